This design comes from an exercise in tuning for small area and a short achievable clock period on the open sky130 flow, not from production work. RTL that was checked went through simulation tests only; none was proved equivalent to the original. Order is by start time. A run may have started before the one above it ended, and the first run may already hold edits. Some runs may be left out. An edit can pass the tests and still lose a function that they never use. No functional check of the RTL was part of run 2. No activity file was given, so power comes from the tool's default toggle rates.

==> design/flow/design.v <==
`timescale 1ns / 1ps
module alu(
     input clk,
     input reset,
     input [5:0] opcode_in,
     input [7:0] src_data_in,
	 input [17:0] src_info_in,
	 input [16:0] des_info_in,
	 input nop_alu_in,
	 output reg branch_valid_out,	 
	 output reg branch_out,
	 output reg stall_alu_out,
	 output nop_alu_out,
	 output reg [7:0] des_data_out,
	 output reg [7:0] A,
	 output reg [7:0] B,
	 output reg [7:0] PSW,
	 output reg [15:0] PC,
	 output reg [15:0] SP,
	 output reg [15:0] DPTR
    );
	integer i;	
	always@(posedge clk)stall_alu_out<=1'b0;
	wire [2:0] unit_select;
	wire [3:0] operation_select;
	wire c_in,ac_in,f0_in,ov_in,p_in;
	wire [1:0] rs_in;
	assign c_in  = PSW[7];
	assign ac_in = PSW[6];
	assign f0_in = PSW[5];
	assign rs_in = PSW[4:3];
	assign ov_in = PSW[2];
	assign p_in  = PSW[0];
	assign unit_select      = opcode_in[5:3];
	assign operation_select = opcode_in[2:0];
	wire[16:0] mulitplier_out;
	assign mulitplier_out = {8'b0, A} * {8'b0, B};
	assign nop_alu_out = (des_info_in[16:15]==2'b11);
	reg [7:0] SFR_src_one;
	reg [7:0] des_data_out_C;
	reg [7:0] des_data_out_branch;
	reg c_branch;
	reg [7:0] A_C;
	reg [7:0] B_C;
	reg [7:0] PSW_C;
	reg [15:0] DPTR_C;
	reg [15:0] PC_C;
	reg [15:0] SP_C;
	reg [4:0] tmp; 	
	always@(*)begin
		case(src_info_in[12:8])
				5'b10000:SFR_src_one = A;
				5'b01000:SFR_src_one = B;
				5'b11000:SFR_src_one = PSW;
				5'b00010:SFR_src_one = DPTR[7:0]; 
				5'b00011:SFR_src_one = DPTR[15:8]; 
				5'b00100:SFR_src_one = PC[7:0]; 
				5'b00101:SFR_src_one = PC[15:8]; 
				5'b00110:SFR_src_one = SP[7:0]; 
				5'b00111:SFR_src_one = SP[15:8];
			   default:SFR_src_one = 8'b0;
	   endcase	   
	end
	always@(*)
			if(reset)begin
					branch_valid_out=1'b0;
					branch_out=1'b0;
					des_data_out_branch=8'b0;
					c_branch=PSW[7];
			end
			else begin
				des_data_out_branch=8'b0;
				c_branch=1'b0;
				if(~nop_alu_in)begin
					case(opcode_in)
							6'b101001:begin
								if(~(|A))begin branch_valid_out=1'b1;branch_out=1'b1;end
								else begin branch_valid_out=1'b1;branch_out=1'b0;end
								des_data_out_branch = 8'b0;
							end
							6'b101010:begin
								if(|A)begin branch_valid_out=1'b1;branch_out=1'b1;end
								else begin branch_valid_out=1'b1;branch_out=1'b0;end
								des_data_out_branch = 8'b0;
							end
							6'b101011:begin
								if(PSW[7])begin branch_valid_out=1'b1;branch_out=1'b1;end
								else begin branch_valid_out=1'b1;branch_out=1'b0;end
								des_data_out_branch = 8'b0;
							end
							6'b101100:begin
								if(~PSW[7])begin branch_valid_out=1'b1;branch_out=1'b1;end
								else begin branch_valid_out=1'b1;branch_out=1'b0;end
								des_data_out_branch = 8'b0;
							end
							6'b101101:begin
									if(src_info_in[17]&&src_info_in[16])begin
											if(|(SFR_src_one&(8'b1<<src_info_in[2:0])))begin
													branch_valid_out=1'b1;branch_out=1'b1;					
											end
											else begin
													branch_valid_out=1'b1;branch_out=1'b0;
											end
									end
									else begin
											if(|(src_data_in&(8'b1<<src_info_in[10:8])))begin
													branch_valid_out=1'b1;branch_out=1'b1;					
											end
											else begin
													branch_valid_out=1'b1;branch_out=1'b0;
											end
									end
									des_data_out_branch = 8'b0;
							end
							6'b101110:begin
									if(src_info_in[17]&&src_info_in[16])begin
											if(~|(SFR_src_one&(8'b1<<src_info_in[2:0])))begin
													branch_valid_out=1'b1;branch_out=1'b1;					
											end
											else begin
													branch_valid_out=1'b1;branch_out=1'b0;
											end
									end
									else begin
											if(~|(src_data_in&(8'b1<<src_info_in[10:8])))begin
													branch_valid_out=1'b1;branch_out=1'b1;					
											end
											else begin
													branch_valid_out=1'b1;branch_out=1'b0;
											end
									end
									des_data_out_branch = 8'b0;
							end
							6'b101111:begin
									if(src_info_in[17]&&src_info_in[16])begin
											if(|(SFR_src_one&(8'b1<<src_info_in[2:0])))begin
													branch_valid_out=1'b1;branch_out=1'b1;
													des_data_out_branch = SFR_src_one&~(8'b1<<src_info_in[2:0]);					
											end
											else begin
													branch_valid_out=1'b1;branch_out=1'b0;
													des_data_out_branch = 8'b0;
											end
									end
									else begin
											if(|(src_data_in&(8'b1<<src_info_in[10:8])))begin
													branch_valid_out=1'b1;branch_out=1'b1;					
													des_data_out_branch = src_data_in&~(8'b1<<src_info_in[10:8]);					
											end
											else begin
													branch_valid_out=1'b1;branch_out=1'b0;
													des_data_out_branch = 8'b0;
											end
									end
							end
							6'b100111:begin
									if(src_info_in[17:16]==2'b11)begin
											if(A!=SFR_src_one)begin
													branch_valid_out=1'b1;branch_out=1'b1;if(A<SFR_src_one)c_branch=1'b1;else c_branch=1'b0;
											end
											else begin branch_valid_out=1'b1;branch_out=1'b0;end
									end
									else begin
											if(A!=src_data_in)begin
													branch_valid_out=1'b1;branch_out=1'b1;if(A<src_data_in)c_branch=1'b1;else c_branch=1'b0;
											end
											else begin branch_valid_out=1'b1;branch_out=1'b0;end
									end
							end
							6'b110000:begin
									if(A!=src_info_in[7:0])begin
											branch_valid_out=1'b1;branch_out=1'b1;if(A<src_info_in[7:0])c_branch=1'b1;else c_branch=1'b0;
									end
									else begin branch_valid_out=1'b1;branch_out=1'b0;end
							end
							6'b110001:begin
									if(src_data_in!=des_info_in[7:0])begin
											branch_valid_out=1'b1;branch_out=1'b1;if(src_data_in<des_info_in[7:0])c_branch=1'b1;else c_branch=1'b0;
									end
									else begin branch_valid_out=1'b1;branch_out=1'b0;end
							end
							6'b110010:begin
									if(src_data_in!=des_info_in[7:0])begin
											branch_valid_out=1'b1;branch_out=1'b1;if(src_data_in<des_info_in[7:0])c_branch=1'b1;else c_branch=1'b0;
									end
									else begin branch_valid_out=1'b1;branch_out=1'b0;end
							end
							6'b101000:begin
									if(src_info_in[17:16]==2'b11)begin
											des_data_out_branch=SFR_src_one-8'b1;
											if(|des_data_out_branch)begin
													branch_valid_out=1'b1;branch_out=1'b1;
											end
											else begin branch_valid_out=1'b1;branch_out=1'b0;end
									end
									else begin
											des_data_out_branch=src_data_in-8'b1;
											if(|des_data_out_branch)begin
													branch_valid_out=1'b1;branch_out=1'b1;
											end
											else begin branch_valid_out=1'b1;branch_out=1'b0;end
									end
							end
							default:begin branch_valid_out=1'b0;branch_out=1'b0;des_data_out_branch=8'b0;end
					endcase
				end
				else begin branch_valid_out=1'b0;branch_out=1'b0;des_data_out_branch=8'b0;c_branch=PSW[7];end
			end
	always@(posedge clk)
			if (reset)begin
					des_data_out <= 8'b0;
					A <= 8'b0;
					B <= 8'b0;
					PSW <= 8'b0;
					DPTR <= 16'b0;
					PC <= 16'b0;
					SP <= 16'b0;
			end
			else begin
					if(opcode_in==6'b101111||opcode_in==6'b101000)des_data_out <= des_data_out_branch;else des_data_out<=des_data_out_C;	
					A <= A_C;
					B <= B_C;
					if(opcode_in==6'b100111||opcode_in==6'b110000||opcode_in==6'b110001||opcode_in==6'b110010)
					PSW <= {c_branch,PSW_C[6:0]};
					else PSW<= PSW_C;
					DPTR <= DPTR_C;
					PC <= PC_C;
					SP <= SP_C;
			end
	always@(*) begin
		tmp = 5'b0;
		i = 0;
		if (reset) begin
			des_data_out_C = 8'b0;
			A_C = 8'b0;
			B_C = 8'b0;
			PSW_C = 8'b0;
			PC_C = 16'b0;
			SP_C = 16'b0;
			DPTR_C = 16'b0;
		end
		else begin
				des_data_out_C = des_data_out;
				A_C = A;
				B_C = B;
				PSW_C = PSW;
				PC_C = PC;
				SP_C = SP;
				DPTR_C = DPTR;
			if(~nop_alu_in)begin
			case (unit_select)
				3'b000:
					case (operation_select)
						3'b000: begin
							if(src_info_in[17]&&src_info_in[16]) begin 
						    		{PSW_C[7],A_C} = {1'b0,A} + {1'b0,SFR_src_one};
									tmp = {1'b0,A[3:0]}+{1'b0,SFR_src_one[3:0]};
							end
							else if (src_info_in[17]&&src_info_in[15])begin
									{PSW_C[7],A_C} = {1'b0,A} + {1'b0,src_info_in[7:0]};
									tmp = {1'b0,A[3:0]}+{1'b0,src_info_in[3:0]};
							end
							else begin
									{PSW_C[7],A_C} = {1'b0,A} + {1'b0,src_data_in};
									tmp = {1'b0,A[3:0]}+{1'b0,src_data_in[3:0]};
							end
							PSW_C[2] = PSW_C[7] ^ A_C[7];
							PSW_C[6] = tmp[4];
						end
						3'b001: begin
							if (src_info_in[17]&&src_info_in[16]) begin 
						    		{PSW_C[7],A_C} = {1'b0,A} + {1'b0,SFR_src_one} + {8'b0,c_in};
									tmp = {1'b0,A[3:0]}+{1'b0,SFR_src_one[3:0]}+{4'b0,c_in};
							end
							else if (src_info_in[17]&&src_info_in[15])begin
									{PSW_C[7],A_C} = {1'b0,A} + {1'b0,src_info_in[7:0]} + {8'b0,c_in};
									tmp = {1'b0,A[3:0]}+{1'b0,src_info_in[3:0]}+{4'b0,c_in};
							end
							else begin
									{PSW_C[7],A_C} = {1'b0,A} + {1'b0,src_data_in}+{8'b0,c_in};
									tmp = {1'b0,A[3:0]}+{1'b0,src_data_in[3:0]}+{4'b0,c_in};
							end
							PSW_C[2] = PSW_C[7] ^ A_C[7];
							PSW_C[6] = tmp[4];
						end
						3'b010: begin
							if (src_info_in[17]&&src_info_in[16]) begin 
						    		{PSW_C[7],A_C} = {1'b0,A} - {1'b0,SFR_src_one} - {8'b0,c_in};
									tmp = {1'b0,A[3:0]}-{1'b0,SFR_src_one[3:0]}-{4'b0,c_in};
						    end
							else if (src_info_in[17]&&src_info_in[15])begin
									{PSW_C[7],A_C} = {1'b0,A} - {1'b0,src_info_in[7:0]}-{8'b0,c_in};
									tmp = {1'b0,A[3:0]}-{1'b0,src_info_in[3:0]}-{4'b0,c_in};
							end
							else begin
									{PSW_C[7],A_C} = {1'b0,A} - {1'b0,src_data_in}-{8'b0,c_in};
									tmp = {1'b0,A[3:0]}-{1'b0,src_data_in[3:0]}-{4'b0,c_in};
							end
							PSW_C[2] = PSW_C[7] ^ A_C[7];
							PSW_C[6] = tmp[4];
						end
						3'b011: begin
							if (src_info_in[17]&&src_info_in[16]) begin 
									if (src_info_in[12:11]==2'b10)
										A_C = A + 8'b1;
									else if (src_info_in[12:11]==2'b01)
									    B_C = B + 8'b1;
									else if (src_info_in[12:11]==2'b11)
										PSW_C = PSW + 8'b1;
									else if (src_info_in[10:8]==3'b010)
										DPTR_C ={DPTR[15:8], DPTR[7:0] + 8'b1};
									else if (src_info_in[10:8]==3'b011)
										DPTR_C = {DPTR[15:8] + 8'b1,DPTR[7:0]};
									else if (src_info_in[10:8]==3'b100)
										PC_C = {PC[15:8],PC[7:0] + 8'b1};
									else if (src_info_in[10:8]==3'b101)
										PC_C = {PC[15:8] + 8'b1,PC[7:0]};
									else if (src_info_in[10:8]==3'b110)
										SP_C = {SP[15:8],SP[7:0] + 8'b1};
									else if (src_info_in[10:8]==3'b111)
										SP_C = {SP[15:8] + 8'b1,SP[7:0]};
						    end
							else
                                    des_data_out_C = src_data_in + 8'b1;
							PSW_C = {1'b0,PSW[6:0]};
						end
						3'b100:begin
							if (src_info_in[17]&&src_info_in[16]) begin 
									if (src_info_in[12:11]==2'b10)
										A_C = A - 8'b1;
									else if (src_info_in[12:11]==2'b01)
									    B_C = B - 8'b1;
									else if (src_info_in[12:11]==2'b11)
										PSW_C = PSW - 8'b1;
									else if (src_info_in[10:8]==3'b010)
										DPTR_C ={DPTR[15:8], DPTR[7:0] - 8'b1};
									else if (src_info_in[10:8]==3'b011)
										DPTR_C = {DPTR[15:8] - 8'b1,DPTR[7:0]};
									else if (src_info_in[10:8]==3'b100)
										PC_C = {PC[15:8],PC[7:0] - 8'b1};
									else if (src_info_in[10:8]==3'b101)
										PC_C = {PC[15:8] - 8'b1,PC[7:0]};
									else if (src_info_in[10:8]==3'b110)
										SP_C = {SP[15:8],SP[7:0] - 8'b1};
									else if (src_info_in[10:8]==3'b111)
										SP_C = {SP[15:8] - 8'b1,SP[7:0]};
						    end
							else
                                    des_data_out_C = src_data_in - 8'b1;
							PSW_C = {1'b0,PSW[6:0]};
						end		
						3'b101: begin
							A_C      = mulitplier_out[7:0];
							B_C      = mulitplier_out[15:8];
							PSW_C    = {1'b0,PSW[6:3],|B,PSW[1:0]};
						end
						3'b110: begin
							if (|B)begin
								A_C       = A / B;		
								B_C       = A % B;
							end
							PSW_C = {1'b0,PSW[6:3],~(&B),PSW[1:0]};
						end
						3'b111: begin
							A_C[3:0] = (A[3] & (A[2] | A[1]) & ac_in) ?  (A[3:0] + 4'b0110) : A[3:0];
							A_C[7:4] = (A[7] & (A[6] | A[5]) & c_in ) ?  (A[7:4] + 4'b0110) : A[7:4];
							PSW_C = {A[7] | (A[6] & ( A[2] | A[3] | A[4])),PSW[6:0]};
						end
					endcase
				3'b010:
					case (operation_select)
						3'b000:begin 
							if (src_info_in[17]&&src_info_in[16]) begin 
						    		A_C = A & SFR_src_one;
							end
							else if (src_info_in[17]&&src_info_in[15])
									A_C = A & src_info_in[7:0];
							else
									A_C = A & src_data_in;
						end
						3'b100:begin
								if(src_info_in[17]&&src_info_in[15])begin 
										if(des_info_in[16]&&des_info_in[15])begin
												if (des_info_in[4:3]==2'b10|des_info_in[8])
													A_C = A & src_info_in[7:0];
												else if (des_info_in[4:3]==2'b01)
												    B_C = B & src_info_in[7:0];
												else if (des_info_in[4:3]==2'b11)
													PSW_C = PSW & src_info_in[7:0];
												else if (des_info_in[2:0]==3'b010)
													DPTR_C = {DPTR[15:8],DPTR[7:0] & src_info_in[7:0]};
												else if (des_info_in[2:0]==3'b011)
													DPTR_C = {DPTR[15:8] & src_info_in[7:0],DPTR[7:0]};
												else if (des_info_in[2:0]==3'b100)
													PC_C = {PC[15:8],PC[7:0] & src_info_in[7:0]};
												else if (des_info_in[2:0]==3'b101)
													PC_C = {PC[15:8] & src_info_in[7:0],PC[7:0]};
												else if (des_info_in[2:0]==3'b110)
													SP_C = {SP[15:8],SP[7:0] & src_info_in[7:0]};
												else if (des_info_in[2:0]==3'b111)
													SP_C = {SP[15:8] & src_info_in[7:0],SP[7:0]};
										end
										else
												des_data_out_C = src_data_in & src_info_in[7:0];
								end
								else begin
										if(des_info_in[16]&&des_info_in[15])begin
												if (des_info_in[4:3]==2'b10|des_info_in[8])
													A_C = A & A;
												else if (des_info_in[4:3]==2'b01)
												    B_C = B & A;
												else if (des_info_in[4:3]==2'b11)
													PSW_C = PSW & A;
												else if (des_info_in[2:0]==3'b010)
													DPTR_C = {DPTR[15:8],DPTR[7:0] & A};
												else if (des_info_in[2:0]==3'b011)
													DPTR_C = {DPTR[15:8] & A,DPTR[7:0]};
												else if (des_info_in[2:0]==3'b100)
													PC_C = {PC[15:8],PC[7:0] & A};
												else if (des_info_in[2:0]==3'b101)
													PC_C = {PC[15:8] & A,PC[7:0]};
												else if (des_info_in[2:0]==3'b110)
													SP_C = {SP[15:8],SP[7:0] & A};
												else if (des_info_in[2:0]==3'b111)
													SP_C = {SP[15:8] & A,SP[7:0]};
										end
										else
												des_data_out_C = src_data_in & A;
								end
						end
						3'b001:begin
							if (src_info_in[17]&&src_info_in[16]) begin 
						    		A_C = A | SFR_src_one;
							end
							else if (src_info_in[17]&&src_info_in[15])
									A_C = A | src_info_in[7:0];
							else
									A_C = A | src_data_in;
						end
						3'b101:begin
								if(src_info_in[17]&&src_info_in[15])begin 
										if(des_info_in[16]&&des_info_in[15])begin
												if (des_info_in[4:3]==2'b10|des_info_in[8])
													A_C = A | src_info_in[7:0];
												else if (des_info_in[4:3]==2'b01)
												    B_C = B | src_info_in[7:0];
												else if (des_info_in[4:3]==2'b11)
													PSW_C = PSW | src_info_in[7:0];
												else if (des_info_in[2:0]==3'b010)
													DPTR_C = {DPTR[15:8],DPTR[7:0] | src_info_in[7:0]};
												else if (des_info_in[2:0]==3'b011)
													DPTR_C = {DPTR[15:8] | src_info_in[7:0],DPTR[7:0]};
												else if (des_info_in[2:0]==3'b100)
													PC_C = {PC[15:8],PC[7:0] | src_info_in[7:0]};
												else if (des_info_in[2:0]==3'b101)
													PC_C = {PC[15:8] | src_info_in[7:0],PC[7:0]};
												else if (des_info_in[2:0]==3'b110)
													SP_C = {SP[15:8],SP[7:0] | src_info_in[7:0]};
												else if (des_info_in[2:0]==3'b111)
													SP_C = {SP[15:8] | src_info_in[7:0],SP[7:0]};
										end
										else
												des_data_out_C = src_data_in | src_info_in[7:0];
								end
								else begin
										if(des_info_in[16]&&des_info_in[15])begin
												if (des_info_in[4:3]==2'b10|des_info_in[8])
													A_C = A | A;
												else if (des_info_in[4:3]==2'b01)
												    B_C = B | A;
												else if (des_info_in[4:3]==2'b11)
													PSW_C = PSW | A;
												else if (des_info_in[2:0]==3'b010)
													DPTR_C = {DPTR[15:8],DPTR[7:0] | A};
												else if (des_info_in[2:0]==3'b011)
													DPTR_C = {DPTR[15:8] | A,DPTR[7:0]};
												else if (des_info_in[2:0]==3'b100)
													PC_C = {PC[15:8],PC[7:0] | A};
												else if (des_info_in[2:0]==3'b101)
													PC_C = {PC[15:8] | A,PC[7:0]};
												else if (des_info_in[2:0]==3'b110)
													SP_C = {SP[15:8],SP[7:0] | A};
												else if (des_info_in[2:0]==3'b111)
													SP_C = {SP[15:8] | A,SP[7:0]};
										end
										else
												des_data_out_C = src_data_in | A;
								end
						end
						3'b010:begin 
							if (src_info_in[17]&&src_info_in[16]) begin 
						    		A_C = A ^ SFR_src_one;
							end
							else if (src_info_in[17]&&src_info_in[15])
									A_C = A ^ src_info_in[7:0];
							else
									A_C = A ^ src_data_in;
						end
						3'b110:begin
								if(src_info_in[17]&&src_info_in[15])begin 
										if(des_info_in[16]&&des_info_in[15])begin
												if (des_info_in[4:3]==2'b10|des_info_in[8])
													A_C = A ^ src_info_in[7:0];
												else if (des_info_in[4:3]==2'b01)
												    B_C = B ^ src_info_in[7:0];
												else if (des_info_in[4:3]==2'b11)
													PSW_C = PSW ^ src_info_in[7:0];
												else if (des_info_in[2:0]==3'b010)
													DPTR_C = {DPTR[15:8],DPTR[7:0] ^ src_info_in[7:0]};
												else if (des_info_in[2:0]==3'b011)
													DPTR_C = {DPTR[15:8] ^ src_info_in[7:0],DPTR[7:0]};
												else if (des_info_in[2:0]==3'b100)
													PC_C = {PC[15:8],PC[7:0] ^ src_info_in[7:0]};
												else if (des_info_in[2:0]==3'b101)
													PC_C = {PC[15:8] ^ src_info_in[7:0],PC[7:0]};
												else if (des_info_in[2:0]==3'b110)
													SP_C = {SP[15:8],SP[7:0] ^ src_info_in[7:0]};
												else if (des_info_in[2:0]==3'b111)
													SP_C = {SP[15:8] ^ src_info_in[7:0],SP[7:0]};
										end
										else
												des_data_out_C = src_data_in ^ src_info_in[7:0];
								end
								else begin
										if(des_info_in[16]&&des_info_in[15])begin
												if (des_info_in[4:3]==2'b10|des_info_in[8])
													A_C = A ^ A;
												else if (des_info_in[4:3]==2'b01)
												    B_C = B ^ A;
												else if (des_info_in[4:3]==2'b11)
													PSW_C = PSW ^ A;
												else if (des_info_in[2:0]==3'b010)
													DPTR_C = {DPTR[15:8],DPTR[7:0] ^ A};
												else if (des_info_in[2:0]==3'b011)
													DPTR_C = {DPTR[15:8] ^ A,DPTR[7:0]};
												else if (des_info_in[2:0]==3'b100)
													PC_C = {PC[15:8],PC[7:0] ^ A};
												else if (des_info_in[2:0]==3'b101)
													PC_C = {PC[15:8] ^ A,PC[7:0]};
												else if (des_info_in[2:0]==3'b110)
													SP_C = {SP[15:8],SP[7:0] ^ A};
												else if (des_info_in[2:0]==3'b111)
													SP_C = {SP[15:8] ^ A,SP[7:0]};
										end
										else
												des_data_out_C = src_data_in ^ A;
								end
						end
						3'b011: begin A_C = 8'b0; end
						3'b111: begin A_C = ~A; end									
					endcase
			3'b001:
					case (operation_select)
							3'b001          : begin A_C = {A[0],A[7:1]};end
							3'b010          : begin A_C = {A[6:0],A[7]};end
							3'b101         : begin PSW_C = {A[0],PSW[6:0]};	A_C = {c_in,A[7:1]};	end
							3'b110         : begin PSW_C = {A[7],PSW[6:0]};	A_C = {A[6:0],c_in};	end
						3'b000    : begin
							if(src_info_in[17]&&src_info_in[16])begin
										if(des_info_in[16]&&des_info_in[15])begin
												if(des_info_in[4:3]==2'b10|des_info_in[8])begin
														A_C = SFR_src_one;
												end
												else if(des_info_in[4:3]==2'b01)begin
														B_C = SFR_src_one;
												end
												else if(des_info_in[4:3]==2'b11)begin
														PSW_C = SFR_src_one;
												end
												else if(des_info_in[2:0]==3'b010)begin
														DPTR_C[7:0] = SFR_src_one;
												end
												else if(des_info_in[2:0]==3'b011)begin
														DPTR_C[15:8] = SFR_src_one;
												end
												else if(des_info_in[2:0]==3'b100)begin
														PC_C[7:0] = SFR_src_one;
												end
												else if(des_info_in[2:0]==3'b101)begin
														PC_C[15:8] = SFR_src_one;
												end
												else if(des_info_in[2:0]==3'b110)begin
														SP_C[7:0] = SFR_src_one;
												end
												else if(des_info_in[2:0]==3'b111)begin
														SP_C[15:8] = SFR_src_one;
												end
										end
										else begin
												des_data_out_C = SFR_src_one;
										end
							end
							else if(src_info_in[17]&&src_info_in[15])begin
								if(des_info_in[16]&&des_info_in[15])begin
										if(des_info_in[4:3]==2'b10|des_info_in[8])begin
												A_C = src_info_in[7:0];
										end
										else if(des_info_in[4:3]==2'b01)begin
												B_C = src_info_in[7:0];
										end
										else if(des_info_in[4:3]==2'b11)begin
												PSW_C = src_info_in[7:0];
										end
										else if(des_info_in[2:0]==3'b010)begin
												DPTR_C[7:0] = src_info_in[7:0];
										end
										else if(des_info_in[2:0]==3'b011)begin
												DPTR_C[15:8] = src_info_in[7:0];
										end
										else if(des_info_in[2:0]==3'b100)begin
												PC_C[7:0] = src_info_in[7:0];
										end
										else if(des_info_in[2:0]==3'b101)begin
												PC_C[15:8] = src_info_in[7:0];
										end
										else if(des_info_in[2:0]==3'b110)begin
												SP_C[7:0] = src_info_in[7:0];
										end
										else if(des_info_in[2:0]==3'b111)begin
												SP_C[15:8] = src_info_in[7:0];
										end
								end
								else begin
										des_data_out_C = src_info_in[7:0];
								end
							end
							else begin
								if(des_info_in[16]&&des_info_in[15])begin
										if(des_info_in[4:3]==2'b10|des_info_in[8])begin
												A_C = src_data_in;
										end
										else if(des_info_in[4:3]==2'b01)begin
												B_C = src_data_in;
										end
										else if(des_info_in[4:3]==2'b11)begin
												PSW_C = src_data_in;
										end
										else if(des_info_in[2:0]==3'b010)begin
												DPTR_C[7:0] = src_data_in;
										end
										else if(des_info_in[2:0]==3'b011)begin
												DPTR_C[15:8] = src_data_in;
										end
										else if(des_info_in[2:0]==3'b100)begin
												PC_C[7:0] = src_data_in;
										end
										else if(des_info_in[2:0]==3'b101)begin
												PC_C[15:8] = src_data_in;
										end
										else if(des_info_in[2:0]==3'b110)begin
												SP_C[7:0] = src_data_in;
										end
										else if(des_info_in[2:0]==3'b111)begin
												SP_C[15:8] = src_data_in;
										end
								end
								else begin
										des_data_out_C = src_data_in;
								end	
							end
						end
						3'b011        : begin
							if (src_info_in[17]&&src_info_in[16]) begin 
									if (src_info_in[12:11]==2'b10)begin
											A_C = A;end
									else if (src_info_in[12:11]==2'b01)begin
											A_C = B;B_C = A;end
									else if (src_info_in[12:11]==2'b11)begin
											A_C = PSW;PSW_C = A;end
									else if (src_info_in[10:8]==3'b010)begin
											A_C = DPTR[7:0];DPTR_C[7:0] = A;end
									else if (src_info_in[10:8]==3'b011)begin
											A_C = DPTR[15:8];DPTR_C[15:8] = A;end
									else if (src_info_in[10:8]==3'b100)begin
											A_C = PC[7:0];PC_C[7:0] = A;end
									else if (src_info_in[10:8]==3'b101)begin
											A_C = PC[15:8];PC_C[15:8] = A;end
									else if (src_info_in[10:8]==3'b110)begin
											A_C = SP[7:0];SP_C[7:0] = A;end
									else if (src_info_in[10:8]==3'b111)begin
											A_C = SP[15:8];SP_C[15:8] = A;end
						    end
							else begin
									A_C = src_data_in;des_data_out_C = A;end
						end
						3'b111 : begin A_C = {A[3:0],A[7:4]};end
					endcase
				3'b011:
					case (operation_select)
							3'b000 : begin
									if(src_info_in[17]&&src_info_in[16])begin
											if (src_info_in[12:11]==2'b10)begin
													A_C=A&~(8'b1<<src_info_in[2:0]);end
											else if (src_info_in[12:11]==2'b01)begin
													B_C=B&~(8'b1<<src_info_in[2:0]);end
											else if (src_info_in[12:11]==2'b11)begin
													PSW_C=PSW&~(8'b1<<src_info_in[2:0]);end
											else if (src_info_in[10:8]==3'b010)begin
													DPTR_C=DPTR&~(16'b1<<src_info_in[2:0]);end
											else if (src_info_in[10:8]==3'b011)begin
													DPTR_C=DPTR&~((16'b1<<src_info_in[2:0])<<8);end
											else if (src_info_in[10:8]==3'b100)begin
													PC_C=PC&~(16'b1<<src_info_in[2:0]);end
											else if (src_info_in[10:8]==3'b101)begin
													PC_C=PC&~((16'b1<<src_info_in[2:0])<<8);end
											else if (src_info_in[10:8]==3'b110)begin
													SP_C=SP&~(16'b1<<src_info_in[2:0]);end
											else if (src_info_in[10:8]==3'b111)begin
													SP_C=SP&~((16'b1<<src_info_in[2:0])<<8);end
									end
									else begin
											des_data_out_C=src_data_in &~(8'b1<<src_info_in[10:8]);
									end
							end
							3'b001 : begin
									if(src_info_in[17]&&src_info_in[16])begin
											if (src_info_in[12:11]==2'b10)begin
													A_C=A|(8'b1<<src_info_in[2:0]);end
											else if (src_info_in[12:11]==2'b01)begin
													B_C=B|(8'b1<<src_info_in[2:0]);end
											else if (src_info_in[12:11]==2'b11)begin
													PSW_C=PSW|(8'b1<<src_info_in[2:0]);end
											else if (src_info_in[10:8]==3'b010)begin
													DPTR_C=DPTR|(16'b1<<src_info_in[2:0]);end
											else if (src_info_in[10:8]==3'b011)begin
													DPTR_C=DPTR|((16'b1<<src_info_in[2:0])<<8);end
											else if (src_info_in[10:8]==3'b100)begin
													PC_C=PC|(16'b1<<src_info_in[2:0]);end
											else if (src_info_in[10:8]==3'b101)begin
													PC_C=PC|((16'b1<<src_info_in[2:0])<<8);end
											else if (src_info_in[10:8]==3'b110)begin
													SP_C=SP|(16'b1<<src_info_in[2:0]);end
											else if (src_info_in[10:8]==3'b111)begin
													SP_C=SP|((16'b1<<src_info_in[2:0])<<8);end
									end
									else begin
											des_data_out_C=src_data_in |(8'b1<<src_info_in[10:8]);
									end
							end
							3'b010 : begin
									if(src_info_in[17]&&src_info_in[16])begin
											if (src_info_in[12:11]==2'b10)begin
													A_C=A^(8'b1<<src_info_in[2:0]);end
											else if (src_info_in[12:11]==2'b01)begin
													B_C=B^(8'b1<<src_info_in[2:0]);end
											else if (src_info_in[12:11]==2'b11)begin
													PSW_C=PSW^(8'b1<<src_info_in[2:0]);end
											else if (src_info_in[10:8]==3'b010)begin
													DPTR_C=DPTR^(16'b1<<src_info_in[2:0]);end
											else if (src_info_in[10:8]==3'b011)begin
													DPTR_C=DPTR^((16'b1<<src_info_in[2:0])<<8);end
											else if (src_info_in[10:8]==3'b100)begin
													PC_C=PC^(16'b1<<src_info_in[2:0]);end
											else if (src_info_in[10:8]==3'b101)begin
													PC_C=PC^((16'b1<<src_info_in[2:0])<<8);end
											else if (src_info_in[10:8]==3'b110)begin
													SP_C=SP^(16'b1<<src_info_in[2:0]);end
											else if (src_info_in[10:8]==3'b111)begin
													SP_C=SP^((16'b1<<src_info_in[2:0])<<8);end
									end
									else begin
											des_data_out_C=src_data_in ^(8'b1<<src_info_in[10:8]);
									end
							end
							3'b011 : begin
									if(src_info_in[17]&&src_info_in[16])begin
											PSW_C[7] = PSW[7] & SFR_src_one[src_info_in[2:0]];
									end
									else begin
											PSW_C[7] = PSW[7] & src_data_in[src_info_in[10:8]];
									end
							end
							3'b100 : begin
									if(src_info_in[17]&&src_info_in[16])begin
											PSW_C[7] = PSW[7] & ~SFR_src_one[src_info_in[2:0]];
									end
									else begin
											PSW_C[7] = PSW[7] & ~src_data_in[src_info_in[10:8]];
									end
							end
							3'b101       : begin
									if(src_info_in[17]&&src_info_in[16])begin
											PSW_C[7] = PSW[7] | SFR_src_one[src_info_in[2:0]];
									end
									else begin
											PSW_C[7] = PSW[7] | src_data_in[src_info_in[10:8]];
									end
							end
							3'b110   : begin
									if(src_info_in[17]&&src_info_in[16])begin
											PSW_C[7] = PSW[7] | ~SFR_src_one[src_info_in[2:0]];
									end
									else begin
											PSW_C[7] = PSW[7] | ~src_data_in[src_info_in[10:8]];
									end
							end
							3'b111 : begin
									if(des_info_in[16:15]==2'b11 && des_info_in[4:3]==2'b11 &&des_info_in[7:5]==3'b111)begin
											if(src_info_in[17:16]==2'b11)begin
													PSW_C[7] = SFR_src_one[src_info_in[2:0]];
											end
									        else begin
									        		PSW_C[7] = src_data_in[src_info_in[2:0]];
									        end
									end	
								    else begin
											if(des_info_in[16]&&des_info_in[15])begin
												if (des_info_in[4:3]==2'b10|des_info_in[8])begin
														A_C[des_info_in[7:5]]=PSW[7];end
												else if (des_info_in[4:3]==2'b01)begin
														B_C[des_info_in[7:5]]=PSW[7];end
												else if (des_info_in[4:3]==2'b11)begin
														PSW_C[des_info_in[7:5]]=PSW[7];end
												else if (des_info_in[2:0]==3'b010)begin
														DPTR_C[des_info_in[7:5]]=PSW[7];end
												else if (des_info_in[2:0]==3'b011)begin
														DPTR_C[{1'b1,des_info_in[2:0]}]=PSW[7];end
												else if (des_info_in[2:0]==3'b100)begin
														PC_C[des_info_in[7:5]]=PSW[7];end
												else if (des_info_in[2:0]==3'b101)begin
														PC_C[{1'b1,des_info_in[2:0]}]=PSW[7];end
												else if (des_info_in[2:0]==3'b110)begin
														SP_C[des_info_in[7:5]]=PSW[7];end
												else if (des_info_in[2:0]==3'b111)begin
														SP_C[{1'b1,des_info_in[2:0]}]=PSW[7];end
											end
											else begin
												for(i = 0;i < 8;i=i+1)
														if (i==src_info_in[2:0])
																des_data_out_C[i] = PSW[7];
														else
																des_data_out_C[i] = src_data_in[i];
											end
									end
							end
					endcase
			endcase
		end	
	end
	end
	endmodule
module decode(clk,rst,ins0,ins1,ins2,source0,dest0,alu,op_length,pc_branch,pc_reladdr,pc_absaddr,branch_valid,branch_test,flush,nop_dec,stall,stall_addr);
output stall;
input stall_addr;
input clk, rst;
input [7:0] ins0,ins1,ins2;
output reg [17:0] source0;
output reg [16:0] dest0;
output reg [5:0] alu;
output reg [1:0] op_length;
output reg [1:0] pc_branch;
output reg [7:0] pc_reladdr;
output reg [15:0] pc_absaddr;
output reg flush;
output nop_dec;
input branch_valid, branch_test;
assign nop_dec = (!(|ins0) || (ins0 == 8'b0000_0010)) ? 1'b1 : 1'b0;
assign stall = (((state == WAIT) && (next_state != IDLE)) || (next_state == WAIT));
localparam WAIT = 2'b0, IDLE = 2'b1, DEL = 2'b10;
reg [1:0] state, next_state;
always@(*) begin
  next_state = state;
  case (state)
    WAIT : if(branch_valid) next_state = IDLE;
    IDLE : if(!stall_addr && (
    	(ins0 == 8'b0001_0000) || 
    	(ins0 == 8'b0010_0000) || 
    	(ins0 == 8'b0011_0000) || 
    	(ins0[7:3] == 5'b10111) ||
    	(ins0[7:1] == 7'b1011011) || 
    	(ins0 == 8'b1011_0101) || 
		(ins0 == 8'b1011_0100) || 
		(ins0 == 8'b1101_0101) || 
		(ins0[7:3] == 5'b11011) || 
		(ins0 == 8'b0100_0000) || 
		(ins0 == 8'b0101_0000) || 
		(ins0 == 8'b0110_0000) || 
		(ins0 == 8'b0111_0000)))
          next_state = WAIT;
  endcase
end
always@(posedge clk)
  if(rst) state <= IDLE;
  else state <= next_state;
always@(*) begin
	flush = 1'b0;
	pc_branch = 2'b0;
  	pc_reladdr = 8'b0;
  	pc_absaddr = 8'b0;
	if (branch_valid && branch_test) begin
		flush = 1'b1;
	    if ((ins0 == 8'b0100_0000) || (ins0 == 8'b0101_0000) || (ins0 == 8'b0110_0000) || (ins0 == 8'b0111_0000) || (ins0[7:3] == 5'b11011)) begin
	    	pc_reladdr = ins1;
	    	pc_branch = 2'b10;
	    end
		else begin
			pc_reladdr = ins2;
			pc_branch = 2'b01;
		end
	end
	else if (ins0 == 8'b1000_0000) begin
		pc_branch = 2'b10; 
		pc_reladdr = ins1;
	end
	else if (ins0 == 8'b0111_0011) begin
		pc_branch = 2'b10; 
		pc_reladdr = ins1;
	end
	else if (ins0 == 8'b0000_0010) begin
		pc_branch = 2'b11; 
		pc_absaddr = {ins1,ins2};
	end
end
always@(*)
begin
        casex (ins0)
          8'bxxx1_0001  : op_length = 2'h2;
          8'bxxx0_0001   : op_length = 2'h2;
          8'b1011_1xxx : op_length = 2'h3;
          8'b1101_1xxx : op_length = 2'h2;
          8'b1010_1xxx : op_length = 2'h2;
          8'b0111_1xxx : op_length = 2'h2;
          8'b1000_1xxx : op_length = 2'h2;
          8'b1011_011x : op_length = 2'h3;
          8'b1000_011x : op_length = 2'h2;
          8'b1010_011x : op_length = 2'h2;
          8'b0111_011x : op_length = 2'h2;
          8'b0010_0101  : op_length = 2'h2;
          8'b0010_0100  : op_length = 2'h2;
          8'b0011_0101 : op_length = 2'h2;
          8'b0011_0100 : op_length = 2'h2;
          8'b0101_0101  : op_length = 2'h2;
          8'b0101_0100  : op_length = 2'h2;
          8'b0101_0010 : op_length = 2'h2;
          8'b0101_0011 : op_length = 2'h3;
          8'b1000_0010  : op_length = 2'h2;
          8'b1011_0000 : op_length = 2'h2;
          8'b1011_0101 : op_length = 2'h3;
          8'b1011_0100 : op_length = 2'h3;
          8'b1100_0010  : op_length = 2'h2;
          8'b1011_0010  : op_length = 2'h2;
          8'b0001_0101  : op_length = 2'h2;
          8'b1101_0101 : op_length = 2'h3;
          8'b0000_0101  : op_length = 2'h2;
          8'b0010_0000     : op_length = 2'h3;
          8'b0001_0000    : op_length = 2'h3;
          8'b0100_0000     : op_length = 2'h2;
          8'b0011_0000    : op_length = 2'h3;
          8'b0101_0000    : op_length = 2'h2;
          8'b0111_0000    : op_length = 2'h2;
          8'b0110_0000     : op_length = 2'h2;
          8'b0001_0010  : op_length = 2'h3;
          8'b0000_0010   : op_length = 2'h3;
          8'b1110_0101  : op_length = 2'h2;
          8'b0111_0100  : op_length = 2'h2;
          8'b1111_0101 : op_length = 2'h2;
          8'b1000_0101 : op_length = 2'h3;
          8'b0111_0101 : op_length = 2'h3;
          8'b1010_0010 : op_length = 2'h2;
          8'b1001_0010 : op_length = 2'h2;
          8'b1001_0000 : op_length = 2'h3;
          8'b0100_0101  : op_length = 2'h2;
          8'b0100_0100  : op_length = 2'h2;
          8'b0100_0010 : op_length = 2'h2;
          8'b0100_0011 : op_length = 2'h3;
          8'b0111_0010  : op_length = 2'h2;
          8'b1010_0000 : op_length = 2'h2;
          8'b1101_0000    : op_length = 2'h2;
          8'b1100_0000   : op_length = 2'h2;
          8'b1101_0010 : op_length = 2'h2;
          8'b1000_0000   : op_length = 2'h2;
          8'b1001_0101 : op_length = 2'h2;
          8'b1001_0100 : op_length = 2'h2;
          8'b1100_0101  : op_length = 2'h2;
          8'b0110_0101  : op_length = 2'h2;
          8'b0110_0100  : op_length = 2'h2;
          8'b0110_0010 : op_length = 2'h2;
          8'b0110_0011 : op_length = 2'h3;
          default : op_length = 2'h1;
        endcase
end
always@(*) begin
casex(ins0)
	8'b0010_0100	  : alu = 6'b0;
	8'b0010_0101	  : alu = 6'b0;
	8'b0010_011x	  : alu = 6'b0;
	8'b0010_1xxx	  : alu = 6'b0;
	8'b0011_0100	  : alu = 6'b1;
	8'b0011_0101	  : alu = 6'b1;
	8'b0011_011x	  : alu = 6'b1;
	8'b0011_1xxx	  : alu = 6'b1;
	8'b1001_0100	  : alu = 6'b10;
	8'b1001_0101	  : alu = 6'b10;
	8'b1001_011x	  : alu = 6'b10;
	8'b1001_1xxx	  : alu = 6'b10;
	8'b0000_0100	  : alu = 6'b11;
	8'b0000_0101	  : alu = 6'b11;
	8'b0000_1xxx	  : alu = 6'b11;
	8'b0000_011x	  : alu = 6'b11;
	8'b0001_0100	  : alu = 6'b100;
	8'b0001_0101	  : alu = 6'b100;
	8'b0001_1xxx	  : alu = 6'b100;
	8'b0001_011x	  : alu = 6'b100;
	8'b1010_0100 	  : alu = 6'b101;
	8'b1000_0100	  : alu = 6'b110;
	8'b1101_0100 	  : alu = 6'b111;
	8'b0101_0100	  : alu = 6'b10000;
	8'b0101_0101	  : alu = 6'b10000;
	8'b0101_011x	  : alu = 6'b10000;
	8'b0101_1xxx	  : alu = 6'b10000;
	8'b0101_0100	  : alu = 6'b10100;
	8'b0101_0010	  : alu = 6'b10100;
	8'b0100_0100	  : alu = 6'b10001;
	8'b0100_0101	  : alu = 6'b10001;
	8'b0100_011x	  : alu = 6'b10001;
	8'b0100_1xxx	  : alu = 6'b10001;
	8'b0100_0100	  : alu = 6'b10101;
	8'b0100_0010	  : alu = 6'b10101;
	8'b0110_0100	  : alu = 6'b10010;
	8'b0110_0101	  : alu = 6'b10010;
	8'b0110_011x	  : alu = 6'b10010;
	8'b0110_1xxx	  : alu = 6'b10010;
	8'b0110_0010	  : alu = 6'b10110;
	8'b1110_0100	  : alu = 6'b10011;
	8'b1111_0100 	  : alu = 6'b10111;
	8'b0000_0011 	  : alu = 6'b01001;
	8'b0010_0011 	  : alu = 6'b01010;
	8'b0001_0011 	  : alu = 6'b01101;
	8'b0011_0011 	  : alu = 6'b01110;
	8'b1110_1xxx	  : alu = 6'b01000;
	8'b1110_0101	  : alu = 6'b01000;
	8'b1110_011x	  : alu = 6'b01000;
	8'b0111_0100	  : alu = 6'b01000;
	8'b1111_1xxx	  : alu = 6'b01000;
	8'b1010_1xxx	  : alu = 6'b01000;
	8'b0111_1xxx	  : alu = 6'b01000;
	8'b1111_0101	  : alu = 6'b01000;
	8'b1000_1xxx	  : alu = 6'b01000;
	8'b1000_0101	  : alu = 6'b01000;
	8'b1000_011x	  : alu = 6'b01000;
	8'b0111_0101	  : alu = 6'b01000;
	8'b1111_011x	  : alu = 6'b01000;
	8'b1010_011x	  : alu = 6'b01000;
	8'b0111_011x	  : alu = 6'b01000;
	8'b1110_011x	  : alu = 6'b01000;
	8'b1111_011x	  : alu = 6'b01000;
	8'b1100_1xxx	  : alu = 6'b01011;
	8'b1100_0101	  : alu = 6'b01011;
	8'b1100_011x	  : alu = 6'b01011;
	8'b1100_0101	  : alu = 6'b01011;
  	8'b1100_0100     : alu = 6'b01111;
  	8'b1100_0010    : alu = 6'b11000;
  	8'b1100_0011    : alu = 6'b11000;
  	8'b1101_0011   : alu = 6'b11001; 
  	8'b1101_0010   : alu = 6'b11001; 
  	8'b1011_0010    : alu = 6'b11010; 
  	8'b1011_0011    : alu = 6'b11010; 
  	8'b1000_0010    : alu = 6'b11011;
  	8'b1011_0000   : alu = 6'b11100;
  	8'b0111_0010    : alu = 6'b11101;
  	8'b1010_0000   : alu = 6'b11110;
  	8'b1010_0010   : alu = 6'b11111;
  	8'b1001_0010   : alu = 6'b11111;
  	8'bxxx1_0001    : alu = 6'b100000;
  	8'b0001_0010    : alu = 6'b100001;
  	8'b0010_0010      : alu = 6'b100010;
  	8'bxxx0_0001     : alu = 6'b100011;
  	8'b0000_0010     : alu = 6'b100100;
  	8'b1000_0000     : alu = 6'b100101;
  	8'b0111_0011    : alu = 6'b100110;
  	8'b1011_0100   : alu = 6'b110000;
  	8'b1011_1xxx   : alu = 6'b110001;
  	8'b1011_011x   : alu = 6'b110010;
  	8'b1011_0101   : alu = 6'b100111;
  	8'b1101_1xxx   : alu = 6'b101000;
  	8'b1101_0101   : alu = 6'b101000;
  	8'b0110_0000       : alu = 6'b101001;
  	8'b0111_0000      : alu = 6'b101010;
  	8'b0100_0000       : alu = 6'b101011;
  	8'b0101_0000      : alu = 6'b101100;
  	8'b0010_0000       : alu = 6'b101101;
  	8'b0011_0000      : alu = 6'b101110;
  	8'b0001_0000      : alu = 6'b101111;
  	default   : alu = 6'b111111;
endcase
end
always@(*) begin
casex(ins0)
  	8'b1011_011x   	: dest0 = {9'b0,ins1};
  	8'b1011_0100   	: dest0 = {9'b0,ins1};
	8'b1101_0101		: dest0 = {3'b101,6'b0,ins1};
	8'b1101_1xxx		: dest0 = {3'b101,2'b10,9'b0,ins0[2:0]};
	8'b0000_0011			: dest0 = {2'b11,7'b1,8'b0};
	8'b0001_0011		: dest0 = {2'b11,7'b1,8'b0};
	8'b0010_0011			: dest0 = {2'b11,7'b1,8'b0};
	8'b0011_0011		: dest0 = {2'b11,7'b1,8'b0};
	8'b1100_0100		: dest0 = {2'b11,7'b1,8'b0};	
	8'b1101_0100			: dest0 = {2'b11,7'b1,8'b0};
	8'b1110_0100		: dest0 = {2'b11,7'b1,8'b0};	
	8'b1111_0100		: dest0 = {2'b11,7'b1,8'b0};	
	8'b0000_0100		: dest0 = {2'b11,7'b1,8'b0};	
	8'b0001_0100		: dest0 = {2'b11,7'b1,8'b0};	
	8'b0010_0100		: dest0 = {2'b11,7'b1,8'b0};	
	8'b0011_0100		: dest0 = {2'b11,7'b1,8'b0};	
	8'b0100_0100		: dest0 = {2'b11,7'b1,8'b0};	
	8'b0101_0100		: dest0 = {2'b11,7'b1,8'b0};	
	8'b0110_0100		: dest0 = {2'b11,7'b1,8'b0};	
	8'b0111_0100		: dest0 = {2'b11,7'b1,8'b0};	
	8'b1001_0100		: dest0 = {2'b11,7'b1,8'b0};	
	8'b0010_0101		: dest0 = {2'b11,7'b1,8'b0};	
	8'b0011_0101		: dest0 = {2'b11,7'b1,8'b0};	
	8'b0100_0101		: dest0 = {2'b11,7'b1,8'b0};	
	8'b0101_0101		: dest0 = {2'b11,7'b1,8'b0};	
	8'b0110_0101		: dest0 = {2'b11,7'b1,8'b0};	
	8'b1001_0101		: dest0 = {2'b11,7'b1,8'b0};	
	8'b1110_0101		: dest0 = {2'b11,7'b1,8'b0};	
	8'b0010_011x		: dest0 = {2'b11,7'b1,8'b0};	
	8'b0011_011x		: dest0 = {2'b11,7'b1,8'b0};	
	8'b0100_011x		: dest0 = {2'b11,7'b1,8'b0};	
	8'b0101_011x		: dest0 = {2'b11,7'b1,8'b0};	
	8'b0110_011x		: dest0 = {2'b11,7'b1,8'b0};	
	8'b1001_011x		: dest0 = {2'b11,7'b1,8'b0};	
	8'b1110_011x		: dest0 = {2'b11,7'b1,8'b0};	
	8'b0010_1xxx		: dest0 = {2'b11,7'b1,8'b0};	
	8'b0011_1xxx		: dest0 = {2'b11,7'b1,8'b0};	
	8'b0100_1xxx		: dest0 = {2'b11,7'b1,8'b0};	
	8'b0101_1xxx		: dest0 = {2'b11,7'b1,8'b0};	
	8'b0110_1xxx		: dest0 = {2'b11,7'b1,8'b0};	
	8'b1001_1xxx		: dest0 = {2'b11,7'b1,8'b0};	
	8'b1110_1xxx		: dest0 = {2'b11,7'b1,8'b0};	
	8'b0000_0101		: dest0 = {3'b101,6'b0,ins1};
	8'b0001_0101		: dest0 = {3'b101,6'b0,ins1};
	8'b0111_0101		: dest0 = {3'b101,6'b0,ins1};
	8'b1000_0101		: dest0 = {3'b101,6'b0,ins1};
	8'b1111_0101		: dest0 = {3'b101,6'b0,ins1};
	8'b1000_011x		: dest0 = {3'b101,6'b0,ins1};
	8'b1000_1xxx		: dest0 = {3'b101,6'b0,ins1};
	8'b0111_011x		: dest0 = {3'b101,2'b01,11'b0,ins0[0]};
	8'b1111_011x		: dest0 = {3'b101,2'b01,11'b0,ins0[0]};
	8'b1010_011x		: dest0 = {3'b101,2'b01,11'b0,ins0[0]};
	8'b1100_0101		: dest0 = {3'b101,6'b1,ins1};
	8'b1000_0100		: dest0 = {2'b11,7'b1,3'b0,2'b1,3'b0};
	8'b1010_0100		: dest0 = {2'b11,7'b1,3'b0,2'b1,3'b0};
	8'b1100_011x		: dest0 = {3'b101,2'b01,4'b1,7'b0,ins0[0]};
	8'b1101_011x		: dest0 = {3'b101,2'b01,4'b1,7'b0,ins0[0]};
	8'b0000_1xxx		: dest0 = {3'b101,2'b10,9'b0,ins0[2:0]};
	8'b0001_1xxx		: dest0 = {3'b101,2'b10,9'b0,ins0[2:0]};
	8'b0111_1xxx		: dest0 = {3'b101,2'b10,9'b0,ins0[2:0]};
	8'b1010_1xxx		: dest0 = {3'b101,2'b10,9'b0,ins0[2:0]};
	8'b1111_1xxx		: dest0 = {3'b101,2'b10,9'b0,ins0[2:0]};
	8'b1100_1xxx		: dest0 = {3'b101,2'b10,4'b1,5'b0,ins0[2:0]};
	8'b0111_0010		: dest0 = {3'b110,6'b0,3'd7,2'b11,3'b0};
	8'b1000_0010		: dest0 = {3'b110,6'b0,3'd7,2'b11,3'b0};
	8'b1010_0010		: dest0 = {3'b110,6'b0,3'd7,2'b11,3'b0};
	8'b1010_0000		: dest0 = {3'b110,6'b0,3'd7,2'b11,3'b0};
	8'b1011_0000		: dest0 = {3'b110,6'b0,3'd7,2'b11,3'b0};
	8'b1011_0011		: dest0 = {3'b110,6'b0,3'd7,2'b11,3'b0};
	8'b1100_0011		: dest0 = {3'b110,6'b0,3'd7,2'b11,3'b0};
	8'b1101_0011		: dest0 = {3'b110,6'b0,3'd7,2'b11,3'b0};
	8'b1011_0010		: dest0 = {3'b101,2'b11,4'b0,ins1};
	8'b1100_0010		: dest0 = {3'b101,2'b11,4'b0,ins1};
	8'b1101_0010		: dest0 = {3'b101,2'b11,4'b0,ins1};
	8'b1001_0010		: dest0 = {3'b101,2'b11,4'b0,ins1};
	8'b0000_011x		: dest0 = {3'b100,2'b01,11'b0,ins0[0]};		
	8'b0001_011x		: dest0 = {3'b100,2'b01,11'b0,ins0[0]};		
	8'b0100_0010		: dest0 = {3'b101,6'b0,ins1};
	8'b0101_0010		: dest0 = {3'b101,6'b0,ins1};
	8'b0110_0010		: dest0 = {3'b101,6'b0,ins1};
	default		: dest0 = 17'b0;
endcase
casex(ins0)
	8'b1011_0100		: source0 = {3'b101,7'b0,ins1};			
	8'b1011_0101		: source0 = {3'b100,7'b0,ins1};			
	8'b1011_011x		: source0 = {3'b100,2'b01,12'b0,ins0[0]};		
	8'b1011_1xxx		: source0 = {3'b100,2'b10,10'b0,ins0[2:0]};		
	8'b1101_0101		: source0 = {3'b100,7'b0,ins1};			
	8'b1101_1xxx		: source0 = {3'b100,2'b10,10'b0,ins0[2:0]};		
	8'b1100_0100   	: source0 = {3'b101,15'b0};
	8'b1101_0100     	: source0 = {3'b101,15'b0};
	8'b1110_0100  	: source0 = {3'b101,15'b0};
	8'b1111_0100  	: source0 = {3'b101,15'b0};
	8'b0000_0011     	: source0 = {3'b101,15'b0};
	8'b0001_0011    	: source0 = {3'b101,15'b0};
	8'b0010_0011     	: source0 = {3'b101,15'b0};
	8'b0011_0011    	: source0 = {3'b101,15'b0};
	8'b0000_0100  	: source0 = {3'b110,2'b0,2'b10,11'b0};
	8'b0001_0100  	: source0 = {3'b110,2'b0,2'b10,11'b0};
	8'b1000_0100    	: source0 = {3'b110,2'b0,2'b10,11'b0};
	8'b1010_0100    	: source0 = {3'b110,2'b0,2'b10,11'b0};
	8'b1111_0101 	: source0 = {3'b110,2'b0,2'b10,11'b0};
	8'b1111_011x 	: source0 = {3'b110,2'b0,2'b10,11'b0};
	8'b1111_1xxx 	: source0 = {3'b110,2'b0,2'b10,11'b0};
	8'b0010_0100		: source0 = {3'b101,7'b0,ins1};			
	8'b0011_0100		: source0 = {3'b101,7'b0,ins1};		
	8'b0100_0100		: source0 = {3'b101,7'b0,ins1};		
	8'b0101_0100		: source0 = {3'b101,7'b0,ins1};		
	8'b0110_0100		: source0 = {3'b101,7'b0,ins1};		
	8'b0111_0100		: source0 = {3'b101,7'b0,ins1};		
	8'b1001_0100		: source0 = {3'b101,7'b0,ins1};		
	8'b0111_0101		: source0 = {3'b101,7'b0,ins2};	
	8'b0111_011x		: source0 = {3'b101,7'b0,ins1};	
	8'b0111_1xxx		: source0 = {3'b101,7'b0,ins1};	
	8'b0000_0101		: source0 = {3'b100,7'b0,ins1};		
	8'b0001_0101		: source0 = {3'b100,7'b0,ins1};		
	8'b0010_0101		: source0 = {3'b100,7'b0,ins1};			
	8'b0011_0101		: source0 = {3'b100,7'b0,ins1};		
	8'b0100_0101		: source0 = {3'b100,7'b0,ins1};			
	8'b0101_0101		: source0 = {3'b100,7'b0,ins1};			
	8'b0110_0101		: source0 = {3'b100,7'b0,ins1};			
	8'b1001_0101		: source0 = {3'b100,7'b0,ins1};		
	8'b1110_0101		: source0 = {3'b100,7'b0,ins1};			
	8'b1100_0101		: source0 = {3'b100,7'b0,ins1};		
	8'b1000_0101		: source0 = {3'b100,7'b0,ins1};		
	8'b1010_011x		: source0 = {3'b100,7'b0,ins1};		
	8'b1010_1xxx		: source0 = {3'b100,7'b0,ins1};	
	8'b0100_0010		: source0 = {3'b100,7'b0,ins1};
	8'b0101_0010		: source0 = {3'b100,7'b0,ins1};
	8'b0110_0010		: source0 = {3'b100,7'b0,ins1};
	8'b0000_011x		: source0 = {3'b100,2'b01,12'b0,ins0[0]};		
	8'b0001_011x		: source0 = {3'b100,2'b01,12'b0,ins0[0]};		
	8'b0010_011x		: source0 = {3'b100,2'b01,12'b0,ins0[0]};			
	8'b0011_011x		: source0 = {3'b100,2'b01,12'b0,ins0[0]};			
	8'b0100_011x		: source0 = {3'b100,2'b01,12'b0,ins0[0]};			
	8'b0101_011x		: source0 = {3'b100,2'b01,12'b0,ins0[0]};			
	8'b0110_011x		: source0 = {3'b100,2'b01,12'b0,ins0[0]};			
	8'b1001_011x		: source0 = {3'b100,2'b01,12'b0,ins0[0]};			
	8'b1110_011x		: source0 = {3'b100,2'b01,12'b0,ins0[0]};			
	8'b1000_011x		: source0 = {3'b100,2'b01,12'b0,ins0[0]};		
	8'b1100_011x		: source0 = {3'b100,2'b01,12'b0,ins0[0]};		
	8'b1101_011x		: source0 = {3'b100,2'b01,12'b0,ins0[0]};		
	8'b0000_1xxx		: source0 = {3'b100,2'b10,10'b0,ins0[2:0]};		
	8'b0001_1xxx		: source0 = {3'b100,2'b10,10'b0,ins0[2:0]};		
	8'b0010_1xxx		: source0 = {3'b100,2'b10,10'b0,ins0[2:0]};			
	8'b0011_1xxx		: source0 = {3'b100,2'b10,10'b0,ins0[2:0]};			
	8'b0100_1xxx		: source0 = {3'b100,2'b10,10'b0,ins0[2:0]};			
	8'b0101_1xxx		: source0 = {3'b100,2'b10,10'b0,ins0[2:0]};			
	8'b0110_1xxx		: source0 = {3'b100,2'b10,10'b0,ins0[2:0]};			
	8'b1001_1xxx		: source0 = {3'b100,2'b10,10'b0,ins0[2:0]};			
	8'b1110_1xxx		: source0 = {3'b100,2'b10,10'b0,ins0[2:0]};			
	8'b1000_1xxx		: source0 = {3'b100,2'b10,10'b0,ins0[2:0]};		
	8'b1100_1xxx		: source0 = {3'b100,2'b10,10'b0,ins0[2:0]};		
	8'b0111_0010		: source0 = {3'b100,2'b11,2'b0,ins1[2:0],ins1};		
	8'b1000_0010		: source0 = {3'b100,2'b11,2'b0,ins1[2:0],ins1};		
	8'b1010_0010		: source0 = {3'b100,2'b11,2'b0,ins1[2:0],ins1};		
	8'b1010_0000		: source0 = {3'b100,2'b11,2'b0,ins1[2:0],ins1};		
	8'b1011_0000		: source0 = {3'b100,2'b11,2'b0,ins1[2:0],ins1};		
	8'b1011_0010		: source0 = {3'b100,2'b11,2'b0,ins1[2:0],ins1};		
	8'b1100_0010		: source0 = {3'b100,2'b11,2'b0,ins1[2:0],ins1};		
	8'b1101_0010		: source0 = {3'b100,2'b11,2'b0,ins1[2:0],ins1};		
	8'b0010_0000			: source0 = {3'b100,2'b11,2'b0,ins1[2:0],ins1};		
	8'b0011_0000		: source0 = {3'b100,2'b11,2'b0,ins1[2:0],ins1};		
	8'b0001_0000		: source0 = {3'b100,2'b11,2'b0,ins1[2:0],ins1};		
	8'b1011_0011	  	: source0 = {3'b110,2'b0,2'b11,3'b0,8'd7};			
	8'b1100_0011    	: source0 = {3'b110,2'b0,2'b11,3'b0,8'd7};						
	8'b1101_0011   	: source0 = {3'b110,2'b0,2'b11,3'b0,8'd7};			
	8'b1001_0010   	: source0 = {3'b110,2'b0,2'b11,3'b0,8'd7};					  
	default 	: source0 = 18'b0;
endcase
end
endmodule
`timescale 1ns / 1ps
module instruction_fetch(
    input clk,
    input rst,
    input [23:0] rom_data,
    output reg [7:0] data1,
    output reg [7:0] data2,
    output reg [7:0] data3
    );
	always@(posedge clk) begin
		if (rst) begin
			data1 <= 8'h0;
			data2 <= 8'h0;
			data3 <= 8'h0;
		end else begin
			data1 <= rom_data[7:0];
			data2 <= rom_data[15:8];
			data3 <= rom_data[23:16];
		end
	end
endmodule
module opAddress(clk,rst,source0,dest0,source1,dest1,dest2,dest3,dest4,R0,R1,R0_valid,R1_valid,R_invalid,addr8,addr16,rom_read,i_ram_read,e_ram_read,bank,stall,stall_alu,stall_dec_addr,nop_dec,nop2,nop3,nop4,hazard);
input clk,rst;
input [17:0] source0;
input [16:0] dest0,dest2,dest3,dest4;
output reg [17:0] source1;
output reg [16:0] dest1;
output [7:0] addr8;
output [15:0] addr16;
output reg rom_read;
output reg i_ram_read;
output reg e_ram_read;
input [1:0] bank;
input [7:0] R1,R0;
input R0_valid, R1_valid, R_invalid;
input stall_alu, nop_dec;
input nop2, nop3, nop4;
input stall_dec_addr;
reg [7:0] add_src, add_dst;
output stall;
output hazard;
assign hazard = stall_s || stall_d;
assign stall = (stall_s || stall_d) && !stall_dec_addr;
reg stall_s, stall_d;
always@(*) begin
  if (source0[17] && !source0[16] && !source0[15]) begin
    case (source0[14:13])
      2'b00   : add_src = source0[7:0];
      2'b01   : add_src = source0[0] ? R1 : R0;
      2'b10   : add_src = {3'b0,bank,source0[2:0]};
      2'b11   : add_src = source0[7] ? {source0[7:3],3'b0} : {2'b0,1'b1,source0[7:3]};
      default : add_src = 8'b0;
    endcase
    if( source0[14:13] != 2'b11 ) 
      case (add_src)
        8'h82 : source1 = {5'b11100,2'b0,3'd2,add_src};   
        8'h83 : source1 = {5'b11100,2'b0,3'd3,add_src};   
        8'h81 : source1 = {5'b11100,2'b0,3'd7,add_src};   
        8'hF0 : source1 = {5'b11100,2'd1,3'b0,add_src};  
        8'hE0 : source1 = {5'b11100,2'd2,3'b0,add_src};  
        8'hD0 : source1 = {5'b11100,2'd3,3'b0,add_src};  
        default : source1 = {10'b1000000000,add_src};
      endcase
    else
      case (add_src)
        8'h82 : source1 = {5'b11100,2'b0,3'd2,source0[7:0]};   
        8'h83 : source1 = {5'b11100,2'b0,3'd3,source0[7:0]};   
        8'h81 : source1 = {5'b11100,2'b0,3'd7,source0[7:0]};   
        8'hF0 : source1 = {5'b11100,2'd1,3'b0,source0[7:0]};  
        8'hE0 : source1 = {5'b11100,2'd2,3'b0,source0[7:0]};  
        8'hD0 : source1 = {5'b11100,2'd3,3'b0,source0[7:0]};  
        default : source1 = {7'b1000000,source0[2:0],add_src};
      endcase
  end
  else begin
    source1 = source0;
    add_src = 8'b0;
  end
end
always@(*) begin
	if (source0[17] && !source0[16] && !source0[15]) begin
		case (source0[14:13])
			2'b00 	: 
          if (!nop2 && ((dest2[16] && !dest2[15] && dest2[14] && (source0[7:0] == dest2[7:0])) || 
              (dest2[16] && !dest2[15] && dest2[14] && (source0[7:0] == dest2[7:0])) ||
              (dest2[16] && !dest2[15] && dest2[14] && (source0[7:0] == dest2[7:0])))) begin
            stall_s = 1'b1; 
          end
          else if (!nop3 && ((dest3[16] && !dest3[15] && dest3[14] && (source0[7:0] == dest3[7:0])) || 
              (dest3[16] && !dest3[15] && dest3[14] && (source0[7:0] == dest3[7:0])) ||
              (dest3[16] && !dest3[15] && dest3[14] && (source0[7:0] == dest3[7:0])))) begin
            stall_s = 1'b1; 
          end
          else if (!nop4 && ((dest4[16] && !dest4[15] && dest4[14] && (source0[7:0] == dest4[7:0])) || 
              (dest4[16] && !dest4[15] && dest4[14] && (source0[7:0] == dest4[7:0])) ||
              (dest4[16] && !dest4[15] && dest4[14] && (source0[7:0] == dest4[7:0])))) begin
            stall_s = 1'b1;
          end
          else begin
            stall_s = 1'b0;            
          end
			2'b11 	: 
          if (source0[17] && !source0[16]) begin
            if (!nop2 && ((dest2[16] && !dest2[15] && dest2[14] && (add_src == dest2[7:0])) || 
                (dest2[16] && !dest2[15] && dest2[14] && (add_src == dest2[7:0])) ||
                (dest2[16] && !dest2[15] && dest2[14] && (add_src == dest2[7:0])))) begin
              stall_s = 1'b1; 
            end
            else if (!nop3 && ((dest3[16] && !dest3[15] && dest3[14] && (add_src == dest3[7:0])) || 
                (dest3[16] && !dest3[15] && dest3[14] && (add_src == dest3[7:0])) ||
                (dest3[16] && !dest3[15] && dest3[14] && (add_src == dest3[7:0])))) begin
              stall_s = 1'b1; 
            end
            else if (!nop4 && ((dest4[16] && !dest4[15] && dest4[14] && (source0[7:0] == dest4[7:0])) || 
                (dest4[16] && !dest4[15] && dest4[14] && (add_src == dest4[7:0])) ||
                (dest4[16] && !dest4[15] && dest4[14] && (add_src == dest4[7:0])))) begin
              stall_s = 1'b1;
            end
            else stall_s = 1'b0;
          end
          else stall_s = 1'b0;            
			2'b01 	: 
               if (!nop2 && ((dest2[16] && dest2[15] && dest2[4] && dest2[3]) || (dest2[16] && !dest2[15] && ((dest2[10] && !source0[0]) || (dest2[11] && source0[0]))))) stall_s = 1'b1;
          else if (!nop3 && ((dest3[16] && dest3[15] && dest3[4] && dest3[3]) || (dest3[16] && !dest3[15] && ((dest3[10] && !source0[0]) || (dest3[11] && source0[0]))))) stall_s = 1'b1;
          else if (!nop4 && ((dest4[16] && dest4[15] && dest4[4] && dest4[3]) || (dest4[16] && !dest4[15] && ((dest4[10] && !source0[0]) || (dest4[11] && source0[0]))))) stall_s = 1'b1;
          else if ((!source0[0] && (!R0_valid || R_invalid)) || (source0[0] && (!R1_valid || R_invalid))) stall_s = 1'b1;
          else if (!nop2 && dest2[16] && !dest2[15] && (source1[7:0] == dest2[7:0])) stall_s = 1'b1;
          else if (!nop3 && dest3[16] && !dest3[15] && (source1[7:0] == dest3[7:0])) stall_s = 1'b1;
          else if (!nop4 && dest4[16] && !dest4[15] && (source1[7:0] == dest4[7:0])) stall_s = 1'b1;
          else stall_s = 1'b0;            
      2'b10 	: 
          if((!nop2 && (dest2[16] && dest2[15] && dest2[4] && dest2[3])) ||
             (!nop3 && (dest3[16] && dest3[15] && dest3[4] && dest3[3])) ||
             (!nop4 && (dest4[16] && dest4[15] && dest4[4] && dest4[3])))
            stall_s = 1'b1; 
          else if (!nop2 && dest2[16] && !dest2[15] && (dest2[7:0] == add_src)) stall_s = 1'b1;
          else if (!nop3 && dest3[16] && !dest3[15] && (dest3[7:0] == add_src)) stall_s = 1'b1;
          else if (!nop4 && dest4[16] && !dest4[15] && (dest4[7:0] == add_src)) stall_s = 1'b1;
          else begin
            stall_s = 1'b0;            
          end
		endcase
	end
  else begin
    stall_s = 1'b0;
  end
end
always@(*) begin
  if (dest0[16] && !dest0[15]) begin
    case (dest0[13:12])
      2'b00   : add_dst = dest0[7:0];
      2'b01   : add_dst = dest0[0] ? R1 : R0;
      2'b10   : add_dst = {3'b0,bank,dest0[2:0]};
      2'b11   : add_dst = dest0[7] ? {dest0[7:3],3'b0} : {2'b0,1'b1,dest0[7:3]};
      default : add_dst = 8'b0;
    endcase
    case (add_dst)
      8'h82 : dest1 = {3'b110,4'b0,dest0[9:8],dest0[2:0],2'd0,3'd2};
      8'h83 : dest1 = {3'b110,4'b0,dest0[9:8],dest0[2:0],2'd0,3'd3};
      8'h81 : dest1 = {3'b110,4'b0,dest0[9:8],dest0[2:0],2'd0,3'd7};
      8'hF0 : dest1 = {3'b110,4'b0,dest0[9:8],dest0[2:0],2'd1,3'd0};
      8'hE0 : dest1 = {3'b110,4'b0,dest0[9:8],dest0[2:0],2'd2,3'd0};
      8'hD0 : dest1 = {3'b110,4'b0,dest0[9:8],dest0[2:0],2'd3,3'd0};
      default : begin
        if      (add_dst == {3'b0,bank,3'b0})  dest1 = {5'b10100,2'b01,dest0[9:8],add_dst}; 
        else if (add_dst == {3'b0,bank,3'b1})  dest1 = {5'b10100,2'b10,dest0[9:8],add_dst}; 
        else                                   dest1 = {5'b10100,2'b00,dest0[9:8],add_dst}; 
      end
    endcase
  end
  else begin
    dest1 = dest0;
    add_dst = 8'b0;
  end
end
always@(*) begin
	if (dest0[16] && !dest0[15] && dest0[14]) begin
		case (dest0[13:12])
			2'b01 	: 
          if (!nop2 && ((dest2[16] && !dest2[15] && dest2[10] && !dest0[0]) ||
              (dest2[16] && !dest2[15] && dest2[11] && dest0[0]) ||
              (dest2[16] && dest2[15] && dest2[4] && dest2[3]))) begin
            stall_d = 1'b1; 
          end
          else if (!nop3 && ((dest3[16] && !dest3[15] && dest3[10] && !dest0[0]) ||
              (dest3[16] && !dest3[15] && dest3[11] && dest0[0]) ||
              (dest3[16] && dest3[15] && dest3[4] && dest3[3]))) begin
            stall_d = 1'b1; 
          end
          else if (!nop4 && ((dest4[16] && !dest4[15] && dest4[10] && !dest0[0]) ||
              (dest4[16] && !dest4[15] && dest4[11] && dest0[0]) ||
              (dest4[16] && dest4[15] && dest4[4] && dest4[3]))) begin
            stall_d = 1'b1; 
          end
          else if (!nop2 && dest2[16] && !dest2[15] && ((dest2[10] && !dest0[0]) || (dest2[11] && dest0[0]))) stall_d = 1'b1;
          else if (!nop3 && dest3[16] && !dest3[15] && ((dest3[10] && !dest0[0]) || (dest3[11] && dest0[0]))) stall_d = 1'b1;
          else if (!nop4 && dest4[16] && !dest4[15] && ((dest4[10] && !dest0[0]) || (dest4[11] && dest0[0]))) stall_d = 1'b1;
          else if ((!dest0[0] && (!R0_valid || R_invalid)) || (dest0[0] && (!R1_valid || R_invalid))) stall_d = 1'b1;
          else if (!nop2 && dest2[16] && !dest2[15] && (dest1[7:0] == dest2[7:0])) stall_d = 1'b1;
          else if (!nop3 && dest3[16] && !dest3[15] && (dest1[7:0] == dest3[7:0])) stall_d = 1'b1;
          else if (!nop4 && dest4[16] && !dest4[15] && (dest1[7:0] == dest4[7:0])) stall_d = 1'b1;
          else stall_d = 1'b0;            
			2'b10 	: 
          if ((!nop2 && dest2[16] && dest2[15] && dest2[4] && dest2[3]) ||
              (!nop3 && dest3[16] && dest3[15] && dest3[4] && dest3[3]) ||
              (!nop4 && dest4[16] && dest4[15] && dest4[4] && dest4[3]))
            stall_d = 1'b1;
          else if (!nop2 && dest2[16] && !dest2[15] && (dest2[7:0] == add_dst)) stall_d = 1'b1;
          else if (!nop3 && dest3[16] && !dest3[15] && (dest3[7:0] == add_dst)) stall_d = 1'b1;
          else if (!nop4 && dest4[16] && !dest4[15] && (dest4[7:0] == add_dst)) stall_d = 1'b1;
          else begin
            stall_d = 1'b0;            
          end
			default : 
          begin stall_d = 1'b0; end
		endcase
	end
	else begin
    stall_d = 1'b0;
  end
end
assign addr16 = source1[15:0];
assign addr8 = (source1[14] && source1[13]) ? (source1[7] ? {source1[7:3],3'b0} : {2'b0,1'b1,source1[7:3]}) : source1[7:0];
always@(*) begin
rom_read = 1'b0;
i_ram_read = 1'b0;
e_ram_read = 1'b0;
if (rst || stall_alu || nop_dec) begin
  rom_read = 1'b0;
  i_ram_read = 1'b0;
  e_ram_read = 1'b0;
end
else if (!source1[17])  
  	if (!source1[16]) e_ram_read = 1'b1;
  	else rom_read = 1'b1;
else 
	if (!source1[15] && !source1[16]) i_ram_read = 1'b1;
end
endmodule
module opReceive(clk,rst,iram_data,eram_data,operand,source2,nop);
input clk,rst;
input [7:0] iram_data;
input [7:0] eram_data;
output reg [7:0] operand;
input [17:0] source2;
input nop;
always@(posedge clk)
  if (rst)
    operand <= 8'b0;
	else if 		(source2[17] && !source2[16] && !source2[15])
		operand <= iram_data;
	else if (source2[17] && !source2[16] && source2[15])
		operand <= source2[7:0];
	else if (source2[17] && source2[16] && source2[15])
    operand <= 8'b0;
endmodule
module pc_module(
    input clk,
	input reset,
	input pc_inc_in,					 
    input [1:0] incval_in,				 
	input [1:0] pc_branch_in,			 
    input [7:0] reladdr_in,				 
    input [15:0] absaddr_in,			 
    output reg [15:0] insfetch_pc_out);	 
	reg [15:0] PC;
	always@(*) begin
		if (reset)
			insfetch_pc_out = 16'h0000;
		else if (pc_branch_in == 2'b10)
      insfetch_pc_out = PC + {{9{reladdr_in[7]}},reladdr_in[6:0]} + 16'd2;
      else if (pc_branch_in == 2'b01)
      insfetch_pc_out = PC + {{9{reladdr_in[7]}},reladdr_in[6:0]} + 16'd3;
		else if (pc_branch_in == 2'b11)
			insfetch_pc_out = absaddr_in;
		else if (pc_inc_in)
			insfetch_pc_out = PC + incval_in;
		else
			insfetch_pc_out = PC;
	end
	always@(posedge clk) 
		if(reset) 	PC <= 16'b0;
		else 		    PC <= insfetch_pc_out;
endmodule
module ram(clk,rst,read,r_addr,r_data,write,w_addr,w_data);
input clk, rst;
input read,write;
input [7:0] r_addr,w_addr,w_data;
output reg [7:0] r_data;
reg [7:0] ram [0:255];
always@(posedge clk)
  if (rst) r_data <= 8'b0;
  else if (read) r_data <= ram[r_addr];
always@(posedge clk) begin
	if (write) ram[w_addr] <= w_data;	
end
endmodule
module ramController(clk,rst,addr8,addr16,read,r_data,w_addr,write,w_data,next_bank,R0,R1,R0_valid,R1_valid,R_invalid);
input clk,rst;
input [7:0] addr8;
input [15:0] addr16;
input read,write;
input [7:0] w_addr;
input [7:0] w_data;
output [7:0] r_data;
input [1:0] next_bank;
output reg R0_valid, R1_valid;
output R_invalid;
output reg [7:0] R0;
output reg [7:0] R1;
reg [1:0] bank;
reg Read;
reg [7:0] R_addr;
wire [7:0] R_data;
localparam INIT = 2'b00, FETCH_R0 = 2'b01, FETCH_R1 = 2'b10, VALID = 2'b11;
reg [1:0] state, next_state, prev_state;
ram ram(clk,rst,Read,R_addr,R_data,write,w_addr,w_data);
assign r_data = R_data;
always@(posedge clk)
	if (rst) state <= INIT;
  else state <= next_state;
always@(posedge clk)
  if (rst) prev_state <= INIT;
  else prev_state <= state;
always@(*) begin
  next_state = state;
	case(state)
    INIT:
      next_state = FETCH_R0;
    FETCH_R0:
      if(R0_valid && R1_valid)  next_state = VALID;
      else if (R0_valid)        next_state = FETCH_R1;
      else if(!read)            next_state = FETCH_R1;
    FETCH_R1:
      if(R0_valid && R1_valid)  next_state = VALID;
      else if (R1_valid)        next_state = FETCH_R0;
      else if(!read)            next_state = VALID;
    VALID:
      if(!R0_valid)             next_state = FETCH_R0;
      else if (!R1_valid)       next_state = FETCH_R1;
  endcase
end
always@(*) begin
  if (rst) begin
    R_addr = 8'b0;
    Read = 1'b0;
  end
  else if (read) begin
    R_addr = addr8;
    Read = 1'b1;
  end
  else begin
    case(state)
      FETCH_R0: begin
        R_addr = {3'b0,next_bank,3'b0};
        Read = 1'b1;
      end
      FETCH_R1: begin
        R_addr = {3'b0,next_bank,3'b1};
        Read = 1'b1;
      end
      default: begin
        R_addr = addr8;
        Read = read;
      end
    endcase
  end
end
assign R_invalid = (bank != next_bank);
always@(posedge clk)
  if (rst) R0_valid <= 1'b0;
  else if (write && (w_addr == {3'b0,next_bank,3'b0})) R0_valid <= 1'b1;
  else if ((prev_state == FETCH_R0)&&(state != FETCH_R0)) R0_valid <= 1'b1;
  else if (R_invalid) R0_valid <= 1'b0;
always@(posedge clk)
  if (rst) R1_valid <= 1'b0;
  else if (write && (w_addr == {3'b0,next_bank,3'b1})) R1_valid <= 1'b1;
  else if ((prev_state == FETCH_R1)&&(state != FETCH_R1)) R1_valid <= 1'b1;
  else if (R_invalid) R1_valid <= 1'b0;
always@(posedge clk)
  if (rst) R0 <= 8'b0;
  else if ((prev_state == FETCH_R0) && (state != FETCH_R0)) R0 <= R_data;
  else if (write && (w_addr == {3'b0,next_bank,3'b0})) R0 <= w_data;
always@(posedge clk)
  if (rst) R1 <= 8'b0;
  else if ((prev_state == FETCH_R1) && (state != FETCH_R1)) R1 <= R_data;
  else if (write && (w_addr == {3'b0,next_bank,3'b1})) R1 <= w_data;
always@(posedge clk)
	if (rst) bank <= 2'b0;
	else if (bank != next_bank) bank <= next_bank;
endmodule
module writeBack(clk,rst,data,source4,dest4,mem_data,mem_write,mem_addr,nop);
input clk,rst;
input [7:0] data;
input [17:0] source4;
input [16:0] dest4;
output [7:0]  mem_data;
output reg [7:0]  mem_addr;
output reg mem_write;
input nop;
assign mem_data = (source4[17] && !source4[16] && source4[15]) ? source4[7:0] : data;
always@(*) begin
  if(rst || nop) mem_write = 1'b0;
  else if(dest4[16] && !dest4[15] && dest4[14]) mem_write = 1'b1;
  else mem_write = 1'b0;
end
always@(*) begin
  if(rst) mem_addr = 8'b0;
  else if(dest4[16] && !dest4[15] && dest4[14]) mem_addr = dest4[7:0];
  else mem_addr = 8'b0;
end
endmodule
module top(rst,clk,acc,rom_addr,rom_data,ram_we,ram_waddr,ram_wdata);
output [7:0] acc;
input rst,clk;
output [15:0] rom_addr;
input [23:0] rom_data;
output ram_we;
output [7:0] ram_waddr;
output [7:0] ram_wdata;
wire [7:0] ins0,ins1,ins2;
wire [7:0] ACC,B,PSW;
wire [15:0] SP;
wire [15:0] DPTR, PC;
wire [7:0] R1,R0;
wire [17:0] source0,source1;
reg [17:0] source2,source3,source4;
wire [16:0] dest0,dest1;
reg [16:0] dest2,dest3,dest4;
wire [7:0] iram_read_data;
wire [7:0] eram_read_data;
wire [7:0] ram_write_data;
wire [7:0] ram_write_addr;
wire [7:0] operand,data; 
assign acc = ACC;
assign eram_read_data = 8'b0;
assign rom_addr = pc;
assign ram_we = ram_write;
assign ram_waddr = ram_write_addr;
assign ram_wdata = ram_write_data;
wire [7:0] addr8;      
wire [15:0] addr16;  	
wire ram_read;
wire ram_write;
wire [5:0] ctrl1;
reg [5:0] ctrl2,ctrl3;
wire flush,rom_read,i_ram_read,e_ram_read;
wire stall_dec;
wire addr_hazard;
wire stall_addr,stall_addr1,stall_alu,stall_alu1;
wire [1:0] pc_incval, pc_branch;
wire [7:0] pc_reladdr;
wire [15:0] pc_absaddr;
wire [15:0] pc;
wire stall;
assign stall = stall_addr || stall_alu || stall_dec;
wire stall_dec_addr;
reg stall_dec_delay;
always@(posedge clk) stall_dec_delay <= stall_dec;
assign stall_dec_addr = stall_dec || stall_dec_delay;
reg nop2, nop3, nop4;
instruction_fetch ins_fetch(clk, rst, rom_data, ins0, ins1, ins2);
reg rst_seq;
always@(posedge clk) rst_seq <= rst;
reg [1:0] state, next_state;
localparam NONE = 2'b0, S1 = 2'b1, S2 = 2'b10;
always@(posedge clk)
  if (rst) state <= NONE;
  else state <= next_state;
  always@(*) begin
  next_state = state;
  case(state)
    NONE:
      if(stall) next_state = S1;
    S1:
      if(!stall_dec_delay) next_state = S2;
    S2:
      next_state = NONE;
  endcase
  end
pc_module program_counter(
	.clk(clk),
	.reset(rst),
	.pc_inc_in(!stall && !rst_seq),
	.incval_in(pc_incval),
	.pc_branch_in(pc_branch),
	.reladdr_in(pc_reladdr),
	.absaddr_in(pc_absaddr),
	.insfetch_pc_out(pc));
reg nop_add;
wire nop_dec;
wire nop_alu,branch_valid,branch_test;
reg stall_seq;
always@(posedge clk) stall_seq <= stall;
wire R0_valid, R1_valid, R_invalid;
decode 		  dec(clk,rst,ins0,ins1,ins2,source0,dest0,ctrl1,pc_incval,pc_branch,pc_reladdr,pc_absaddr,branch_valid,branch_test,flush,nop_dec,stall_dec,addr_hazard);
opAddress 	  opAdd(clk,rst,source0,dest0,source1,dest1,dest2,dest3,dest4,R0,R1,R0_valid,R1_valid,R_invalid,addr8,addr16,rom_read,i_ram_read,e_ram_read,PSW[4:3],stall_addr,stall_alu,stall_dec_addr,nop_add,nop2,nop3,nop4,addr_hazard);
opReceive	  opRec(clk,rst,iram_read_data,eram_read_data,operand,source2,nop2);
alu           alu(clk,rst,ctrl3,operand,source3,dest3,nop3,branch_valid,branch_test,stall_alu,nop_alu,data,ACC,B,PSW,PC,SP,DPTR);
writeBack     writeBack(clk,rst,data,source4,dest4,ram_write_data,ram_write,ram_write_addr,nop4);
ramController ramCtrl(clk,rst,addr8,addr16,i_ram_read,iram_read_data,ram_write_addr,ram_write,ram_write_data,PSW[4:3],R0,R1,R0_valid,R1_valid,R_invalid);
always@(*)
  if (rst || flush || nop_dec || stall_alu) nop_add = 1'b1;
  else nop_add = 1'b0;
always@(posedge clk) begin
	if (rst || flush || ((nop_dec || stall_addr || stall_dec_delay) && !stall_alu))  nop2 <= 1'b1;
	else  nop2 <= 1'b0;
	if (rst || flush)  nop3 <= 1'b1;
	else  nop3 <= nop2;
	if (rst || nop_alu || stall_alu)   nop4 <= 1'b1;
	else  nop4 <= nop3;
	if (rst)								begin source2 <= 18'b0; dest2 <= 17'b0; end
	else if (!stall_addr && !stall_alu) 	begin source2 <= source1; dest2 <= dest1; end
	if (rst) 								begin source3 <= 18'b0; dest3 <= 17'b0; end
	else if (!stall_alu) 					begin source3 <= source2; dest3 <= dest2; end	
	if (rst) 								begin source4 <= 18'b0; dest4 <= 17'b0; end
	else if (!stall_alu) 					begin source4 <= source3; dest4 <= dest3; end
	if (!stall_addr && !stall_alu) 			ctrl2 <= ctrl1; 
	if (!stall_alu) 						ctrl3 <= ctrl2; 
end
endmodule
==> design/flow/run.sh <==
#!/bin/bash
# synth_recipe.tcl (not shown) runs the flow's synth.tcl, then flattens the netlist and writes it again
# the make line also repeats each setting of config.mk as NAME=value (left out here)
make -C /OpenROAD-flow-scripts/flow DESIGN_CONFIG=/design/flow/config.mk WORK_HOME=/design/flow/orfs CLKGATE_MAP_FILE= SYNTH_SCRIPT=/design/flow/synth_recipe.tcl finish
==> design/flow/config.mk <==
export PLATFORM = sky130hd
export DESIGN_NAME = top
export DESIGN_NICKNAME = top
export VERILOG_FILES = /design/flow/design.v
export SDC_FILE = /design/flow/constraint.sdc
export NUM_CORES = 4
export LEC_CHECK = 0
export CAP_MARGIN = 20
export CORE_MARGIN = 2
export CORE_UTILIZATION = 45
export PLACE_DENSITY = 0.6
export SLEW_MARGIN = 20
==> design/flow/constraint.sdc <==
create_clock -name core_clock -period 20.0 [get_ports {clk}]
set_input_delay 4.0000 -clock core_clock [delete_from_list [all_inputs] [get_ports {clk}]]
set_output_delay 4.0000 -clock core_clock [all_outputs]
set_load 0.01 [all_outputs]
==> impl_metrics.toml, run 1 <==
[logic_synthesis]
ys.flop_type = "edfxtp_1"
synth.area.top_cells = "edfxtp_1 48%, ha_1 6.8%, nand2_1 6.7%"
avgSynthCellArea_um2 = 10.3
synth_top_area_share_pct = 48.0
ys_warn_count = 10
ys_seq_elements = 2311
yosys-top-cells-count = "2296 x nand2_1, 2054 x edfxtp_1, 852 x nor2_1"
yosysMostFrequentCell = "nand2_1"
synth-edff-count = 2054
async_reset_ff_share_pct = 0
ys_seq_area_share_pct = 52.0
synth_cells = 12500
syn_area_um2 = 128000
ys_types = 127
yosysTopAreaCell = "edfxtp_1"

[timing]
tightest_slew_ps = 1340
period_needed_ps = 16110
fmax_mhz = 62.1
drv_slew = 0
finalHoldViolCount = 0
maxSlewHeadroom_pct = 10.7
hold_ws_ps = 460
tns_ps = 0
rsz0062_at_grt = "no"
clock_skew_ps = 206
setup_viol = 0
fin_crit_sh_pct = 80.5

[worst_setup_path]
cpMaxStageDelayCell = "a311oi_1"
cpMostUsedCell = "o21ai_0"
crit_arrival_ps = 12110
crit_fanout = 45
worstSetupPathType = "reg2out"
worst_setup_path_end_kind = "output pin"
cp-start-kind = "register"
r2r-start = "alu.B[4]"
cp_top_family = "compound AO/OA/AOI/OAI gates"
startpoint = "source3[8]"
cpPeakStageDelay_ps = 660
worst-path-buf-inv = 8
worstPathRequired_ps = 16000

[route]
drtIter0Drc = 15100
wl_per_cell_um = 34.2
drc_errors = 0
drtAntennaViolNets = 0
drt_first_pass_iters = 9
vias = 109000
wl_um = 558000
vias_per_cell = 6.69

[pwr]
combPwrFrac_pct = 47.3
swShare_pct = 40.6
power_switching_mw = 7.85
leakagePower_nw = 51.4
p_int_mw = 11.5
peakVddDrop_mv = 1.08
p_seq_share_pct = 28.8
p_clk_share_pct = 23.9
p_per_area_nw_per_um2 = 137
total_power_mw = 19.3

[clock_tree]
clkTransAtPathRegs_ps = 60
clk_latency_ps = 1020
numCtsBuffers = 244
cts_max_path_buffers = 4
cts_tree = "done"
postCtsSetupBuffers = 0
htree_num_levels = 4
hold_buffers = 0
cts_resized = 0
cts_num_sinks = 2311
cts-root-buf = "clkbuf_16"

[hold_path]
hold_start = "dest2[8]"
worstHoldPathType = "reg2reg"

[die]
core_area_um2 = 284000
start_util_pct = 45.1
die_area_um2 = 290000
fp-row-count = 196
io_pins = 67
dieHeight_um = 538
die_x_um = 538

[outcome]
outcome = "complete, no violations"

[cells_and_area]
fillers = 25800
fin_nets = 13100
syn_to_final_growth_pct = 10.3
drive_gt1_share_pct = 7.98

[global_routing]
grt-ovfl-total = 0
grt_first_pass_wirelength_um = 779000
grt_pass1_vias = 102000
antenna_found_initial = 26
grt_max_degree = 194
grt_usage_pct = 37.4

[placed_design]
hpwl_um = 365000
place.gp.congestion = 1.02
numPortBuffers = 66

[run]
drv_cap = 0
## worst reg2reg max path: cells and delay by family, from the launching register on
kind / cells / cell delay [ps]
buffers and inverters: 2 / 780
and+or+nand+nor: 13 / 3130
DFF: 1 / 450
AOI/OAI and AO/OA: 41 / 8410
adders and majority gates: 7 / 2050
muxes: 1 / 460
## final cells by class
class	count	area, um^2	share of cell area, %
diodes	24	60.1	0.0424
clock inverters	168	1690	1.19
flip-flops and latches	2311	66800	47.2
clock buffers	286	6310	4.46
multi-input cells	8994	57100	40.3
repair buffers	454	3770	2.66
inverters	293	1160	0.820
well taps	3762	4710	3.32
## final timing paths
| kind | to | slack, ps | cells after the start |
|---|---|---|---|
| hold / removal | dest3[8] | 460 | 1 |
| hold reg to reg | dest3[8] | 460 | 1 |
| setup reg to reg | alu.B[2] | 4630 | 64 |
| setup / recovery | rom_addr[14] | 3890 | 42 |
## stage by stage
stage	instances	instance area (um^2)	worst slack, ps	utilization (%)
2_1_floorplan	12500	128000	6880	-
3_3_place_gp	15800	134000	4650	47.0
3_5_place_dp	15800	134000	4740	47.0
4_1_cts	16300	142000	3950	49.8
5_1_grt	16300	142000	2970	49.8
6_report	16300	142000	3890	49.8
## cell families (layout without fill, tap and decap cells)
kind of cell | Yosys count | count (layout) | synth area share [%]
XOR/XNOR | 270 | 270 | 1.85
flip-flops | 2311 | 2311 | 52.0
multiplexers | 427 | 427 | 3.44
AO/OA/AOI/OAI | 2848 | 2848 | 15.0
adder cells (fa/ha/maj) | 753 | 753 | 7.62
buffers and inverters | 1193 | 1201 | 3.80
AND/OR/NAND/NOR | 4696 | 4696 | 16.2
other | 0 | 24 | 0
## flip-flops by register name, summed over array words and instances (netlist names), 11 cells and up
name	cells
ramCtrl.ram.ram	2048
dest3	14
source3	16
dest4	13
dest2	14
alu.PC	16
alu.SP	16
source4	11
program_counter.PC	16
alu.DPTR	16
source2	16
## placed cells by master (no fill, tap or decap), types with 173 or more instances in the layout
master	instances
nor2_1	834
nand3_1	648
buf_4	373
xnor2_1	208
edfxtp_1	2054
o21ai_0	430
ha_1	703
clkbuf_16	244
a311oi_1	204
nand2_1	2282
nor3_1	181
inv_1	266
a21oi_1	753
dfxtp_1	243
o22ai_1	221
and3_1	173
mux2i_1	375
## power by group through the flow
stage,clock network [mW],logic [mW],registers (mW)
after floorplan,0,9.59,5.66
after global placement,0,9.10,5.66
after detailed placement,0,9.01,5.67
after CTS,4.65,8.97,5.56
after global routing,4.83,9.50,5.57
final,4.63,9.15,5.57
## layer usage
layer	vias to the layer above	track usage, %	wire [um]
met3	1861	8.95	61500
met1	53600	48.1	211000
li1	46000	-	-
met4	22	24.7	43200
met2	7424	56.2	242000
met5	-	0	146
==> run 2: changes to the inputs <==
==> design/flow/design.v (replaced) <==
`timescale 1ns / 1ps
module alu(
     input clk,
     input reset,
     input [5:0] opcode_in,
     input [7:0] src_data_in,
	 input [17:0] src_info_in,
	 input [16:0] des_info_in,
	 input nop_alu_in,
	 output reg branch_valid_out,
	 output reg branch_out,
	 output nop_alu_out,
	 output reg [7:0] des_data_out,
	 output reg [7:0] A,
	 output reg [7:0] B,
	 output reg [7:0] PSW,
	 output [15:0] SP,
	 output [15:0] DPTR
    );
	wire [17:0] src = src_info_in;
	wire [16:0] des = des_info_in;
	wire [7:0] opnd = src_data_in;
	reg [7:0] SPH, DPL, DPH;
	assign SP = {SPH, 8'b0};
	assign DPTR = {DPH, DPL};
	wire c_in  = PSW[7];
	wire ac_in = PSW[6];
	assign nop_alu_out = (des[16:15] == 2'b11);
	wire s_sfr = src[17] & src[16];
	wire s_imm = src[17] & src[15];
	reg [7:0] sfrv;
	always @(*) begin
		case (src[12:8])
			5'b10000: sfrv = A;
			5'b01000: sfrv = B;
			5'b11000: sfrv = PSW;
			5'b00010: sfrv = DPL;
			5'b00011: sfrv = DPH;
			5'b00111: sfrv = SPH;
			default:  sfrv = 8'b0;
		endcase
	end
	wire [7:0] sv = s_sfr ? sfrv : s_imm ? src[7:0] : opnd;
	wire ts_a  = (src[12:11] == 2'b10);
	wire ts_b  = (src[12:11] == 2'b01);
	wire ts_p  = (src[12:11] == 2'b11);
	wire ts_lo = (src[12:11] == 2'b00);
	wire ts_dl = ts_lo & (src[10:8] == 3'b010);
	wire ts_dh = ts_lo & (src[10:8] == 3'b011);
	wire ts_sh = ts_lo & (src[10:8] == 3'b111);
	wire ts_pc = ts_lo & ((src[10:8] == 3'b100) | (src[10:8] == 3'b101) | (src[10:8] == 3'b110));
	wire [7:0] tsv = ts_a ? A : ts_b ? B : ts_p ? PSW : ts_dl ? DPL : ts_dh ? DPH : ts_sh ? SPH : ts_pc ? 8'b0 : A;
	wire d_sfr = des[16] & des[15];
	wire td_a  = (des[4:3] == 2'b10) | des[8];
	wire td_b  = ~td_a & (des[4:3] == 2'b01);
	wire td_p  = ~td_a & (des[4:3] == 2'b11);
	wire td_lo = ~td_a & (des[4:3] == 2'b00);
	wire td_dl = td_lo & (des[2:0] == 3'b010);
	wire td_dh = td_lo & (des[2:0] == 3'b011);
	wire td_sh = td_lo & (des[2:0] == 3'b111);
	wire [7:0] tdv = td_a ? A : td_b ? B : td_p ? PSW : td_dl ? DPL : td_dh ? DPH : td_sh ? SPH : 8'b0;
	wire d_is_c = (des[16:15] == 2'b11) && (des[4:3] == 2'b11) && (des[7:5] == 3'b111);
	wire v = ~nop_alu_in;
	wire [2:0] u = opcode_in[5:3];
	wire [2:0] o = opcode_in[2:0];
	wire u_ar = v & (u == 3'b000);
	wire u_tr = v & (u == 3'b001);
	wire u_lg = v & (u == 3'b010);
	wire u_bo = v & (u == 3'b011);
	wire op_addsub = u_ar & (o == 3'd0 || o == 3'd1 || o == 3'd2);
	wire op_incdec = u_ar & (o == 3'd3 || o == 3'd4);
	wire op_mul    = u_ar & (o == 3'd5);
	wire op_div    = u_ar & (o == 3'd6);
	wire op_da     = u_ar & (o == 3'd7);
	wire op_mov    = u_tr & (o == 3'd0);
	wire op_rr     = u_tr & (o == 3'd1);
	wire op_rl     = u_tr & (o == 3'd2);
	wire op_xch    = u_tr & (o == 3'd3);
	wire op_rrc    = u_tr & (o == 3'd5);
	wire op_rlc    = u_tr & (o == 3'd6);
	wire op_swapn  = u_tr & (o == 3'd7);
	wire op_lga    = u_lg & (o == 3'd0 || o == 3'd1 || o == 3'd2);
	wire op_lgd    = u_lg & (o == 3'd4 || o == 3'd5 || o == 3'd6);
	wire op_clra   = u_lg & (o == 3'd3);
	wire op_cpla   = u_lg & (o == 3'd7);
	wire op_bmod   = u_bo & (o == 3'd0 || o == 3'd1 || o == 3'd2);
	wire op_cbit   = u_bo & (o == 3'd3 || o == 3'd4 || o == 3'd5 || o == 3'd6);
	wire op_movb   = u_bo & (o == 3'd7);
	wire sub = (o == 3'd2);
	wire cin = (o == 3'd0) ? sub : (sub ? ~c_in : c_in);
	wire [7:0] sv_x = sub ? ~sv : sv;
	wire [4:0] lo_sum = {1'b0, A[3:0]} + {1'b0, sv_x[3:0]} + {4'b0, cin};
	wire [4:0] hi_sum = {1'b0, A[7:4]} + {1'b0, sv_x[7:4]} + {4'b0, lo_sum[4]};
	wire [7:0] as_res = {hi_sum[3:0], lo_sum[3:0]};
	wire as_c  = hi_sum[4] ^ sub;
	wire as_ac = lo_sum[4] ^ sub;
	wire [7:0] id_in  = s_sfr ? tsv : opnd;
	wire [7:0] id_res = (o == 3'd3) ? id_in + 8'd1 : id_in - 8'd1;
	wire [15:0] mul_res = A * B;
	wire [7:0] div_q, div_r;
	wire [9:0] div_b1 = {2'b0, B};
	wire [9:0] div_b2 = {1'b0, B, 1'b0};
	wire [9:0] div_b3 = div_b1 + div_b2;
	wire [1:0] div_p3 = A[7:6];
	wire [10:0] div_e3_1 = {9'b0, div_p3} - {1'b0, div_b1};
	wire [10:0] div_e3_2 = {9'b0, div_p3} - {1'b0, div_b2};
	wire [10:0] div_e3_3 = {9'b0, div_p3} - {1'b0, div_b3};
	wire [1:0] div_q3 = ~div_e3_3[10] ? 2'd3 : ~div_e3_2[10] ? 2'd2 : ~div_e3_1[10] ? 2'd1 : 2'd0;
	wire [1:0] div_r3 = ~div_e3_3[10] ? div_e3_3[1:0] : ~div_e3_2[10] ? div_e3_2[1:0] : ~div_e3_1[10] ? div_e3_1[1:0] : div_p3;
	wire [3:0] div_p2 = {div_r3, A[5:4]};
	wire [10:0] div_e2_1 = {7'b0, div_p2} - {1'b0, div_b1};
	wire [10:0] div_e2_2 = {7'b0, div_p2} - {1'b0, div_b2};
	wire [10:0] div_e2_3 = {7'b0, div_p2} - {1'b0, div_b3};
	wire [1:0] div_q2 = ~div_e2_3[10] ? 2'd3 : ~div_e2_2[10] ? 2'd2 : ~div_e2_1[10] ? 2'd1 : 2'd0;
	wire [3:0] div_r2 = ~div_e2_3[10] ? div_e2_3[3:0] : ~div_e2_2[10] ? div_e2_2[3:0] : ~div_e2_1[10] ? div_e2_1[3:0] : div_p2;
	wire [5:0] div_p1 = {div_r2, A[3:2]};
	wire [10:0] div_e1_1 = {5'b0, div_p1} - {1'b0, div_b1};
	wire [10:0] div_e1_2 = {5'b0, div_p1} - {1'b0, div_b2};
	wire [10:0] div_e1_3 = {5'b0, div_p1} - {1'b0, div_b3};
	wire [1:0] div_q1 = ~div_e1_3[10] ? 2'd3 : ~div_e1_2[10] ? 2'd2 : ~div_e1_1[10] ? 2'd1 : 2'd0;
	wire [5:0] div_r1 = ~div_e1_3[10] ? div_e1_3[5:0] : ~div_e1_2[10] ? div_e1_2[5:0] : ~div_e1_1[10] ? div_e1_1[5:0] : div_p1;
	wire [7:0] div_p0 = {div_r1, A[1:0]};
	wire [10:0] div_e0_1 = {3'b0, div_p0} - {1'b0, div_b1};
	wire [10:0] div_e0_2 = {3'b0, div_p0} - {1'b0, div_b2};
	wire [10:0] div_e0_3 = {3'b0, div_p0} - {1'b0, div_b3};
	wire [1:0] div_q0 = ~div_e0_3[10] ? 2'd3 : ~div_e0_2[10] ? 2'd2 : ~div_e0_1[10] ? 2'd1 : 2'd0;
	assign div_r = ~div_e0_3[10] ? div_e0_3[7:0] : ~div_e0_2[10] ? div_e0_2[7:0] : ~div_e0_1[10] ? div_e0_1[7:0] : div_p0;
	assign div_q = {div_q3, div_q2, div_q1, div_q0};
	wire b_nz = |B;
	wire [7:0] da_res;
	assign da_res[3:0] = (A[3] & (A[2] | A[1]) & ac_in) ? (A[3:0] + 4'b0110) : A[3:0];
	assign da_res[7:4] = (A[7] & (A[6] | A[5]) & c_in) ? (A[7:4] + 4'b0110) : A[7:4];
	wire da_c = A[7] | (A[6] & (A[2] | A[3] | A[4]));
	function [7:0] lop;
		input [1:0] f;
		input [7:0] x, y;
		lop = (f == 2'b00) ? (x & y) : (f == 2'b01) ? (x | y) : (x ^ y);
	endfunction
	wire [7:0] lx = (src[17] & src[15]) ? src[7:0] : A;
	function [7:0] bmod;
		input [1:0] f;
		input [7:0] x;
		input [2:0] i;
		reg [7:0] m;
		begin
			m = 8'b1 << i;
			bmod = (f == 2'b00) ? (x & ~m) : (f == 2'b01) ? (x | m) : (x ^ m);
		end
	endfunction
	wire bitv = s_sfr ? sfrv[src[2:0]] : opnd[src[10:8]];
	wire [2:0] td_bit = td_dh ? 3'd3 : td_sh ? 3'd7 : des[7:5];
	wire we_s = s_sfr & (op_incdec | op_xch | op_bmod);
	wire [7:0] ws = op_incdec ? id_res : op_xch ? A : bmod(o[1:0], tsv, src[2:0]);
	wire we_d = d_sfr & (op_mov | op_lgd | (op_movb & ~d_is_c));
	reg [7:0] wd;
	always @(*) begin
		wd = tdv;
		if (op_mov) wd = sv;
		else if (op_lgd) wd = lop(o[1:0], tdv, lx);
		else wd[td_bit] = c_in;
	end
	reg [7:0] A_C, B_C, PSW_C, DPL_C, DPH_C, SPH_C, dd_C;
	always @(*) begin
		A_C = A;
		if (op_addsub)                 A_C = as_res;
		if (op_mul)                    A_C = mul_res[7:0];
		if (op_div & b_nz)             A_C = div_q;
		if (op_da)                     A_C = da_res;
		if (op_rr)                     A_C = {A[0], A[7:1]};
		if (op_rl)                     A_C = {A[6:0], A[7]};
		if (op_rrc)                    A_C = {c_in, A[7:1]};
		if (op_rlc)                    A_C = {A[6:0], c_in};
		if (op_swapn)                  A_C = {A[3:0], A[7:4]};
		if (op_xch)                    A_C = s_sfr ? tsv : opnd;
		if (op_lga)                    A_C = lop(o[1:0], A, sv);
		if (op_clra)                   A_C = 8'b0;
		if (op_cpla)                   A_C = ~A;
		if (we_s & ts_a & ~op_xch)     A_C = ws;
		if (we_d & td_a)               A_C = wd;
		B_C = B;
		if (op_mul)                    B_C = mul_res[15:8];
		if (op_div & b_nz)             B_C = div_r;
		if (we_s & ts_b)               B_C = ws;
		if (we_d & td_b)               B_C = wd;
		PSW_C = PSW;
		if (op_addsub)                 PSW_C = {as_c, as_ac, PSW[5:3], as_c ^ as_res[7], PSW[1:0]};
		if (op_mul)                    PSW_C = {1'b0, PSW[6:3], b_nz, PSW[1:0]};
		if (op_div)                    PSW_C = {1'b0, PSW[6:3], ~(&B), PSW[1:0]};
		if (op_da)                     PSW_C = {da_c, PSW[6:0]};
		if (op_rrc)                    PSW_C = {A[0], PSW[6:0]};
		if (op_rlc)                    PSW_C = {A[7], PSW[6:0]};
		if (we_s & ts_p & ~op_incdec)  PSW_C = ws;
		if (op_incdec)                 PSW_C = {1'b0, PSW[6:0]};
		if (we_d & td_p)               PSW_C = wd;
		if (op_cbit)                   PSW_C = {(o == 3'd3) ? (c_in & bitv) : (o == 3'd4) ? (c_in & ~bitv) :
		                                        (o == 3'd5) ? (c_in | bitv) : (c_in | ~bitv), PSW[6:0]};
		if (op_movb & d_is_c)          PSW_C = {(src[17:16] == 2'b11) ? sfrv[src[2:0]] : opnd[src[2:0]], PSW[6:0]};
		DPL_C = DPL;
		if (we_s & ts_dl)              DPL_C = ws;
		if (we_d & td_dl)              DPL_C = wd;
		DPH_C = DPH;
		if (we_s & ts_dh)              DPH_C = ws;
		if (we_d & td_dh)              DPH_C = wd;
		SPH_C = SPH;
		if (we_s & ts_sh)              SPH_C = ws;
		if (we_d & td_sh)              SPH_C = wd;
		dd_C = des_data_out;
		if (op_incdec & ~s_sfr)        dd_C = id_res;
		if (op_mov & ~d_sfr)           dd_C = sv;
		if (op_xch & ~s_sfr)           dd_C = A;
		if (op_lgd & ~d_sfr)           dd_C = lop(o[1:0], opnd, lx);
		if (op_bmod & ~s_sfr)          dd_C = bmod(o[1:0], opnd, src[10:8]);
		if (op_movb & ~d_is_c & ~d_sfr) begin dd_C = opnd; dd_C[src[2:0]] = c_in; end
	end
	reg [7:0] dd_branch;
	reg c_branch;
	wire [7:0] bval = (src[17:16] == 2'b11) ? sfrv : opnd;
	wire [7:0] dj = bval - 8'b1;
	wire [7:0] jbc_clr = s_sfr ? (sfrv & ~(8'b1 << src[2:0])) : (opnd & ~(8'b1 << src[10:8]));
	wire [7:0] cj_x = (opcode_in == 6'b110001 || opcode_in == 6'b110010) ? opnd : A;
	wire [7:0] cj_y = (opcode_in == 6'b110001 || opcode_in == 6'b110010) ? des[7:0] :
	                  (opcode_in == 6'b110000) ? src[7:0] : bval;
	wire cj_ne = (cj_x != cj_y);
	wire cj_lt = (cj_x < cj_y);
	always @(*) begin
		branch_valid_out = 1'b0;
		branch_out = 1'b0;
		dd_branch = 8'b0;
		c_branch = PSW[7];
		if (v) begin
			c_branch = 1'b0;
			case (opcode_in)
				6'b101001:  begin branch_valid_out = 1'b1; branch_out = ~(|A); end
				6'b101010: begin branch_valid_out = 1'b1; branch_out = |A; end
				6'b101011:  begin branch_valid_out = 1'b1; branch_out = c_in; end
				6'b101100: begin branch_valid_out = 1'b1; branch_out = ~c_in; end
				6'b101101:  begin branch_valid_out = 1'b1; branch_out = bitv; end
				6'b101110: begin branch_valid_out = 1'b1; branch_out = ~bitv; end
				6'b101111: begin branch_valid_out = 1'b1; branch_out = bitv; dd_branch = bitv ? jbc_clr : 8'b0; end
				6'b100111, 6'b110000, 6'b110001, 6'b110010:
				          begin branch_valid_out = 1'b1; branch_out = cj_ne; c_branch = cj_ne & cj_lt; end
				6'b101000: begin branch_valid_out = 1'b1; branch_out = |dj; dd_branch = dj; end
				default: ;
			endcase
		end
	end
	wire is_cjne = (opcode_in == 6'b100111) || (opcode_in == 6'b110000) ||
	               (opcode_in == 6'b110001) || (opcode_in == 6'b110010);
	always@(posedge clk)
		if (reset) begin
			des_data_out <= 8'b0;
			A <= 8'b0;
			B <= 8'b0;
			PSW <= 8'b0;
			DPL <= 8'b0;
			DPH <= 8'b0;
			SPH <= 8'b0;
		end
		else begin
			des_data_out <= (opcode_in == 6'b101111 || opcode_in == 6'b101000) ? dd_branch : dd_C;
			A <= A_C;
			B <= B_C;
			PSW <= is_cjne ? {c_branch, PSW_C[6:0]} : PSW_C;
			DPL <= DPL_C;
			DPH <= DPH_C;
			SPH <= SPH_C;
		end
endmodule
module decode(ins0,ins1,ins2,source0,dest0,alu,op_length);
input [7:0] ins0,ins1,ins2;
output reg [17:0] source0;
output reg [16:0] dest0;
output reg [5:0] alu;
output reg [1:0] op_length;
always@(*)
begin
        casex (ins0)
          8'bxxx1_0001  : op_length = 2'h2;
          8'bxxx0_0001   : op_length = 2'h2;
          8'b1011_1xxx : op_length = 2'h3;
          8'b1101_1xxx : op_length = 2'h2;
          8'b1010_1xxx : op_length = 2'h2;
          8'b0111_1xxx : op_length = 2'h2;
          8'b1000_1xxx : op_length = 2'h2;
          8'b1011_011x : op_length = 2'h3;
          8'b1000_011x : op_length = 2'h2;
          8'b1010_011x : op_length = 2'h2;
          8'b0111_011x : op_length = 2'h2;
          8'b0010_0101  : op_length = 2'h2;
          8'b0010_0100  : op_length = 2'h2;
          8'b0011_0101 : op_length = 2'h2;
          8'b0011_0100 : op_length = 2'h2;
          8'b0101_0101  : op_length = 2'h2;
          8'b0101_0100  : op_length = 2'h2;
          8'b0101_0010 : op_length = 2'h2;
          8'b0101_0011 : op_length = 2'h3;
          8'b1000_0010  : op_length = 2'h2;
          8'b1011_0000 : op_length = 2'h2;
          8'b1011_0101 : op_length = 2'h3;
          8'b1011_0100 : op_length = 2'h3;
          8'b1100_0010  : op_length = 2'h2;
          8'b1011_0010  : op_length = 2'h2;
          8'b0001_0101  : op_length = 2'h2;
          8'b1101_0101 : op_length = 2'h3;
          8'b0000_0101  : op_length = 2'h2;
          8'b0010_0000     : op_length = 2'h3;
          8'b0001_0000    : op_length = 2'h3;
          8'b0100_0000     : op_length = 2'h2;
          8'b0011_0000    : op_length = 2'h3;
          8'b0101_0000    : op_length = 2'h2;
          8'b0111_0000    : op_length = 2'h2;
          8'b0110_0000     : op_length = 2'h2;
          8'b0001_0010  : op_length = 2'h3;
          8'b0000_0010   : op_length = 2'h3;
          8'b1110_0101  : op_length = 2'h2;
          8'b0111_0100  : op_length = 2'h2;
          8'b1111_0101 : op_length = 2'h2;
          8'b1000_0101 : op_length = 2'h3;
          8'b0111_0101 : op_length = 2'h3;
          8'b1010_0010 : op_length = 2'h2;
          8'b1001_0010 : op_length = 2'h2;
          8'b1001_0000 : op_length = 2'h3;
          8'b0100_0101  : op_length = 2'h2;
          8'b0100_0100  : op_length = 2'h2;
          8'b0100_0010 : op_length = 2'h2;
          8'b0100_0011 : op_length = 2'h3;
          8'b0111_0010  : op_length = 2'h2;
          8'b1010_0000 : op_length = 2'h2;
          8'b1101_0000    : op_length = 2'h2;
          8'b1100_0000   : op_length = 2'h2;
          8'b1101_0010 : op_length = 2'h2;
          8'b1000_0000   : op_length = 2'h2;
          8'b1001_0101 : op_length = 2'h2;
          8'b1001_0100 : op_length = 2'h2;
          8'b1100_0101  : op_length = 2'h2;
          8'b0110_0101  : op_length = 2'h2;
          8'b0110_0100  : op_length = 2'h2;
          8'b0110_0010 : op_length = 2'h2;
          8'b0110_0011 : op_length = 2'h3;
          default : op_length = 2'h1;
        endcase
end
always@(*) begin
casex(ins0)
	8'b0010_0100	  : alu = 6'b0;
	8'b0010_0101	  : alu = 6'b0;
	8'b0010_011x	  : alu = 6'b0;
	8'b0010_1xxx	  : alu = 6'b0;
	8'b0011_0100	  : alu = 6'b1;
	8'b0011_0101	  : alu = 6'b1;
	8'b0011_011x	  : alu = 6'b1;
	8'b0011_1xxx	  : alu = 6'b1;
	8'b1001_0100	  : alu = 6'b10;
	8'b1001_0101	  : alu = 6'b10;
	8'b1001_011x	  : alu = 6'b10;
	8'b1001_1xxx	  : alu = 6'b10;
	8'b0000_0100	  : alu = 6'b11;
	8'b0000_0101	  : alu = 6'b11;
	8'b0000_1xxx	  : alu = 6'b11;
	8'b0000_011x	  : alu = 6'b11;
	8'b0001_0100	  : alu = 6'b100;
	8'b0001_0101	  : alu = 6'b100;
	8'b0001_1xxx	  : alu = 6'b100;
	8'b0001_011x	  : alu = 6'b100;
	8'b1010_0100 	  : alu = 6'b101;
	8'b1000_0100	  : alu = 6'b110;
	8'b1101_0100 	  : alu = 6'b111;
	8'b0101_0100	  : alu = 6'b10000;
	8'b0101_0101	  : alu = 6'b10000;
	8'b0101_011x	  : alu = 6'b10000;
	8'b0101_1xxx	  : alu = 6'b10000;
	8'b0101_0100	  : alu = 6'b10100;
	8'b0101_0010	  : alu = 6'b10100;
	8'b0100_0100	  : alu = 6'b10001;
	8'b0100_0101	  : alu = 6'b10001;
	8'b0100_011x	  : alu = 6'b10001;
	8'b0100_1xxx	  : alu = 6'b10001;
	8'b0100_0100	  : alu = 6'b10101;
	8'b0100_0010	  : alu = 6'b10101;
	8'b0110_0100	  : alu = 6'b10010;
	8'b0110_0101	  : alu = 6'b10010;
	8'b0110_011x	  : alu = 6'b10010;
	8'b0110_1xxx	  : alu = 6'b10010;
	8'b0110_0010	  : alu = 6'b10110;
	8'b1110_0100	  : alu = 6'b10011;
	8'b1111_0100 	  : alu = 6'b10111;
	8'b0000_0011 	  : alu = 6'b01001;
	8'b0010_0011 	  : alu = 6'b01010;
	8'b0001_0011 	  : alu = 6'b01101;
	8'b0011_0011 	  : alu = 6'b01110;
	8'b1110_1xxx	  : alu = 6'b01000;
	8'b1110_0101	  : alu = 6'b01000;
	8'b1110_011x	  : alu = 6'b01000;
	8'b0111_0100	  : alu = 6'b01000;
	8'b1111_1xxx	  : alu = 6'b01000;
	8'b1010_1xxx	  : alu = 6'b01000;
	8'b0111_1xxx	  : alu = 6'b01000;
	8'b1111_0101	  : alu = 6'b01000;
	8'b1000_1xxx	  : alu = 6'b01000;
	8'b1000_0101	  : alu = 6'b01000;
	8'b1000_011x	  : alu = 6'b01000;
	8'b0111_0101	  : alu = 6'b01000;
	8'b1111_011x	  : alu = 6'b01000;
	8'b1010_011x	  : alu = 6'b01000;
	8'b0111_011x	  : alu = 6'b01000;
	8'b1110_011x	  : alu = 6'b01000;
	8'b1111_011x	  : alu = 6'b01000;
	8'b1100_1xxx	  : alu = 6'b01011;
	8'b1100_0101	  : alu = 6'b01011;
	8'b1100_011x	  : alu = 6'b01011;
	8'b1100_0101	  : alu = 6'b01011;
  	8'b1100_0100     : alu = 6'b01111;
  	8'b1100_0010    : alu = 6'b11000;
  	8'b1100_0011    : alu = 6'b11000;
  	8'b1101_0011   : alu = 6'b11001; 
  	8'b1101_0010   : alu = 6'b11001; 
  	8'b1011_0010    : alu = 6'b11010; 
  	8'b1011_0011    : alu = 6'b11010; 
  	8'b1000_0010    : alu = 6'b11011;
  	8'b1011_0000   : alu = 6'b11100;
  	8'b0111_0010    : alu = 6'b11101;
  	8'b1010_0000   : alu = 6'b11110;
  	8'b1010_0010   : alu = 6'b11111;
  	8'b1001_0010   : alu = 6'b11111;
  	8'bxxx1_0001    : alu = 6'b100000;
  	8'b0001_0010    : alu = 6'b100001;
  	8'b0010_0010      : alu = 6'b100010;
  	8'bxxx0_0001     : alu = 6'b100011;
  	8'b0000_0010     : alu = 6'b100100;
  	8'b1000_0000     : alu = 6'b100101;
  	8'b0111_0011    : alu = 6'b100110;
  	8'b1011_0100   : alu = 6'b110000;
  	8'b1011_1xxx   : alu = 6'b110001;
  	8'b1011_011x   : alu = 6'b110010;
  	8'b1011_0101   : alu = 6'b100111;
  	8'b1101_1xxx   : alu = 6'b101000;
  	8'b1101_0101   : alu = 6'b101000;
  	8'b0110_0000       : alu = 6'b101001;
  	8'b0111_0000      : alu = 6'b101010;
  	8'b0100_0000       : alu = 6'b101011;
  	8'b0101_0000      : alu = 6'b101100;
  	8'b0010_0000       : alu = 6'b101101;
  	8'b0011_0000      : alu = 6'b101110;
  	8'b0001_0000      : alu = 6'b101111;
  	default   : alu = 6'b111111;
endcase
end
always@(*) begin
casex(ins0)
  	8'b1011_011x   	: dest0 = {9'b0,ins1};
  	8'b1011_0100   	: dest0 = {9'b0,ins1};
	8'b1101_0101		: dest0 = {3'b101,6'b0,ins1};
	8'b1101_1xxx		: dest0 = {3'b101,2'b10,9'b0,ins0[2:0]};
	8'b0000_0011			: dest0 = {2'b11,7'b1,8'b0};
	8'b0001_0011		: dest0 = {2'b11,7'b1,8'b0};
	8'b0010_0011			: dest0 = {2'b11,7'b1,8'b0};
	8'b0011_0011		: dest0 = {2'b11,7'b1,8'b0};
	8'b1100_0100		: dest0 = {2'b11,7'b1,8'b0};	
	8'b1101_0100			: dest0 = {2'b11,7'b1,8'b0};
	8'b1110_0100		: dest0 = {2'b11,7'b1,8'b0};	
	8'b1111_0100		: dest0 = {2'b11,7'b1,8'b0};	
	8'b0000_0100		: dest0 = {2'b11,7'b1,8'b0};	
	8'b0001_0100		: dest0 = {2'b11,7'b1,8'b0};	
	8'b0010_0100		: dest0 = {2'b11,7'b1,8'b0};	
	8'b0011_0100		: dest0 = {2'b11,7'b1,8'b0};	
	8'b0100_0100		: dest0 = {2'b11,7'b1,8'b0};	
	8'b0101_0100		: dest0 = {2'b11,7'b1,8'b0};	
	8'b0110_0100		: dest0 = {2'b11,7'b1,8'b0};	
	8'b0111_0100		: dest0 = {2'b11,7'b1,8'b0};	
	8'b1001_0100		: dest0 = {2'b11,7'b1,8'b0};	
	8'b0010_0101		: dest0 = {2'b11,7'b1,8'b0};	
	8'b0011_0101		: dest0 = {2'b11,7'b1,8'b0};	
	8'b0100_0101		: dest0 = {2'b11,7'b1,8'b0};	
	8'b0101_0101		: dest0 = {2'b11,7'b1,8'b0};	
	8'b0110_0101		: dest0 = {2'b11,7'b1,8'b0};	
	8'b1001_0101		: dest0 = {2'b11,7'b1,8'b0};	
	8'b1110_0101		: dest0 = {2'b11,7'b1,8'b0};	
	8'b0010_011x		: dest0 = {2'b11,7'b1,8'b0};	
	8'b0011_011x		: dest0 = {2'b11,7'b1,8'b0};	
	8'b0100_011x		: dest0 = {2'b11,7'b1,8'b0};	
	8'b0101_011x		: dest0 = {2'b11,7'b1,8'b0};	
	8'b0110_011x		: dest0 = {2'b11,7'b1,8'b0};	
	8'b1001_011x		: dest0 = {2'b11,7'b1,8'b0};	
	8'b1110_011x		: dest0 = {2'b11,7'b1,8'b0};	
	8'b0010_1xxx		: dest0 = {2'b11,7'b1,8'b0};	
	8'b0011_1xxx		: dest0 = {2'b11,7'b1,8'b0};	
	8'b0100_1xxx		: dest0 = {2'b11,7'b1,8'b0};	
	8'b0101_1xxx		: dest0 = {2'b11,7'b1,8'b0};	
	8'b0110_1xxx		: dest0 = {2'b11,7'b1,8'b0};	
	8'b1001_1xxx		: dest0 = {2'b11,7'b1,8'b0};	
	8'b1110_1xxx		: dest0 = {2'b11,7'b1,8'b0};	
	8'b0000_0101		: dest0 = {3'b101,6'b0,ins1};
	8'b0001_0101		: dest0 = {3'b101,6'b0,ins1};
	8'b0111_0101		: dest0 = {3'b101,6'b0,ins1};
	8'b1000_0101		: dest0 = {3'b101,6'b0,ins1};
	8'b1111_0101		: dest0 = {3'b101,6'b0,ins1};
	8'b1000_011x		: dest0 = {3'b101,6'b0,ins1};
	8'b1000_1xxx		: dest0 = {3'b101,6'b0,ins1};
	8'b0111_011x		: dest0 = {3'b101,2'b01,11'b0,ins0[0]};
	8'b1111_011x		: dest0 = {3'b101,2'b01,11'b0,ins0[0]};
	8'b1010_011x		: dest0 = {3'b101,2'b01,11'b0,ins0[0]};
	8'b1100_0101		: dest0 = {3'b101,6'b1,ins1};
	8'b1000_0100		: dest0 = {2'b11,7'b1,3'b0,2'b1,3'b0};
	8'b1010_0100		: dest0 = {2'b11,7'b1,3'b0,2'b1,3'b0};
	8'b1100_011x		: dest0 = {3'b101,2'b01,4'b1,7'b0,ins0[0]};
	8'b1101_011x		: dest0 = {3'b101,2'b01,4'b1,7'b0,ins0[0]};
	8'b0000_1xxx		: dest0 = {3'b101,2'b10,9'b0,ins0[2:0]};
	8'b0001_1xxx		: dest0 = {3'b101,2'b10,9'b0,ins0[2:0]};
	8'b0111_1xxx		: dest0 = {3'b101,2'b10,9'b0,ins0[2:0]};
	8'b1010_1xxx		: dest0 = {3'b101,2'b10,9'b0,ins0[2:0]};
	8'b1111_1xxx		: dest0 = {3'b101,2'b10,9'b0,ins0[2:0]};
	8'b1100_1xxx		: dest0 = {3'b101,2'b10,4'b1,5'b0,ins0[2:0]};
	8'b0111_0010		: dest0 = {3'b110,6'b0,3'd7,2'b11,3'b0};
	8'b1000_0010		: dest0 = {3'b110,6'b0,3'd7,2'b11,3'b0};
	8'b1010_0010		: dest0 = {3'b110,6'b0,3'd7,2'b11,3'b0};
	8'b1010_0000		: dest0 = {3'b110,6'b0,3'd7,2'b11,3'b0};
	8'b1011_0000		: dest0 = {3'b110,6'b0,3'd7,2'b11,3'b0};
	8'b1011_0011		: dest0 = {3'b110,6'b0,3'd7,2'b11,3'b0};
	8'b1100_0011		: dest0 = {3'b110,6'b0,3'd7,2'b11,3'b0};
	8'b1101_0011		: dest0 = {3'b110,6'b0,3'd7,2'b11,3'b0};
	8'b1011_0010		: dest0 = {3'b101,2'b11,4'b0,ins1};
	8'b1100_0010		: dest0 = {3'b101,2'b11,4'b0,ins1};
	8'b1101_0010		: dest0 = {3'b101,2'b11,4'b0,ins1};
	8'b1001_0010		: dest0 = {3'b101,2'b11,4'b0,ins1};
	8'b0000_011x		: dest0 = {3'b100,2'b01,11'b0,ins0[0]};		
	8'b0001_011x		: dest0 = {3'b100,2'b01,11'b0,ins0[0]};		
	8'b0100_0010		: dest0 = {3'b101,6'b0,ins1};
	8'b0101_0010		: dest0 = {3'b101,6'b0,ins1};
	8'b0110_0010		: dest0 = {3'b101,6'b0,ins1};
	default		: dest0 = 17'b0;
endcase
casex(ins0)
	8'b1011_0100		: source0 = {3'b101,7'b0,ins1};			
	8'b1011_0101		: source0 = {3'b100,7'b0,ins1};			
	8'b1011_011x		: source0 = {3'b100,2'b01,12'b0,ins0[0]};		
	8'b1011_1xxx		: source0 = {3'b100,2'b10,10'b0,ins0[2:0]};		
	8'b1101_0101		: source0 = {3'b100,7'b0,ins1};			
	8'b1101_1xxx		: source0 = {3'b100,2'b10,10'b0,ins0[2:0]};		
	8'b1100_0100   	: source0 = {3'b101,15'b0};
	8'b1101_0100     	: source0 = {3'b101,15'b0};
	8'b1110_0100  	: source0 = {3'b101,15'b0};
	8'b1111_0100  	: source0 = {3'b101,15'b0};
	8'b0000_0011     	: source0 = {3'b101,15'b0};
	8'b0001_0011    	: source0 = {3'b101,15'b0};
	8'b0010_0011     	: source0 = {3'b101,15'b0};
	8'b0011_0011    	: source0 = {3'b101,15'b0};
	8'b0000_0100  	: source0 = {3'b110,2'b0,2'b10,11'b0};
	8'b0001_0100  	: source0 = {3'b110,2'b0,2'b10,11'b0};
	8'b1000_0100    	: source0 = {3'b110,2'b0,2'b10,11'b0};
	8'b1010_0100    	: source0 = {3'b110,2'b0,2'b10,11'b0};
	8'b1111_0101 	: source0 = {3'b110,2'b0,2'b10,11'b0};
	8'b1111_011x 	: source0 = {3'b110,2'b0,2'b10,11'b0};
	8'b1111_1xxx 	: source0 = {3'b110,2'b0,2'b10,11'b0};
	8'b0010_0100		: source0 = {3'b101,7'b0,ins1};			
	8'b0011_0100		: source0 = {3'b101,7'b0,ins1};		
	8'b0100_0100		: source0 = {3'b101,7'b0,ins1};		
	8'b0101_0100		: source0 = {3'b101,7'b0,ins1};		
	8'b0110_0100		: source0 = {3'b101,7'b0,ins1};		
	8'b0111_0100		: source0 = {3'b101,7'b0,ins1};		
	8'b1001_0100		: source0 = {3'b101,7'b0,ins1};		
	8'b0111_0101		: source0 = {3'b101,7'b0,ins2};	
	8'b0111_011x		: source0 = {3'b101,7'b0,ins1};	
	8'b0111_1xxx		: source0 = {3'b101,7'b0,ins1};	
	8'b0000_0101		: source0 = {3'b100,7'b0,ins1};		
	8'b0001_0101		: source0 = {3'b100,7'b0,ins1};		
	8'b0010_0101		: source0 = {3'b100,7'b0,ins1};			
	8'b0011_0101		: source0 = {3'b100,7'b0,ins1};		
	8'b0100_0101		: source0 = {3'b100,7'b0,ins1};			
	8'b0101_0101		: source0 = {3'b100,7'b0,ins1};			
	8'b0110_0101		: source0 = {3'b100,7'b0,ins1};			
	8'b1001_0101		: source0 = {3'b100,7'b0,ins1};		
	8'b1110_0101		: source0 = {3'b100,7'b0,ins1};			
	8'b1100_0101		: source0 = {3'b100,7'b0,ins1};		
	8'b1000_0101		: source0 = {3'b100,7'b0,ins1};		
	8'b1010_011x		: source0 = {3'b100,7'b0,ins1};		
	8'b1010_1xxx		: source0 = {3'b100,7'b0,ins1};	
	8'b0100_0010		: source0 = {3'b100,7'b0,ins1};
	8'b0101_0010		: source0 = {3'b100,7'b0,ins1};
	8'b0110_0010		: source0 = {3'b100,7'b0,ins1};
	8'b0000_011x		: source0 = {3'b100,2'b01,12'b0,ins0[0]};		
	8'b0001_011x		: source0 = {3'b100,2'b01,12'b0,ins0[0]};		
	8'b0010_011x		: source0 = {3'b100,2'b01,12'b0,ins0[0]};			
	8'b0011_011x		: source0 = {3'b100,2'b01,12'b0,ins0[0]};			
	8'b0100_011x		: source0 = {3'b100,2'b01,12'b0,ins0[0]};			
	8'b0101_011x		: source0 = {3'b100,2'b01,12'b0,ins0[0]};			
	8'b0110_011x		: source0 = {3'b100,2'b01,12'b0,ins0[0]};			
	8'b1001_011x		: source0 = {3'b100,2'b01,12'b0,ins0[0]};			
	8'b1110_011x		: source0 = {3'b100,2'b01,12'b0,ins0[0]};			
	8'b1000_011x		: source0 = {3'b100,2'b01,12'b0,ins0[0]};		
	8'b1100_011x		: source0 = {3'b100,2'b01,12'b0,ins0[0]};		
	8'b1101_011x		: source0 = {3'b100,2'b01,12'b0,ins0[0]};		
	8'b0000_1xxx		: source0 = {3'b100,2'b10,10'b0,ins0[2:0]};		
	8'b0001_1xxx		: source0 = {3'b100,2'b10,10'b0,ins0[2:0]};		
	8'b0010_1xxx		: source0 = {3'b100,2'b10,10'b0,ins0[2:0]};			
	8'b0011_1xxx		: source0 = {3'b100,2'b10,10'b0,ins0[2:0]};			
	8'b0100_1xxx		: source0 = {3'b100,2'b10,10'b0,ins0[2:0]};			
	8'b0101_1xxx		: source0 = {3'b100,2'b10,10'b0,ins0[2:0]};			
	8'b0110_1xxx		: source0 = {3'b100,2'b10,10'b0,ins0[2:0]};			
	8'b1001_1xxx		: source0 = {3'b100,2'b10,10'b0,ins0[2:0]};			
	8'b1110_1xxx		: source0 = {3'b100,2'b10,10'b0,ins0[2:0]};			
	8'b1000_1xxx		: source0 = {3'b100,2'b10,10'b0,ins0[2:0]};		
	8'b1100_1xxx		: source0 = {3'b100,2'b10,10'b0,ins0[2:0]};		
	8'b0111_0010		: source0 = {3'b100,2'b11,2'b0,ins1[2:0],ins1};		
	8'b1000_0010		: source0 = {3'b100,2'b11,2'b0,ins1[2:0],ins1};		
	8'b1010_0010		: source0 = {3'b100,2'b11,2'b0,ins1[2:0],ins1};		
	8'b1010_0000		: source0 = {3'b100,2'b11,2'b0,ins1[2:0],ins1};		
	8'b1011_0000		: source0 = {3'b100,2'b11,2'b0,ins1[2:0],ins1};		
	8'b1011_0010		: source0 = {3'b100,2'b11,2'b0,ins1[2:0],ins1};		
	8'b1100_0010		: source0 = {3'b100,2'b11,2'b0,ins1[2:0],ins1};		
	8'b1101_0010		: source0 = {3'b100,2'b11,2'b0,ins1[2:0],ins1};		
	8'b0010_0000			: source0 = {3'b100,2'b11,2'b0,ins1[2:0],ins1};		
	8'b0011_0000		: source0 = {3'b100,2'b11,2'b0,ins1[2:0],ins1};		
	8'b0001_0000		: source0 = {3'b100,2'b11,2'b0,ins1[2:0],ins1};		
	8'b1011_0011	  	: source0 = {3'b110,2'b0,2'b11,3'b0,8'd7};			
	8'b1100_0011    	: source0 = {3'b110,2'b0,2'b11,3'b0,8'd7};						
	8'b1101_0011   	: source0 = {3'b110,2'b0,2'b11,3'b0,8'd7};			
	8'b1001_0010   	: source0 = {3'b110,2'b0,2'b11,3'b0,8'd7};					  
	default 	: source0 = 18'b0;
endcase
end
endmodule
module opAddress(clk,rst,source0,dest0,source1,dest1,dest2,dest3,dest4,R0,R1,R0_valid,R1_valid,R_invalid,addr8,addr16,rom_read,i_ram_read,e_ram_read,bank,nop_dec,nop2,nop3,nop4,hazard);
input clk,rst;
input [17:0] source0;
input [16:0] dest0,dest2,dest3,dest4;
output reg [17:0] source1;
output reg [16:0] dest1;
output [7:0] addr8;
output [15:0] addr16;
output reg rom_read;
output reg i_ram_read;
output reg e_ram_read;
input [1:0] bank;
input [7:0] R1,R0;
input R0_valid, R1_valid, R_invalid;
input nop_dec;
input nop2, nop3, nop4;
reg [7:0] add_src, add_dst;
output hazard;
assign hazard = stall_s || stall_d;
reg stall_s, stall_d;
always@(*) begin
  if (source0[17] && !source0[16] && !source0[15]) begin
    case (source0[14:13])
      2'b00   : add_src = source0[7:0];
      2'b01   : add_src = source0[0] ? R1 : R0;
      2'b10   : add_src = {3'b0,bank,source0[2:0]};
      2'b11   : add_src = source0[7] ? {source0[7:3],3'b0} : {2'b0,1'b1,source0[7:3]};
      default : add_src = 8'b0;
    endcase
    if( source0[14:13] != 2'b11 ) 
      case (add_src)
        8'h82 : source1 = {5'b11100,2'b0,3'd2,add_src};   
        8'h83 : source1 = {5'b11100,2'b0,3'd3,add_src};   
        8'h81 : source1 = {5'b11100,2'b0,3'd7,add_src};   
        8'hF0 : source1 = {5'b11100,2'd1,3'b0,add_src};  
        8'hE0 : source1 = {5'b11100,2'd2,3'b0,add_src};  
        8'hD0 : source1 = {5'b11100,2'd3,3'b0,add_src};  
        default : source1 = {10'b1000000000,add_src};
      endcase
    else
      case (add_src)
        8'h82 : source1 = {5'b11100,2'b0,3'd2,source0[7:0]};   
        8'h83 : source1 = {5'b11100,2'b0,3'd3,source0[7:0]};   
        8'h81 : source1 = {5'b11100,2'b0,3'd7,source0[7:0]};   
        8'hF0 : source1 = {5'b11100,2'd1,3'b0,source0[7:0]};  
        8'hE0 : source1 = {5'b11100,2'd2,3'b0,source0[7:0]};  
        8'hD0 : source1 = {5'b11100,2'd3,3'b0,source0[7:0]};  
        default : source1 = {7'b1000000,source0[2:0],add_src};
      endcase
  end
  else begin
    source1 = source0;
    add_src = 8'b0;
  end
end
always@(*) begin
	if (source0[17] && !source0[16] && !source0[15]) begin
		case (source0[14:13])
			2'b00 	: 
          if (!nop2 && ((dest2[16] && !dest2[15] && dest2[14] && (source0[7:0] == dest2[7:0])) || 
              (dest2[16] && !dest2[15] && dest2[14] && (source0[7:0] == dest2[7:0])) ||
              (dest2[16] && !dest2[15] && dest2[14] && (source0[7:0] == dest2[7:0])))) begin
            stall_s = 1'b1; 
          end
          else if (!nop3 && ((dest3[16] && !dest3[15] && dest3[14] && (source0[7:0] == dest3[7:0])) || 
              (dest3[16] && !dest3[15] && dest3[14] && (source0[7:0] == dest3[7:0])) ||
              (dest3[16] && !dest3[15] && dest3[14] && (source0[7:0] == dest3[7:0])))) begin
            stall_s = 1'b1; 
          end
          else if (!nop4 && ((dest4[16] && !dest4[15] && dest4[14] && (source0[7:0] == dest4[7:0])) || 
              (dest4[16] && !dest4[15] && dest4[14] && (source0[7:0] == dest4[7:0])) ||
              (dest4[16] && !dest4[15] && dest4[14] && (source0[7:0] == dest4[7:0])))) begin
            stall_s = 1'b1;
          end
          else begin
            stall_s = 1'b0;            
          end
			2'b11 	: 
          if (source0[17] && !source0[16]) begin
            if (!nop2 && ((dest2[16] && !dest2[15] && dest2[14] && (add_src == dest2[7:0])) || 
                (dest2[16] && !dest2[15] && dest2[14] && (add_src == dest2[7:0])) ||
                (dest2[16] && !dest2[15] && dest2[14] && (add_src == dest2[7:0])))) begin
              stall_s = 1'b1; 
            end
            else if (!nop3 && ((dest3[16] && !dest3[15] && dest3[14] && (add_src == dest3[7:0])) || 
                (dest3[16] && !dest3[15] && dest3[14] && (add_src == dest3[7:0])) ||
                (dest3[16] && !dest3[15] && dest3[14] && (add_src == dest3[7:0])))) begin
              stall_s = 1'b1; 
            end
            else if (!nop4 && ((dest4[16] && !dest4[15] && dest4[14] && (source0[7:0] == dest4[7:0])) || 
                (dest4[16] && !dest4[15] && dest4[14] && (add_src == dest4[7:0])) ||
                (dest4[16] && !dest4[15] && dest4[14] && (add_src == dest4[7:0])))) begin
              stall_s = 1'b1;
            end
            else stall_s = 1'b0;
          end
          else stall_s = 1'b0;            
			2'b01 	: 
               if (!nop2 && ((dest2[16] && dest2[15] && dest2[4] && dest2[3]) || (dest2[16] && !dest2[15] && ((dest2[10] && !source0[0]) || (dest2[11] && source0[0]))))) stall_s = 1'b1;
          else if (!nop3 && ((dest3[16] && dest3[15] && dest3[4] && dest3[3]) || (dest3[16] && !dest3[15] && ((dest3[10] && !source0[0]) || (dest3[11] && source0[0]))))) stall_s = 1'b1;
          else if (!nop4 && ((dest4[16] && dest4[15] && dest4[4] && dest4[3]) || (dest4[16] && !dest4[15] && ((dest4[10] && !source0[0]) || (dest4[11] && source0[0]))))) stall_s = 1'b1;
          else if ((!source0[0] && (!R0_valid || R_invalid)) || (source0[0] && (!R1_valid || R_invalid))) stall_s = 1'b1;
          else if (!nop2 && dest2[16] && !dest2[15] && (source1[7:0] == dest2[7:0])) stall_s = 1'b1;
          else if (!nop3 && dest3[16] && !dest3[15] && (source1[7:0] == dest3[7:0])) stall_s = 1'b1;
          else if (!nop4 && dest4[16] && !dest4[15] && (source1[7:0] == dest4[7:0])) stall_s = 1'b1;
          else stall_s = 1'b0;            
      2'b10 	: 
          if((!nop2 && (dest2[16] && dest2[15] && dest2[4] && dest2[3])) ||
             (!nop3 && (dest3[16] && dest3[15] && dest3[4] && dest3[3])) ||
             (!nop4 && (dest4[16] && dest4[15] && dest4[4] && dest4[3])))
            stall_s = 1'b1; 
          else if (!nop2 && dest2[16] && !dest2[15] && (dest2[7:0] == add_src)) stall_s = 1'b1;
          else if (!nop3 && dest3[16] && !dest3[15] && (dest3[7:0] == add_src)) stall_s = 1'b1;
          else if (!nop4 && dest4[16] && !dest4[15] && (dest4[7:0] == add_src)) stall_s = 1'b1;
          else begin
            stall_s = 1'b0;            
          end
		endcase
	end
  else begin
    stall_s = 1'b0;
  end
end
always@(*) begin
  if (dest0[16] && !dest0[15]) begin
    case (dest0[13:12])
      2'b00   : add_dst = dest0[7:0];
      2'b01   : add_dst = dest0[0] ? R1 : R0;
      2'b10   : add_dst = {3'b0,bank,dest0[2:0]};
      2'b11   : add_dst = dest0[7] ? {dest0[7:3],3'b0} : {2'b0,1'b1,dest0[7:3]};
      default : add_dst = 8'b0;
    endcase
    case (add_dst)
      8'h82 : dest1 = {3'b110,4'b0,dest0[9:8],dest0[2:0],2'd0,3'd2};
      8'h83 : dest1 = {3'b110,4'b0,dest0[9:8],dest0[2:0],2'd0,3'd3};
      8'h81 : dest1 = {3'b110,4'b0,dest0[9:8],dest0[2:0],2'd0,3'd7};
      8'hF0 : dest1 = {3'b110,4'b0,dest0[9:8],dest0[2:0],2'd1,3'd0};
      8'hE0 : dest1 = {3'b110,4'b0,dest0[9:8],dest0[2:0],2'd2,3'd0};
      8'hD0 : dest1 = {3'b110,4'b0,dest0[9:8],dest0[2:0],2'd3,3'd0};
      default : begin
        if      (add_dst == {3'b0,bank,3'b0})  dest1 = {5'b10100,2'b01,dest0[9:8],add_dst}; 
        else if (add_dst == {3'b0,bank,3'b1})  dest1 = {5'b10100,2'b10,dest0[9:8],add_dst}; 
        else                                   dest1 = {5'b10100,2'b00,dest0[9:8],add_dst}; 
      end
    endcase
  end
  else begin
    dest1 = dest0;
    add_dst = 8'b0;
  end
end
always@(*) begin
	if (dest0[16] && !dest0[15] && dest0[14]) begin
		case (dest0[13:12])
			2'b01 	: 
          if (!nop2 && ((dest2[16] && !dest2[15] && dest2[10] && !dest0[0]) ||
              (dest2[16] && !dest2[15] && dest2[11] && dest0[0]) ||
              (dest2[16] && dest2[15] && dest2[4] && dest2[3]))) begin
            stall_d = 1'b1; 
          end
          else if (!nop3 && ((dest3[16] && !dest3[15] && dest3[10] && !dest0[0]) ||
              (dest3[16] && !dest3[15] && dest3[11] && dest0[0]) ||
              (dest3[16] && dest3[15] && dest3[4] && dest3[3]))) begin
            stall_d = 1'b1; 
          end
          else if (!nop4 && ((dest4[16] && !dest4[15] && dest4[10] && !dest0[0]) ||
              (dest4[16] && !dest4[15] && dest4[11] && dest0[0]) ||
              (dest4[16] && dest4[15] && dest4[4] && dest4[3]))) begin
            stall_d = 1'b1; 
          end
          else if (!nop2 && dest2[16] && !dest2[15] && ((dest2[10] && !dest0[0]) || (dest2[11] && dest0[0]))) stall_d = 1'b1;
          else if (!nop3 && dest3[16] && !dest3[15] && ((dest3[10] && !dest0[0]) || (dest3[11] && dest0[0]))) stall_d = 1'b1;
          else if (!nop4 && dest4[16] && !dest4[15] && ((dest4[10] && !dest0[0]) || (dest4[11] && dest0[0]))) stall_d = 1'b1;
          else if ((!dest0[0] && (!R0_valid || R_invalid)) || (dest0[0] && (!R1_valid || R_invalid))) stall_d = 1'b1;
          else if (!nop2 && dest2[16] && !dest2[15] && (dest1[7:0] == dest2[7:0])) stall_d = 1'b1;
          else if (!nop3 && dest3[16] && !dest3[15] && (dest1[7:0] == dest3[7:0])) stall_d = 1'b1;
          else if (!nop4 && dest4[16] && !dest4[15] && (dest1[7:0] == dest4[7:0])) stall_d = 1'b1;
          else stall_d = 1'b0;            
			2'b10 	: 
          if ((!nop2 && dest2[16] && dest2[15] && dest2[4] && dest2[3]) ||
              (!nop3 && dest3[16] && dest3[15] && dest3[4] && dest3[3]) ||
              (!nop4 && dest4[16] && dest4[15] && dest4[4] && dest4[3]))
            stall_d = 1'b1;
          else if (!nop2 && dest2[16] && !dest2[15] && (dest2[7:0] == add_dst)) stall_d = 1'b1;
          else if (!nop3 && dest3[16] && !dest3[15] && (dest3[7:0] == add_dst)) stall_d = 1'b1;
          else if (!nop4 && dest4[16] && !dest4[15] && (dest4[7:0] == add_dst)) stall_d = 1'b1;
          else begin
            stall_d = 1'b0;            
          end
			default : 
          begin stall_d = 1'b0; end
		endcase
	end
	else begin
    stall_d = 1'b0;
  end
end
assign addr16 = source1[15:0];
assign addr8 = (source1[14] && source1[13]) ? (source1[7] ? {source1[7:3],3'b0} : {2'b0,1'b1,source1[7:3]}) : source1[7:0];
always@(*) begin
rom_read = 1'b0;
i_ram_read = 1'b0;
e_ram_read = 1'b0;
if (rst || nop_dec) begin
  rom_read = 1'b0;
  i_ram_read = 1'b0;
  e_ram_read = 1'b0;
end
else if (!source1[17])  
  	if (!source1[16]) e_ram_read = 1'b1;
  	else rom_read = 1'b1;
else 
	if (!source1[15] && !source1[16]) i_ram_read = 1'b1;
end
endmodule
module opReceive(clk,rst,iram_data,operand,source2);
input clk,rst;
input [7:0] iram_data;
output reg [7:0] operand;
input [17:0] source2;
always@(posedge clk)
  if (rst)
    operand <= 8'b0;
  else if (source2[17] && !source2[16] && !source2[15])
    operand <= iram_data;
  else if (source2[17] && !source2[16] && source2[15])
    operand <= source2[7:0];
  else if (source2[17] && source2[16] && source2[15])
    operand <= 8'b0;
endmodule
module ram(clk,rst,read,r_addr,fetch,fbank,fsel,r_data,write,w_addr,w_data);
input clk, rst;
input read, fetch, write;
input [7:0] r_addr, w_addr, w_data;
input [1:0] fbank;
input fsel;
output reg [7:0] r_data;
function is_sfr;
  input [7:0] a;
  is_sfr = (a == 8'h81) || (a == 8'h82) || (a == 8'h83) || (a == 8'hD0) || (a == 8'hE0) || (a == 8'hF0);
endfunction
reg [7:0] mem [0:255];
wire [15:0] rh = 16'b1 << r_addr[7:4];
wire [15:0] rl = 16'b1 << r_addr[3:0];
wire [15:0] wh = 16'b1 << w_addr[7:4];
wire [15:0] wl = {16{write}} & (16'b1 << w_addr[3:0]);
reg [7:0] rd;
integer i;
always @(*) begin
  rd = 8'b0;
  for (i = 0; i < 256; i = i + 1)
    if (!is_sfr(i)) rd = rd | (mem[i] & {8{rh[i >> 4] & rl[i & 15]}});
end
wire [7:0] fd = mem[{3'b0, fbank, 2'b0, fsel}];
always@(posedge clk)
  if (rst) r_data <= 8'b0;
  else if (read) r_data <= rd;
  else if (fetch) r_data <= fd;
genvar g;
generate for (g = 0; g < 256; g = g + 1) begin : w
  if (!((g == 8'h81) || (g == 8'h82) || (g == 8'h83) || (g == 8'hD0) || (g == 8'hE0) || (g == 8'hF0))) begin : b
    always @(posedge clk) if (wh[g >> 4] & wl[g & 15]) mem[g] <= w_data;
  end
end endgenerate
endmodule
module ramController(clk,rst,addr8,read,r_data,w_addr,write,w_data,next_bank,R0,R1,R0_valid,R1_valid,R_invalid);
input clk,rst;
input [7:0] addr8;
input read,write;
input [7:0] w_addr;
input [7:0] w_data;
output [7:0] r_data;
input [1:0] next_bank;
output reg R0_valid, R1_valid;
output R_invalid;
output reg [7:0] R0;
output reg [7:0] R1;
reg [1:0] bank;
localparam INIT = 2'b00, FETCH_R0 = 2'b01, FETCH_R1 = 2'b10, VALID = 2'b11;
reg [1:0] state, next_state, prev_state;
wire fetch = (state == FETCH_R0) || (state == FETCH_R1);
ram ram(clk,rst,read,addr8,fetch,next_bank,state[1],r_data,write,w_addr,w_data);
always@(posedge clk)
	if (rst) state <= INIT;
  else state <= next_state;
always@(posedge clk)
  if (rst) prev_state <= INIT;
  else prev_state <= state;
always@(*) begin
  next_state = state;
	case(state)
    INIT:
      next_state = FETCH_R0;
    FETCH_R0:
      if(R0_valid && R1_valid)  next_state = VALID;
      else if (R0_valid)        next_state = FETCH_R1;
      else if(!read)            next_state = FETCH_R1;
    FETCH_R1:
      if(R0_valid && R1_valid)  next_state = VALID;
      else if (R1_valid)        next_state = FETCH_R0;
      else if(!read)            next_state = VALID;
    VALID:
      if(!R0_valid)             next_state = FETCH_R0;
      else if (!R1_valid)       next_state = FETCH_R1;
  endcase
end
assign R_invalid = (bank != next_bank);
wire w_r0 = write && (w_addr == {3'b0,next_bank,3'b0});
wire w_r1 = write && (w_addr == {3'b0,next_bank,3'b1});
wire got_r0 = (prev_state == FETCH_R0) && (state != FETCH_R0);
wire got_r1 = (prev_state == FETCH_R1) && (state != FETCH_R1);
always@(posedge clk)
  if (rst) R0_valid <= 1'b0;
  else if (w_r0) R0_valid <= 1'b1;
  else if (got_r0) R0_valid <= 1'b1;
  else if (R_invalid) R0_valid <= 1'b0;
always@(posedge clk)
  if (rst) R1_valid <= 1'b0;
  else if (w_r1) R1_valid <= 1'b1;
  else if (got_r1) R1_valid <= 1'b1;
  else if (R_invalid) R1_valid <= 1'b0;
always@(posedge clk)
  if (rst) R0 <= 8'b0;
  else if (got_r0) R0 <= r_data;
  else if (w_r0) R0 <= w_data;
always@(posedge clk)
  if (rst) R1 <= 8'b0;
  else if (got_r1) R1 <= r_data;
  else if (w_r1) R1 <= w_data;
always@(posedge clk)
	if (rst) bank <= 2'b0;
	else if (bank != next_bank) bank <= next_bank;
endmodule
module top(rst,clk,acc,rom_addr,rom_data,ram_we,ram_waddr,ram_wdata);
output [7:0] acc;
input rst,clk;
output [15:0] rom_addr;
input [23:0] rom_data;
output ram_we;
output [7:0] ram_waddr;
output [7:0] ram_wdata;
wire [7:0] ACC,B,PSW;
wire [15:0] SP;
wire [15:0] DPTR, PC_alu;
wire [7:0] R1,R0;
wire R0_valid, R1_valid, R_invalid;
wire [17:0] source0,source1;
reg [17:0] source2,source3,source4;
wire [16:0] dest0,dest1;
reg [16:0] dest2,dest3,dest4;
wire [5:0] ctrl1;
reg [5:0] ctrl2,ctrl3;
reg nop2, nop3, nop4;
wire [7:0] iram_read_data;
wire [7:0] operand, data;
wire [7:0] addr8;
wire [15:0] addr16;
wire rom_read, i_ram_read, e_ram_read;
wire [1:0] op_len;
wire [7:0] f0 = rst ? 8'h00 : rom_data[7:0];
wire [7:0] f1 = rst ? 8'h00 : rom_data[15:8];
wire [7:0] f2 = rst ? 8'h00 : rom_data[23:16];
wire [17:0] f_source0;
wire [16:0] f_dest0;
wire [5:0] f_ctrl1;
wire [1:0] f_op_len;
decode dec(f0,f1,f2,f_source0,f_dest0,f_ctrl1,f_op_len);
reg [7:0] ins1, ins2;
reg [17:0] source0_r;
reg [16:0] dest0_r;
reg [5:0] ctrl1_r;
reg [1:0] op_len_r;
reg nop_dec, is_short, is_condbr, is_rjmp, is_ljmp;
always@(posedge clk) begin
  ins1 <= f1; ins2 <= f2;
  source0_r <= f_source0; dest0_r <= f_dest0; ctrl1_r <= f_ctrl1; op_len_r <= f_op_len;
  nop_dec   <= (f0 == 8'h00) || (f0 == 8'b0000_0010);
  is_short  <= (f0 == 8'b0100_0000) || (f0 == 8'b0101_0000) || (f0 == 8'b0110_0000) || (f0 == 8'b0111_0000) || (f0[7:3] == 5'b11011);
  is_condbr <= (f0 == 8'b0001_0000) || (f0 == 8'b0010_0000) || (f0 == 8'b0011_0000) || (f0[7:3] == 5'b10111) ||
               (f0[7:1] == 7'b1011011) || (f0 == 8'b1011_0101) || (f0 == 8'b1011_0100) || (f0 == 8'b1101_0101) ||
               (f0[7:3] == 5'b11011) || (f0 == 8'b0100_0000) || (f0 == 8'b0101_0000) || (f0 == 8'b0110_0000) || (f0 == 8'b0111_0000);
  is_rjmp   <= (f0 == 8'b1000_0000) || (f0 == 8'b0111_0011);
  is_ljmp   <= (f0 == 8'b0000_0010);
end
assign source0 = source0_r;
assign dest0 = dest0_r;
assign ctrl1 = ctrl1_r;
assign op_len = op_len_r;
reg rst_seq;
always@(posedge clk) rst_seq <= rst;
wire bv_nr, bt_nr;
wire bv = bv_nr & ~rst;
wire bt = bt_nr & ~rst;
wire flush = bv & bt;
reg dwait;
wire hazard;
wire stall_dec    = dwait ? ~bv    : (~hazard & is_condbr);
wire stall_dec_nr = dwait ? ~bv_nr : (~hazard & is_condbr);
always@(posedge clk)
  if (rst) dwait <= 1'b0;
  else if (dwait) dwait <= ~bv;
  else dwait <= ~hazard & is_condbr;
reg stall_dec_delay;
always@(posedge clk) stall_dec_delay <= stall_dec;
wire stall_addr    = hazard & ~(stall_dec    | stall_dec_delay);
wire stall_addr_nr = hazard & ~(stall_dec_nr | stall_dec_delay);
wire stall    = stall_addr    | stall_dec;
wire stall_nr = stall_addr_nr | stall_dec_nr;
reg [15:0] PC;
wire [15:0] pc_t1 = PC + {{8{ins1[7]}}, ins1} + 16'd2;
wire [15:0] pc_t2 = PC + {{8{ins2[7]}}, ins2} + 16'd3;
wire [15:0] pc_t4 = PC + {14'b0, op_len};
wire pc_inc_nr = ~stall_nr & ~rst_seq;
wire taken_nr = bv_nr & bt_nr;
wire [15:0] pc_jmp = is_rjmp ? pc_t1 : is_ljmp ? {ins1, ins2} : pc_t4;
wire [15:0] pc_tkn = is_short ? pc_t1 : pc_t2;
wire pc_go = is_rjmp | is_ljmp | pc_inc_nr;
wire [15:0] pc_nr = taken_nr ? pc_tkn : pc_go ? pc_jmp : PC;
assign rom_addr = rst ? 16'h0000 : pc_nr;
always@(posedge clk) PC <= rom_addr;
wire nop_add = rst || flush || nop_dec;
opAddress opAdd(clk,rst,source0,dest0,source1,dest1,dest2,dest3,dest4,R0,R1,R0_valid,R1_valid,R_invalid,addr8,addr16,rom_read,i_ram_read,e_ram_read,PSW[4:3],nop_add,nop2,nop3,nop4,hazard);
wire nop_alu;
always@(posedge clk) begin
  if (rst || flush || nop_dec || stall_addr || stall_dec_delay) nop2 <= 1'b1;
  else nop2 <= 1'b0;
  if (rst || flush) nop3 <= 1'b1;
  else nop3 <= nop2;
  if (rst || nop_alu) nop4 <= 1'b1;
  else nop4 <= nop3;
  if (rst)              begin source2 <= 18'b0; dest2 <= 17'b0; end
  else if (!stall_addr) begin source2 <= source1; dest2 <= dest1; end
  if (rst) begin source3 <= 18'b0; dest3 <= 17'b0; end
  else     begin source3 <= source2; dest3 <= dest2; end
  if (rst) begin source4 <= 18'b0; dest4 <= 17'b0; end
  else     begin source4 <= source3; dest4 <= dest3; end
  if (!stall_addr) ctrl2 <= ctrl1;
  ctrl3 <= ctrl2;
end
opReceive opRec(clk,rst,iram_read_data,operand,source2);
alu alu(clk,rst,ctrl3,operand,source3,dest3,nop3,bv_nr,bt_nr,nop_alu,data,ACC,B,PSW,SP,DPTR);
assign acc = ACC;
wire wb_dst_ram = dest4[16] && !dest4[15] && dest4[14];
wire ram_write = !rst && !nop4 && wb_dst_ram;
wire [7:0] ram_write_addr = (!rst && wb_dst_ram) ? dest4[7:0] : 8'b0;
wire [7:0] ram_write_data = (source4[17] && !source4[16] && source4[15]) ? source4[7:0] : data;
assign ram_we = ram_write;
assign ram_waddr = ram_write_addr;
assign ram_wdata = ram_write_data;
ramController ramCtrl(clk,rst,addr8,i_ram_read,iram_read_data,ram_write_addr,ram_write,ram_write_data,PSW[4:3],R0,R1,R0_valid,R1_valid,R_invalid);
endmodule
==> impl_metrics.toml, run 2 <==
[die]
core_area_um2 = 237000
die_x_um = 492
start_util_pct = 45.1
dieHeight_um = 492
die_area_um2 = 242000
io_pins = 67
fp-row-count = 179

[logic_synthesis]
ys.flop_type = "edfxtp_1"
synth_top_area_share_pct = 56.2
ys_types = 126
synthXorXnorAreaFrac_pct = 1.56
yosysMostFrequentCell = "edfxtp_1"
synth_compound_area_share_pct = 17.2
synth_mux_area_share_pct = 1.63
ys_seq_elements = 2274
synthAdderAreaFrac_pct = 4.48
avgSynthCellArea_um2 = 12.2
syn_area_um2 = 107000
synth.area.top_cells = "edfxtp_1 56%, dfxtp_1 5.0%, ha_1 3.4%"
yosys-top-cells-count = "2006 x edfxtp_1, 777 x nor2_1, 598 x nand2_1"
ys_warn_count = 56
yosys.area_share.simple_pct = 11.0
ys_seq_area_share_pct = 61.2
synth-edff-count = 2006
async_reset_ff_share_pct = 0
synth_cells = 8756
synth_top_family_by_area = "compound AO/OA/AOI/OAI gates"
yosysTopAreaCell = "edfxtp_1"

[clock_tree]
cts_num_sinks = 2274
cts-root-buf = "clkbuf_16"
clkTransAtPathRegs_ps = 60
hold_buffers = 0
cts_resized = 0
numCtsBuffers = 235
htree_num_levels = 4
cts_max_path_buffers = 3
clk_latency_ps = 1020
cts_tree = "done"
postCtsSetupBuffers = 0

[cells_and_area]
largest-register = "ramCtrl.ram.mem"
drive_gt1_share_pct = 14.4
largest_reg_flops = 2000
layout_commonest_cell = "edfxtp_1"
fillers = 20600
syn_to_final_growth_pct = 15.2
reg_top3 = "ramCtrl.ram.mem x2000, source0_r x17"
final_cell_mix = "2006 x edfxtp_1, 601 x nor2_1, 590 x nand2_1"
fin_nets = 9437

[route]
drc_errors = 0
drtAntennaViolNets = 0
vias_per_cell = 7.75
vias = 97200
drt_first_pass_iters = 14
wl_um = 650000
drtIter0Drc = 21400
wl_per_cell_um = 51.9

[timing]
worst_slack_ps = 8510
clock_skew_ps = 135
tightest_slew_ps = 1530
finalHoldViolCount = 0
rsz0062_at_grt = "no"
setup_viol = 0
fmax_mhz = 87.0
maxSlewHeadroom_pct = -2.09
fin_crit_sh_pct = 57.4
drv_slew = 4
period_needed_ps = 11490
tns_ps = 0

[worst_setup_path]
rrSetupSlack_ps = 8510
crit_arrival_ps = 12290
crit_fanout = 12
cp-start-kind = "register"
r2r-start = "alu.B[3]"
timing.rr.end = "alu.B[0]"
worst_setup_path_end_kind = "register"
cpMostUsedCell = "a21oi_1"
reg2reg_depth = 42
cpMaxStageDelayCell = "o21ai_1"
worstSetupPathType = "reg2reg"
worstPathRequired_ps = 20800
cpPeakStageDelay_ps = 700

[hold_path]
worstHoldPathType = "reg2reg"
hold_depth = 0
hold_start = "ctrl2[3]"
min_to = "ctrl3[3]"

[global_routing]
grt-ovfl-total = 0
grt_max_degree = 177
grt_usage_pct = 52.4
grt_pass1_vias = 85000
grt_first_pass_wirelength_um = 838000
antenna_found_initial = 92

[pwr]
p_seq_share_pct = 46.8
p_int_mw = 8.14
p_clk_share_pct = 38.6
swShare_pct = 29.4
p_per_area_nw_per_um2 = 93.4
power_switching_mw = 3.39
leakagePower_nw = 41.0
combPwrFrac_pct = 14.6
peakVddDrop_mv = 0.0869

[outcome]
so_faults = "max-capacitance violations, max-slew violations"
outcome = "complete, but fails checks"

[placed_design]
pre_cts_ws_ps = 8600
numPortBuffers = 66
hpwl_um = 442000
place.gp.congestion = 1.13

[run]
drv_cap = 3
run 2: final cells by class:
cell class | instances | area [um^2] | area share (%)
well taps | 3167 | 3960 | 3.21
multi-input cells | 5695 | 39900 | 32.4
inverters | 224 | 901 | 0.730
diodes | 99 | 248 | 0.201
clock buffers | 289 | 6140 | 4.98
repair buffers | 631 | 5180 | 4.20
flip-flops and latches | 2274 | 65600 | 53.1
clock inverters | 152 | 1470 | 1.19
run 2: how the worst max path moves through the flow:
| stage | slack, ps | depth (start not counted) | end | from |
|---|---|---|---|---|
| final | 8510 | 42 | alu.B[0] | alu.B[3] |
| after global routing | 7390 | 41 | alu.B[0] | alu.B[3] |
| after CTS | 8520 | 13 | rom_addr[6] | source0_r[7] |
| after detailed placement | 8600 | 41 | alu.A[0] | alu.B[3] |
| after global placement | 8440 | 41 | alu.A[0] | alu.B[3] |
| after floorplan | 10120 | 8 | rom_addr[7] | rst |
run 2: critical path, delay by kind of cell (launching register included):
family | cells | cell delay [ps]
DFF | 1 | 620
adders and majority gates | 4 | 1530
buffers and inverters | 4 | 510
muxes | 4 | 2170
and+or+nand+nor | 7 | 1630
AOI/OAI and AO/OA | 23 | 4940
run 2: power groups by stage:
stage | clock network (mW) | registers (mW) | logic, mW
finish | 4.45 | 5.39 | 1.68
global route | 4.57 | 5.39 | 1.70
CTS | 4.39 | 5.39 | 1.57
detailed placement | 0 | 5.49 | 1.56
global placement | 0 | 5.49 | 1.55
floorplan | 0 | 5.49 | 0.847
run 2: cells by family after synthesis:
logic type / after synthesis
compound gates: 2527
xor+xnor: 191
fa+ha+maj: 350
buf+inv: 787
flops: 2274
mux: 154
simple gates: 2473
run 2: routing by layer:
| metal | global-route usage (%) | vias up | wire length, um |
|---|---|---|---|
| met5 | 2.22 | - | 1160 |
| met4 | 43.3 | 58 | 70800 |
| li1 | - | 35200 | - |
| met1 | 60.7 | 48100 | 214000 |
| met2 | 70.2 | 10800 | 256000 |
| met3 | 28.6 | 3043 | 109000 |
run 2: per-stage QoR:
step                      cell area, um^2  util, %  std cells  hold WS (ps)  power (mW)
after detailed placement           115000     48.5      12000           334        7.05
after global routing               123000     51.9      12500           343        11.7
final                              123000     52.0      12500           339        11.5
after CTS                          123000     51.7      12400           345        11.3
after global placement             115000     48.4      12000           331        7.05
after floorplan                    107000        -       8756           323        6.34
==> run 3: changes to the inputs <==
==> design/flow/design.v (replaced) <==
module ram(clk,rst,read,r_addr,fetch,fbank,fsel,r_data,write,w_addr,w_data);
input clk, rst;
input read, fetch, write;
input [7:0] r_addr, w_addr, w_data;
input [1:0] fbank;
input fsel;
output reg [7:0] r_data;
function is_sfr;
  input integer a;
  is_sfr = (a == 8'h81) || (a == 8'h82) || (a == 8'h83) || (a == 8'hD0) || (a == 8'hE0) || (a == 8'hF0);
endfunction
reg [7:0] mem [0:255];
wire [15:0] rh = 16'b1 << r_addr[7:4];
wire [15:0] rl = 16'b1 << r_addr[3:0];
wire [15:0] wh = 16'b1 << w_addr[7:4];
wire [15:0] wl = {16{write}} & (16'b1 << w_addr[3:0]);
localparam NG = 86;
wire [8*NG-1:0] grp_n;
genvar g;
generate for (g = 0; g < NG; g = g + 1) begin : rg
  wire [7:0] d0 = is_sfr(3*g)   ? 8'b0 : mem[3*g];
  wire [7:0] d1 = (3*g+1 > 255 || is_sfr(3*g+1)) ? 8'b0 : mem[(3*g+1) & 255];
  wire [7:0] d2 = (3*g+2 > 255 || is_sfr(3*g+2)) ? 8'b0 : mem[(3*g+2) & 255];
  wire s0 = rh[(3*g) >> 4] & rl[(3*g) & 15];
  wire s1 = (3*g+1 > 255) ? 1'b0 : rh[((3*g+1) >> 4) & 15] & rl[(3*g+1) & 15];
  wire s2 = (3*g+2 > 255) ? 1'b0 : rh[((3*g+2) >> 4) & 15] & rl[(3*g+2) & 15];
  ram_aoi3 a(d0, d1, d2, s0, s1, s2, grp_n[8*g +: 8]);
end endgenerate
reg [7:0] rd;
integer i;
always @(*) begin
  rd = 8'b0;
  for (i = 0; i < NG; i = i + 1)
    rd = rd | ~grp_n[8*i +: 8];
end
wire [7:0] fd = mem[{3'b0, fbank, 2'b0, fsel}];
always@(posedge clk)
  if (rst) r_data <= 8'b0;
  else if (read) r_data <= rd;
  else if (fetch) r_data <= fd;
generate for (g = 0; g < 256; g = g + 1) begin : w
  if (!is_sfr(g)) begin : b
    always @(posedge clk) if (wh[g >> 4] & wl[g & 15]) mem[g] <= w_data;
  end
end endgenerate
endmodule
module ram_aoi3(d0, d1, d2, s0, s1, s2, y_n);
input [7:0] d0, d1, d2;
input s0, s1, s2;
output [7:0] y_n;
assign y_n = ~((d0 & {8{s0}}) | (d1 & {8{s1}}) | (d2 & {8{s2}}));
endmodule
module top(rst,clk,acc,rom_addr,rom_data,ram_we,ram_waddr,ram_wdata);
output [7:0] acc;
input rst,clk;
output [15:0] rom_addr;
input [23:0] rom_data;
output ram_we;
output [7:0] ram_waddr;
output [7:0] ram_wdata;
reg [7:0] Rs, Rd;
reg [17:0] f_source0;
reg [16:0] f_dest0;
reg [5:0] f_ctrl1;
reg [1:0] f_op_len;
reg [17:0] source1;
reg [16:0] dest1;
wire [7:0] addr8;
wire [15:0] addr16;
reg  rom_read;
reg  i_ram_read;
reg  e_ram_read;
wire  hazard;
reg [7:0] add_src, add_dst;
reg stall_s, stall_d;
reg [7:0] operand;
reg  bv_nr;
reg  bt_nr;
wire  nop_alu;
reg [7:0] data;
reg [7:0] ACC;
reg [7:0] B;
reg [7:0] PSW;
wire [15:0] SP;
wire [15:0] DPTR;
reg [7:0] SPH, DPL, DPH;
reg [7:0] sfrv;
wire [7:0] div_q, div_r;
wire [7:0] da_res;
reg [7:0] m;
reg [7:0] wd;
reg [7:0] A_C, B_C, PSW_C, DPL_C, DPH_C, SPH_C, dd_C;
reg [7:0] dd_branch;
reg c_branch;
wire [7:0] iram_read_data;
reg  R0_valid;
reg  R1_valid;
wire  R_invalid;
reg [7:0] R0;
reg [7:0] R1;
reg [1:0] bank;
reg [1:0] state, next_state, prev_state;
wire [17:0] source0;
reg [17:0] source2,source3,source4;
wire [16:0] dest0;
reg [16:0] dest2,dest3,dest4;
wire [5:0] ctrl1;
reg [5:0] ctrl2,ctrl3;
reg nop2, nop3, nop4;
wire [1:0] op_len;
wire [7:0] f0 = rst ? 8'h00 : rom_data[7:0];
wire [7:0] f1 = rst ? 8'h00 : rom_data[15:8];
wire [7:0] f2 = rst ? 8'h00 : rom_data[23:16];
reg [7:0] ins1, ins2;
reg [17:0] source0_r;
reg [16:0] dest0_r;
reg [5:0] ctrl1_r;
reg [1:0] op_len_r;
reg nop_dec, is_short, is_condbr, is_rjmp, is_ljmp;
always@(posedge clk) begin
  ins1 <= f1; ins2 <= f2;
  source0_r <= f_source0; dest0_r <= f_dest0; ctrl1_r <= f_ctrl1; op_len_r <= f_op_len;
  nop_dec   <= (f0 == 8'h00) || (f0 == 8'b0000_0010);
  is_short  <= (f0 == 8'b0100_0000) || (f0 == 8'b0101_0000) || (f0 == 8'b0110_0000) || (f0 == 8'b0111_0000) || (f0[7:3] == 5'b11011);
  is_condbr <= (f0 == 8'b0001_0000) || (f0 == 8'b0010_0000) || (f0 == 8'b0011_0000) || (f0[7:3] == 5'b10111) ||
               (f0[7:1] == 7'b1011011) || (f0 == 8'b1011_0101) || (f0 == 8'b1011_0100) || (f0 == 8'b1101_0101) ||
               (f0[7:3] == 5'b11011) || (f0 == 8'b0100_0000) || (f0 == 8'b0101_0000) || (f0 == 8'b0110_0000) || (f0 == 8'b0111_0000);
  is_rjmp   <= (f0 == 8'b1000_0000) || (f0 == 8'b0111_0011);
  is_ljmp   <= (f0 == 8'b0000_0010);
end
assign source0 = source0_r;
assign dest0 = dest0_r;
assign ctrl1 = ctrl1_r;
assign op_len = op_len_r;
reg rst_seq;
always@(posedge clk) rst_seq <= rst;
wire bv = bv_nr & ~rst;
wire bt = bt_nr & ~rst;
wire flush = bv & bt;
reg dwait;
wire stall_dec    = dwait ? ~bv    : (~hazard & is_condbr);
wire stall_dec_nr = dwait ? ~bv_nr : (~hazard & is_condbr);
always@(posedge clk)
  if (rst) dwait <= 1'b0;
  else if (dwait) dwait <= ~bv;
  else dwait <= ~hazard & is_condbr;
reg stall_dec_delay;
always@(posedge clk) stall_dec_delay <= stall_dec;
wire stall_addr    = hazard & ~(stall_dec    | stall_dec_delay);
wire stall_addr_nr = hazard & ~(stall_dec_nr | stall_dec_delay);
wire stall    = stall_addr    | stall_dec;
wire stall_nr = stall_addr_nr | stall_dec_nr;
reg [15:0] PC;
wire [15:0] pc_t1 = PC + {{8{ins1[7]}}, ins1} + 16'd2;
wire [15:0] pc_t2 = PC + {{8{ins2[7]}}, ins2} + 16'd3;
wire [15:0] pc_t4 = PC + {14'b0, op_len};
wire pc_inc_nr = ~stall_nr & ~rst_seq;
wire taken_nr = bv_nr & bt_nr;
wire [15:0] pc_jmp = is_rjmp ? pc_t1 : is_ljmp ? {ins1, ins2} : pc_t4;
wire [15:0] pc_tkn = is_short ? pc_t1 : pc_t2;
wire pc_go = is_rjmp | is_ljmp | pc_inc_nr;
wire [15:0] pc_nr = taken_nr ? pc_tkn : pc_go ? pc_jmp : PC;
assign rom_addr = rst ? 16'h0000 : pc_nr;
always@(posedge clk) PC <= rom_addr;
wire nop_add = rst || flush || nop_dec;
always@(posedge clk) begin
  if (rst || flush || nop_dec || stall_addr || stall_dec_delay) nop2 <= 1'b1;
  else nop2 <= 1'b0;
  if (rst || flush) nop3 <= 1'b1;
  else nop3 <= nop2;
  if (rst || nop_alu) nop4 <= 1'b1;
  else nop4 <= nop3;
  if (rst)              begin source2 <= 18'b0; dest2 <= 17'b0; end
  else if (!stall_addr) begin source2 <= source1; dest2 <= dest1; end
  if (rst) begin source3 <= 18'b0; dest3 <= 17'b0; end
  else     begin source3 <= source2; dest3 <= dest2; end
  if (rst) begin source4 <= 18'b0; dest4 <= 17'b0; end
  else     begin source4 <= source3; dest4 <= dest3; end
  if (!stall_addr) ctrl2 <= ctrl1;
  ctrl3 <= ctrl2;
end
assign acc = ACC;
wire wb_dst_ram = dest4[16] && !dest4[15] && dest4[14];
wire ram_write = !rst && !nop4 && wb_dst_ram;
wire [7:0] ram_write_addr = (!rst && wb_dst_ram) ? dest4[7:0] : 8'b0;
wire [7:0] ram_write_data = (source4[17] && !source4[16] && source4[15]) ? source4[7:0] : data;
assign ram_we = ram_write;
assign ram_waddr = ram_write_addr;
assign ram_wdata = ram_write_data;
always@(*)
begin
        casex (f0)
          8'bxxx1_0001  : f_op_len = 2'h2;
          8'bxxx0_0001   : f_op_len = 2'h2;
          8'b1011_1xxx : f_op_len = 2'h3;
          8'b1101_1xxx : f_op_len = 2'h2;
          8'b1010_1xxx : f_op_len = 2'h2;
          8'b0111_1xxx : f_op_len = 2'h2;
          8'b1000_1xxx : f_op_len = 2'h2;
          8'b1011_011x : f_op_len = 2'h3;
          8'b1000_011x : f_op_len = 2'h2;
          8'b1010_011x : f_op_len = 2'h2;
          8'b0111_011x : f_op_len = 2'h2;
          8'b0010_0101  : f_op_len = 2'h2;
          8'b0010_0100  : f_op_len = 2'h2;
          8'b0011_0101 : f_op_len = 2'h2;
          8'b0011_0100 : f_op_len = 2'h2;
          8'b0101_0101  : f_op_len = 2'h2;
          8'b0101_0100  : f_op_len = 2'h2;
          8'b0101_0010 : f_op_len = 2'h2;
          8'b0101_0011 : f_op_len = 2'h3;
          8'b1000_0010  : f_op_len = 2'h2;
          8'b1011_0000 : f_op_len = 2'h2;
          8'b1011_0101 : f_op_len = 2'h3;
          8'b1011_0100 : f_op_len = 2'h3;
          8'b1100_0010  : f_op_len = 2'h2;
          8'b1011_0010  : f_op_len = 2'h2;
          8'b0001_0101  : f_op_len = 2'h2;
          8'b1101_0101 : f_op_len = 2'h3;
          8'b0000_0101  : f_op_len = 2'h2;
          8'b0010_0000     : f_op_len = 2'h3;
          8'b0001_0000    : f_op_len = 2'h3;
          8'b0100_0000     : f_op_len = 2'h2;
          8'b0011_0000    : f_op_len = 2'h3;
          8'b0101_0000    : f_op_len = 2'h2;
          8'b0111_0000    : f_op_len = 2'h2;
          8'b0110_0000     : f_op_len = 2'h2;
          8'b0001_0010  : f_op_len = 2'h3;
          8'b0000_0010   : f_op_len = 2'h3;
          8'b1110_0101  : f_op_len = 2'h2;
          8'b0111_0100  : f_op_len = 2'h2;
          8'b1111_0101 : f_op_len = 2'h2;
          8'b1000_0101 : f_op_len = 2'h3;
          8'b0111_0101 : f_op_len = 2'h3;
          8'b1010_0010 : f_op_len = 2'h2;
          8'b1001_0010 : f_op_len = 2'h2;
          8'b1001_0000 : f_op_len = 2'h3;
          8'b0100_0101  : f_op_len = 2'h2;
          8'b0100_0100  : f_op_len = 2'h2;
          8'b0100_0010 : f_op_len = 2'h2;
          8'b0100_0011 : f_op_len = 2'h3;
          8'b0111_0010  : f_op_len = 2'h2;
          8'b1010_0000 : f_op_len = 2'h2;
          8'b1101_0000    : f_op_len = 2'h2;
          8'b1100_0000   : f_op_len = 2'h2;
          8'b1101_0010 : f_op_len = 2'h2;
          8'b1000_0000   : f_op_len = 2'h2;
          8'b1001_0101 : f_op_len = 2'h2;
          8'b1001_0100 : f_op_len = 2'h2;
          8'b1100_0101  : f_op_len = 2'h2;
          8'b0110_0101  : f_op_len = 2'h2;
          8'b0110_0100  : f_op_len = 2'h2;
          8'b0110_0010 : f_op_len = 2'h2;
          8'b0110_0011 : f_op_len = 2'h3;
          default : f_op_len = 2'h1;
        endcase
end
always@(*) begin
casex(f0)
	8'b0010_0100	  : f_ctrl1 = 6'b0;
	8'b0010_0101	  : f_ctrl1 = 6'b0;
	8'b0010_011x	  : f_ctrl1 = 6'b0;
	8'b0010_1xxx	  : f_ctrl1 = 6'b0;
	8'b0011_0100	  : f_ctrl1 = 6'b1;
	8'b0011_0101	  : f_ctrl1 = 6'b1;
	8'b0011_011x	  : f_ctrl1 = 6'b1;
	8'b0011_1xxx	  : f_ctrl1 = 6'b1;
	8'b1001_0100	  : f_ctrl1 = 6'b10;
	8'b1001_0101	  : f_ctrl1 = 6'b10;
	8'b1001_011x	  : f_ctrl1 = 6'b10;
	8'b1001_1xxx	  : f_ctrl1 = 6'b10;
	8'b0000_0100	  : f_ctrl1 = 6'b11;
	8'b0000_0101	  : f_ctrl1 = 6'b11;
	8'b0000_1xxx	  : f_ctrl1 = 6'b11;
	8'b0000_011x	  : f_ctrl1 = 6'b11;
	8'b0001_0100	  : f_ctrl1 = 6'b100;
	8'b0001_0101	  : f_ctrl1 = 6'b100;
	8'b0001_1xxx	  : f_ctrl1 = 6'b100;
	8'b0001_011x	  : f_ctrl1 = 6'b100;
	8'b1010_0100 	  : f_ctrl1 = 6'b101;
	8'b1000_0100	  : f_ctrl1 = 6'b110;
	8'b1101_0100 	  : f_ctrl1 = 6'b111;
	8'b0101_0100	  : f_ctrl1 = 6'b10000;
	8'b0101_0101	  : f_ctrl1 = 6'b10000;
	8'b0101_011x	  : f_ctrl1 = 6'b10000;
	8'b0101_1xxx	  : f_ctrl1 = 6'b10000;
	8'b0101_0100	  : f_ctrl1 = 6'b10100;
	8'b0101_0010	  : f_ctrl1 = 6'b10100;
	8'b0100_0100	  : f_ctrl1 = 6'b10001;
	8'b0100_0101	  : f_ctrl1 = 6'b10001;
	8'b0100_011x	  : f_ctrl1 = 6'b10001;
	8'b0100_1xxx	  : f_ctrl1 = 6'b10001;
	8'b0100_0100	  : f_ctrl1 = 6'b10101;
	8'b0100_0010	  : f_ctrl1 = 6'b10101;
	8'b0110_0100	  : f_ctrl1 = 6'b10010;
	8'b0110_0101	  : f_ctrl1 = 6'b10010;
	8'b0110_011x	  : f_ctrl1 = 6'b10010;
	8'b0110_1xxx	  : f_ctrl1 = 6'b10010;
	8'b0110_0010	  : f_ctrl1 = 6'b10110;
	8'b1110_0100	  : f_ctrl1 = 6'b10011;
	8'b1111_0100 	  : f_ctrl1 = 6'b10111;
	8'b0000_0011 	  : f_ctrl1 = 6'b01001;
	8'b0010_0011 	  : f_ctrl1 = 6'b01010;
	8'b0001_0011 	  : f_ctrl1 = 6'b01101;
	8'b0011_0011 	  : f_ctrl1 = 6'b01110;
	8'b1110_1xxx	  : f_ctrl1 = 6'b01000;
	8'b1110_0101	  : f_ctrl1 = 6'b01000;
	8'b1110_011x	  : f_ctrl1 = 6'b01000;
	8'b0111_0100	  : f_ctrl1 = 6'b01000;
	8'b1111_1xxx	  : f_ctrl1 = 6'b01000;
	8'b1010_1xxx	  : f_ctrl1 = 6'b01000;
	8'b0111_1xxx	  : f_ctrl1 = 6'b01000;
	8'b1111_0101	  : f_ctrl1 = 6'b01000;
	8'b1000_1xxx	  : f_ctrl1 = 6'b01000;
	8'b1000_0101	  : f_ctrl1 = 6'b01000;
	8'b1000_011x	  : f_ctrl1 = 6'b01000;
	8'b0111_0101	  : f_ctrl1 = 6'b01000;
	8'b1111_011x	  : f_ctrl1 = 6'b01000;
	8'b1010_011x	  : f_ctrl1 = 6'b01000;
	8'b0111_011x	  : f_ctrl1 = 6'b01000;
	8'b1110_011x	  : f_ctrl1 = 6'b01000;
	8'b1111_011x	  : f_ctrl1 = 6'b01000;
	8'b1100_1xxx	  : f_ctrl1 = 6'b01011;
	8'b1100_0101	  : f_ctrl1 = 6'b01011;
	8'b1100_011x	  : f_ctrl1 = 6'b01011;
	8'b1100_0101	  : f_ctrl1 = 6'b01011;
  	8'b1100_0100     : f_ctrl1 = 6'b01111;
  	8'b1100_0010    : f_ctrl1 = 6'b11000;
  	8'b1100_0011    : f_ctrl1 = 6'b11000;
  	8'b1101_0011   : f_ctrl1 = 6'b11001; 
  	8'b1101_0010   : f_ctrl1 = 6'b11001; 
  	8'b1011_0010    : f_ctrl1 = 6'b11010; 
  	8'b1011_0011    : f_ctrl1 = 6'b11010; 
  	8'b1000_0010    : f_ctrl1 = 6'b11011;
  	8'b1011_0000   : f_ctrl1 = 6'b11100;
  	8'b0111_0010    : f_ctrl1 = 6'b11101;
  	8'b1010_0000   : f_ctrl1 = 6'b11110;
  	8'b1010_0010   : f_ctrl1 = 6'b11111;
  	8'b1001_0010   : f_ctrl1 = 6'b11111;
  	8'bxxx1_0001    : f_ctrl1 = 6'b100000;
  	8'b0001_0010    : f_ctrl1 = 6'b100001;
  	8'b0010_0010      : f_ctrl1 = 6'b100010;
  	8'bxxx0_0001     : f_ctrl1 = 6'b100011;
  	8'b0000_0010     : f_ctrl1 = 6'b100100;
  	8'b1000_0000     : f_ctrl1 = 6'b100101;
  	8'b0111_0011    : f_ctrl1 = 6'b100110;
  	8'b1011_0100   : f_ctrl1 = 6'b110000;
  	8'b1011_1xxx   : f_ctrl1 = 6'b110001;
  	8'b1011_011x   : f_ctrl1 = 6'b110010;
  	8'b1011_0101   : f_ctrl1 = 6'b100111;
  	8'b1101_1xxx   : f_ctrl1 = 6'b101000;
  	8'b1101_0101   : f_ctrl1 = 6'b101000;
  	8'b0110_0000       : f_ctrl1 = 6'b101001;
  	8'b0111_0000      : f_ctrl1 = 6'b101010;
  	8'b0100_0000       : f_ctrl1 = 6'b101011;
  	8'b0101_0000      : f_ctrl1 = 6'b101100;
  	8'b0010_0000       : f_ctrl1 = 6'b101101;
  	8'b0011_0000      : f_ctrl1 = 6'b101110;
  	8'b0001_0000      : f_ctrl1 = 6'b101111;
  	default   : f_ctrl1 = 6'b111111;
endcase
end
always@(*) begin
casex(f0)
  	8'b1011_011x   	: f_dest0 = {9'b0,f1};
  	8'b1011_0100   	: f_dest0 = {9'b0,f1};
	8'b1101_0101		: f_dest0 = {3'b101,6'b0,f1};
	8'b1101_1xxx		: f_dest0 = {3'b101,2'b10,9'b0,f0[2:0]};
	8'b0000_0011			: f_dest0 = {2'b11,7'b1,8'b0};
	8'b0001_0011		: f_dest0 = {2'b11,7'b1,8'b0};
	8'b0010_0011			: f_dest0 = {2'b11,7'b1,8'b0};
	8'b0011_0011		: f_dest0 = {2'b11,7'b1,8'b0};
	8'b1100_0100		: f_dest0 = {2'b11,7'b1,8'b0};	
	8'b1101_0100			: f_dest0 = {2'b11,7'b1,8'b0};
	8'b1110_0100		: f_dest0 = {2'b11,7'b1,8'b0};	
	8'b1111_0100		: f_dest0 = {2'b11,7'b1,8'b0};	
	8'b0000_0100		: f_dest0 = {2'b11,7'b1,8'b0};	
	8'b0001_0100		: f_dest0 = {2'b11,7'b1,8'b0};	
	8'b0010_0100		: f_dest0 = {2'b11,7'b1,8'b0};	
	8'b0011_0100		: f_dest0 = {2'b11,7'b1,8'b0};	
	8'b0100_0100		: f_dest0 = {2'b11,7'b1,8'b0};	
	8'b0101_0100		: f_dest0 = {2'b11,7'b1,8'b0};	
	8'b0110_0100		: f_dest0 = {2'b11,7'b1,8'b0};	
	8'b0111_0100		: f_dest0 = {2'b11,7'b1,8'b0};	
	8'b1001_0100		: f_dest0 = {2'b11,7'b1,8'b0};	
	8'b0010_0101		: f_dest0 = {2'b11,7'b1,8'b0};	
	8'b0011_0101		: f_dest0 = {2'b11,7'b1,8'b0};	
	8'b0100_0101		: f_dest0 = {2'b11,7'b1,8'b0};	
	8'b0101_0101		: f_dest0 = {2'b11,7'b1,8'b0};	
	8'b0110_0101		: f_dest0 = {2'b11,7'b1,8'b0};	
	8'b1001_0101		: f_dest0 = {2'b11,7'b1,8'b0};	
	8'b1110_0101		: f_dest0 = {2'b11,7'b1,8'b0};	
	8'b0010_011x		: f_dest0 = {2'b11,7'b1,8'b0};	
	8'b0011_011x		: f_dest0 = {2'b11,7'b1,8'b0};	
	8'b0100_011x		: f_dest0 = {2'b11,7'b1,8'b0};	
	8'b0101_011x		: f_dest0 = {2'b11,7'b1,8'b0};	
	8'b0110_011x		: f_dest0 = {2'b11,7'b1,8'b0};	
	8'b1001_011x		: f_dest0 = {2'b11,7'b1,8'b0};	
	8'b1110_011x		: f_dest0 = {2'b11,7'b1,8'b0};	
	8'b0010_1xxx		: f_dest0 = {2'b11,7'b1,8'b0};	
	8'b0011_1xxx		: f_dest0 = {2'b11,7'b1,8'b0};	
	8'b0100_1xxx		: f_dest0 = {2'b11,7'b1,8'b0};	
	8'b0101_1xxx		: f_dest0 = {2'b11,7'b1,8'b0};	
	8'b0110_1xxx		: f_dest0 = {2'b11,7'b1,8'b0};	
	8'b1001_1xxx		: f_dest0 = {2'b11,7'b1,8'b0};	
	8'b1110_1xxx		: f_dest0 = {2'b11,7'b1,8'b0};	
	8'b0000_0101		: f_dest0 = {3'b101,6'b0,f1};
	8'b0001_0101		: f_dest0 = {3'b101,6'b0,f1};
	8'b0111_0101		: f_dest0 = {3'b101,6'b0,f1};
	8'b1000_0101		: f_dest0 = {3'b101,6'b0,f1};
	8'b1111_0101		: f_dest0 = {3'b101,6'b0,f1};
	8'b1000_011x		: f_dest0 = {3'b101,6'b0,f1};
	8'b1000_1xxx		: f_dest0 = {3'b101,6'b0,f1};
	8'b0111_011x		: f_dest0 = {3'b101,2'b01,11'b0,f0[0]};
	8'b1111_011x		: f_dest0 = {3'b101,2'b01,11'b0,f0[0]};
	8'b1010_011x		: f_dest0 = {3'b101,2'b01,11'b0,f0[0]};
	8'b1100_0101		: f_dest0 = {3'b101,6'b1,f1};
	8'b1000_0100		: f_dest0 = {2'b11,7'b1,3'b0,2'b1,3'b0};
	8'b1010_0100		: f_dest0 = {2'b11,7'b1,3'b0,2'b1,3'b0};
	8'b1100_011x		: f_dest0 = {3'b101,2'b01,4'b1,7'b0,f0[0]};
	8'b1101_011x		: f_dest0 = {3'b101,2'b01,4'b1,7'b0,f0[0]};
	8'b0000_1xxx		: f_dest0 = {3'b101,2'b10,9'b0,f0[2:0]};
	8'b0001_1xxx		: f_dest0 = {3'b101,2'b10,9'b0,f0[2:0]};
	8'b0111_1xxx		: f_dest0 = {3'b101,2'b10,9'b0,f0[2:0]};
	8'b1010_1xxx		: f_dest0 = {3'b101,2'b10,9'b0,f0[2:0]};
	8'b1111_1xxx		: f_dest0 = {3'b101,2'b10,9'b0,f0[2:0]};
	8'b1100_1xxx		: f_dest0 = {3'b101,2'b10,4'b1,5'b0,f0[2:0]};
	8'b0111_0010		: f_dest0 = {3'b110,6'b0,3'd7,2'b11,3'b0};
	8'b1000_0010		: f_dest0 = {3'b110,6'b0,3'd7,2'b11,3'b0};
	8'b1010_0010		: f_dest0 = {3'b110,6'b0,3'd7,2'b11,3'b0};
	8'b1010_0000		: f_dest0 = {3'b110,6'b0,3'd7,2'b11,3'b0};
	8'b1011_0000		: f_dest0 = {3'b110,6'b0,3'd7,2'b11,3'b0};
	8'b1011_0011		: f_dest0 = {3'b110,6'b0,3'd7,2'b11,3'b0};
	8'b1100_0011		: f_dest0 = {3'b110,6'b0,3'd7,2'b11,3'b0};
	8'b1101_0011		: f_dest0 = {3'b110,6'b0,3'd7,2'b11,3'b0};
	8'b1011_0010		: f_dest0 = {3'b101,2'b11,4'b0,f1};
	8'b1100_0010		: f_dest0 = {3'b101,2'b11,4'b0,f1};
	8'b1101_0010		: f_dest0 = {3'b101,2'b11,4'b0,f1};
	8'b1001_0010		: f_dest0 = {3'b101,2'b11,4'b0,f1};
	8'b0000_011x		: f_dest0 = {3'b100,2'b01,11'b0,f0[0]};		
	8'b0001_011x		: f_dest0 = {3'b100,2'b01,11'b0,f0[0]};		
	8'b0100_0010		: f_dest0 = {3'b101,6'b0,f1};
	8'b0101_0010		: f_dest0 = {3'b101,6'b0,f1};
	8'b0110_0010		: f_dest0 = {3'b101,6'b0,f1};
	default		: f_dest0 = 17'b0;
endcase
casex(f0)
	8'b1011_0100		: f_source0 = {3'b101,7'b0,f1};			
	8'b1011_0101		: f_source0 = {3'b100,7'b0,f1};			
	8'b1011_011x		: f_source0 = {3'b100,2'b01,12'b0,f0[0]};		
	8'b1011_1xxx		: f_source0 = {3'b100,2'b10,10'b0,f0[2:0]};		
	8'b1101_0101		: f_source0 = {3'b100,7'b0,f1};			
	8'b1101_1xxx		: f_source0 = {3'b100,2'b10,10'b0,f0[2:0]};		
	8'b1100_0100   	: f_source0 = {3'b101,15'b0};
	8'b1101_0100     	: f_source0 = {3'b101,15'b0};
	8'b1110_0100  	: f_source0 = {3'b101,15'b0};
	8'b1111_0100  	: f_source0 = {3'b101,15'b0};
	8'b0000_0011     	: f_source0 = {3'b101,15'b0};
	8'b0001_0011    	: f_source0 = {3'b101,15'b0};
	8'b0010_0011     	: f_source0 = {3'b101,15'b0};
	8'b0011_0011    	: f_source0 = {3'b101,15'b0};
	8'b0000_0100  	: f_source0 = {3'b110,2'b0,2'b10,11'b0};
	8'b0001_0100  	: f_source0 = {3'b110,2'b0,2'b10,11'b0};
	8'b1000_0100    	: f_source0 = {3'b110,2'b0,2'b10,11'b0};
	8'b1010_0100    	: f_source0 = {3'b110,2'b0,2'b10,11'b0};
	8'b1111_0101 	: f_source0 = {3'b110,2'b0,2'b10,11'b0};
	8'b1111_011x 	: f_source0 = {3'b110,2'b0,2'b10,11'b0};
	8'b1111_1xxx 	: f_source0 = {3'b110,2'b0,2'b10,11'b0};
	8'b0010_0100		: f_source0 = {3'b101,7'b0,f1};			
	8'b0011_0100		: f_source0 = {3'b101,7'b0,f1};		
	8'b0100_0100		: f_source0 = {3'b101,7'b0,f1};		
	8'b0101_0100		: f_source0 = {3'b101,7'b0,f1};		
	8'b0110_0100		: f_source0 = {3'b101,7'b0,f1};		
	8'b0111_0100		: f_source0 = {3'b101,7'b0,f1};		
	8'b1001_0100		: f_source0 = {3'b101,7'b0,f1};		
	8'b0111_0101		: f_source0 = {3'b101,7'b0,f2};	
	8'b0111_011x		: f_source0 = {3'b101,7'b0,f1};	
	8'b0111_1xxx		: f_source0 = {3'b101,7'b0,f1};	
	8'b0000_0101		: f_source0 = {3'b100,7'b0,f1};		
	8'b0001_0101		: f_source0 = {3'b100,7'b0,f1};		
	8'b0010_0101		: f_source0 = {3'b100,7'b0,f1};			
	8'b0011_0101		: f_source0 = {3'b100,7'b0,f1};		
	8'b0100_0101		: f_source0 = {3'b100,7'b0,f1};			
	8'b0101_0101		: f_source0 = {3'b100,7'b0,f1};			
	8'b0110_0101		: f_source0 = {3'b100,7'b0,f1};			
	8'b1001_0101		: f_source0 = {3'b100,7'b0,f1};		
	8'b1110_0101		: f_source0 = {3'b100,7'b0,f1};			
	8'b1100_0101		: f_source0 = {3'b100,7'b0,f1};		
	8'b1000_0101		: f_source0 = {3'b100,7'b0,f1};		
	8'b1010_011x		: f_source0 = {3'b100,7'b0,f1};		
	8'b1010_1xxx		: f_source0 = {3'b100,7'b0,f1};	
	8'b0100_0010		: f_source0 = {3'b100,7'b0,f1};
	8'b0101_0010		: f_source0 = {3'b100,7'b0,f1};
	8'b0110_0010		: f_source0 = {3'b100,7'b0,f1};
	8'b0000_011x		: f_source0 = {3'b100,2'b01,12'b0,f0[0]};		
	8'b0001_011x		: f_source0 = {3'b100,2'b01,12'b0,f0[0]};		
	8'b0010_011x		: f_source0 = {3'b100,2'b01,12'b0,f0[0]};			
	8'b0011_011x		: f_source0 = {3'b100,2'b01,12'b0,f0[0]};			
	8'b0100_011x		: f_source0 = {3'b100,2'b01,12'b0,f0[0]};			
	8'b0101_011x		: f_source0 = {3'b100,2'b01,12'b0,f0[0]};			
	8'b0110_011x		: f_source0 = {3'b100,2'b01,12'b0,f0[0]};			
	8'b1001_011x		: f_source0 = {3'b100,2'b01,12'b0,f0[0]};			
	8'b1110_011x		: f_source0 = {3'b100,2'b01,12'b0,f0[0]};			
	8'b1000_011x		: f_source0 = {3'b100,2'b01,12'b0,f0[0]};		
	8'b1100_011x		: f_source0 = {3'b100,2'b01,12'b0,f0[0]};		
	8'b1101_011x		: f_source0 = {3'b100,2'b01,12'b0,f0[0]};		
	8'b0000_1xxx		: f_source0 = {3'b100,2'b10,10'b0,f0[2:0]};		
	8'b0001_1xxx		: f_source0 = {3'b100,2'b10,10'b0,f0[2:0]};		
	8'b0010_1xxx		: f_source0 = {3'b100,2'b10,10'b0,f0[2:0]};			
	8'b0011_1xxx		: f_source0 = {3'b100,2'b10,10'b0,f0[2:0]};			
	8'b0100_1xxx		: f_source0 = {3'b100,2'b10,10'b0,f0[2:0]};			
	8'b0101_1xxx		: f_source0 = {3'b100,2'b10,10'b0,f0[2:0]};			
	8'b0110_1xxx		: f_source0 = {3'b100,2'b10,10'b0,f0[2:0]};			
	8'b1001_1xxx		: f_source0 = {3'b100,2'b10,10'b0,f0[2:0]};			
	8'b1110_1xxx		: f_source0 = {3'b100,2'b10,10'b0,f0[2:0]};			
	8'b1000_1xxx		: f_source0 = {3'b100,2'b10,10'b0,f0[2:0]};		
	8'b1100_1xxx		: f_source0 = {3'b100,2'b10,10'b0,f0[2:0]};		
	8'b0111_0010		: f_source0 = {3'b100,2'b11,2'b0,f1[2:0],f1};		
	8'b1000_0010		: f_source0 = {3'b100,2'b11,2'b0,f1[2:0],f1};		
	8'b1010_0010		: f_source0 = {3'b100,2'b11,2'b0,f1[2:0],f1};		
	8'b1010_0000		: f_source0 = {3'b100,2'b11,2'b0,f1[2:0],f1};		
	8'b1011_0000		: f_source0 = {3'b100,2'b11,2'b0,f1[2:0],f1};		
	8'b1011_0010		: f_source0 = {3'b100,2'b11,2'b0,f1[2:0],f1};		
	8'b1100_0010		: f_source0 = {3'b100,2'b11,2'b0,f1[2:0],f1};		
	8'b1101_0010		: f_source0 = {3'b100,2'b11,2'b0,f1[2:0],f1};		
	8'b0010_0000			: f_source0 = {3'b100,2'b11,2'b0,f1[2:0],f1};		
	8'b0011_0000		: f_source0 = {3'b100,2'b11,2'b0,f1[2:0],f1};		
	8'b0001_0000		: f_source0 = {3'b100,2'b11,2'b0,f1[2:0],f1};		
	8'b1011_0011	  	: f_source0 = {3'b110,2'b0,2'b11,3'b0,8'd7};			
	8'b1100_0011    	: f_source0 = {3'b110,2'b0,2'b11,3'b0,8'd7};						
	8'b1101_0011   	: f_source0 = {3'b110,2'b0,2'b11,3'b0,8'd7};			
	8'b1001_0010   	: f_source0 = {3'b110,2'b0,2'b11,3'b0,8'd7};					  
	default 	: f_source0 = 18'b0;
endcase
end
assign hazard = stall_s || stall_d;
always@(*) begin
  if (source0[17] && !source0[16] && !source0[15]) begin
    case (source0[14:13])
      2'b00   : add_src = source0[7:0];
      2'b01   : add_src = Rs;
      2'b10   : add_src = {3'b0,PSW[4:3],source0[2:0]};
      2'b11   : add_src = source0[7] ? {source0[7:3],3'b0} : {2'b0,1'b1,source0[7:3]};
      default : add_src = 8'b0;
    endcase
    if( source0[14:13] != 2'b11 ) 
      case (add_src)
        8'h82 : source1 = {5'b11100,2'b0,3'd2,add_src};   
        8'h83 : source1 = {5'b11100,2'b0,3'd3,add_src};   
        8'h81 : source1 = {5'b11100,2'b0,3'd7,add_src};   
        8'hF0 : source1 = {5'b11100,2'd1,3'b0,add_src};  
        8'hE0 : source1 = {5'b11100,2'd2,3'b0,add_src};  
        8'hD0 : source1 = {5'b11100,2'd3,3'b0,add_src};  
        default : source1 = {10'b1000000000,add_src};
      endcase
    else
      case (add_src)
        8'h82 : source1 = {5'b11100,2'b0,3'd2,source0[7:0]};   
        8'h83 : source1 = {5'b11100,2'b0,3'd3,source0[7:0]};   
        8'h81 : source1 = {5'b11100,2'b0,3'd7,source0[7:0]};   
        8'hF0 : source1 = {5'b11100,2'd1,3'b0,source0[7:0]};  
        8'hE0 : source1 = {5'b11100,2'd2,3'b0,source0[7:0]};  
        8'hD0 : source1 = {5'b11100,2'd3,3'b0,source0[7:0]};  
        default : source1 = {7'b1000000,source0[2:0],add_src};
      endcase
  end
  else begin
    source1 = source0;
    add_src = 8'b0;
  end
end
always@(*) begin
	if (source0[17] && !source0[16] && !source0[15]) begin
		case (source0[14:13])
			2'b00 	: 
          if (!nop2 && ((dest2[16] && !dest2[15] && dest2[14] && (source0[7:0] == dest2[7:0])) || 
              (dest2[16] && !dest2[15] && dest2[14] && (source0[7:0] == dest2[7:0])) ||
              (dest2[16] && !dest2[15] && dest2[14] && (source0[7:0] == dest2[7:0])))) begin
            stall_s = 1'b1; 
          end
          else if (!nop3 && ((dest3[16] && !dest3[15] && dest3[14] && (source0[7:0] == dest3[7:0])) || 
              (dest3[16] && !dest3[15] && dest3[14] && (source0[7:0] == dest3[7:0])) ||
              (dest3[16] && !dest3[15] && dest3[14] && (source0[7:0] == dest3[7:0])))) begin
            stall_s = 1'b1; 
          end
          else if (!nop4 && ((dest4[16] && !dest4[15] && dest4[14] && (source0[7:0] == dest4[7:0])) || 
              (dest4[16] && !dest4[15] && dest4[14] && (source0[7:0] == dest4[7:0])) ||
              (dest4[16] && !dest4[15] && dest4[14] && (source0[7:0] == dest4[7:0])))) begin
            stall_s = 1'b1;
          end
          else begin
            stall_s = 1'b0;            
          end
			2'b11 	: 
          if (source0[17] && !source0[16]) begin
            if (!nop2 && ((dest2[16] && !dest2[15] && dest2[14] && (add_src == dest2[7:0])) || 
                (dest2[16] && !dest2[15] && dest2[14] && (add_src == dest2[7:0])) ||
                (dest2[16] && !dest2[15] && dest2[14] && (add_src == dest2[7:0])))) begin
              stall_s = 1'b1; 
            end
            else if (!nop3 && ((dest3[16] && !dest3[15] && dest3[14] && (add_src == dest3[7:0])) || 
                (dest3[16] && !dest3[15] && dest3[14] && (add_src == dest3[7:0])) ||
                (dest3[16] && !dest3[15] && dest3[14] && (add_src == dest3[7:0])))) begin
              stall_s = 1'b1; 
            end
            else if (!nop4 && ((dest4[16] && !dest4[15] && dest4[14] && (source0[7:0] == dest4[7:0])) || 
                (dest4[16] && !dest4[15] && dest4[14] && (add_src == dest4[7:0])) ||
                (dest4[16] && !dest4[15] && dest4[14] && (add_src == dest4[7:0])))) begin
              stall_s = 1'b1;
            end
            else stall_s = 1'b0;
          end
          else stall_s = 1'b0;            
			2'b01 	: 
               if (!nop2 && ((dest2[16] && dest2[15] && dest2[4] && dest2[3]) || (dest2[16] && !dest2[15] && ((dest2[10] && !source0[0]) || (dest2[11] && source0[0]))))) stall_s = 1'b1;
          else if (!nop3 && ((dest3[16] && dest3[15] && dest3[4] && dest3[3]) || (dest3[16] && !dest3[15] && ((dest3[10] && !source0[0]) || (dest3[11] && source0[0]))))) stall_s = 1'b1;
          else if (!nop4 && ((dest4[16] && dest4[15] && dest4[4] && dest4[3]) || (dest4[16] && !dest4[15] && ((dest4[10] && !source0[0]) || (dest4[11] && source0[0]))))) stall_s = 1'b1;
          else if ((!source0[0] && (!R0_valid || R_invalid)) || (source0[0] && (!R1_valid || R_invalid))) stall_s = 1'b1;
          else if (!nop2 && dest2[16] && !dest2[15] && (source1[7:0] == dest2[7:0])) stall_s = 1'b1;
          else if (!nop3 && dest3[16] && !dest3[15] && (source1[7:0] == dest3[7:0])) stall_s = 1'b1;
          else if (!nop4 && dest4[16] && !dest4[15] && (source1[7:0] == dest4[7:0])) stall_s = 1'b1;
          else stall_s = 1'b0;            
      2'b10 	: 
          if((!nop2 && (dest2[16] && dest2[15] && dest2[4] && dest2[3])) ||
             (!nop3 && (dest3[16] && dest3[15] && dest3[4] && dest3[3])) ||
             (!nop4 && (dest4[16] && dest4[15] && dest4[4] && dest4[3])))
            stall_s = 1'b1; 
          else if (!nop2 && dest2[16] && !dest2[15] && (dest2[7:0] == add_src)) stall_s = 1'b1;
          else if (!nop3 && dest3[16] && !dest3[15] && (dest3[7:0] == add_src)) stall_s = 1'b1;
          else if (!nop4 && dest4[16] && !dest4[15] && (dest4[7:0] == add_src)) stall_s = 1'b1;
          else begin
            stall_s = 1'b0;            
          end
		endcase
	end
  else begin
    stall_s = 1'b0;
  end
end
always@(*) begin
  if (dest0[16] && !dest0[15]) begin
    case (dest0[13:12])
      2'b00   : add_dst = dest0[7:0];
      2'b01   : add_dst = Rd;
      2'b10   : add_dst = {3'b0,PSW[4:3],dest0[2:0]};
      2'b11   : add_dst = dest0[7] ? {dest0[7:3],3'b0} : {2'b0,1'b1,dest0[7:3]};
      default : add_dst = 8'b0;
    endcase
    case (add_dst)
      8'h82 : dest1 = {3'b110,4'b0,dest0[9:8],dest0[2:0],2'd0,3'd2};
      8'h83 : dest1 = {3'b110,4'b0,dest0[9:8],dest0[2:0],2'd0,3'd3};
      8'h81 : dest1 = {3'b110,4'b0,dest0[9:8],dest0[2:0],2'd0,3'd7};
      8'hF0 : dest1 = {3'b110,4'b0,dest0[9:8],dest0[2:0],2'd1,3'd0};
      8'hE0 : dest1 = {3'b110,4'b0,dest0[9:8],dest0[2:0],2'd2,3'd0};
      8'hD0 : dest1 = {3'b110,4'b0,dest0[9:8],dest0[2:0],2'd3,3'd0};
      default : begin
        if      (add_dst == {3'b0,PSW[4:3],3'b0})  dest1 = {5'b10100,2'b01,dest0[9:8],add_dst}; 
        else if (add_dst == {3'b0,PSW[4:3],3'b1})  dest1 = {5'b10100,2'b10,dest0[9:8],add_dst}; 
        else                                   dest1 = {5'b10100,2'b00,dest0[9:8],add_dst}; 
      end
    endcase
  end
  else begin
    dest1 = dest0;
    add_dst = 8'b0;
  end
end
always@(*) begin
	if (dest0[16] && !dest0[15] && dest0[14]) begin
		case (dest0[13:12])
			2'b01 	: 
          if (!nop2 && ((dest2[16] && !dest2[15] && dest2[10] && !dest0[0]) ||
              (dest2[16] && !dest2[15] && dest2[11] && dest0[0]) ||
              (dest2[16] && dest2[15] && dest2[4] && dest2[3]))) begin
            stall_d = 1'b1; 
          end
          else if (!nop3 && ((dest3[16] && !dest3[15] && dest3[10] && !dest0[0]) ||
              (dest3[16] && !dest3[15] && dest3[11] && dest0[0]) ||
              (dest3[16] && dest3[15] && dest3[4] && dest3[3]))) begin
            stall_d = 1'b1; 
          end
          else if (!nop4 && ((dest4[16] && !dest4[15] && dest4[10] && !dest0[0]) ||
              (dest4[16] && !dest4[15] && dest4[11] && dest0[0]) ||
              (dest4[16] && dest4[15] && dest4[4] && dest4[3]))) begin
            stall_d = 1'b1; 
          end
          else if (!nop2 && dest2[16] && !dest2[15] && ((dest2[10] && !dest0[0]) || (dest2[11] && dest0[0]))) stall_d = 1'b1;
          else if (!nop3 && dest3[16] && !dest3[15] && ((dest3[10] && !dest0[0]) || (dest3[11] && dest0[0]))) stall_d = 1'b1;
          else if (!nop4 && dest4[16] && !dest4[15] && ((dest4[10] && !dest0[0]) || (dest4[11] && dest0[0]))) stall_d = 1'b1;
          else if ((!dest0[0] && (!R0_valid || R_invalid)) || (dest0[0] && (!R1_valid || R_invalid))) stall_d = 1'b1;
          else if (!nop2 && dest2[16] && !dest2[15] && (dest1[7:0] == dest2[7:0])) stall_d = 1'b1;
          else if (!nop3 && dest3[16] && !dest3[15] && (dest1[7:0] == dest3[7:0])) stall_d = 1'b1;
          else if (!nop4 && dest4[16] && !dest4[15] && (dest1[7:0] == dest4[7:0])) stall_d = 1'b1;
          else stall_d = 1'b0;            
			2'b10 	: 
          if ((!nop2 && dest2[16] && dest2[15] && dest2[4] && dest2[3]) ||
              (!nop3 && dest3[16] && dest3[15] && dest3[4] && dest3[3]) ||
              (!nop4 && dest4[16] && dest4[15] && dest4[4] && dest4[3]))
            stall_d = 1'b1;
          else if (!nop2 && dest2[16] && !dest2[15] && (dest2[7:0] == add_dst)) stall_d = 1'b1;
          else if (!nop3 && dest3[16] && !dest3[15] && (dest3[7:0] == add_dst)) stall_d = 1'b1;
          else if (!nop4 && dest4[16] && !dest4[15] && (dest4[7:0] == add_dst)) stall_d = 1'b1;
          else begin
            stall_d = 1'b0;            
          end
			default : 
          begin stall_d = 1'b0; end
		endcase
	end
	else begin
    stall_d = 1'b0;
  end
end
assign addr16 = source1[15:0];
assign addr8 = (source1[14] && source1[13]) ? (source1[7] ? {source1[7:3],3'b0} : {2'b0,1'b1,source1[7:3]}) : source1[7:0];
always@(*) begin
rom_read = 1'b0;
i_ram_read = 1'b0;
e_ram_read = 1'b0;
if (rst || nop_add) begin
  rom_read = 1'b0;
  i_ram_read = 1'b0;
  e_ram_read = 1'b0;
end
else if (!source1[17])  
  	if (!source1[16]) e_ram_read = 1'b1;
  	else rom_read = 1'b1;
else 
	if (!source1[15] && !source1[16]) i_ram_read = 1'b1;
end
always@(posedge clk)
  if (rst)
    operand <= 8'b0;
  else if (source2[17] && !source2[16] && !source2[15])
    operand <= iram_read_data;
  else if (source2[17] && !source2[16] && source2[15])
    operand <= source2[7:0];
  else if (source2[17] && source2[16] && source2[15])
    operand <= 8'b0;
	wire [17:0] src = source3;
	wire [16:0] des = dest3;
	wire [7:0] opnd = operand;
	assign SP = {SPH, 8'b0};
	assign DPTR = {DPH, DPL};
	wire c_in  = PSW[7];
	wire ac_in = PSW[6];
	assign nop_alu = (des[16:15] == 2'b11);
	wire s_sfr = src[17] & src[16];
	wire s_imm = src[17] & src[15];
	always @(*) begin
		case (src[12:8])
			5'b10000: sfrv = ACC;
			5'b01000: sfrv = B;
			5'b11000: sfrv = PSW;
			5'b00010: sfrv = DPL;
			5'b00011: sfrv = DPH;
			5'b00111: sfrv = SPH;
			default:  sfrv = 8'b0;
		endcase
	end
	wire [7:0] sv = s_sfr ? sfrv : s_imm ? src[7:0] : opnd;
	wire ts_a  = (src[12:11] == 2'b10);
	wire ts_b  = (src[12:11] == 2'b01);
	wire ts_p  = (src[12:11] == 2'b11);
	wire ts_lo = (src[12:11] == 2'b00);
	wire ts_dl = ts_lo & (src[10:8] == 3'b010);
	wire ts_dh = ts_lo & (src[10:8] == 3'b011);
	wire ts_sh = ts_lo & (src[10:8] == 3'b111);
	wire ts_pc = ts_lo & ((src[10:8] == 3'b100) | (src[10:8] == 3'b101) | (src[10:8] == 3'b110));
	wire [7:0] tsv = ts_a ? ACC : ts_b ? B : ts_p ? PSW : ts_dl ? DPL : ts_dh ? DPH : ts_sh ? SPH : ts_pc ? 8'b0 : ACC;
	wire d_sfr = des[16] & des[15];
	wire td_a  = (des[4:3] == 2'b10) | des[8];
	wire td_b  = ~td_a & (des[4:3] == 2'b01);
	wire td_p  = ~td_a & (des[4:3] == 2'b11);
	wire td_lo = ~td_a & (des[4:3] == 2'b00);
	wire td_dl = td_lo & (des[2:0] == 3'b010);
	wire td_dh = td_lo & (des[2:0] == 3'b011);
	wire td_sh = td_lo & (des[2:0] == 3'b111);
	wire [7:0] tdv = td_a ? ACC : td_b ? B : td_p ? PSW : td_dl ? DPL : td_dh ? DPH : td_sh ? SPH : 8'b0;
	wire d_is_c = (des[16:15] == 2'b11) && (des[4:3] == 2'b11) && (des[7:5] == 3'b111);
	wire v = ~nop3;
	wire [2:0] u = ctrl3[5:3];
	wire [2:0] o = ctrl3[2:0];
	wire u_ar = v & (u == 3'b000);
	wire u_tr = v & (u == 3'b001);
	wire u_lg = v & (u == 3'b010);
	wire u_bo = v & (u == 3'b011);
	wire op_addsub = u_ar & (o == 3'd0 || o == 3'd1 || o == 3'd2);
	wire op_incdec = u_ar & (o == 3'd3 || o == 3'd4);
	wire op_mul    = u_ar & (o == 3'd5);
	wire op_div    = u_ar & (o == 3'd6);
	wire op_da     = u_ar & (o == 3'd7);
	wire op_mov    = u_tr & (o == 3'd0);
	wire op_rr     = u_tr & (o == 3'd1);
	wire op_rl     = u_tr & (o == 3'd2);
	wire op_xch    = u_tr & (o == 3'd3);
	wire op_rrc    = u_tr & (o == 3'd5);
	wire op_rlc    = u_tr & (o == 3'd6);
	wire op_swapn  = u_tr & (o == 3'd7);
	wire op_lga    = u_lg & (o == 3'd0 || o == 3'd1 || o == 3'd2);
	wire op_lgd    = u_lg & (o == 3'd4 || o == 3'd5 || o == 3'd6);
	wire op_clra   = u_lg & (o == 3'd3);
	wire op_cpla   = u_lg & (o == 3'd7);
	wire op_bmod   = u_bo & (o == 3'd0 || o == 3'd1 || o == 3'd2);
	wire op_cbit   = u_bo & (o == 3'd3 || o == 3'd4 || o == 3'd5 || o == 3'd6);
	wire op_movb   = u_bo & (o == 3'd7);
	wire sub = (o == 3'd2);
	wire cin = (o == 3'd0) ? sub : (sub ? ~c_in : c_in);
	wire [7:0] sv_x = sub ? ~sv : sv;
	wire [4:0] lo_sum = {1'b0, ACC[3:0]} + {1'b0, sv_x[3:0]} + {4'b0, cin};
	wire [4:0] hi_sum = {1'b0, ACC[7:4]} + {1'b0, sv_x[7:4]} + {4'b0, lo_sum[4]};
	wire [7:0] as_res = {hi_sum[3:0], lo_sum[3:0]};
	wire as_c  = hi_sum[4] ^ sub;
	wire as_ac = lo_sum[4] ^ sub;
	wire [7:0] id_in  = s_sfr ? tsv : opnd;
	wire [7:0] id_res = (o == 3'd3) ? id_in + 8'd1 : id_in - 8'd1;
	wire [15:0] mul_res = ACC * B;
	wire [9:0] div_b1 = {2'b0, B};
	wire [9:0] div_b2 = {1'b0, B, 1'b0};
	wire [9:0] div_b3 = div_b1 + div_b2;
	wire [1:0] div_p3 = ACC[7:6];
	wire [10:0] div_e3_1 = {9'b0, div_p3} - {1'b0, div_b1};
	wire [10:0] div_e3_2 = {9'b0, div_p3} - {1'b0, div_b2};
	wire [10:0] div_e3_3 = {9'b0, div_p3} - {1'b0, div_b3};
	wire [1:0] div_q3 = ~div_e3_3[10] ? 2'd3 : ~div_e3_2[10] ? 2'd2 : ~div_e3_1[10] ? 2'd1 : 2'd0;
	wire [1:0] div_r3 = ~div_e3_3[10] ? div_e3_3[1:0] : ~div_e3_2[10] ? div_e3_2[1:0] : ~div_e3_1[10] ? div_e3_1[1:0] : div_p3;
	wire [3:0] div_p2 = {div_r3, ACC[5:4]};
	wire [10:0] div_e2_1 = {7'b0, div_p2} - {1'b0, div_b1};
	wire [10:0] div_e2_2 = {7'b0, div_p2} - {1'b0, div_b2};
	wire [10:0] div_e2_3 = {7'b0, div_p2} - {1'b0, div_b3};
	wire [1:0] div_q2 = ~div_e2_3[10] ? 2'd3 : ~div_e2_2[10] ? 2'd2 : ~div_e2_1[10] ? 2'd1 : 2'd0;
	wire [3:0] div_r2 = ~div_e2_3[10] ? div_e2_3[3:0] : ~div_e2_2[10] ? div_e2_2[3:0] : ~div_e2_1[10] ? div_e2_1[3:0] : div_p2;
	wire [5:0] div_p1 = {div_r2, ACC[3:2]};
	wire [10:0] div_e1_1 = {5'b0, div_p1} - {1'b0, div_b1};
	wire [10:0] div_e1_2 = {5'b0, div_p1} - {1'b0, div_b2};
	wire [10:0] div_e1_3 = {5'b0, div_p1} - {1'b0, div_b3};
	wire [1:0] div_q1 = ~div_e1_3[10] ? 2'd3 : ~div_e1_2[10] ? 2'd2 : ~div_e1_1[10] ? 2'd1 : 2'd0;
	wire [5:0] div_r1 = ~div_e1_3[10] ? div_e1_3[5:0] : ~div_e1_2[10] ? div_e1_2[5:0] : ~div_e1_1[10] ? div_e1_1[5:0] : div_p1;
	wire [7:0] div_p0 = {div_r1, ACC[1:0]};
	wire [10:0] div_e0_1 = {3'b0, div_p0} - {1'b0, div_b1};
	wire [10:0] div_e0_2 = {3'b0, div_p0} - {1'b0, div_b2};
	wire [10:0] div_e0_3 = {3'b0, div_p0} - {1'b0, div_b3};
	wire [1:0] div_q0 = ~div_e0_3[10] ? 2'd3 : ~div_e0_2[10] ? 2'd2 : ~div_e0_1[10] ? 2'd1 : 2'd0;
	assign div_r = ~div_e0_3[10] ? div_e0_3[7:0] : ~div_e0_2[10] ? div_e0_2[7:0] : ~div_e0_1[10] ? div_e0_1[7:0] : div_p0;
	assign div_q = {div_q3, div_q2, div_q1, div_q0};
	wire b_nz = |B;
	assign da_res[3:0] = (ACC[3] & (ACC[2] | ACC[1]) & ac_in) ? (ACC[3:0] + 4'b0110) : ACC[3:0];
	assign da_res[7:4] = (ACC[7] & (ACC[6] | ACC[5]) & c_in) ? (ACC[7:4] + 4'b0110) : ACC[7:4];
	wire da_c = ACC[7] | (ACC[6] & (ACC[2] | ACC[3] | ACC[4]));
	function [7:0] lop;
		input [1:0] f;
		input [7:0] x, y;
		lop = (f == 2'b00) ? (x & y) : (f == 2'b01) ? (x | y) : (x ^ y);
	endfunction
	wire [7:0] lx = (src[17] & src[15]) ? src[7:0] : ACC;
	function [7:0] bmod;
		input [1:0] f;
		input [7:0] x;
		input [2:0] i;
		bmod = (f == 2'b00) ? (x & ~(8'b1 << i)) : (f == 2'b01) ? (x | (8'b1 << i)) : (x ^ (8'b1 << i));
	endfunction
	wire bitv = s_sfr ? sfrv[src[2:0]] : opnd[src[10:8]];
	wire [2:0] td_bit = td_dh ? 3'd3 : td_sh ? 3'd7 : des[7:5];
	wire we_s = s_sfr & (op_incdec | op_xch | op_bmod);
	wire [7:0] ws = op_incdec ? id_res : op_xch ? ACC : bmod(o[1:0], tsv, src[2:0]);
	wire we_d = d_sfr & (op_mov | op_lgd | (op_movb & ~d_is_c));
	always @(*) begin
		wd = tdv;
		if (op_mov) wd = sv;
		else if (op_lgd) wd = lop(o[1:0], tdv, lx);
		else wd[td_bit] = c_in;
	end
	always @(*) begin
		A_C = ACC;
		if (op_addsub)                 A_C = as_res;
		if (op_mul)                    A_C = mul_res[7:0];
		if (op_div & b_nz)             A_C = div_q;
		if (op_da)                     A_C = da_res;
		if (op_rr)                     A_C = {ACC[0], ACC[7:1]};
		if (op_rl)                     A_C = {ACC[6:0], ACC[7]};
		if (op_rrc)                    A_C = {c_in, ACC[7:1]};
		if (op_rlc)                    A_C = {ACC[6:0], c_in};
		if (op_swapn)                  A_C = {ACC[3:0], ACC[7:4]};
		if (op_xch)                    A_C = s_sfr ? tsv : opnd;
		if (op_lga)                    A_C = lop(o[1:0], ACC, sv);
		if (op_clra)                   A_C = 8'b0;
		if (op_cpla)                   A_C = ~ACC;
		if (we_s & ts_a & ~op_xch)     A_C = ws;
		if (we_d & td_a)               A_C = wd;
		B_C = B;
		if (op_mul)                    B_C = mul_res[15:8];
		if (op_div & b_nz)             B_C = div_r;
		if (we_s & ts_b)               B_C = ws;
		if (we_d & td_b)               B_C = wd;
		PSW_C = PSW;
		if (op_addsub)                 PSW_C = {as_c, as_ac, PSW[5:3], as_c ^ as_res[7], PSW[1:0]};
		if (op_mul)                    PSW_C = {1'b0, PSW[6:3], b_nz, PSW[1:0]};
		if (op_div)                    PSW_C = {1'b0, PSW[6:3], ~(&B), PSW[1:0]};
		if (op_da)                     PSW_C = {da_c, PSW[6:0]};
		if (op_rrc)                    PSW_C = {ACC[0], PSW[6:0]};
		if (op_rlc)                    PSW_C = {ACC[7], PSW[6:0]};
		if (we_s & ts_p & ~op_incdec)  PSW_C = ws;
		if (op_incdec)                 PSW_C = {1'b0, PSW[6:0]};
		if (we_d & td_p)               PSW_C = wd;
		if (op_cbit)                   PSW_C = {(o == 3'd3) ? (c_in & bitv) : (o == 3'd4) ? (c_in & ~bitv) :
		                                        (o == 3'd5) ? (c_in | bitv) : (c_in | ~bitv), PSW[6:0]};
		if (op_movb & d_is_c)          PSW_C = {(src[17:16] == 2'b11) ? sfrv[src[2:0]] : opnd[src[2:0]], PSW[6:0]};
		DPL_C = DPL;
		if (we_s & ts_dl)              DPL_C = ws;
		if (we_d & td_dl)              DPL_C = wd;
		DPH_C = DPH;
		if (we_s & ts_dh)              DPH_C = ws;
		if (we_d & td_dh)              DPH_C = wd;
		SPH_C = SPH;
		if (we_s & ts_sh)              SPH_C = ws;
		if (we_d & td_sh)              SPH_C = wd;
		dd_C = data;
		if (op_incdec & ~s_sfr)        dd_C = id_res;
		if (op_mov & ~d_sfr)           dd_C = sv;
		if (op_xch & ~s_sfr)           dd_C = ACC;
		if (op_lgd & ~d_sfr)           dd_C = lop(o[1:0], opnd, lx);
		if (op_bmod & ~s_sfr)          dd_C = bmod(o[1:0], opnd, src[10:8]);
		if (op_movb & ~d_is_c & ~d_sfr) begin dd_C = opnd; dd_C[src[2:0]] = c_in; end
	end
	wire [7:0] bval = (src[17:16] == 2'b11) ? sfrv : opnd;
	wire [7:0] dj = bval - 8'b1;
	wire [7:0] jbc_clr = s_sfr ? (sfrv & ~(8'b1 << src[2:0])) : (opnd & ~(8'b1 << src[10:8]));
	wire [7:0] cj_x = (ctrl3 == 6'b110001 || ctrl3 == 6'b110010) ? opnd : ACC;
	wire [7:0] cj_y = (ctrl3 == 6'b110001 || ctrl3 == 6'b110010) ? des[7:0] :
	                  (ctrl3 == 6'b110000) ? src[7:0] : bval;
	wire cj_ne = (cj_x != cj_y);
	wire cj_lt = (cj_x < cj_y);
	always @(*) begin
		bv_nr = 1'b0;
		bt_nr = 1'b0;
		dd_branch = 8'b0;
		c_branch = PSW[7];
		if (v) begin
			c_branch = 1'b0;
			case (ctrl3)
				6'b101001:  begin bv_nr = 1'b1; bt_nr = ~(|ACC); end
				6'b101010: begin bv_nr = 1'b1; bt_nr = |ACC; end
				6'b101011:  begin bv_nr = 1'b1; bt_nr = c_in; end
				6'b101100: begin bv_nr = 1'b1; bt_nr = ~c_in; end
				6'b101101:  begin bv_nr = 1'b1; bt_nr = bitv; end
				6'b101110: begin bv_nr = 1'b1; bt_nr = ~bitv; end
				6'b101111: begin bv_nr = 1'b1; bt_nr = bitv; dd_branch = bitv ? jbc_clr : 8'b0; end
				6'b100111, 6'b110000, 6'b110001, 6'b110010:
				          begin bv_nr = 1'b1; bt_nr = cj_ne; c_branch = cj_ne & cj_lt; end
				6'b101000: begin bv_nr = 1'b1; bt_nr = |dj; dd_branch = dj; end
				default: ;
			endcase
		end
	end
	wire is_cjne = (ctrl3 == 6'b100111) || (ctrl3 == 6'b110000) ||
	               (ctrl3 == 6'b110001) || (ctrl3 == 6'b110010);
	always@(posedge clk)
		if (rst) begin
			data <= 8'b0;
			ACC <= 8'b0;
			B <= 8'b0;
			PSW <= 8'b0;
			DPL <= 8'b0;
			DPH <= 8'b0;
			SPH <= 8'b0;
		end
		else begin
			data <= (ctrl3 == 6'b101111 || ctrl3 == 6'b101000) ? dd_branch : dd_C;
			ACC <= A_C;
			B <= B_C;
			PSW <= is_cjne ? {c_branch, PSW_C[6:0]} : PSW_C;
			DPL <= DPL_C;
			DPH <= DPH_C;
			SPH <= SPH_C;
		end
localparam INIT = 2'b00, FETCH_R0 = 2'b01, FETCH_R1 = 2'b10, VALID = 2'b11;
wire fetch = (state == FETCH_R0) || (state == FETCH_R1);
ram ram(clk,rst,i_ram_read,addr8,fetch,PSW[4:3],state[1],iram_read_data,ram_write,ram_write_addr,ram_write_data);
always@(posedge clk)
	if (rst) state <= INIT;
  else state <= next_state;
always@(posedge clk)
  if (rst) prev_state <= INIT;
  else prev_state <= state;
always@(*) begin
  next_state = state;
	case(state)
    INIT:
      next_state = FETCH_R0;
    FETCH_R0:
      if(R0_valid && R1_valid)  next_state = VALID;
      else if (R0_valid)        next_state = FETCH_R1;
      else if(!i_ram_read)            next_state = FETCH_R1;
    FETCH_R1:
      if(R0_valid && R1_valid)  next_state = VALID;
      else if (R1_valid)        next_state = FETCH_R0;
      else if(!i_ram_read)            next_state = VALID;
    VALID:
      if(!R0_valid)             next_state = FETCH_R0;
      else if (!R1_valid)       next_state = FETCH_R1;
  endcase
end
assign R_invalid = (bank != PSW[4:3]);
wire w_r0 = ram_write && (ram_write_addr == {3'b0,PSW[4:3],3'b0});
wire w_r1 = ram_write && (ram_write_addr == {3'b0,PSW[4:3],3'b1});
wire got_r0 = (prev_state == FETCH_R0) && (state != FETCH_R0);
wire got_r1 = (prev_state == FETCH_R1) && (state != FETCH_R1);
always@(posedge clk)
  if (rst) R0_valid <= 1'b0;
  else if (w_r0) R0_valid <= 1'b1;
  else if (got_r0) R0_valid <= 1'b1;
  else if (R_invalid) R0_valid <= 1'b0;
always@(posedge clk)
  if (rst) R1_valid <= 1'b0;
  else if (w_r1) R1_valid <= 1'b1;
  else if (got_r1) R1_valid <= 1'b1;
  else if (R_invalid) R1_valid <= 1'b0;
wire [7:0] R0_next = rst ? 8'b0 : got_r0 ? iram_read_data : w_r0 ? ram_write_data : R0;
wire [7:0] R1_next = rst ? 8'b0 : got_r1 ? iram_read_data : w_r1 ? ram_write_data : R1;
always@(posedge clk) begin
  R0 <= R0_next;
  R1 <= R1_next;
end
always@(posedge clk) begin
  Rs <= f_source0[0] ? R1_next : R0_next;
  Rd <= f_dest0[0] ? R1_next : R0_next;
end
always@(posedge clk)
	if (rst) bank <= 2'b0;
	else if (bank != PSW[4:3]) bank <= PSW[4:3];
endmodule
==> design/flow/flow/run.sh (new file) <==
#!/bin/bash
# The standard layout, with timing repair aiming past the clock period so that
# the resizer works on the paths that set the achieved period.
set -euo pipefail
export SETUP_SLACK_MARGIN=11
export TNS_END_PERCENT=100
bash standard.sh > flow_standard.log 2>&1
==> design/flow/standard.sh (new file) <==
#!/bin/bash
# synth_recipe.tcl (not shown) runs the flow's synth.tcl, then flattens the netlist and writes it again
# the make line also repeats each setting of config.mk as NAME=value (left out here)
make -C /OpenROAD-flow-scripts/flow DESIGN_CONFIG=/design/flow/config.mk WORK_HOME=/design/flow/orfs CLKGATE_MAP_FILE= SYNTH_SCRIPT=/design/flow/synth_recipe.tcl "${@:-finish}"
--- a/design/flow/config.mk
+++ b/design/flow/config.mk
@@ -7,3 +7,3 @@
 export LEC_CHECK = 0
-export CAP_MARGIN = 20
+export CAP_MARGIN = 45
 export CORE_MARGIN = 2
@@ -11,2 +11,3 @@
 export PLACE_DENSITY = 0.6
-export SLEW_MARGIN = 20
+export SLEW_MARGIN = 45
+export SYNTH_HIERARCHICAL = 1
removed: design/flow/run.sh
==> impl_metrics.toml, run 3 <==
[logic_synthesis]
ys_seq_elements = 2290
yosysMostFrequentCell = "edfxtp_1"
avgSynthCellArea_um2 = 13.1
ys_types = 107
synth.area.top_cells = "edfxtp_1 59%, a222oi_1 6.8%, dfxtp_1 5.5%"
synth_top_area_share_pct = 58.5
yosysTopAreaCell = "edfxtp_1"
ys_warn_count = 57
ys.flop_type = "edfxtp_1"
yosys-top-cells-count = "2006 x edfxtp_1, 949 x nor2_1, 703 x a222oi_1"
synth-edff-count = 2006
syn_area_um2 = 103000
synth_cells = 7887
async_reset_ff_share_pct = 0
ys_seq_area_share_pct = 64.0

[clock_tree]
htree_num_levels = 4
clk_latency_ps = 910
cts_num_sinks = 2290
numCtsBuffers = 224
cts_tree = "done"
hold_buffers = 0
clkTransAtPathRegs_ps = 60
cts_max_path_buffers = 3
cts-root-buf = "clkbuf_16"

[die]
die_x_um = 482
start_util_pct = 45.3
die_area_um2 = 233000
dieHeight_um = 482
fp-row-count = 175
io_pins = 67
core_area_um2 = 227000

[route]
drc_errors = 0
vias_per_cell = 6.65
drt_first_pass_iters = 11
wl_um = 361000
drtAntennaViolNets = 0
wl_per_cell_um = 32.0
vias = 75000
drtIter0Drc = 13600

[cells_and_area]
layout.cells.non_filler = 11300
syn_to_final_growth_pct = 14.2
reg_top3 = "ram.mem x2000, source0_r x17"
layout_commonest_cell = "edfxtp_1"
largest_reg_flops = 2000
largest-register = "ram.mem"
post-route-util_pct = 51.7
fin_area_um2 = 118000
final_cell_mix = "2006 x edfxtp_1, 851 x nor2_1, 703 x a222oi_1"
fin_nets = 8459
drive_gt1_share_pct = 13.8

[timing]
period_needed_ps = 9580
fin_crit_sh_pct = 47.9
setup_viol = 0
tns_ps = 0
tightest_slew_ps = 871
fmax_mhz = 104
finalHoldViolCount = 0
maxSlewHeadroom_pct = 41.9
clock_skew_ps = 94.4
rsz0062_at_grt = "yes"
drv_slew = 0
worst_slack_ps = 10420

[global_routing]
met2_usage_pct = 47.4
grt_util_met3_pct = 5.37
grt_usage_pct = 30.2
met1_usage_pct = 41.4
grt_first_pass_wirelength_um = 511000
grt_max_degree = 171
grt_pass1_vias = 70800
grt-ovfl-total = 0
grt-busiest-layer = "met2"
antenna_found_initial = 16

[placed_design]
placed_area_um2 = 108000
hpwl_um = 236000
pre_cts_ws_ps = 9520
numPortBuffers = 66
placed_cells = 10700
place.gp.congestion = 0.985

[hold_path]
worstHoldPathType = "reg2reg"

[worst_setup_path]
worstPathRequired_ps = 16000
cp-start-kind = "register"
cpMaxStageDelayCell = "or4_4"
crit_fanout = 11
crit_arrival_ps = 5580
cpPeakStageDelay_ps = 580
worstSetupPathType = "reg2out"
crit_chain = "buf_4 -> ha_4 -> nor2b_2 -> a22oi_2 -> or4_4 -> o22a_1 -> o32ai_4 -> mux2_4 -> a2111oi_4 -> nand4_1 -> a41oi_4 -> o31ai_4 -> a311o_2 -> buf_6 -> buf_16 -> mux2i_4 -> o22ai_4 -> buf_2"
worst_setup_path_end_kind = "output pin"

[outcome]
outcome = "complete, no violations"

[pwr]
p_per_area_nw_per_um2 = 92.1
leakagePower_nw = 39.4
peakVddDrop_mv = 0.0867

[run]
drv_cap = 0
==> run 3: cell types whose count changed after synthesis, sizes merged, moves of 106 or more <==
cell / previous run / this run
a32oi: 196 / 6
nor2: 781 / 952
a222oi: 62 / 703
a22oi: 372 / 62
a21oi: 442 / 328
nand3: 271 / 92
a22o: 119 / 13
nand2: 598 / 437
==> run 3: critical path: cells and delay by family, from the launching register on <==
kind	cells	cell delay, ps
mux	2	540
buf+inv	4	580
compound gates	8	1950
flops	1	360
simple gates	3	1090
fa+ha+maj	1	210
==> run 3: area by class of cell <==
class	count	area (um^2)
inverters	240	915
clock buffers	264	5840
repair buffers	416	3490
multi-input cells	4913	35900
diodes	2	5.00
clock inverters	152	1630
flip-flops and latches	2290	66000
well taps	3009	3760
fillers	19200	110000
==> run 3: logic make-up after synthesis <==
kind of cell	count (synthesis)	synth area share [%]
AO/OA/AOI/OAI	1896	14.5
XOR/XNOR	207	1.76
adder cells (fa/ha/maj)	348	4.64
buffers and inverters	751	3.05
flip-flops	2290	64.0
multiplexers	177	2.02
other	1	0.00364
AND/OR/NAND/NOR	2217	10.0
==> run 3: stage by stage <==
stage               hold slack, ps  power, mW
global placement               329       6.51
detailed placement             329       6.53
global route                   342       11.1
finish                         337       10.8
floorplan                      323       6.09
CTS                            336       10.8
==> run 3: timing repair <==
action | CTS | global route
setup endpoints to repair | 35 | 29
setup buffers | 90 | 47
pin swaps | 42 | 52
endpoints found under the hold margin | 0 | 0
gates resized for setup | 218 | 112
gates cloned | 5 | 0
==> run 3: per-module statistics from Yosys, one instance, submodules excluded <==
module / copies in the design / flip-flops and latches
top: 1 / 282
ram: 1 / 2008
ram_aoi3: 86 / 0
==> run 3: final timing paths <==
kind                            slack [ps]            to  cells past startpoint   startpoint
worst max-delay path                 10420  rom_addr[10]                     18  dest0_r[12]
worst min register to register         340      ctrl3[5]                      0     ctrl2[5]
worst max register to register       11070        ACC[4]                     58         B[1]
worst min-delay path                   340      ctrl3[5]                      0     ctrl2[5]
==> run 3: power by group <==
part	internal (mW)	switching, mW
Sequential	5.34	0.0712
Combinational	0.336	0.784
Clock	2.42	1.87
Total	8.09	2.73
==> run 3: metal layers <==
layer	wire length, um	vias to the layer above
met5	61	-
met4	17400	8
met3	39000	844
met2	166000	4859
met1	139000	37500
li1	-	31800
==> run 4: changes to the inputs <==
==> design/flow/run.sh (new file) <==
#!/bin/bash
# synth_recipe.tcl (not shown) runs the flow's synth.tcl, then flattens the netlist and writes it again
# the make line also repeats each setting of config.mk as NAME=value (left out here)
make -C /OpenROAD-flow-scripts/flow DESIGN_CONFIG=/design/flow/config.mk WORK_HOME=/design/flow/orfs CLKGATE_MAP_FILE= SYNTH_SCRIPT=/design/flow/synth_recipe.tcl finish
removed: design/flow/flow/run.sh
removed: design/flow/standard.sh
==> impl_metrics.toml, run 4 <==
[route]
vias = 74300
drtAntennaViolNets = 0
drc_errors = 0
wl_um = 362000
wl_per_cell_um = 32.5
drtIter0Drc = 13100
drt_first_pass_iters = 13
vias_per_cell = 6.67

[timing]
rsz0062_at_grt = "no"
tightest_slew_ps = 978
period_needed_ps = 11180
hold_ws_ps = 340
clock_skew_ps = 98.6
maxSlewHeadroom_pct = 34.2
tns_ps = 0
finalHoldViolCount = 0
setup_viol = 0
fmax_mhz = 89.4
drv_slew = 0
fin_crit_sh_pct = 55.9

[logic_synthesis]
yosysMostFrequentCell = "edfxtp_1"
ys_seq_elements = 2290
yosys.area_share.simple_pct = 10.0
ys_types = 107
synth_compound_area_share_pct = 14.5
synth_top_area_share_pct = 58.5
ys_warn_count = 57
synth_mux_area_share_pct = 2.02
synth.area.top_cells = "edfxtp_1 59%, a222oi_1 6.8%, dfxtp_1 5.5%"
synthXorXnorAreaFrac_pct = 1.76
yosys-top-cells-count = "2006 x edfxtp_1, 949 x nor2_1, 703 x a222oi_1"
synth-edff-count = 2006
avgSynthCellArea_um2 = 13.1
syn_area_um2 = 103000
synth_cells = 7887
ys.flop_type = "edfxtp_1"
synth_top_family_by_area = "compound AO/OA/AOI/OAI gates"
synthAdderAreaFrac_pct = 4.64
yosysTopAreaCell = "edfxtp_1"
async_reset_ff_share_pct = 0
ys_seq_area_share_pct = 64.0

[global_routing]
antenna_found_initial = 12
grt_pass1_vias = 70500
grt_usage_pct = 30.3
grt_max_degree = 137
grt-ovfl-total = 0
grt_first_pass_wirelength_um = 513000

[clock_tree]
hold_buffers = 0
clk_latency_ps = 940
postCtsSetupBuffers = 0
cts_tree = "done"
clkTransAtPathRegs_ps = 60
cts_resized = 0
numCtsBuffers = 226
cts-root-buf = "clkbuf_16"
cts_max_path_buffers = 3
cts_num_sinks = 2290
htree_num_levels = 4

[cells_and_area]
layout.cells.non_filler = 11100
layout_commonest_cell = "edfxtp_1"
largest_reg_flops = 2000
multi_input_area_um2 = 35000
fillers = 19400
reg_top3 = "ram.mem x2000, source0_r x17"
largest-register = "ram.mem"
fin_nets = 8313
syn_to_final_growth_pct = 11.8
drive_gt1_share_pct = 10.4
final_cell_mix = "2006 x edfxtp_1, 842 x nor2_1, 703 x a222oi_1"
seq_area_um2 = 65900

[outcome]
outcome = "complete, no violations"

[pwr]
peakVddDrop_mv = 0.0781
leakagePower_nw = 38.3
p_per_area_nw_per_um2 = 92.4

[placed_design]
placed_cells = 10700
place.gp.congestion = 0.974
numPortBuffers = 66
hpwl_um = 240000

[worst_setup_path]
worst_setup_path_end_kind = "output pin"
r2r-start = "B[3]"
cp-start-kind = "register"
crit_fanout = 23
startpoint = "source3[11]"
rrSetupSlack_ps = 9440
worstSetupPathType = "reg2out"
worstPathRequired_ps = 16000
crit_arrival_ps = 7180

[die]
io_pins = 67
dieHeight_um = 482
die_area_um2 = 233000
start_util_pct = 45.3
die_x_um = 482
fp-row-count = 175
core_area_um2 = 227000

[hold_path]
hold_start = "ctrl2[4]"
worstHoldPathType = "reg2reg"

[run]
drv_cap = 0
==> run 4: path summary, 6_finish.rpt <==
kind                                      to  cells after the start
worst max-delay path            rom_addr[13]                     17
worst min-delay path                ctrl3[4]                      0
worst max register to register        ACC[0]                     42
worst min register to register      ctrl3[4]                      0
==> run 4: stage by stage <==
stage	worst slack [ps]	util, %	area [um^2]	power [mW]
floorplan	10230	-	103000	6.09
global placement	9760	47.0	107000	6.50
detailed placement	9660	47.2	107000	6.52
CTS	8980	50.4	115000	10.6
global route	8640	50.6	115000	10.9
finish	8820	50.6	115000	10.6
==> run 4: cell type report <==
| cell class | instances | share of cell area (%) |
|---|---|---|
| Inverter | 240 | 0.783 |
| Timing Repair Buffer | 270 | 1.94 |
| Clock buffer | 283 | 5.24 |
| Multi-Input combinational cell | 4911 | 30.4 |
| Clock inverter | 134 | 1.06 |
| Antenna cell | 7 | 0.0152 |
| Tap cell | 3009 | 3.27 |
| Sequential cell | 2290 | 57.3 |
==> run 4: report_power, final <==
group	total, mW	switching (mW)	internal (mW)
Combinational	1.05	0.757	0.290
Sequential	5.41	0.0694	5.34
Clock	4.18	1.89	2.29
==> run 4: cell families (layout without fill, tap and decap cells) <==
logic type / after synthesis / count (layout)
AOI/OAI and AO/OA: 1896 / 1896
and+or+nand+nor: 2217 / 2217
other: 1 / 73
adders and majority gates: 348 / 348
DFF: 2290 / 2290
buffers and inverters: 751 / 927
xor gates and xnor gates: 207 / 207
muxes: 177 / 177
==> run 4: layer usage <==
metal	track usage (%)	part of all wire (%)	vias up
li1	-	-	31500
met1	42.0	39	37400
met2	47.3	46	4656
met3	5.40	10	783
met4	12.7	4.6	8
met5	0	0.015	-
==> run 4: per-module statistics from Yosys (local to each module, per instance) <==
module    copies in the design  flip-flops and latches  cells inside  area, um^2
ram_aoi3                    86                       0            10        90.1
ram                          1                    2008          2997       65000
top                          1                     282          4030       30200
==> run 4: critical path, stage by stage (launching register included) <==
cell	delay, ps
dfxtp_1	560
nor4bb_1	710
nor2b_1	570
a22o_1	280
a221oi_1	100
a21oi_1	480
nor2_1	70
o21ai_0	170
o221ai_1	140
ha_1	330
nand4_1	120
o21ai_0	530
o21a_1	210
o211ai_1	90
o21bai_1	450
nand2b_2	460
o32ai_1	450
clkdlybuf4s50_1	600
==> run 5: changes to the inputs <==
--- a/design/flow/design.v
+++ b/design/flow/design.v
@@ -60,2 +60,4 @@
 output [7:0] ram_wdata;
+reg [10:0] brf;
+reg [20:0] opf;
 reg [7:0] Rs, Rd;
@@ -74,3 +76,2 @@
 reg [7:0] add_src, add_dst;
-reg stall_s, stall_d;
 reg [7:0] operand;
@@ -162,3 +163,3 @@
 wire [15:0] pc_nr = taken_nr ? pc_tkn : pc_go ? pc_jmp : PC;
-assign rom_addr = rst ? 16'h0000 : pc_nr;
+rst_gate #(16) rom_addr_gate(rst, pc_nr, rom_addr);
 always@(posedge clk) PC <= rom_addr;
@@ -186,4 +187,4 @@
 wire [7:0] ram_write_data = (source4[17] && !source4[16] && source4[15]) ? source4[7:0] : data;
-assign ram_we = ram_write;
-assign ram_waddr = ram_write_addr;
+rst_gate #(1) ram_we_gate(rst, !nop4 && wb_dst_ram, ram_we);
+rst_gate #(8) ram_waddr_gate(rst, wb_dst_ram ? dest4[7:0] : 8'b0, ram_waddr);
 assign ram_wdata = ram_write_data;
@@ -535,3 +536,2 @@
 end
-assign hazard = stall_s || stall_d;
 always@(*) begin
@@ -572,70 +572,2 @@
 always@(*) begin
-	if (source0[17] && !source0[16] && !source0[15]) begin
-		case (source0[14:13])
-			2'b00 	: 
-          if (!nop2 && ((dest2[16] && !dest2[15] && dest2[14] && (source0[7:0] == dest2[7:0])) || 
-              (dest2[16] && !dest2[15] && dest2[14] && (source0[7:0] == dest2[7:0])) ||
-              (dest2[16] && !dest2[15] && dest2[14] && (source0[7:0] == dest2[7:0])))) begin
-            stall_s = 1'b1; 
-          end
-          else if (!nop3 && ((dest3[16] && !dest3[15] && dest3[14] && (source0[7:0] == dest3[7:0])) || 
-              (dest3[16] && !dest3[15] && dest3[14] && (source0[7:0] == dest3[7:0])) ||
-              (dest3[16] && !dest3[15] && dest3[14] && (source0[7:0] == dest3[7:0])))) begin
-            stall_s = 1'b1; 
-          end
-          else if (!nop4 && ((dest4[16] && !dest4[15] && dest4[14] && (source0[7:0] == dest4[7:0])) || 
-              (dest4[16] && !dest4[15] && dest4[14] && (source0[7:0] == dest4[7:0])) ||
-              (dest4[16] && !dest4[15] && dest4[14] && (source0[7:0] == dest4[7:0])))) begin
-            stall_s = 1'b1;
-          end
-          else begin
-            stall_s = 1'b0;            
-          end
-			2'b11 	: 
-          if (source0[17] && !source0[16]) begin
-            if (!nop2 && ((dest2[16] && !dest2[15] && dest2[14] && (add_src == dest2[7:0])) || 
-                (dest2[16] && !dest2[15] && dest2[14] && (add_src == dest2[7:0])) ||
-                (dest2[16] && !dest2[15] && dest2[14] && (add_src == dest2[7:0])))) begin
-              stall_s = 1'b1; 
-            end
-            else if (!nop3 && ((dest3[16] && !dest3[15] && dest3[14] && (add_src == dest3[7:0])) || 
-                (dest3[16] && !dest3[15] && dest3[14] && (add_src == dest3[7:0])) ||
-                (dest3[16] && !dest3[15] && dest3[14] && (add_src == dest3[7:0])))) begin
-              stall_s = 1'b1; 
-            end
-            else if (!nop4 && ((dest4[16] && !dest4[15] && dest4[14] && (source0[7:0] == dest4[7:0])) || 
-                (dest4[16] && !dest4[15] && dest4[14] && (add_src == dest4[7:0])) ||
-                (dest4[16] && !dest4[15] && dest4[14] && (add_src == dest4[7:0])))) begin
-              stall_s = 1'b1;
-            end
-            else stall_s = 1'b0;
-          end
-          else stall_s = 1'b0;            
-			2'b01 	: 
-               if (!nop2 && ((dest2[16] && dest2[15] && dest2[4] && dest2[3]) || (dest2[16] && !dest2[15] && ((dest2[10] && !source0[0]) || (dest2[11] && source0[0]))))) stall_s = 1'b1;
-          else if (!nop3 && ((dest3[16] && dest3[15] && dest3[4] && dest3[3]) || (dest3[16] && !dest3[15] && ((dest3[10] && !source0[0]) || (dest3[11] && source0[0]))))) stall_s = 1'b1;
-          else if (!nop4 && ((dest4[16] && dest4[15] && dest4[4] && dest4[3]) || (dest4[16] && !dest4[15] && ((dest4[10] && !source0[0]) || (dest4[11] && source0[0]))))) stall_s = 1'b1;
-          else if ((!source0[0] && (!R0_valid || R_invalid)) || (source0[0] && (!R1_valid || R_invalid))) stall_s = 1'b1;
-          else if (!nop2 && dest2[16] && !dest2[15] && (source1[7:0] == dest2[7:0])) stall_s = 1'b1;
-          else if (!nop3 && dest3[16] && !dest3[15] && (source1[7:0] == dest3[7:0])) stall_s = 1'b1;
-          else if (!nop4 && dest4[16] && !dest4[15] && (source1[7:0] == dest4[7:0])) stall_s = 1'b1;
-          else stall_s = 1'b0;            
-      2'b10 	: 
-          if((!nop2 && (dest2[16] && dest2[15] && dest2[4] && dest2[3])) ||
-             (!nop3 && (dest3[16] && dest3[15] && dest3[4] && dest3[3])) ||
-             (!nop4 && (dest4[16] && dest4[15] && dest4[4] && dest4[3])))
-            stall_s = 1'b1; 
-          else if (!nop2 && dest2[16] && !dest2[15] && (dest2[7:0] == add_src)) stall_s = 1'b1;
-          else if (!nop3 && dest3[16] && !dest3[15] && (dest3[7:0] == add_src)) stall_s = 1'b1;
-          else if (!nop4 && dest4[16] && !dest4[15] && (dest4[7:0] == add_src)) stall_s = 1'b1;
-          else begin
-            stall_s = 1'b0;            
-          end
-		endcase
-	end
-  else begin
-    stall_s = 1'b0;
-  end
-end
-always@(*) begin
   if (dest0[16] && !dest0[15]) begin
@@ -667,48 +599,2 @@
 end
-always@(*) begin
-	if (dest0[16] && !dest0[15] && dest0[14]) begin
-		case (dest0[13:12])
-			2'b01 	: 
-          if (!nop2 && ((dest2[16] && !dest2[15] && dest2[10] && !dest0[0]) ||
-              (dest2[16] && !dest2[15] && dest2[11] && dest0[0]) ||
-              (dest2[16] && dest2[15] && dest2[4] && dest2[3]))) begin
-            stall_d = 1'b1; 
-          end
-          else if (!nop3 && ((dest3[16] && !dest3[15] && dest3[10] && !dest0[0]) ||
-              (dest3[16] && !dest3[15] && dest3[11] && dest0[0]) ||
-              (dest3[16] && dest3[15] && dest3[4] && dest3[3]))) begin
-            stall_d = 1'b1; 
-          end
-          else if (!nop4 && ((dest4[16] && !dest4[15] && dest4[10] && !dest0[0]) ||
-              (dest4[16] && !dest4[15] && dest4[11] && dest0[0]) ||
-              (dest4[16] && dest4[15] && dest4[4] && dest4[3]))) begin
-            stall_d = 1'b1; 
-          end
-          else if (!nop2 && dest2[16] && !dest2[15] && ((dest2[10] && !dest0[0]) || (dest2[11] && dest0[0]))) stall_d = 1'b1;
-          else if (!nop3 && dest3[16] && !dest3[15] && ((dest3[10] && !dest0[0]) || (dest3[11] && dest0[0]))) stall_d = 1'b1;
-          else if (!nop4 && dest4[16] && !dest4[15] && ((dest4[10] && !dest0[0]) || (dest4[11] && dest0[0]))) stall_d = 1'b1;
-          else if ((!dest0[0] && (!R0_valid || R_invalid)) || (dest0[0] && (!R1_valid || R_invalid))) stall_d = 1'b1;
-          else if (!nop2 && dest2[16] && !dest2[15] && (dest1[7:0] == dest2[7:0])) stall_d = 1'b1;
-          else if (!nop3 && dest3[16] && !dest3[15] && (dest1[7:0] == dest3[7:0])) stall_d = 1'b1;
-          else if (!nop4 && dest4[16] && !dest4[15] && (dest1[7:0] == dest4[7:0])) stall_d = 1'b1;
-          else stall_d = 1'b0;            
-			2'b10 	: 
-          if ((!nop2 && dest2[16] && dest2[15] && dest2[4] && dest2[3]) ||
-              (!nop3 && dest3[16] && dest3[15] && dest3[4] && dest3[3]) ||
-              (!nop4 && dest4[16] && dest4[15] && dest4[4] && dest4[3]))
-            stall_d = 1'b1;
-          else if (!nop2 && dest2[16] && !dest2[15] && (dest2[7:0] == add_dst)) stall_d = 1'b1;
-          else if (!nop3 && dest3[16] && !dest3[15] && (dest3[7:0] == add_dst)) stall_d = 1'b1;
-          else if (!nop4 && dest4[16] && !dest4[15] && (dest4[7:0] == add_dst)) stall_d = 1'b1;
-          else begin
-            stall_d = 1'b0;            
-          end
-			default : 
-          begin stall_d = 1'b0; end
-		endcase
-	end
-	else begin
-    stall_d = 1'b0;
-  end
-end
 assign addr16 = source1[15:0];
@@ -730,2 +616,56 @@
 end
+function [7:0] bitbyte;
+  input [7:0] b;
+  bitbyte = b[7] ? {b[7:3], 3'b0} : {2'b0, 1'b1, b[7:3]};
+endfunction
+function is_sfr_addr;
+  input [7:0] a;
+  is_sfr_addr = (a == 8'h81) || (a == 8'h82) || (a == 8'h83) || (a == 8'hD0) || (a == 8'hE0) || (a == 8'hF0);
+endfunction
+function [4:0] sfr_code;
+  input [7:0] a;
+  sfr_code = (a == 8'h82) ? {2'd0, 3'd2} : (a == 8'h83) ? {2'd0, 3'd3} : (a == 8'h81) ? {2'd0, 3'd7} :
+             (a == 8'hF0) ? {2'd1, 3'd0} : (a == 8'hE0) ? {2'd2, 3'd0} : {2'd3, 3'd0};
+endfunction
+wire [7:0] hz_dir_n = f_source0[7:0];                        
+wire [7:0] hz_bit_n = bitbyte(f_source0[7:0]);               
+wire [7:0] hz_rs_n  = f_source0[0] ? R1_next : R0_next;      
+wire [7:0] hz_rdr_n = f_dest0[0] ? R1_next : R0_next;        
+wire [7:0] hz_rd_n  = is_sfr_addr(hz_rdr_n) ? {f_dest0[2:0], sfr_code(hz_rdr_n)} : hz_rdr_n;
+wire [7:0] d2_next = stall_addr ? dest2[7:0] : dest1[7:0];
+reg [2:0] eq_dir, eq_bit, eq_rs, eq_rd;    
+reg [2:0] eq_rsn, eq_rdn;                  
+reg eq_dir4;
+always@(posedge clk) begin
+  eq_dir <= {hz_dir_n == dest3[7:0], hz_dir_n == dest2[7:0], hz_dir_n == d2_next};
+  eq_bit <= {hz_bit_n == dest3[7:0], hz_bit_n == dest2[7:0], hz_bit_n == d2_next};
+  eq_rs  <= {hz_rs_n  == dest3[7:0], hz_rs_n  == dest2[7:0], hz_rs_n  == d2_next};
+  eq_rd  <= {hz_rd_n  == dest3[7:0], hz_rd_n  == dest2[7:0], hz_rd_n  == d2_next};
+  eq_rsn <= {dest3[7:5] == 3'b0 && dest3[2:0] == f_source0[2:0], dest2[7:5] == 3'b0 && dest2[2:0] == f_source0[2:0],
+             d2_next[7:5] == 3'b0 && d2_next[2:0] == f_source0[2:0]};
+  eq_rdn <= {dest3[7:5] == 3'b0 && dest3[2:0] == f_dest0[2:0], dest2[7:5] == 3'b0 && dest2[2:0] == f_dest0[2:0],
+             d2_next[7:5] == 3'b0 && d2_next[2:0] == f_dest0[2:0]};
+end
+wire [2:0] hz_nop  = {nop4, nop3, nop2};
+wire [16:0] dk0 = dest2, dk1 = dest3, dk2 = dest4;
+wire [2:0] ramw   = ~hz_nop & {dk2[16] & ~dk2[15], dk1[16] & ~dk1[15], dk0[16] & ~dk0[15]};
+wire [2:0] ramw14 = ramw & {dk2[14], dk1[14], dk0[14]};
+wire [2:0] pswk   = ~hz_nop & {dk2[16] & dk2[15] & dk2[4] & dk2[3], dk1[16] & dk1[15] & dk1[4] & dk1[3], dk0[16] & dk0[15] & dk0[4] & dk0[3]};
+wire [2:0] ri0    = ramw & {dk2[10], dk1[10], dk0[10]};
+wire [2:0] ri1    = ramw & {dk2[11], dk1[11], dk0[11]};
+wire [2:0] bankeq = {dk2[4:3] == PSW[4:3], dk1[4:3] == PSW[4:3], dk0[4:3] == PSW[4:3]};
+wire s_dir = source0[17:13] == 5'b10000;
+wire s_ind = source0[17:13] == 5'b10001;
+wire s_reg = source0[17:13] == 5'b10010;
+wire s_bit = source0[17:13] == 5'b10011;
+wire d_ind = dest0[16:12] == 5'b10101;
+wire d_reg = dest0[16:12] == 5'b10110;
+wire s_sel = source0[0], d_sel = dest0[0];
+wire hz_s = (s_dir & |(ramw14 & eq_dir)) |
+            (s_bit & (|(ramw14[1:0] & eq_bit[1:0]) | (ramw14[2] & (eq_dir[2] | eq_bit[2])))) |
+            (s_ind & (|pswk | |(s_sel ? ri1 : ri0) | (s_sel ? ~R1_valid : ~R0_valid) | R_invalid | |(ramw & eq_rs))) |
+            (s_reg & (|pswk | |(ramw & eq_rsn & bankeq)));
+wire hz_d = (d_ind & (|pswk | |(d_sel ? ri1 : ri0) | (d_sel ? ~R1_valid : ~R0_valid) | R_invalid | |(ramw & eq_rd))) |
+            (d_reg & (|pswk | |(ramw & eq_rdn & bankeq)));
+assign hazard = hz_s | hz_d;
 always@(posedge clk)
@@ -783,25 +723,51 @@
 	wire [2:0] o = ctrl3[2:0];
-	wire u_ar = v & (u == 3'b000);
-	wire u_tr = v & (u == 3'b001);
-	wire u_lg = v & (u == 3'b010);
-	wire u_bo = v & (u == 3'b011);
-	wire op_addsub = u_ar & (o == 3'd0 || o == 3'd1 || o == 3'd2);
-	wire op_incdec = u_ar & (o == 3'd3 || o == 3'd4);
-	wire op_mul    = u_ar & (o == 3'd5);
-	wire op_div    = u_ar & (o == 3'd6);
-	wire op_da     = u_ar & (o == 3'd7);
-	wire op_mov    = u_tr & (o == 3'd0);
-	wire op_rr     = u_tr & (o == 3'd1);
-	wire op_rl     = u_tr & (o == 3'd2);
-	wire op_xch    = u_tr & (o == 3'd3);
-	wire op_rrc    = u_tr & (o == 3'd5);
-	wire op_rlc    = u_tr & (o == 3'd6);
-	wire op_swapn  = u_tr & (o == 3'd7);
-	wire op_lga    = u_lg & (o == 3'd0 || o == 3'd1 || o == 3'd2);
-	wire op_lgd    = u_lg & (o == 3'd4 || o == 3'd5 || o == 3'd6);
-	wire op_clra   = u_lg & (o == 3'd3);
-	wire op_cpla   = u_lg & (o == 3'd7);
-	wire op_bmod   = u_bo & (o == 3'd0 || o == 3'd1 || o == 3'd2);
-	wire op_cbit   = u_bo & (o == 3'd3 || o == 3'd4 || o == 3'd5 || o == 3'd6);
-	wire op_movb   = u_bo & (o == 3'd7);
+	function [20:0] opdec;
+		input [5:0] c;
+		reg [2:0] uu, oo;
+		begin
+			uu = c[5:3]; oo = c[2:0];
+			opdec = 21'b0;
+			opdec[0]  = (uu == 3'b000) & (oo == 3'd0 || oo == 3'd1 || oo == 3'd2);
+			opdec[1]  = (uu == 3'b000) & (oo == 3'd3 || oo == 3'd4);
+			opdec[2]  = (uu == 3'b000) & (oo == 3'd5);
+			opdec[3]  = (uu == 3'b000) & (oo == 3'd6);
+			opdec[4]  = (uu == 3'b000) & (oo == 3'd7);
+			opdec[5]  = (uu == 3'b001) & (oo == 3'd0);
+			opdec[6]  = (uu == 3'b001) & (oo == 3'd1);
+			opdec[7]  = (uu == 3'b001) & (oo == 3'd2);
+			opdec[8]  = (uu == 3'b001) & (oo == 3'd3);
+			opdec[9]  = (uu == 3'b001) & (oo == 3'd5);
+			opdec[10] = (uu == 3'b001) & (oo == 3'd6);
+			opdec[11] = (uu == 3'b001) & (oo == 3'd7);
+			opdec[12] = (uu == 3'b010) & (oo == 3'd0 || oo == 3'd1 || oo == 3'd2);
+			opdec[13] = (uu == 3'b010) & (oo == 3'd4 || oo == 3'd5 || oo == 3'd6);
+			opdec[14] = (uu == 3'b010) & (oo == 3'd3);
+			opdec[15] = (uu == 3'b010) & (oo == 3'd7);
+			opdec[16] = (uu == 3'b011) & (oo == 3'd0 || oo == 3'd1 || oo == 3'd2);
+			opdec[17] = (uu == 3'b011) & (oo == 3'd3 || oo == 3'd4 || oo == 3'd5 || oo == 3'd6);
+			opdec[18] = (uu == 3'b011) & (oo == 3'd7);
+			opdec[19] = (c == 6'b101111) || (c == 6'b101000);
+			opdec[20] = (c == 6'b100111) || (c == 6'b110000) || (c == 6'b110001) || (c == 6'b110010);
+		end
+	endfunction
+	always@(posedge clk) opf <= opdec(ctrl2);
+	wire op_addsub = v & opf[0];
+	wire op_incdec = v & opf[1];
+	wire op_mul    = v & opf[2];
+	wire op_div    = v & opf[3];
+	wire op_da     = v & opf[4];
+	wire op_mov    = v & opf[5];
+	wire op_rr     = v & opf[6];
+	wire op_rl     = v & opf[7];
+	wire op_xch    = v & opf[8];
+	wire op_rrc    = v & opf[9];
+	wire op_rlc    = v & opf[10];
+	wire op_swapn  = v & opf[11];
+	wire op_lga    = v & opf[12];
+	wire op_lgd    = v & opf[13];
+	wire op_clra   = v & opf[14];
+	wire op_cpla   = v & opf[15];
+	wire op_bmod   = v & opf[16];
+	wire op_cbit   = v & opf[17];
+	wire op_movb   = v & opf[18];
 	wire sub = (o == 3'd2);
@@ -875,4 +841,2 @@
 		if (op_addsub)                 A_C = as_res;
-		if (op_mul)                    A_C = mul_res[7:0];
-		if (op_div & b_nz)             A_C = div_q;
 		if (op_da)                     A_C = da_res;
@@ -889,7 +853,9 @@
 		if (we_d & td_a)               A_C = wd;
+		if (op_mul)                    A_C = mul_res[7:0];
+		if (op_div & b_nz)             A_C = div_q;
 		B_C = B;
-		if (op_mul)                    B_C = mul_res[15:8];
-		if (op_div & b_nz)             B_C = div_r;
 		if (we_s & ts_b)               B_C = ws;
 		if (we_d & td_b)               B_C = wd;
+		if (op_mul)                    B_C = mul_res[15:8];
+		if (op_div & b_nz)             B_C = div_r;
 		PSW_C = PSW;
@@ -927,28 +893,32 @@
 	wire [7:0] jbc_clr = s_sfr ? (sfrv & ~(8'b1 << src[2:0])) : (opnd & ~(8'b1 << src[10:8]));
-	wire [7:0] cj_x = (ctrl3 == 6'b110001 || ctrl3 == 6'b110010) ? opnd : ACC;
-	wire [7:0] cj_y = (ctrl3 == 6'b110001 || ctrl3 == 6'b110010) ? des[7:0] :
-	                  (ctrl3 == 6'b110000) ? src[7:0] : bval;
-	wire cj_ne = (cj_x != cj_y);
-	wire cj_lt = (cj_x < cj_y);
+	always@(posedge clk) begin
+		brf[0]  <= ctrl2 == 6'b101001;
+		brf[1]  <= ctrl2 == 6'b101010;
+		brf[2]  <= ctrl2 == 6'b101011;
+		brf[3]  <= ctrl2 == 6'b101100;
+		brf[4]  <= ctrl2 == 6'b101101;
+		brf[5]  <= ctrl2 == 6'b101110;
+		brf[6]  <= ctrl2 == 6'b101111;
+		brf[7]  <= (ctrl2 == 6'b100111) || (ctrl2 == 6'b110000) || (ctrl2 == 6'b110001) || (ctrl2 == 6'b110010);
+		brf[8]  <= (ctrl2 == 6'b110001) || (ctrl2 == 6'b110010);
+		brf[9]  <= ctrl2 == 6'b110000;
+		brf[10] <= ctrl2 == 6'b101000;
+	end
+	wire ne_r = (opnd != des[7:0]);
+	wire lt_r = (opnd < des[7:0]);
+	wire ne_i = (ACC != src[7:0]);
+	wire lt_i = (ACC < src[7:0]);
+	wire ne_b = (ACC != bval);
+	wire lt_b = (ACC < bval);
+	wire cj_ne = brf[8] ? ne_r : brf[9] ? ne_i : ne_b;
+	wire cj_lt = brf[8] ? lt_r : brf[9] ? lt_i : lt_b;
+	wire acc_nz = |ACC;
 	always @(*) begin
-		bv_nr = 1'b0;
-		bt_nr = 1'b0;
+		bv_nr = v & (|brf[7:0] | brf[10]);
+		bt_nr = v & ((brf[0] & ~acc_nz) | (brf[1] & acc_nz) | (brf[2] & c_in) | (brf[3] & ~c_in) |
+		             ((brf[4] | brf[6]) & bitv) | (brf[5] & ~bitv) | (brf[7] & cj_ne) | (brf[10] & (bval != 8'h01)));
 		dd_branch = 8'b0;
-		c_branch = PSW[7];
-		if (v) begin
-			c_branch = 1'b0;
-			case (ctrl3)
-				6'b101001:  begin bv_nr = 1'b1; bt_nr = ~(|ACC); end
-				6'b101010: begin bv_nr = 1'b1; bt_nr = |ACC; end
-				6'b101011:  begin bv_nr = 1'b1; bt_nr = c_in; end
-				6'b101100: begin bv_nr = 1'b1; bt_nr = ~c_in; end
-				6'b101101:  begin bv_nr = 1'b1; bt_nr = bitv; end
-				6'b101110: begin bv_nr = 1'b1; bt_nr = ~bitv; end
-				6'b101111: begin bv_nr = 1'b1; bt_nr = bitv; dd_branch = bitv ? jbc_clr : 8'b0; end
-				6'b100111, 6'b110000, 6'b110001, 6'b110010:
-				          begin bv_nr = 1'b1; bt_nr = cj_ne; c_branch = cj_ne & cj_lt; end
-				6'b101000: begin bv_nr = 1'b1; bt_nr = |dj; dd_branch = dj; end
-				default: ;
-			endcase
-		end
+		if (v & brf[6] & bitv) dd_branch = jbc_clr;
+		if (v & brf[10])       dd_branch = dj;
+		c_branch = v ? (brf[7] & cj_ne & cj_lt) : PSW[7];
 	end
@@ -967,6 +937,6 @@
 		else begin
-			data <= (ctrl3 == 6'b101111 || ctrl3 == 6'b101000) ? dd_branch : dd_C;
+			data <= opf[19] ? dd_branch : dd_C;
 			ACC <= A_C;
 			B <= B_C;
-			PSW <= is_cjne ? {c_branch, PSW_C[6:0]} : PSW_C;
+			PSW <= opf[20] ? {c_branch, PSW_C[6:0]} : PSW_C;
 			DPL <= DPL_C;
@@ -1031 +1001,7 @@
 endmodule
+module rst_gate #(parameter W = 1) (rst, d, q);
+input rst;
+input [W-1:0] d;
+output [W-1:0] q;
+assign q = d & {W{~rst}};
+endmodule
==> design/flow/flow/run.sh (new file) <==
#!/bin/bash
# The standard layout, with timing repair aiming past the clock period so that
# the resizer works on the paths that set the achieved period.
set -euo pipefail
export SETUP_SLACK_MARGIN=11
export TNS_END_PERCENT=100
bash standard.sh > flow_standard.log 2>&1
==> design/flow/standard.sh (new file) <==
#!/bin/bash
# synth_recipe.tcl (not shown) runs the flow's synth.tcl, then flattens the netlist and writes it again
# the make line also repeats each setting of config.mk as NAME=value (left out here)
make -C /OpenROAD-flow-scripts/flow DESIGN_CONFIG=/design/flow/config.mk WORK_HOME=/design/flow/orfs CLKGATE_MAP_FILE= SYNTH_SCRIPT=/design/flow/synth_recipe.tcl "${@:-finish}"
--- a/design/flow/config.mk
+++ b/design/flow/config.mk
@@ -10,2 +10,4 @@
 export CORE_UTILIZATION = 45
+export CTS_CLUSTER_DIAMETER = 100
+export CTS_CLUSTER_SIZE = 22
 export PLACE_DENSITY = 0.6
removed: design/flow/run.sh
==> impl_metrics.toml, run 5 <==
[die]
io_pins = 67
dieHeight_um = 486
die_x_um = 486
start_util_pct = 45.4
fp-row-count = 176
die_area_um2 = 236000
core_area_um2 = 230000

[logic_synthesis]
syn_area_um2 = 104000
ys_types = 119
ys_seq_elements = 2336
yosysMostFrequentCell = "edfxtp_1"
yosys-top-cells-count = "2006 x edfxtp_1, 980 x nor2_1, 690 x a222oi_1"
ys.flop_type = "edfxtp_1"
ys_seq_area_share_pct = 64.0
avgSynthCellArea_um2 = 13.0
yosysTopAreaCell = "edfxtp_1"
async_reset_ff_share_pct = 0
synth_top_area_share_pct = 57.6
synth-edff-count = 2006
synth_cells = 8015
synth.area.top_cells = "edfxtp_1 58%, a222oi_1 6.6%, dfxtp_1 6.3%"
ys_warn_count = 57

[worst_setup_path]
worst_setup_path_end_kind = "output pin"
worstSetupPathType = "in2out"
crit_fanout = 33
crit_arrival_ps = 4950
cp-start-kind = "input port"
worstPathRequired_ps = 16000

[global_routing]
grt-ovfl-total = 0
grt_usage_pct = 29.5
grt_pass1_vias = 70100
antenna_found_initial = 9
grt_first_pass_wirelength_um = 510000
grt_max_degree = 140

[run]
drv_cap = 0

[timing]
period_needed_ps = 8950
fmax_mhz = 112
finalHoldViolCount = 0
tightest_slew_ps = 953
setup_viol = 0
rsz0062_at_grt = "yes"
tns_ps = 0
maxSlewHeadroom_pct = 35.9
clock_skew_ps = 76.1
worst_slack_ps = 11050
drv_slew = 0
fin_crit_sh_pct = 44.8

[clock_tree]
cts-root-buf = "clkbuf_16"
cts_num_sinks = 2336
htree_num_levels = 3
cts_max_path_buffers = 3
clkTransAtPathRegs_ps = 80
numCtsBuffers = 120
clk_latency_ps = 860
cts_tree = "done"
hold_buffers = 0

[route]
drtAntennaViolNets = 0
vias = 74300
drt_first_pass_iters = 9
drc_errors = 0
wl_um = 360000
drtIter0Drc = 13300
vias_per_cell = 6.68
wl_per_cell_um = 32.4

[cells_and_area]
seq_area_um2 = 66900
largest_reg_flops = 2000
syn_to_final_growth_pct = 8.90
multi_input_area_um2 = 35700
drive_gt1_share_pct = 9.95
final_cell_mix = "2006 x edfxtp_1, 879 x nor2_1, 690 x a222oi_1"
layout_commonest_cell = "edfxtp_1"
fillers = 19900
reg_top3 = "ram.mem x2000, opf x20, source0_r x17"
fin_nets = 8435
largest-register = "ram.mem"

[placed_design]
numPortBuffers = 66
pre_cts_ws_ps = 9260
hpwl_um = 241000
place.gp.congestion = 0.956

[pwr]
p_per_area_nw_per_um2 = 82.8
p_clk_share_pct = 28.7
p_int_mw = 6.96
swShare_pct = 26.1
power_switching_mw = 2.46
leakagePower_nw = 37.9
combPwrFrac_pct = 12.8
peakVddDrop_mv = 0.0818
p_seq_share_pct = 58.5

[outcome]
outcome = "complete, no violations"

[hold_path]
worstHoldPathType = "reg2reg"
-- run 5: power by group through the flow --
stage               logic [mW]  clock network, mW  registers (mW)
CTS                       1.16               2.73            5.51
detailed placement        1.13                  0            5.62
global route              1.29               2.89            5.51
finish                    1.21               2.71            5.51
global placement          1.12                  0            5.62
floorplan                0.698                  0            5.61
-- run 5: final timing paths --
check | from | end | slack, ps | cells after the start
min reg2reg | ctrl1_r[5] | ctrl2[5] | 410 | 0
max reg2reg | B[1] | B[3] | 11440 | 38
max | rst | ram_waddr[1] | 11050 | 3
min | ctrl1_r[5] | ctrl2[5] | 410 | 0
-- run 5: Yosys stat by module (local to each module, per instance), excerpt --
module	copies in the design	cells	area, um^2
top	1	4132	31500
ram	1	2997	65000
ram_aoi3	86	10	90.1
-- run 5: final cells by class --
cell class              instances  share of cell area (%)
multi-input cells            4980                    31.4
flip-flops and latches       2336                    58.8
repair buffers                327                    2.47
well taps                    3026                    3.33
diodes                          6                  0.0132
clock inverters                17                   0.288
inverters                     283                    1.00
clock buffers                 146                    2.74
-- run 5: logic make-up after synthesis --
kind of cell | Yosys count | share of synthesized area [%]
simple gates | 2383 | 11.0
flops | 2336 | 64.0
compound gates | 1798 | 13.7
buf+inv | 766 | 3.07
fa+ha+maj | 361 | 4.72
xor+xnor | 207 | 1.76
mux | 163 | 1.83
other cells | 1 | 0.00359
-- run 5: repair_timing --
item                                    4_1_cts  5_1_grt
cloned                                        4        1
gates resized for setup                     142       62
setup buffers                                36       24
endpoints found under the setup margin       35       27
pin swaps                                    22       27
-- run 5: per-stage QoR --
step	instance area, um^2	utilization, %	power [mW]	std cells	hold WS, ps
final	114000	49.4	9.42	11100	412
after global routing	114000	49.4	9.69	11100	418
after CTS	113000	49.1	9.40	11100	411
after detailed placement	109000	47.3	6.75	10900	392
after global placement	108000	47.0	6.74	10800	391
after floorplan	105000	-	6.31	8080	346
-- run 5: critical path, cell delays in order --
cell and delay, ps:
clkbuf_16 200, nor2b_1 160, clkdlybuf4s50_1 560
-- run 5: per-layer routing --
| layer | up-vias | wire, um | GRT usage (%) |
|---|---|---|---|
| met5 | - | 36 | 0 |
| met4 | 6 | 16400 | 11.9 |
| met3 | 722 | 36300 | 4.76 |
| met2 | 4556 | 167000 | 47.0 |
| met1 | 37300 | 140000 | 40.5 |
| li1 | 31700 | - | - |
==> run 6: changes to the inputs <==
--- a/design/flow/design.v
+++ b/design/flow/design.v
@@ -783,30 +783,60 @@
 	wire [15:0] mul_res = ACC * B;
-	wire [9:0] div_b1 = {2'b0, B};
-	wire [9:0] div_b2 = {1'b0, B, 1'b0};
-	wire [9:0] div_b3 = div_b1 + div_b2;
-	wire [1:0] div_p3 = ACC[7:6];
-	wire [10:0] div_e3_1 = {9'b0, div_p3} - {1'b0, div_b1};
-	wire [10:0] div_e3_2 = {9'b0, div_p3} - {1'b0, div_b2};
-	wire [10:0] div_e3_3 = {9'b0, div_p3} - {1'b0, div_b3};
-	wire [1:0] div_q3 = ~div_e3_3[10] ? 2'd3 : ~div_e3_2[10] ? 2'd2 : ~div_e3_1[10] ? 2'd1 : 2'd0;
-	wire [1:0] div_r3 = ~div_e3_3[10] ? div_e3_3[1:0] : ~div_e3_2[10] ? div_e3_2[1:0] : ~div_e3_1[10] ? div_e3_1[1:0] : div_p3;
-	wire [3:0] div_p2 = {div_r3, ACC[5:4]};
-	wire [10:0] div_e2_1 = {7'b0, div_p2} - {1'b0, div_b1};
-	wire [10:0] div_e2_2 = {7'b0, div_p2} - {1'b0, div_b2};
-	wire [10:0] div_e2_3 = {7'b0, div_p2} - {1'b0, div_b3};
-	wire [1:0] div_q2 = ~div_e2_3[10] ? 2'd3 : ~div_e2_2[10] ? 2'd2 : ~div_e2_1[10] ? 2'd1 : 2'd0;
-	wire [3:0] div_r2 = ~div_e2_3[10] ? div_e2_3[3:0] : ~div_e2_2[10] ? div_e2_2[3:0] : ~div_e2_1[10] ? div_e2_1[3:0] : div_p2;
-	wire [5:0] div_p1 = {div_r2, ACC[3:2]};
-	wire [10:0] div_e1_1 = {5'b0, div_p1} - {1'b0, div_b1};
-	wire [10:0] div_e1_2 = {5'b0, div_p1} - {1'b0, div_b2};
-	wire [10:0] div_e1_3 = {5'b0, div_p1} - {1'b0, div_b3};
-	wire [1:0] div_q1 = ~div_e1_3[10] ? 2'd3 : ~div_e1_2[10] ? 2'd2 : ~div_e1_1[10] ? 2'd1 : 2'd0;
-	wire [5:0] div_r1 = ~div_e1_3[10] ? div_e1_3[5:0] : ~div_e1_2[10] ? div_e1_2[5:0] : ~div_e1_1[10] ? div_e1_1[5:0] : div_p1;
-	wire [7:0] div_p0 = {div_r1, ACC[1:0]};
-	wire [10:0] div_e0_1 = {3'b0, div_p0} - {1'b0, div_b1};
-	wire [10:0] div_e0_2 = {3'b0, div_p0} - {1'b0, div_b2};
-	wire [10:0] div_e0_3 = {3'b0, div_p0} - {1'b0, div_b3};
-	wire [1:0] div_q0 = ~div_e0_3[10] ? 2'd3 : ~div_e0_2[10] ? 2'd2 : ~div_e0_1[10] ? 2'd1 : 2'd0;
-	assign div_r = ~div_e0_3[10] ? div_e0_3[7:0] : ~div_e0_2[10] ? div_e0_2[7:0] : ~div_e0_1[10] ? div_e0_1[7:0] : div_p0;
-	assign div_q = {div_q3, div_q2, div_q1, div_q0};
+	wire [10:0] div_m1 = {3'b0, B};
+	wire [10:0] div_m2 = 2 * {3'b0, B};
+	wire [10:0] div_m3 = 3 * {3'b0, B};
+	wire [10:0] div_m4 = 4 * {3'b0, B};
+	wire [10:0] div_m5 = 5 * {3'b0, B};
+	wire [10:0] div_m6 = 6 * {3'b0, B};
+	wire [10:0] div_m7 = 7 * {3'b0, B};
+	wire [1:0] div_p0 = ACC[7:6];
+	wire [11:0] div_e0_1 = {10'b0, div_p0} - {1'b0, div_m1};
+	wire [11:0] div_e0_2 = {10'b0, div_p0} - {1'b0, div_m2};
+	wire [11:0] div_e0_3 = {10'b0, div_p0} - {1'b0, div_m3};
+	reg [1:0] div_q0; reg [1:0] div_r0;
+	always @(*) begin
+		div_q0 = 2'd0; div_r0 = div_p0;
+		if (~div_e0_1[11]) begin div_q0 = 2'd1; div_r0 = div_e0_1[1:0]; end
+		if (~div_e0_2[11]) begin div_q0 = 2'd2; div_r0 = div_e0_2[1:0]; end
+		if (~div_e0_3[11]) begin div_q0 = 2'd3; div_r0 = div_e0_3[1:0]; end
+	end
+	wire [4:0] div_p1 = {div_r0, ACC[5:3]};
+	wire [11:0] div_e1_1 = {7'b0, div_p1} - {1'b0, div_m1};
+	wire [11:0] div_e1_2 = {7'b0, div_p1} - {1'b0, div_m2};
+	wire [11:0] div_e1_3 = {7'b0, div_p1} - {1'b0, div_m3};
+	wire [11:0] div_e1_4 = {7'b0, div_p1} - {1'b0, div_m4};
+	wire [11:0] div_e1_5 = {7'b0, div_p1} - {1'b0, div_m5};
+	wire [11:0] div_e1_6 = {7'b0, div_p1} - {1'b0, div_m6};
+	wire [11:0] div_e1_7 = {7'b0, div_p1} - {1'b0, div_m7};
+	reg [2:0] div_q1; reg [4:0] div_r1;
+	always @(*) begin
+		div_q1 = 3'd0; div_r1 = div_p1;
+		if (~div_e1_1[11]) begin div_q1 = 3'd1; div_r1 = div_e1_1[4:0]; end
+		if (~div_e1_2[11]) begin div_q1 = 3'd2; div_r1 = div_e1_2[4:0]; end
+		if (~div_e1_3[11]) begin div_q1 = 3'd3; div_r1 = div_e1_3[4:0]; end
+		if (~div_e1_4[11]) begin div_q1 = 3'd4; div_r1 = div_e1_4[4:0]; end
+		if (~div_e1_5[11]) begin div_q1 = 3'd5; div_r1 = div_e1_5[4:0]; end
+		if (~div_e1_6[11]) begin div_q1 = 3'd6; div_r1 = div_e1_6[4:0]; end
+		if (~div_e1_7[11]) begin div_q1 = 3'd7; div_r1 = div_e1_7[4:0]; end
+	end
+	wire [7:0] div_p2 = {div_r1, ACC[2:0]};
+	wire [11:0] div_e2_1 = {4'b0, div_p2} - {1'b0, div_m1};
+	wire [11:0] div_e2_2 = {4'b0, div_p2} - {1'b0, div_m2};
+	wire [11:0] div_e2_3 = {4'b0, div_p2} - {1'b0, div_m3};
+	wire [11:0] div_e2_4 = {4'b0, div_p2} - {1'b0, div_m4};
+	wire [11:0] div_e2_5 = {4'b0, div_p2} - {1'b0, div_m5};
+	wire [11:0] div_e2_6 = {4'b0, div_p2} - {1'b0, div_m6};
+	wire [11:0] div_e2_7 = {4'b0, div_p2} - {1'b0, div_m7};
+	reg [2:0] div_q2; reg [7:0] div_r2;
+	always @(*) begin
+		div_q2 = 3'd0; div_r2 = div_p2;
+		if (~div_e2_1[11]) begin div_q2 = 3'd1; div_r2 = div_e2_1[7:0]; end
+		if (~div_e2_2[11]) begin div_q2 = 3'd2; div_r2 = div_e2_2[7:0]; end
+		if (~div_e2_3[11]) begin div_q2 = 3'd3; div_r2 = div_e2_3[7:0]; end
+		if (~div_e2_4[11]) begin div_q2 = 3'd4; div_r2 = div_e2_4[7:0]; end
+		if (~div_e2_5[11]) begin div_q2 = 3'd5; div_r2 = div_e2_5[7:0]; end
+		if (~div_e2_6[11]) begin div_q2 = 3'd6; div_r2 = div_e2_6[7:0]; end
+		if (~div_e2_7[11]) begin div_q2 = 3'd7; div_r2 = div_e2_7[7:0]; end
+	end
+	assign div_q = {div_q0, div_q1, div_q2};
+	assign div_r = div_r2;
 	wire b_nz = |B;
==> impl_metrics.toml, run 6 <==
[route]
vias_per_cell = 6.60
wl_um = 366000
drtIter0Drc = 12800
drt_first_pass_iters = 14
wl_per_cell_um = 32.0
drc_errors = 0
drtAntennaViolNets = 0
vias = 75700

[logic_synthesis]
yosys.area_share.simple_pct = 10.9
synth_top_family_by_area = "compound AO/OA/AOI/OAI gates"
synth_mux_area_share_pct = 1.93
synth.area.top_cells = "edfxtp_1 57%, a222oi_1 6.5%, dfxtp_1 6.2%"
ys.flop_type = "edfxtp_1"
ys_seq_area_share_pct = 62.9
synthXorXnorAreaFrac_pct = 1.90
syn_area_um2 = 106000
synth_compound_area_share_pct = 13.9
yosysMostFrequentCell = "edfxtp_1"
synth-edff-count = 2006
synth_cells = 8210
yosys-top-cells-count = "2006 x edfxtp_1, 994 x nor2_1, 691 x a222oi_1"
ys_warn_count = 57
ys_seq_elements = 2336
ys_types = 124
synth_top_area_share_pct = 56.7
synthAdderAreaFrac_pct = 5.37
avgSynthCellArea_um2 = 12.9
async_reset_ff_share_pct = 0
yosysTopAreaCell = "edfxtp_1"

[cells_and_area]
seq_area_um2 = 66900
reg_top3 = "ram.mem x2000, opf x20, source0_r x17"
largest_reg_flops = 2000
largest-register = "ram.mem"
layout_commonest_cell = "edfxtp_1"
drive_gt1_share_pct = 9.78
fillers = 20400
fin_nets = 8689
syn_to_final_growth_pct = 8.85
multi_input_area_um2 = 37400
final_cell_mix = "2006 x edfxtp_1, 901 x nor2_1, 691 x a222oi_1"

[clock_tree]
cts_max_path_buffers = 3
numCtsBuffers = 120
clkTransAtPathRegs_ps = 90
hold_buffers = 0
cts-root-buf = "clkbuf_16"
htree_num_levels = 3
cts_tree = "done"
clk_latency_ps = 860
cts_num_sinks = 2336

[global_routing]
grt_pass1_vias = 71400
grt_util_met3_pct = 5.24
grt-busiest-layer = "met2"
grt_max_degree = 171
antenna_found_initial = 15
grt-ovfl-total = 0
grt_first_pass_wirelength_um = 519000
met1_usage_pct = 41.4
met2_usage_pct = 46.4
grt_usage_pct = 29.7

[die]
start_util_pct = 45.2
fp-row-count = 178
core_area_um2 = 235000
io_pins = 67
die_x_um = 490
dieHeight_um = 490
die_area_um2 = 240000

[pwr]
leakagePower_nw = 39.5
total_power_mw = 9.68
p_per_area_nw_per_um2 = 83.8
peakVddDrop_mv = 0.0795

[placed_design]
hpwl_um = 247000
numPortBuffers = 66
pre_cts_ws_ps = 10300
place.gp.congestion = 0.947

[timing]
setup_viol = 0
maxSlewHeadroom_pct = 39.7
drv_slew = 0
fmax_mhz = 112
hold_ws_ps = 414
rsz0062_at_grt = "yes"
period_needed_ps = 8950
fin_crit_sh_pct = 44.8
finalHoldViolCount = 0
tns_ps = 0
worst_slack_ps = 11050
tightest_slew_ps = 905
clock_skew_ps = 70.0

[hold_path]
worstHoldPathType = "reg2reg"
hold_start = "ctrl1_r[1]"
min_to = "ctrl2[1]"
hold_depth = 0

[worst_setup_path]
worstSetupPathType = "in2out"
worst_setup_path_end_kind = "output pin"
crit_arrival_ps = 4950
r2r-start = "B[0]"
timing.rr.end = "B[0]"
reg2reg_depth = 32
cp-start-kind = "input port"
worstPathRequired_ps = 16000
rrSetupSlack_ps = 11480
crit_fanout = 36

[run]
drv_cap = 0

[outcome]
outcome = "complete, no violations"
[run 6: cell count changes after synthesis, sizes merged, moves of 13 or more]
cell and delta:
a21o +24, nor2 +14, nand2b +22, ha +45, o21a +19, nand3 -17
nor3 +13, a31oi +17, nor2b +22, o211ai +21, a211oi -22, xor2 +23
a21oi +32
[run 6: worst max path at each step]
stage | from | to | slack [ps] | depth (start not counted)
floorplan | rst | rom_addr[11] | 11660 | 2
global placement | source3[11] | rom_addr[0] | 9760 | 19
detailed placement | source3[11] | rom_addr[0] | 10300 | 18
CTS | source3[12] | rom_addr[1] | 10880 | 20
global route | source3[12] | rom_addr[4] | 10970 | 19
finish | rst | ram_waddr[1] | 11050 | 5
[run 6: metal layers]
metal  wire [um]  up-vias
li1            -    32400
met1      147000    38200
met2      168000     4418
met3       36100      691
met4       15500        8
met5          54        -
[run 6: what timing repair did]
action	CTS	global route
buffers inserted	40	16
pin swaps	16	23
endpoints found under the hold margin	0	0
endpoints found under the setup margin	28	27
cloned	4	0
resized for setup	122	74
[run 6: metrics by stage]
step           std cells  utilization (%)  cell area (um^2)
2_1_floorplan       8275                -            106000
3_3_place_gp       11200             46.9            110000
3_5_place_dp       11200             47.1            111000
4_1_cts            11400             48.9            115000
5_1_grt            11500             49.2            116000
6_report           11500             49.2            116000
[run 6: cells by family after synthesis]
| family | after synthesis |
|---|---|
| other | 1 |
| adder cells (fa/ha/maj) | 416 |
| AO/OA/AOI/OAI | 1878 |
| buffers and inverters | 759 |
| XOR/XNOR | 230 |
| flip-flops | 2336 |
| multiplexers | 171 |
| AND/OR/NAND/NOR | 2419 |
[run 6: report_power, final]
group	leakage (nW)	switching, mW	internal (mW)
Combinational	16.2	1.02	0.453
Sequential	21.6	0.0851	5.45
Clock	1.65	1.55	1.12
[run 6: cell type report]
cell class / instances / share of cell area [%]
Multi-Input combinational cell: 5181 / 32.3
Antenna cell: 24 / 0.0520
Clock inverter: 16 / 0.247
Clock buffer: 149 / 2.71
Timing Repair Buffer: 326 / 2.43
Sequential cell: 2336 / 57.9
Inverter: 282 / 0.967
Tap cell: 3150 / 3.41
[run 6: per-module statistics from Yosys, one instance, submodules excluded, a selection]
module    cells inside  flops+latches
top               4327            328
ram_aoi3            10              0
ram               2997           2008
[run 6: critical path, cell delays in order]
cell	delay, ps
buf_16	170
buf_16	190
buf_4	150
nor2b_1	110
dlygate4sd2_1	280
==> run 7: changes to the inputs <==
==> design/flow/flow/run.sh (replaced) <==
#!/bin/bash
# The standard layout, with two changes: timing repair aims past the clock
# period, so that the resizer works on the paths that set the achieved period;
# and the port buffers are plain buffers (sky130_fd_sc_hd__buf_4) that the
# resizer may size, instead of the delay cells buffer_ports picks by itself.
set -euo pipefail
export SETUP_SLACK_MARGIN=11
export TNS_END_PERCENT=100
export BUFFER_PORTS_ARGS="-buffer_cell sky130_fd_sc_hd__buf_4"
bash standard.sh > flow_standard.log 2>&1
==> impl_metrics.toml, run 7 <==
[placed_design]
numPortBuffers = 66
placed_cells = 11200
placed_area_um2 = 111000
hpwl_um = 252000
place.gp.congestion = 0.960

[worst_setup_path]
worstSetupPathType = "reg2out"
crit_arrival_ps = 4940
worstPathRequired_ps = 16000
crit_fanout = 7
worst_setup_path_end_kind = "output pin"
rrSetupSlack_ps = 11350
cp-start-kind = "register"

[timing]
clock_skew_ps = 68.1
fmax_mhz = 112
setup_viol = 0
tns_ps = 0
fin_crit_sh_pct = 44.7
drv_slew = 0
finalHoldViolCount = 0
maxSlewHeadroom_pct = 37.6
rsz0062_at_grt = "yes"
period_needed_ps = 8940
tightest_slew_ps = 936

[clock_tree]
hold_buffers = 0
cts-root-buf = "clkbuf_16"
clk_latency_ps = 860
htree_num_levels = 3
cts_max_path_buffers = 3
clkTransAtPathRegs_ps = 90
numCtsBuffers = 121
cts_tree = "done"
cts_num_sinks = 2336

[run]
drv_cap = 0

[global_routing]
grt_pass1_vias = 71700
grt-ovfl-total = 0
antenna_found_initial = 21
grt_max_degree = 98
grt_usage_pct = 29.9
grt_first_pass_wirelength_um = 521000

[pwr]
p_clk_share_pct = 28.0
power_switching_mw = 2.68
leakagePower_nw = 39.5
combPwrFrac_pct = 15.1
peakVddDrop_mv = 0.103
swShare_pct = 27.6
p_per_area_nw_per_um2 = 84.1
p_int_mw = 7.04
p_seq_share_pct = 57.0
total_power_mw = 9.71

[logic_synthesis]
yosysTopAreaCell = "edfxtp_1"
yosys-top-cells-count = "2006 x edfxtp_1, 994 x nor2_1, 691 x a222oi_1"
synth_cells = 8210
ys_types = 124
ys.flop_type = "edfxtp_1"
synth_top_area_share_pct = 56.7
ys_seq_area_share_pct = 62.9
synth-edff-count = 2006
synth.area.top_cells = "edfxtp_1 57%, a222oi_1 6.5%, dfxtp_1 6.2%"
syn_area_um2 = 106000
async_reset_ff_share_pct = 0
ys_warn_count = 57
ys_seq_elements = 2336
avgSynthCellArea_um2 = 12.9
yosysMostFrequentCell = "edfxtp_1"

[cells_and_area]
largest-register = "ram.mem"
post-route-util_pct = 49.1
fin_nets = 8675
syn_to_final_growth_pct = 8.74
layout.cells.non_filler = 11500
fin_area_um2 = 115000
drive_gt1_share_pct = 10.6
reg_top3 = "ram.mem x2000, opf x20, source0_r x17"
largest_reg_flops = 2000
layout_commonest_cell = "edfxtp_1"
final_cell_mix = "2006 x edfxtp_1, 875 x nor2_1, 691 x a222oi_1"

[die]
die_area_um2 = 240000
io_pins = 67
dieHeight_um = 490
die_x_um = 490
core_area_um2 = 235000
fp-row-count = 178
start_util_pct = 45.2

[route]
dr_wl_met2_um = 168000
drt_first_pass_iters = 11
vias = 75600
wl_per_cell_um = 32.2
drc_errors = 0
wl_met1_um = 147000
drtIter0Drc = 13400
top_layer = "met5"
wl_um = 369000
vias_per_cell = 6.60
drtAntennaViolNets = 0
met3_length_um = 36100

[outcome]
outcome = "complete, no violations"

[hold_path]
worstHoldPathType = "reg2reg"
[run 7: cell types whose count changed in the layout (fill, tap and decap cells not counted), sizes merged, moves of 3 or more]
cell | previous run | this run
clkdlybuf4s18 | 7 | 12
clkbuf | 163 | 155
buf | 253 | 291
clkdlybuf4s50 | 41 | 0
clkinv | 17 | 20
dlygate4sd2 | 8 | 0
diode | 24 | 30
[run 7: routing by layer]
metal	vias to the layer above	GRT usage [%]
li1	32400	-
met1	38200	41.6
met2	4346	46.4
met3	716	4.88
met4	12	12.9
met5	-	0
[run 7: cells by family after synthesis]
family | Yosys count | synth area share [%]
DFF | 2336 | 62.9
xor gates and xnor gates | 230 | 1.90
AOI/OAI and AO/OA | 1878 | 13.9
adders and majority gates | 416 | 5.37
other | 1 | 0.00353
muxes | 171 | 1.93
and+or+nand+nor | 2419 | 10.9
buffers and inverters | 759 | 3.01
[run 7: worst paths after layout]
| path | startpoint | end | cells after the start |
|---|---|---|---|
| worst min register to register | ctrl1_r[3] | ctrl2[3] | 0 |
| worst min-delay path | ctrl1_r[3] | ctrl2[3] | 0 |
| worst max-delay path | source3[12] | rom_addr[4] | 19 |
| worst max register to register | B[0] | ACC[0] | 33 |
[run 7: per-stage QoR]
step	setup slack [ps]	hold WS, ps
final	11060	403
after floorplan	11660	346
after global placement	9990	394
after CTS	11000	408
after global routing	10920	421
after detailed placement	10070	391
[run 7: worst max-delay path: stages (launching register included)]
cell	delay [ps]
dfxtp_4	400
buf_6	140
nor2b_4	150
buf_6	130
a221oi_4	270
o211ai_1	180
a21oi_2	210
nand2_1	90
o21ai_2	100
ha_1	270
nand4_1	110
nor3_2	70
a21oi_2	300
o221ai_2	180
and3_4	200
a31o_4	280
mux2_4	400
a221o_1	370
nor2b_4	130
buf_6	130
[run 7: final cells by class]
class                   instances  area, um^2
inverters                     282        1120
clock buffers                 149        3150
well taps                    3150        3940
diodes                         30        75.1
repair buffers                309        2550
flip-flops and latches       2336       66900
multi-input cells            5183       37400
fillers                     20400      119000
clock inverters                19         317
[run 7: repair_timing]
item | in CTS | in global routing
pin swaps | 10 | 31
resized for setup | 82 | 56
setup buffers | 34 | 23
endpoints found under the setup margin | 35 | 27
cloned | 1 | 3
[run 7: power by group through the flow]
stage	clock (mW)	sequential (mW)	combinational (mW)
6_report	2.72	5.53	1.46
5_1_grt	2.89	5.54	1.57
4_1_cts	2.74	5.53	1.42
3_5_place_dp	0	5.64	1.40
3_3_place_gp	0	5.64	1.38
2_1_floorplan	0	5.63	0.867
[run 7: Yosys stat by module (local to each module, per instance), excerpt]
module    times used  cell area [um^2]  cells inside
ram_aoi3          86              90.1            10
ram                1             65000          2997
top                1             33200          4327
==> run 8: changes to the inputs <==
--- a/design/flow/design.v
+++ b/design/flow/design.v
@@ -60,2 +60,3 @@
 output [7:0] ram_wdata;
+reg [5:0] s3sel;
 reg [10:0] brf;
@@ -690,12 +691,9 @@
 	always @(*) begin
-		case (src[12:8])
-			5'b10000: sfrv = ACC;
-			5'b01000: sfrv = B;
-			5'b11000: sfrv = PSW;
-			5'b00010: sfrv = DPL;
-			5'b00011: sfrv = DPH;
-			5'b00111: sfrv = SPH;
-			default:  sfrv = 8'b0;
-		endcase
+		sfrv = ({8{s3sel[0]}} & ACC) | ({8{s3sel[1]}} & B) | ({8{s3sel[2]}} & PSW) |
+		       ({8{s3sel[3]}} & DPL) | ({8{s3sel[4]}} & DPH) | ({8{s3sel[5]}} & SPH);
 	end
+	always@(posedge clk)
+		if (rst) s3sel <= 6'b0;
+		else s3sel <= {source2[12:8] == 5'b00111, source2[12:8] == 5'b00011, source2[12:8] == 5'b00010,
+		               source2[12:8] == 5'b11000, source2[12:8] == 5'b01000, source2[12:8] == 5'b10000};
 	wire [7:0] sv = s_sfr ? sfrv : s_imm ? src[7:0] : opnd;
@@ -940,3 +938,5 @@
 	wire lt_i = (ACC < src[7:0]);
-	wire ne_b = (ACC != bval);
+	wire ne_sfr = (s3sel[1] & (ACC != B)) | (s3sel[2] & (ACC != PSW)) | (s3sel[3] & (ACC != DPL)) |
+	              (s3sel[4] & (ACC != DPH)) | (s3sel[5] & (ACC != SPH)) | (~(|s3sel) & (|ACC));
+	wire ne_b = s_sfr ? ne_sfr : (ACC != opnd);
 	wire lt_b = (ACC < bval);
==> impl_metrics.toml, run 8 <==
[global_routing]
grt-ovfl-total = 0
grt_first_pass_wirelength_um = 518000
grt_usage_pct = 29.3
antenna_found_initial = 8
grt_max_degree = 171
grt_pass1_vias = 71300

[cells_and_area]
post-route-util_pct = 49.0
drive_gt1_share_pct = 9.63
layout.cells.non_filler = 11400
reg_top3 = "ram.mem x2000, opf x20, source0_r x17"
final_cell_mix = "2006 x edfxtp_1, 846 x nor2_1, 689 x a222oi_1"
largest-register = "ram.mem"
largest_reg_flops = 2000
fin_nets = 8644
layout_commonest_cell = "edfxtp_1"
syn_to_final_growth_pct = 8.16

[worst_setup_path]
worstSetupPathType = "reg2out"
cpPeakStageDelay_ps = 500
cpMostUsedCell = "buf_4"
cp_top_family = "compound AO/OA/AOI/OAI gates"
cpMaxStageDelayCell = "dfxtp_4"
crit_arrival_ps = 4940
worst_setup_path_end_kind = "output pin"
crit_chain = "buf_16 -> ha_1 -> nor4_1 -> nand4_1 -> a2111oi_2 -> a211oi_1 -> o31ai_2 -> buf_4 -> a41o_1 -> buf_8 -> mux2i_4 -> o32a_1 -> o21ai_0 -> nor2b_2 -> buf_4"
rrSetupSlack_ps = 11440
crit_fanout = 28
worstPathRequired_ps = 16000
worst-path-buf-inv = 4
cp-start-kind = "register"

[pwr]
p_per_area_nw_per_um2 = 82.3
leakagePower_nw = 39.5
peakVddDrop_mv = 0.0768

[timing]
tightest_slew_ps = 910
period_needed_ps = 8940
rsz0062_at_grt = "yes"
fin_crit_sh_pct = 44.7
hold_ws_ps = 406
tns_ps = 0
fmax_mhz = 112
clock_skew_ps = 90.7
drv_slew = 0
maxSlewHeadroom_pct = 38.8
finalHoldViolCount = 0
worst_slack_ps = 11060
setup_viol = 0

[route]
wl_um = 366000
vias_per_cell = 6.64
top_layer = "met5"
wl_per_cell_um = 32.1
drt_first_pass_iters = 14
dr_wl_met2_um = 170000
met3_length_um = 35600
drtIter0Drc = 12900
vias = 75700
drtAntennaViolNets = 0
wl_met1_um = 145000
drc_errors = 0

[placed_design]
placed_cells = 11200
hpwl_um = 246000
numPortBuffers = 66
pre_cts_ws_ps = 10300
place.gp.congestion = 0.964

[die]
fp-row-count = 178
start_util_pct = 45.3
io_pins = 67
die_x_um = 491
dieHeight_um = 491
core_area_um2 = 235000
die_area_um2 = 241000

[logic_synthesis]
ys_seq_elements = 2342
async_reset_ff_share_pct = 0
avgSynthCellArea_um2 = 13.0
ys_seq_area_share_pct = 62.8
ys.flop_type = "edfxtp_1"
synth_cells = 8233
ys_warn_count = 57
ys_types = 119
yosysMostFrequentCell = "edfxtp_1"
syn_area_um2 = 107000
yosys-top-cells-count = "2006 x edfxtp_1, 960 x nor2_1, 689 x a222oi_1"
synth_top_area_share_pct = 56.5
yosysTopAreaCell = "edfxtp_1"
synth.area.top_cells = "edfxtp_1 56%, a222oi_1 6.5%, dfxtp_1 6.3%"
synth-edff-count = 2006

[hold_path]
worstHoldPathType = "reg2reg"

[clock_tree]
cts_tree = "done"
clkTransAtPathRegs_ps = 90
cts_max_path_buffers = 3
htree_num_levels = 3
clk_latency_ps = 860
cts-root-buf = "clkbuf_16"
numCtsBuffers = 121
cts_num_sinks = 2342

[outcome]
outcome = "complete, no violations"

[run]
drv_cap = 0
==> run 8: cell count changes after synthesis, moves of 12 or more <==
cell      change
xnor2_1      +40
clkbuf_1     +27
a21oi_1      +35
nand3_1      +18
o211ai_1     -28
o21ai_0      -23
nand2_1      -62
nor2b_1      -16
a22oi_1      +12
nor2_1       -34
==> run 8: metal layers <==
layer | vias up | track usage [%]
met5 | - | 0
met1 | 38200 | 40.1
met2 | 4401 | 46.8
met4 | 8 | 10.4
met3 | 657 | 5.41
li1 | 32400 | -
==> run 8: cell type report <==
cell class | instances | area, um^2
tap | 3150 | 3940
sequential | 2342 | 67000
antenna | 2 | 5.00
clock inverter | 19 | 353
inverter | 286 | 1100
timing repair buffer | 265 | 2220
fill | 20500 | 120000
clock buffer | 149 | 3150
multi-input combinational | 5182 | 37600
==> run 8: metrics by stage <==
stage	cell area [um^2]	total power, mW
after detailed placement	111000	6.83
final	115000	9.49
after CTS	115000	9.48
after floorplan	107000	6.35
after global placement	111000	6.81
after global routing	115000	9.77
==> run 8: power by group <==
part           switching, mW  internal (mW)
registers             0.0794           5.45
logic                  0.861          0.373
clock network           1.57           1.16
total                   2.51           6.98
==> run 8: path summary, 6_finish.rpt <==
kind,startpoint,to,cells past startpoint
worst min-delay path,ctrl1_r[5],ctrl2[5],0
worst max-delay path,ACC[5],rom_addr[5],15
worst min register to register,ctrl1_r[5],ctrl2[5],0
worst max register to register,B[1],B[4],31
==> run 8: kinds of logic (layout without fill, tap and decap cells) <==
kind of cell	Yosys count	in the layout	share of synthesized area [%]
flops	2342	2342	62.8
simple gates	2341	2341	10.6
compound gates	1907	1907	14.0
buf+inv	774	719	3.00
fa+ha+maj	420	420	5.39
xor+xnor	274	274	2.25
mux	174	174	1.98
other cells	1	68	0.00351
==> run 8: worst reg2reg max path, delay by kind of cell (launching register included) <==
| kind | cells | cell delay [ps] |
|---|---|---|
| AND/OR/NAND/NOR | 5 | 670 |
| buffers and inverters | 2 | 590 |
| multiplexers | 3 | 910 |
| flip-flops | 1 | 570 |
| AO/OA/AOI/OAI | 17 | 4490 |
| adder cells (fa/ha/maj) | 4 | 1210 |
==> run 8: per-module statistics from Yosys, one instance, submodules excluded, excerpt <==
module / area (um^2) / copies in the design / flops+latches
ram: 65000 / 1 / 2008
top: 33700 / 1 / 334
ram_aoi3: 90.1 / 86 / 0
==> run 8: what timing repair did <==
item / in CTS / in global routing
setup buffers: 1 / 7
hold buffers: 0 / 0
gates resized for setup: 40 / 28
endpoints found under the setup margin: 28 / 17
gates cloned: 0 / 1
pin swaps: 1 / 5
==> run 9: changes to the inputs <==
--- a/design/flow/design.v
+++ b/design/flow/design.v
@@ -781,60 +781,30 @@
 	wire [15:0] mul_res = ACC * B;
-	wire [10:0] div_m1 = {3'b0, B};
-	wire [10:0] div_m2 = 2 * {3'b0, B};
-	wire [10:0] div_m3 = 3 * {3'b0, B};
-	wire [10:0] div_m4 = 4 * {3'b0, B};
-	wire [10:0] div_m5 = 5 * {3'b0, B};
-	wire [10:0] div_m6 = 6 * {3'b0, B};
-	wire [10:0] div_m7 = 7 * {3'b0, B};
-	wire [1:0] div_p0 = ACC[7:6];
-	wire [11:0] div_e0_1 = {10'b0, div_p0} - {1'b0, div_m1};
-	wire [11:0] div_e0_2 = {10'b0, div_p0} - {1'b0, div_m2};
-	wire [11:0] div_e0_3 = {10'b0, div_p0} - {1'b0, div_m3};
-	reg [1:0] div_q0; reg [1:0] div_r0;
-	always @(*) begin
-		div_q0 = 2'd0; div_r0 = div_p0;
-		if (~div_e0_1[11]) begin div_q0 = 2'd1; div_r0 = div_e0_1[1:0]; end
-		if (~div_e0_2[11]) begin div_q0 = 2'd2; div_r0 = div_e0_2[1:0]; end
-		if (~div_e0_3[11]) begin div_q0 = 2'd3; div_r0 = div_e0_3[1:0]; end
-	end
-	wire [4:0] div_p1 = {div_r0, ACC[5:3]};
-	wire [11:0] div_e1_1 = {7'b0, div_p1} - {1'b0, div_m1};
-	wire [11:0] div_e1_2 = {7'b0, div_p1} - {1'b0, div_m2};
-	wire [11:0] div_e1_3 = {7'b0, div_p1} - {1'b0, div_m3};
-	wire [11:0] div_e1_4 = {7'b0, div_p1} - {1'b0, div_m4};
-	wire [11:0] div_e1_5 = {7'b0, div_p1} - {1'b0, div_m5};
-	wire [11:0] div_e1_6 = {7'b0, div_p1} - {1'b0, div_m6};
-	wire [11:0] div_e1_7 = {7'b0, div_p1} - {1'b0, div_m7};
-	reg [2:0] div_q1; reg [4:0] div_r1;
-	always @(*) begin
-		div_q1 = 3'd0; div_r1 = div_p1;
-		if (~div_e1_1[11]) begin div_q1 = 3'd1; div_r1 = div_e1_1[4:0]; end
-		if (~div_e1_2[11]) begin div_q1 = 3'd2; div_r1 = div_e1_2[4:0]; end
-		if (~div_e1_3[11]) begin div_q1 = 3'd3; div_r1 = div_e1_3[4:0]; end
-		if (~div_e1_4[11]) begin div_q1 = 3'd4; div_r1 = div_e1_4[4:0]; end
-		if (~div_e1_5[11]) begin div_q1 = 3'd5; div_r1 = div_e1_5[4:0]; end
-		if (~div_e1_6[11]) begin div_q1 = 3'd6; div_r1 = div_e1_6[4:0]; end
-		if (~div_e1_7[11]) begin div_q1 = 3'd7; div_r1 = div_e1_7[4:0]; end
-	end
-	wire [7:0] div_p2 = {div_r1, ACC[2:0]};
-	wire [11:0] div_e2_1 = {4'b0, div_p2} - {1'b0, div_m1};
-	wire [11:0] div_e2_2 = {4'b0, div_p2} - {1'b0, div_m2};
-	wire [11:0] div_e2_3 = {4'b0, div_p2} - {1'b0, div_m3};
-	wire [11:0] div_e2_4 = {4'b0, div_p2} - {1'b0, div_m4};
-	wire [11:0] div_e2_5 = {4'b0, div_p2} - {1'b0, div_m5};
-	wire [11:0] div_e2_6 = {4'b0, div_p2} - {1'b0, div_m6};
-	wire [11:0] div_e2_7 = {4'b0, div_p2} - {1'b0, div_m7};
-	reg [2:0] div_q2; reg [7:0] div_r2;
-	always @(*) begin
-		div_q2 = 3'd0; div_r2 = div_p2;
-		if (~div_e2_1[11]) begin div_q2 = 3'd1; div_r2 = div_e2_1[7:0]; end
-		if (~div_e2_2[11]) begin div_q2 = 3'd2; div_r2 = div_e2_2[7:0]; end
-		if (~div_e2_3[11]) begin div_q2 = 3'd3; div_r2 = div_e2_3[7:0]; end
-		if (~div_e2_4[11]) begin div_q2 = 3'd4; div_r2 = div_e2_4[7:0]; end
-		if (~div_e2_5[11]) begin div_q2 = 3'd5; div_r2 = div_e2_5[7:0]; end
-		if (~div_e2_6[11]) begin div_q2 = 3'd6; div_r2 = div_e2_6[7:0]; end
-		if (~div_e2_7[11]) begin div_q2 = 3'd7; div_r2 = div_e2_7[7:0]; end
-	end
-	assign div_q = {div_q0, div_q1, div_q2};
-	assign div_r = div_r2;
+	wire [9:0] div_b1 = {2'b0, B};
+	wire [9:0] div_b2 = {1'b0, B, 1'b0};
+	wire [9:0] div_b3 = div_b1 + div_b2;
+	wire [1:0] div_p3 = ACC[7:6];
+	wire [10:0] div_e3_1 = {9'b0, div_p3} - {1'b0, div_b1};
+	wire [10:0] div_e3_2 = {9'b0, div_p3} - {1'b0, div_b2};
+	wire [10:0] div_e3_3 = {9'b0, div_p3} - {1'b0, div_b3};
+	wire [1:0] div_q3 = ~div_e3_3[10] ? 2'd3 : ~div_e3_2[10] ? 2'd2 : ~div_e3_1[10] ? 2'd1 : 2'd0;
+	wire [1:0] div_r3 = ~div_e3_3[10] ? div_e3_3[1:0] : ~div_e3_2[10] ? div_e3_2[1:0] : ~div_e3_1[10] ? div_e3_1[1:0] : div_p3;
+	wire [3:0] div_p2 = {div_r3, ACC[5:4]};
+	wire [10:0] div_e2_1 = {7'b0, div_p2} - {1'b0, div_b1};
+	wire [10:0] div_e2_2 = {7'b0, div_p2} - {1'b0, div_b2};
+	wire [10:0] div_e2_3 = {7'b0, div_p2} - {1'b0, div_b3};
+	wire [1:0] div_q2 = ~div_e2_3[10] ? 2'd3 : ~div_e2_2[10] ? 2'd2 : ~div_e2_1[10] ? 2'd1 : 2'd0;
+	wire [3:0] div_r2 = ~div_e2_3[10] ? div_e2_3[3:0] : ~div_e2_2[10] ? div_e2_2[3:0] : ~div_e2_1[10] ? div_e2_1[3:0] : div_p2;
+	wire [5:0] div_p1 = {div_r2, ACC[3:2]};
+	wire [10:0] div_e1_1 = {5'b0, div_p1} - {1'b0, div_b1};
+	wire [10:0] div_e1_2 = {5'b0, div_p1} - {1'b0, div_b2};
+	wire [10:0] div_e1_3 = {5'b0, div_p1} - {1'b0, div_b3};
+	wire [1:0] div_q1 = ~div_e1_3[10] ? 2'd3 : ~div_e1_2[10] ? 2'd2 : ~div_e1_1[10] ? 2'd1 : 2'd0;
+	wire [5:0] div_r1 = ~div_e1_3[10] ? div_e1_3[5:0] : ~div_e1_2[10] ? div_e1_2[5:0] : ~div_e1_1[10] ? div_e1_1[5:0] : div_p1;
+	wire [7:0] div_p0 = {div_r1, ACC[1:0]};
+	wire [10:0] div_e0_1 = {3'b0, div_p0} - {1'b0, div_b1};
+	wire [10:0] div_e0_2 = {3'b0, div_p0} - {1'b0, div_b2};
+	wire [10:0] div_e0_3 = {3'b0, div_p0} - {1'b0, div_b3};
+	wire [1:0] div_q0 = ~div_e0_3[10] ? 2'd3 : ~div_e0_2[10] ? 2'd2 : ~div_e0_1[10] ? 2'd1 : 2'd0;
+	assign div_r = ~div_e0_3[10] ? div_e0_3[7:0] : ~div_e0_2[10] ? div_e0_2[7:0] : ~div_e0_1[10] ? div_e0_1[7:0] : div_p0;
+	assign div_q = {div_q3, div_q2, div_q1, div_q0};
 	wire b_nz = |B;
==> impl_metrics.toml, run 9 <==
[clock_tree]
clkTransAtPathRegs_ps = 90
hold_buffers = 0
cts_tree = "done"
cts-root-buf = "clkbuf_16"
numCtsBuffers = 120
htree_num_levels = 3
cts_num_sinks = 2342
clk_latency_ps = 850
cts_max_path_buffers = 3

[logic_synthesis]
avgSynthCellArea_um2 = 13.1
yosys-top-cells-count = "2006 x edfxtp_1, 979 x nor2_1, 689 x a222oi_1"
synth.area.top_cells = "edfxtp_1 57%, a222oi_1 6.6%, dfxtp_1 6.4%"
synth-edff-count = 2006
synth_top_area_share_pct = 57.3
yosysTopAreaCell = "edfxtp_1"
ys_seq_area_share_pct = 63.8
ys.flop_type = "edfxtp_1"
synth_cells = 8030
ys_warn_count = 57
async_reset_ff_share_pct = 0
syn_area_um2 = 105000
ys_types = 130
yosysMostFrequentCell = "edfxtp_1"
ys_seq_elements = 2342

[global_routing]
grt_pass1_vias = 70500
grt-ovfl-total = 0
grt_usage_pct = 29.5
grt_max_degree = 155
antenna_found_initial = 15
grt_first_pass_wirelength_um = 511000

[timing]
setup_viol = 0
tightest_slew_ps = 980
period_needed_ps = 8970
worst_slack_ps = 11030
drv_slew = 0
tns_ps = 0
rsz0062_at_grt = "no"
fin_crit_sh_pct = 44.9
fmax_mhz = 111
hold_ws_ps = 412
clock_skew_ps = 69.1
finalHoldViolCount = 0
maxSlewHeadroom_pct = 34.7

[hold_path]
hold_start = "ctrl1_r[0]"
min_to = "ctrl2[0]"
hold_depth = 0
worstHoldPathType = "reg2reg"

[cells_and_area]
drive_gt1_share_pct = 10.3
syn_to_final_growth_pct = 8.36
fin_area_um2 = 114000
layout.cells.non_filler = 11100
largest_reg_flops = 2000
final_cell_mix = "2006 x edfxtp_1, 873 x nor2_1, 689 x a222oi_1"
fin_nets = 8430
layout_commonest_cell = "edfxtp_1"
reg_top3 = "ram.mem x2000, opf x20, source0_r x17"
largest-register = "ram.mem"

[route]
drc_errors = 0
wl_per_cell_um = 32.3
drt_first_pass_iters = 13
vias = 74600
drtAntennaViolNets = 0
vias_per_cell = 6.70
wl_um = 360000
drtIter0Drc = 13800

[worst_setup_path]
worstPathRequired_ps = 16000
worst-path-buf-inv = 2
cpMaxStageDelayCell = "clkbuf_8"
crit_fanout = 69
worstSetupPathType = "in2out"
timing.rr.end = "ram.r_data[2]"
r2r-start = "source0_r[14]"
cp_top_family = "buffers and inverters"
reg2reg_depth = 19
cp-start-kind = "input port"
cpPeakStageDelay_ps = 470
crit_arrival_ps = 4970
worst_setup_path_end_kind = "output pin"
rrSetupSlack_ps = 11420
crit_chain = "clkbuf_8 -> and2b_2 -> buf_4"

[pwr]
p_per_area_nw_per_um2 = 81.8
swShare_pct = 25.7
p_clk_share_pct = 28.8
combPwrFrac_pct = 12.0
peakVddDrop_mv = 0.0814
power_switching_mw = 2.39
leakagePower_nw = 39.0
p_seq_share_pct = 59.1
p_int_mw = 6.91

[run]
drv_cap = 0

[die]
die_x_um = 487
start_util_pct = 45.2
dieHeight_um = 487
die_area_um2 = 237000
fp-row-count = 177
io_pins = 67
core_area_um2 = 232000

[placed_design]
place.gp.congestion = 0.973
numPortBuffers = 66
hpwl_um = 243000
placed_area_um2 = 109000
pre_cts_ws_ps = 9330
placed_cells = 10900

[outcome]
outcome = "complete, no violations"
-- run 9: cell count changes in the layout (fill, tap and decap cells not counted), sizes merged, moves of 19 or more --
cell    previous run  this run
ha               354       309
buf              250       282
mux2i            114        90
a21oi            319       297
a211oi            74        54
a31oi             59        40
mux2              35        54
-- run 9: area by class of cell --
| cell class | instances | area [um^2] |
|---|---|---|
| Antenna cell | 3 | 7.51 |
| Clock buffer | 154 | 3170 |
| Clock inverter | 14 | 235 |
| Fill cell | 20100 | 119000 |
| Inverter | 282 | 1100 |
| Multi-Input combinational cell | 4994 | 36000 |
| Sequential cell | 2342 | 67000 |
| Tap cell | 3043 | 3810 |
| Timing Repair Buffer | 299 | 2490 |
-- run 9: routing by layer --
| metal | track usage, % | vias to the layer above | wire length (um) |
|---|---|---|---|
| li1 | - | 31700 | - |
| met1 | 41.4 | 37600 | 142000 |
| met2 | 46.0 | 4575 | 163000 |
| met3 | 4.78 | 714 | 38100 |
| met4 | 11.0 | 4 | 15800 |
| met5 | 0 | - | 23 |
-- run 9: cells by family after synthesis --
logic type,count (synthesis),share of synthesized area [%]
AOI/OAI and AO/OA,1807,13.7
xor gates and xnor gates,254,2.12
adders and majority gates,365,4.75
buffers and inverters,759,3.03
DFF,2342,63.8
muxes,168,2.00
other,1,0.00357
and+or+nand+nor,2334,10.7
-- run 9: worst max path at each step --
stage | start | end | slack (ps) | depth (start not counted)
4_1_cts | ACC[4] | rom_addr[12] | 11010 | 16
5_1_grt | rst | rom_addr[2] | 11000 | 3
3_3_place_gp | B[3] | B[5] | 9350 | 38
3_5_place_dp | B[3] | B[5] | 9330 | 38
6_report | rst | rom_addr[2] | 11030 | 3
2_1_floorplan | B[7] | B[1] | 11310 | 39
-- run 9: worst register-to-register path, cell delays in order (launching register included) --
cell      delay (ps)
dfxtp_1          630
inv_1            370
mux4_2           590
or2_2            360
or3_1            320
a21o_1           200
o21ai_1          590
mux2i_1          280
o22ai_1          630
nor2b_1          220
nand2_1          690
buf_4            510
nor2_1           260
a222oi_1         740
nand4_1          440
nor4_2           650
nand4_1          400
nor4_1           320
buf_4            200
o41ai_1           60
-- run 9: what timing repair did --
| action | CTS | global route |
|---|---|---|
| cloned | 1 | 2 |
| buffers inserted | 14 | 16 |
| gates resized for setup | 47 | 46 |
| pin swaps | 6 | 6 |
| endpoints found under the setup margin | 26 | 22 |
-- run 9: per-module statistics from Yosys (local to each module, per instance), excerpt --
module | copies in the design | flops+latches | cell area [um^2]
ram | 1 | 2008 | 65000
ram_aoi3 | 86 | 0 | 90.1
top | 1 | 334 | 32100
-- run 9: power groups by stage --
stage / Sequential, mW / Combinational (mW) / Clock [mW]
2_1_floorplan: 5.60 / 0.650 / 0
3_3_place_gp: 5.62 / 1.04 / 0
3_5_place_dp: 5.61 / 1.06 / 0
4_1_cts: 5.50 / 1.09 / 2.71
5_1_grt: 5.51 / 1.20 / 2.86
6_report: 5.50 / 1.12 / 2.68
-- run 9: metrics by stage --
step | util [%] | power, mW
after CTS | 48.7 | 9.30
final | 49.0 | 9.31
after global routing | 49.0 | 9.56
after detailed placement | 47.1 | 6.68
after global placement | 46.8 | 6.66
after floorplan | - | 6.25
==> run 10: changes to the inputs <==
--- a/design/flow/flow/run.sh
+++ b/design/flow/flow/run.sh
@@ -6,3 +6,3 @@
 set -euo pipefail
-export SETUP_SLACK_MARGIN=11
+export SETUP_SLACK_MARGIN=12
 export TNS_END_PERCENT=100
==> impl_metrics.toml, run 10 <==
[global_routing]
grt-ovfl-total = 0
grt_usage_pct = 30.2
grt_max_degree = 168
antenna_found_initial = 16
grt_first_pass_wirelength_um = 521000
grt_pass1_vias = 70900

[placed_design]
place.gp.congestion = 0.956
hpwl_um = 244000
numPortBuffers = 66
placed_cells = 10900
placed_area_um2 = 110000
pre_cts_ws_ps = 10020

[logic_synthesis]
ys_seq_area_share_pct = 63.8
ys_warn_count = 57
synth.area.top_cells = "edfxtp_1 57%, a222oi_1 6.6%, dfxtp_1 6.4%"
syn_area_um2 = 105000
ys.flop_type = "edfxtp_1"
synth_cells = 8030
yosysTopAreaCell = "edfxtp_1"
yosysMostFrequentCell = "edfxtp_1"
synth_top_area_share_pct = 57.3
avgSynthCellArea_um2 = 13.1
async_reset_ff_share_pct = 0
ys_seq_elements = 2342
synth-edff-count = 2006
yosys-top-cells-count = "2006 x edfxtp_1, 979 x nor2_1, 689 x a222oi_1"
ys_types = 130

[cells_and_area]
seq_area_um2 = 67100
fin_area_um2 = 117000
drive_gt1_share_pct = 13.7
largest-register = "ram.mem"
reg_top3 = "ram.mem x2000, opf x20, source0_r x17"
layout_commonest_cell = "edfxtp_1"
fillers = 19600
syn_to_final_growth_pct = 11.4
final_cell_mix = "2006 x edfxtp_1, 880 x nor2_1, 689 x a222oi_1"
multi_input_area_um2 = 37000
layout.cells.non_filler = 11300
fin_nets = 8558
largest_reg_flops = 2000

[die]
start_util_pct = 45.2
core_area_um2 = 232000
die_area_um2 = 237000
fp-row-count = 177
die_x_um = 487
dieHeight_um = 487
io_pins = 67

[worst_setup_path]
r2r-start = "source0_r[14]"
worstSetupPathType = "reg2out"
cp-start-kind = "register"
crit_fanout = 7
reg2reg_depth = 19
worst_setup_path_end_kind = "output pin"
timing.rr.end = "ram.r_data[2]"
crit_arrival_ps = 4520
rrSetupSlack_ps = 12010
worstPathRequired_ps = 16000

[timing]
clock_skew_ps = 58.9
period_needed_ps = 8520
worst_slack_ps = 11480
drv_slew = 0
finalHoldViolCount = 0
tightest_slew_ps = 935
tns_ps = 0
maxSlewHeadroom_pct = 37.7
setup_viol = 0
fin_crit_sh_pct = 42.6
fmax_mhz = 117
rsz0062_at_grt = "yes"

[route]
drt_first_pass_iters = 14
vias_per_cell = 6.73
wl_per_cell_um = 32.9
wl_um = 370000
vias = 75800
drtAntennaViolNets = 0
drtIter0Drc = 14100
drc_errors = 0

[clock_tree]
cts_max_path_buffers = 3
clk_latency_ps = 840
cts_tree = "done"
clkTransAtPathRegs_ps = 90
htree_num_levels = 4
cts-root-buf = "clkbuf_16"
numCtsBuffers = 130
cts_num_sinks = 2342
hold_buffers = 0

[run]
drv_cap = 0

[pwr]
leakagePower_nw = 40.4
p_clk_share_pct = 29.8
peakVddDrop_mv = 0.0962
combPwrFrac_pct = 13.2
swShare_pct = 26.0
p_seq_share_pct = 57.1
power_switching_mw = 2.51
p_per_area_nw_per_um2 = 82.4
p_int_mw = 7.13
total_power_mw = 9.64

[hold_path]
hold_depth = 0
worstHoldPathType = "reg2reg"
min_to = "ctrl2[3]"
hold_start = "ctrl1_r[3]"

[outcome]
outcome = "complete, no violations"
[run 10: cell counts after synthesis]
No cell type changed its count.
[run 10: stage by stage]
step / utilization, % / hold WS [ps]
2_1_floorplan: - / 346
5_1_grt: 50.4 / 441
6_report: 50.4 / 420
3_5_place_dp: 47.2 / 400
3_3_place_gp: 46.9 / 397
4_1_cts: 49.8 / 422
[run 10: power groups by stage]
stage	Clock [mW]	Combinational, mW	Sequential, mW
final	2.87	1.27	5.50
after global routing	3.04	1.34	5.51
after floorplan	0	0.655	5.60
after global placement	0	1.05	5.62
after detailed placement	0	1.07	5.61
after CTS	2.89	1.15	5.50
[run 10: Yosys stat by module (local to each module, per instance), excerpt]
module,times used,cell area [um^2],cells,flip-flops and latches
top,1,32100,4147,334
ram,1,65000,2997,2008
ram_aoi3,86,90.1,10,0
[run 10: timing repair]
action,in CTS,in global routing
pin swaps,49,81
gates resized for setup,219,145
endpoints found under the setup margin,44,41
gates cloned,17,1
buffers inserted,91,46
[run 10: how the worst max path moves through the flow]
| stage | startpoint | to | slack [ps] | cells after the start |
|---|---|---|---|---|
| 6_report | ACC[4] | rom_addr[9] | 11480 | 16 |
| 3_5_place_dp | B[3] | B[5] | 10020 | 37 |
| 3_3_place_gp | B[3] | B[5] | 10050 | 38 |
| 5_1_grt | ACC[4] | rom_addr[2] | 11410 | 16 |
| 4_1_cts | rst | ram_waddr[3] | 11480 | 4 |
| 2_1_floorplan | rst | rom_addr[10] | 11730 | 2 |
[run 10: metal layers]
| metal | track usage, % | vias to the layer above | routed length [um] | part of all wire [%] |
|---|---|---|---|---|
| met4 | 11.3 | 8 | 15700 | 4.3 |
| met5 | 0 | - | 54 | 0.015 |
| met3 | 5.49 | 731 | 40300 | 11 |
| met2 | 46.9 | 4916 | 169000 | 46 |
| met1 | 42.3 | 38200 | 145000 | 39 |
| li1 | - | 32000 | - | - |
[run 10: cells by family (layout without fill, tap and decap cells)]
group	Yosys count	after routing	synth area share [%]
buffers and inverters	759	877	3.03
XOR/XNOR	254	254	2.12
adder cells (fa/ha/maj)	365	365	4.75
AND/OR/NAND/NOR	2334	2334	10.7
other	1	73	0.00357
flip-flops	2342	2342	63.8
multiplexers	168	168	2.00
AO/OA/AOI/OAI	1807	1807	13.7
[run 10: final cells by class]
class | count | share of cell area [%]
diodes | 7 | 0.0150
well taps | 3043 | 3.25
inverters | 282 | 0.941
multi-input cells | 4994 | 31.6
flip-flops and latches | 2342 | 57.3
clock buffers | 155 | 2.92
clock inverters | 23 | 0.325
repair buffers | 417 | 3.60
[run 10: critical path, stage by stage, from the launching register on]
cell and delay (ps):
dfxtp_2 330, buf_12 130, buf_12 140, ha_4 210
nor4_4 140, nand4_1 280, a21oi_2 230, nand3_2 110
o211ai_1 550, a31oi_2 220, o31ai_4 290, buf_12 180
nor2b_4 260, o211ai_1 150, o211ai_1 150, nor2b_4 180
buf_4 120
==> run 11: changes to the inputs <==
--- a/design/flow/design.v
+++ b/design/flow/design.v
@@ -186,6 +186,6 @@
 wire ram_write = !rst && !nop4 && wb_dst_ram;
-wire [7:0] ram_write_addr = (!rst && wb_dst_ram) ? dest4[7:0] : 8'b0;
+wire [7:0] ram_write_addr = dest4[7:0];
 wire [7:0] ram_write_data = (source4[17] && !source4[16] && source4[15]) ? source4[7:0] : data;
 rst_gate #(1) ram_we_gate(rst, !nop4 && wb_dst_ram, ram_we);
-rst_gate #(8) ram_waddr_gate(rst, wb_dst_ram ? dest4[7:0] : 8'b0, ram_waddr);
+assign ram_waddr = ram_write_addr;
 assign ram_wdata = ram_write_data;
==> impl_metrics.toml, run 11 <==
[outcome]
outcome = "complete, no violations"

[worst_setup_path]
cp-start-kind = "input port"
crit_fanout = 6
worstPathRequired_ps = 16000
worst_setup_path_end_kind = "output pin"
crit_arrival_ps = 4530
worstSetupPathType = "in2out"

[logic_synthesis]
async_reset_ff_share_pct = 0
ys_seq_area_share_pct = 64.0
ys_seq_elements = 2342
ys_types = 117
yosysMostFrequentCell = "edfxtp_1"
yosysTopAreaCell = "edfxtp_1"
avgSynthCellArea_um2 = 13.0
syn_area_um2 = 105000
synth.area.top_cells = "edfxtp_1 58%, a222oi_1 6.6%, dfxtp_1 6.4%"
ys_warn_count = 57
ys.flop_type = "edfxtp_1"
synth_cells = 8033
synth_top_area_share_pct = 57.5
yosys-top-cells-count = "2006 x edfxtp_1, 979 x nor2_1, 689 x a222oi_1"
synth-edff-count = 2006

[pwr]
p_per_area_nw_per_um2 = 86.7
leakagePower_nw = 38.9
peakVddDrop_mv = 0.0779
total_power_mw = 10.0

[timing]
setup_viol = 0
fmax_mhz = 117
period_needed_ps = 8530
fin_crit_sh_pct = 42.6
clock_skew_ps = 65.2
tightest_slew_ps = 954
rsz0062_at_grt = "yes"
maxSlewHeadroom_pct = 36.4
worst_slack_ps = 11480
tns_ps = 0
drv_slew = 0
finalHoldViolCount = 0

[die]
start_util_pct = 45.2
die_x_um = 486
die_area_um2 = 237000
io_pins = 67
core_area_um2 = 232000
dieHeight_um = 486
fp-row-count = 177

[cells_and_area]
fillers = 19900
fin_nets = 8480
drive_gt1_share_pct = 12.8
reg_top3 = "ram.mem x2000, opf x20, source0_r x17"
layout_commonest_cell = "edfxtp_1"
layout.cells.non_filler = 11200
syn_to_final_growth_pct = 10.2
final_cell_mix = "2006 x edfxtp_1, 848 x nor2_1, 689 x a222oi_1"
largest_reg_flops = 2000
largest-register = "ram.mem"

[global_routing]
grt-ovfl-total = 0
grt_max_degree = 165
grt_pass1_vias = 71100
antenna_found_initial = 19
grt_first_pass_wirelength_um = 514000
grt_usage_pct = 29.7

[run]
drv_cap = 0

[clock_tree]
hold_buffers = 0
clkTransAtPathRegs_ps = 90
cts_num_sinks = 2342
cts_tree = "done"
clk_latency_ps = 860
numCtsBuffers = 121
cts_max_path_buffers = 3
cts-root-buf = "clkbuf_16"
htree_num_levels = 3

[placed_design]
place.gp.congestion = 0.986
hpwl_um = 239000
placed_cells = 10900
numPortBuffers = 66
pre_cts_ws_ps = 10200

[route]
vias = 74600
drtAntennaViolNets = 0
drt_first_pass_iters = 13
drtIter0Drc = 13900
vias_per_cell = 6.67
drc_errors = 0
wl_um = 363000
wl_per_cell_um = 32.4

[hold_path]
worstHoldPathType = "reg2reg"
[run 11: per-layer routing]
metal	share of wire, %	vias to the layer above	global-route usage, %	wire (um)
li1	-	31800	-	-
met1	38	37500	40.1	140000
met2	46	4508	47.2	167000
met3	10	783	5.22	36700
met4	5.2	14	13.2	18800
met5	0.027	-	0	97
[run 11: cells by family (layout without fill, tap and decap cells)]
| family | after synthesis | after routing | share of synthesized area [%] |
|---|---|---|---|
| buffers and inverters | 780 | 815 | 3.10 |
| multiplexers | 158 | 158 | 1.89 |
| flip-flops | 2342 | 2342 | 64.0 |
| AND/OR/NAND/NOR | 2309 | 2309 | 10.5 |
| other | 1 | 73 | 0.00358 |
| AO/OA/AOI/OAI | 1834 | 1834 | 13.8 |
| XOR/XNOR | 244 | 244 | 2.04 |
| adder cells (fa/ha/maj) | 365 | 365 | 4.76 |
[run 11: critical path, cell delays in order]
cell	delay (ps)
clkbuf_16	150
buf_12	140
nor2b_4	110
buf_6	110
[run 11: cell type report]
cell class / count / area (um^2) / share of cell area [%]
inverter: 281 / 1090 / 0.944
antenna: 7 / 17.5 / 0.0152
timing repair buffer: 367 / 3390 / 2.94
clock buffer: 150 / 3170 / 2.75
clock inverter: 17 / 268 / 0.232
tap: 3043 / 3810 / 3.30
sequential: 2342 / 67000 / 58.1
multi-input combinational: 4976 / 36600 / 31.7
[run 11: metrics by stage]
step | hold slack [ps] | util [%] | cell area [um^2]
global route | 417 | 49.8 | 115000
finish | 412 | 49.8 | 115000
global placement | 389 | 46.8 | 108000
floorplan | 346 | - | 105000
CTS | 415 | 49.3 | 114000
detailed placement | 392 | 47.0 | 109000
[run 11: power by group]
part,leakage [nW],total (mW),switching [mW],internal [mW]
logic,15.6,1.74,1.09,0.647
clock network,1.66,2.70,1.57,1.13
registers,21.7,5.56,0.0945,5.47
[run 11: final timing paths]
check	from	end	slack [ps]	cells past startpoint
setup / recovery	rst	rom_addr[10]	11480	4
hold / removal	ctrl1_r[1]	ctrl2[1]	410	0
setup reg to reg	B[5]	B[6]	11850	41
hold reg to reg	ctrl1_r[1]	ctrl2[1]	410	0
[run 11: repair_timing]
item                       CTS  global route
setup endpoints to repair   28            35
setup buffers               83            36
gates resized for setup    186           109
pin swaps                   62            83
cloned                       7             2
[run 11: per-module statistics from Yosys, one instance, submodules excluded, a selection]
| module | flops+latches | copies in the design | cell area (um^2) | cells inside |
|---|---|---|---|---|
| ram | 2008 | 1 | 65000 | 2997 |
| ram_aoi3 | 0 | 86 | 90.1 | 10 |
| top | 334 | 1 | 31800 | 4158 |
==> run 12: changes to the inputs <==
--- a/design/flow/config.mk
+++ b/design/flow/config.mk
@@ -9,6 +9,6 @@
 export CORE_MARGIN = 2
-export CORE_UTILIZATION = 45
+export CORE_UTILIZATION = 60
 export CTS_CLUSTER_DIAMETER = 100
 export CTS_CLUSTER_SIZE = 22
-export PLACE_DENSITY = 0.6
+export PLACE_DENSITY = 0.7
 export SLEW_MARGIN = 45
==> impl_metrics.toml, run 12 <==
[outcome]
outcome = "complete, no violations"

[timing]
worst_slack_ps = 11520
rsz0062_at_grt = "yes"
clock_skew_ps = 72.9
maxSlewHeadroom_pct = 31.5
drv_slew = 0
period_needed_ps = 8480
tightest_slew_ps = 1030
fin_crit_sh_pct = 42.4
fmax_mhz = 118
finalHoldViolCount = 0
setup_viol = 0
tns_ps = 0

[logic_synthesis]
async_reset_ff_share_pct = 0
synth_cells = 8033
ys_types = 117
yosys-top-cells-count = "2006 x edfxtp_1, 979 x nor2_1, 689 x a222oi_1"
syn_area_um2 = 105000
synth-edff-count = 2006
ys_seq_area_share_pct = 64.0
ys_warn_count = 57
synth.area.top_cells = "edfxtp_1 58%, a222oi_1 6.6%, dfxtp_1 6.4%"
ys_seq_elements = 2342
ys.flop_type = "edfxtp_1"
avgSynthCellArea_um2 = 13.0
synth_top_area_share_pct = 57.5
yosysMostFrequentCell = "edfxtp_1"
yosysTopAreaCell = "edfxtp_1"

[hold_path]
worstHoldPathType = "reg2reg"
hold_depth = 0

[cells_and_area]
largest_reg_flops = 2000
layout_commonest_cell = "edfxtp_1"
largest-register = "ram.mem"
syn_to_final_growth_pct = 9.63
drive_gt1_share_pct = 12.6
reg_top3 = "ram.mem x2000, opf x20, source0_r x17"
fillers = 12700
fin_nets = 8546
post-route-util_pct = 66.1
final_cell_mix = "2006 x edfxtp_1, 909 x nor2_1, 689 x a222oi_1"

[route]
vias = 76400
wl_um = 353000
drc_errors = 0
vias_per_cell = 7.27
drt_first_pass_iters = 13
drtAntennaViolNets = 0
wl_per_cell_um = 33.6
drtIter0Drc = 15200

[placed_design]
numPortBuffers = 66
hpwl_um = 229000
pre_cts_ws_ps = 10100
place.gp.congestion = 1.01

[clock_tree]
htree_num_levels = 3
cts-root-buf = "clkbuf_16"
cts_tree = "done"
cts_max_path_buffers = 3
clk_latency_ps = 830
clkTransAtPathRegs_ps = 90
numCtsBuffers = 119
cts_num_sinks = 2342

[die]
start_util_pct = 60.3
die_x_um = 422
core_area_um2 = 174000
io_pins = 67
dieHeight_um = 422
die_area_um2 = 178000
fp-row-count = 153

[pwr]
leakagePower_nw = 39.2
peakVddDrop_mv = 0.0998
p_per_area_nw_per_um2 = 86.0

[global_routing]
grt_pass1_vias = 70900
grt_max_degree = 156
grt_usage_pct = 38.3
grt_first_pass_wirelength_um = 497000
antenna_found_initial = 17
grt-ovfl-total = 0

[worst_setup_path]
worstPathRequired_ps = 20690
worst_setup_path_end_kind = "register"
cpPeakStageDelay_ps = 430
cpMostUsedCell = "fa_2"
cpMaxStageDelayCell = "a2111oi_4"
cp-start-kind = "register"
crit_arrival_ps = 9170
crit_fanout = 5
reg2reg_depth = 39
worstSetupPathType = "reg2reg"

[run]
drv_cap = 0
-- run 12: cell type report --
class	instances	area, um^2	area share, %
multi-input cells	4976	36400	31.7
diodes	5	12.5	0.0109
inverters	281	1090	0.951
well taps	2325	2910	2.53
flip-flops and latches	2342	67000	58.4
repair buffers	435	4080	3.56
clock inverters	12	204	0.178
clock buffers	137	3060	2.66
-- run 12: stage by stage --
stage          power, mW  instances  hold slack (ps)  area [um^2]
2_1_floorplan       6.53       8098              346       105000
3_3_place_gp        7.01      10100              392       108000
3_5_place_dp        7.05      10200              393       108000
4_1_cts             9.74      10400              415       113000
5_1_grt             10.1      10500              419       115000
6_report            9.87      10500              412       115000
-- run 12: kinds of logic after synthesis --
group | after synthesis | synth area share, %
AO/OA/AOI/OAI | 1834 | 13.8
buffers and inverters | 780 | 3.10
AND/OR/NAND/NOR | 2309 | 10.5
multiplexers | 158 | 1.89
flip-flops | 2342 | 64.0
other | 1 | 0.00358
XOR/XNOR | 244 | 2.04
adder cells (fa/ha/maj) | 365 | 4.76
-- run 12: report_power, final --
| part | switching, mW | internal, mW | total [mW] |
|---|---|---|---|
| clock | 1.51 | 1.09 | 2.60 |
| sequential | 0.0870 | 5.47 | 5.56 |
| combinational | 1.09 | 0.627 | 1.72 |
-- run 12: per-module statistics from Yosys, one instance, submodules excluded, excerpt --
module    times used  flops+latches  cell area (um^2)
ram                1           2008             65000
top                1            334             31800
ram_aoi3          86              0              90.1
-- run 12: final timing paths --
kind | startpoint | endpoint | slack, ps
hold / removal | ctrl1_r[1] | ctrl2[1] | 410
setup / recovery | B[1] | B[6] | 11520
hold reg to reg | ctrl1_r[1] | ctrl2[1] | 410
setup reg to reg | B[1] | B[6] | 11520
-- run 12: critical path: cells and delay by family, from the launching register on --
family	cells	cell delay (ps)
AO/OA/AOI/OAI	20	3600
adder cells (fa/ha/maj)	5	1740
multiplexers	3	1070
AND/OR/NAND/NOR	6	970
buffers and inverters	5	630
flip-flops	1	360
-- run 12: routing by layer --
| layer | GRT usage [%] | share of wire [%] | vias to the layer above | wire, um |
|---|---|---|---|---|
| li1 | - | - | 31900 | - |
| met2 | 58.6 | 45 | 5857 | 160000 |
| met3 | 7.77 | 12 | 1228 | 43200 |
| met4 | 22.2 | 7.1 | 10 | 24900 |
| met5 | 0 | 0.022 | - | 76 |
| met1 | 51.1 | 35 | 37400 | 125000 |
-- run 12: repair_timing --
item | CTS | global route
resized for setup | 166 | 163
pin swaps | 42 | 75
hold buffers | 0 | 0
endpoints found under the setup margin | 27 | 31
setup buffers | 131 | 52
gates cloned | 7 | 7
==> run 13: changes to the inputs <==
--- a/design/flow/flow/run.sh
+++ b/design/flow/flow/run.sh
@@ -6,3 +6,3 @@
 set -euo pipefail
-export SETUP_SLACK_MARGIN=12
+export SETUP_SLACK_MARGIN=11.5
 export TNS_END_PERCENT=100
--- a/design/flow/config.mk
+++ b/design/flow/config.mk
@@ -9,6 +9,6 @@
 export CORE_MARGIN = 2
-export CORE_UTILIZATION = 60
+export CORE_UTILIZATION = 45
 export CTS_CLUSTER_DIAMETER = 100
 export CTS_CLUSTER_SIZE = 22
-export PLACE_DENSITY = 0.7
+export PLACE_DENSITY = 0.6
 export SLEW_MARGIN = 45
==> impl_metrics.toml, run 13 <==
[outcome]
outcome = "complete, no violations"

[logic_synthesis]
async_reset_ff_share_pct = 0
synth-edff-count = 2006
avgSynthCellArea_um2 = 13.0
synth_top_area_share_pct = 57.5
synth_mux_area_share_pct = 1.89
synth_cells = 8033
synth_compound_area_share_pct = 13.8
ys_types = 117
ys.flop_type = "edfxtp_1"
synth_top_family_by_area = "compound AO/OA/AOI/OAI gates"
yosys-top-cells-count = "2006 x edfxtp_1, 979 x nor2_1, 689 x a222oi_1"
ys_seq_area_share_pct = 64.0
synthAdderAreaFrac_pct = 4.76
ys_seq_elements = 2342
yosys.area_share.simple_pct = 10.5
ys_warn_count = 57
synthXorXnorAreaFrac_pct = 2.04
syn_area_um2 = 105000
yosysTopAreaCell = "edfxtp_1"
synth.area.top_cells = "edfxtp_1 58%, a222oi_1 6.6%, dfxtp_1 6.4%"
yosysMostFrequentCell = "edfxtp_1"

[global_routing]
grt_first_pass_wirelength_um = 514000
grt-ovfl-total = 0
grt_max_degree = 161
grt_usage_pct = 29.8
antenna_found_initial = 15
grt_pass1_vias = 70200

[die]
fp-row-count = 177
core_area_um2 = 232000
die_area_um2 = 237000
start_util_pct = 45.2
io_pins = 67
dieHeight_um = 486
die_x_um = 486

[placed_design]
placed_cells = 10900
hpwl_um = 240000
pre_cts_ws_ps = 9410
place.gp.congestion = 0.968
numPortBuffers = 66

[cells_and_area]
layout.cells.non_filler = 11200
layout_commonest_cell = "edfxtp_1"
fin_nets = 8496
largest_reg_flops = 2000
reg_top3 = "ram.mem x2000, opf x20, source0_r x17"
post-route-util_pct = 49.8
final_cell_mix = "2006 x edfxtp_1, 867 x nor2_1, 689 x a222oi_1"
syn_to_final_growth_pct = 10.3
drive_gt1_share_pct = 12.6
largest-register = "ram.mem"

[clock_tree]
cts_tree = "done"
clk_latency_ps = 850
cts-root-buf = "clkbuf_16"
numCtsBuffers = 130
clkTransAtPathRegs_ps = 90
hold_buffers = 0
cts_num_sinks = 2342
cts_max_path_buffers = 3
htree_num_levels = 4

[timing]
tightest_slew_ps = 946
maxSlewHeadroom_pct = 36.9
clock_skew_ps = 54.7
fin_crit_sh_pct = 42.5
tns_ps = 0
rsz0062_at_grt = "yes"
setup_viol = 0
drv_slew = 0
fmax_mhz = 118
worst_slack_ps = 11510
finalHoldViolCount = 0
hold_ws_ps = 409
period_needed_ps = 8490

[worst_setup_path]
worst-path-buf-inv = 3
crit_arrival_ps = 4490
reg2reg_depth = 18
worst-path-stages = 4
r2r-start = "source0_r[14]"
cpPeakStageDelay_ps = 150
worst_setup_path_end_kind = "output pin"
rrSetupSlack_ps = 11550
crit_chain = "clkbuf_16 -> buf_12 -> nor2b_4 -> buf_4"
cp-start-kind = "input port"
worstSetupPathType = "in2out"
cp_top_family = "buffers and inverters"
timing.rr.end = "ram.r_data[1]"
startpoint = "rst"
crit_fanout = 5
worstPathRequired_ps = 16000
cpMaxStageDelayCell = "clkbuf_16"
endpoint = "ram_we"

[pwr]
p_seq_share_pct = 55.2
combPwrFrac_pct = 16.5
p_int_mw = 7.30
power_switching_mw = 2.76
peakVddDrop_mv = 0.0800
swShare_pct = 27.4
p_clk_share_pct = 28.3
leakagePower_nw = 39.1
p_per_area_nw_per_um2 = 87.2

[route]
vias = 74900
drt_first_pass_iters = 13
vias_per_cell = 6.69
drtIter0Drc = 13500
wl_um = 364000
drc_errors = 0
wl_per_cell_um = 32.5
drtAntennaViolNets = 0

[hold_path]
hold_depth = 0
worstHoldPathType = "reg2reg"

[run]
drv_cap = 0
## run 13: cells by family (layout without fill, tap and decap cells)
kind of cell | count (synthesis) | after routing
DFF | 2342 | 2342
and+or+nand+nor | 2309 | 2309
AOI/OAI and AO/OA | 1834 | 1834
buffers and inverters | 780 | 829
adders and majority gates | 365 | 365
xor gates and xnor gates | 244 | 244
muxes | 158 | 158
other | 1 | 72
## run 13: area by class of cell
class	instances	area (um^2)
antenna	6	15.0
fill	20000	116000
inverter	281	1080
sequential	2342	67000
clock inverter	25	390
tap	3043	3810
multi-input combinational	4976	36400
timing repair buffer	374	3400
clock buffer	149	3350
## run 13: timing repair
item,in CTS,in global routing
resized for setup,132,153
pin swaps,19,87
gates cloned,9,3
setup endpoints to repair,27,26
setup buffers,51,62
## run 13: per-module statistics from Yosys, one instance, submodules excluded, a selection
module / area, um^2 / cells
top: 31800 / 4158
ram_aoi3: 90.1 / 10
ram: 65000 / 2997
## run 13: layer usage
layer / vias up / track usage (%) / part of all wire [%]
met5: - / 0 / 0.010
met4: 6 / 12.6 / 4.7
met3: 752 / 5.02 / 10
met2: 4636 / 47.0 / 46
met1: 37700 / 40.9 / 39
li1: 31800 / - / -
## run 13: worst reg2reg max path, delay by kind of cell (launching register included)
family,cells,cell delay [ps]
AOI/OAI and AO/OA,4,1670
DFF,1,410
and+or+nand+nor,8,3660
buffers and inverters,3,1180
muxes,3,1410
## run 13: worst min-delay path by stage
stage / start / end
floorplan: ctrl2[0] / ctrl3[0]
global placement: ctrl1_r[4] / ctrl2[4]
detailed placement: ctrl1_r[2] / ctrl2[2]
CTS: ctrl1_r[2] / ctrl2[2]
global route: ctrl1_r[5] / ctrl2[5]
finish: ctrl1_r[3] / ctrl2[3]
## run 13: metrics by stage
stage,area (um^2),power (mW)
2_1_floorplan,105000,6.51
3_3_place_gp,108000,7.02
3_5_place_dp,109000,7.06
4_1_cts,114000,9.92
5_1_grt,115000,10.4
6_report,115000,10.1
## run 13: power groups by stage
stage | logic (mW) | clock network (mW) | registers [mW]
after floorplan | 0.881 | 0 | 5.63
after global placement | 1.35 | 0 | 5.67
after detailed placement | 1.39 | 0 | 5.67
after CTS | 1.50 | 2.87 | 5.55
after global routing | 1.78 | 3.03 | 5.56
final | 1.67 | 2.85 | 5.56
==> run 14: changes to the inputs <==
--- a/design/flow/config.mk
+++ b/design/flow/config.mk
@@ -9,6 +9,6 @@
 export CORE_MARGIN = 2
-export CORE_UTILIZATION = 45
+export CORE_UTILIZATION = 60
 export CTS_CLUSTER_DIAMETER = 100
 export CTS_CLUSTER_SIZE = 22
-export PLACE_DENSITY = 0.6
+export PLACE_DENSITY = 0.7
 export SLEW_MARGIN = 45
==> impl_metrics.toml, run 14 <==
[hold_path]
hold_depth = 0
min_to = "ctrl2[2]"
hold_start = "ctrl1_r[2]"
worstHoldPathType = "reg2reg"

[die]
die_x_um = 422
dieHeight_um = 422
io_pins = 67
core_area_um2 = 174000
fp-row-count = 153
start_util_pct = 60.3
die_area_um2 = 178000

[global_routing]
grt_pass1_vias = 71000
grt-ovfl-total = 0
grt_first_pass_wirelength_um = 497000
antenna_found_initial = 12
grt_usage_pct = 38.2
grt_max_degree = 179

[timing]
maxSlewHeadroom_pct = 42.0
clock_skew_ps = 75.2
rsz0062_at_grt = "yes"
fmax_mhz = 118
tightest_slew_ps = 862
fin_crit_sh_pct = 42.4
finalHoldViolCount = 0
drv_slew = 0
tns_ps = 0
period_needed_ps = 8490
setup_viol = 0

[worst_setup_path]
startpoint = "rst"
cp-start-kind = "input port"
r2r-start = "B[0]"
worstSetupPathType = "in2out"
worst_setup_path_end_kind = "output pin"
crit_arrival_ps = 4490
reg2reg_depth = 38
crit_fanout = 6
rrSetupSlack_ps = 11820
timing.rr.end = "B[3]"
worstPathRequired_ps = 16000

[route]
drtAntennaViolNets = 0
drtIter0Drc = 14200
drc_errors = 0
vias_per_cell = 7.25
vias = 75700
drt_first_pass_iters = 13
wl_um = 350000
wl_per_cell_um = 33.5

[cells_and_area]
layout_commonest_cell = "edfxtp_1"
final_cell_mix = "2006 x edfxtp_1, 906 x nor2_1, 689 x a222oi_1"
syn_to_final_growth_pct = 8.50
reg_top3 = "ram.mem x2000, opf x20, source0_r x17"
fin_area_um2 = 114000
drive_gt1_share_pct = 11.2
fin_nets = 8453
largest-register = "ram.mem"
largest_reg_flops = 2000

[clock_tree]
cts_num_sinks = 2342
clkTransAtPathRegs_ps = 90
hold_buffers = 0
numCtsBuffers = 119
clk_latency_ps = 840
cts_max_path_buffers = 3
cts-root-buf = "clkbuf_16"
htree_num_levels = 3
cts_tree = "done"

[logic_synthesis]
synth.area.top_cells = "edfxtp_1 58%, a222oi_1 6.6%, dfxtp_1 6.4%"
ys_seq_elements = 2342
async_reset_ff_share_pct = 0
avgSynthCellArea_um2 = 13.0
synth_cells = 8033
yosysMostFrequentCell = "edfxtp_1"
ys_warn_count = 57
ys_types = 117
yosys-top-cells-count = "2006 x edfxtp_1, 979 x nor2_1, 689 x a222oi_1"
syn_area_um2 = 105000
ys.flop_type = "edfxtp_1"
synth-edff-count = 2006
synth_top_area_share_pct = 57.5
yosysTopAreaCell = "edfxtp_1"
ys_seq_area_share_pct = 64.0

[pwr]
p_seq_share_pct = 57.0
swShare_pct = 27.1
p_clk_share_pct = 27.2
power_switching_mw = 2.64
combPwrFrac_pct = 15.8
peakVddDrop_mv = 0.0957
leakagePower_nw = 38.7
p_per_area_nw_per_um2 = 85.9
p_int_mw = 7.12

[placed_design]
placed_area_um2 = 108000
numPortBuffers = 66
hpwl_um = 229000
place.gp.congestion = 0.979

[run]
drv_cap = 0

[outcome]
outcome = "complete, no violations"
run 14: how the worst max path moves through the flow:
| stage | endpoint |
|---|---|
| floorplan | B[6] |
| global placement | B[6] |
| detailed placement | B[6] |
| CTS | rom_addr[0] |
| global route | B[4] |
| finish | rom_addr[1] |
run 14: metrics by stage:
step / util, % / instances / hold WS (ps) / worst slack (ps) / power (mW)
CTS: 64.7 / 10400 / 411 / 11480 / 9.64
global route: 65.4 / 10400 / 415 / 11460 / 10.0
floorplan: - / 8098 / 346 / 11510 / 6.51
global placement: 61.9 / 10100 / 390 / 9860 / 7.01
finish: 65.4 / 10400 / 409 / 11510 / 9.76
detailed placement: 62.2 / 10200 / 389 / 9740 / 7.04
run 14: per-layer routing:
metal  vias to the layer above  GRT usage, %  share of wire (%)
met1                     37300          51.7                 36
met5                         -             0              0.020
li1                      31800             -                  -
met3                      1075          7.72                 12
met4                        10          20.5                6.3
met2                      5626          58.5                 45
run 14: kinds of logic (layout without fill, tap and decap cells):
| kind of cell | Yosys count | after routing | share of synthesized area, % |
|---|---|---|---|
| buffers and inverters | 780 | 790 | 3.10 |
| DFF | 2342 | 2342 | 64.0 |
| other | 1 | 76 | 0.00358 |
| adders and majority gates | 365 | 365 | 4.76 |
| xor gates and xnor gates | 244 | 244 | 2.04 |
| and+or+nand+nor | 2309 | 2309 | 10.5 |
| muxes | 158 | 158 | 1.89 |
| AOI/OAI and AO/OA | 1834 | 1834 | 13.8 |
run 14: cell type report:
cell class,count,area (um^2)
timing repair buffer,342,3080
fill,12800,60000
clock buffer,155,3170
antenna,10,25.0
multi-input combinational,4976,36100
tap,2325,2910
sequential,2342,67000
clock inverter,12,226
inverter,281,1080
run 14: what timing repair did:
item,4_1_cts,5_1_grt
gates resized for setup,125,116
endpoints found under the setup margin,27,26
pin swaps,23,46
setup buffers,51,33
gates cloned,7,5
run 14: critical path, stage by stage:
cell and delay [ps]:
clkbuf_16 120, and2b_2 220, buf_4 140
run 14: Yosys stat by module (local to each module, per instance), excerpt:
module | cells | area (um^2) | flops+latches
top | 4158 | 31800 | 334
ram | 2997 | 65000 | 2008
ram_aoi3 | 10 | 90.1 | 0
run 14: power by group through the flow:
stage / registers, mW / logic (mW) / clock network [mW]
after floorplan: 5.63 / 0.881 / 0
after global placement: 5.67 / 1.34 / 0
after detailed placement: 5.67 / 1.37 / 0
after CTS: 5.56 / 1.43 / 2.65
after global routing: 5.57 / 1.64 / 2.81
final: 5.56 / 1.55 / 2.65
==> run 15: changes to the inputs <==
--- a/design/flow/flow/run.sh
+++ b/design/flow/flow/run.sh
@@ -6,3 +6,3 @@
 set -euo pipefail
-export SETUP_SLACK_MARGIN=11.5
+export SETUP_SLACK_MARGIN=13
 export TNS_END_PERCENT=100
--- a/design/flow/config.mk
+++ b/design/flow/config.mk
@@ -9,6 +9,6 @@
 export CORE_MARGIN = 2
-export CORE_UTILIZATION = 60
+export CORE_UTILIZATION = 45
 export CTS_CLUSTER_DIAMETER = 100
 export CTS_CLUSTER_SIZE = 22
-export PLACE_DENSITY = 0.7
+export PLACE_DENSITY = 0.6
 export SLEW_MARGIN = 45
==> impl_metrics.toml, run 15 <==
[cells_and_area]
final_cell_mix = "2006 x edfxtp_1, 856 x nor2_1, 689 x a222oi_1"
layout_commonest_cell = "edfxtp_1"
drive_gt1_share_pct = 13.9
syn_to_final_growth_pct = 11.2
post-route-util_pct = 50.2
fillers = 19900
reg_top3 = "ram.mem x2000, opf x20, source0_r x17"
largest-register = "ram.mem"
fin_nets = 8553
largest_reg_flops = 2000

[die]
core_area_um2 = 232000
start_util_pct = 45.2
die_area_um2 = 237000
io_pins = 67
die_x_um = 486
fp-row-count = 177
dieHeight_um = 486

[logic_synthesis]
yosys-top-cells-count = "2006 x edfxtp_1, 979 x nor2_1, 689 x a222oi_1"
synth_mux_area_share_pct = 1.89
synthXorXnorAreaFrac_pct = 2.04
synth.area.top_cells = "edfxtp_1 58%, a222oi_1 6.6%, dfxtp_1 6.4%"
synth_compound_area_share_pct = 13.8
avgSynthCellArea_um2 = 13.0
synth_top_family_by_area = "compound AO/OA/AOI/OAI gates"
syn_area_um2 = 105000
ys_types = 117
synth_top_area_share_pct = 57.5
yosysMostFrequentCell = "edfxtp_1"
ys_seq_elements = 2342
synthAdderAreaFrac_pct = 4.76
synth-edff-count = 2006
yosysTopAreaCell = "edfxtp_1"
synth_cells = 8033
ys.flop_type = "edfxtp_1"
yosys.area_share.simple_pct = 10.5
async_reset_ff_share_pct = 0
ys_seq_area_share_pct = 64.0
ys_warn_count = 57

[pwr]
leakagePower_nw = 39.4
peakVddDrop_mv = 0.0885
p_per_area_nw_per_um2 = 85.7

[worst_setup_path]
crit_fanout = 6
cp-start-kind = "input port"
worstPathRequired_ps = 16000
cpPeakStageDelay_ps = 230
cp_top_family = "buffers and inverters"
crit_arrival_ps = 4480
crit_chain = "clkbuf_16 -> and2b_2 -> buf_6"
cpMaxStageDelayCell = "and2b_2"
worst-path-buf-inv = 2
worstSetupPathType = "in2out"
worst_setup_path_end_kind = "output pin"

[run]
drv_cap = 0

[route]
wl_um = 368000
drc_errors = 0
vias_per_cell = 6.66
wl_per_cell_um = 32.7
vias = 74800
drt_first_pass_iters = 13
drtAntennaViolNets = 0
drtIter0Drc = 13300

[global_routing]
antenna_found_initial = 16
grt_usage_pct = 30.1
grt-ovfl-total = 0
grt_max_degree = 157
grt_pass1_vias = 70800
grt_first_pass_wirelength_um = 518000

[hold_path]
worstHoldPathType = "reg2reg"

[timing]
setup_viol = 0
clock_skew_ps = 79.9
maxSlewHeadroom_pct = 38.6
tightest_slew_ps = 921
rsz0062_at_grt = "yes"
period_needed_ps = 8480
fin_crit_sh_pct = 42.4
tns_ps = 0
finalHoldViolCount = 0
fmax_mhz = 118
worst_slack_ps = 11520
drv_slew = 0

[outcome]
outcome = "complete, no violations"

[placed_design]
numPortBuffers = 66
pre_cts_ws_ps = 10420
place.gp.congestion = 0.958
hpwl_um = 241000

[clock_tree]
cts_max_path_buffers = 3
cts-root-buf = "clkbuf_16"
clk_latency_ps = 870
numCtsBuffers = 119
hold_buffers = 0
htree_num_levels = 3
cts_num_sinks = 2342
clkTransAtPathRegs_ps = 90
cts_tree = "done"
## run 15: cell counts after synthesis
Identical to the previous run, type by type.
## run 15: worst paths after layout
path / from / to / slack, ps / cells after the start
setup / recovery: rst / rom_addr[3] / 11520 / 3
hold / removal: ctrl1_r[1] / ctrl2[1] / 400 / 0
setup reg to reg: B[1] / B[6] / 11670 / 40
hold reg to reg: ctrl1_r[1] / ctrl2[1] / 400 / 0
## run 15: timing repair
| action | CTS | global route |
|---|---|---|
| pin swaps | 75 | 88 |
| gates cloned | 11 | 1 |
| setup endpoints to repair | 249 | 143 |
| setup buffers | 106 | 56 |
| hold endpoints to repair | 0 | 0 |
| resized for setup | 255 | 150 |
## run 15: routing by layer
| layer | routed length (um) | vias up | part of all wire, % | track usage (%) |
|---|---|---|---|---|
| met3 | 38400 | 706 | 10 | 5.66 |
| met1 | 143000 | 37600 | 39 | 41.2 |
| met5 | 59 | - | 0.016 | 0 |
| met4 | 17200 | 10 | 4.7 | 12.0 |
| li1 | - | 31900 | - | - |
| met2 | 169000 | 4614 | 46 | 47.4 |
## run 15: cells by family (layout without fill, tap and decap cells)
logic type      after synthesis  after routing
buf+inv                     780            884
xor+xnor                    244            244
simple gates               2309           2309
mux                         158            158
fa+ha+maj                   365            365
other cells                   1             67
flops                      2342           2342
compound gates             1834           1834
## run 15: area by class of cell
class / instances / area [um^2] / area share [%]
clock buffer: 147 / 3080 / 2.65
multi-input combinational: 4976 / 37000 / 31.8
tap: 3043 / 3810 / 3.27
timing repair buffer: 442 / 4150 / 3.57
sequential: 2342 / 67000 / 57.6
clock inverter: 14 / 264 / 0.227
inverter: 281 / 1090 / 0.933
antenna: 1 / 2.50 / 0.00215
## run 15: stage by stage
| step | cells | hold slack (ps) | total power, mW | cell area (um^2) |
|---|---|---|---|---|
| 2_1_floorplan | 8098 | 346 | 6.57 | 105000 |
| 3_3_place_gp | 10900 | 389 | 7.07 | 109000 |
| 3_5_place_dp | 10900 | 391 | 7.10 | 109000 |
| 4_1_cts | 11200 | 402 | 9.83 | 115000 |
| 5_1_grt | 11200 | 410 | 10.3 | 116000 |
| 6_report | 11200 | 400 | 9.97 | 116000 |
## run 15: power by group
part           switching [mW]  internal, mW
registers              0.0927          5.47
clock network            1.56          1.10
logic                    1.10         0.659
## run 15: modules after synthesis, one instance, submodules excluded, a selection
| module | cell area, um^2 | cells |
|---|---|---|
| ram | 65000 | 2997 |
| ram_aoi3 | 90.1 | 10 |
| top | 31800 | 4158 |
## run 15: worst register-to-register path, delay by kind of cell (launching register included)
family / cells / cell delay (ps)
AOI/OAI and AO/OA: 17 / 3120
adders and majority gates: 4 / 1410
buffers and inverters: 8 / 970
DFF: 1 / 360
muxes: 3 / 1060
and+or+nand+nor: 8 / 1330
==> run 16: changes to the inputs <==
--- a/design/flow/flow/run.sh
+++ b/design/flow/flow/run.sh
@@ -6,3 +6,3 @@
 set -euo pipefail
-export SETUP_SLACK_MARGIN=13
+export SETUP_SLACK_MARGIN=12
 export TNS_END_PERCENT=100
--- a/design/flow/config.mk
+++ b/design/flow/config.mk
@@ -9,6 +9,6 @@
 export CORE_MARGIN = 2
-export CORE_UTILIZATION = 45
+export CORE_UTILIZATION = 70
 export CTS_CLUSTER_DIAMETER = 100
 export CTS_CLUSTER_SIZE = 22
-export PLACE_DENSITY = 0.6
+export PLACE_DENSITY = 0.8
 export SLEW_MARGIN = 45
==> impl_metrics.toml, run 16 <==
[logic_synthesis]
synth_top_area_share_pct = 57.5
avgSynthCellArea_um2 = 13.0
synthXorXnorAreaFrac_pct = 2.04
ys_seq_elements = 2342
ys_warn_count = 57
yosysTopAreaCell = "edfxtp_1"
ys_seq_area_share_pct = 64.0
synth_compound_area_share_pct = 13.8
synth-edff-count = 2006
synthAdderAreaFrac_pct = 4.76
syn_area_um2 = 105000
ys.flop_type = "edfxtp_1"
yosysMostFrequentCell = "edfxtp_1"
synth_cells = 8033
async_reset_ff_share_pct = 0
yosys-top-cells-count = "2006 x edfxtp_1, 979 x nor2_1, 689 x a222oi_1"
synth.area.top_cells = "edfxtp_1 58%, a222oi_1 6.6%, dfxtp_1 6.4%"
yosys.area_share.simple_pct = 10.5
synth_mux_area_share_pct = 1.89
ys_types = 117
synth_top_family_by_area = "compound AO/OA/AOI/OAI gates"

[cells_and_area]
reg_top3 = "ram.mem x2000, opf x20, source0_r x17"
largest-register = "ram.mem"
drive_gt1_share_pct = 12.3
largest_reg_flops = 2000
syn_to_final_growth_pct = 8.84
fin_nets = 8504
layout_commonest_cell = "edfxtp_1"
final_cell_mix = "2006 x edfxtp_1, 915 x nor2_1, 689 x a222oi_1"

[worst_setup_path]
cp-start-kind = "input port"
reg2reg_depth = 41
startpoint = "rst"
worstPathRequired_ps = 16000
worstSetupPathType = "in2out"
rrSetupSlack_ps = 11750
cpMaxStageDelayCell = "and2b_2"
crit_chain = "clkbuf_16 -> and2b_2 -> buf_6"
cp_top_family = "buffers and inverters"
worst-path-buf-inv = 2
cpPeakStageDelay_ps = 230
r2r-start = "B[1]"
worst_setup_path_end_kind = "output pin"
crit_fanout = 6
crit_arrival_ps = 4480
timing.rr.end = "B[6]"

[pwr]
leakagePower_nw = 39.1
peakVddDrop_mv = 0.104
p_per_area_nw_per_um2 = 87.9

[timing]
fin_crit_sh_pct = 42.4
period_needed_ps = 8480
tightest_slew_ps = 953
drv_slew = 0
tns_ps = 0
clock_skew_ps = 82.0
maxSlewHeadroom_pct = 35.9
rsz0062_at_grt = "yes"
fmax_mhz = 118
worst_slack_ps = 11520
finalHoldViolCount = 0
setup_viol = 0

[clock_tree]
hold_buffers = 0
cts_max_path_buffers = 3
cts-root-buf = "clkbuf_16"
cts_tree = "done"
clk_latency_ps = 860
cts_num_sinks = 2342
clkTransAtPathRegs_ps = 90
numCtsBuffers = 119
htree_num_levels = 3

[route]
vias_per_cell = 7.71
wl_um = 346000
drc_errors = 0
drtIter0Drc = 17000
vias = 77900
drt_first_pass_iters = 14
drtAntennaViolNets = 0
wl_per_cell_um = 34.2

[global_routing]
grt-ovfl-total = 0
grt_pass1_vias = 72100
met1_usage_pct = 58.7
antenna_found_initial = 11
grt_first_pass_wirelength_um = 491000
grt_max_degree = 140
met2_usage_pct = 66.0
grt_util_met3_pct = 12.7
grt_usage_pct = 44.4
grt-busiest-layer = "met2"

[placed_design]
numPortBuffers = 66
pre_cts_ws_ps = 10120
place.gp.congestion = 1.02
hpwl_um = 225000

[die]
die_x_um = 391
start_util_pct = 70.6
core_area_um2 = 148000
die_area_um2 = 153000
io_pins = 67
fp-row-count = 141
dieHeight_um = 391

[outcome]
outcome = "complete, no violations"

[hold_path]
hold_start = "ctrl1_r[4]"
worstHoldPathType = "reg2reg"
hold_depth = 0
min_to = "ctrl2[4]"

[run]
drv_cap = 0
-- run 16: changes by cell type in the layout (fill, tap and decap cells not counted), moves of 12 or more --
cell and change:
mux2i_4 -12, buf_12 -13, buf_6 -12, diode_2 +12, nor4_1 +18, nor2_2 -58, mux2i_1 +17, buf_4 -14
nor2_1 +59, buf_2 -12
-- run 16: kinds of logic after synthesis --
kind of cell    Yosys count
flops                  2342
simple gates           2309
compound gates         1834
buf+inv                 780
fa+ha+maj               365
xor+xnor                244
mux                     158
other cells               1
-- run 16: per-layer routing --
layer  vias up  wire [um]
met1     37300     115000
met3      1494      53100
li1      31900          -
met5         -        231
met4        24      26700
met2      7228     150000
-- run 16: per-stage QoR --
step	power [mW]	cell area [um^2]	util (%)	std cells	hold slack [ps]
global route	10.2	114000	76.9	10100	417
global placement	6.99	107000	72.1	9716	391
finish	10.0	114000	76.9	10100	411
detailed placement	7.03	107000	72.4	9739	390
floorplan	6.53	105000	-	8098	346
CTS	9.73	113000	76.0	10000	411
-- run 16: worst max path at each step --
stage / end / cells after the start
floorplan: rom_addr[10] / 2
global placement: B[3] / 33
detailed placement: B[3] / 40
CTS: rom_addr[1] / 3
global route: rom_addr[15] / 19
finish: rom_addr[1] / 3
-- run 16: worst register-to-register path, delay by kind of cell (launching register included) --
kind	cells	cell delay (ps)
compound gates	18	3260
fa+ha+maj	5	1420
buf+inv	6	830
flops	1	360
mux	3	1070
simple gates	9	1220
-- run 16: layout make-up --
type	instances	area, um^2
antenna	13	32.5
clock inverter	16	323
multi-input combinational	4976	36400
timing repair buffer	393	3540
sequential	2342	67000
tap	1930	2410
clock buffer	149	3090
inverter	281	1100
fill	8984	34200
-- run 16: power breakdown --
part,internal [mW],leakage (nW),switching [mW],total [mW]
combinational,0.684,15.8,1.13,1.81
clock,1.13,1.64,1.52,2.64
sequential,5.47,21.7,0.0864,5.55
-- run 16: timing repair --
action | 4_1_cts | 5_1_grt
setup endpoints to repair | 27 | 30
cloned | 8 | 2
gates resized for setup | 185 | 127
pin swaps | 45 | 75
setup buffers | 116 | 45
-- run 16: Yosys stat by module, one instance, submodules excluded, a selection --
module | cells inside | cell area (um^2) | flops+latches | copies in the design
top | 4158 | 31800 | 334 | 1
ram_aoi3 | 10 | 90.1 | 0 | 86
ram | 2997 | 65000 | 2008 | 1

port drivers added, routing unchanged:
The flow's constraints put no driver on any port. The routed layouts listed below were extracted and timed again, unchanged, in two steps. Step 1, drivers: a clkbuf_16 drives clk and a buf_2 each remaining input, both assumed. Step 2 moves the port delays by t, midway between the first and last clock arrival at a register: inputs arrive t later, outputs are due t later. That takes back most of the time a late clock gives input paths. a / b / c = ideal / step 1 / step 2; a / b = the first two.
run | shift t [ns] | setup slack, ns | pins driven straight from the clock port
run 1 | 1.018 | 3.893 / 3.794 / 4.631 | 1
run 2 | 1.059 | 8.512 / 8.457 / 8.512 | 1
run 3 | 0.950 | 10.424 / 10.334 / 10.788 | 1
run 4 | 0.971 | 8.820 / 8.740 / 9.437 | 1
run 5 | 0.903 | 11.045 / 10.952 / 10.677 | 1
run 6 | 0.913 | 11.047 / 10.917 / 10.801 | 1
run 7 | 0.912 | 11.059 / 10.945 / 10.401 | 1
run 8 | 0.907 | 11.059 / 10.963 / 10.902 | 1
run 9 | 0.904 | 11.029 / 10.972 / 10.991 | 1
run 10 | 0.903 | 11.476 / 11.145 / 11.145 | 1
run 11 | 0.908 | 11.475 / 11.241 / 11.236 | 1
run 12 | 0.890 | 11.516 / 11.164 / 11.164 | 1
run 13 | 0.924 | 11.510 / 11.213 / 11.213 | 1
run 14 | 0.886 | 11.514 / 11.239 / 11.239 | 1
run 15 | 0.925 | 11.525 / 11.122 / 11.122 | 1
run 16 | 0.910 | 11.516 / 11.167 / 11.167 | 1
The setup slack of run 7, which loses most, moves by -0.114 ns with the drivers and by -0.658 ns with both steps.
